This is an optimization exercise on Yosys and OpenROAD, whose aim is small area and a short achievable clock period, not a production implementation.
Where RTL was checked, it was by simulation tests only, not by an equivalence proof against the original.
The runs stand in the order in which they began. Some may have run side by side, so a run need not build on the results above it, and the first need not be the original design.
Some runs may be left out. An edit can pass the tests and still lose a function that they never use.
Function not checked in runs 7, 8, 10, 12, 15, 19, 24, 30, 31, 34 and 38: the RTL went through the layout flow alone.

<file path="design.v">
module bowling(clock, reset, calculate_score, pin_count, roll, score);
input clock;
input reset;
input calculate_score;
input[3:0] pin_count;
input roll;
output[8:0] score;
reg [8:0] score;
reg [3:0] rolls [0:21];
reg [4:0] frames [0:9];
reg [4:0] roll_index;
reg [4:0] idx;
always @ (posedge clock) begin
   if(reset) begin
      score <= 0;   
      roll_index <= 0;
      idx <= 0;
   end
   else begin
      if(roll) begin
         rolls[roll_index] <= pin_count;
         roll_index <= roll_index + 1;      
      end
      else if (calculate_score) begin
         if(rolls[idx] == 10) begin
            score <= score + 10 + rolls[idx+1] + rolls[idx+2];
            idx <= idx + 1;
         end
         else if(rolls[idx] + rolls[idx+1] == 10) begin
            score <= score + 10 + rolls[idx+2];
            idx <= idx + 2;
         end
         else begin
            score <= score + rolls[idx] + rolls[idx+1];
            idx <= idx + 2;
         end
      end
      else begin
         score <= score;
      end       
   end
end
endmodule
</file>
<file path="constraint.sdc">
create_clock -name core_clock -period 5.0 [get_ports {clock}]
set_input_delay 1.0000 -clock core_clock [delete_from_list [all_inputs] [get_ports {clock}]]
set_output_delay 1.0000 -clock core_clock [all_outputs]
set_load 0.01 [all_outputs]
</file>
<file path="config.mk">
export PLATFORM = sky130hd
export DESIGN_NAME = bowling
export DESIGN_NICKNAME = bowling
export VERILOG_FILES = /design/flow/design.v
export SDC_FILE = /design/flow/constraint.sdc
export NUM_CORES = 4
export LEC_CHECK = 0
export CAP_MARGIN = 20
export CORE_MARGIN = 2
export CORE_UTILIZATION = 40
export SLEW_MARGIN = 20
</file>
<file path="run.sh">
#!/bin/bash
# synth_recipe.tcl (not shown) runs the flow's synth.tcl, then flattens the netlist and writes it again
# the make line also repeats each setting of config.mk as NAME=value (left out here)
make -C /OpenROAD-flow-scripts/flow DESIGN_CONFIG=/design/flow/config.mk WORK_HOME=/design/flow/orfs CLKGATE_MAP_FILE= SYNTH_SCRIPT=/design/flow/synth_recipe.tcl finish
</file>
==> run notes, run 1 <==
# TYPE chip_impl_metric gauge
chip_impl_info{name="dominantRegCellSynth",value="sky130_fd_sc_hd__edfxtp_1"} 1
chip_impl_info{name="hold_path.class",value="flip-flop to flip-flop"} 1
chip_impl_metric{name="synth_seq_cells",unit=""} 112
chip_impl_metric{name="cp.required",unit="ps"} 5250
chip_impl_metric{name="max-clock-path-buffers",unit=""} 2
chip_impl_info{name="synth_most_common_cell",value="sky130_fd_sc_hd__edfxtp_1"} 1
chip_impl_metric{name="drc",unit=""} 0
chip_impl_info{name="critical_path.startpoint_type",value="flip-flop"} 1
chip_impl_metric{name="timing.final.hold_violations",unit=""} 0
chip_impl_metric{name="floorplan.die_area",unit="mm^2"} 0.0194
chip_impl_metric{name="finish.utilization",unit="%"} 44.5
chip_impl_metric{name="io-pin-count",unit=""} 17
chip_impl_metric{name="setup_ws",unit="ps"} 637
chip_impl_metric{name="slew_headroom",unit="%"} 34.7
chip_impl_metric{name="antenna_cells_inserted",unit=""} 0
chip_impl_metric{name="synth_sequential_area_ratio",unit="%"} 42.6
chip_impl_metric{name="ant_nets",unit=""} 0
chip_impl_metric{name="die_width",unit="um"} 139
chip_impl_metric{name="yosysWarningCount",unit=""} 1
chip_impl_metric{name="maximum_number_of_pins_on_one_net_before_global_route_repair",unit=""} 52
chip_impl_metric{name="grt_util_all_layers",unit="%"} 19.0
chip_impl_metric{name="holdWs",unit="ps"} 546
chip_impl_metric{name="antenna_found_initial",unit=""} 0
chip_impl_metric{name="final_nets",unit=""} 653
chip_impl_metric{name="htree_num_levels",unit=""} 3
chip_impl_metric{name="grt_pass1_vias",unit=""} 5052
chip_impl_metric{name="gpl.final_weighted_congestion",unit=""} 0.881
chip_impl_metric{name="area_growth_syn_to_layout",unit="%"} 8.96
chip_impl_metric{name="worst_slew_pin_slew",unit="ps"} 976
chip_impl_metric{name="synthDistinctLibCells",unit=""} 51
chip_impl_metric{name="drt-pass1-iter-count",unit=""} 5
chip_impl_info{name="result_of_the_run",value="no timing/DRC/antenna violations"} 1
chip_impl_metric{name="worst_path_arrival_time",unit="ps"} 4610
chip_impl_metric{name="detailedPlace.worstSlack",unit="ps"} 663
chip_impl_metric{name="syn_nets",unit=""} 650
chip_impl_metric{name="vias_per_cell",unit=""} 5.94
chip_impl_info{name="worstSetupPathType",value="flip-flop to flip-flop"} 1
chip_impl_info{name="cts_tree",value="yes"} 1
chip_impl_metric{name="maximum_clock_rate",unit="MHz"} 229
chip_impl_metric{name="std_cell_rows",unit=""} 49
chip_impl_metric{name="final.setup_skew",unit="ps"} 15.3
chip_impl_metric{name="slew_viol_final",unit=""} 0
chip_impl_info{name="synth_commonest_cells",value="88 x sky130_fd_sc_hd__edfxtp_1, 55 x sky130_fd_sc_hd__nor2_1, 52 x sky130_fd_sc_hd__mux2i_1"} 1
chip_impl_metric{name="placeableCoreArea",unit="mm^2"} 0.0180
chip_impl_metric{name="synthesis.area_per_instance",unit="um^2"} 12.1
chip_impl_metric{name="synth-edff-count",unit=""} 88
chip_impl_metric{name="num_vias",unit=""} 5010
chip_impl_metric{name="layout_min_cycle_time",unit="ps"} 4360
chip_impl_metric{name="post_synth_inst_count",unit=""} 607
chip_impl_metric{name="grt_first_pass_wirelength",unit="um"} 28500
chip_impl_info{name="ctsRootBufferMaster",value="sky130_fd_sc_hd__clkbuf_16"} 1
chip_impl_metric{name="worstPathMaxFanout",unit=""} 51
chip_impl_info{name="synth_top_area_cell",value="sky130_fd_sc_hd__edfxtp_1"} 1
chip_impl_info{name="rsz_0062_raised_after_global_routing",value="false"} 1
chip_impl_metric{name="wl_per_cell",unit="um"} 21.2
chip_impl_metric{name="global_route.overflow_total",unit=""} 0
chip_impl_metric{name="fraction_of_the_cycle_the_final_worst_path_needs",unit="%"} 87.3
chip_impl_metric{name="post_route_cells_drive_above_1_share",unit="%"} 14.6
chip_impl_metric{name="post_cts.resized_instances",unit=""} 0
chip_impl_metric{name="dpl.hpwl",unit="um"} 13400
chip_impl_metric{name="clock_latency",unit="ps"} 370
chip_impl_metric{name="cts_post_setup_buffers_inserted",unit=""} 0
chip_impl_metric{name="first_iter_violations",unit=""} 453
chip_impl_metric{name="cts.sink_count",unit=""} 112
chip_impl_metric{name="maxCapViolations",unit=""} 0
chip_impl_metric{name="finalWirelength",unit="um"} 17900
chip_impl_info{name="critPathCaptureType",value="flip-flop"} 1
chip_impl_metric{name="share_of_the_synthesized_area_in_the_top_cell_type",unit="%"} 36.0
chip_impl_metric{name="numPortBuffers",unit=""} 16
chip_impl_metric{name="cts.reportedPaths.clkPinSlew",unit="ps"} 90
chip_impl_metric{name="setup_viol",unit=""} 0
chip_impl_metric{name="die_height",unit="um"} 139
chip_impl_metric{name="holdBufCountCts",unit=""} 0
chip_impl_info{name="synthTopCellsByArea",value="sky130_fd_sc_hd__edfxtp_1 36%, sky130_fd_sc_hd__mux4_2 15%, sky130_fd_sc_hd__mux2i_1 7.1%"} 1
chip_impl_metric{name="ys_async_sr_fraction",unit="%"} 0
chip_impl_metric{name="post_synth_instance_area",unit="mm^2"} 0.00733
chip_impl_metric{name="floorplan.initialDensity",unit="%"} 40.8
chip_impl_metric{name="numCtsBuffers",unit=""} 9
chip_impl_metric{name="fin_tns_setup",unit="ps"} 0
-- critical path, cell delays in order, from the launching register on --
cell and delay [ps]:
sky130_fd_sc_hd__dfxtp_2 360, sky130_fd_sc_hd__buf_12 310, sky130_fd_sc_hd__mux4_2 570, sky130_fd_sc_hd__mux4_2 470
sky130_fd_sc_hd__nand2_1 80, sky130_fd_sc_hd__o21a_1 220, sky130_fd_sc_hd__fa_1 440, sky130_fd_sc_hd__inv_1 70
sky130_fd_sc_hd__ha_1 160, sky130_fd_sc_hd__inv_1 50, sky130_fd_sc_hd__fa_1 400, sky130_fd_sc_hd__inv_1 70
sky130_fd_sc_hd__a21o_1 100, sky130_fd_sc_hd__a21oi_1 100, sky130_fd_sc_hd__nor3_1 190, sky130_fd_sc_hd__xnor2_1 140
sky130_fd_sc_hd__nor2_1 70, sky130_fd_sc_hd__a2111oi_2 370
-- stage by stage --
step / cell area [um^2] / instances
floorplan: 7330 / 607
global placement: 7690 / 828
detailed placement: 7690 / 828
CTS: 7990 / 844
global route: 7990 / 844
finish: 7990 / 844
-- layout make-up --
class / instances / area [um^2]
repair buffers: 27 / 268
multi-input cells: 423 / 3870
clock buffers: 9 / 225
flip-flops and latches: 112 / 3130
well taps: 229 / 287
inverters: 37 / 139
clock inverters: 7 / 75.1
fillers: 1636 / 9980
-- registers in the layout (all words and copies together) (netlist names), named ones only --
| register | flops |
|---|---|
| rolls | 88 |
| roll_index | 5 |
| score | 9 |
| idx | 5 |
-- cell families (layout without fill, tap and decap cells) --
logic type               after synthesis  after routing  share of synthesized area (%)
AO/OA/AOI/OAI                         98             98                           9.73
XOR/XNOR                              33             33                           3.94
adder cells (fa/ha/maj)               35             35                           7.20
buffers and inverters                 72             80                           4.63
flip-flops                           112            112                           42.6
multiplexers                         101            101                           22.0
AND/OR/NAND/NOR                      156            156                           9.90
-- per-layer routing --
metal  track usage, %  up-vias  routed length [um]
li1                 -     2279                   -
met3             3.65       37                 898
met1             25.5     2528                7730
met2             30.9      166                8710
met5                0        -                   0
met4             6.96        0                 539
-- path summary, 6_finish.rpt --
path,from,to,slack [ps],cells after the start
worst min-delay path,score[0],score[0],550,1
worst min register to register,score[0],score[0],550,1
worst max register to register,idx[0],score[7],640,17
worst max-delay path,idx[0],score[7],640,17
-- cells in the final DEF (no fill, tap or decap), types with 3 or more instances in the layout --
| cell | count |
|---|---|
| sky130_fd_sc_hd__nor2b_1 | 7 |
| sky130_fd_sc_hd__nor2_1 | 55 |
| sky130_fd_sc_hd__fa_1 | 12 |
| sky130_fd_sc_hd__o21ai_0 | 20 |
| sky130_fd_sc_hd__a22oi_1 | 16 |
| sky130_fd_sc_hd__nand2_1 | 50 |
| sky130_fd_sc_hd__dfxtp_1 | 22 |
| sky130_fd_sc_hd__a211oi_1 | 5 |
| sky130_fd_sc_hd__or3_1 | 3 |
| sky130_fd_sc_hd__nor3_1 | 4 |
| sky130_fd_sc_hd__a22o_1 | 5 |
| sky130_fd_sc_hd__o21a_1 | 8 |
| sky130_fd_sc_hd__ha_1 | 23 |
| sky130_fd_sc_hd__a211o_1 | 3 |
| sky130_fd_sc_hd__mux4_2 | 48 |
| sky130_fd_sc_hd__clkbuf_16 | 9 |
| sky130_fd_sc_hd__a21o_1 | 6 |
| sky130_fd_sc_hd__buf_4 | 9 |
| sky130_fd_sc_hd__edfxtp_1 | 88 |
| sky130_fd_sc_hd__nand3_1 | 19 |
| sky130_fd_sc_hd__a21oi_1 | 18 |
| sky130_fd_sc_hd__a2111oi_2 | 5 |
| sky130_fd_sc_hd__mux2i_1 | 52 |
| sky130_fd_sc_hd__a31oi_1 | 3 |
| sky130_fd_sc_hd__clkdlybuf4s50_1 | 16 |
| sky130_fd_sc_hd__inv_1 | 37 |
| sky130_fd_sc_hd__nand3b_1 | 3 |
| sky130_fd_sc_hd__xor2_1 | 18 |
| sky130_fd_sc_hd__xnor2_1 | 15 |
Power of run 1 is not shown: the default activity estimate is doubtful for this run.
==> run 2, diff against run 1 <==
==> design.v (replaced) <==
module bowling(clock, reset, calculate_score, pin_count, roll, score);
input clock;
input reset;
input calculate_score;
input [3:0] pin_count;
input roll;
output [8:0] score;
reg [8:0] score;
reg [3:0] rolls [0:21];
reg [4:0] roll_index;
reg [2:0] q;
reg [1:0] r;
integer k;
always @(posedge clock)
   if (roll && !reset)
      for (k = 0; k < 22; k = k + 1)
         if (roll_index == k) rolls[k] <= pin_count;
wire [2:0] q1 = q + 3'd1;
wire [2:0] a0 = (r != 2'd0) ? q1 : q;
wire [2:0] a1 = (r == 2'd2) ? q1 : q;
wire [2:0] a2 = q;
reg [3:0] B0, B1, B2;
always @* begin
   case (a0)
      3'd0: B0 = rolls[0];  3'd1: B0 = rolls[3];  3'd2: B0 = rolls[6];  3'd3: B0 = rolls[9];
      3'd4: B0 = rolls[12]; 3'd5: B0 = rolls[15]; 3'd6: B0 = rolls[18]; default: B0 = rolls[21];
   endcase
   case (a1)
      3'd0: B1 = rolls[1];  3'd1: B1 = rolls[4];  3'd2: B1 = rolls[7];  3'd3: B1 = rolls[10];
      3'd4: B1 = rolls[13]; 3'd5: B1 = rolls[16]; default: B1 = rolls[19];
   endcase
   case (a2)
      3'd0: B2 = rolls[2];  3'd1: B2 = rolls[5];  3'd2: B2 = rolls[8];  3'd3: B2 = rolls[11];
      3'd4: B2 = rolls[14]; 3'd5: B2 = rolls[17]; default: B2 = rolls[20];
   endcase
end
wire [3:0] a = (r == 2'd0) ? B0 : (r == 2'd1) ? B1 : B2;
wire [3:0] b = (r == 2'd0) ? B1 : (r == 2'd1) ? B2 : B0;
wire [3:0] c = (r == 2'd0) ? B2 : (r == 2'd1) ? B0 : B1;
wire [4:0] ab = a + b;
wire strike = (a == 4'd10);
wire bonus = strike || (ab == 5'd10);
wire [5:0] inc = ab + (bonus ? c : 4'd0);
always @(posedge clock) begin
   if (reset) begin
      score <= 0;
      roll_index <= 0;
      q <= 0;
      r <= 0;
   end
   else if (roll)
      roll_index <= roll_index + 5'd1;
   else if (calculate_score) begin
      score <= score + inc;
      if (strike) begin
         if (r == 2'd2) begin q <= q1; r <= 2'd0; end
         else r <= r + 2'd1;
      end
      else begin
         if (r == 2'd0) r <= 2'd2;
         else begin q <= q1; r <= r - 2'd1; end
      end
   end
end
endmodule
==> run notes, run 2 <==
# TYPE chip_impl_metric gauge
chip_impl_info{name="result_of_the_run",value="complete, but fails checks"} 1
chip_impl_info{name="failed_checks",value="negative setup slack"} 1
chip_impl_metric{name="slew_viol_final",unit=""} 0
chip_impl_metric{name="reg2regPathDepth",unit=""} 28
chip_impl_metric{name="final.setup_skew",unit="ps"} 9.61
chip_impl_info{name="rsz_0062_raised_after_global_routing",value="true"} 1
chip_impl_metric{name="maxCapViolations",unit=""} 0
chip_impl_metric{name="worstPathMaxFanout",unit=""} 7
chip_impl_metric{name="synth-edff-count",unit=""} 88
chip_impl_info{name="ctsRootBufferMaster",value="sky130_fd_sc_hd__clkbuf_16"} 1
chip_impl_info{name="most-common-layout-cells",value="88 x sky130_fd_sc_hd__edfxtp_1, 78 x sky130_fd_sc_hd__buf_4, 52 x sky130_fd_sc_hd__nor2_1"} 1
chip_impl_metric{name="wl_per_cell",unit="um"} 18.5
chip_impl_metric{name="io-pin-count",unit=""} 17
chip_impl_metric{name="worst-path-buf-inv",unit=""} 4
chip_impl_info{name="synth_top_area_cell",value="sky130_fd_sc_hd__edfxtp_1"} 1
chip_impl_metric{name="worst_slew_pin_slew",unit="ps"} 962
chip_impl_metric{name="final_nets",unit=""} 596
chip_impl_metric{name="gpl.final_weighted_congestion",unit=""} 0.860
chip_impl_metric{name="post_synth_inst_count",unit=""} 466
chip_impl_metric{name="synthDistinctLibCells",unit=""} 66
chip_impl_metric{name="die_width",unit="um"} 121
chip_impl_metric{name="drt-pass1-iter-count",unit=""} 5
chip_impl_info{name="critical_path.startpoint_type",value="flip-flop"} 1
chip_impl_metric{name="max-clock-path-buffers",unit=""} 2
chip_impl_metric{name="largest_register_ff_count",unit=""} 88
chip_impl_metric{name="holdBufCountCts",unit=""} 0
chip_impl_metric{name="synth_sequential_area_ratio",unit="%"} 55.0
chip_impl_metric{name="numCtsBuffers",unit=""} 9
chip_impl_metric{name="std_cell_rows",unit=""} 42
chip_impl_metric{name="first_iter_violations",unit=""} 256
chip_impl_metric{name="vias_per_cell",unit=""} 5.36
chip_impl_metric{name="grt_pass1_vias",unit=""} 4072
chip_impl_metric{name="synthesis.area_per_instance",unit="um^2"} 11.8
chip_impl_info{name="critical_path.top_delay_family",value="adder cells"} 1
chip_impl_metric{name="fraction_of_the_cycle_the_final_worst_path_needs",unit="%"} 104
chip_impl_info{name="worstSetupPathType",value="flip-flop to flip-flop"} 1
chip_impl_metric{name="global_route.overflow_total",unit=""} 0
chip_impl_info{name="critPathCaptureType",value="flip-flop"} 1
chip_impl_info{name="registers.top_by_ff_count",value="rolls"} 1
chip_impl_metric{name="antenna_cells_inserted",unit=""} 0
chip_impl_metric{name="slew_headroom",unit="%"} 35.4
chip_impl_metric{name="syn_nets",unit=""} 505
chip_impl_metric{name="post_synth_instance_area",unit="mm^2"} 0.00550
chip_impl_metric{name="share_of_the_synthesized_area_in_the_top_cell_type",unit="%"} 48.1
chip_impl_info{name="final_common_cell",value="sky130_fd_sc_hd__edfxtp_1"} 1
chip_impl_metric{name="numPortBuffers",unit=""} 16
chip_impl_metric{name="muxShareOfSynthArea",unit="%"} 4.69
chip_impl_info{name="hold_path.class",value="flip-flop to flip-flop"} 1
chip_impl_metric{name="grt_first_pass_wirelength",unit="um"} 21900
chip_impl_metric{name="post_route_cells_drive_above_1_share",unit="%"} 30.2
chip_impl_metric{name="critical_path_cell_count",unit=""} 28
chip_impl_metric{name="setup_ws",unit="ps"} -215
chip_impl_metric{name="whs_path_depth",unit=""} 2
chip_impl_metric{name="cp.required",unit="ps"} 5300
chip_impl_metric{name="floorplan.die_area",unit="mm^2"} 0.0147
chip_impl_info{name="worst_path_max_delay_cell",value="sky130_fd_sc_hd__fa_1"} 1
chip_impl_metric{name="area_growth_syn_to_layout",unit="%"} 29.3
chip_impl_metric{name="floorplan.initialDensity",unit="%"} 41.2
chip_impl_info{name="reg_top3",value="rolls: 88 flops, score: 9 flops, roll_index: 5 flops"} 1
chip_impl_info{name="synth_commonest_cells",value="88 x sky130_fd_sc_hd__edfxtp_1, 57 x sky130_fd_sc_hd__nor2_1, 28 x sky130_fd_sc_hd__nand2_1"} 1
chip_impl_info{name="crit_path_frequent_cell",value="sky130_fd_sc_hd__a21oi_2"} 1
chip_impl_metric{name="dpl.hpwl",unit="um"} 9720
chip_impl_metric{name="die_height",unit="um"} 121
chip_impl_info{name="synthTopCellsByArea",value="sky130_fd_sc_hd__edfxtp_1 48%, sky130_fd_sc_hd__dfxtp_1 6.9%, sky130_fd_sc_hd__ha_1 5.7%"} 1
chip_impl_metric{name="setup_viol",unit=""} 4
chip_impl_metric{name="ys_async_sr_fraction",unit="%"} 0
chip_impl_metric{name="timing.final.hold_violations",unit=""} 0
chip_impl_metric{name="finalWirelength",unit="um"} 13600
chip_impl_metric{name="placeableCoreArea",unit="mm^2"} 0.0133
chip_impl_metric{name="grt_util_all_layers",unit="%"} 19.8
chip_impl_metric{name="n_fill_cell",unit=""} 1178
chip_impl_metric{name="synth_compound_gate_area_share",unit="%"} 13.0
chip_impl_metric{name="clock_latency",unit="ps"} 360
chip_impl_metric{name="ant_nets",unit=""} 0
chip_impl_metric{name="cts.sink_count",unit=""} 107
chip_impl_info{name="largest_family_of_logic_cells_by_synthesized_area",value="simple AND/OR/NAND/NOR gates"} 1
chip_impl_metric{name="synth_simple_gate_area_share",unit="%"} 14.0
chip_impl_metric{name="critPathMaxStageDelay",unit="ps"} 440
chip_impl_metric{name="synth_seq_cells",unit=""} 107
chip_impl_info{name="cts_tree",value="yes"} 1
chip_impl_metric{name="yosysWarningCount",unit=""} 2
chip_impl_metric{name="ff2ff_setup_slack",unit="ps"} -210
chip_impl_metric{name="cts.reportedPaths.clkPinSlew",unit="ps"} 70
chip_impl_info{name="synth_most_common_cell",value="sky130_fd_sc_hd__edfxtp_1"} 1
chip_impl_metric{name="drc",unit=""} 0
chip_impl_metric{name="antenna_found_initial",unit=""} 0
chip_impl_metric{name="maximum_clock_rate",unit="MHz"} 192
chip_impl_metric{name="htree_num_levels",unit=""} 3
chip_impl_metric{name="post_synth_xor_area_fraction",unit="%"} 2.07
chip_impl_metric{name="num_vias",unit=""} 3958
chip_impl_metric{name="finish.utilization",unit="%"} 53.2
chip_impl_metric{name="layout_min_cycle_time",unit="ps"} 5210
chip_impl_metric{name="post_synth_fa_ha_maj_area_fraction",unit="%"} 7.88
chip_impl_metric{name="worst_path_arrival_time",unit="ps"} 5510
chip_impl_info{name="dominantRegCellSynth",value="sky130_fd_sc_hd__edfxtp_1"} 1
chip_impl_metric{name="maximum_number_of_pins_on_one_net_before_global_route_repair",unit=""} 24
==> run 2: changes by cell type after synthesis, moves of 9 or more <==
cell,previous run,this run
sky130_fd_sc_hd__a22oi_1,16,6
sky130_fd_sc_hd__inv_1,37,24
sky130_fd_sc_hd__mux2i_1,52,15
sky130_fd_sc_hd__mux4_2,48,2
sky130_fd_sc_hd__nand2_1,50,28
sky130_fd_sc_hd__nand3_1,19,7
sky130_fd_sc_hd__nor3_1,4,13
sky130_fd_sc_hd__o21ai_0,20,9
sky130_fd_sc_hd__xnor2_1,15,5
sky130_fd_sc_hd__xor2_1,18,8
==> run 2: kinds of logic (layout without fill, tap and decap cells) <==
family	count (synthesis)	count (layout)
AND/OR/NAND/NOR	155	155
flip-flops	107	107
multiplexers	22	22
adder cells (fa/ha/maj)	31	31
buffers and inverters	45	141
AO/OA/AOI/OAI	93	93
XOR/XNOR	13	13
==> run 2: path summary, 6_finish.rpt <==
kind	start	to
worst max-delay path	r[0]	score[7]
worst min-delay path	score[8]	score[8]
worst max register to register	r[0]	score[7]
worst min register to register	score[8]	score[8]
==> run 2: area by class of cell <==
cell class / instances / area, um^2 / area share [%]
clock buffer: 9 / 225 / 3.17
clock inverter: 7 / 68.8 / 0.968
inverter: 24 / 90.1 / 1.27
multi-input combinational: 314 / 2630 / 37.0
sequential: 107 / 3030 / 42.7
tap: 176 / 220 / 3.10
timing repair buffer: 101 / 842 / 11.9
==> run 2: stage by stage <==
stage	worst slack [ps]	setup TNS (ps)	hold WS, ps	instance area (um^2)	instances
finish	-215	-765	517	7110	738
global route	-508	-2290	564	7110	738
CTS	-186	-607	514	6970	734
detailed placement	-357	-1270	503	6530	711
global placement	-262	-824	494	6530	711
floorplan	-93.3	-107	497	5670	466
==> run 2: worst min-delay path: cells and delay by family (launching register included) <==
| family | cells | cell delay, ps |
|---|---|---|
| flops | 1 | 340 |
| xor+xnor | 1 | 70 |
| simple gates | 1 | 70 |
==> run 2: repair_timing <==
item / 4_1_cts / 5_1_grt
gates resized for setup: 22 / 21
setup endpoints to repair: 6 / 7
setup buffers: 7 / 4
pin swaps: 15 / 16
==> run 2: metal layers <==
| metal | GRT usage, % | vias to the layer above | share of wire [%] |
|---|---|---|---|
| li1 | - | 1922 | - |
| met1 | 26.1 | 1951 | 46 |
| met2 | 33.3 | 74 | 49 |
| met3 | 4.61 | 11 | 4.0 |
| met4 | 4.67 | 0 | 0.99 |
| met5 | 0 | - | 0 |
Power of run 2 is not shown: the default activity estimate is doubtful for this run.
==> run 3, diff against run 2 <==
==> design.v (replaced) <==
module bowling(clock, reset, calculate_score, pin_count, roll, score);
input clock;
input reset;
input calculate_score;
input [3:0] pin_count;
input roll;
output [8:0] score;
reg [8:0] score;
reg [3:0] rolls [4:21];
reg [4:0] roll_index;
reg [4:0] diff;           
reg [2:0] r;              
reg [2:0] j0, j1, j2;     
reg [3:0] w0, w1, w2, w3;
reg [4:0] s01;
reg bon;
integer k;
always @(posedge clock)
   if (roll)
      for (k = 4; k < 22; k = k + 1)
         if (roll_index == k) rolls[k] <= pin_count;
function [5:0] jdec;
   input [2:0] j;
   jdec = {j[2] & ~j[1], j[1] & ~j[0], j[2] & j[0], ~j[2] & j[1], ~j[1] & j[0], ~j[2] & ~j[0]};
endfunction
function [3:0] sel6;
   input [5:0] s;
   input [3:0] e0, e1, e2, e3, e4, e5;
   sel6 = ({4{s[0]}} & e0) | ({4{s[1]}} & e1) | ({4{s[2]}} & e2)
        | ({4{s[3]}} & e3) | ({4{s[4]}} & e4) | ({4{s[5]}} & e5);
endfunction
wire [5:0] d0 = jdec(j0);
wire [5:0] d1 = jdec(j1);
wire [5:0] d2 = jdec(j2);
wire [3:0] R0 = sel6(d0, rolls[6], rolls[9], rolls[12], rolls[15], rolls[18], rolls[21]);
wire [3:0] R1 = sel6(d1, rolls[4], rolls[7], rolls[10], rolls[13], rolls[16], rolls[19]);
wire [3:0] R2 = sel6(d2, rolls[5], rolls[8], rolls[11], rolls[14], rolls[17], rolls[20]);
wire [3:0] t4 = ({4{r[0]}} & R1) | ({4{r[1]}} & R2) | ({4{r[2]}} & R0);
wire [3:0] t5 = ({4{r[0]}} & R2) | ({4{r[1]}} & R0) | ({4{r[2]}} & R1);
wire strike = (w0 == 4'd10);
wire [4:0] s12 = w1 + w2;
wire [4:0] s23 = w2 + w3;
wire [4:0] sp1 = pin_count + w1;
wire [4:0] s0p = w0 + pin_count;
wire bon12 = (w1 == 4'd10) || (s12 == 5'd10);
wire bon23 = (w2 == 4'd10) || (s23 == 5'd10);
wire bonp1 = (pin_count == 4'd10) || (sp1 == 5'd10);
wire bon0p = strike || (s0p == 5'd10);
wire [8:0] score_next = score + s01 + (bon ? w2 : 4'd0);
always @(posedge clock) begin
   if (reset) begin
      score <= 0;
      roll_index <= 0;
      diff <= 0;
      r <= 3'b001;
      j0 <= 3'd0;
      j1 <= 3'd0;
      j2 <= 3'd0;
   end
   else if (roll) begin
      roll_index <= roll_index + 5'd1;
      diff <= diff + 5'd1;
   end
   else if (calculate_score) begin
      score <= score_next;
      if (strike) begin
         diff <= diff - 5'd1;
         r <= {r[1:0], r[2]};
         if (r[2]) j0 <= {j0[1:0], ~j0[2]};
         if (r[0]) j1 <= {j1[1:0], ~j1[2]};
         if (r[1]) j2 <= {j2[1:0], ~j2[2]};
      end
      else begin
         diff <= diff - 5'd2;
         r <= {r[0], r[2:1]};
         if (!r[0]) j0 <= {j0[1:0], ~j0[2]};
         if (!r[1]) j1 <= {j1[1:0], ~j1[2]};
         if (!r[2]) j2 <= {j2[1:0], ~j2[2]};
      end
   end
end
always @(posedge clock) begin
   if (roll) begin
      if (diff == 5'd0) begin w0 <= pin_count; s01 <= sp1; bon <= bonp1; end
      if (diff == 5'd1) begin w1 <= pin_count; s01 <= s0p; bon <= bon0p; end
      if (diff == 5'd2) w2 <= pin_count;
      if (diff == 5'd3) w3 <= pin_count;
   end
   else if (calculate_score) begin
      if (strike) begin
         w0 <= w1; w1 <= w2; w2 <= w3; w3 <= t4;
         s01 <= s12; bon <= bon12;
      end
      else begin
         w0 <= w2; w1 <= w3; w2 <= t4; w3 <= t5;
         s01 <= s23; bon <= bon23;
      end
   end
end
endmodule
==> run notes, run 3 <==
# TYPE chip_impl_metric gauge
chip_impl_metric{name="muxShareOfSynthArea",unit="%"} 2.13
chip_impl_info{name="synth_top_area_cell",value="sky130_fd_sc_hd__edfxtp_1"} 1
chip_impl_metric{name="synth_compound_gate_area_share",unit="%"} 15.0
chip_impl_info{name="largest_family_of_logic_cells_by_synthesized_area",value="compound AO/OA/AOI/OAI gates"} 1
chip_impl_metric{name="ff2ff_setup_slack",unit="ps"} 2140
chip_impl_metric{name="num_vias",unit=""} 4631
chip_impl_info{name="synthTopCellsByArea",value="sky130_fd_sc_hd__edfxtp_1 43%, sky130_fd_sc_hd__dfxtp_1 9.4%, sky130_fd_sc_hd__ha_1 6.7%"} 1
chip_impl_info{name="registers.top_by_ff_count",value="rolls"} 1
chip_impl_info{name="rsz_0062_raised_after_global_routing",value="false"} 1
chip_impl_metric{name="reg2regPathDepth",unit=""} 11
chip_impl_metric{name="dpl.hpwl",unit="um"} 10500
chip_impl_metric{name="worstPathMaxFanout",unit=""} 8
chip_impl_metric{name="cp.required",unit="ps"} 5180
chip_impl_metric{name="slew_viol_final",unit=""} 0
chip_impl_metric{name="post_synth_xor_area_fraction",unit="%"} 2.53
chip_impl_info{name="final_common_cell",value="sky130_fd_sc_hd__edfxtp_1"} 1
chip_impl_info{name="cts_tree",value="yes"} 1
chip_impl_metric{name="post_route_cells_drive_above_1_share",unit="%"} 7.55
chip_impl_metric{name="post_cts.resized_instances",unit=""} 0
chip_impl_metric{name="maxCapViolations",unit=""} 0
chip_impl_metric{name="max-clock-path-buffers",unit=""} 2
chip_impl_metric{name="antenna_cells_inserted",unit=""} 0
chip_impl_metric{name="final.setup_skew",unit="ps"} 6.99
chip_impl_metric{name="fraction_of_the_cycle_the_final_worst_path_needs",unit="%"} 60.7
chip_impl_metric{name="timing.final.hold_violations",unit=""} 0
chip_impl_metric{name="vias_per_cell",unit=""} 5.44
chip_impl_metric{name="drc",unit=""} 0
chip_impl_info{name="dominantRegCellSynth",value="sky130_fd_sc_hd__edfxtp_1"} 1
chip_impl_info{name="hold_path.class",value="flip-flop to flip-flop"} 1
chip_impl_metric{name="share_of_the_synthesized_area_in_the_top_cell_type",unit="%"} 42.9
chip_impl_info{name="synth_commonest_cells",value="94 x sky130_fd_sc_hd__edfxtp_1, 74 x sky130_fd_sc_hd__nand2_1, 45 x sky130_fd_sc_hd__nor2_1"} 1
chip_impl_info{name="critPathCaptureType",value="flip-flop"} 1
chip_impl_metric{name="post_synth_instance_area",unit="mm^2"} 0.00658
chip_impl_metric{name="post_synth_fa_ha_maj_area_fraction",unit="%"} 9.39
chip_impl_metric{name="wl_per_cell",unit="um"} 17.6
chip_impl_metric{name="maximum_clock_rate",unit="MHz"} 329
chip_impl_metric{name="layout_min_cycle_time",unit="ps"} 3040
chip_impl_info{name="critical_path.startpoint",value="pin_count[1]"} 1
chip_impl_metric{name="floorplan.initialDensity",unit="%"} 41.1
chip_impl_metric{name="slew_headroom",unit="%"} 33.6
chip_impl_metric{name="htree_num_levels",unit=""} 4
chip_impl_metric{name="die_height",unit="um"} 132
chip_impl_info{name="highest_layer",value="met4"} 1
chip_impl_metric{name="cts.sink_count",unit=""} 125
chip_impl_metric{name="synth_sequential_area_ratio",unit="%"} 52.3
chip_impl_metric{name="grt_util_all_layers",unit="%"} 17.8
chip_impl_metric{name="holdBufCountCts",unit=""} 0
chip_impl_metric{name="synthDistinctLibCells",unit=""} 65
chip_impl_metric{name="n_fill_cell",unit=""} 1475
chip_impl_info{name="worstSetupPathType",value="input port to flip-flop"} 1
chip_impl_metric{name="gpl.final_weighted_congestion",unit=""} 0.941
chip_impl_info{name="critPathCapture",value="bon"} 1
chip_impl_metric{name="largest_register_ff_count",unit=""} 72
chip_impl_metric{name="setup_viol",unit=""} 0
chip_impl_metric{name="grt_pass1_vias",unit=""} 4557
chip_impl_info{name="most-common-layout-cells",value="94 x sky130_fd_sc_hd__edfxtp_1, 74 x sky130_fd_sc_hd__nand2_1, 45 x sky130_fd_sc_hd__nor2_1"} 1
chip_impl_metric{name="met1Wirelength",unit="um"} 6920
chip_impl_metric{name="fin_tns_setup",unit="ps"} 0
chip_impl_info{name="reg_top3",value="rolls: 72 flops, score: 9 flops"} 1
chip_impl_metric{name="yosysWarningCount",unit=""} 2
chip_impl_info{name="min-delay-start",value="score[5]"} 1
chip_impl_info{name="worst_r2r_startpoint",value="w2[1]"} 1
chip_impl_metric{name="met3_length",unit="um"} 623
chip_impl_metric{name="final_nets",unit=""} 675
chip_impl_metric{name="maximum_number_of_pins_on_one_net_before_global_route_repair",unit=""} 37
chip_impl_info{name="ctsRootBufferMaster",value="sky130_fd_sc_hd__clkbuf_16"} 1
chip_impl_metric{name="numCtsBuffers",unit=""} 17
chip_impl_metric{name="ys_async_sr_fraction",unit="%"} 0
chip_impl_metric{name="worst_path_arrival_time",unit="ps"} 3210
chip_impl_metric{name="synthesis.area_per_instance",unit="um^2"} 10.8
chip_impl_metric{name="antenna_found_initial",unit=""} 0
chip_impl_metric{name="std_cell_rows",unit=""} 46
chip_impl_metric{name="post_synth_inst_count",unit=""} 607
chip_impl_metric{name="die_width",unit="um"} 132
chip_impl_metric{name="area_growth_syn_to_layout",unit="%"} 13.7
chip_impl_metric{name="syn_nets",unit=""} 659
chip_impl_metric{name="io-pin-count",unit=""} 17
chip_impl_metric{name="placeableCoreArea",unit="mm^2"} 0.0160
chip_impl_metric{name="numPortBuffers",unit=""} 16
chip_impl_metric{name="floorplan.die_area",unit="mm^2"} 0.0175
chip_impl_metric{name="grt_first_pass_wirelength",unit="um"} 24100
chip_impl_metric{name="drt-pass1-iter-count",unit=""} 5
chip_impl_metric{name="synth_simple_gate_area_share",unit="%"} 14.2
chip_impl_metric{name="synth-edff-count",unit=""} 94
chip_impl_metric{name="global_route.overflow_total",unit=""} 0
chip_impl_metric{name="synth_seq_cells",unit=""} 125
chip_impl_metric{name="worst_slew_pin_slew",unit="ps"} 994
chip_impl_metric{name="routed-wl-met2",unit="um"} 7170
chip_impl_metric{name="clock_latency",unit="ps"} 420
chip_impl_metric{name="finalWirelength",unit="um"} 15000
chip_impl_info{name="critical_path.startpoint_type",value="input port"} 1
chip_impl_metric{name="cts_post_setup_buffers_inserted",unit=""} 0
chip_impl_info{name="synth_most_common_cell",value="sky130_fd_sc_hd__edfxtp_1"} 1
chip_impl_info{name="critical_path.reg2reg.endpoint",value="score[7]"} 1
chip_impl_metric{name="ant_nets",unit=""} 0
chip_impl_info{name="result_of_the_run",value="no timing/DRC/antenna violations"} 1
chip_impl_metric{name="cts.reportedPaths.clkPinSlew",unit="ps"} 60
chip_impl_metric{name="first_iter_violations",unit=""} 304
## run 3: changes by cell type after synthesis, sizes merged, moves of 10 or more
| cell | before | now |
|---|---|---|
| dfxtp | 19 | 31 |
| inv | 24 | 39 |
| nand2 | 28 | 75 |
| ha | 25 | 35 |
| a31oi | 2 | 15 |
| buf | 10 | 20 |
| o21ai | 9 | 25 |
| and2 | 8 | 23 |
| nor2 | 57 | 45 |
## run 3: cell type report
type,instances,area [um^2],area share [%]
flip-flops and latches,125,3440,46.0
multi-input cells,416,2850,38.1
clock buffers,19,433,5.79
well taps,216,270,3.61
repair buffers,24,220,2.94
inverters,39,146,1.96
clock inverters,13,120,1.61
## run 3: cell families (layout without fill, tap and decap cells)
family,Yosys count,after routing
and+or+nand+nor,196,196
AOI/OAI and AO/OA,143,143
DFF,125,125
buffers and inverters,66,95
adders and majority gates,44,44
xor gates and xnor gates,19,19
muxes,14,14
## run 3: critical path, stage by stage
cell                              delay, ps
sky130_fd_sc_hd__clkdlybuf4s50_1        690
sky130_fd_sc_hd__inv_1                  180
sky130_fd_sc_hd__fa_1                   480
sky130_fd_sc_hd__xnor2_1                210
sky130_fd_sc_hd__nor3_1                  70
sky130_fd_sc_hd__a311o_1                350
sky130_fd_sc_hd__a31o_2                 230
## run 3: worst min path at each step
stage	to	slack, ps	cells after the start
floorplan	roll_index[4]	480	2
global placement	score[4]	460	2
detailed placement	score[5]	470	2
CTS	score[5]	480	2
global route	score[5]	500	2
finish	score[5]	480	2
## run 3: metrics by stage
step | setup WS, ps | area, um^2 | instances | hold slack (ps) | utilization, %
CTS | 1980 | 7480 | 852 | 478 | 46.8
global placement | 1570 | 6930 | 820 | 458 | 43.3
global route | 1810 | 7480 | 852 | 501 | 46.8
floorplan | 2370 | 6580 | 607 | 484 | -
finish | 1960 | 7480 | 852 | 480 | 46.8
detailed placement | 1540 | 6930 | 820 | 469 | 43.3
## run 3: metal layers
metal,global-route usage [%],vias up
met1,23.0,2254
met3,4.54,22
met5,0,-
met2,28.8,113
li1,-,2242
met4,6.69,0
Power of run 3 is not shown: the default activity estimate is doubtful for this run.
==> run 4, diff against run 3 <==
--- a/config.mk
+++ b/config.mk
@@ -8,4 +8,5 @@
 export CAP_MARGIN = 20
 export CORE_MARGIN = 2
 export CORE_UTILIZATION = 40
+export SETUP_SLACK_MARGIN = 2.2
 export SLEW_MARGIN = 20
==> run notes, run 4 <==
# TYPE chip_impl_metric gauge
chip_impl_metric{name="final_nets",unit=""} 679
chip_impl_metric{name="slew_headroom",unit="%"} 60.3
chip_impl_info{name="reg_top3",value="rolls: 72 flops, score: 9 flops"} 1
chip_impl_metric{name="numPortBuffers",unit=""} 16
chip_impl_metric{name="final.setup_skew",unit="ps"} 7.25
chip_impl_metric{name="io-pin-count",unit=""} 17
chip_impl_metric{name="fraction_of_the_cycle_the_final_worst_path_needs",unit="%"} 54.6
chip_impl_metric{name="cp.required",unit="ps"} 5170
chip_impl_info{name="result_of_the_run",value="no timing/DRC/antenna violations"} 1
chip_impl_metric{name="floorplan.initialDensity",unit="%"} 41.1
chip_impl_info{name="registers.top_by_ff_count",value="rolls"} 1
chip_impl_metric{name="drt-pass1-iter-count",unit=""} 11
chip_impl_metric{name="worst_slew_pin_slew",unit="ps"} 593
chip_impl_metric{name="syn_nets",unit=""} 659
chip_impl_info{name="critical_path.startpoint",value="pin_count[2]"} 1
chip_impl_metric{name="area_growth_syn_to_layout",unit="%"} 14.5
chip_impl_metric{name="ff2ff_setup_slack",unit="ps"} 2310
chip_impl_metric{name="post_dp_cell_area",unit="mm^2"} 0.00693
chip_impl_metric{name="worst_path_arrival_time",unit="ps"} 2900
chip_impl_info{name="final_common_cell",value="sky130_fd_sc_hd__edfxtp_1"} 1
chip_impl_metric{name="max-clock-path-buffers",unit=""} 2
chip_impl_metric{name="grt_first_pass_wirelength",unit="um"} 24200
chip_impl_metric{name="fin_tns_setup",unit="ps"} 0
chip_impl_metric{name="maximum_clock_rate",unit="MHz"} 366
chip_impl_metric{name="global_route.overflow_total",unit=""} 0
chip_impl_metric{name="maximum_number_of_pins_on_one_net_before_global_route_repair",unit=""} 37
chip_impl_metric{name="std_cell_rows",unit=""} 46
chip_impl_metric{name="post_synth_inst_count",unit=""} 607
chip_impl_info{name="critical_path.reg2reg.endpoint",value="score[8]"} 1
chip_impl_metric{name="grt_pass1_vias",unit=""} 4564
chip_impl_metric{name="post_synth_instance_area",unit="mm^2"} 0.00658
chip_impl_metric{name="antenna_found_initial",unit=""} 0
chip_impl_metric{name="timing.final.hold_violations",unit=""} 0
chip_impl_metric{name="layout_min_cycle_time",unit="ps"} 2730
chip_impl_metric{name="maxCapViolations",unit=""} 0
chip_impl_info{name="synth_most_common_cell",value="sky130_fd_sc_hd__edfxtp_1"} 1
chip_impl_info{name="worstSetupPathType",value="input port to flip-flop"} 1
chip_impl_metric{name="num_vias",unit=""} 4655
chip_impl_metric{name="grt_util_all_layers",unit="%"} 17.9
chip_impl_metric{name="htree_num_levels",unit=""} 4
chip_impl_info{name="most-common-layout-cells",value="94 x sky130_fd_sc_hd__edfxtp_1, 73 x sky130_fd_sc_hd__nand2_1, 45 x sky130_fd_sc_hd__nor2_1"} 1
chip_impl_metric{name="cts.reportedPaths.clkPinSlew",unit="ps"} 60
chip_impl_metric{name="largest_register_ff_count",unit=""} 72
chip_impl_info{name="critical_path.startpoint_type",value="input port"} 1
chip_impl_metric{name="dpl.hpwl",unit="um"} 10500
chip_impl_metric{name="synth_seq_cells",unit=""} 125
chip_impl_info{name="hold_path.class",value="flip-flop to flip-flop"} 1
chip_impl_metric{name="wl_per_cell",unit="um"} 17.6
chip_impl_info{name="cts_tree",value="yes"} 1
chip_impl_metric{name="worstPathMaxFanout",unit=""} 23
chip_impl_info{name="synthTopCellsByArea",value="sky130_fd_sc_hd__edfxtp_1 43%, sky130_fd_sc_hd__dfxtp_1 9.4%, sky130_fd_sc_hd__ha_1 6.7%"} 1
chip_impl_metric{name="die_height",unit="um"} 132
chip_impl_metric{name="cts.sink_count",unit=""} 125
chip_impl_metric{name="placeableCoreArea",unit="mm^2"} 0.0160
chip_impl_metric{name="setup_viol",unit=""} 0
chip_impl_info{name="dominantRegCellSynth",value="sky130_fd_sc_hd__edfxtp_1"} 1
chip_impl_metric{name="synthesis.area_per_instance",unit="um^2"} 10.8
chip_impl_metric{name="gpl.final_weighted_congestion",unit=""} 0.941
chip_impl_metric{name="post_route_cells_drive_above_1_share",unit="%"} 8.91
chip_impl_metric{name="finish.instance_area",unit="mm^2"} 0.00753
chip_impl_info{name="critPathCapture",value="bon"} 1
chip_impl_metric{name="antenna_cells_inserted",unit=""} 0
chip_impl_metric{name="first_iter_violations",unit=""} 373
chip_impl_metric{name="slew_viol_final",unit=""} 0
chip_impl_info{name="worst_r2r_startpoint",value="bon"} 1
chip_impl_metric{name="ant_nets",unit=""} 0
chip_impl_metric{name="share_of_the_synthesized_area_in_the_top_cell_type",unit="%"} 42.9
chip_impl_metric{name="reg2regPathDepth",unit=""} 10
chip_impl_metric{name="drc",unit=""} 0
chip_impl_info{name="synth_commonest_cells",value="94 x sky130_fd_sc_hd__edfxtp_1, 74 x sky130_fd_sc_hd__nand2_1, 45 x sky130_fd_sc_hd__nor2_1"} 1
chip_impl_metric{name="synthDistinctLibCells",unit=""} 65
chip_impl_metric{name="finalWirelength",unit="um"} 15100
chip_impl_metric{name="ys_async_sr_fraction",unit="%"} 0
chip_impl_info{name="synth_top_area_cell",value="sky130_fd_sc_hd__edfxtp_1"} 1
chip_impl_metric{name="clock_latency",unit="ps"} 420
chip_impl_metric{name="synth-edff-count",unit=""} 94
chip_impl_metric{name="die_width",unit="um"} 132
chip_impl_metric{name="yosysWarningCount",unit=""} 2
chip_impl_metric{name="finish.utilization",unit="%"} 47.1
chip_impl_info{name="critPathCaptureType",value="flip-flop"} 1
chip_impl_info{name="ctsRootBufferMaster",value="sky130_fd_sc_hd__clkbuf_16"} 1
chip_impl_metric{name="numCtsBuffers",unit=""} 17
chip_impl_metric{name="vias_per_cell",unit=""} 5.44
chip_impl_metric{name="synth_sequential_area_ratio",unit="%"} 52.3
chip_impl_info{name="rsz_0062_raised_after_global_routing",value="true"} 1
chip_impl_metric{name="floorplan.die_area",unit="mm^2"} 0.0175
-- run 4: cell counts after synthesis --
Identical to the previous run, type by type.
-- run 4: through the flow --
| stage | std cells | setup WS, ps | hold slack, ps |
|---|---|---|---|
| 2_1_floorplan | 607 | 2370 | 484 |
| 3_3_place_gp | 820 | 1570 | 458 |
| 3_5_place_dp | 820 | 1540 | 469 |
| 4_1_cts | 854 | 2180 | 478 |
| 5_1_grt | 856 | 2130 | 501 |
| 6_report | 856 | 2270 | 479 |
-- run 4: kinds of logic (layout without fill, tap and decap cells) --
logic type	count (synthesis)	after routing	synth area share, %
xor gates and xnor gates	19	19	2.53
and+or+nand+nor	196	196	14.2
buffers and inverters	66	99	4.39
adders and majority gates	44	44	9.39
AOI/OAI and AO/OA	143	143	15.0
DFF	125	125	52.3
muxes	14	14	2.13
-- run 4: repair_timing --
action	in CTS	in global routing
pin swaps	0	1
setup buffers	2	2
gates resized for setup	2	11
setup endpoints to repair	2	34
hold buffers	0	0
-- run 4: how the worst min path moves through the flow --
stage                        startpoint  cells past startpoint       endpoint
after global routing           score[5]                      2       score[5]
after detailed placement       score[5]                      2       score[5]
after floorplan           roll_index[4]                      2  roll_index[4]
final                          score[5]                      2       score[5]
after CTS                      score[5]                      2       score[5]
after global placement         score[4]                      2       score[4]
-- run 4: critical path, cell delays in order --
cell                              delay [ps]
sky130_fd_sc_hd__clkdlybuf4s50_1         440
sky130_fd_sc_hd__buf_12                  180
sky130_fd_sc_hd__ha_1                    350
sky130_fd_sc_hd__a21oi_2                 150
sky130_fd_sc_hd__xor2_1                  230
sky130_fd_sc_hd__nand4b_1                140
sky130_fd_sc_hd__o311ai_0                140
sky130_fd_sc_hd__a31o_2                  270
-- run 4: final cells by class --
class	count	area, um^2
multi-input combinational	416	2860
inverter	39	146
clock buffer	19	433
timing repair buffer	28	260
sequential	125	3440
tap	216	270
fill	1473	8470
clock inverter	13	120
-- run 4: routing by layer --
| layer | GRT usage [%] | wire [um] | share of wire [%] |
|---|---|---|---|
| met4 | 6.81 | 204 | 1.4 |
| met2 | 29.0 | 7300 | 48 |
| met5 | 0 | 0 | 0 |
| met1 | 23.2 | 6870 | 46 |
| met3 | 4.34 | 722 | 4.8 |
Power of run 4 is not shown: the default activity estimate is doubtful for this run.
==> run 5, diff against run 4 <==
--- a/config.mk
+++ b/config.mk
@@ -8,5 +8,5 @@
 export CAP_MARGIN = 20
 export CORE_MARGIN = 2
 export CORE_UTILIZATION = 40
-export SETUP_SLACK_MARGIN = 2.2
+export SETUP_SLACK_MARGIN = 2.7
 export SLEW_MARGIN = 20
==> run notes, run 5 <==
# TYPE chip_impl_metric gauge
chip_impl_info{name="result_of_the_run",value="no timing/DRC/antenna violations"} 1
chip_impl_metric{name="dpl.hpwl",unit="um"} 10900
chip_impl_info{name="critPathCaptureType",value="flip-flop"} 1
chip_impl_metric{name="maxCapViolations",unit=""} 0
chip_impl_metric{name="worst_slew_pin_slew",unit="ps"} 539
chip_impl_metric{name="area_growth_syn_to_layout",unit="%"} 19.7
chip_impl_metric{name="final_nets",unit=""} 695
chip_impl_metric{name="finalWirelength",unit="um"} 16200
chip_impl_info{name="rsz_0062_raised_after_global_routing",value="true"} 1
chip_impl_metric{name="die_height",unit="um"} 132
chip_impl_info{name="final_common_cell",value="sky130_fd_sc_hd__edfxtp_1"} 1
chip_impl_metric{name="numCtsBuffers",unit=""} 17
chip_impl_metric{name="post_synth_inst_count",unit=""} 607
chip_impl_metric{name="max-clock-path-buffers",unit=""} 2
chip_impl_metric{name="drc",unit=""} 0
chip_impl_metric{name="slew_headroom",unit="%"} 64.0
chip_impl_metric{name="maximum_clock_rate",unit="MHz"} 396
chip_impl_metric{name="post_route_cells_drive_above_1_share",unit="%"} 16.8
chip_impl_metric{name="synth-edff-count",unit=""} 94
chip_impl_metric{name="synth_sequential_area_ratio",unit="%"} 52.3
chip_impl_metric{name="htree_num_levels",unit=""} 4
chip_impl_metric{name="floorplan.initialDensity",unit="%"} 41.1
chip_impl_info{name="synth_most_common_cell",value="sky130_fd_sc_hd__edfxtp_1"} 1
chip_impl_metric{name="syn_nets",unit=""} 659
chip_impl_info{name="hold-path-endpoint",value="score[5]"} 1
chip_impl_metric{name="num_vias",unit=""} 4764
chip_impl_info{name="largest_family_of_logic_cells_by_synthesized_area",value="compound AO/OA/AOI/OAI gates"} 1
chip_impl_metric{name="antenna_found_initial",unit=""} 0
chip_impl_metric{name="post_synth_fa_ha_maj_area_fraction",unit="%"} 9.39
chip_impl_metric{name="cts.sink_count",unit=""} 125
chip_impl_info{name="critical_path.top_delay_family",value="adder cells"} 1
chip_impl_metric{name="die_width",unit="um"} 132
chip_impl_info{name="ctsRootBufferMaster",value="sky130_fd_sc_hd__clkbuf_16"} 1
chip_impl_info{name="worstSetupPathType",value="flip-flop to flip-flop"} 1
chip_impl_metric{name="layout_min_cycle_time",unit="ps"} 2530
chip_impl_metric{name="drt-pass1-iter-count",unit=""} 5
chip_impl_metric{name="maximum_number_of_pins_on_one_net_before_global_route_repair",unit=""} 33
chip_impl_metric{name="fraction_of_the_cycle_the_final_worst_path_needs",unit="%"} 50.5
chip_impl_metric{name="first_iter_violations",unit=""} 435
chip_impl_metric{name="vias_per_cell",unit=""} 5.46
chip_impl_metric{name="synth_seq_cells",unit=""} 125
chip_impl_metric{name="slew_viol_final",unit=""} 0
chip_impl_metric{name="gpl.final_weighted_congestion",unit=""} 0.876
chip_impl_metric{name="antenna_cells_inserted",unit=""} 0
chip_impl_metric{name="share_of_the_synthesized_area_in_the_top_cell_type",unit="%"} 42.9
chip_impl_metric{name="global_route.overflow_total",unit=""} 0
chip_impl_info{name="hold_path.class",value="flip-flop to flip-flop"} 1
chip_impl_info{name="critical_path.reg2reg.endpoint",value="score[7]"} 1
chip_impl_metric{name="synthesis.area_per_instance",unit="um^2"} 10.8
chip_impl_info{name="crit_chain",value="and2_4 -> fa_1 -> ha_2 -> inv_2 -> fa_2 -> nor2b_4 -> o21ai_2 -> a21boi_2 -> o211ai_1 -> xor2_1 -> nor2_1"} 1
chip_impl_metric{name="io-pin-count",unit=""} 17
chip_impl_metric{name="cts.reportedPaths.clkPinSlew",unit="ps"} 60
chip_impl_info{name="dominantRegCellSynth",value="sky130_fd_sc_hd__edfxtp_1"} 1
chip_impl_metric{name="grt_util_all_layers",unit="%"} 19.0
chip_impl_metric{name="grt_first_pass_wirelength",unit="um"} 25700
chip_impl_info{name="min-delay-start",value="score[5]"} 1
chip_impl_metric{name="setup_ws",unit="ps"} 2470
chip_impl_metric{name="wl_per_cell",unit="um"} 18.6
chip_impl_metric{name="ff2ff_setup_slack",unit="ps"} 2470
chip_impl_metric{name="post_synth_instance_area",unit="mm^2"} 0.00658
chip_impl_metric{name="worst-path-buf-inv",unit=""} 1
chip_impl_metric{name="worstPathMaxFanout",unit=""} 2
chip_impl_info{name="synth_commonest_cells",value="94 x sky130_fd_sc_hd__edfxtp_1, 74 x sky130_fd_sc_hd__nand2_1, 45 x sky130_fd_sc_hd__nor2_1"} 1
chip_impl_metric{name="placeableCoreArea",unit="mm^2"} 0.0160
chip_impl_metric{name="synth_compound_gate_area_share",unit="%"} 15.0
chip_impl_metric{name="reg2regPathDepth",unit=""} 11
chip_impl_metric{name="timing.final.hold_violations",unit=""} 0
chip_impl_info{name="reg_top3",value="rolls: 72 flops, score: 9 flops"} 1
chip_impl_info{name="cts_tree",value="yes"} 1
chip_impl_metric{name="detailedPlace.worstSlack",unit="ps"} 1380
chip_impl_metric{name="whs_path_depth",unit=""} 2
chip_impl_metric{name="grt_pass1_vias",unit=""} 4782
chip_impl_info{name="most-common-layout-cells",value="94 x sky130_fd_sc_hd__edfxtp_1, 73 x sky130_fd_sc_hd__nand2_1, 42 x sky130_fd_sc_hd__nor2_1"} 1
chip_impl_metric{name="largest_register_ff_count",unit=""} 72
chip_impl_info{name="worst_r2r_startpoint",value="w2[1]"} 1
chip_impl_metric{name="clock_latency",unit="ps"} 430
chip_impl_metric{name="floorplan.die_area",unit="mm^2"} 0.0175
chip_impl_info{name="worst_path_max_delay_cell",value="sky130_fd_sc_hd__fa_1"} 1
chip_impl_metric{name="fin_tns_setup",unit="ps"} 0
chip_impl_metric{name="post_synth_xor_area_fraction",unit="%"} 2.53
chip_impl_metric{name="final.setup_skew",unit="ps"} 6.46
chip_impl_metric{name="synthDistinctLibCells",unit=""} 65
chip_impl_metric{name="synth_simple_gate_area_share",unit="%"} 14.2
chip_impl_metric{name="finish.instance_area",unit="mm^2"} 0.00787
chip_impl_metric{name="cp.required",unit="ps"} 5300
chip_impl_metric{name="worst_path_arrival_time",unit="ps"} 2820
chip_impl_info{name="synthTopCellsByArea",value="sky130_fd_sc_hd__edfxtp_1 43%, sky130_fd_sc_hd__dfxtp_1 9.4%, sky130_fd_sc_hd__ha_1 6.7%"} 1
chip_impl_metric{name="ant_nets",unit=""} 0
chip_impl_metric{name="holdWs",unit="ps"} 476
chip_impl_metric{name="post_dp_cell_area",unit="mm^2"} 0.00696
chip_impl_metric{name="n_fill_cell",unit=""} 1506
chip_impl_metric{name="ys_async_sr_fraction",unit="%"} 0
chip_impl_info{name="critical_path.startpoint_type",value="flip-flop"} 1
chip_impl_metric{name="std_cell_rows",unit=""} 46
chip_impl_info{name="synth_top_area_cell",value="sky130_fd_sc_hd__edfxtp_1"} 1
chip_impl_metric{name="critPathMaxStageDelay",unit="ps"} 480
chip_impl_info{name="registers.top_by_ff_count",value="rolls"} 1
chip_impl_metric{name="muxShareOfSynthArea",unit="%"} 2.13
chip_impl_metric{name="yosysWarningCount",unit=""} 2
chip_impl_metric{name="numPortBuffers",unit=""} 16
chip_impl_metric{name="setup_viol",unit=""} 0
==> run 5: cell counts after synthesis <==
Identical to the previous run, type by type.
==> run 5: tightest hold or removal path, stage by stage (launching register included) <==
cell and delay (ps):
sky130_fd_sc_hd__dfxtp_1 320, sky130_fd_sc_hd__nand2_1 60, sky130_fd_sc_hd__a21oi_1 50
==> run 5: cell type report <==
class / count / area (um^2) / area share (%)
timing repair buffer: 44 / 435 / 5.53
inverter: 39 / 150 / 1.91
tap: 216 / 270 / 3.43
clock inverter: 15 / 150 / 1.91
multi-input combinational: 416 / 3000 / 38.1
clock buffer: 17 / 425 / 5.40
sequential: 125 / 3440 / 43.7
==> run 5: how the worst max path moves through the flow <==
stage,start,slack (ps),end,cells after the start
6_report,w2[1],2470,score[7],11
5_1_grt,w2[1],2360,score[7],11
4_1_cts,pin_count[1],2450,bon,9
3_5_place_dp,pin_count[3],1380,bon,6
3_3_place_gp,pin_count[3],1370,bon,6
2_1_floorplan,pin_count[0],2490,bon,8
==> run 5: logic make-up after synthesis <==
family,count (synthesis)
muxes,14
adders and majority gates,44
buffers and inverters,66
AOI/OAI and AO/OA,143
xor gates and xnor gates,19
DFF,125
and+or+nand+nor,196
==> run 5: through the flow <==
step,util (%),std cells
after global routing,49.2,872
after global placement,43.5,819
after CTS,48.3,864
after detailed placement,43.5,819
after floorplan,-,607
final,49.2,872
==> run 5: per-layer routing <==
metal	vias to the layer above	wire (um)	GRT usage, %
met1	2290	7130	24.2
met2	146	7950	31.4
met4	0	342	6.57
li1	2287	-	-
met3	41	782	5.00
met5	-	0	0
==> run 5: timing repair <==
| item | CTS | global route |
|---|---|---|
| resized for setup | 52 | 27 |
| setup buffers | 11 | 8 |
| pin swaps | 7 | 17 |
| gates cloned | 2 | 0 |
| hold endpoints to repair | 0 | 0 |
| setup endpoints to repair | 137 | 26 |
| hold buffers | 0 | 0 |
Power of run 5 is not shown: the default activity estimate is doubtful for this run.
==> run 6, diff against run 5 <==
==> design.v (replaced) <==
module bowling(clock, reset, calculate_score, pin_count, roll, score);
input clock;
input reset;
input calculate_score;
input [3:0] pin_count;
input roll;
output [8:0] score;
reg [8:0] score;
reg [3:0] e [0:10];
reg [3:0] o [0:10];
reg [4:0] diff;           
reg ph;                   
reg [4:0] s01;            
reg st;                   
reg bon;                  
wire [3:0] a = ph ? o[0] : e[0];
wire [3:0] b = ph ? e[0] : o[0];
wire [3:0] c = ph ? o[1] : e[1];
wire [3:0] d = ph ? e[1] : o[1];
wire [8:0] score_next = score + s01 + (bon ? c : 4'd0);
wire calc = calculate_score && !roll;
wire shift_e = calc && !(ph && st);
wire shift_o = calc && !(!ph && st);
wire wr_o = roll && (ph ^ diff[0]);
wire wr_e = roll && !(ph ^ diff[0]);
wire head = (diff[4:1] == 4'd0);
wire [4:0] s01_r = pin_count + (diff[0] ? a : b);
wire st_r = diff[0] ? st : (pin_count == 4'd10);
wire bon_r = st_r || (s01_r == 5'd10);
wire [3:0] a_c = st ? b : c;
wire [4:0] s01_c = c + (st ? b : d);
wire st_c = (a_c == 4'd10);
wire bon_c = st_c || (s01_c == 5'd10);
wire [4:0] diff_r = diff + 5'd1;
wire [4:0] diff_c = st ? diff - 5'd1 : diff - 5'd2;
integer i;
reg we, wo;
always @(posedge clock) begin
   for (i = 0; i < 11; i = i + 1) begin
      we = wr_e && (diff[4:1] == i);
      wo = wr_o && (diff[4:1] == i);
      e[i] <= ({4{we}} & pin_count)
            | ({4{shift_e}} & ((i < 10) ? e[i+1] : 4'd0))
            | ({4{!we && !shift_e}} & e[i]);
      o[i] <= ({4{wo}} & pin_count)
            | ({4{shift_o}} & ((i < 10) ? o[i+1] : 4'd0))
            | ({4{!wo && !shift_o}} & o[i]);
   end
end
wire up_r = roll && head;
wire up_c = calc;
always @(posedge clock) begin
   s01 <= ({5{up_r}} & s01_r) | ({5{up_c}} & s01_c) | ({5{!up_r && !up_c}} & s01);
   st <= (up_r & st_r) | (up_c & st_c) | (!up_r && !up_c && st);
   bon <= (up_r & bon_r) | (up_c & bon_c) | (!up_r && !up_c && bon);
end
always @(posedge clock) begin
   if (reset) begin
      score <= 0;
      diff <= 0;
      ph <= 0;
   end
   else if (roll)
      diff <= diff_r;
   else if (calculate_score) begin
      score <= score_next;
      diff <= diff_c;
      ph <= ph ^ st;
   end
end
endmodule
--- a/config.mk
+++ b/config.mk
@@ -8,5 +8,5 @@
 export CAP_MARGIN = 20
 export CORE_MARGIN = 2
 export CORE_UTILIZATION = 40
-export SETUP_SLACK_MARGIN = 2.7
+export SETUP_SLACK_MARGIN = 2.5
 export SLEW_MARGIN = 20
==> run notes, run 6 <==
# TYPE chip_impl_metric gauge
chip_impl_metric{name="max-clock-path-buffers",unit=""} 2
chip_impl_metric{name="grt_pass1_vias",unit=""} 4362
chip_impl_metric{name="n_fill_cell",unit=""} 1271
chip_impl_info{name="hold-path-endpoint",value="e[3][0]"} 1
chip_impl_metric{name="cts.reportedPaths.clkPinSlew",unit="ps"} 70
chip_impl_metric{name="fraction_of_the_cycle_the_final_worst_path_needs",unit="%"} 54.6
chip_impl_info{name="critical_path.reg2reg.endpoint",value="score[7]"} 1
chip_impl_metric{name="numCtsBuffers",unit=""} 9
chip_impl_metric{name="yosysWarningCount",unit=""} 3
chip_impl_metric{name="worstPathMaxFanout",unit=""} 6
chip_impl_metric{name="clock_latency",unit="ps"} 360
chip_impl_metric{name="maximum_number_of_pins_on_one_net_before_global_route_repair",unit=""} 25
chip_impl_metric{name="share_of_the_synthesized_area_in_the_top_cell_type",unit="%"} 41.1
chip_impl_metric{name="finish.instance_area",unit="mm^2"} 0.00632
chip_impl_metric{name="holdWs",unit="ps"} 446
chip_impl_metric{name="reg2regPathDepth",unit=""} 10
chip_impl_metric{name="worst_slew_pin_slew",unit="ps"} 613
chip_impl_metric{name="routed-wl-met2",unit="um"} 6420
chip_impl_metric{name="first_iter_violations",unit=""} 345
chip_impl_metric{name="timing.final.hold_violations",unit=""} 0
chip_impl_metric{name="placed_cells_incl_taps",unit=""} 749
chip_impl_metric{name="synthDistinctLibCells",unit=""} 47
chip_impl_metric{name="instances_no_fill",unit=""} 780
chip_impl_info{name="dominantRegCellSynth",value="sky130_fd_sc_hd__dfxtp_1"} 1
chip_impl_metric{name="antenna_cells_inserted",unit=""} 0
chip_impl_metric{name="drt-pass1-iter-count",unit=""} 4
chip_impl_metric{name="slew_viol_final",unit=""} 0
chip_impl_metric{name="cts.sink_count",unit=""} 110
chip_impl_metric{name="grt_util_all_layers",unit="%"} 19.7
chip_impl_info{name="reg_top3",value="e: 44 flops, o: 44 flops, score: 9 flops"} 1
chip_impl_metric{name="area_growth_syn_to_layout",unit="%"} 17.9
chip_impl_info{name="most-common-layout-cells",value="108 x sky130_fd_sc_hd__dfxtp_1, 89 x sky130_fd_sc_hd__nand2_1, 62 x sky130_fd_sc_hd__a21o_1"} 1
chip_impl_info{name="critical_path.startpoint",value="ph"} 1
chip_impl_metric{name="fin_tns_setup",unit="ps"} 0
chip_impl_metric{name="final.setup_skew",unit="ps"} 11.4
chip_impl_metric{name="post_synth_inst_count",unit=""} 575
chip_impl_metric{name="std_cell_rows",unit=""} 42
chip_impl_info{name="worst_r2r_startpoint",value="ph"} 1
chip_impl_info{name="result_of_the_run",value="no timing/DRC/antenna violations"} 1
chip_impl_info{name="final_common_cell",value="sky130_fd_sc_hd__dfxtp_1"} 1
chip_impl_metric{name="grt_first_pass_wirelength",unit="um"} 22100
chip_impl_info{name="highest_layer",value="met4"} 1
chip_impl_info{name="cts_tree",value="yes"} 1
chip_impl_metric{name="synth_seq_cells",unit=""} 110
chip_impl_info{name="hold_path.class",value="flip-flop to flip-flop"} 1
chip_impl_metric{name="floorplan.die_area",unit="mm^2"} 0.0144
chip_impl_info{name="synth_top_area_cell",value="sky130_fd_sc_hd__dfxtp_1"} 1
chip_impl_metric{name="die_width",unit="um"} 120
chip_impl_metric{name="io-pin-count",unit=""} 17
chip_impl_metric{name="wl_per_cell",unit="um"} 17.4
chip_impl_info{name="rsz_0062_raised_after_global_routing",value="true"} 1
chip_impl_metric{name="maxCapViolations",unit=""} 0
chip_impl_metric{name="drc",unit=""} 0
chip_impl_metric{name="final_nets",unit=""} 639
chip_impl_metric{name="worst_path_arrival_time",unit="ps"} 2940
chip_impl_metric{name="vias_per_cell",unit=""} 5.60
chip_impl_metric{name="num_vias",unit=""} 4368
chip_impl_metric{name="synthesis.area_per_instance",unit="um^2"} 9.33
chip_impl_metric{name="ff2ff_setup_slack",unit="ps"} 2270
chip_impl_metric{name="maximum_clock_rate",unit="MHz"} 366
chip_impl_metric{name="floorplan.initialDensity",unit="%"} 40.7
chip_impl_metric{name="synth_sequential_area_ratio",unit="%"} 41.1
chip_impl_metric{name="ys_async_sr_fraction",unit="%"} 0
chip_impl_metric{name="holdBufCountCts",unit=""} 0
chip_impl_metric{name="dpl.hpwl",unit="um"} 8500
chip_impl_metric{name="syn_nets",unit=""} 613
chip_impl_metric{name="cp.required",unit="ps"} 5210
chip_impl_metric{name="post_dp_cell_area",unit="mm^2"} 0.00573
chip_impl_metric{name="finalWirelength",unit="um"} 13600
chip_impl_metric{name="numPortBuffers",unit=""} 16
chip_impl_metric{name="whs_path_depth",unit=""} 2
chip_impl_metric{name="post_synth_instance_area",unit="mm^2"} 0.00536
chip_impl_metric{name="placeableCoreArea",unit="mm^2"} 0.0132
chip_impl_metric{name="post_route_cells_drive_above_1_share",unit="%"} 13.2
chip_impl_info{name="worstSetupPathType",value="flip-flop to flip-flop"} 1
chip_impl_metric{name="synth-edff-count",unit=""} 0
chip_impl_info{name="critPathCaptureType",value="flip-flop"} 1
chip_impl_info{name="ctsRootBufferMaster",value="sky130_fd_sc_hd__clkbuf_16"} 1
chip_impl_metric{name="met1Wirelength",unit="um"} 6390
chip_impl_metric{name="setup_viol",unit=""} 0
chip_impl_info{name="critical_path.startpoint_type",value="flip-flop"} 1
chip_impl_info{name="synth_commonest_cells",value="110 x sky130_fd_sc_hd__dfxtp_1, 89 x sky130_fd_sc_hd__nand2_1, 62 x sky130_fd_sc_hd__a21o_1"} 1
chip_impl_info{name="min-delay-start",value="e[3][0]"} 1
chip_impl_info{name="synthTopCellsByArea",value="sky130_fd_sc_hd__dfxtp_1 41%, sky130_fd_sc_hd__a22o_1 9.1%, sky130_fd_sc_hd__a21o_1 8.7%"} 1
chip_impl_metric{name="gpl.final_weighted_congestion",unit=""} 0.806
chip_impl_metric{name="layout_min_cycle_time",unit="ps"} 2730
chip_impl_metric{name="global_route.overflow_total",unit=""} 0
chip_impl_metric{name="htree_num_levels",unit=""} 3
chip_impl_metric{name="met3_length",unit="um"} 609
chip_impl_info{name="synth_most_common_cell",value="sky130_fd_sc_hd__dfxtp_1"} 1
chip_impl_metric{name="antenna_found_initial",unit=""} 0
chip_impl_metric{name="slew_headroom",unit="%"} 59.1
chip_impl_metric{name="ant_nets",unit=""} 0
chip_impl_metric{name="die_height",unit="um"} 120
## run 6: worst max path at each step
stage	to	slack [ps]	cells after the start
after global placement	e[6][2]	1470	6
after floorplan	score[7]	2280	11
after CTS	score[5]	2250	10
final	score[7]	2270	10
after global routing	score[7]	2200	10
after detailed placement	e[5][2]	1400	6
## run 6: cell type report
type                       instances  area (um^2)  share of cell area, %
sequential                       110         2210                   34.9
inverter                           9         33.8                  0.534
clock buffer                      13          260                   4.12
timing repair buffer              38          400                   6.33
tap                              176          220                   3.48
multi-input combinational        433         3170                   50.1
clock inverter                     1         30.0                  0.475
## run 6: metrics by stage
| step | util, % | setup slack [ps] |
|---|---|---|
| final | 47.9 | 2270 |
| after global routing | 47.9 | 2200 |
| after CTS | 47.5 | 2250 |
| after detailed placement | 43.5 | 1400 |
| after global placement | 43.5 | 1470 |
| after floorplan | - | 2280 |
## run 6: cell families after synthesis
| logic type | share of synthesized area [%] |
|---|---|
| AO/OA/AOI/OAI | 26.7 |
| XOR/XNOR | 2.57 |
| buffers and inverters | 2.59 |
| flip-flops | 41.1 |
| multiplexers | 2.50 |
| AND/OR/NAND/NOR | 16.7 |
| adder cells (fa/ha/maj) | 7.98 |
## run 6: worst max-delay path, stage by stage, from the launching register on
cell and delay [ps]:
sky130_fd_sc_hd__dfxtp_4 400, sky130_fd_sc_hd__mux2_4 320, sky130_fd_sc_hd__and2_4 170, sky130_fd_sc_hd__fa_1 480, sky130_fd_sc_hd__ha_4 190, sky130_fd_sc_hd__fa_2 350, sky130_fd_sc_hd__a21o_1 170, sky130_fd_sc_hd__a21o_1 200
sky130_fd_sc_hd__a21oi_2 140, sky130_fd_sc_hd__or3_1 110, sky130_fd_sc_hd__a21oi_1 60
## run 6: layer usage
layer  track usage (%)  vias to the layer above
li1                  -                     2138
met1              26.4                     2129
met2              31.6                       88
met3              5.32                       13
met4              4.78                        0
met5                 0                        -
## run 6: timing repair
action	4_1_cts	5_1_grt
gates cloned	4	1
endpoints found under the setup margin	91	11
buffers inserted	12	0
resized for setup	28	7
endpoints found under the hold margin	0	0
pin swaps	11	6
Power of run 6 is not shown: the default activity estimate is doubtful for this run.
==> run 7, diff against run 6 <==
--- a/design.v
+++ b/design.v
@@ -13,10 +13,12 @@
 reg [4:0] s01;            
 reg st;                   
 reg bon;                  
+reg [3:0] cc;             
 wire [3:0] a = ph ? o[0] : e[0];
 wire [3:0] b = ph ? e[0] : o[0];
-wire [3:0] c = ph ? o[1] : e[1];
+wire [3:0] c = cc;
 wire [3:0] d = ph ? e[1] : o[1];
+wire [3:0] f = ph ? o[2] : e[2];
 wire [8:0] score_next = score + s01 + (bon ? c : 4'd0);
 wire calc = calculate_score && !roll;
 wire shift_e = calc && !(ph && st);
@@ -31,6 +33,7 @@
 wire [4:0] s01_c = c + (st ? b : d);
 wire st_c = (a_c == 4'd10);
 wire bon_c = st_c || (s01_c == 5'd10);
+wire [3:0] cc_c = st ? d : f;
 wire [4:0] diff_r = diff + 5'd1;
 wire [4:0] diff_c = st ? diff - 5'd1 : diff - 5'd2;
 integer i;
@@ -53,6 +56,8 @@
    s01 <= ({5{up_r}} & s01_r) | ({5{up_c}} & s01_c) | ({5{!up_r && !up_c}} & s01);
    st <= (up_r & st_r) | (up_c & st_c) | (!up_r && !up_c && st);
    bon <= (up_r & bon_r) | (up_c & bon_c) | (!up_r && !up_c && bon);
+   cc <= ({4{roll && diff == 5'd2}} & pin_count) | ({4{up_c}} & cc_c)
+       | ({4{!(roll && diff == 5'd2) && !up_c}} & cc);
 end
 always @(posedge clock) begin
    if (reset) begin
--- a/config.mk
+++ b/config.mk
@@ -8,5 +8,6 @@
 export CAP_MARGIN = 20
 export CORE_MARGIN = 2
 export CORE_UTILIZATION = 40
+export CTS_BUF_LIST = sky130_fd_sc_hd__clkbuf_4 sky130_fd_sc_hd__clkbuf_8
 export SETUP_SLACK_MARGIN = 2.5
 export SLEW_MARGIN = 20
==> run notes, run 7 <==
# TYPE chip_impl_metric gauge
chip_impl_metric{name="reg2regPathDepth",unit=""} 7
chip_impl_metric{name="area_growth_syn_to_layout",unit="%"} 18.2
chip_impl_metric{name="worstPathMaxFanout",unit=""} 4
chip_impl_metric{name="synth-edff-count",unit=""} 0
chip_impl_info{name="synth_top_area_cell",value="sky130_fd_sc_hd__dfxtp_1"} 1
chip_impl_metric{name="fin_tns_setup",unit="ps"} 0
chip_impl_info{name="worst_r2r_startpoint",value="ph"} 1
chip_impl_metric{name="critPathMaxStageDelay",unit="ps"} 560
chip_impl_metric{name="post_synth_instance_area",unit="mm^2"} 0.00580
chip_impl_metric{name="slew_headroom",unit="%"} 51.3
chip_impl_metric{name="yosysWarningCount",unit=""} 3
chip_impl_metric{name="antenna_found_initial",unit=""} 0
chip_impl_metric{name="io-pin-count",unit=""} 17
chip_impl_metric{name="cts.sink_count",unit=""} 114
chip_impl_metric{name="post_synth_inst_count",unit=""} 581
chip_impl_info{name="hold-path-endpoint",value="e[6][3]"} 1
chip_impl_metric{name="floorplan.initialDensity",unit="%"} 40.4
chip_impl_info{name="dominantRegCellSynth",value="sky130_fd_sc_hd__dfxtp_1"} 1
chip_impl_info{name="synthTopCellsByArea",value="sky130_fd_sc_hd__dfxtp_1 39%, sky130_fd_sc_hd__a22o_1 12%, sky130_fd_sc_hd__a21o_1 11%"} 1
chip_impl_metric{name="share_of_the_synthesized_area_in_the_top_cell_type",unit="%"} 39.3
chip_impl_metric{name="final.setup_skew",unit="ps"} 7.37
chip_impl_metric{name="std_cell_rows",unit=""} 44
chip_impl_metric{name="syn_nets",unit=""} 620
chip_impl_metric{name="synth_seq_cells",unit=""} 114
chip_impl_info{name="worstSetupPathType",value="flip-flop to flip-flop"} 1
chip_impl_metric{name="clock_latency",unit="ps"} 440
chip_impl_metric{name="whs_path_depth",unit=""} 1
chip_impl_info{name="crit_chain",value="mux4_2 -> ha_4 -> fa_1 -> and3b_1 -> nand3b_1 -> nor4b_1 -> or4_1"} 1
chip_impl_metric{name="timing.final.hold_violations",unit=""} 0
chip_impl_metric{name="finalWirelength",unit="um"} 15000
chip_impl_info{name="final_common_cell",value="sky130_fd_sc_hd__dfxtp_1"} 1
chip_impl_metric{name="grt_first_pass_wirelength",unit="um"} 23600
chip_impl_metric{name="holdBufCountCts",unit=""} 0
chip_impl_metric{name="layout_min_cycle_time",unit="ps"} 2580
chip_impl_info{name="worst_path_max_delay_cell",value="sky130_fd_sc_hd__mux4_2"} 1
chip_impl_metric{name="maximum_clock_rate",unit="MHz"} 388
chip_impl_metric{name="dpl.hpwl",unit="um"} 9190
chip_impl_metric{name="grt_pass1_vias",unit=""} 4533
chip_impl_metric{name="global_route.overflow_total",unit=""} 0
chip_impl_metric{name="first_iter_violations",unit=""} 386
chip_impl_info{name="critical_path.reg2reg.endpoint",value="bon"} 1
chip_impl_metric{name="final_nets",unit=""} 647
chip_impl_metric{name="slew_viol_final",unit=""} 0
chip_impl_info{name="synth_most_common_cell",value="sky130_fd_sc_hd__dfxtp_1"} 1
chip_impl_metric{name="cts.reportedPaths.clkPinSlew",unit="ps"} 70
chip_impl_info{name="cts_tree",value="yes"} 1
chip_impl_metric{name="ant_nets",unit=""} 0
chip_impl_metric{name="max-clock-path-buffers",unit=""} 2
chip_impl_metric{name="cp.required",unit="ps"} 5320
chip_impl_info{name="most-common-layout-cells",value="108 x sky130_fd_sc_hd__dfxtp_1, 83 x sky130_fd_sc_hd__a21o_1, 80 x sky130_fd_sc_hd__a22o_1"} 1
chip_impl_info{name="critPathCaptureType",value="flip-flop"} 1
chip_impl_metric{name="n_fill_cell",unit=""} 1345
chip_impl_metric{name="numPortBuffers",unit=""} 16
chip_impl_metric{name="post_route_cells_drive_above_1_share",unit="%"} 16.1
chip_impl_metric{name="maximum_number_of_pins_on_one_net_before_global_route_repair",unit=""} 51
chip_impl_metric{name="ff2ff_setup_slack",unit="ps"} 2420
chip_impl_metric{name="drt-pass1-iter-count",unit=""} 5
chip_impl_metric{name="grt_util_all_layers",unit="%"} 19.1
chip_impl_metric{name="regArea",unit="mm^2"} 0.00229
chip_impl_metric{name="htree_num_levels",unit=""} 4
chip_impl_metric{name="gpl.final_weighted_congestion",unit=""} 0.796
chip_impl_info{name="min-delay-start",value="e[6][3]"} 1
chip_impl_metric{name="synth_sequential_area_ratio",unit="%"} 39.3
chip_impl_info{name="reg_top3",value="e: 44 flops, o: 44 flops, score: 9 flops"} 1
chip_impl_metric{name="synthDistinctLibCells",unit=""} 57
chip_impl_info{name="result_of_the_run",value="no timing/DRC/antenna violations"} 1
chip_impl_metric{name="worst_slew_pin_slew",unit="ps"} 729
chip_impl_metric{name="fraction_of_the_cycle_the_final_worst_path_needs",unit="%"} 51.5
chip_impl_metric{name="setup_viol",unit=""} 0
chip_impl_metric{name="synthesis.area_per_instance",unit="um^2"} 9.98
chip_impl_metric{name="die_height",unit="um"} 124
chip_impl_metric{name="wl_per_cell",unit="um"} 18.6
chip_impl_metric{name="maxCapViolations",unit=""} 0
chip_impl_metric{name="num_vias",unit=""} 4731
chip_impl_metric{name="antenna_cells_inserted",unit=""} 0
chip_impl_metric{name="ys_async_sr_fraction",unit="%"} 0
chip_impl_metric{name="worst_path_arrival_time",unit="ps"} 2890
chip_impl_info{name="synth_commonest_cells",value="114 x sky130_fd_sc_hd__dfxtp_1, 83 x sky130_fd_sc_hd__a21o_1, 80 x sky130_fd_sc_hd__a22o_1"} 1
chip_impl_metric{name="multi_input_comb_area",unit="mm^2"} 0.00338
chip_impl_metric{name="die_width",unit="um"} 124
chip_impl_info{name="hold_path.class",value="flip-flop to flip-flop"} 1
chip_impl_metric{name="drc",unit=""} 0
chip_impl_info{name="critical_path.startpoint_type",value="flip-flop"} 1
chip_impl_metric{name="placeableCoreArea",unit="mm^2"} 0.0144
chip_impl_info{name="ctsRootBufferMaster",value="sky130_fd_sc_hd__clkbuf_8"} 1
chip_impl_metric{name="numCtsBuffers",unit=""} 17
chip_impl_info{name="rsz_0062_raised_after_global_routing",value="true"} 1
chip_impl_metric{name="vias_per_cell",unit=""} 5.88
chip_impl_metric{name="floorplan.die_area",unit="mm^2"} 0.0155
## run 7: cell types whose count changed in the layout (fill, tap and decap cells not counted), sizes merged, moves of 5 or more
cell / previous run / this run
and3: 7 / 12
nor3: 1 / 17
clkinv: 0 / 6
a221o: 0 / 6
nor2: 48 / 40
clkbuf: 14 / 22
inv: 9 / 21
xor2: 8 / 2
a21o: 62 / 83
nand2: 89 / 21
and2: 17 / 7
a22oi: 26 / 1
a22o: 56 / 80
## run 7: worst max path at each step
stage | start | end | slack [ps]
after floorplan | ph | bon | 2430
after global placement | roll | e[6][0] | 1270
after CTS | ph | bon | 2470
after detailed placement | roll | e[4][0] | 1130
after global routing | ph | bon | 2420
final | ph | bon | 2420
## run 7: critical path: cells and delay by family (launching register included)
kind	cells	cell delay (ps)
muxes	1	560
adders and majority gates	2	650
DFF	1	390
and+or+nand+nor	4	830
## run 7: final cells by class
class / count / share of cell area, %
inverters: 21 / 1.15
multi-input cells: 415 / 49.3
flip-flops and latches: 114 / 33.5
repair buffers: 39 / 6.70
well taps: 184 / 3.36
clock buffers: 21 / 4.03
clock inverters: 11 / 1.97
## run 7: per-stage QoR
stage | std cells | utilization, % | setup WS [ps] | area, um^2 | hold slack [ps]
after floorplan | 581 | - | 2430 | 5820 | 426
after global placement | 756 | 42.5 | 1270 | 6110 | 438
after detailed placement | 756 | 42.5 | 1130 | 6110 | 440
after CTS | 797 | 46.9 | 2470 | 6740 | 456
after global routing | 805 | 47.7 | 2420 | 6860 | 472
final | 805 | 47.7 | 2420 | 6860 | 452
## run 7: kinds of logic after synthesis
logic type,after synthesis,share of synthesized area (%)
AOI/OAI and AO/OA,223,29.9
xor gates and xnor gates,7,1.32
adders and majority gates,31,7.59
buffers and inverters,54,4.31
DFF,114,39.3
muxes,10,3.45
and+or+nand+nor,142,14.1
## run 7: repair_timing
item	4_1_cts	5_1_grt
endpoints found under the hold margin	0	0
buffers inserted	6	6
pin swaps	2	3
setup endpoints to repair	110	55
resized for setup	29	16
gates cloned	3	2
## run 7: layer usage
metal | routed length [um] | vias to the layer above | track usage (%)
met3 | 761 | 27 | 5.54
met2 | 6910 | 118 | 29.5
met1 | 7010 | 2323 | 25.8
li1 | - | 2263 | -
met4 | 273 | 0 | 5.75
met5 | 0 | - | 0
Power of run 7 is not shown: the default activity estimate is doubtful for this run.
==> run 8, diff against run 7 <==
--- a/config.mk
+++ b/config.mk
@@ -9,5 +9,5 @@
 export CORE_MARGIN = 2
 export CORE_UTILIZATION = 40
 export CTS_BUF_LIST = sky130_fd_sc_hd__clkbuf_4 sky130_fd_sc_hd__clkbuf_8
-export SETUP_SLACK_MARGIN = 2.5
+export SETUP_SLACK_MARGIN = 2.9
 export SLEW_MARGIN = 20
==> run notes, run 8 <==
# TYPE chip_impl_metric gauge
chip_impl_metric{name="fraction_of_the_cycle_the_final_worst_path_needs",unit="%"} 50.8
chip_impl_metric{name="critPathMaxStageDelay",unit="ps"} 570
chip_impl_info{name="synth_commonest_cells",value="114 x sky130_fd_sc_hd__dfxtp_1, 83 x sky130_fd_sc_hd__a21o_1, 80 x sky130_fd_sc_hd__a22o_1"} 1
chip_impl_metric{name="maximum_number_of_pins_on_one_net_before_global_route_repair",unit=""} 51
chip_impl_metric{name="floorplan.initialDensity",unit="%"} 40.4
chip_impl_metric{name="maximum_clock_rate",unit="MHz"} 393
chip_impl_metric{name="setup_viol",unit=""} 0
chip_impl_metric{name="numCtsBuffers",unit=""} 17
chip_impl_metric{name="cts.sink_count",unit=""} 114
chip_impl_info{name="crit_chain",value="mux4_2 -> ha_4 -> fa_2 -> and3b_1 -> nand3b_1 -> nor4b_1 -> or4_1"} 1
chip_impl_info{name="result_of_the_run",value="no timing/DRC/antenna violations"} 1
chip_impl_metric{name="max-clock-path-buffers",unit=""} 2
chip_impl_metric{name="placeableCoreArea",unit="mm^2"} 0.0144
chip_impl_info{name="reg_top3",value="e: 44 flops, o: 44 flops, score: 9 flops"} 1
chip_impl_metric{name="holdWs",unit="ps"} 452
chip_impl_metric{name="dpl.hpwl",unit="um"} 9370
chip_impl_metric{name="share_of_the_synthesized_area_in_the_top_cell_type",unit="%"} 39.3
chip_impl_metric{name="fin_tns_setup",unit="ps"} 0
chip_impl_info{name="dominantRegCellSynth",value="sky130_fd_sc_hd__dfxtp_1"} 1
chip_impl_metric{name="io-pin-count",unit=""} 17
chip_impl_info{name="most-common-layout-cells",value="102 x sky130_fd_sc_hd__dfxtp_1, 83 x sky130_fd_sc_hd__a21o_1, 80 x sky130_fd_sc_hd__a22o_1"} 1
chip_impl_metric{name="cts.reportedPaths.clkPinSlew",unit="ps"} 70
chip_impl_metric{name="layout_min_cycle_time",unit="ps"} 2540
chip_impl_metric{name="syn_nets",unit=""} 620
chip_impl_metric{name="synth_sequential_area_ratio",unit="%"} 39.3
chip_impl_metric{name="timing.final.hold_violations",unit=""} 0
chip_impl_metric{name="wl_per_cell",unit="um"} 18.7
chip_impl_metric{name="antenna_found_initial",unit=""} 0
chip_impl_metric{name="slew_viol_final",unit=""} 0
chip_impl_metric{name="global_route.overflow_total",unit=""} 0
chip_impl_metric{name="post_synth_inst_count",unit=""} 581
chip_impl_metric{name="finalWirelength",unit="um"} 15200
chip_impl_metric{name="grt_util_all_layers",unit="%"} 20.0
chip_impl_info{name="synth_most_common_cell",value="sky130_fd_sc_hd__dfxtp_1"} 1
chip_impl_metric{name="antenna_cells_inserted",unit=""} 0
chip_impl_info{name="hold_path.class",value="flip-flop to flip-flop"} 1
chip_impl_metric{name="worst_slew_pin_slew",unit="ps"} 739
chip_impl_metric{name="clock_latency",unit="ps"} 440
chip_impl_metric{name="worst_path_arrival_time",unit="ps"} 2850
chip_impl_info{name="cts_tree",value="yes"} 1
chip_impl_metric{name="grt_first_pass_wirelength",unit="um"} 24700
chip_impl_metric{name="n_fill_cell",unit=""} 1277
chip_impl_metric{name="post_synth_instance_area",unit="mm^2"} 0.00580
chip_impl_metric{name="area_growth_syn_to_layout",unit="%"} 20.8
chip_impl_info{name="ctsRootBufferMaster",value="sky130_fd_sc_hd__clkbuf_8"} 1
chip_impl_info{name="final_common_cell",value="sky130_fd_sc_hd__dfxtp_1"} 1
chip_impl_info{name="critical_path.top_delay_family",value="simple AND/OR/NAND/NOR gates"} 1
chip_impl_metric{name="numPortBuffers",unit=""} 16
chip_impl_metric{name="cp.required",unit="ps"} 5310
chip_impl_metric{name="slew_headroom",unit="%"} 50.6
chip_impl_metric{name="synth_seq_cells",unit=""} 114
chip_impl_metric{name="drc",unit=""} 0
chip_impl_metric{name="floorplan.die_area",unit="mm^2"} 0.0155
chip_impl_metric{name="final_nets",unit=""} 657
chip_impl_metric{name="post_route_cells_drive_above_1_share",unit="%"} 22.0
chip_impl_metric{name="maxCapViolations",unit=""} 0
chip_impl_metric{name="std_cell_rows",unit=""} 44
chip_impl_metric{name="num_vias",unit=""} 4752
chip_impl_info{name="critical_path.startpoint_type",value="flip-flop"} 1
chip_impl_metric{name="htree_num_levels",unit=""} 4
chip_impl_info{name="rsz_0062_raised_after_global_routing",value="true"} 1
chip_impl_info{name="critPathCaptureType",value="flip-flop"} 1
chip_impl_metric{name="synthDistinctLibCells",unit=""} 57
chip_impl_metric{name="die_width",unit="um"} 124
chip_impl_metric{name="drt-pass1-iter-count",unit=""} 4
chip_impl_metric{name="yosysWarningCount",unit=""} 3
chip_impl_info{name="synthTopCellsByArea",value="sky130_fd_sc_hd__dfxtp_1 39%, sky130_fd_sc_hd__a22o_1 12%, sky130_fd_sc_hd__a21o_1 11%"} 1
chip_impl_metric{name="synth-edff-count",unit=""} 0
chip_impl_info{name="synth_top_area_cell",value="sky130_fd_sc_hd__dfxtp_1"} 1
chip_impl_metric{name="ant_nets",unit=""} 0
chip_impl_metric{name="synthesis.area_per_instance",unit="um^2"} 9.98
chip_impl_metric{name="holdBufCountCts",unit=""} 0
chip_impl_metric{name="ys_async_sr_fraction",unit="%"} 0
chip_impl_metric{name="worst-path-buf-inv",unit=""} 0
chip_impl_metric{name="final.setup_skew",unit="ps"} 8.15
chip_impl_metric{name="die_height",unit="um"} 124
chip_impl_metric{name="first_iter_violations",unit=""} 457
chip_impl_metric{name="worstPathMaxFanout",unit=""} 5
chip_impl_metric{name="grt_pass1_vias",unit=""} 4678
chip_impl_info{name="worst_path_max_delay_cell",value="sky130_fd_sc_hd__mux4_2"} 1
chip_impl_info{name="worstSetupPathType",value="flip-flop to flip-flop"} 1
chip_impl_metric{name="vias_per_cell",unit=""} 5.85
chip_impl_metric{name="gpl.final_weighted_congestion",unit=""} 0.789
-- run 8: kinds of logic (layout without fill, tap and decap cells) --
| logic type | after synthesis | count (layout) | share of synthesized area [%] |
|---|---|---|---|
| compound gates | 223 | 223 | 29.9 |
| simple gates | 142 | 147 | 14.1 |
| flops | 114 | 114 | 39.3 |
| buf+inv | 54 | 96 | 4.31 |
| fa+ha+maj | 31 | 31 | 7.59 |
| mux | 10 | 10 | 3.45 |
| xor+xnor | 7 | 7 | 1.32 |
-- run 8: layout make-up --
cell class	count	area [um^2]	share of cell area, %
Clock buffer	23	304	4.34
Clock inverter	6	80.1	1.14
Inverter	21	78.8	1.13
Multi-Input combinational cell	418	3520	50.2
Sequential cell	114	2300	32.9
Tap cell	184	230	3.29
Timing Repair Buffer	46	494	7.05
-- run 8: repair_timing --
item | CTS | global route
endpoints found under the setup margin | 121 | 94
setup buffers | 14 | 5
resized for setup | 72 | 27
pin swaps | 15 | 6
gates cloned | 7 | 0
-- run 8: final timing paths --
kind / from / to / slack, ps / depth (start not counted)
setup / recovery: ph / bon / 2460 / 7
hold / removal: o[5][2] / o[5][2] / 450 / 1
setup reg to reg: ph / bon / 2460 / 7
hold reg to reg: o[5][2] / o[5][2] / 450 / 1
-- run 8: worst reg2reg max path, delay by kind of cell (launching register included) --
family	cells	cell delay [ps]
muxes	1	570
adders and majority gates	2	620
DFF	1	400
and+or+nand+nor	4	820
-- run 8: stage by stage --
step	util, %	setup slack [ps]	area [um^2]	instances
floorplan	-	2450	5850	581
global placement	42.8	1290	6150	757
detailed placement	42.8	1180	6150	757
CTS	48.0	2480	6890	807
global route	48.8	2460	7010	812
finish	48.8	2460	7010	812
-- run 8: routing by layer --
layer	track usage, %	part of all wire, %	up-vias
met3	4.55	5.4	26
met4	7.73	1.8	0
li1	-	-	2270
met2	31.3	46	126
met5	0	0	-
met1	26.9	46	2330
Power of run 8 is not shown: the default activity estimate is doubtful for this run.
==> run 9, diff against run 8 <==
--- a/design.v
+++ b/design.v
@@ -13,12 +13,10 @@
 reg [4:0] s01;            
 reg st;                   
 reg bon;                  
-reg [3:0] cc;             
 wire [3:0] a = ph ? o[0] : e[0];
 wire [3:0] b = ph ? e[0] : o[0];
-wire [3:0] c = cc;
+wire [3:0] c = ph ? o[1] : e[1];
 wire [3:0] d = ph ? e[1] : o[1];
-wire [3:0] f = ph ? o[2] : e[2];
 wire [8:0] score_next = score + s01 + (bon ? c : 4'd0);
 wire calc = calculate_score && !roll;
 wire shift_e = calc && !(ph && st);
@@ -33,7 +31,6 @@
 wire [4:0] s01_c = c + (st ? b : d);
 wire st_c = (a_c == 4'd10);
 wire bon_c = st_c || (s01_c == 5'd10);
-wire [3:0] cc_c = st ? d : f;
 wire [4:0] diff_r = diff + 5'd1;
 wire [4:0] diff_c = st ? diff - 5'd1 : diff - 5'd2;
 integer i;
@@ -56,8 +53,6 @@
    s01 <= ({5{up_r}} & s01_r) | ({5{up_c}} & s01_c) | ({5{!up_r && !up_c}} & s01);
    st <= (up_r & st_r) | (up_c & st_c) | (!up_r && !up_c && st);
    bon <= (up_r & bon_r) | (up_c & bon_c) | (!up_r && !up_c && bon);
-   cc <= ({4{roll && diff == 5'd2}} & pin_count) | ({4{up_c}} & cc_c)
-       | ({4{!(roll && diff == 5'd2) && !up_c}} & cc);
 end
 always @(posedge clock) begin
    if (reset) begin
--- a/config.mk
+++ b/config.mk
@@ -9,5 +9,5 @@
 export CORE_MARGIN = 2
 export CORE_UTILIZATION = 40
 export CTS_BUF_LIST = sky130_fd_sc_hd__clkbuf_4 sky130_fd_sc_hd__clkbuf_8
-export SETUP_SLACK_MARGIN = 2.9
+export SETUP_SLACK_MARGIN = 2.5
 export SLEW_MARGIN = 20
==> run notes, run 9 <==
# TYPE chip_impl_metric gauge
chip_impl_info{name="result_of_the_run",value="no timing/DRC/antenna violations"} 1
chip_impl_info{name="rsz_0062_raised_after_global_routing",value="true"} 1
chip_impl_info{name="critical_path.startpoint_type",value="flip-flop"} 1
chip_impl_metric{name="synthDistinctLibCells",unit=""} 47
chip_impl_metric{name="io-pin-count",unit=""} 17
chip_impl_metric{name="std_cell_rows",unit=""} 42
chip_impl_info{name="critPathCaptureType",value="flip-flop"} 1
chip_impl_info{name="highest_layer",value="met4"} 1
chip_impl_metric{name="fin_tns_setup",unit="ps"} 0
chip_impl_metric{name="area_growth_syn_to_layout",unit="%"} 15.8
chip_impl_metric{name="floorplan.initialDensity",unit="%"} 40.7
chip_impl_metric{name="slew_headroom",unit="%"} 57.2
chip_impl_metric{name="fraction_of_the_cycle_the_final_worst_path_needs",unit="%"} 54.6
chip_impl_info{name="synth_most_common_cell",value="sky130_fd_sc_hd__dfxtp_1"} 1
chip_impl_info{name="synthTopCellsByArea",value="sky130_fd_sc_hd__dfxtp_1 41%, sky130_fd_sc_hd__a22o_1 9.1%, sky130_fd_sc_hd__a21o_1 8.7%"} 1
chip_impl_metric{name="clock_latency",unit="ps"} 390
chip_impl_metric{name="gpl.final_weighted_congestion",unit=""} 0.806
chip_impl_metric{name="cts.sink_count",unit=""} 110
chip_impl_metric{name="maxCapViolations",unit=""} 0
chip_impl_metric{name="floorplan.die_area",unit="mm^2"} 0.0144
chip_impl_metric{name="cts.reportedPaths.clkPinSlew",unit="ps"} 100
chip_impl_metric{name="layout_min_cycle_time",unit="ps"} 2730
chip_impl_info{name="hold_path.class",value="flip-flop to flip-flop"} 1
chip_impl_metric{name="antenna_cells_inserted",unit=""} 0
chip_impl_metric{name="synth_seq_cells",unit=""} 110
chip_impl_metric{name="die_width",unit="um"} 120
chip_impl_info{name="reg_top3",value="e: 44 flops, o: 44 flops, score: 9 flops"} 1
chip_impl_metric{name="worst_path_arrival_time",unit="ps"} 3040
chip_impl_metric{name="die_height",unit="um"} 120
chip_impl_metric{name="ant_nets",unit=""} 0
chip_impl_metric{name="final_nets",unit=""} 640
chip_impl_info{name="dominantRegCellSynth",value="sky130_fd_sc_hd__dfxtp_1"} 1
chip_impl_metric{name="wl_per_cell",unit="um"} 17.3
chip_impl_metric{name="met3_length",unit="um"} 763
chip_impl_metric{name="grt_util_all_layers",unit="%"} 19.7
chip_impl_metric{name="cp.required",unit="ps"} 5310
chip_impl_metric{name="num_vias",unit=""} 4384
chip_impl_info{name="synth_commonest_cells",value="110 x sky130_fd_sc_hd__dfxtp_1, 89 x sky130_fd_sc_hd__nand2_1, 62 x sky130_fd_sc_hd__a21o_1"} 1
chip_impl_metric{name="ff2ff_setup_slack",unit="ps"} 2270
chip_impl_metric{name="max-clock-path-buffers",unit=""} 2
chip_impl_metric{name="final.setup_skew",unit="ps"} 16.7
chip_impl_metric{name="vias_per_cell",unit=""} 5.61
chip_impl_metric{name="htree_num_levels",unit=""} 3
chip_impl_metric{name="finalWirelength",unit="um"} 13500
chip_impl_metric{name="share_of_the_synthesized_area_in_the_top_cell_type",unit="%"} 41.1
chip_impl_metric{name="yosysWarningCount",unit=""} 3
chip_impl_metric{name="post_synth_instance_area",unit="mm^2"} 0.00536
chip_impl_metric{name="maximum_number_of_pins_on_one_net_before_global_route_repair",unit=""} 25
chip_impl_metric{name="ys_async_sr_fraction",unit="%"} 0
chip_impl_info{name="synth_top_area_cell",value="sky130_fd_sc_hd__dfxtp_1"} 1
chip_impl_metric{name="post_synth_inst_count",unit=""} 575
chip_impl_metric{name="dpl.hpwl",unit="um"} 8500
chip_impl_metric{name="grt_first_pass_wirelength",unit="um"} 22100
chip_impl_metric{name="antenna_found_initial",unit=""} 0
chip_impl_metric{name="met1Wirelength",unit="um"} 6220
chip_impl_metric{name="worst_slew_pin_slew",unit="ps"} 641
chip_impl_metric{name="holdBufCountCts",unit=""} 0
chip_impl_metric{name="first_iter_violations",unit=""} 343
chip_impl_metric{name="placeableCoreArea",unit="mm^2"} 0.0132
chip_impl_metric{name="numPortBuffers",unit=""} 16
chip_impl_metric{name="drt-pass1-iter-count",unit=""} 5
chip_impl_metric{name="global_route.overflow_total",unit=""} 0
chip_impl_metric{name="slew_viol_final",unit=""} 0
chip_impl_metric{name="grt_pass1_vias",unit=""} 4358
chip_impl_metric{name="worstPathMaxFanout",unit=""} 6
chip_impl_metric{name="post_route_cells_drive_above_1_share",unit="%"} 13.7
chip_impl_info{name="final_common_cell",value="sky130_fd_sc_hd__dfxtp_1"} 1
chip_impl_metric{name="syn_nets",unit=""} 613
chip_impl_metric{name="setup_viol",unit=""} 0
chip_impl_metric{name="timing.final.hold_violations",unit=""} 0
chip_impl_metric{name="routed-wl-met2",unit="um"} 6340
chip_impl_info{name="cts_tree",value="yes"} 1
chip_impl_info{name="ctsRootBufferMaster",value="sky130_fd_sc_hd__clkbuf_8"} 1
chip_impl_metric{name="numCtsBuffers",unit=""} 9
chip_impl_metric{name="synth_sequential_area_ratio",unit="%"} 41.1
chip_impl_info{name="most-common-layout-cells",value="108 x sky130_fd_sc_hd__dfxtp_1, 89 x sky130_fd_sc_hd__nand2_1, 62 x sky130_fd_sc_hd__a21o_1"} 1
chip_impl_info{name="worstSetupPathType",value="flip-flop to flip-flop"} 1
chip_impl_metric{name="drc",unit=""} 0
chip_impl_metric{name="synth-edff-count",unit=""} 0
chip_impl_metric{name="synthesis.area_per_instance",unit="um^2"} 9.33
chip_impl_metric{name="maximum_clock_rate",unit="MHz"} 366
chip_impl_metric{name="n_fill_cell",unit=""} 1283
run 9: cell count changes in the layout (fill, tap and decap cells not counted), sizes merged, moves of 6 or more:
cell,delta
clkdlybuf4s15,-9
a22oi,+25
nor3,-16
nand2,+68
and2,+10
a21o,-21
nor2,+6
buf,-8
clkdlybuf4s50,+13
clkbuf,-13
a221o,-6
inv,-12
xor2,+6
a22o,-24
run 9: per-stage QoR:
step | cell area (um^2) | util, % | std cells | hold slack [ps] | setup slack, ps
global placement | 5730 | 43.5 | 749 | 436 | 1470
global route | 6210 | 47.1 | 781 | 466 | 2180
detailed placement | 5730 | 43.5 | 749 | 436 | 1400
floorplan | 5390 | - | 575 | 423 | 2280
finish | 6210 | 47.1 | 781 | 453 | 2270
CTS | 6180 | 46.9 | 781 | 453 | 2240
run 9: metal layers:
layer,vias to the layer above,GRT usage [%]
li1,2139,-
met4,0,6.10
met1,2134,26.4
met3,14,4.71
met2,97,31.5
met5,-,0
run 9: final cells by class:
cell class              instances  area, um^2  share of cell area (%)
flip-flops and latches        110        2210                    35.5
clock inverters                 1        30.0                   0.483
multi-input cells             433        3170                    51.0
repair buffers                 39         384                    6.18
well taps                     176         220                    3.54
inverters                       9        33.8                   0.544
clock buffers                  13         166                    2.68
run 9: kinds of logic after synthesis:
group,synth area share [%]
buffers and inverters,2.59
flip-flops,41.1
adder cells (fa/ha/maj),7.98
AND/OR/NAND/NOR,16.7
multiplexers,2.50
XOR/XNOR,2.57
AO/OA/AOI/OAI,26.7
run 9: final timing paths:
path | from | to | depth (start not counted)
max | ph | score[5] | 10
min | e[3][0] | e[3][0] | 2
max reg2reg | ph | score[5] | 10
min reg2reg | e[3][0] | e[3][0] | 2
run 9: repair_timing:
item | in CTS | in global routing
hold endpoints to repair | 0 | 0
resized for setup | 25 | 7
setup endpoints to repair | 90 | 87
gates cloned | 4 | 0
buffers inserted | 14 | 0
pin swaps | 11 | 3
run 9: critical path, stage by stage, from the launching register on:
cell and delay (ps):
sky130_fd_sc_hd__dfxtp_4 400, sky130_fd_sc_hd__mux2_4 320, sky130_fd_sc_hd__and2_4 170, sky130_fd_sc_hd__fa_1 480, sky130_fd_sc_hd__ha_4 190, sky130_fd_sc_hd__fa_2 350, sky130_fd_sc_hd__a21o_1 170, sky130_fd_sc_hd__a21o_1 200
sky130_fd_sc_hd__xor2_1 190, sky130_fd_sc_hd__nand2_1 80, sky130_fd_sc_hd__a21oi_1 110
Power of run 9 is not shown: the default activity estimate is doubtful for this run.
==> run 10, diff against run 9 <==
==> design.v (replaced) <==
module bowling(clock, reset, calculate_score, pin_count, roll, score);
input clock;
input reset;
input calculate_score;
input [3:0] pin_count;
input roll;
output [8:0] score;
reg [8:0] score;
reg [3:0] e [0:10];
reg [3:0] o [0:10];
reg [4:0] diff;           
reg ph;                   
reg [4:0] s01;            
reg st;                   
reg bon;                  
reg [3:0] cc;             
wire [3:0] a = ph ? o[0] : e[0];
wire [3:0] b = ph ? e[0] : o[0];
wire [3:0] d = ph ? e[1] : o[1];
wire [3:0] f = ph ? o[2] : e[2];
wire [8:0] score_next = score + s01 + (bon ? cc : 4'd0);
function [4:0] k10;
   input [3:0] x;
   k10 = (x <= 4'd10) ? 5'd10 - x : 5'd31;
endfunction
wire calc = calculate_score && !roll;
wire shift_e = calc && !(ph && st);
wire shift_o = calc && !(!ph && st);
wire wr_o = roll && (ph ^ diff[0]);
wire wr_e = roll && !(ph ^ diff[0]);
wire head = (diff[4:1] == 4'd0);
wire [3:0] other = diff[0] ? a : b;
wire [4:0] s01_r = pin_count + other;
wire st_r = diff[0] ? st : (pin_count == 4'd10);
wire bon_r = st_r || ({1'b0, pin_count} == k10(other));
wire [3:0] nb = st ? b : d;
wire [4:0] s01_c = cc + nb;
wire st_c = st ? (b == 4'd10) : (cc == 4'd10);
wire bon_c = st_c || ({1'b0, cc} == k10(nb));
wire [3:0] cc_c = st ? d : f;
wire [4:0] diff_r = diff + 5'd1;
wire [4:0] diff_c = st ? diff - 5'd1 : diff - 5'd2;
integer i;
reg we, wo;
always @(posedge clock) begin
   for (i = 0; i < 11; i = i + 1) begin
      we = wr_e && (diff[4:1] == i);
      wo = wr_o && (diff[4:1] == i);
      e[i] <= ({4{we}} & pin_count)
            | ({4{shift_e}} & ((i < 10) ? e[i+1] : e[i]))
            | ({4{!we && !shift_e}} & e[i]);
      o[i] <= ({4{wo}} & pin_count)
            | ({4{shift_o}} & ((i < 10) ? o[i+1] : o[i]))
            | ({4{!wo && !shift_o}} & o[i]);
   end
end
wire up_r = roll && head;
wire wr_c = roll && (diff == 5'd2);
always @(posedge clock) begin
   s01 <= ({5{up_r}} & s01_r) | ({5{calc}} & s01_c) | ({5{!up_r && !calc}} & s01);
   st <= (up_r & st_r) | (calc & st_c) | (!up_r && !calc && st);
   bon <= (up_r & bon_r) | (calc & bon_c) | (!up_r && !calc && bon);
   cc <= ({4{wr_c}} & pin_count) | ({4{calc}} & cc_c) | ({4{!wr_c && !calc}} & cc);
end
always @(posedge clock) begin
   if (reset) begin
      score <= 0;
      diff <= 0;
      ph <= 0;
   end
   else if (roll)
      diff <= diff_r;
   else if (calculate_score) begin
      score <= score_next;
      diff <= diff_c;
      ph <= ph ^ st;
   end
end
endmodule
--- a/config.mk
+++ b/config.mk
@@ -9,5 +9,5 @@
 export CORE_MARGIN = 2
 export CORE_UTILIZATION = 40
 export CTS_BUF_LIST = sky130_fd_sc_hd__clkbuf_4 sky130_fd_sc_hd__clkbuf_8
-export SETUP_SLACK_MARGIN = 2.5
+export SETUP_SLACK_MARGIN = 2.7
 export SLEW_MARGIN = 20
==> run notes, run 10 <==
# TYPE chip_impl_metric gauge
chip_impl_metric{name="clock_latency",unit="ps"} 450
chip_impl_metric{name="numPortBuffers",unit=""} 16
chip_impl_info{name="rsz_0062_raised_after_global_routing",value="true"} 1
chip_impl_metric{name="die_height",unit="um"} 124
chip_impl_metric{name="io-pin-count",unit=""} 17
chip_impl_metric{name="numCtsBuffers",unit=""} 17
chip_impl_info{name="dominantRegCellSynth",value="sky130_fd_sc_hd__dfxtp_1"} 1
chip_impl_metric{name="drc",unit=""} 0
chip_impl_metric{name="yosysWarningCount",unit=""} 3
chip_impl_metric{name="wl_per_cell",unit="um"} 16.3
chip_impl_info{name="ctsRootBufferMaster",value="sky130_fd_sc_hd__clkbuf_8"} 1
chip_impl_info{name="critPathCaptureType",value="flip-flop"} 1
chip_impl_metric{name="std_cell_rows",unit=""} 43
chip_impl_metric{name="max-clock-path-buffers",unit=""} 2
chip_impl_metric{name="slew_headroom",unit="%"} 58.8
chip_impl_metric{name="whs_path_depth",unit=""} 2
chip_impl_metric{name="finish.instance_area",unit="mm^2"} 0.00700
chip_impl_info{name="critical_path.reg2reg.endpoint",value="score[7]"} 1
chip_impl_metric{name="die_width",unit="um"} 124
chip_impl_metric{name="cts.sink_count",unit=""} 114
chip_impl_info{name="most-common-layout-cells",value="198 x sky130_fd_sc_hd__nand2_1, 105 x sky130_fd_sc_hd__dfxtp_1, 89 x sky130_fd_sc_hd__a22oi_1"} 1
chip_impl_metric{name="fraction_of_the_cycle_the_final_worst_path_needs",unit="%"} 49.1
chip_impl_metric{name="synth_seq_cells",unit=""} 114
chip_impl_metric{name="cts.reportedPaths.clkPinSlew",unit="ps"} 80
chip_impl_metric{name="setup_viol",unit=""} 0
chip_impl_info{name="hold_path.class",value="flip-flop to flip-flop"} 1
chip_impl_metric{name="maximum_clock_rate",unit="MHz"} 408
chip_impl_metric{name="cp.required",unit="ps"} 5300
chip_impl_info{name="synth_commonest_cells",value="200 x sky130_fd_sc_hd__nand2_1, 114 x sky130_fd_sc_hd__dfxtp_1, 89 x sky130_fd_sc_hd__a22oi_1"} 1
chip_impl_metric{name="post_synth_inst_count",unit=""} 685
chip_impl_info{name="critical_path.startpoint_type",value="flip-flop"} 1
chip_impl_metric{name="synthesis.area_per_instance",unit="um^2"} 8.46
chip_impl_info{name="result_of_the_run",value="no timing/DRC/antenna violations"} 1
chip_impl_metric{name="antenna_cells_inserted",unit=""} 0
chip_impl_metric{name="drt-pass1-iter-count",unit=""} 6
chip_impl_metric{name="fin_tns_setup",unit="ps"} 0
chip_impl_metric{name="maximum_number_of_pins_on_one_net_before_global_route_repair",unit=""} 51
chip_impl_metric{name="critical_path_cell_count",unit=""} 11
chip_impl_metric{name="n_fill_cell",unit=""} 1323
chip_impl_metric{name="post_dp_cell_area",unit="mm^2"} 0.00611
chip_impl_metric{name="critPathMaxStageDelay",unit="ps"} 480
chip_impl_info{name="cts_tree",value="yes"} 1
chip_impl_metric{name="gpl.final_weighted_congestion",unit=""} 0.838
chip_impl_metric{name="antenna_found_initial",unit=""} 0
chip_impl_metric{name="maxCapViolations",unit=""} 0
chip_impl_metric{name="slew_viol_final",unit=""} 0
chip_impl_info{name="worstSetupPathType",value="flip-flop to flip-flop"} 1
chip_impl_info{name="synth_top_area_cell",value="sky130_fd_sc_hd__dfxtp_1"} 1
chip_impl_metric{name="area_growth_syn_to_layout",unit="%"} 20.8
chip_impl_metric{name="ant_nets",unit=""} 0
chip_impl_metric{name="num_vias",unit=""} 5054
chip_impl_metric{name="htree_num_levels",unit=""} 4
chip_impl_metric{name="synth_sequential_area_ratio",unit="%"} 39.4
chip_impl_metric{name="worst_slew_pin_slew",unit="ps"} 617
chip_impl_info{name="worst_r2r_startpoint",value="cc[1]"} 1
chip_impl_metric{name="share_of_the_synthesized_area_in_the_top_cell_type",unit="%"} 39.4
chip_impl_metric{name="reg2regPathDepth",unit=""} 11
chip_impl_metric{name="post_route_cells_drive_above_1_share",unit="%"} 17.1
chip_impl_info{name="critical_path.top_delay_family",value="adder cells"} 1
chip_impl_info{name="worst_path_max_delay_cell",value="sky130_fd_sc_hd__fa_1"} 1
chip_impl_metric{name="syn_nets",unit=""} 728
chip_impl_metric{name="timing.final.hold_violations",unit=""} 0
chip_impl_metric{name="floorplan.initialDensity",unit="%"} 41.3
chip_impl_metric{name="layout_min_cycle_time",unit="ps"} 2450
chip_impl_info{name="final_common_cell",value="sky130_fd_sc_hd__nand2_1"} 1
chip_impl_metric{name="ff2ff_setup_slack",unit="ps"} 2550
chip_impl_metric{name="grt_pass1_vias",unit=""} 4812
chip_impl_metric{name="synth-edff-count",unit=""} 0
chip_impl_metric{name="worst_path_arrival_time",unit="ps"} 2760
chip_impl_metric{name="first_iter_violations",unit=""} 459
chip_impl_metric{name="final_nets",unit=""} 766
chip_impl_metric{name="worst-path-buf-inv",unit=""} 1
chip_impl_metric{name="final.setup_skew",unit="ps"} 15.1
chip_impl_metric{name="grt_first_pass_wirelength",unit="um"} 24300
chip_impl_metric{name="grt_util_all_layers",unit="%"} 19.3
chip_impl_metric{name="finalWirelength",unit="um"} 15000
chip_impl_info{name="synthTopCellsByArea",value="sky130_fd_sc_hd__dfxtp_1 39%, sky130_fd_sc_hd__nand2_1 13%, sky130_fd_sc_hd__a22oi_1 12%"} 1
chip_impl_info{name="reg_top3",value="e: 44 flops, o: 44 flops, score: 9 flops"} 1
chip_impl_metric{name="placeableCoreArea",unit="mm^2"} 0.0140
chip_impl_metric{name="synthDistinctLibCells",unit=""} 51
chip_impl_info{name="synth_most_common_cell",value="sky130_fd_sc_hd__nand2_1"} 1
chip_impl_metric{name="post_synth_instance_area",unit="mm^2"} 0.00580
chip_impl_metric{name="vias_per_cell",unit=""} 5.52
chip_impl_metric{name="dpl.hpwl",unit="um"} 9550
chip_impl_info{name="critPathCapture",value="score[7]"} 1
chip_impl_metric{name="ys_async_sr_fraction",unit="%"} 0
chip_impl_metric{name="floorplan.die_area",unit="mm^2"} 0.0155
chip_impl_metric{name="worstPathMaxFanout",unit=""} 2
chip_impl_info{name="crit_chain",value="and2_4 -> fa_1 -> ha_2 -> inv_2 -> fa_2 -> nor2b_4 -> o21ai_2 -> a21boi_2 -> o211ai_1 -> xor2_1 -> nor2_1"} 1
chip_impl_info{name="critical_path.startpoint",value="cc[1]"} 1
chip_impl_metric{name="global_route.overflow_total",unit=""} 0
[run 10: cell types whose count changed in the layout (fill, tap and decap cells not counted), sizes merged, moves of 6 or more]
cell           delta
a21o             -57
a21oi             +9
a22o             -56
a22oi            +63
buf              +12
clkbuf           +12
clkdlybuf4s50    -12
clkinv            +6
dlygate4sd2       +9
inv               +7
nand2           +111
nand3             -7
[run 10: area by class of cell]
type | instances | area [um^2] | area share, %
well taps | 180 | 225 | 3.22
multi-input cells | 522 | 3450 | 49.3
repair buffers | 52 | 519 | 7.42
flip-flops and latches | 114 | 2300 | 32.9
inverters | 16 | 62.6 | 0.893
clock buffers | 21 | 283 | 4.04
clock inverters | 11 | 154 | 2.20
[run 10: repair_timing]
action	4_1_cts	5_1_grt
gates resized for setup	49	40
hold endpoints to repair	0	0
hold buffers	0	0
cloned	0	2
pin swaps	12	18
endpoints found under the setup margin	111	90
buffers inserted	16	10
[run 10: metrics by stage]
stage / cells / util [%] / setup WS (ps) / hold WS, ps
floorplan: 685 / - / 2660 / 422
global placement: 856 / 43.5 / 1720 / 433
detailed placement: 856 / 43.5 / 1630 / 433
CTS: 904 / 48.2 / 2560 / 447
global route: 916 / 49.9 / 2440 / 455
finish: 916 / 49.9 / 2550 / 443
[run 10: logic make-up after synthesis]
group           count (synthesis)  synth area share [%]
compound gates                151                  17.9
simple gates                  298                  21.8
buf+inv                        49                  3.69
mux                            18                  5.68
xor+xnor                       20                  3.15
flops                         114                  39.4
fa+ha+maj                      35                  8.46
[run 10: how the worst min path moves through the flow]
stage            start  endpoint  slack, ps
6_report       e[6][0]   e[6][0]        440
5_1_grt        o[9][1]   o[9][1]        460
4_1_cts        e[8][0]   e[8][0]        450
3_5_place_dp   o[9][1]   o[9][1]        430
3_3_place_gp   e[6][0]   e[6][0]        430
2_1_floorplan   s01[0]    s01[0]        420
[run 10: tightest hold or removal path, stage by stage, from the launching register on]
cell	delay [ps]
sky130_fd_sc_hd__dfxtp_1	310
sky130_fd_sc_hd__nand2_1	50
sky130_fd_sc_hd__nand2_1	40
[run 10: per-layer routing]
| layer | share of wire [%] | vias up | track usage, % |
|---|---|---|---|
| met5 | 0 | - | 0 |
| met4 | 1.2 | 0 | 5.75 |
| met3 | 5.3 | 18 | 4.81 |
| met2 | 48 | 129 | 30.8 |
| met1 | 45 | 2439 | 25.9 |
| li1 | - | 2468 | - |
Power of run 10 is not shown: the default activity estimate is doubtful for this run.
==> run 11, diff against run 10 <==
==> design.v (replaced) <==
module bowling(clock, reset, calculate_score, pin_count, roll, score);
input clock;
input reset;
input calculate_score;
input [3:0] pin_count;
input roll;
output [8:0] score;
reg [8:0] score;
reg [3:0] e [0:10];
reg [3:0] o [0:10];
reg [4:0] diff;           
reg ph;                   
reg [4:0] s01;            
reg st;                   
reg bon;                  
wire [3:0] a = ph ? o[0] : e[0];
wire [3:0] b = ph ? e[0] : o[0];
wire [3:0] c = ph ? o[1] : e[1];
wire [3:0] d = ph ? e[1] : o[1];
wire [8:0] score_next = score + s01 + (bon ? c : 4'd0);
wire calc = calculate_score && !roll;
wire shift_e = calc && !(ph && st);
wire shift_o = calc && !(!ph && st);
wire wr_o = roll && (ph ^ diff[0]);
wire wr_e = roll && !(ph ^ diff[0]);
wire head = (diff[4:1] == 4'd0);
wire [4:0] s01_r = pin_count + (diff[0] ? a : b);
wire st_r = diff[0] ? st : (pin_count == 4'd10);
wire bon_r = st_r || (s01_r == 5'd10);
wire [3:0] a_c = st ? b : c;
wire [4:0] s01_c = c + (st ? b : d);
wire st_c = (a_c == 4'd10);
wire bon_c = st_c || (s01_c == 5'd10);
wire [4:0] diff_r = diff + 5'd1;
wire [4:0] diff_c = st ? diff - 5'd1 : diff - 5'd2;
integer i;
reg we, wo;
always @(posedge clock) begin
   for (i = 0; i < 11; i = i + 1) begin
      we = wr_e && (diff[4:1] == i);
      wo = wr_o && (diff[4:1] == i);
      e[i] <= ({4{we}} & pin_count)
            | ({4{shift_e}} & ((i < 10) ? e[i+1] : 4'd0))
            | ({4{!we && !shift_e}} & e[i]);
      o[i] <= ({4{wo}} & pin_count)
            | ({4{shift_o}} & ((i < 10) ? o[i+1] : 4'd0))
            | ({4{!wo && !shift_o}} & o[i]);
   end
end
wire up_r = roll && head;
wire up_c = calc;
always @(posedge clock) begin
   s01 <= ({5{up_r}} & s01_r) | ({5{up_c}} & s01_c) | ({5{!up_r && !up_c}} & s01);
   st <= (up_r & st_r) | (up_c & st_c) | (!up_r && !up_c && st);
   bon <= (up_r & bon_r) | (up_c & bon_c) | (!up_r && !up_c && bon);
end
always @(posedge clock) begin
   if (reset) begin
      score <= 0;
      diff <= 0;
      ph <= 0;
   end
   else if (roll)
      diff <= diff_r;
   else if (calculate_score) begin
      score <= score_next;
      diff <= diff_c;
      ph <= ph ^ st;
   end
end
endmodule
--- a/config.mk
+++ b/config.mk
@@ -7,7 +7,7 @@
 export LEC_CHECK = 0
 export CAP_MARGIN = 20
 export CORE_MARGIN = 2
-export CORE_UTILIZATION = 40
+export CORE_UTILIZATION = 60
 export CTS_BUF_LIST = sky130_fd_sc_hd__clkbuf_4 sky130_fd_sc_hd__clkbuf_8
-export SETUP_SLACK_MARGIN = 2.7
+export SETUP_SLACK_MARGIN = 2.5
 export SLEW_MARGIN = 20
==> run notes, run 11 <==
# TYPE chip_impl_metric gauge
chip_impl_metric{name="finish.utilization",unit="%"} 72.0
chip_impl_metric{name="worstPathMaxFanout",unit=""} 6
chip_impl_metric{name="numPortBuffers",unit=""} 16
chip_impl_metric{name="maximum_clock_rate",unit="MHz"} 369
chip_impl_info{name="critical_path.startpoint_type",value="flip-flop"} 1
chip_impl_metric{name="layout_min_cycle_time",unit="ps"} 2710
chip_impl_metric{name="final_nets",unit=""} 644
chip_impl_metric{name="placeableCoreArea",unit="mm^2"} 0.00868
chip_impl_info{name="cts_tree",value="yes"} 1
chip_impl_metric{name="antenna_found_initial",unit=""} 0
chip_impl_info{name="ctsRootBufferMaster",value="sky130_fd_sc_hd__clkbuf_8"} 1
chip_impl_metric{name="n_fill_cell",unit=""} 697
chip_impl_info{name="hold_path.class",value="flip-flop to flip-flop"} 1
chip_impl_metric{name="post_route_cells_drive_above_1_share",unit="%"} 15.7
chip_impl_metric{name="antenna_cells_inserted",unit=""} 0
chip_impl_metric{name="post_synth_inst_count",unit=""} 575
chip_impl_metric{name="synth_seq_cells",unit=""} 110
chip_impl_metric{name="drc",unit=""} 0
chip_impl_metric{name="clock_latency",unit="ps"} 390
chip_impl_metric{name="multi_input_comb_area",unit="mm^2"} 0.00320
chip_impl_info{name="synth_commonest_cells",value="110 x sky130_fd_sc_hd__dfxtp_1, 89 x sky130_fd_sc_hd__nand2_1, 62 x sky130_fd_sc_hd__a21o_1"} 1
chip_impl_metric{name="numCtsBuffers",unit=""} 9
chip_impl_info{name="critPathCaptureType",value="flip-flop"} 1
chip_impl_info{name="final_common_cell",value="sky130_fd_sc_hd__dfxtp_1"} 1
chip_impl_metric{name="yosysWarningCount",unit=""} 3
chip_impl_metric{name="maximum_number_of_pins_on_one_net_before_global_route_repair",unit=""} 31
chip_impl_metric{name="max-clock-path-buffers",unit=""} 2
chip_impl_info{name="synth_most_common_cell",value="sky130_fd_sc_hd__dfxtp_1"} 1
chip_impl_metric{name="ant_nets",unit=""} 0
chip_impl_metric{name="setup_viol",unit=""} 0
chip_impl_metric{name="htree_num_levels",unit=""} 3
chip_impl_metric{name="io-pin-count",unit=""} 17
chip_impl_metric{name="grt_first_pass_wirelength",unit="um"} 21600
chip_impl_info{name="most-common-layout-cells",value="107 x sky130_fd_sc_hd__dfxtp_1, 88 x sky130_fd_sc_hd__nand2_1, 62 x sky130_fd_sc_hd__a21o_1"} 1
chip_impl_metric{name="area_growth_syn_to_layout",unit="%"} 16.4
chip_impl_metric{name="fin_tns_setup",unit="ps"} 0
chip_impl_info{name="result_of_the_run",value="no timing/DRC/antenna violations"} 1
chip_impl_metric{name="maxCapViolations",unit=""} 0
chip_impl_metric{name="timing.final.hold_violations",unit=""} 0
chip_impl_metric{name="synthesis.area_per_instance",unit="um^2"} 9.33
chip_impl_info{name="synthTopCellsByArea",value="sky130_fd_sc_hd__dfxtp_1 41%, sky130_fd_sc_hd__a22o_1 9.1%, sky130_fd_sc_hd__a21o_1 8.7%"} 1
chip_impl_metric{name="wl_per_cell",unit="um"} 18.2
chip_impl_info{name="synth_top_area_cell",value="sky130_fd_sc_hd__dfxtp_1"} 1
chip_impl_metric{name="final.setup_skew",unit="ps"} 9.79
chip_impl_info{name="dominantRegCellSynth",value="sky130_fd_sc_hd__dfxtp_1"} 1
chip_impl_metric{name="first_iter_violations",unit=""} 264
chip_impl_metric{name="gpl.final_weighted_congestion",unit=""} 0.843
chip_impl_metric{name="die_height",unit="um"} 98.6
chip_impl_metric{name="syn_nets",unit=""} 613
chip_impl_metric{name="die_width",unit="um"} 98.6
chip_impl_metric{name="share_of_the_synthesized_area_in_the_top_cell_type",unit="%"} 41.1
chip_impl_info{name="worstSetupPathType",value="flip-flop to flip-flop"} 1
chip_impl_metric{name="grt_util_all_layers",unit="%"} 27.7
chip_impl_metric{name="std_cell_rows",unit=""} 34
chip_impl_metric{name="cts.sink_count",unit=""} 110
chip_impl_metric{name="floorplan.die_area",unit="mm^2"} 0.00971
chip_impl_metric{name="synthDistinctLibCells",unit=""} 47
chip_impl_metric{name="cts.reportedPaths.clkPinSlew",unit="ps"} 110
chip_impl_metric{name="grt_pass1_vias",unit=""} 4429
chip_impl_metric{name="worst_path_arrival_time",unit="ps"} 2970
chip_impl_info{name="reg_top3",value="e: 44 flops, o: 44 flops, score: 9 flops"} 1
chip_impl_metric{name="worst_slew_pin_slew",unit="ps"} 650
chip_impl_metric{name="holdWs",unit="ps"} 457
chip_impl_metric{name="slew_viol_final",unit=""} 0
chip_impl_metric{name="drt-pass1-iter-count",unit=""} 5
chip_impl_metric{name="regArea",unit="mm^2"} 0.00221
chip_impl_metric{name="fraction_of_the_cycle_the_final_worst_path_needs",unit="%"} 54.2
chip_impl_metric{name="synth-edff-count",unit=""} 0
chip_impl_metric{name="floorplan.initialDensity",unit="%"} 61.8
chip_impl_metric{name="global_route.overflow_total",unit=""} 0
chip_impl_metric{name="num_vias",unit=""} 4444
chip_impl_metric{name="post_synth_instance_area",unit="mm^2"} 0.00536
chip_impl_metric{name="vias_per_cell",unit=""} 6.18
chip_impl_metric{name="ys_async_sr_fraction",unit="%"} 0
chip_impl_metric{name="synth_sequential_area_ratio",unit="%"} 41.1
chip_impl_metric{name="finalWirelength",unit="um"} 13100
chip_impl_metric{name="slew_headroom",unit="%"} 56.5
chip_impl_info{name="rsz_0062_raised_after_global_routing",value="true"} 1
chip_impl_metric{name="dpl.hpwl",unit="um"} 8210
chip_impl_metric{name="cp.required",unit="ps"} 5260
[run 11: changes by cell type after synthesis, sizes merged, moves of 5 or more]
cell | before | now
ha | 28 | 23
a22oi | 89 | 26
inv | 16 | 9
a21o | 5 | 62
nand2 | 200 | 89
mux2 | 8 | 3
nand3 | 4 | 11
a22o | 0 | 56
a21oi | 25 | 16
[run 11: layout make-up]
class                           count  area share, %
Clock inverter                      7           1.40
Timing Repair Buffer               44           7.33
Inverter                            9          0.541
Tap cell                          108           2.16
Sequential cell                   110           35.4
Clock buffer                        9           1.98
Multi-Input combinational cell    432           51.2
[run 11: cell families after synthesis]
kind of cell,share of synthesized area [%]
flip-flops,41.1
adder cells (fa/ha/maj),7.98
buffers and inverters,2.59
AND/OR/NAND/NOR,16.7
XOR/XNOR,2.57
AO/OA/AOI/OAI,26.7
multiplexers,2.50
[run 11: path summary, 6_finish.rpt]
check | end | depth (start not counted) | start | slack [ps]
setup reg to reg | score[7] | 10 | ph | 2290
hold reg to reg | o[3][3] | 2 | o[3][3] | 460
setup / recovery | score[7] | 10 | ph | 2290
hold / removal | o[3][3] | 2 | o[3][3] | 460
[run 11: layer usage]
metal	GRT usage [%]	part of all wire, %	vias up
li1	-	-	2153
met1	36.7	45	2129
met2	45.1	48	138
met3	5.32	5.5	24
met4	10.4	1.9	0
met5	0	0	-
[run 11: metrics by stage]
| stage | instance area, um^2 | setup WS, ps | instances |
|---|---|---|---|
| 2_1_floorplan | 5390 | 2280 | 575 |
| 3_3_place_gp | 5650 | 1490 | 682 |
| 3_5_place_dp | 5650 | 1400 | 682 |
| 4_1_cts | 6130 | 2300 | 715 |
| 5_1_grt | 6240 | 2190 | 719 |
| 6_report | 6240 | 2290 | 719 |
[run 11: critical path: stages (launching register included)]
cell and delay (ps):
sky130_fd_sc_hd__dfxtp_4 410, sky130_fd_sc_hd__mux2_4 330, sky130_fd_sc_hd__and2_4 170, sky130_fd_sc_hd__fa_1 480, sky130_fd_sc_hd__ha_4 190, sky130_fd_sc_hd__fa_2 340
sky130_fd_sc_hd__a21o_1 160, sky130_fd_sc_hd__a21o_1 180, sky130_fd_sc_hd__a21oi_2 150, sky130_fd_sc_hd__or3_1 120, sky130_fd_sc_hd__a21oi_1 60
[run 11: repair_timing]
| item | in CTS | in global routing |
|---|---|---|
| setup buffers | 14 | 3 |
| hold endpoints to repair | 0 | 0 |
| setup endpoints to repair | 92 | 8 |
| cloned | 3 | 1 |
| hold buffers | 0 | 0 |
| resized for setup | 28 | 14 |
| pin swaps | 10 | 12 |
Power of run 11 is not shown: the default activity estimate is doubtful for this run.
==> run 12, diff against run 11 <==
==> design.v (replaced) <==
module bowling(clock, reset, calculate_score, pin_count, roll, score);
input clock;
input reset;
input calculate_score;
input [3:0] pin_count;
input roll;
output [8:0] score;
reg [8:0] score;
reg [3:0] e [0:10];
reg [3:0] o [0:10];
reg [4:0] diff;           
reg ph;                   
reg [4:0] s01;            
reg st;                   
reg bon;                  
reg [3:0] cc;             
wire [3:0] a = ph ? o[0] : e[0];
wire [3:0] b = ph ? e[0] : o[0];
wire [3:0] d = ph ? e[1] : o[1];
wire [3:0] f = ph ? o[2] : e[2];
wire [8:0] score_next = score + s01 + (bon ? cc : 4'd0);
function [4:0] k10;
   input [3:0] x;
   k10 = (x <= 4'd10) ? 5'd10 - x : 5'd31;
endfunction
wire calc = calculate_score && !roll;
wire shift_e = calc && !(ph && st);
wire shift_o = calc && !(!ph && st);
wire wr_o = roll && (ph ^ diff[0]);
wire wr_e = roll && !(ph ^ diff[0]);
wire head = (diff[4:1] == 4'd0);
wire [3:0] other = diff[0] ? a : b;
wire [4:0] s01_r = pin_count + other;
wire st_r = diff[0] ? st : (pin_count == 4'd10);
wire bon_r = st_r || ({1'b0, pin_count} == k10(other));
wire [3:0] nb = st ? b : d;
wire [4:0] s01_c = cc + nb;
wire st_c = st ? (b == 4'd10) : (cc == 4'd10);
wire bon_c = st_c || ({1'b0, cc} == k10(nb));
wire [3:0] cc_c = st ? d : f;
wire [4:0] diff_r = diff + 5'd1;
wire [4:0] diff_c = st ? diff - 5'd1 : diff - 5'd2;
integer i;
reg we, wo;
always @(posedge clock) begin
   for (i = 0; i < 11; i = i + 1) begin
      we = wr_e && (diff[4:1] == i);
      wo = wr_o && (diff[4:1] == i);
      e[i] <= ({4{we}} & pin_count)
            | ({4{shift_e}} & ((i < 10) ? e[i+1] : e[i]))
            | ({4{!we && !shift_e}} & e[i]);
      o[i] <= ({4{wo}} & pin_count)
            | ({4{shift_o}} & ((i < 10) ? o[i+1] : o[i]))
            | ({4{!wo && !shift_o}} & o[i]);
   end
end
wire up_r = roll && head;
wire wr_c = roll && (diff == 5'd2);
always @(posedge clock) begin
   s01 <= ({5{up_r}} & s01_r) | ({5{calc}} & s01_c) | ({5{!up_r && !calc}} & s01);
   st <= (up_r & st_r) | (calc & st_c) | (!up_r && !calc && st);
   bon <= (up_r & bon_r) | (calc & bon_c) | (!up_r && !calc && bon);
   cc <= ({4{wr_c}} & pin_count) | ({4{calc}} & cc_c) | ({4{!wr_c && !calc}} & cc);
end
always @(posedge clock) begin
   if (reset) begin
      score <= 0;
      diff <= 0;
      ph <= 0;
   end
   else if (roll)
      diff <= diff_r;
   else if (calculate_score) begin
      score <= score_next;
      diff <= diff_c;
      ph <= ph ^ st;
   end
end
endmodule
--- a/config.mk
+++ b/config.mk
@@ -7,7 +7,7 @@
 export LEC_CHECK = 0
 export CAP_MARGIN = 20
 export CORE_MARGIN = 2
-export CORE_UTILIZATION = 60
+export CORE_UTILIZATION = 40
 export CTS_BUF_LIST = sky130_fd_sc_hd__clkbuf_4 sky130_fd_sc_hd__clkbuf_8
-export SETUP_SLACK_MARGIN = 2.5
+export SETUP_SLACK_MARGIN = 2.4
 export SLEW_MARGIN = 20
==> run notes, run 12 <==
# TYPE chip_impl_metric gauge
chip_impl_metric{name="timing.final.hold_violations",unit=""} 0
chip_impl_metric{name="layout_min_cycle_time",unit="ps"} 2540
chip_impl_metric{name="antenna_found_initial",unit=""} 0
chip_impl_metric{name="synth_compound_gate_area_share",unit="%"} 17.9
chip_impl_metric{name="floorplan.die_area",unit="mm^2"} 0.0155
chip_impl_metric{name="synth_sequential_area_ratio",unit="%"} 39.4
chip_impl_metric{name="dpl.hpwl",unit="um"} 9330
chip_impl_metric{name="share_of_the_synthesized_area_in_the_top_cell_type",unit="%"} 39.4
chip_impl_info{name="final_common_cell",value="sky130_fd_sc_hd__nand2_1"} 1
chip_impl_metric{name="std_cell_rows",unit=""} 43
chip_impl_metric{name="maxCapViolations",unit=""} 0
chip_impl_info{name="hold_path.class",value="flip-flop to flip-flop"} 1
chip_impl_metric{name="numPortBuffers",unit=""} 16
chip_impl_metric{name="post_synth_inst_count",unit=""} 685
chip_impl_metric{name="syn_nets",unit=""} 728
chip_impl_metric{name="max-clock-path-buffers",unit=""} 2
chip_impl_metric{name="floorplan.initialDensity",unit="%"} 41.3
chip_impl_metric{name="final_nets",unit=""} 744
chip_impl_metric{name="ant_nets",unit=""} 0
chip_impl_metric{name="clock_latency",unit="ps"} 440
chip_impl_metric{name="ys_async_sr_fraction",unit="%"} 0
chip_impl_metric{name="worst_path_arrival_time",unit="ps"} 2890
chip_impl_metric{name="synth_simple_gate_area_share",unit="%"} 21.8
chip_impl_metric{name="synthDistinctLibCells",unit=""} 51
chip_impl_info{name="rsz_0062_raised_after_global_routing",value="true"} 1
chip_impl_metric{name="maximum_number_of_pins_on_one_net_before_global_route_repair",unit=""} 51
chip_impl_metric{name="drc",unit=""} 0
chip_impl_info{name="crit_chain",value="clkdlybuf4s50_1 -> nor2b_1 -> buf_4 -> nand3_1 -> or3_1 -> a21oi_1"} 1
chip_impl_metric{name="post_route_cells_drive_above_1_share",unit="%"} 10.5
chip_impl_metric{name="holdBufCountCts",unit=""} 0
chip_impl_metric{name="final.setup_skew",unit="ps"} 14.7
chip_impl_metric{name="finalWirelength",unit="um"} 13800
chip_impl_metric{name="setup_viol",unit=""} 0
chip_impl_metric{name="cts.reportedPaths.clkPinSlew",unit="ps"} 70
chip_impl_info{name="most-common-layout-cells",value="200 x sky130_fd_sc_hd__nand2_1, 109 x sky130_fd_sc_hd__dfxtp_1, 89 x sky130_fd_sc_hd__a22oi_1"} 1
chip_impl_metric{name="grt_util_all_layers",unit="%"} 18.2
chip_impl_metric{name="wl_per_cell",unit="um"} 15.5
chip_impl_metric{name="yosysWarningCount",unit=""} 3
chip_impl_metric{name="global_route.overflow_total",unit=""} 0
chip_impl_info{name="largest_family_of_logic_cells_by_synthesized_area",value="simple AND/OR/NAND/NOR gates"} 1
chip_impl_info{name="worst_path_max_delay_cell",value="sky130_fd_sc_hd__clkdlybuf4s50_1"} 1
chip_impl_metric{name="placeableCoreArea",unit="mm^2"} 0.0140
chip_impl_metric{name="slew_headroom",unit="%"} 49.1
chip_impl_metric{name="maximum_clock_rate",unit="MHz"} 394
chip_impl_metric{name="synthesis.area_per_instance",unit="um^2"} 8.46
chip_impl_metric{name="cts.sink_count",unit=""} 114
chip_impl_info{name="reg_top3",value="e: 44 flops, o: 44 flops, score: 9 flops"} 1
chip_impl_info{name="critical_path.startpoint_type",value="input port"} 1
chip_impl_info{name="synthTopCellsByArea",value="sky130_fd_sc_hd__dfxtp_1 39%, sky130_fd_sc_hd__nand2_1 13%, sky130_fd_sc_hd__a22oi_1 12%"} 1
chip_impl_metric{name="instances_no_fill",unit=""} 894
chip_impl_metric{name="worstPathMaxFanout",unit=""} 16
chip_impl_metric{name="detailedPlace.worstSlack",unit="ps"} 1570
chip_impl_metric{name="drt-pass1-iter-count",unit=""} 6
chip_impl_info{name="dominantRegCellSynth",value="sky130_fd_sc_hd__dfxtp_1"} 1
chip_impl_metric{name="first_iter_violations",unit=""} 334
chip_impl_metric{name="finish.instance_area",unit="mm^2"} 0.00662
chip_impl_info{name="ctsRootBufferMaster",value="sky130_fd_sc_hd__clkbuf_8"} 1
chip_impl_metric{name="synth_seq_cells",unit=""} 114
chip_impl_metric{name="fraction_of_the_cycle_the_final_worst_path_needs",unit="%"} 50.8
chip_impl_metric{name="grt_first_pass_wirelength",unit="um"} 23000
chip_impl_metric{name="vias_per_cell",unit=""} 5.43
chip_impl_metric{name="fin_tns_setup",unit="ps"} 0
chip_impl_metric{name="placed_cells_incl_taps",unit=""} 857
chip_impl_metric{name="synth-edff-count",unit=""} 0
chip_impl_metric{name="muxShareOfSynthArea",unit="%"} 5.68
chip_impl_info{name="worstSetupPathType",value="input port to flip-flop"} 1
chip_impl_metric{name="antenna_cells_inserted",unit=""} 0
chip_impl_info{name="synth_top_area_cell",value="sky130_fd_sc_hd__dfxtp_1"} 1
chip_impl_metric{name="grt_pass1_vias",unit=""} 4667
chip_impl_metric{name="gpl.final_weighted_congestion",unit=""} 0.814
chip_impl_info{name="synth_commonest_cells",value="200 x sky130_fd_sc_hd__nand2_1, 114 x sky130_fd_sc_hd__dfxtp_1, 89 x sky130_fd_sc_hd__a22oi_1"} 1
chip_impl_metric{name="setup_ws",unit="ps"} 2460
chip_impl_info{name="critPathCaptureType",value="flip-flop"} 1
chip_impl_metric{name="io-pin-count",unit=""} 17
chip_impl_metric{name="die_height",unit="um"} 124
chip_impl_metric{name="post_synth_xor_area_fraction",unit="%"} 3.15
chip_impl_info{name="result_of_the_run",value="no timing/DRC/antenna violations"} 1
chip_impl_info{name="cts_tree",value="yes"} 1
chip_impl_metric{name="post_dp_cell_area",unit="mm^2"} 0.00610
chip_impl_info{name="synth_most_common_cell",value="sky130_fd_sc_hd__nand2_1"} 1
chip_impl_metric{name="htree_num_levels",unit=""} 4
chip_impl_metric{name="numCtsBuffers",unit=""} 17
chip_impl_metric{name="num_vias",unit=""} 4857
chip_impl_metric{name="worst_slew_pin_slew",unit="ps"} 762
chip_impl_metric{name="post_synth_instance_area",unit="mm^2"} 0.00580
chip_impl_metric{name="post_synth_fa_ha_maj_area_fraction",unit="%"} 8.46
chip_impl_metric{name="critPathMaxStageDelay",unit="ps"} 600
chip_impl_metric{name="area_growth_syn_to_layout",unit="%"} 14.2
chip_impl_metric{name="slew_viol_final",unit=""} 0
chip_impl_metric{name="cp.required",unit="ps"} 5350
chip_impl_metric{name="die_width",unit="um"} 124
run 12: cell types whose count changed in the layout (fill, tap and decap cells not counted), sizes merged, moves of 9 or more:
cell / change
a22oi: +63
a22o: -56
buf: -12
nand2: +111
clkbuf: +11
a21o: -57
a21oi: +9
run 12: metal layers:
layer	share of wire (%)	vias to the layer above	routed length [um]	track usage (%)
li1	-	2426	-	-
met2	48	106	6600	29.3
met4	1.2	0	161	6.87
met1	47	2310	6520	23.4
met3	4.1	15	567	4.98
met5	0	-	0	0
run 12: kinds of logic after synthesis:
family | after synthesis
XOR/XNOR | 20
AO/OA/AOI/OAI | 151
flip-flops | 114
multiplexers | 18
buffers and inverters | 49
adder cells (fa/ha/maj) | 35
AND/OR/NAND/NOR | 298
run 12: final cells by class:
class,count,area (um^2)
Multi-Input combinational cell,522,3360
Fill cell,1374,7420
Sequential cell,114,2300
Clock inverter,11,126
Tap cell,180,225
Inverter,16,60.1
Clock buffer,21,277
Timing Repair Buffer,30,274
run 12: stage by stage:
stage          hold slack [ps]  util (%)
2_1_floorplan              422         -
3_5_place_dp               434      43.4
4_1_cts                    447      46.7
6_report                   445      47.1
5_1_grt                    455      47.1
3_3_place_gp               431      43.4
run 12: path summary, 6_finish.rpt:
path	cells after the start	slack, ps	start	to
worst max register to register	11	2530	cc[1]	score[7]
worst min-delay path	2	440	o[8][1]	o[8][1]
worst min register to register	2	440	o[8][1]	o[8][1]
worst max-delay path	6	2460	roll	score[8]
run 12: timing repair:
item                       in CTS  in global routing
setup endpoints to repair      94                 72
resized for setup              15                 11
buffers inserted                1                  4
pin swaps                       4                  3
run 12: worst max-delay path: cells and delay by family:
kind / cells / cell delay [ps]
compound gates: 1 / 150
buf+inv: 2 / 900
simple gates: 3 / 830
Power of run 12 is not shown: the default activity estimate is doubtful for this run.
==> run 13, diff against run 12 <==
==> design.v (replaced) <==
module bowling(clock, reset, calculate_score, pin_count, roll, score);
input clock;
input reset;
input calculate_score;
input [3:0] pin_count;
input roll;
output [8:0] score;
reg [8:0] score;
reg [3:0] e [0:10];
reg [3:0] o [0:10];
reg [4:0] diff;           
reg ph;                   
reg [4:0] s01;            
reg st;                   
reg bon;                  
wire [3:0] a = ph ? o[0] : e[0];
wire [3:0] b = ph ? e[0] : o[0];
wire [3:0] c = ph ? o[1] : e[1];
wire [3:0] d = ph ? e[1] : o[1];
wire [8:0] score_next = score + s01 + (bon ? c : 4'd0);
wire calc = calculate_score && !roll;
wire shift_e = calc && !(ph && st);
wire shift_o = calc && !(!ph && st);
wire wr_o = roll && (ph ^ diff[0]);
wire wr_e = roll && !(ph ^ diff[0]);
wire head = (diff[4:1] == 4'd0);
wire [4:0] s01_r = pin_count + (diff[0] ? a : b);
wire st_r = diff[0] ? st : (pin_count == 4'd10);
wire bon_r = st_r || (s01_r == 5'd10);
wire [3:0] a_c = st ? b : c;
wire [4:0] s01_c = c + (st ? b : d);
wire st_c = (a_c == 4'd10);
wire bon_c = st_c || (s01_c == 5'd10);
wire [4:0] diff_r = diff + 5'd1;
wire [4:0] diff_c = st ? diff - 5'd1 : diff - 5'd2;
integer i;
reg we, wo;
always @(posedge clock) begin
   for (i = 0; i < 11; i = i + 1) begin
      we = wr_e && (diff[4:1] == i);
      wo = wr_o && (diff[4:1] == i);
      e[i] <= ({4{we}} & pin_count)
            | ({4{shift_e}} & ((i < 10) ? e[i+1] : 4'd0))
            | ({4{!we && !shift_e}} & e[i]);
      o[i] <= ({4{wo}} & pin_count)
            | ({4{shift_o}} & ((i < 10) ? o[i+1] : 4'd0))
            | ({4{!wo && !shift_o}} & o[i]);
   end
end
wire up_r = roll && head;
wire up_c = calc;
always @(posedge clock) begin
   s01 <= ({5{up_r}} & s01_r) | ({5{up_c}} & s01_c) | ({5{!up_r && !up_c}} & s01);
   st <= (up_r & st_r) | (up_c & st_c) | (!up_r && !up_c && st);
   bon <= (up_r & bon_r) | (up_c & bon_c) | (!up_r && !up_c && bon);
end
always @(posedge clock) begin
   if (reset) begin
      score <= 0;
      diff <= 0;
      ph <= 0;
   end
   else if (roll)
      diff <= diff_r;
   else if (calculate_score) begin
      score <= score_next;
      diff <= diff_c;
      ph <= ph ^ st;
   end
end
endmodule
--- a/config.mk
+++ b/config.mk
@@ -8,6 +8,8 @@
 export CAP_MARGIN = 20
 export CORE_MARGIN = 2
 export CORE_UTILIZATION = 40
-export CTS_BUF_LIST = sky130_fd_sc_hd__clkbuf_4 sky130_fd_sc_hd__clkbuf_8
-export SETUP_SLACK_MARGIN = 2.4
+export CTS_BUF_LIST = sky130_fd_sc_hd__clkbuf_8
+export CTS_CLUSTER_DIAMETER = 80
+export CTS_CLUSTER_SIZE = 30
+export SETUP_SLACK_MARGIN = 2.5
 export SLEW_MARGIN = 20
==> run notes, run 13 <==
# TYPE chip_impl_metric gauge
chip_impl_info{name="result_of_the_run",value="no timing/DRC/antenna violations"} 1
chip_impl_metric{name="maximum_clock_rate",unit="MHz"} 366
chip_impl_info{name="worstSetupPathType",value="flip-flop to flip-flop"} 1
chip_impl_metric{name="area_growth_syn_to_layout",unit="%"} 15.7
chip_impl_metric{name="post_synth_inst_count",unit=""} 575
chip_impl_metric{name="slew_viol_final",unit=""} 0
chip_impl_metric{name="die_height",unit="um"} 120
chip_impl_metric{name="clock_latency",unit="ps"} 390
chip_impl_metric{name="maxCapViolations",unit=""} 0
chip_impl_metric{name="wl_per_cell",unit="um"} 17.3
chip_impl_metric{name="gpl.final_weighted_congestion",unit=""} 0.806
chip_impl_metric{name="synthesis.area_per_instance",unit="um^2"} 9.33
chip_impl_metric{name="floorplan.die_area",unit="mm^2"} 0.0144
chip_impl_info{name="reg_top3",value="e: 44 flops, o: 44 flops, score: 9 flops"} 1
chip_impl_info{name="final_common_cell",value="sky130_fd_sc_hd__dfxtp_1"} 1
chip_impl_metric{name="htree_num_levels",unit=""} 3
chip_impl_metric{name="finish.instance_area",unit="mm^2"} 0.00620
chip_impl_metric{name="finalWirelength",unit="um"} 13500
chip_impl_info{name="rsz_0062_raised_after_global_routing",value="true"} 1
chip_impl_metric{name="die_width",unit="um"} 120
chip_impl_metric{name="yosysWarningCount",unit=""} 3
chip_impl_metric{name="first_iter_violations",unit=""} 344
chip_impl_info{name="worst_r2r_startpoint",value="ph"} 1
chip_impl_info{name="synth_top_area_cell",value="sky130_fd_sc_hd__dfxtp_1"} 1
chip_impl_metric{name="worst_path_arrival_time",unit="ps"} 3040
chip_impl_metric{name="share_of_the_synthesized_area_in_the_top_cell_type",unit="%"} 41.1
chip_impl_metric{name="ff2ff_setup_slack",unit="ps"} 2270
chip_impl_metric{name="antenna_cells_inserted",unit=""} 0
chip_impl_metric{name="global_route.overflow_total",unit=""} 0
chip_impl_metric{name="setup_ws",unit="ps"} 2270
chip_impl_metric{name="post_route_cells_drive_above_1_share",unit="%"} 13.4
chip_impl_metric{name="cts.sink_count",unit=""} 110
chip_impl_metric{name="reg2regPathDepth",unit=""} 10
chip_impl_metric{name="fraction_of_the_cycle_the_final_worst_path_needs",unit="%"} 54.6
chip_impl_info{name="hold_path.class",value="flip-flop to flip-flop"} 1
chip_impl_metric{name="fin_tns_setup",unit="ps"} 0
chip_impl_info{name="cts_tree",value="yes"} 1
chip_impl_metric{name="layout_min_cycle_time",unit="ps"} 2730
chip_impl_metric{name="worst_slew_pin_slew",unit="ps"} 641
chip_impl_info{name="dominantRegCellSynth",value="sky130_fd_sc_hd__dfxtp_1"} 1
chip_impl_metric{name="post_synth_instance_area",unit="mm^2"} 0.00536
chip_impl_metric{name="synth_sequential_area_ratio",unit="%"} 41.1
chip_impl_metric{name="io-pin-count",unit=""} 17
chip_impl_metric{name="dpl.hpwl",unit="um"} 8500
chip_impl_metric{name="numPortBuffers",unit=""} 16
chip_impl_info{name="synthTopCellsByArea",value="sky130_fd_sc_hd__dfxtp_1 41%, sky130_fd_sc_hd__a22o_1 9.1%, sky130_fd_sc_hd__a21o_1 8.7%"} 1
chip_impl_info{name="min-delay-start",value="o[3][2]"} 1
chip_impl_metric{name="cts.reportedPaths.clkPinSlew",unit="ps"} 100
chip_impl_metric{name="detailedPlace.worstSlack",unit="ps"} 1400
chip_impl_metric{name="cp.required",unit="ps"} 5310
chip_impl_metric{name="ant_nets",unit=""} 0
chip_impl_metric{name="grt_first_pass_wirelength",unit="um"} 22100
chip_impl_metric{name="synth-edff-count",unit=""} 0
chip_impl_metric{name="slew_headroom",unit="%"} 57.2
chip_impl_metric{name="final_nets",unit=""} 640
chip_impl_info{name="hold-path-endpoint",value="o[3][2]"} 1
chip_impl_metric{name="placeableCoreArea",unit="mm^2"} 0.0132
chip_impl_metric{name="ys_async_sr_fraction",unit="%"} 0
chip_impl_metric{name="synthDistinctLibCells",unit=""} 47
chip_impl_info{name="synth_most_common_cell",value="sky130_fd_sc_hd__dfxtp_1"} 1
chip_impl_metric{name="syn_nets",unit=""} 613
chip_impl_metric{name="final.setup_skew",unit="ps"} 16.7
chip_impl_metric{name="grt_util_all_layers",unit="%"} 19.7
chip_impl_info{name="critical_path.startpoint_type",value="flip-flop"} 1
chip_impl_metric{name="grt_pass1_vias",unit=""} 4358
chip_impl_metric{name="timing.final.hold_violations",unit=""} 0
chip_impl_metric{name="antenna_found_initial",unit=""} 0
chip_impl_metric{name="drt-pass1-iter-count",unit=""} 5
chip_impl_metric{name="maximum_number_of_pins_on_one_net_before_global_route_repair",unit=""} 25
chip_impl_metric{name="num_vias",unit=""} 4379
chip_impl_info{name="most-common-layout-cells",value="108 x sky130_fd_sc_hd__dfxtp_1, 89 x sky130_fd_sc_hd__nand2_1, 62 x sky130_fd_sc_hd__a21o_1"} 1
chip_impl_info{name="critPathCaptureType",value="flip-flop"} 1
chip_impl_metric{name="worstPathMaxFanout",unit=""} 6
chip_impl_info{name="critical_path.reg2reg.endpoint",value="score[5]"} 1
chip_impl_metric{name="floorplan.initialDensity",unit="%"} 40.7
chip_impl_info{name="ctsRootBufferMaster",value="sky130_fd_sc_hd__clkbuf_8"} 1
chip_impl_metric{name="max-clock-path-buffers",unit=""} 2
chip_impl_metric{name="synth_seq_cells",unit=""} 110
chip_impl_metric{name="drc",unit=""} 0
chip_impl_metric{name="std_cell_rows",unit=""} 42
chip_impl_metric{name="vias_per_cell",unit=""} 5.61
chip_impl_metric{name="setup_viol",unit=""} 0
chip_impl_metric{name="post_dp_cell_area",unit="mm^2"} 0.00573
chip_impl_metric{name="whs_path_depth",unit=""} 2
chip_impl_metric{name="numCtsBuffers",unit=""} 9
chip_impl_info{name="synth_commonest_cells",value="110 x sky130_fd_sc_hd__dfxtp_1, 89 x sky130_fd_sc_hd__nand2_1, 62 x sky130_fd_sc_hd__a21o_1"} 1
## run 13: cell count changes in the layout (fill, tap and decap cells not counted), moves of 8 or more
| cell | before | now |
|---|---|---|
| sky130_fd_sc_hd__a21o_1 | 5 | 62 |
| sky130_fd_sc_hd__a21oi_1 | 24 | 14 |
| sky130_fd_sc_hd__a22o_1 | 0 | 56 |
| sky130_fd_sc_hd__a22oi_1 | 89 | 26 |
| sky130_fd_sc_hd__and2_4 | 0 | 8 |
| sky130_fd_sc_hd__clkbuf_8 | 19 | 11 |
| sky130_fd_sc_hd__nand2_1 | 200 | 89 |
| sky130_fd_sc_hd__nor2_1 | 44 | 36 |
## run 13: how the worst max path moves through the flow
stage / start / to / slack (ps) / depth (start not counted)
final: ph / score[5] / 2270 / 10
after CTS: ph / score[5] / 2240 / 10
after detailed placement: roll / e[5][2] / 1400 / 6
after global routing: ph / score[7] / 2180 / 10
after floorplan: ph / score[7] / 2280 / 11
after global placement: roll / e[6][2] / 1470 / 6
## run 13: timing repair
action,4_1_cts,5_1_grt
hold buffers,0,0
endpoints found under the setup margin,90,87
pin swaps,11,3
resized for setup,25,7
setup buffers,14,0
gates cloned,4,0
## run 13: logic make-up (layout without fill, tap and decap cells)
group | after synthesis | after routing | share of synthesized area (%)
AND/OR/NAND/NOR | 189 | 192 | 16.7
multiplexers | 8 | 8 | 2.50
XOR/XNOR | 14 | 14 | 2.57
adder cells (fa/ha/maj) | 30 | 30 | 7.98
buffers and inverters | 35 | 62 | 2.59
AO/OA/AOI/OAI | 189 | 189 | 26.7
flip-flops | 110 | 110 | 41.1
## run 13: area by class of cell
| class | count | area (um^2) |
|---|---|---|
| fillers | 1284 | 6990 |
| multi-input cells | 433 | 3170 |
| flip-flops and latches | 110 | 2210 |
| repair buffers | 39 | 384 |
| well taps | 176 | 220 |
| clock buffers | 11 | 151 |
| clock inverters | 3 | 37.5 |
| inverters | 9 | 33.8 |
## run 13: worst max-delay path: stages, from the launching register on
cell	delay, ps
sky130_fd_sc_hd__dfxtp_4	400
sky130_fd_sc_hd__mux2_4	320
sky130_fd_sc_hd__and2_4	170
sky130_fd_sc_hd__fa_1	480
sky130_fd_sc_hd__ha_4	190
sky130_fd_sc_hd__fa_2	350
sky130_fd_sc_hd__a21o_1	170
sky130_fd_sc_hd__a21o_1	200
sky130_fd_sc_hd__xor2_1	190
sky130_fd_sc_hd__nand2_1	80
sky130_fd_sc_hd__a21oi_1	110
## run 13: through the flow
stage / std cells / hold WS (ps) / util (%)
floorplan: 575 / 423 / -
global placement: 749 / 436 / 43.5
detailed placement: 749 / 436 / 43.5
CTS: 781 / 453 / 46.8
global route: 781 / 466 / 47.0
finish: 781 / 453 / 47.0
## run 13: metal layers
metal  vias up  wire length [um]  GRT usage (%)
met3        14               789           4.71
met4         0               194           6.10
met1      2127              6200           26.4
met5         -                 0              0
li1       2139                 -              -
met2        99              6330           31.5
Power of run 13 is not shown: the default activity estimate is doubtful for this run.
==> run 14, diff against run 13 <==
--- a/config.mk
+++ b/config.mk
@@ -8,8 +8,6 @@
 export CAP_MARGIN = 20
 export CORE_MARGIN = 2
 export CORE_UTILIZATION = 40
-export CTS_BUF_LIST = sky130_fd_sc_hd__clkbuf_8
-export CTS_CLUSTER_DIAMETER = 80
-export CTS_CLUSTER_SIZE = 30
-export SETUP_SLACK_MARGIN = 2.5
+export CTS_BUF_LIST = sky130_fd_sc_hd__clkbuf_4 sky130_fd_sc_hd__clkbuf_8
+export SETUP_SLACK_MARGIN = 2.3
 export SLEW_MARGIN = 20
==> run notes, run 14 <==
# TYPE chip_impl_metric gauge
chip_impl_metric{name="worst_slew_pin_slew",unit="ps"} 779
chip_impl_info{name="worstSetupPathType",value="flip-flop to flip-flop"} 1
chip_impl_metric{name="antenna_cells_inserted",unit=""} 0
chip_impl_info{name="result_of_the_run",value="no timing/DRC/antenna violations"} 1
chip_impl_metric{name="io-pin-count",unit=""} 17
chip_impl_metric{name="share_of_the_synthesized_area_in_the_top_cell_type",unit="%"} 41.1
chip_impl_metric{name="die_height",unit="um"} 120
chip_impl_info{name="final_common_cell",value="sky130_fd_sc_hd__dfxtp_1"} 1
chip_impl_metric{name="gpl.final_weighted_congestion",unit=""} 0.872
chip_impl_info{name="synth_commonest_cells",value="110 x sky130_fd_sc_hd__dfxtp_1, 89 x sky130_fd_sc_hd__nand2_1, 62 x sky130_fd_sc_hd__a21o_1"} 1
chip_impl_metric{name="final_nets",unit=""} 630
chip_impl_info{name="synth_most_common_cell",value="sky130_fd_sc_hd__dfxtp_1"} 1
chip_impl_metric{name="floorplan.die_area",unit="mm^2"} 0.0144
chip_impl_metric{name="die_width",unit="um"} 120
chip_impl_metric{name="maxCapViolations",unit=""} 0
chip_impl_metric{name="drc",unit=""} 0
chip_impl_metric{name="htree_num_levels",unit=""} 3
chip_impl_metric{name="syn_nets",unit=""} 613
chip_impl_metric{name="drt-pass1-iter-count",unit=""} 5
chip_impl_metric{name="floorplan.initialDensity",unit="%"} 40.7
chip_impl_info{name="most-common-layout-cells",value="108 x sky130_fd_sc_hd__dfxtp_1, 89 x sky130_fd_sc_hd__nand2_1, 62 x sky130_fd_sc_hd__a21o_1"} 1
chip_impl_metric{name="grt_util_all_layers",unit="%"} 18.5
chip_impl_metric{name="final.setup_skew",unit="ps"} 13.1
chip_impl_metric{name="finalWirelength",unit="um"} 12700
chip_impl_metric{name="slew_viol_final",unit=""} 0
chip_impl_metric{name="clock_latency",unit="ps"} 400
chip_impl_metric{name="placeableCoreArea",unit="mm^2"} 0.0132
chip_impl_metric{name="numCtsBuffers",unit=""} 9
chip_impl_metric{name="post_route_cells_drive_above_1_share",unit="%"} 12.2
chip_impl_metric{name="layout_min_cycle_time",unit="ps"} 2770
chip_impl_metric{name="setup_viol",unit=""} 0
chip_impl_metric{name="timing.final.hold_violations",unit=""} 0
chip_impl_metric{name="global_route.overflow_total",unit=""} 0
chip_impl_metric{name="grt_pass1_vias",unit=""} 4102
chip_impl_metric{name="num_vias",unit=""} 4255
chip_impl_metric{name="holdBufCountCts",unit=""} 0
chip_impl_metric{name="maximum_number_of_pins_on_one_net_before_global_route_repair",unit=""} 51
chip_impl_metric{name="synth_sequential_area_ratio",unit="%"} 41.1
chip_impl_metric{name="ff2ff_setup_slack",unit="ps"} 2230
chip_impl_info{name="critPathCaptureType",value="flip-flop"} 1
chip_impl_metric{name="std_cell_rows",unit=""} 42
chip_impl_metric{name="area_growth_syn_to_layout",unit="%"} 13.4
chip_impl_metric{name="synthesis.area_per_instance",unit="um^2"} 9.33
chip_impl_metric{name="synthDistinctLibCells",unit=""} 47
chip_impl_metric{name="fin_tns_setup",unit="ps"} 0
chip_impl_metric{name="worstPathMaxFanout",unit=""} 6
chip_impl_metric{name="cts.sink_count",unit=""} 110
chip_impl_metric{name="reg2regPathDepth",unit=""} 10
chip_impl_metric{name="grt_first_pass_wirelength",unit="um"} 21100
chip_impl_metric{name="yosysWarningCount",unit=""} 3
chip_impl_metric{name="slew_headroom",unit="%"} 48.0
chip_impl_metric{name="antenna_found_initial",unit=""} 0
chip_impl_metric{name="post_synth_instance_area",unit="mm^2"} 0.00536
chip_impl_info{name="rsz_0062_raised_after_global_routing",value="true"} 1
chip_impl_metric{name="wl_per_cell",unit="um"} 16.4
chip_impl_metric{name="synth_seq_cells",unit=""} 110
chip_impl_metric{name="ys_async_sr_fraction",unit="%"} 0
chip_impl_info{name="reg_top3",value="e: 44 flops, o: 44 flops, score: 9 flops"} 1
chip_impl_info{name="critical_path.startpoint_type",value="flip-flop"} 1
chip_impl_metric{name="n_fill_cell",unit=""} 1310
chip_impl_metric{name="post_synth_inst_count",unit=""} 575
chip_impl_metric{name="multi_input_comb_area",unit="mm^2"} 0.00313
chip_impl_metric{name="ant_nets",unit=""} 0
chip_impl_metric{name="numPortBuffers",unit=""} 16
chip_impl_info{name="hold_path.class",value="flip-flop to flip-flop"} 1
chip_impl_metric{name="whs_path_depth",unit=""} 2
chip_impl_metric{name="regArea",unit="mm^2"} 0.00221
chip_impl_info{name="synth_top_area_cell",value="sky130_fd_sc_hd__dfxtp_1"} 1
chip_impl_metric{name="first_iter_violations",unit=""} 333
chip_impl_info{name="cts_tree",value="yes"} 1
chip_impl_metric{name="maximum_clock_rate",unit="MHz"} 360
chip_impl_metric{name="dpl.hpwl",unit="um"} 8760
chip_impl_metric{name="synth-edff-count",unit=""} 0
chip_impl_metric{name="cts.reportedPaths.clkPinSlew",unit="ps"} 110
chip_impl_metric{name="vias_per_cell",unit=""} 5.50
chip_impl_info{name="dominantRegCellSynth",value="sky130_fd_sc_hd__dfxtp_1"} 1
chip_impl_metric{name="fraction_of_the_cycle_the_final_worst_path_needs",unit="%"} 55.5
chip_impl_metric{name="worst_path_arrival_time",unit="ps"} 3030
chip_impl_info{name="ctsRootBufferMaster",value="sky130_fd_sc_hd__clkbuf_8"} 1
chip_impl_metric{name="cp.required",unit="ps"} 5250
chip_impl_info{name="synthTopCellsByArea",value="sky130_fd_sc_hd__dfxtp_1 41%, sky130_fd_sc_hd__a22o_1 9.1%, sky130_fd_sc_hd__a21o_1 8.7%"} 1
chip_impl_metric{name="max-clock-path-buffers",unit=""} 2
[run 14: cell counts after synthesis]
No cell type changed its count.
[run 14: routing by layer]
metal | track usage [%] | up-vias | part of all wire, %
li1 | - | 2122 | -
met1 | 25.5 | 2060 | 49
met2 | 29.8 | 59 | 47
met3 | 4.18 | 14 | 3.2
met4 | 4.12 | 0 | 1.1
met5 | 0 | - | 0
[run 14: through the flow]
step / instances / area (um^2) / utilization (%) / hold slack, ps / worst slack (ps)
after floorplan: 575 / 5390 / - / 423 / 2280
after global placement: 748 / 5710 / 43.3 / 436 / 1420
after detailed placement: 748 / 5710 / 43.3 / 439 / 1330
after CTS: 771 / 6010 / 45.6 / 459 / 2270
after global routing: 773 / 6080 / 46.1 / 470 / 2140
final: 773 / 6080 / 46.1 / 456 / 2230
[run 14: worst paths after layout]
path / start / to
max: ph / score[7]
min: e[2][1] / e[2][1]
max reg2reg: ph / score[7]
min reg2reg: e[2][1] / e[2][1]
[run 14: cell type report]
cell class,count,area share (%)
inverters,9,0.555
repair buffers,30,4.52
multi-input cells,432,51.5
clock buffers,9,2.04
clock inverters,7,1.50
well taps,176,3.62
flip-flops and latches,110,36.3
[run 14: repair_timing]
item | in CTS | in global routing
setup buffers | 5 | 2
setup endpoints to repair | 85 | 54
gates resized for setup | 9 | 15
gates cloned | 2 | 0
pin swaps | 2 | 5
[run 14: logic make-up after synthesis]
group                    Yosys count  share of synthesized area (%)
adder cells (fa/ha/maj)           30                           7.98
flip-flops                       110                           41.1
XOR/XNOR                          14                           2.57
AND/OR/NAND/NOR                  189                           16.7
AO/OA/AOI/OAI                    189                           26.7
buffers and inverters             35                           2.59
multiplexers                       8                           2.50
[run 14: worst max-delay path, cell delays in order, from the launching register on]
cell and delay [ps]:
sky130_fd_sc_hd__dfxtp_4 410, sky130_fd_sc_hd__mux2_4 320, sky130_fd_sc_hd__and2_4 160, sky130_fd_sc_hd__fa_1 480, sky130_fd_sc_hd__ha_4 190, sky130_fd_sc_hd__fa_2 340, sky130_fd_sc_hd__a21o_1 170, sky130_fd_sc_hd__a21o_1 210
sky130_fd_sc_hd__a21oi_2 170, sky130_fd_sc_hd__or3_1 130, sky130_fd_sc_hd__a21oi_1 60
Power of run 14 is not shown: the default activity estimate is doubtful for this run.
==> run 15, diff against run 14 <==
--- a/design.v
+++ b/design.v
@@ -13,10 +13,12 @@
 reg [4:0] s01;            
 reg st;                   
 reg bon;                  
+reg [3:0] cc;             
 wire [3:0] a = ph ? o[0] : e[0];
 wire [3:0] b = ph ? e[0] : o[0];
-wire [3:0] c = ph ? o[1] : e[1];
+wire [3:0] c = cc;
 wire [3:0] d = ph ? e[1] : o[1];
+wire [3:0] f = ph ? o[2] : e[2];
 wire [8:0] score_next = score + s01 + (bon ? c : 4'd0);
 wire calc = calculate_score && !roll;
 wire shift_e = calc && !(ph && st);
@@ -31,6 +33,7 @@
 wire [4:0] s01_c = c + (st ? b : d);
 wire st_c = (a_c == 4'd10);
 wire bon_c = st_c || (s01_c == 5'd10);
+wire [3:0] cc_c = st ? d : f;
 wire [4:0] diff_r = diff + 5'd1;
 wire [4:0] diff_c = st ? diff - 5'd1 : diff - 5'd2;
 integer i;
@@ -53,6 +56,8 @@
    s01 <= ({5{up_r}} & s01_r) | ({5{up_c}} & s01_c) | ({5{!up_r && !up_c}} & s01);
    st <= (up_r & st_r) | (up_c & st_c) | (!up_r && !up_c && st);
    bon <= (up_r & bon_r) | (up_c & bon_c) | (!up_r && !up_c && bon);
+   cc <= ({4{roll && diff == 5'd2}} & pin_count) | ({4{up_c}} & cc_c)
+       | ({4{!(roll && diff == 5'd2) && !up_c}} & cc);
 end
 always @(posedge clock) begin
    if (reset) begin
==> flow/run.sh (new file) <==
#!/bin/bash
# The standard layout, with each port buffered by buf_2 instead of the
# cell buffer_ports picks by default. ORFS keeps each step's log under
# orfs/logs; make's own output goes to make.log.
set -euo pipefail
export BUFFER_PORTS_ARGS="-buffer_cell sky130_fd_sc_hd__buf_2"
bash standard.sh > make.log 2>&1
==> standard.sh (new file) <==
#!/bin/bash
# synth_recipe.tcl (not shown) runs the flow's synth.tcl, then flattens the netlist and writes it again
# the make line also repeats each setting of config.mk as NAME=value (left out here)
make -C /OpenROAD-flow-scripts/flow DESIGN_CONFIG=/design/flow/config.mk WORK_HOME=/design/flow/orfs CLKGATE_MAP_FILE= SYNTH_SCRIPT=/design/flow/synth_recipe.tcl "${@:-finish}"
--- a/config.mk
+++ b/config.mk
@@ -9,5 +9,5 @@
 export CORE_MARGIN = 2
 export CORE_UTILIZATION = 40
 export CTS_BUF_LIST = sky130_fd_sc_hd__clkbuf_4 sky130_fd_sc_hd__clkbuf_8
-export SETUP_SLACK_MARGIN = 2.3
+export SETUP_SLACK_MARGIN = 2.4
 export SLEW_MARGIN = 20
removed: run.sh
==> run notes, run 15 <==
# TYPE chip_impl_metric gauge
chip_impl_metric{name="worst_slew_pin_slew",unit="ps"} 701
chip_impl_metric{name="n_fill_cell",unit=""} 1359
chip_impl_metric{name="drt-pass1-iter-count",unit=""} 4
chip_impl_info{name="synth_top_area_cell",value="sky130_fd_sc_hd__dfxtp_1"} 1
chip_impl_info{name="reg_top3",value="e: 44 flops, o: 44 flops, score: 9 flops"} 1
chip_impl_metric{name="grt_pass1_vias",unit=""} 4650
chip_impl_metric{name="fin_tns_setup",unit="ps"} 0
chip_impl_metric{name="finish.utilization",unit="%"} 45.2
chip_impl_metric{name="synth_seq_cells",unit=""} 114
chip_impl_metric{name="ys_async_sr_fraction",unit="%"} 0
chip_impl_metric{name="ant_nets",unit=""} 0
chip_impl_metric{name="cp.required",unit="ps"} 5320
chip_impl_metric{name="maxCapViolations",unit=""} 0
chip_impl_metric{name="area_growth_syn_to_layout",unit="%"} 12.0
chip_impl_info{name="cts_tree",value="yes"} 1
chip_impl_info{name="critical_path.startpoint_type",value="flip-flop"} 1
chip_impl_metric{name="worst_path_arrival_time",unit="ps"} 2980
chip_impl_metric{name="cts.sink_count",unit=""} 114
chip_impl_metric{name="io-pin-count",unit=""} 17
chip_impl_info{name="synth_commonest_cells",value="114 x sky130_fd_sc_hd__dfxtp_1, 83 x sky130_fd_sc_hd__a21o_1, 80 x sky130_fd_sc_hd__a22o_1"} 1
chip_impl_metric{name="htree_num_levels",unit=""} 4
chip_impl_info{name="ctsRootBufferMaster",value="sky130_fd_sc_hd__clkbuf_8"} 1
chip_impl_metric{name="vias_per_cell",unit=""} 5.91
chip_impl_info{name="crit_chain",value="mux4_2 -> ha_4 -> fa_1 -> and3b_1 -> nand3b_1 -> nor4b_1 -> or4_1"} 1
chip_impl_info{name="worstSetupPathType",value="flip-flop to flip-flop"} 1
chip_impl_info{name="dominantRegCellSynth",value="sky130_fd_sc_hd__dfxtp_1"} 1
chip_impl_metric{name="antenna_cells_inserted",unit=""} 0
chip_impl_metric{name="synth-edff-count",unit=""} 0
chip_impl_metric{name="grt_util_all_layers",unit="%"} 19.2
chip_impl_metric{name="holdBufCountCts",unit=""} 0
chip_impl_info{name="rsz_0062_raised_after_global_routing",value="true"} 1
chip_impl_metric{name="grt_first_pass_wirelength",unit="um"} 23900
chip_impl_info{name="synth_most_common_cell",value="sky130_fd_sc_hd__dfxtp_1"} 1
chip_impl_info{name="most-common-layout-cells",value="112 x sky130_fd_sc_hd__dfxtp_1, 83 x sky130_fd_sc_hd__a21o_1, 80 x sky130_fd_sc_hd__a22o_1"} 1
chip_impl_metric{name="max-clock-path-buffers",unit=""} 2
chip_impl_metric{name="floorplan.initialDensity",unit="%"} 40.4
chip_impl_info{name="final_common_cell",value="sky130_fd_sc_hd__dfxtp_1"} 1
chip_impl_metric{name="wl_per_cell",unit="um"} 18.4
chip_impl_metric{name="layout_min_cycle_time",unit="ps"} 2660
chip_impl_metric{name="slew_headroom",unit="%"} 53.2
chip_impl_metric{name="setup_viol",unit=""} 0
chip_impl_metric{name="die_height",unit="um"} 124
chip_impl_metric{name="final.setup_skew",unit="ps"} 8.46
chip_impl_metric{name="finalWirelength",unit="um"} 14600
chip_impl_metric{name="placeableCoreArea",unit="mm^2"} 0.0144
chip_impl_metric{name="num_vias",unit=""} 4672
chip_impl_info{name="hold_path.class",value="flip-flop to flip-flop"} 1
chip_impl_metric{name="maximum_clock_rate",unit="MHz"} 376
chip_impl_metric{name="holdWs",unit="ps"} 456
chip_impl_metric{name="slew_viol_final",unit=""} 0
chip_impl_metric{name="dpl.hpwl",unit="um"} 9330
chip_impl_metric{name="drc",unit=""} 0
chip_impl_metric{name="std_cell_rows",unit=""} 44
chip_impl_metric{name="cts.reportedPaths.clkPinSlew",unit="ps"} 70
chip_impl_metric{name="maximum_number_of_pins_on_one_net_before_global_route_repair",unit=""} 26
chip_impl_metric{name="post_synth_inst_count",unit=""} 581
chip_impl_metric{name="clock_latency",unit="ps"} 450
chip_impl_metric{name="post_synth_instance_area",unit="mm^2"} 0.00580
chip_impl_info{name="result_of_the_run",value="no timing/DRC/antenna violations"} 1
chip_impl_info{name="synthTopCellsByArea",value="sky130_fd_sc_hd__dfxtp_1 39%, sky130_fd_sc_hd__a22o_1 12%, sky130_fd_sc_hd__a21o_1 11%"} 1
chip_impl_metric{name="die_width",unit="um"} 124
chip_impl_metric{name="detailedPlace.worstSlack",unit="ps"} 1640
chip_impl_metric{name="yosysWarningCount",unit=""} 3
chip_impl_metric{name="antenna_found_initial",unit=""} 0
chip_impl_metric{name="numPortBuffers",unit=""} 16
chip_impl_metric{name="post_route_cells_drive_above_1_share",unit="%"} 14.7
chip_impl_metric{name="share_of_the_synthesized_area_in_the_top_cell_type",unit="%"} 39.3
chip_impl_metric{name="gpl.final_weighted_congestion",unit=""} 0.826
chip_impl_metric{name="worstPathMaxFanout",unit=""} 6
chip_impl_metric{name="first_iter_violations",unit=""} 359
chip_impl_metric{name="synthesis.area_per_instance",unit="um^2"} 9.98
chip_impl_metric{name="floorplan.die_area",unit="mm^2"} 0.0155
chip_impl_info{name="critPathCaptureType",value="flip-flop"} 1
chip_impl_metric{name="numCtsBuffers",unit=""} 17
chip_impl_info{name="worst_path_max_delay_cell",value="sky130_fd_sc_hd__mux4_2"} 1
chip_impl_metric{name="timing.final.hold_violations",unit=""} 0
chip_impl_metric{name="global_route.overflow_total",unit=""} 0
chip_impl_metric{name="final_nets",unit=""} 633
chip_impl_metric{name="syn_nets",unit=""} 620
chip_impl_metric{name="synth_sequential_area_ratio",unit="%"} 39.3
chip_impl_metric{name="setup_ws",unit="ps"} 2340
chip_impl_metric{name="synthDistinctLibCells",unit=""} 57
chip_impl_metric{name="fraction_of_the_cycle_the_final_worst_path_needs",unit="%"} 53.2
chip_impl_metric{name="critPathMaxStageDelay",unit="ps"} 570
[run 15: cell types whose count changed in the layout (fill, tap and decap cells not counted), moves of 15 or more]
cell and delta:
sky130_fd_sc_hd__nand2_1 -68, sky130_fd_sc_hd__a22oi_1 -25, sky130_fd_sc_hd__a22o_1 +24, sky130_fd_sc_hd__a21o_1 +21, sky130_fd_sc_hd__buf_2 +16, sky130_fd_sc_hd__clkdlybuf4s50_1 -15
[run 15: timing repair]
action	4_1_cts	5_1_grt
gates resized for setup	4	3
pin swaps	2	0
gates cloned	4	0
endpoints found under the setup margin	83	5
setup buffers	0	4
[run 15: metal layers]
layer / vias to the layer above / GRT usage (%) / share of wire [%]
met5: - / 0 / 0
met4: 0 / 5.95 / 1.2
met3: 17 / 4.77 / 3.5
met2: 76 / 30.7 / 47
met1: 2345 / 25.6 / 48
li1: 2234 / - / -
[run 15: worst paths after layout]
kind	from	end	slack, ps	cells past startpoint
setup reg to reg	ph	bon	2340	7
hold reg to reg	e[9][2]	e[9][2]	460	1
setup / recovery	ph	bon	2340	7
hold / removal	e[9][2]	e[9][2]	460	1
[run 15: layout make-up]
cell class | instances | area, um^2 | share of cell area, %
Clock inverter | 12 | 133 | 2.04
Multi-Input combinational cell | 417 | 3360 | 51.7
Clock buffer | 20 | 275 | 4.24
Tap cell | 184 | 230 | 3.54
Inverter | 21 | 78.8 | 1.21
Sequential cell | 114 | 2290 | 35.2
Timing Repair Buffer | 23 | 130 | 2.00
[run 15: worst max-delay path: cells and delay by family (launching register included)]
family                   cells  cell delay [ps]
flip-flops                   1              450
adder cells (fa/ha/maj)      2              670
AND/OR/NAND/NOR              4              830
multiplexers                 1              570
[run 15: through the flow]
stage          cell area (um^2)  std cells
2_1_floorplan              5820        581
3_3_place_gp               5990        751
3_5_place_dp               5990        751
4_1_cts                    6450        787
5_1_grt                    6490        791
6_report                   6490        791
[run 15: cells by family after synthesis]
kind of cell | count (synthesis) | synth area share [%]
AO/OA/AOI/OAI | 223 | 29.9
AND/OR/NAND/NOR | 142 | 14.1
flip-flops | 114 | 39.3
buffers and inverters | 54 | 4.31
adder cells (fa/ha/maj) | 31 | 7.59
multiplexers | 10 | 3.45
XOR/XNOR | 7 | 1.32
Power of run 15 is not shown: the default activity estimate is doubtful for this run.
==> run 16, diff against run 15 <==
--- a/design.v
+++ b/design.v
@@ -13,12 +13,10 @@
 reg [4:0] s01;            
 reg st;                   
 reg bon;                  
-reg [3:0] cc;             
 wire [3:0] a = ph ? o[0] : e[0];
 wire [3:0] b = ph ? e[0] : o[0];
-wire [3:0] c = cc;
+wire [3:0] c = ph ? o[1] : e[1];
 wire [3:0] d = ph ? e[1] : o[1];
-wire [3:0] f = ph ? o[2] : e[2];
 wire [8:0] score_next = score + s01 + (bon ? c : 4'd0);
 wire calc = calculate_score && !roll;
 wire shift_e = calc && !(ph && st);
@@ -33,7 +31,6 @@
 wire [4:0] s01_c = c + (st ? b : d);
 wire st_c = (a_c == 4'd10);
 wire bon_c = st_c || (s01_c == 5'd10);
-wire [3:0] cc_c = st ? d : f;
 wire [4:0] diff_r = diff + 5'd1;
 wire [4:0] diff_c = st ? diff - 5'd1 : diff - 5'd2;
 integer i;
@@ -56,8 +53,6 @@
    s01 <= ({5{up_r}} & s01_r) | ({5{up_c}} & s01_c) | ({5{!up_r && !up_c}} & s01);
    st <= (up_r & st_r) | (up_c & st_c) | (!up_r && !up_c && st);
    bon <= (up_r & bon_r) | (up_c & bon_c) | (!up_r && !up_c && bon);
-   cc <= ({4{roll && diff == 5'd2}} & pin_count) | ({4{up_c}} & cc_c)
-       | ({4{!(roll && diff == 5'd2) && !up_c}} & cc);
 end
 always @(posedge clock) begin
    if (reset) begin
==> run notes, run 16 <==
# TYPE chip_impl_metric gauge
chip_impl_info{name="result_of_the_run",value="no timing/DRC/antenna violations"} 1
chip_impl_metric{name="die_height",unit="um"} 120
chip_impl_info{name="synth_top_area_cell",value="sky130_fd_sc_hd__dfxtp_1"} 1
chip_impl_metric{name="grt_util_met3",unit="%"} 3.71
chip_impl_metric{name="worst_slew_pin_slew",unit="ps"} 675
chip_impl_metric{name="reg2regPathDepth",unit=""} 10
chip_impl_metric{name="layout_min_cycle_time",unit="ps"} 2680
chip_impl_metric{name="maximum_number_of_pins_on_one_net_before_global_route_repair",unit=""} 26
chip_impl_metric{name="clock_latency",unit="ps"} 390
chip_impl_info{name="rsz_0062_raised_after_global_routing",value="true"} 1
chip_impl_metric{name="io-pin-count",unit=""} 17
chip_impl_info{name="most-common-layout-cells",value="108 x sky130_fd_sc_hd__dfxtp_1, 89 x sky130_fd_sc_hd__nand2_1, 62 x sky130_fd_sc_hd__a21o_1"} 1
chip_impl_info{name="min-delay-start",value="e[3][3]"} 1
chip_impl_metric{name="cts.reportedPaths.clkPinSlew",unit="ps"} 100
chip_impl_metric{name="floorplan.initialDensity",unit="%"} 40.7
chip_impl_info{name="synth_most_common_cell",value="sky130_fd_sc_hd__dfxtp_1"} 1
chip_impl_metric{name="gpl.final_weighted_congestion",unit=""} 0.822
chip_impl_metric{name="maximum_clock_rate",unit="MHz"} 374
chip_impl_metric{name="share_of_the_synthesized_area_in_the_top_cell_type",unit="%"} 41.1
chip_impl_info{name="hold-path-endpoint",value="e[3][3]"} 1
chip_impl_metric{name="yosysWarningCount",unit=""} 3
chip_impl_metric{name="final_nets",unit=""} 626
chip_impl_info{name="critical_path.startpoint_type",value="flip-flop"} 1
chip_impl_metric{name="slew_headroom",unit="%"} 54.9
chip_impl_metric{name="setup_viol",unit=""} 0
chip_impl_metric{name="timing.final.hold_violations",unit=""} 0
chip_impl_metric{name="slew_viol_final",unit=""} 0
chip_impl_metric{name="drt-pass1-iter-count",unit=""} 4
chip_impl_metric{name="floorplan.die_area",unit="mm^2"} 0.0144
chip_impl_info{name="critical_path.reg2reg.endpoint",value="score[7]"} 1
chip_impl_metric{name="synth_sequential_area_ratio",unit="%"} 41.1
chip_impl_metric{name="synthDistinctLibCells",unit=""} 47
chip_impl_metric{name="ant_nets",unit=""} 0
chip_impl_metric{name="groute.layer.met1.usage",unit="%"} 25.7
chip_impl_metric{name="gr-usage-met2",unit="%"} 28.3
chip_impl_metric{name="cp.required",unit="ps"} 5270
chip_impl_metric{name="vias_per_cell",unit=""} 5.57
chip_impl_metric{name="placed_cells_incl_taps",unit=""} 742
chip_impl_metric{name="htree_num_levels",unit=""} 3
chip_impl_metric{name="dpl.hpwl",unit="um"} 8280
chip_impl_metric{name="cts.sink_count",unit=""} 110
chip_impl_info{name="dominantRegCellSynth",value="sky130_fd_sc_hd__dfxtp_1"} 1
chip_impl_metric{name="grt_util_all_layers",unit="%"} 18.4
chip_impl_info{name="ctsRootBufferMaster",value="sky130_fd_sc_hd__clkbuf_8"} 1
chip_impl_metric{name="synth-edff-count",unit=""} 0
chip_impl_info{name="hold_path.class",value="flip-flop to flip-flop"} 1
chip_impl_metric{name="grt_first_pass_wirelength",unit="um"} 21100
chip_impl_metric{name="synthesis.area_per_instance",unit="um^2"} 9.33
chip_impl_metric{name="drc",unit=""} 0
chip_impl_metric{name="grt_pass1_vias",unit=""} 4181
chip_impl_metric{name="final.setup_skew",unit="ps"} 13.3
chip_impl_metric{name="finish.instance_area",unit="mm^2"} 0.00596
chip_impl_metric{name="antenna_found_initial",unit=""} 0
chip_impl_metric{name="max-clock-path-buffers",unit=""} 2
chip_impl_metric{name="placeableCoreArea",unit="mm^2"} 0.0132
chip_impl_metric{name="fin_tns_setup",unit="ps"} 0
chip_impl_info{name="worstSetupPathType",value="flip-flop to flip-flop"} 1
chip_impl_metric{name="holdWs",unit="ps"} 455
chip_impl_metric{name="post_synth_inst_count",unit=""} 575
chip_impl_metric{name="first_iter_violations",unit=""} 295
chip_impl_info{name="cts_tree",value="yes"} 1
chip_impl_metric{name="global_route.overflow_total",unit=""} 0
chip_impl_metric{name="n_fill_cell",unit=""} 1303
chip_impl_metric{name="maxCapViolations",unit=""} 0
chip_impl_metric{name="die_width",unit="um"} 120
chip_impl_metric{name="finalWirelength",unit="um"} 13000
chip_impl_info{name="reg_top3",value="e: 44 flops, o: 44 flops, score: 9 flops"} 1
chip_impl_info{name="critPathCaptureType",value="flip-flop"} 1
chip_impl_metric{name="std_cell_rows",unit=""} 42
chip_impl_metric{name="syn_nets",unit=""} 613
chip_impl_metric{name="post_synth_instance_area",unit="mm^2"} 0.00536
chip_impl_metric{name="worst_path_arrival_time",unit="ps"} 2950
chip_impl_metric{name="fraction_of_the_cycle_the_final_worst_path_needs",unit="%"} 53.5
chip_impl_metric{name="synth_seq_cells",unit=""} 110
chip_impl_info{name="worst_r2r_startpoint",value="ph"} 1
chip_impl_metric{name="instances_no_fill",unit=""} 769
chip_impl_metric{name="post_route_cells_drive_above_1_share",unit="%"} 13.8
chip_impl_metric{name="post_dp_cell_area",unit="mm^2"} 0.00560
chip_impl_metric{name="ff2ff_setup_slack",unit="ps"} 2320
chip_impl_metric{name="whs_path_depth",unit=""} 2
chip_impl_metric{name="wl_per_cell",unit="um"} 16.8
chip_impl_metric{name="antenna_cells_inserted",unit=""} 0
chip_impl_metric{name="num_vias",unit=""} 4284
chip_impl_metric{name="numPortBuffers",unit=""} 16
chip_impl_metric{name="worstPathMaxFanout",unit=""} 7
chip_impl_metric{name="area_growth_syn_to_layout",unit="%"} 11.2
chip_impl_info{name="final_common_cell",value="sky130_fd_sc_hd__dfxtp_1"} 1
chip_impl_metric{name="ys_async_sr_fraction",unit="%"} 0
chip_impl_info{name="grt_busiest_layer",value="met2"} 1
chip_impl_info{name="synthTopCellsByArea",value="sky130_fd_sc_hd__dfxtp_1 41%, sky130_fd_sc_hd__a22o_1 9.1%, sky130_fd_sc_hd__a21o_1 8.7%"} 1
chip_impl_metric{name="numCtsBuffers",unit=""} 9
chip_impl_info{name="synth_commonest_cells",value="110 x sky130_fd_sc_hd__dfxtp_1, 89 x sky130_fd_sc_hd__nand2_1, 62 x sky130_fd_sc_hd__a21o_1"} 1
[run 16: cell types whose count changed in the layout (fill, tap and decap cells not counted), moves of 7 or more]
| cell | change |
|---|---|
| sky130_fd_sc_hd__a21o_1 | -21 |
| sky130_fd_sc_hd__a22o_1 | -24 |
| sky130_fd_sc_hd__a22oi_1 | +25 |
| sky130_fd_sc_hd__and2_4 | +8 |
| sky130_fd_sc_hd__clkbuf_8 | -11 |
| sky130_fd_sc_hd__inv_1 | -12 |
| sky130_fd_sc_hd__nand2_1 | +68 |
| sky130_fd_sc_hd__nor3_1 | -7 |
| sky130_fd_sc_hd__nor3_2 | -9 |
[run 16: final cells by class]
class / instances / area [um^2] / area share, %
Sequential cell: 110 / 2210 / 37.1
Clock buffer: 9 / 124 / 2.08
Inverter: 9 / 33.8 / 0.567
Multi-Input combinational cell: 434 / 3130 / 52.5
Clock inverter: 7 / 103 / 1.72
Tap cell: 176 / 220 / 3.69
Timing Repair Buffer: 24 / 140 / 2.35
[run 16: worst max path at each step]
stage | from | end
floorplan | ph | score[7]
global placement | roll | e[0][3]
detailed placement | roll | e[0][1]
CTS | ph | score[7]
global route | ph | bon
finish | ph | score[7]
[run 16: through the flow]
step                setup slack, ps  utilization, %
finish                         2320            45.2
floorplan                      2280               -
detailed placement             1800            42.4
CTS                            2320            44.8
global placement               1860            42.4
global route                   2220            45.2
[run 16: worst max-delay path: stages (launching register included)]
cell and delay, ps:
sky130_fd_sc_hd__dfxtp_4 420, sky130_fd_sc_hd__mux2_4 320, sky130_fd_sc_hd__and2_4 150, sky130_fd_sc_hd__fa_1 470
sky130_fd_sc_hd__ha_4 190, sky130_fd_sc_hd__fa_2 340, sky130_fd_sc_hd__a21o_1 160, sky130_fd_sc_hd__a21o_1 200
sky130_fd_sc_hd__a21oi_2 130, sky130_fd_sc_hd__or3_1 110, sky130_fd_sc_hd__a21oi_1 60
[run 16: repair_timing]
item / 4_1_cts / 5_1_grt
pin swaps: 4 / 5
hold buffers: 0 / 0
endpoints found under the setup margin: 87 / 86
gates resized for setup: 9 / 6
gates cloned: 2 / 2
buffers inserted: 5 / 2
[run 16: kinds of logic after synthesis]
logic type / after synthesis / synth area share, %
AO/OA/AOI/OAI: 189 / 26.7
AND/OR/NAND/NOR: 189 / 16.7
flip-flops: 110 / 41.1
buffers and inverters: 35 / 2.59
adder cells (fa/ha/maj): 30 / 7.98
XOR/XNOR: 14 / 2.57
multiplexers: 8 / 2.50
[run 16: per-layer routing]
metal	routed length (um)	share of wire [%]
met4	199	1.5
met1	6250	48
met3	693	5.3
met2	5820	45
met5	0	0
Power of run 16 is not shown: the default activity estimate is doubtful for this run.
==> run 17, diff against run 16 <==
==> flow/run.sh (replaced) <==
#!/bin/bash
# The standard layout (standard.sh) with two changes: each port is buffered
# by buf_2 rather than the cell buffer_ports picks by default, and clock tree
# synthesis inserts no dummy loads. ORFS keeps each step's log under
# orfs/logs; make's own output goes to make.log.
set -euo pipefail
export BUFFER_PORTS_ARGS="-buffer_cell sky130_fd_sc_hd__buf_2"
export CTS_ARGS="-sink_clustering_enable -repair_clock_nets -buf_list {sky130_fd_sc_hd__clkbuf_4 sky130_fd_sc_hd__clkbuf_8} -dont_use_dummy_load"
bash standard.sh > make.log 2>&1
--- a/config.mk
+++ b/config.mk
@@ -8,6 +8,5 @@
 export CAP_MARGIN = 20
 export CORE_MARGIN = 2
 export CORE_UTILIZATION = 40
-export CTS_BUF_LIST = sky130_fd_sc_hd__clkbuf_4 sky130_fd_sc_hd__clkbuf_8
 export SETUP_SLACK_MARGIN = 2.4
 export SLEW_MARGIN = 20
==> run notes, run 17 <==
# TYPE chip_impl_metric gauge
chip_impl_metric{name="dpl.hpwl",unit="um"} 8280
chip_impl_metric{name="grt_pass1_vias",unit=""} 4143
chip_impl_metric{name="io-pin-count",unit=""} 17
chip_impl_metric{name="cts.sink_count",unit=""} 110
chip_impl_metric{name="ant_nets",unit=""} 0
chip_impl_info{name="most-common-layout-cells",value="107 x sky130_fd_sc_hd__dfxtp_1, 89 x sky130_fd_sc_hd__nand2_1, 62 x sky130_fd_sc_hd__a21o_1"} 1
chip_impl_info{name="synthTopCellsByArea",value="sky130_fd_sc_hd__dfxtp_1 41%, sky130_fd_sc_hd__a22o_1 9.1%, sky130_fd_sc_hd__a21o_1 8.7%"} 1
chip_impl_metric{name="maximum_clock_rate",unit="MHz"} 372
chip_impl_metric{name="antenna_cells_inserted",unit=""} 0
chip_impl_metric{name="setup_viol",unit=""} 0
chip_impl_metric{name="numCtsBuffers",unit=""} 9
chip_impl_metric{name="vias_per_cell",unit=""} 5.64
chip_impl_metric{name="floorplan.die_area",unit="mm^2"} 0.0144
chip_impl_info{name="worst_path_max_delay_cell",value="sky130_fd_sc_hd__fa_1"} 1
chip_impl_info{name="result_of_the_run",value="no timing/DRC/antenna violations"} 1
chip_impl_metric{name="cp.required",unit="ps"} 5250
chip_impl_metric{name="timing.final.hold_violations",unit=""} 0
chip_impl_metric{name="synth-edff-count",unit=""} 0
chip_impl_metric{name="grt_first_pass_wirelength",unit="um"} 21000
chip_impl_metric{name="syn_nets",unit=""} 613
chip_impl_metric{name="n_fill_cell",unit=""} 1310
chip_impl_metric{name="post_synth_instance_area",unit="mm^2"} 0.00536
chip_impl_metric{name="worstPathMaxFanout",unit=""} 7
chip_impl_metric{name="grt_util_all_layers",unit="%"} 18.5
chip_impl_info{name="synth_most_common_cell",value="sky130_fd_sc_hd__dfxtp_1"} 1
chip_impl_metric{name="wl_per_cell",unit="um"} 17.1
chip_impl_metric{name="placeableCoreArea",unit="mm^2"} 0.0132
chip_impl_metric{name="area_growth_syn_to_layout",unit="%"} 10.5
chip_impl_metric{name="worst-path-buf-inv",unit=""} 0
chip_impl_metric{name="synth_sequential_area_ratio",unit="%"} 41.1
chip_impl_metric{name="post_route_cells_drive_above_1_share",unit="%"} 13.6
chip_impl_metric{name="layout_min_cycle_time",unit="ps"} 2690
chip_impl_info{name="synth_top_area_cell",value="sky130_fd_sc_hd__dfxtp_1"} 1
chip_impl_metric{name="synth_seq_cells",unit=""} 110
chip_impl_info{name="critical_path.startpoint_type",value="flip-flop"} 1
chip_impl_metric{name="finish.instance_area",unit="mm^2"} 0.00593
chip_impl_metric{name="synthDistinctLibCells",unit=""} 47
chip_impl_metric{name="holdBufCountCts",unit=""} 0
chip_impl_metric{name="max-clock-path-buffers",unit=""} 2
chip_impl_metric{name="die_height",unit="um"} 120
chip_impl_metric{name="final.setup_skew",unit="ps"} 32.2
chip_impl_info{name="critPathCaptureType",value="flip-flop"} 1
chip_impl_info{name="crit_chain",value="mux2_4 -> and2_4 -> fa_1 -> ha_4 -> fa_2 -> a21o_1 -> a21o_1 -> a21oi_2 -> or3_1 -> a21oi_1"} 1
chip_impl_metric{name="num_vias",unit=""} 4309
chip_impl_info{name="reg_top3",value="e: 44 flops, o: 44 flops, score: 9 flops"} 1
chip_impl_metric{name="std_cell_rows",unit=""} 42
chip_impl_metric{name="yosysWarningCount",unit=""} 3
chip_impl_metric{name="global_route.overflow_total",unit=""} 0
chip_impl_metric{name="maxCapViolations",unit=""} 0
chip_impl_info{name="dominantRegCellSynth",value="sky130_fd_sc_hd__dfxtp_1"} 1
chip_impl_metric{name="worst_path_arrival_time",unit="ps"} 2940
chip_impl_info{name="rsz_0062_raised_after_global_routing",value="true"} 1
chip_impl_metric{name="floorplan.initialDensity",unit="%"} 40.7
chip_impl_info{name="worstSetupPathType",value="flip-flop to flip-flop"} 1
chip_impl_info{name="critical_path.top_delay_family",value="adder cells"} 1
chip_impl_metric{name="slew_viol_final",unit=""} 0
chip_impl_metric{name="synthesis.area_per_instance",unit="um^2"} 9.33
chip_impl_metric{name="fraction_of_the_cycle_the_final_worst_path_needs",unit="%"} 53.7
chip_impl_metric{name="finalWirelength",unit="um"} 13100
chip_impl_metric{name="drc",unit=""} 0
chip_impl_metric{name="htree_num_levels",unit=""} 3
chip_impl_info{name="synth_commonest_cells",value="110 x sky130_fd_sc_hd__dfxtp_1, 89 x sky130_fd_sc_hd__nand2_1, 62 x sky130_fd_sc_hd__a21o_1"} 1
chip_impl_metric{name="clock_latency",unit="ps"} 390
chip_impl_info{name="cts_tree",value="yes"} 1
chip_impl_metric{name="first_iter_violations",unit=""} 364
chip_impl_metric{name="post_dp_cell_area",unit="mm^2"} 0.00560
chip_impl_metric{name="share_of_the_synthesized_area_in_the_top_cell_type",unit="%"} 41.1
chip_impl_metric{name="final_nets",unit=""} 628
chip_impl_metric{name="critPathMaxStageDelay",unit="ps"} 470
chip_impl_metric{name="slew_headroom",unit="%"} 59.0
chip_impl_metric{name="worst_slew_pin_slew",unit="ps"} 615
chip_impl_info{name="hold_path.class",value="flip-flop to flip-flop"} 1
chip_impl_info{name="final_common_cell",value="sky130_fd_sc_hd__dfxtp_1"} 1
chip_impl_info{name="ctsRootBufferMaster",value="sky130_fd_sc_hd__clkbuf_8"} 1
chip_impl_metric{name="post_synth_inst_count",unit=""} 575
chip_impl_metric{name="antenna_found_initial",unit=""} 0
chip_impl_metric{name="die_width",unit="um"} 120
chip_impl_metric{name="holdWs",unit="ps"} 451
chip_impl_metric{name="drt-pass1-iter-count",unit=""} 5
chip_impl_metric{name="ys_async_sr_fraction",unit="%"} 0
chip_impl_metric{name="gpl.final_weighted_congestion",unit=""} 0.822
chip_impl_metric{name="cts.reportedPaths.clkPinSlew",unit="ps"} 90
chip_impl_info{name="crit_path_frequent_cell",value="sky130_fd_sc_hd__a21o_1"} 1
chip_impl_metric{name="maximum_number_of_pins_on_one_net_before_global_route_repair",unit=""} 26
chip_impl_metric{name="fin_tns_setup",unit="ps"} 0
chip_impl_metric{name="numPortBuffers",unit=""} 16
-- run 17: cell counts after synthesis --
Identical to the previous run, type by type.
-- run 17: layer usage --
metal	track usage, %	vias to the layer above	wire, um
met5	0	-	0
met4	5.00	0	161
met3	4.75	12	617
met2	28.1	79	5890
met1	26.0	2099	6410
li1	-	2119	-
-- run 17: path summary, 6_finish.rpt --
path,cells past startpoint,startpoint,to,slack (ps)
hold / removal,2,e[3][3],e[3][3],450
setup / recovery,10,ph,score[7],2310
hold reg to reg,2,e[3][3],e[3][3],450
setup reg to reg,10,ph,score[7],2310
-- run 17: cells by family (layout without fill, tap and decap cells) --
kind of cell	after synthesis	count (layout)	share of synthesized area (%)
AO/OA/AOI/OAI	189	189	26.7
flip-flops	110	110	41.1
multiplexers	8	8	2.50
adder cells (fa/ha/maj)	30	30	7.98
buffers and inverters	35	43	2.59
XOR/XNOR	14	14	2.57
AND/OR/NAND/NOR	189	194	16.7
-- run 17: metrics by stage --
step                      cells  util (%)  setup slack [ps]
after floorplan             575         -              2280
after global routing        764      45.0              2230
after global placement      742      42.4              1860
after detailed placement    742      42.4              1800
final                       764      45.0              2310
after CTS                   758      44.1              2250
-- run 17: layout make-up --
| type | count | area, um^2 | share of cell area (%) |
|---|---|---|---|
| multi-input cells | 435 | 3190 | 53.9 |
| flip-flops and latches | 110 | 2210 | 37.3 |
| well taps | 176 | 220 | 3.71 |
| repair buffers | 25 | 148 | 2.49 |
| clock buffers | 9 | 124 | 2.09 |
| inverters | 9 | 33.8 | 0.570 |
-- run 17: timing repair --
action | in CTS | in global routing
resized for setup | 9 | 13
setup buffers | 5 | 3
gates cloned | 2 | 3
endpoints found under the setup margin | 87 | 85
pin swaps | 8 | 6
-- run 17: tightest hold or removal path, stage by stage, from the launching register on --
cell	delay, ps
sky130_fd_sc_hd__dfxtp_1	320
sky130_fd_sc_hd__nand2_1	50
sky130_fd_sc_hd__nand2_1	40
Power of run 17 is not shown: the default activity estimate is doubtful for this run.
==> run 18, diff against run 17 <==
--- a/config.mk
+++ b/config.mk
@@ -8,5 +8,5 @@
 export CAP_MARGIN = 20
 export CORE_MARGIN = 2
 export CORE_UTILIZATION = 40
-export SETUP_SLACK_MARGIN = 2.4
+export SETUP_SLACK_MARGIN = 2.6
 export SLEW_MARGIN = 20
==> run notes, run 18 <==
# TYPE chip_impl_metric gauge
chip_impl_metric{name="post_route_cells_drive_above_1_share",unit="%"} 13.9
chip_impl_metric{name="num_vias",unit=""} 4375
chip_impl_metric{name="met3_length",unit="um"} 532
chip_impl_info{name="worst_path_max_delay_cell",value="sky130_fd_sc_hd__fa_1"} 1
chip_impl_metric{name="cts.reportedPaths.clkPinSlew",unit="ps"} 90
chip_impl_info{name="worstSetupPathType",value="flip-flop to flip-flop"} 1
chip_impl_info{name="synthTopCellsByArea",value="sky130_fd_sc_hd__dfxtp_1 41%, sky130_fd_sc_hd__a22o_1 9.1%, sky130_fd_sc_hd__a21o_1 8.7%"} 1
chip_impl_metric{name="vias_per_cell",unit=""} 5.72
chip_impl_metric{name="synth_compound_gate_area_share",unit="%"} 26.7
chip_impl_metric{name="met1Wirelength",unit="um"} 6290
chip_impl_metric{name="grt_util_all_layers",unit="%"} 19.4
chip_impl_metric{name="synth_simple_gate_area_share",unit="%"} 16.7
chip_impl_info{name="ctsRootBufferMaster",value="sky130_fd_sc_hd__clkbuf_8"} 1
chip_impl_info{name="dominantRegCellSynth",value="sky130_fd_sc_hd__dfxtp_1"} 1
chip_impl_metric{name="synth_seq_cells",unit=""} 110
chip_impl_metric{name="maximum_number_of_pins_on_one_net_before_global_route_repair",unit=""} 26
chip_impl_metric{name="holdWs",unit="ps"} 448
chip_impl_metric{name="maxCapViolations",unit=""} 0
chip_impl_metric{name="slew_headroom",unit="%"} 51.4
chip_impl_metric{name="grt_pass1_vias",unit=""} 4263
chip_impl_metric{name="placed_cells_incl_taps",unit=""} 742
chip_impl_metric{name="routed-wl-met2",unit="um"} 6250
chip_impl_metric{name="dpl.hpwl",unit="um"} 8460
chip_impl_metric{name="finalWirelength",unit="um"} 13400
chip_impl_metric{name="drt-pass1-iter-count",unit=""} 5
chip_impl_metric{name="synth_sequential_area_ratio",unit="%"} 41.1
chip_impl_metric{name="post_synth_xor_area_fraction",unit="%"} 2.57
chip_impl_metric{name="antenna_found_initial",unit=""} 0
chip_impl_info{name="cts_tree",value="yes"} 1
chip_impl_metric{name="worstPathMaxFanout",unit=""} 5
chip_impl_metric{name="post_synth_fa_ha_maj_area_fraction",unit="%"} 7.98
chip_impl_info{name="final_common_cell",value="sky130_fd_sc_hd__dfxtp_1"} 1
chip_impl_metric{name="numPortBuffers",unit=""} 16
chip_impl_info{name="crit_path_frequent_cell",value="sky130_fd_sc_hd__a21o_1"} 1
chip_impl_metric{name="io-pin-count",unit=""} 17
chip_impl_metric{name="final_nets",unit=""} 629
chip_impl_metric{name="slew_viol_final",unit=""} 0
chip_impl_metric{name="synthesis.area_per_instance",unit="um^2"} 9.33
chip_impl_info{name="most-common-layout-cells",value="107 x sky130_fd_sc_hd__dfxtp_1, 89 x sky130_fd_sc_hd__nand2_1, 62 x sky130_fd_sc_hd__a21o_1"} 1
chip_impl_info{name="reg_top3",value="e: 44 flops, o: 44 flops, score: 9 flops"} 1
chip_impl_metric{name="layout_min_cycle_time",unit="ps"} 2700
chip_impl_metric{name="yosysWarningCount",unit=""} 3
chip_impl_metric{name="max-clock-path-buffers",unit=""} 2
chip_impl_metric{name="floorplan.initialDensity",unit="%"} 40.7
chip_impl_info{name="critical_path.startpoint_type",value="flip-flop"} 1
chip_impl_metric{name="std_cell_rows",unit=""} 42
chip_impl_metric{name="timing.final.hold_violations",unit=""} 0
chip_impl_metric{name="final.setup_skew",unit="ps"} 22.3
chip_impl_metric{name="share_of_the_synthesized_area_in_the_top_cell_type",unit="%"} 41.1
chip_impl_metric{name="finish.utilization",unit="%"} 45.0
chip_impl_metric{name="wl_per_cell",unit="um"} 17.5
chip_impl_metric{name="setup_viol",unit=""} 0
chip_impl_metric{name="post_synth_instance_area",unit="mm^2"} 0.00536
chip_impl_metric{name="syn_nets",unit=""} 613
chip_impl_metric{name="critPathMaxStageDelay",unit="ps"} 480
chip_impl_metric{name="fraction_of_the_cycle_the_final_worst_path_needs",unit="%"} 54.0
chip_impl_metric{name="synth-edff-count",unit=""} 0
chip_impl_info{name="largest_family_of_logic_cells_by_synthesized_area",value="compound AO/OA/AOI/OAI gates"} 1
chip_impl_metric{name="instances_no_fill",unit=""} 765
chip_impl_metric{name="cts.sink_count",unit=""} 110
chip_impl_metric{name="first_iter_violations",unit=""} 349
chip_impl_metric{name="worst_slew_pin_slew",unit="ps"} 729
chip_impl_metric{name="gpl.final_weighted_congestion",unit=""} 0.822
chip_impl_metric{name="ant_nets",unit=""} 0
chip_impl_metric{name="maximum_clock_rate",unit="MHz"} 371
chip_impl_info{name="synth_top_area_cell",value="sky130_fd_sc_hd__dfxtp_1"} 1
chip_impl_metric{name="placeableCoreArea",unit="mm^2"} 0.0132
chip_impl_metric{name="holdBufCountCts",unit=""} 0
chip_impl_metric{name="htree_num_levels",unit=""} 3
chip_impl_metric{name="worst_path_arrival_time",unit="ps"} 2950
chip_impl_metric{name="drc",unit=""} 0
chip_impl_metric{name="muxShareOfSynthArea",unit="%"} 2.50
chip_impl_metric{name="die_width",unit="um"} 120
chip_impl_metric{name="post_synth_inst_count",unit=""} 575
chip_impl_metric{name="area_growth_syn_to_layout",unit="%"} 10.7
chip_impl_metric{name="antenna_cells_inserted",unit=""} 0
chip_impl_info{name="critPathCaptureType",value="flip-flop"} 1
chip_impl_metric{name="floorplan.die_area",unit="mm^2"} 0.0144
chip_impl_metric{name="n_fill_cell",unit=""} 1278
chip_impl_info{name="crit_chain",value="mux2_4 -> and2_4 -> fa_1 -> ha_4 -> fa_2 -> a21o_1 -> a21o_1 -> a21oi_2 -> or3_1 -> a21oi_1"} 1
chip_impl_metric{name="synthDistinctLibCells",unit=""} 47
chip_impl_metric{name="fin_tns_setup",unit="ps"} 0
chip_impl_info{name="synth_most_common_cell",value="sky130_fd_sc_hd__dfxtp_1"} 1
chip_impl_metric{name="clock_latency",unit="ps"} 380
chip_impl_metric{name="cp.required",unit="ps"} 5250
chip_impl_info{name="hold_path.class",value="flip-flop to flip-flop"} 1
chip_impl_info{name="result_of_the_run",value="no timing/DRC/antenna violations"} 1
chip_impl_info{name="highest_layer",value="met4"} 1
chip_impl_metric{name="global_route.overflow_total",unit=""} 0
chip_impl_metric{name="grt_first_pass_wirelength",unit="um"} 21800
chip_impl_metric{name="ys_async_sr_fraction",unit="%"} 0
chip_impl_metric{name="numCtsBuffers",unit=""} 9
chip_impl_metric{name="die_height",unit="um"} 120
chip_impl_info{name="synth_commonest_cells",value="110 x sky130_fd_sc_hd__dfxtp_1, 89 x sky130_fd_sc_hd__nand2_1, 62 x sky130_fd_sc_hd__a21o_1"} 1
chip_impl_info{name="rsz_0062_raised_after_global_routing",value="true"} 1
## run 18: what timing repair did
item	in CTS	in global routing
buffers inserted	8	0
setup endpoints to repair	91	16
gates resized for setup	15	8
pin swaps	6	4
hold endpoints to repair	0	0
cloned	5	1
## run 18: cell families (layout without fill, tap and decap cells)
| family | Yosys count | in the layout |
|---|---|---|
| adder cells (fa/ha/maj) | 30 | 30 |
| multiplexers | 8 | 8 |
| flip-flops | 110 | 110 |
| AO/OA/AOI/OAI | 189 | 189 |
| AND/OR/NAND/NOR | 189 | 195 |
| buffers and inverters | 35 | 43 |
| XOR/XNOR | 14 | 14 |
## run 18: path summary, 6_finish.rpt
check / cells past startpoint / slack (ps) / end / startpoint
worst min register to register: 2 / 450 / e[3][1] / e[3][1]
worst max-delay path: 10 / 2300 / score[7] / ph
worst max register to register: 10 / 2300 / score[7] / ph
worst min-delay path: 2 / 450 / e[3][1] / e[3][1]
## run 18: worst max-delay path: cells and delay by family, from the launching register on
kind | cells | cell delay (ps)
adder cells (fa/ha/maj) | 3 | 1000
AO/OA/AOI/OAI | 4 | 570
flip-flops | 1 | 390
multiplexers | 1 | 310
AND/OR/NAND/NOR | 2 | 290
## run 18: area by class of cell
type	count	area, um^2	area share, %
flip-flops and latches	110	2210	37.2
clock buffers	9	124	2.09
inverters	9	33.8	0.569
repair buffers	25	160	2.70
multi-input cells	436	3190	53.7
well taps	176	220	3.71
## run 18: through the flow
step,setup slack (ps),area [um^2]
after floorplan,2280,5390
after global routing,2180,5940
after global placement,1870,5600
final,2300,5940
after detailed placement,1780,5600
after CTS,2310,5880
## run 18: per-layer routing
| metal | global-route usage (%) | up-vias |
|---|---|---|
| met1 | 25.9 | 2133 |
| met5 | 0 | - |
| li1 | - | 2123 |
| met3 | 4.33 | 24 |
| met2 | 30.9 | 95 |
| met4 | 7.13 | 0 |
Power of run 18 is not shown: the default activity estimate is doubtful for this run.
==> run 19, diff against run 18 <==
--- a/design.v
+++ b/design.v
@@ -12,11 +12,13 @@
 reg ph;                   
 reg [4:0] s01;            
 reg st;                   
-reg bon;                  
+reg [3:0] cc;             
 wire [3:0] a = ph ? o[0] : e[0];
 wire [3:0] b = ph ? e[0] : o[0];
-wire [3:0] c = ph ? o[1] : e[1];
+wire [3:0] c = cc;
 wire [3:0] d = ph ? e[1] : o[1];
+wire [3:0] f = ph ? o[2] : e[2];
+wire bon = st || (s01 == 5'd10);
 wire [8:0] score_next = score + s01 + (bon ? c : 4'd0);
 wire calc = calculate_score && !roll;
 wire shift_e = calc && !(ph && st);
@@ -26,11 +28,10 @@
 wire head = (diff[4:1] == 4'd0);
 wire [4:0] s01_r = pin_count + (diff[0] ? a : b);
 wire st_r = diff[0] ? st : (pin_count == 4'd10);
-wire bon_r = st_r || (s01_r == 5'd10);
 wire [3:0] a_c = st ? b : c;
 wire [4:0] s01_c = c + (st ? b : d);
 wire st_c = (a_c == 4'd10);
-wire bon_c = st_c || (s01_c == 5'd10);
+wire [3:0] cc_c = st ? d : f;
 wire [4:0] diff_r = diff + 5'd1;
 wire [4:0] diff_c = st ? diff - 5'd1 : diff - 5'd2;
 integer i;
@@ -52,7 +53,8 @@
 always @(posedge clock) begin
    s01 <= ({5{up_r}} & s01_r) | ({5{up_c}} & s01_c) | ({5{!up_r && !up_c}} & s01);
    st <= (up_r & st_r) | (up_c & st_c) | (!up_r && !up_c && st);
-   bon <= (up_r & bon_r) | (up_c & bon_c) | (!up_r && !up_c && bon);
+   cc <= ({4{roll && diff == 5'd2}} & pin_count) | ({4{up_c}} & cc_c)
+       | ({4{!(roll && diff == 5'd2) && !up_c}} & cc);
 end
 always @(posedge clock) begin
    if (reset) begin
--- a/config.mk
+++ b/config.mk
@@ -8,5 +8,5 @@
 export CAP_MARGIN = 20
 export CORE_MARGIN = 2
 export CORE_UTILIZATION = 40
-export SETUP_SLACK_MARGIN = 2.6
+export SETUP_SLACK_MARGIN = 2.4
 export SLEW_MARGIN = 20
==> run notes, run 19 <==
# TYPE chip_impl_metric gauge
chip_impl_info{name="synth_commonest_cells",value="113 x sky130_fd_sc_hd__dfxtp_1, 87 x sky130_fd_sc_hd__a21o_1, 73 x sky130_fd_sc_hd__a22o_1"} 1
chip_impl_metric{name="ys_async_sr_fraction",unit="%"} 0
chip_impl_metric{name="syn_nets",unit=""} 615
chip_impl_metric{name="wl_per_cell",unit="um"} 18.0
chip_impl_info{name="critPathCaptureType",value="flip-flop"} 1
chip_impl_metric{name="worst_slew_pin_slew",unit="ps"} 657
chip_impl_metric{name="maxCapViolations",unit=""} 0
chip_impl_metric{name="ant_nets",unit=""} 0
chip_impl_metric{name="layout_min_cycle_time",unit="ps"} 2660
chip_impl_info{name="worst_r2r_startpoint",value="s01[2]"} 1
chip_impl_metric{name="post_synth_inst_count",unit=""} 576
chip_impl_metric{name="post_route_cells_drive_above_1_share",unit="%"} 20.2
chip_impl_metric{name="antenna_cells_inserted",unit=""} 0
chip_impl_metric{name="num_vias",unit=""} 4528
chip_impl_info{name="hold_path.class",value="flip-flop to flip-flop"} 1
chip_impl_metric{name="maximum_clock_rate",unit="MHz"} 375
chip_impl_metric{name="ff2ff_setup_slack",unit="ps"} 2340
chip_impl_metric{name="worst_path_arrival_time",unit="ps"} 3030
chip_impl_metric{name="gpl.final_weighted_congestion",unit=""} 0.750
chip_impl_metric{name="drc",unit=""} 0
chip_impl_metric{name="area_growth_syn_to_layout",unit="%"} 10.0
chip_impl_metric{name="critPathMaxStageDelay",unit="ps"} 400
chip_impl_metric{name="finalWirelength",unit="um"} 14000
chip_impl_metric{name="whs_path_depth",unit=""} 1
chip_impl_metric{name="die_height",unit="um"} 125
chip_impl_info{name="critical_path.top_delay_family",value="compound AO/OA/AOI/OAI gates"} 1
chip_impl_metric{name="global_route.overflow_total",unit=""} 0
chip_impl_metric{name="grt_util_met3",unit="%"} 5.09
chip_impl_metric{name="synth_seq_cells",unit=""} 113
chip_impl_metric{name="grt_pass1_vias",unit=""} 4367
chip_impl_metric{name="cts.sink_count",unit=""} 113
chip_impl_info{name="critical_path.startpoint_type",value="flip-flop"} 1
chip_impl_metric{name="synthesis.area_per_instance",unit="um^2"} 10.2
chip_impl_metric{name="clock_latency",unit="ps"} 440
chip_impl_metric{name="max-clock-path-buffers",unit=""} 2
chip_impl_metric{name="groute.layer.met1.usage",unit="%"} 24.1
chip_impl_metric{name="numPortBuffers",unit=""} 16
chip_impl_metric{name="dpl.hpwl",unit="um"} 8980
chip_impl_info{name="min-delay-start",value="e[3][1]"} 1
chip_impl_metric{name="grt_util_all_layers",unit="%"} 18.0
chip_impl_info{name="result_of_the_run",value="no timing/DRC/antenna violations"} 1
chip_impl_metric{name="timing.final.hold_violations",unit=""} 0
chip_impl_metric{name="numCtsBuffers",unit=""} 17
chip_impl_metric{name="placeableCoreArea",unit="mm^2"} 0.0144
chip_impl_metric{name="floorplan.die_area",unit="mm^2"} 0.0156
chip_impl_metric{name="floorplan.initialDensity",unit="%"} 40.6
chip_impl_metric{name="antenna_found_initial",unit=""} 0
chip_impl_metric{name="gr-usage-met2",unit="%"} 28.4
chip_impl_metric{name="vias_per_cell",unit=""} 5.81
chip_impl_metric{name="io-pin-count",unit=""} 17
chip_impl_info{name="final_common_cell",value="sky130_fd_sc_hd__dfxtp_1"} 1
chip_impl_info{name="synth_most_common_cell",value="sky130_fd_sc_hd__dfxtp_1"} 1
chip_impl_metric{name="fraction_of_the_cycle_the_final_worst_path_needs",unit="%"} 53.3
chip_impl_metric{name="first_iter_violations",unit=""} 280
chip_impl_metric{name="post_synth_instance_area",unit="mm^2"} 0.00586
chip_impl_info{name="critical_path.reg2reg.endpoint",value="score[7]"} 1
chip_impl_info{name="worst_path_max_delay_cell",value="sky130_fd_sc_hd__o41ai_4"} 1
chip_impl_metric{name="synth_sequential_area_ratio",unit="%"} 38.6
chip_impl_metric{name="cts.reportedPaths.clkPinSlew",unit="ps"} 70
chip_impl_info{name="synthTopCellsByArea",value="sky130_fd_sc_hd__dfxtp_1 39%, sky130_fd_sc_hd__a21o_1 11%, sky130_fd_sc_hd__a22o_1 11%"} 1
chip_impl_metric{name="slew_viol_final",unit=""} 0
chip_impl_metric{name="std_cell_rows",unit=""} 44
chip_impl_metric{name="final_nets",unit=""} 636
chip_impl_info{name="reg_top3",value="e: 44 flops, o: 44 flops, score: 9 flops"} 1
chip_impl_metric{name="drt-pass1-iter-count",unit=""} 5
chip_impl_info{name="synth_top_area_cell",value="sky130_fd_sc_hd__dfxtp_1"} 1
chip_impl_metric{name="synth-edff-count",unit=""} 0
chip_impl_info{name="crit_chain",value="o41ai_4 -> buf_4 -> buf_4 -> nand2_1 -> fa_2 -> inv_2 -> ha_4 -> fa_2 -> a21oi_2 -> o211a_1 -> or3_1 -> a21oi_2"} 1
chip_impl_metric{name="synthDistinctLibCells",unit=""} 61
chip_impl_info{name="rsz_0062_raised_after_global_routing",value="true"} 1
chip_impl_metric{name="die_width",unit="um"} 125
chip_impl_metric{name="reg2regPathDepth",unit=""} 12
chip_impl_info{name="worstSetupPathType",value="flip-flop to flip-flop"} 1
chip_impl_metric{name="fin_tns_setup",unit="ps"} 0
chip_impl_metric{name="maximum_number_of_pins_on_one_net_before_global_route_repair",unit=""} 26
chip_impl_metric{name="htree_num_levels",unit=""} 4
chip_impl_metric{name="worstPathMaxFanout",unit=""} 3
chip_impl_metric{name="share_of_the_synthesized_area_in_the_top_cell_type",unit="%"} 38.6
chip_impl_metric{name="grt_first_pass_wirelength",unit="um"} 22700
chip_impl_metric{name="setup_viol",unit=""} 0
chip_impl_info{name="ctsRootBufferMaster",value="sky130_fd_sc_hd__clkbuf_8"} 1
chip_impl_info{name="cts_tree",value="yes"} 1
chip_impl_info{name="most-common-layout-cells",value="107 x sky130_fd_sc_hd__dfxtp_1, 87 x sky130_fd_sc_hd__a21o_1, 73 x sky130_fd_sc_hd__a22o_1"} 1
chip_impl_metric{name="final.setup_skew",unit="ps"} 23.7
chip_impl_metric{name="slew_headroom",unit="%"} 56.1
chip_impl_metric{name="worst-path-buf-inv",unit=""} 3
chip_impl_info{name="hold-path-endpoint",value="e[3][1]"} 1
chip_impl_metric{name="cp.required",unit="ps"} 5360
chip_impl_metric{name="yosysWarningCount",unit=""} 3
chip_impl_info{name="grt_busiest_layer",value="met2"} 1
chip_impl_info{name="dominantRegCellSynth",value="sky130_fd_sc_hd__dfxtp_1"} 1
run 19: cell count changes in the layout (fill, tap and decap cells not counted), moves of 6 or more:
cell                       before  now
sky130_fd_sc_hd__and2_4         8    1
sky130_fd_sc_hd__nand2_1       89   29
sky130_fd_sc_hd__inv_1          9   22
sky130_fd_sc_hd__a22o_2         0    7
sky130_fd_sc_hd__a21o_1        62   87
sky130_fd_sc_hd__clkbuf_8       9   17
sky130_fd_sc_hd__a22o_1        56   73
sky130_fd_sc_hd__a22oi_1       26    1
sky130_fd_sc_hd__nor3_2         0    6
sky130_fd_sc_hd__nor2_1        36   29
sky130_fd_sc_hd__a221o_1        0    6
run 19: final cells by class:
class	instances	area, um^2
inverters	25	93.8
fillers	1382	7980
well taps	184	230
multi-input cells	412	3440
clock buffers	17	234
flip-flops and latches	113	2270
repair buffers	28	170
run 19: layer usage:
layer	share of wire (%)	vias to the layer above
met2	46	87
met1	48	2236
met5	0	-
met4	1.6	0
li1	-	2184
met3	4.2	21
run 19: worst max-delay path by stage:
stage           start       end  cells past startpoint
2_1_floorplan  s01[1]  score[5]                      9
3_3_place_gp     roll   e[2][3]                      5
3_5_place_dp     roll   e[2][3]                      5
4_1_cts          roll   e[9][3]                      5
5_1_grt        s01[1]  score[8]                     11
6_report       s01[2]  score[7]                     12
run 19: kinds of logic (layout without fill, tap and decap cells):
| logic type | after synthesis | after routing | synth area share [%] |
|---|---|---|---|
| AND/OR/NAND/NOR | 135 | 139 | 13.8 |
| AO/OA/AOI/OAI | 220 | 220 | 29.2 |
| flip-flops | 113 | 113 | 38.6 |
| multiplexers | 13 | 13 | 4.19 |
| buffers and inverters | 55 | 70 | 5.10 |
| adder cells (fa/ha/maj) | 31 | 31 | 7.52 |
| XOR/XNOR | 9 | 9 | 1.60 |
run 19: repair_timing:
action | in CTS | in global routing
resized for setup | 15 | 12
buffers inserted | 4 | 6
pin swaps | 15 | 8
endpoints found under the setup margin | 91 | 88
cloned | 2 | 2
hold buffers | 0 | 0
run 19: per-stage QoR:
stage	utilization (%)	setup WS [ps]	instance area (um^2)	instances	hold WS (ps)
floorplan	-	2420	5890	576	426
global placement	41.8	1770	6020	748	439
detailed placement	41.8	1710	6020	748	444
CTS	44.0	2220	6340	771	453
global route	44.7	2250	6450	779	463
finish	44.7	2340	6450	779	450
Power of run 19 is not shown: the default activity estimate is doubtful for this run.
==> run 20, diff against run 19 <==
--- a/design.v
+++ b/design.v
@@ -12,12 +12,10 @@
 reg ph;                   
 reg [4:0] s01;            
 reg st;                   
-reg [3:0] cc;             
 wire [3:0] a = ph ? o[0] : e[0];
 wire [3:0] b = ph ? e[0] : o[0];
-wire [3:0] c = cc;
+wire [3:0] c = ph ? o[1] : e[1];
 wire [3:0] d = ph ? e[1] : o[1];
-wire [3:0] f = ph ? o[2] : e[2];
 wire bon = st || (s01 == 5'd10);
 wire [8:0] score_next = score + s01 + (bon ? c : 4'd0);
 wire calc = calculate_score && !roll;
@@ -31,7 +29,6 @@
 wire [3:0] a_c = st ? b : c;
 wire [4:0] s01_c = c + (st ? b : d);
 wire st_c = (a_c == 4'd10);
-wire [3:0] cc_c = st ? d : f;
 wire [4:0] diff_r = diff + 5'd1;
 wire [4:0] diff_c = st ? diff - 5'd1 : diff - 5'd2;
 integer i;
@@ -53,8 +50,6 @@
 always @(posedge clock) begin
    s01 <= ({5{up_r}} & s01_r) | ({5{up_c}} & s01_c) | ({5{!up_r && !up_c}} & s01);
    st <= (up_r & st_r) | (up_c & st_c) | (!up_r && !up_c && st);
-   cc <= ({4{roll && diff == 5'd2}} & pin_count) | ({4{up_c}} & cc_c)
-       | ({4{!(roll && diff == 5'd2) && !up_c}} & cc);
 end
 always @(posedge clock) begin
    if (reset) begin
--- a/config.mk
+++ b/config.mk
@@ -8,5 +8,5 @@
 export CAP_MARGIN = 20
 export CORE_MARGIN = 2
 export CORE_UTILIZATION = 40
-export SETUP_SLACK_MARGIN = 2.4
+export SETUP_SLACK_MARGIN = 2.6
 export SLEW_MARGIN = 20
==> run notes, run 20 <==
# TYPE chip_impl_metric gauge
chip_impl_metric{name="share_of_the_synthesized_area_in_the_top_cell_type",unit="%"} 39.4
chip_impl_metric{name="synth-edff-count",unit=""} 0
chip_impl_metric{name="cp.required",unit="ps"} 5290
chip_impl_metric{name="numPortBuffers",unit=""} 16
chip_impl_info{name="worstSetupPathType",value="flip-flop to flip-flop"} 1
chip_impl_metric{name="layout_min_cycle_time",unit="ps"} 2660
chip_impl_info{name="synthTopCellsByArea",value="sky130_fd_sc_hd__dfxtp_1 39%, sky130_fd_sc_hd__a22o_1 11%, sky130_fd_sc_hd__a21o_1 9.5%"} 1
chip_impl_metric{name="floorplan.die_area",unit="mm^2"} 0.0148
chip_impl_metric{name="global_route.overflow_total",unit=""} 0
chip_impl_info{name="synth_most_common_cell",value="sky130_fd_sc_hd__dfxtp_1"} 1
chip_impl_metric{name="slew_viol_final",unit=""} 0
chip_impl_info{name="critPathCapture",value="score[3]"} 1
chip_impl_metric{name="multi_input_comb_area",unit="mm^2"} 0.00330
chip_impl_metric{name="max-clock-path-buffers",unit=""} 2
chip_impl_metric{name="post_route_cells_drive_above_1_share",unit="%"} 20.6
chip_impl_metric{name="ant_nets",unit=""} 0
chip_impl_metric{name="final.setup_skew",unit="ps"} 33.4
chip_impl_metric{name="n_fill_cell",unit=""} 1301
chip_impl_metric{name="cts.sink_count",unit=""} 109
chip_impl_metric{name="grt_util_all_layers",unit="%"} 19.6
chip_impl_metric{name="grt_pass1_vias",unit=""} 4384
chip_impl_info{name="synth_commonest_cells",value="109 x sky130_fd_sc_hd__dfxtp_1, 72 x sky130_fd_sc_hd__a22o_1, 70 x sky130_fd_sc_hd__a21o_1"} 1
chip_impl_info{name="final_common_cell",value="sky130_fd_sc_hd__dfxtp_1"} 1
chip_impl_metric{name="io-pin-count",unit=""} 17
chip_impl_info{name="synth_top_area_cell",value="sky130_fd_sc_hd__dfxtp_1"} 1
chip_impl_metric{name="placeableCoreArea",unit="mm^2"} 0.0137
chip_impl_info{name="critical_path.reg2reg.endpoint",value="score[3]"} 1
chip_impl_metric{name="ys_async_sr_fraction",unit="%"} 0
chip_impl_metric{name="std_cell_rows",unit=""} 43
chip_impl_metric{name="final_nets",unit=""} 627
chip_impl_metric{name="post_synth_inst_count",unit=""} 562
chip_impl_metric{name="area_growth_syn_to_layout",unit="%"} 12.6
chip_impl_metric{name="worstPathMaxFanout",unit=""} 5
chip_impl_metric{name="numCtsBuffers",unit=""} 9
chip_impl_metric{name="ff2ff_setup_slack",unit="ps"} 2340
chip_impl_info{name="critPathCaptureType",value="flip-flop"} 1
chip_impl_metric{name="dpl.hpwl",unit="um"} 8930
chip_impl_metric{name="grt_first_pass_wirelength",unit="um"} 22700
chip_impl_info{name="critical_path.startpoint_type",value="flip-flop"} 1
chip_impl_metric{name="first_iter_violations",unit=""} 385
chip_impl_info{name="most-common-layout-cells",value="104 x sky130_fd_sc_hd__dfxtp_1, 72 x sky130_fd_sc_hd__a22o_1, 70 x sky130_fd_sc_hd__a21o_1"} 1
chip_impl_metric{name="htree_num_levels",unit=""} 3
chip_impl_info{name="hold_path.class",value="flip-flop to flip-flop"} 1
chip_impl_metric{name="drc",unit=""} 0
chip_impl_metric{name="synth_seq_cells",unit=""} 109
chip_impl_metric{name="setup_viol",unit=""} 0
chip_impl_metric{name="floorplan.initialDensity",unit="%"} 40.4
chip_impl_metric{name="worst_slew_pin_slew",unit="ps"} 647
chip_impl_metric{name="slew_headroom",unit="%"} 56.9
chip_impl_info{name="worst_r2r_startpoint",value="ph"} 1
chip_impl_metric{name="syn_nets",unit=""} 600
chip_impl_metric{name="finalWirelength",unit="um"} 14000
chip_impl_metric{name="wl_per_cell",unit="um"} 18.3
chip_impl_metric{name="antenna_found_initial",unit=""} 0
chip_impl_info{name="cts_tree",value="yes"} 1
chip_impl_metric{name="maxCapViolations",unit=""} 0
chip_impl_metric{name="cts.reportedPaths.clkPinSlew",unit="ps"} 90
chip_impl_metric{name="num_vias",unit=""} 4461
chip_impl_info{name="reg_top3",value="e: 44 flops, o: 44 flops, score: 9 flops"} 1
chip_impl_info{name="ctsRootBufferMaster",value="sky130_fd_sc_hd__clkbuf_8"} 1
chip_impl_metric{name="drt-pass1-iter-count",unit=""} 4
chip_impl_metric{name="gpl.final_weighted_congestion",unit=""} 0.839
chip_impl_metric{name="post_synth_instance_area",unit="mm^2"} 0.00554
chip_impl_info{name="result_of_the_run",value="no timing/DRC/antenna violations"} 1
chip_impl_info{name="dominantRegCellSynth",value="sky130_fd_sc_hd__dfxtp_1"} 1
chip_impl_metric{name="synthDistinctLibCells",unit=""} 58
chip_impl_metric{name="worst_path_arrival_time",unit="ps"} 2950
chip_impl_metric{name="fraction_of_the_cycle_the_final_worst_path_needs",unit="%"} 53.1
chip_impl_metric{name="vias_per_cell",unit=""} 5.82
chip_impl_metric{name="synth_sequential_area_ratio",unit="%"} 39.4
chip_impl_info{name="critical_path.startpoint",value="ph"} 1
chip_impl_metric{name="die_width",unit="um"} 122
chip_impl_metric{name="synthesis.area_per_instance",unit="um^2"} 9.86
chip_impl_metric{name="timing.final.hold_violations",unit=""} 0
chip_impl_metric{name="maximum_number_of_pins_on_one_net_before_global_route_repair",unit=""} 26
chip_impl_metric{name="clock_latency",unit="ps"} 390
chip_impl_metric{name="regArea",unit="mm^2"} 0.00219
chip_impl_metric{name="reg2regPathDepth",unit=""} 10
chip_impl_info{name="rsz_0062_raised_after_global_routing",value="true"} 1
chip_impl_metric{name="maximum_clock_rate",unit="MHz"} 376
chip_impl_metric{name="fin_tns_setup",unit="ps"} 0
chip_impl_metric{name="antenna_cells_inserted",unit=""} 0
chip_impl_metric{name="yosysWarningCount",unit=""} 3
chip_impl_metric{name="die_height",unit="um"} 122
-- run 20: area by class of cell --
type                    count  area share, %
inverters                  24           1.44
flip-flops and latches    109           35.2
multi-input cells         401           52.8
repair buffers             44           4.99
clock buffers               9           1.99
well taps                 180           3.61
-- run 20: logic make-up after synthesis --
family | synth area share (%)
buffers and inverters | 4.38
multiplexers | 3.18
AND/OR/NAND/NOR | 13.6
AO/OA/AOI/OAI | 29.9
adder cells (fa/ha/maj) | 7.72
flip-flops | 39.4
XOR/XNOR | 1.90
-- run 20: repair_timing --
action                                 4_1_cts  5_1_grt
pin swaps                                   16       17
endpoints found under the hold margin        0        0
resized for setup                           22       19
setup endpoints to repair                   91       10
hold buffers                                 0        0
buffers inserted                            18        8
gates cloned                                 4        0
-- run 20: per-layer routing --
metal / GRT usage, % / share of wire, % / routed length, um
met1: 26.3 / 47 / 6620
met2: 31.5 / 47 / 6590
met3: 3.14 / 3.9 / 547
met4: 7.90 / 2.0 / 285
met5: 0 / 0 / 0
-- run 20: per-stage QoR --
| stage | hold slack, ps | worst slack [ps] | cell area (um^2) | util, % | instances |
|---|---|---|---|---|---|
| after CTS | 465 | 2420 | 6100 | 44.4 | 759 |
| after global routing | 477 | 2220 | 6240 | 45.5 | 767 |
| after floorplan | 426 | 2330 | 5570 | - | 562 |
| after global placement | 437 | 1820 | 5740 | 41.8 | 728 |
| final | 461 | 2340 | 6240 | 45.5 | 767 |
| after detailed placement | 443 | 1740 | 5740 | 41.8 | 728 |
-- run 20: worst max-delay path: stages (launching register included) --
cell and delay (ps):
sky130_fd_sc_hd__dfxtp_4 400, sky130_fd_sc_hd__mux2_4 310, sky130_fd_sc_hd__and2_4 160, sky130_fd_sc_hd__fa_1 470, sky130_fd_sc_hd__buf_6 140, sky130_fd_sc_hd__fa_2 420, sky130_fd_sc_hd__buf_6 130, sky130_fd_sc_hd__buf_6 100
sky130_fd_sc_hd__xor2_1 140, sky130_fd_sc_hd__nor2_1 80, sky130_fd_sc_hd__a211oi_1 220
-- run 20: worst min-delay path by stage --
stage / slack [ps] / end / startpoint / cells past startpoint
2_1_floorplan: 430 / o[2][3] / o[2][3] / 1
3_3_place_gp: 440 / o[7][3] / o[7][3] / 1
3_5_place_dp: 440 / o[8][0] / o[8][0] / 1
4_1_cts: 460 / o[7][2] / o[7][2] / 1
5_1_grt: 480 / e[8][0] / e[8][0] / 1
6_report: 460 / o[7][2] / o[7][2] / 1
Power of run 20 is not shown: the default activity estimate is doubtful for this run.
==> run 21, diff against run 20 <==
--- a/config.mk
+++ b/config.mk
@@ -8,5 +8,6 @@
 export CAP_MARGIN = 20
 export CORE_MARGIN = 2
 export CORE_UTILIZATION = 40
-export SETUP_SLACK_MARGIN = 2.6
+export SETUP_SLACK_MARGIN = 2.4
 export SLEW_MARGIN = 20
+export TNS_END_PERCENT = 0
==> run notes, run 21 <==
# TYPE chip_impl_metric gauge
chip_impl_info{name="result_of_the_run",value="no timing/DRC/antenna violations"} 1
chip_impl_info{name="hold_path.class",value="flip-flop to flip-flop"} 1
chip_impl_metric{name="wl_per_cell",unit="um"} 17.2
chip_impl_info{name="synth_top_area_cell",value="sky130_fd_sc_hd__dfxtp_1"} 1
chip_impl_metric{name="io-pin-count",unit=""} 17
chip_impl_metric{name="maximum_clock_rate",unit="MHz"} 382
chip_impl_metric{name="yosysWarningCount",unit=""} 3
chip_impl_metric{name="grt_first_pass_wirelength",unit="um"} 20700
chip_impl_info{name="dominantRegCellSynth",value="sky130_fd_sc_hd__dfxtp_1"} 1
chip_impl_metric{name="worst-path-buf-inv",unit=""} 2
chip_impl_metric{name="dpl.hpwl",unit="um"} 8630
chip_impl_metric{name="die_height",unit="um"} 122
chip_impl_metric{name="global_route.overflow_total",unit=""} 0
chip_impl_metric{name="worst_slew_pin_slew",unit="ps"} 992
chip_impl_metric{name="post_synth_instance_area",unit="mm^2"} 0.00554
chip_impl_metric{name="ys_async_sr_fraction",unit="%"} 0
chip_impl_metric{name="num_vias",unit=""} 4326
chip_impl_info{name="critPathCaptureType",value="flip-flop"} 1
chip_impl_metric{name="ff2ff_setup_slack",unit="ps"} 2410
chip_impl_info{name="critical_path.startpoint",value="roll"} 1
chip_impl_metric{name="clock_latency",unit="ps"} 380
chip_impl_info{name="critPathCapture",value="e[6][0]"} 1
chip_impl_metric{name="holdBufCountCts",unit=""} 0
chip_impl_metric{name="synth_seq_cells",unit=""} 109
chip_impl_metric{name="worstPathMaxFanout",unit=""} 25
chip_impl_metric{name="final.setup_skew",unit="ps"} 31.2
chip_impl_metric{name="critical_path_cell_count",unit=""} 6
chip_impl_metric{name="antenna_found_initial",unit=""} 0
chip_impl_metric{name="htree_num_levels",unit=""} 3
chip_impl_metric{name="layout_min_cycle_time",unit="ps"} 2620
chip_impl_info{name="critical_path.reg2reg.endpoint",value="score[3]"} 1
chip_impl_metric{name="finalWirelength",unit="um"} 12900
chip_impl_info{name="worst_path_max_delay_cell",value="sky130_fd_sc_hd__nand2b_1"} 1
chip_impl_metric{name="timing.final.hold_violations",unit=""} 0
chip_impl_info{name="synth_commonest_cells",value="109 x sky130_fd_sc_hd__dfxtp_1, 72 x sky130_fd_sc_hd__a22o_1, 70 x sky130_fd_sc_hd__a21o_1"} 1
chip_impl_metric{name="detailedPlace.worstSlack",unit="ps"} 1770
chip_impl_metric{name="grt_pass1_vias",unit=""} 4176
chip_impl_metric{name="gpl.final_weighted_congestion",unit=""} 0.830
chip_impl_info{name="ctsRootBufferMaster",value="sky130_fd_sc_hd__clkbuf_8"} 1
chip_impl_metric{name="synthDistinctLibCells",unit=""} 58
chip_impl_metric{name="floorplan.die_area",unit="mm^2"} 0.0148
chip_impl_metric{name="placeableCoreArea",unit="mm^2"} 0.0137
chip_impl_info{name="synth_most_common_cell",value="sky130_fd_sc_hd__dfxtp_1"} 1
chip_impl_info{name="synthTopCellsByArea",value="sky130_fd_sc_hd__dfxtp_1 39%, sky130_fd_sc_hd__a22o_1 11%, sky130_fd_sc_hd__a21o_1 9.5%"} 1
chip_impl_metric{name="share_of_the_synthesized_area_in_the_top_cell_type",unit="%"} 39.4
chip_impl_metric{name="slew_headroom",unit="%"} 33.8
chip_impl_metric{name="antenna_cells_inserted",unit=""} 0
chip_impl_info{name="rsz_0062_raised_after_global_routing",value="true"} 1
chip_impl_metric{name="grt_util_all_layers",unit="%"} 17.8
chip_impl_metric{name="drt-pass1-iter-count",unit=""} 5
chip_impl_metric{name="cts.sink_count",unit=""} 109
chip_impl_metric{name="post_synth_inst_count",unit=""} 562
chip_impl_metric{name="ant_nets",unit=""} 0
chip_impl_metric{name="floorplan.initialDensity",unit="%"} 40.4
chip_impl_metric{name="synth_sequential_area_ratio",unit="%"} 39.4
chip_impl_metric{name="post_route_cells_drive_above_1_share",unit="%"} 15.3
chip_impl_metric{name="fin_tns_setup",unit="ps"} 0
chip_impl_info{name="worst_r2r_startpoint",value="ph"} 1
chip_impl_metric{name="syn_nets",unit=""} 600
chip_impl_info{name="cts_tree",value="yes"} 1
chip_impl_metric{name="setup_viol",unit=""} 0
chip_impl_metric{name="max-clock-path-buffers",unit=""} 2
chip_impl_info{name="final_common_cell",value="sky130_fd_sc_hd__dfxtp_1"} 1
chip_impl_metric{name="first_iter_violations",unit=""} 260
chip_impl_metric{name="reg2regPathDepth",unit=""} 10
chip_impl_metric{name="final_nets",unit=""} 608
chip_impl_info{name="worstSetupPathType",value="input port to flip-flop"} 1
chip_impl_info{name="critical_path.top_delay_family",value="simple AND/OR/NAND/NOR gates"} 1
chip_impl_metric{name="cp.required",unit="ps"} 5270
chip_impl_info{name="reg_top3",value="e: 44 flops, o: 44 flops, score: 9 flops"} 1
chip_impl_metric{name="worst_path_arrival_time",unit="ps"} 2890
chip_impl_metric{name="numPortBuffers",unit=""} 16
chip_impl_metric{name="area_growth_syn_to_layout",unit="%"} 8.87
chip_impl_metric{name="synth-edff-count",unit=""} 0
chip_impl_info{name="crit_chain",value="buf_2 -> nand2b_1 -> nor2_4 -> buf_16 -> nor2_1 -> a21o_1"} 1
chip_impl_metric{name="slew_viol_final",unit=""} 0
chip_impl_metric{name="cts.reportedPaths.clkPinSlew",unit="ps"} 90
chip_impl_metric{name="fraction_of_the_cycle_the_final_worst_path_needs",unit="%"} 52.4
chip_impl_info{name="most-common-layout-cells",value="104 x sky130_fd_sc_hd__dfxtp_1, 72 x sky130_fd_sc_hd__a22o_1, 70 x sky130_fd_sc_hd__a21o_1"} 1
chip_impl_metric{name="critPathMaxStageDelay",unit="ps"} 620
chip_impl_metric{name="std_cell_rows",unit=""} 43
chip_impl_metric{name="maxCapViolations",unit=""} 0
chip_impl_metric{name="setup_ws",unit="ps"} 2380
chip_impl_metric{name="numCtsBuffers",unit=""} 9
chip_impl_metric{name="die_width",unit="um"} 122
chip_impl_metric{name="synthesis.area_per_instance",unit="um^2"} 9.86
chip_impl_metric{name="drc",unit=""} 0
chip_impl_metric{name="vias_per_cell",unit=""} 5.78
chip_impl_info{name="critical_path.startpoint_type",value="input port"} 1
chip_impl_metric{name="maximum_number_of_pins_on_one_net_before_global_route_repair",unit=""} 51
run 21: logic make-up (layout without fill, tap and decap cells):
logic type | count (synthesis) | after routing | synth area share (%)
buf+inv | 56 | 59 | 4.38
xor+xnor | 9 | 9 | 1.90
fa+ha+maj | 30 | 30 | 7.72
simple gates | 135 | 138 | 13.6
mux | 12 | 12 | 3.18
compound gates | 211 | 211 | 29.9
flops | 109 | 109 | 39.4
run 21: layer usage:
layer / GRT usage, % / wire length, um / vias to the layer above
met1: 23.9 / 6200 / 2118
met4: 7.26 / 253 / 0
li1: - / - / 2101
met5: 0 / 0 / -
met3: 2.90 / 525 / 18
met2: 28.5 / 5890 / 89
run 21: through the flow:
step	utilization [%]	hold slack, ps	instances	cell area (um^2)
after floorplan	-	426	562	5570
after global placement	41.8	435	728	5740
after detailed placement	41.8	439	728	5740
after CTS	42.9	461	740	5890
after global routing	44.0	473	748	6030
final	44.0	463	748	6030
run 21: repair_timing:
item,4_1_cts,5_1_grt
pin swaps,0,6
endpoints found under the setup margin,90,65
cloned,0,3
buffers inserted,3,4
gates resized for setup,3,13
run 21: final cells by class:
cell class	instances	area [um^2]
Timing Repair Buffer	26	179
Fill cell	1328	7690
Clock buffer	9	124
Multi-Input combinational cell	400	3220
Inverter	24	90.1
Tap cell	180	225
Sequential cell	109	2190
run 21: worst register-to-register path, stage by stage, from the launching register on:
cell and delay, ps:
sky130_fd_sc_hd__dfxtp_4 380, sky130_fd_sc_hd__mux2i_4 240, sky130_fd_sc_hd__inv_1 90, sky130_fd_sc_hd__and2_1 150
sky130_fd_sc_hd__fa_1 480, sky130_fd_sc_hd__ha_4 190, sky130_fd_sc_hd__fa_2 400, sky130_fd_sc_hd__buf_4 150
sky130_fd_sc_hd__xor2_1 140, sky130_fd_sc_hd__nor2_1 50, sky130_fd_sc_hd__a211oi_1 220
run 21: worst min path at each step:
stage,slack (ps),from,cells after the start,endpoint
2_1_floorplan,430,o[2][3],1,o[2][3]
3_3_place_gp,440,o[7][3],1,o[7][3]
3_5_place_dp,440,o[7][3],1,o[7][3]
4_1_cts,460,e[5][0],1,e[5][0]
5_1_grt,470,e[6][2],1,e[6][2]
6_report,460,e[6][2],1,e[6][2]
Power of run 21 is not shown: the default activity estimate is doubtful for this run.
==> run 22, diff against run 21 <==
--- a/config.mk
+++ b/config.mk
@@ -8,6 +8,5 @@
 export CAP_MARGIN = 20
 export CORE_MARGIN = 2
 export CORE_UTILIZATION = 40
-export SETUP_SLACK_MARGIN = 2.4
+export SETUP_SLACK_MARGIN = 2.2
 export SLEW_MARGIN = 20
-export TNS_END_PERCENT = 0
==> run notes, run 22 <==
# TYPE chip_impl_metric gauge
chip_impl_info{name="result_of_the_run",value="no timing/DRC/antenna violations"} 1
chip_impl_metric{name="gpl.final_weighted_congestion",unit=""} 0.843
chip_impl_metric{name="floorplan.die_area",unit="mm^2"} 0.0148
chip_impl_info{name="worst_r2r_startpoint",value="ph"} 1
chip_impl_metric{name="final_nets",unit=""} 603
chip_impl_metric{name="synth_seq_cells",unit=""} 109
chip_impl_metric{name="first_iter_violations",unit=""} 323
chip_impl_metric{name="timing.final.hold_violations",unit=""} 0
chip_impl_metric{name="placed_cells_incl_taps",unit=""} 729
chip_impl_metric{name="antenna_cells_inserted",unit=""} 0
chip_impl_metric{name="dpl.hpwl",unit="um"} 8740
chip_impl_metric{name="maxCapViolations",unit=""} 0
chip_impl_metric{name="max-clock-path-buffers",unit=""} 2
chip_impl_info{name="reg_top3",value="e: 44 flops, o: 44 flops, score: 9 flops"} 1
chip_impl_metric{name="post_route_cells_drive_above_1_share",unit="%"} 13.7
chip_impl_metric{name="numCtsBuffers",unit=""} 9
chip_impl_metric{name="maximum_clock_rate",unit="MHz"} 373
chip_impl_info{name="cts_tree",value="yes"} 1
chip_impl_metric{name="worst_slew_pin_slew",unit="ps"} 920
chip_impl_info{name="hold_path.class",value="flip-flop to flip-flop"} 1
chip_impl_metric{name="post_synth_inst_count",unit=""} 562
chip_impl_metric{name="floorplan.initialDensity",unit="%"} 40.4
chip_impl_metric{name="worst-path-buf-inv",unit=""} 1
chip_impl_metric{name="share_of_the_synthesized_area_in_the_top_cell_type",unit="%"} 39.4
chip_impl_metric{name="clock_latency",unit="ps"} 380
chip_impl_info{name="ctsRootBufferMaster",value="sky130_fd_sc_hd__clkbuf_8"} 1
chip_impl_metric{name="placeableCoreArea",unit="mm^2"} 0.0137
chip_impl_metric{name="cts.reportedPaths.clkPinSlew",unit="ps"} 80
chip_impl_info{name="critPathCaptureType",value="flip-flop"} 1
chip_impl_info{name="critical_path.startpoint_type",value="input port"} 1
chip_impl_metric{name="io-pin-count",unit=""} 17
chip_impl_metric{name="die_height",unit="um"} 122
chip_impl_metric{name="worst_path_arrival_time",unit="ps"} 3000
chip_impl_info{name="synth_commonest_cells",value="109 x sky130_fd_sc_hd__dfxtp_1, 72 x sky130_fd_sc_hd__a22o_1, 70 x sky130_fd_sc_hd__a21o_1"} 1
chip_impl_metric{name="synth-edff-count",unit=""} 0
chip_impl_metric{name="whs_path_depth",unit=""} 1
chip_impl_info{name="most-common-layout-cells",value="105 x sky130_fd_sc_hd__dfxtp_1, 72 x sky130_fd_sc_hd__a22o_1, 70 x sky130_fd_sc_hd__a21o_1"} 1
chip_impl_metric{name="final.setup_skew",unit="ps"} 26.0
chip_impl_metric{name="setup_ws",unit="ps"} 2320
chip_impl_metric{name="yosysWarningCount",unit=""} 3
chip_impl_metric{name="grt_first_pass_wirelength",unit="um"} 20200
chip_impl_metric{name="drc",unit=""} 0
chip_impl_metric{name="critPathMaxStageDelay",unit="ps"} 920
chip_impl_metric{name="synthDistinctLibCells",unit=""} 58
chip_impl_metric{name="synth_sequential_area_ratio",unit="%"} 39.4
chip_impl_info{name="worstSetupPathType",value="input port to flip-flop"} 1
chip_impl_metric{name="reg2regPathDepth",unit=""} 9
chip_impl_metric{name="layout_min_cycle_time",unit="ps"} 2680
chip_impl_info{name="critical_path.reg2reg.endpoint",value="score[5]"} 1
chip_impl_metric{name="ys_async_sr_fraction",unit="%"} 0
chip_impl_metric{name="post_synth_instance_area",unit="mm^2"} 0.00554
chip_impl_metric{name="die_width",unit="um"} 122
chip_impl_metric{name="worstPathMaxFanout",unit=""} 22
chip_impl_metric{name="finalWirelength",unit="um"} 12500
chip_impl_info{name="min-delay-start",value="e[9][3]"} 1
chip_impl_info{name="final_common_cell",value="sky130_fd_sc_hd__dfxtp_1"} 1
chip_impl_metric{name="htree_num_levels",unit=""} 3
chip_impl_info{name="worst_path_max_delay_cell",value="sky130_fd_sc_hd__nor2_2"} 1
chip_impl_metric{name="wl_per_cell",unit="um"} 16.9
chip_impl_info{name="synth_top_area_cell",value="sky130_fd_sc_hd__dfxtp_1"} 1
chip_impl_metric{name="global_route.overflow_total",unit=""} 0
chip_impl_info{name="synthTopCellsByArea",value="sky130_fd_sc_hd__dfxtp_1 39%, sky130_fd_sc_hd__a22o_1 11%, sky130_fd_sc_hd__a21o_1 9.5%"} 1
chip_impl_metric{name="ff2ff_setup_slack",unit="ps"} 2320
chip_impl_metric{name="area_growth_syn_to_layout",unit="%"} 6.80
chip_impl_metric{name="fin_tns_setup",unit="ps"} 0
chip_impl_metric{name="maximum_number_of_pins_on_one_net_before_global_route_repair",unit=""} 51
chip_impl_metric{name="detailedPlace.worstSlack",unit="ps"} 1740
chip_impl_metric{name="slew_viol_final",unit=""} 0
chip_impl_info{name="critical_path.top_delay_family",value="simple AND/OR/NAND/NOR gates"} 1
chip_impl_metric{name="numPortBuffers",unit=""} 16
chip_impl_info{name="dominantRegCellSynth",value="sky130_fd_sc_hd__dfxtp_1"} 1
chip_impl_metric{name="vias_per_cell",unit=""} 5.71
chip_impl_info{name="crit_chain",value="buf_2 -> nand2b_1 -> nor2_2 -> a22o_1 -> a21o_2"} 1
chip_impl_metric{name="grt_pass1_vias",unit=""} 4026
chip_impl_metric{name="ant_nets",unit=""} 0
chip_impl_metric{name="antenna_found_initial",unit=""} 0
chip_impl_metric{name="cp.required",unit="ps"} 5310
chip_impl_metric{name="synthesis.area_per_instance",unit="um^2"} 9.86
chip_impl_metric{name="instances_no_fill",unit=""} 743
chip_impl_info{name="synth_most_common_cell",value="sky130_fd_sc_hd__dfxtp_1"} 1
chip_impl_metric{name="std_cell_rows",unit=""} 43
chip_impl_metric{name="syn_nets",unit=""} 600
chip_impl_metric{name="slew_headroom",unit="%"} 38.6
chip_impl_metric{name="fraction_of_the_cycle_the_final_worst_path_needs",unit="%"} 53.7
chip_impl_info{name="hold-path-endpoint",value="e[9][3]"} 1
chip_impl_metric{name="drt-pass1-iter-count",unit=""} 4
chip_impl_metric{name="grt_util_all_layers",unit="%"} 17.3
chip_impl_info{name="rsz_0062_raised_after_global_routing",value="false"} 1
chip_impl_metric{name="cts.sink_count",unit=""} 109
chip_impl_metric{name="num_vias",unit=""} 4240
chip_impl_metric{name="setup_viol",unit=""} 0
[run 22: cell counts after synthesis]
No cell type changed its count.
[run 22: logic make-up (layout without fill, tap and decap cells)]
group                      count (synthesis)  count (layout)  synth area share, %
xor gates and xnor gates                   9               9                 1.90
buffers and inverters                     56              56                 4.38
and+or+nand+nor                          135             136                 13.6
muxes                                     12              12                 3.18
adders and majority gates                 30              30                 7.72
DFF                                      109             109                 39.4
AOI/OAI and AO/OA                        211             211                 29.9
[run 22: worst max-delay path by stage]
| stage | depth (start not counted) | startpoint | end | slack [ps] |
|---|---|---|---|---|
| floorplan | 12 | ph | score[7] | 2240 |
| global placement | 8 | ph | score[8] | 1820 |
| detailed placement | 5 | roll | e[4][2] | 1740 |
| finish | 5 | roll | o[2][0] | 2320 |
| CTS | 5 | roll | e[7][1] | 2160 |
| global route | 8 | st | score[5] | 2210 |
[run 22: layout make-up]
type | count | area [um^2]
multi-input cells | 398 | 3140
fillers | 1337 | 7800
inverters | 24 | 90.1
clock buffers | 9 | 124
repair buffers | 23 | 145
flip-flops and latches | 109 | 2190
well taps | 180 | 225
[run 22: per-stage QoR]
stage / cell area [um^2] / utilization, % / hold slack, ps
floorplan: 5560 / - / 426
global placement: 5740 / 41.8 / 436
detailed placement: 5740 / 41.8 / 440
CTS: 5890 / 42.9 / 461
global route: 5920 / 43.1 / 478
finish: 5920 / 43.1 / 456
[run 22: routing by layer]
| metal | vias up | track usage [%] | part of all wire [%] | wire, um |
|---|---|---|---|---|
| met5 | - | 0 | 0 | 0 |
| met4 | 0 | 4.24 | 1.4 | 172 |
| met3 | 15 | 4.07 | 4.5 | 564 |
| met2 | 77 | 27.4 | 47 | 5930 |
| met1 | 2058 | 23.8 | 47 | 5870 |
| li1 | 2090 | - | - | - |
[run 22: repair_timing]
| action | 4_1_cts | 5_1_grt |
|---|---|---|
| pin swaps | 0 | 1 |
| gates cloned | 0 | 1 |
| endpoints found under the setup margin | 49 | 44 |
| buffers inserted | 3 | 0 |
| resized for setup | 3 | 3 |
| hold buffers | 0 | 0 |
[run 22: worst reg2reg max path: stages, from the launching register on]
cell,delay (ps)
sky130_fd_sc_hd__dfxtp_4,390
sky130_fd_sc_hd__mux2i_2,260
sky130_fd_sc_hd__inv_1,80
sky130_fd_sc_hd__and2_1,170
sky130_fd_sc_hd__fa_1,430
sky130_fd_sc_hd__ha_1,230
sky130_fd_sc_hd__fa_2,420
sky130_fd_sc_hd__a21oi_1,180
sky130_fd_sc_hd__o21ai_0,120
sky130_fd_sc_hd__o41ai_1,290
Power of run 22 is not shown: the default activity estimate is doubtful for this run.
==> run 23, diff against run 22 <==
--- a/config.mk
+++ b/config.mk
@@ -8,5 +8,5 @@
 export CAP_MARGIN = 20
 export CORE_MARGIN = 2
 export CORE_UTILIZATION = 40
-export SETUP_SLACK_MARGIN = 2.2
+export SETUP_SLACK_MARGIN = 2.4
 export SLEW_MARGIN = 20
==> run notes, run 23 <==
# TYPE chip_impl_metric gauge
chip_impl_metric{name="syn_nets",unit=""} 600
chip_impl_metric{name="slew_headroom",unit="%"} 50.7
chip_impl_metric{name="timing.final.hold_violations",unit=""} 0
chip_impl_metric{name="max-clock-path-buffers",unit=""} 2
chip_impl_metric{name="grt_first_pass_wirelength",unit="um"} 21800
chip_impl_metric{name="slew_viol_final",unit=""} 0
chip_impl_metric{name="floorplan.initialDensity",unit="%"} 40.4
chip_impl_metric{name="setup_ws",unit="ps"} 2410
chip_impl_metric{name="worstPathMaxFanout",unit=""} 5
chip_impl_info{name="final_common_cell",value="sky130_fd_sc_hd__dfxtp_1"} 1
chip_impl_info{name="dominantRegCellSynth",value="sky130_fd_sc_hd__dfxtp_1"} 1
chip_impl_metric{name="io-pin-count",unit=""} 17
chip_impl_metric{name="fraction_of_the_cycle_the_final_worst_path_needs",unit="%"} 51.7
chip_impl_info{name="critPathCaptureType",value="flip-flop"} 1
chip_impl_info{name="crit_chain",value="mux2_2 -> and2_1 -> fa_1 -> ha_1 -> a21o_1 -> o21ai_4 -> a21oi_2 -> mux2_2"} 1
chip_impl_metric{name="synthDistinctLibCells",unit=""} 58
chip_impl_info{name="most-common-layout-cells",value="104 x sky130_fd_sc_hd__dfxtp_1, 72 x sky130_fd_sc_hd__a22o_1, 70 x sky130_fd_sc_hd__a21o_1"} 1
chip_impl_info{name="reg_top3",value="e: 44 flops, o: 44 flops, score: 9 flops"} 1
chip_impl_metric{name="floorplan.die_area",unit="mm^2"} 0.0148
chip_impl_metric{name="wl_per_cell",unit="um"} 17.7
chip_impl_metric{name="drt-pass1-iter-count",unit=""} 6
chip_impl_metric{name="post_synth_inst_count",unit=""} 562
chip_impl_metric{name="post_route_cells_drive_above_1_share",unit="%"} 17.4
chip_impl_metric{name="placed_cells_incl_taps",unit=""} 728
chip_impl_info{name="crit_path_frequent_cell",value="sky130_fd_sc_hd__mux2_2"} 1
chip_impl_info{name="critical_path.top_delay_family",value="adder cells"} 1
chip_impl_metric{name="worst_path_arrival_time",unit="ps"} 2840
chip_impl_info{name="worst_path_max_delay_cell",value="sky130_fd_sc_hd__fa_1"} 1
chip_impl_metric{name="critical_path_cell_count",unit=""} 8
chip_impl_metric{name="holdWs",unit="ps"} 461
chip_impl_metric{name="htree_num_levels",unit=""} 3
chip_impl_metric{name="worst_slew_pin_slew",unit="ps"} 738
chip_impl_metric{name="die_width",unit="um"} 122
chip_impl_info{name="rsz_0062_raised_after_global_routing",value="true"} 1
chip_impl_metric{name="grt_pass1_vias",unit=""} 4216
chip_impl_metric{name="die_height",unit="um"} 122
chip_impl_metric{name="critPathMaxStageDelay",unit="ps"} 490
chip_impl_metric{name="antenna_found_initial",unit=""} 0
chip_impl_info{name="cts_tree",value="yes"} 1
chip_impl_metric{name="std_cell_rows",unit=""} 43
chip_impl_info{name="critical_path.startpoint_type",value="flip-flop"} 1
chip_impl_metric{name="share_of_the_synthesized_area_in_the_top_cell_type",unit="%"} 39.4
chip_impl_metric{name="drc",unit=""} 0
chip_impl_info{name="ctsRootBufferMaster",value="sky130_fd_sc_hd__clkbuf_8"} 1
chip_impl_metric{name="synth_sequential_area_ratio",unit="%"} 39.4
chip_impl_metric{name="cts.reportedPaths.clkPinSlew",unit="ps"} 80
chip_impl_metric{name="fin_tns_setup",unit="ps"} 0
chip_impl_info{name="hold_path.class",value="flip-flop to flip-flop"} 1
chip_impl_metric{name="whs_path_depth",unit=""} 1
chip_impl_metric{name="synth_seq_cells",unit=""} 109
chip_impl_metric{name="placeableCoreArea",unit="mm^2"} 0.0137
chip_impl_metric{name="instances_no_fill",unit=""} 755
chip_impl_metric{name="first_iter_violations",unit=""} 325
chip_impl_metric{name="area_growth_syn_to_layout",unit="%"} 9.75
chip_impl_metric{name="grt_util_all_layers",unit="%"} 18.9
chip_impl_metric{name="final_nets",unit=""} 615
chip_impl_metric{name="setup_viol",unit=""} 0
chip_impl_metric{name="reg2regPathDepth",unit=""} 8
chip_impl_metric{name="dpl.hpwl",unit="um"} 8740
chip_impl_metric{name="vias_per_cell",unit=""} 5.76
chip_impl_info{name="synthTopCellsByArea",value="sky130_fd_sc_hd__dfxtp_1 39%, sky130_fd_sc_hd__a22o_1 11%, sky130_fd_sc_hd__a21o_1 9.5%"} 1
chip_impl_metric{name="global_route.overflow_total",unit=""} 0
chip_impl_metric{name="ant_nets",unit=""} 0
chip_impl_metric{name="finalWirelength",unit="um"} 13300
chip_impl_metric{name="post_synth_instance_area",unit="mm^2"} 0.00554
chip_impl_metric{name="num_vias",unit=""} 4350
chip_impl_metric{name="cp.required",unit="ps"} 5250
chip_impl_metric{name="numCtsBuffers",unit=""} 9
chip_impl_metric{name="cts.sink_count",unit=""} 109
chip_impl_info{name="worstSetupPathType",value="flip-flop to flip-flop"} 1
chip_impl_metric{name="ys_async_sr_fraction",unit="%"} 0
chip_impl_metric{name="antenna_cells_inserted",unit=""} 0
chip_impl_metric{name="layout_min_cycle_time",unit="ps"} 2590
chip_impl_metric{name="final.setup_skew",unit="ps"} 34.2
chip_impl_metric{name="worst-path-buf-inv",unit=""} 0
chip_impl_metric{name="detailedPlace.worstSlack",unit="ps"} 1710
chip_impl_metric{name="clock_latency",unit="ps"} 390
chip_impl_metric{name="ff2ff_setup_slack",unit="ps"} 2410
chip_impl_metric{name="synth-edff-count",unit=""} 0
chip_impl_metric{name="maximum_number_of_pins_on_one_net_before_global_route_repair",unit=""} 26
chip_impl_metric{name="numPortBuffers",unit=""} 16
chip_impl_info{name="synth_most_common_cell",value="sky130_fd_sc_hd__dfxtp_1"} 1
chip_impl_metric{name="gpl.final_weighted_congestion",unit=""} 0.822
chip_impl_info{name="synth_commonest_cells",value="109 x sky130_fd_sc_hd__dfxtp_1, 72 x sky130_fd_sc_hd__a22o_1, 70 x sky130_fd_sc_hd__a21o_1"} 1
chip_impl_metric{name="maxCapViolations",unit=""} 0
chip_impl_info{name="synth_top_area_cell",value="sky130_fd_sc_hd__dfxtp_1"} 1
chip_impl_metric{name="synthesis.area_per_instance",unit="um^2"} 9.86
chip_impl_metric{name="maximum_clock_rate",unit="MHz"} 387
chip_impl_metric{name="yosysWarningCount",unit=""} 3
chip_impl_info{name="result_of_the_run",value="no timing/DRC/antenna violations"} 1
==> run 23: cell count changes in the layout (fill, tap and decap cells not counted), moves of 2 or more <==
| cell | previous run | this run |
|---|---|---|
| sky130_fd_sc_hd__buf_4 | 6 | 15 |
| sky130_fd_sc_hd__ha_1 | 23 | 21 |
| sky130_fd_sc_hd__a21oi_2 | 2 | 6 |
| sky130_fd_sc_hd__ha_4 | 0 | 2 |
| sky130_fd_sc_hd__nor2_4 | 2 | 4 |
| sky130_fd_sc_hd__a21oi_1 | 13 | 9 |
==> run 23: cell families after synthesis <==
family,after synthesis,share of synthesized area [%]
DFF,109,39.4
muxes,12,3.18
adders and majority gates,30,7.72
and+or+nand+nor,135,13.6
buffers and inverters,56,4.38
AOI/OAI and AO/OA,211,29.9
xor gates and xnor gates,9,1.90
==> run 23: through the flow <==
step | utilization [%] | instance area [um^2]
2_1_floorplan | - | 5570
3_3_place_gp | 41.8 | 5740
3_5_place_dp | 41.8 | 5740
4_1_cts | 43.7 | 5990
5_1_grt | 44.3 | 6080
6_report | 44.3 | 6080
==> run 23: per-layer routing <==
| layer | routed length (um) | up-vias | global-route usage (%) | part of all wire [%] |
|---|---|---|---|---|
| met5 | 0 | - | 0 | 0 |
| met4 | 198 | 0 | 6.32 | 1.5 |
| met3 | 428 | 14 | 3.79 | 3.2 |
| met2 | 6130 | 71 | 30.4 | 46 |
| met1 | 6590 | 2154 | 25.4 | 49 |
| li1 | - | 2111 | - | - |
==> run 23: cell type report <==
| class | instances | area, um^2 |
|---|---|---|
| clock buffer | 9 | 124 |
| fill | 1310 | 7640 |
| inverter | 24 | 90.1 |
| multi-input combinational | 401 | 3250 |
| sequential | 109 | 2190 |
| tap | 180 | 225 |
| timing repair buffer | 32 | 204 |
==> run 23: path summary, 6_finish.rpt <==
path,to,from
max,score[8],ph
min,e[6][2],e[6][2]
max reg2reg,score[8],ph
min reg2reg,e[6][2],e[6][2]
==> run 23: timing repair <==
| action | 4_1_cts | 5_1_grt |
|---|---|---|
| pin swaps | 3 | 5 |
| setup buffers | 9 | 5 |
| endpoints found under the setup margin | 90 | 8 |
| hold endpoints to repair | 0 | 0 |
| hold buffers | 0 | 0 |
| gates cloned | 4 | 0 |
| resized for setup | 12 | 10 |
Power of run 23 is not shown: the default activity estimate is doubtful for this run.
==> run 24, diff against run 23 <==
--- a/design.v
+++ b/design.v
@@ -17,7 +17,8 @@
 wire [3:0] c = ph ? o[1] : e[1];
 wire [3:0] d = ph ? e[1] : o[1];
 wire bon = st || (s01 == 5'd10);
-wire [8:0] score_next = score + s01 + (bon ? c : 4'd0);
+wire [3:0] m = ({4{bon && ph}} & o[1]) | ({4{bon && !ph}} & e[1]);
+wire [8:0] score_next = score + s01 + m;
 wire calc = calculate_score && !roll;
 wire shift_e = calc && !(ph && st);
 wire shift_o = calc && !(!ph && st);
==> run notes, run 24 <==
# TYPE chip_impl_metric gauge
chip_impl_metric{name="die_height",unit="um"} 121
chip_impl_metric{name="post_synth_fa_ha_maj_area_fraction",unit="%"} 7.81
chip_impl_metric{name="yosysWarningCount",unit=""} 3
chip_impl_metric{name="std_cell_rows",unit=""} 42
chip_impl_metric{name="slew_viol_final",unit=""} 0
chip_impl_metric{name="post_synth_xor_area_fraction",unit="%"} 1.71
chip_impl_metric{name="max-clock-path-buffers",unit=""} 2
chip_impl_metric{name="maximum_clock_rate",unit="MHz"} 378
chip_impl_info{name="largest_family_of_logic_cells_by_synthesized_area",value="compound AO/OA/AOI/OAI gates"} 1
chip_impl_info{name="result_of_the_run",value="no timing/DRC/antenna violations"} 1
chip_impl_metric{name="synthDistinctLibCells",unit=""} 57
chip_impl_metric{name="cts.reportedPaths.clkPinSlew",unit="ps"} 80
chip_impl_info{name="worstSetupPathType",value="flip-flop to flip-flop"} 1
chip_impl_metric{name="synth_compound_gate_area_share",unit="%"} 30.4
chip_impl_metric{name="synth-edff-count",unit=""} 0
chip_impl_metric{name="layout_min_cycle_time",unit="ps"} 2650
chip_impl_metric{name="fin_tns_setup",unit="ps"} 0
chip_impl_info{name="synth_commonest_cells",value="109 x sky130_fd_sc_hd__dfxtp_1, 87 x sky130_fd_sc_hd__a21o_1, 80 x sky130_fd_sc_hd__a22o_1"} 1
chip_impl_metric{name="global_route.overflow_total",unit=""} 0
chip_impl_metric{name="antenna_cells_inserted",unit=""} 0
chip_impl_metric{name="numPortBuffers",unit=""} 16
chip_impl_metric{name="post_route_cells_drive_above_1_share",unit="%"} 17.4
chip_impl_metric{name="drt-pass1-iter-count",unit=""} 4
chip_impl_metric{name="num_vias",unit=""} 4285
chip_impl_metric{name="synth_simple_gate_area_share",unit="%"} 12.8
chip_impl_info{name="critPathCaptureType",value="flip-flop"} 1
chip_impl_metric{name="htree_num_levels",unit=""} 3
chip_impl_metric{name="gpl.final_weighted_congestion",unit=""} 0.815
chip_impl_metric{name="dpl.hpwl",unit="um"} 8460
chip_impl_metric{name="placed_cells_incl_taps",unit=""} 721
chip_impl_metric{name="final_nets",unit=""} 610
chip_impl_info{name="synth_top_area_cell",value="sky130_fd_sc_hd__dfxtp_1"} 1
chip_impl_metric{name="share_of_the_synthesized_area_in_the_top_cell_type",unit="%"} 39.8
chip_impl_info{name="hold_path.class",value="flip-flop to flip-flop"} 1
chip_impl_metric{name="post_synth_inst_count",unit=""} 557
chip_impl_info{name="most-common-layout-cells",value="104 x sky130_fd_sc_hd__dfxtp_1, 87 x sky130_fd_sc_hd__a21o_1, 80 x sky130_fd_sc_hd__a22o_1"} 1
chip_impl_info{name="critical_path.top_delay_family",value="adder cells"} 1
chip_impl_metric{name="floorplan.die_area",unit="mm^2"} 0.0146
chip_impl_metric{name="numCtsBuffers",unit=""} 9
chip_impl_metric{name="post_synth_instance_area",unit="mm^2"} 0.00548
chip_impl_metric{name="grt_util_all_layers",unit="%"} 18.8
chip_impl_metric{name="vias_per_cell",unit=""} 5.74
chip_impl_metric{name="synth_sequential_area_ratio",unit="%"} 39.8
chip_impl_metric{name="finish.utilization",unit="%"} 45.6
chip_impl_info{name="rsz_0062_raised_after_global_routing",value="true"} 1
chip_impl_metric{name="maximum_number_of_pins_on_one_net_before_global_route_repair",unit=""} 51
chip_impl_metric{name="final.setup_skew",unit="ps"} 23.6
chip_impl_metric{name="ff2ff_setup_slack",unit="ps"} 2350
chip_impl_info{name="ctsRootBufferMaster",value="sky130_fd_sc_hd__clkbuf_8"} 1
chip_impl_metric{name="first_iter_violations",unit=""} 263
chip_impl_metric{name="syn_nets",unit=""} 595
chip_impl_metric{name="drc",unit=""} 0
chip_impl_metric{name="cp.required",unit="ps"} 5260
chip_impl_metric{name="timing.final.hold_violations",unit=""} 0
chip_impl_metric{name="critPathMaxStageDelay",unit="ps"} 600
chip_impl_info{name="final_common_cell",value="sky130_fd_sc_hd__dfxtp_1"} 1
chip_impl_metric{name="synth_seq_cells",unit=""} 109
chip_impl_metric{name="cts.sink_count",unit=""} 109
chip_impl_metric{name="area_growth_syn_to_layout",unit="%"} 10.7
chip_impl_metric{name="clock_latency",unit="ps"} 380
chip_impl_info{name="synthTopCellsByArea",value="sky130_fd_sc_hd__dfxtp_1 40%, sky130_fd_sc_hd__a22o_1 13%, sky130_fd_sc_hd__a21o_1 12%"} 1
chip_impl_metric{name="maxCapViolations",unit=""} 0
chip_impl_metric{name="worst_path_arrival_time",unit="ps"} 2900
chip_impl_metric{name="ys_async_sr_fraction",unit="%"} 0
chip_impl_metric{name="antenna_found_initial",unit=""} 0
chip_impl_metric{name="finalWirelength",unit="um"} 13000
chip_impl_metric{name="worst-path-buf-inv",unit=""} 2
chip_impl_info{name="synth_most_common_cell",value="sky130_fd_sc_hd__dfxtp_1"} 1
chip_impl_info{name="reg_top3",value="e: 44 flops, o: 44 flops, score: 9 flops"} 1
chip_impl_metric{name="floorplan.initialDensity",unit="%"} 41.2
chip_impl_metric{name="wl_per_cell",unit="um"} 17.4
chip_impl_metric{name="placeableCoreArea",unit="mm^2"} 0.0133
chip_impl_metric{name="io-pin-count",unit=""} 17
chip_impl_metric{name="muxShareOfSynthArea",unit="%"} 3.40
chip_impl_metric{name="worstPathMaxFanout",unit=""} 3
chip_impl_info{name="critical_path.startpoint_type",value="flip-flop"} 1
chip_impl_metric{name="grt_first_pass_wirelength",unit="um"} 21600
chip_impl_metric{name="fraction_of_the_cycle_the_final_worst_path_needs",unit="%"} 52.9
chip_impl_metric{name="instances_no_fill",unit=""} 746
chip_impl_info{name="cts_tree",value="yes"} 1
chip_impl_info{name="crit_chain",value="buf_6 -> mux2i_4 -> inv_2 -> and2_4 -> fa_2 -> ha_4 -> a21o_1 -> o21ai_4 -> a21oi_2 -> mux2_2"} 1
chip_impl_info{name="worst_path_max_delay_cell",value="sky130_fd_sc_hd__fa_2"} 1
chip_impl_metric{name="die_width",unit="um"} 121
chip_impl_metric{name="grt_pass1_vias",unit=""} 4303
chip_impl_metric{name="ant_nets",unit=""} 0
chip_impl_metric{name="setup_viol",unit=""} 0
chip_impl_info{name="dominantRegCellSynth",value="sky130_fd_sc_hd__dfxtp_1"} 1
chip_impl_metric{name="worst_slew_pin_slew",unit="ps"} 715
chip_impl_metric{name="slew_headroom",unit="%"} 52.3
chip_impl_metric{name="synthesis.area_per_instance",unit="um^2"} 9.84
==> run 24: cell type report <==
class | count | area, um^2
inverter | 21 | 78.8
multi-input combinational | 399 | 3240
timing repair buffer | 32 | 211
fill | 1241 | 7230
sequential | 109 | 2190
tap | 176 | 220
clock buffer | 9 | 124
==> run 24: kinds of logic after synthesis <==
kind of cell,after synthesis
fa+ha+maj,30
mux,13
simple gates,129
flops,109
xor+xnor,9
compound gates,216
buf+inv,51
==> run 24: repair_timing <==
action	CTS	global route
endpoints found under the setup margin	46	87
endpoints found under the hold margin	0	0
gates resized for setup	16	17
pin swaps	10	8
cloned	1	1
setup buffers	13	1
hold buffers	0	0
==> run 24: final timing paths <==
kind                              start  endpoint  cells past startpoint
worst max-delay path                 ph  score[6]                     10
worst min-delay path            o[3][1]   o[3][1]                      1
worst max register to register       ph  score[6]                     10
worst min register to register  o[3][1]   o[3][1]                      1
==> run 24: metrics by stage <==
step	setup slack (ps)	instance area, um^2	hold slack [ps]
after floorplan	2420	5490	426
after global placement	1880	5670	436
after detailed placement	1780	5670	441
after CTS	2340	5980	462
after global routing	2260	6060	483
final	2350	6060	460
==> run 24: metal layers <==
metal | part of all wire [%] | up-vias | global-route usage, % | routed length [um]
li1 | - | 2088 | - | -
met1 | 46 | 2110 | 23.4 | 5990
met2 | 48 | 66 | 31.4 | 6300
met3 | 3.3 | 21 | 4.65 | 424
met4 | 2.2 | 0 | 6.61 | 290
met5 | 0 | - | 0 | 0
Power of run 24 is not shown: the default activity estimate is doubtful for this run.
==> run 25, diff against run 24 <==
--- a/design.v
+++ b/design.v
@@ -17,8 +17,7 @@
 wire [3:0] c = ph ? o[1] : e[1];
 wire [3:0] d = ph ? e[1] : o[1];
 wire bon = st || (s01 == 5'd10);
-wire [3:0] m = ({4{bon && ph}} & o[1]) | ({4{bon && !ph}} & e[1]);
-wire [8:0] score_next = score + s01 + m;
+wire [8:0] score_next = score + s01 + (bon ? c : 4'd0);
 wire calc = calculate_score && !roll;
 wire shift_e = calc && !(ph && st);
 wire shift_o = calc && !(!ph && st);
--- a/config.mk
+++ b/config.mk
@@ -8,5 +8,6 @@
 export CAP_MARGIN = 20
 export CORE_MARGIN = 2
 export CORE_UTILIZATION = 40
+export PLACE_DENSITY = 0.8
 export SETUP_SLACK_MARGIN = 2.4
 export SLEW_MARGIN = 20
==> run notes, run 25 <==
# TYPE chip_impl_metric gauge
chip_impl_info{name="result_of_the_run",value="no timing/DRC/antenna violations"} 1
chip_impl_metric{name="max-clock-path-buffers",unit=""} 2
chip_impl_info{name="synth_most_common_cell",value="sky130_fd_sc_hd__dfxtp_1"} 1
chip_impl_info{name="ctsRootBufferMaster",value="sky130_fd_sc_hd__clkbuf_8"} 1
chip_impl_metric{name="std_cell_rows",unit=""} 43
chip_impl_metric{name="maximum_clock_rate",unit="MHz"} 383
chip_impl_metric{name="drc",unit=""} 0
chip_impl_info{name="final_common_cell",value="sky130_fd_sc_hd__dfxtp_1"} 1
chip_impl_metric{name="placed_cells_incl_taps",unit=""} 730
chip_impl_metric{name="wl_per_cell",unit="um"} 17.1
chip_impl_metric{name="holdBufCountCts",unit=""} 0
chip_impl_metric{name="area_growth_syn_to_layout",unit="%"} 8.94
chip_impl_metric{name="numPortBuffers",unit=""} 16
chip_impl_metric{name="maximum_number_of_pins_on_one_net_before_global_route_repair",unit=""} 51
chip_impl_metric{name="drt-pass1-iter-count",unit=""} 5
chip_impl_metric{name="grt_first_pass_wirelength",unit="um"} 21200
chip_impl_metric{name="slew_viol_final",unit=""} 0
chip_impl_metric{name="final_nets",unit=""} 610
chip_impl_metric{name="timing.final.hold_violations",unit=""} 0
chip_impl_metric{name="floorplan.initialDensity",unit="%"} 40.4
chip_impl_metric{name="final.setup_skew",unit="ps"} 17.3
chip_impl_info{name="rsz_0062_raised_after_global_routing",value="true"} 1
chip_impl_metric{name="setup_viol",unit=""} 0
chip_impl_metric{name="htree_num_levels",unit=""} 3
chip_impl_metric{name="global_route.overflow_total",unit=""} 0
chip_impl_metric{name="worstPathMaxFanout",unit=""} 5
chip_impl_info{name="synth_commonest_cells",value="109 x sky130_fd_sc_hd__dfxtp_1, 72 x sky130_fd_sc_hd__a22o_1, 70 x sky130_fd_sc_hd__a21o_1"} 1
chip_impl_metric{name="worst_path_arrival_time",unit="ps"} 2900
chip_impl_metric{name="cts.sink_count",unit=""} 109
chip_impl_info{name="cts_tree",value="yes"} 1
chip_impl_info{name="worst_path_max_delay_cell",value="sky130_fd_sc_hd__fa_1"} 1
chip_impl_metric{name="finalWirelength",unit="um"} 12800
chip_impl_info{name="critical_path.startpoint_type",value="flip-flop"} 1
chip_impl_metric{name="syn_nets",unit=""} 600
chip_impl_metric{name="instances_no_fill",unit=""} 750
chip_impl_info{name="most-common-layout-cells",value="103 x sky130_fd_sc_hd__dfxtp_1, 72 x sky130_fd_sc_hd__a22o_1, 70 x sky130_fd_sc_hd__a21o_1"} 1
chip_impl_metric{name="synth-edff-count",unit=""} 0
chip_impl_metric{name="reg2regPathDepth",unit=""} 10
chip_impl_metric{name="die_width",unit="um"} 122
chip_impl_metric{name="num_vias",unit=""} 4458
chip_impl_metric{name="synth_seq_cells",unit=""} 109
chip_impl_metric{name="vias_per_cell",unit=""} 5.94
chip_impl_metric{name="die_height",unit="um"} 122
chip_impl_metric{name="post_synth_instance_area",unit="mm^2"} 0.00554
chip_impl_metric{name="synth_sequential_area_ratio",unit="%"} 39.4
chip_impl_info{name="worstSetupPathType",value="flip-flop to flip-flop"} 1
chip_impl_metric{name="critPathMaxStageDelay",unit="ps"} 490
chip_impl_info{name="crit_chain",value="mux2i_2 -> inv_1 -> and2_4 -> fa_1 -> ha_2 -> fa_2 -> a21oi_2 -> o211a_1 -> or3_1 -> a21oi_2"} 1
chip_impl_metric{name="placeableCoreArea",unit="mm^2"} 0.0137
chip_impl_metric{name="cp.required",unit="ps"} 5290
chip_impl_metric{name="share_of_the_synthesized_area_in_the_top_cell_type",unit="%"} 39.4
chip_impl_info{name="hold_path.class",value="flip-flop to flip-flop"} 1
chip_impl_metric{name="post_route_cells_drive_above_1_share",unit="%"} 17.4
chip_impl_metric{name="multi_input_comb_area",unit="mm^2"} 0.00322
chip_impl_metric{name="whs_path_depth",unit=""} 1
chip_impl_metric{name="clock_latency",unit="ps"} 370
chip_impl_metric{name="yosysWarningCount",unit=""} 3
chip_impl_metric{name="finish.instance_area",unit="mm^2"} 0.00604
chip_impl_metric{name="post_dp_cell_area",unit="mm^2"} 0.00574
chip_impl_metric{name="floorplan.die_area",unit="mm^2"} 0.0148
chip_impl_metric{name="antenna_cells_inserted",unit=""} 0
chip_impl_metric{name="dpl.hpwl",unit="um"} 8630
chip_impl_metric{name="synthDistinctLibCells",unit=""} 58
chip_impl_metric{name="antenna_found_initial",unit=""} 0
chip_impl_metric{name="maxCapViolations",unit=""} 0
chip_impl_metric{name="layout_min_cycle_time",unit="ps"} 2610
chip_impl_metric{name="cts.reportedPaths.clkPinSlew",unit="ps"} 90
chip_impl_metric{name="fraction_of_the_cycle_the_final_worst_path_needs",unit="%"} 52.2
chip_impl_metric{name="regArea",unit="mm^2"} 0.00219
chip_impl_metric{name="post_synth_inst_count",unit=""} 562
chip_impl_info{name="critPathCaptureType",value="flip-flop"} 1
chip_impl_metric{name="gpl.final_weighted_congestion",unit=""} 0.890
chip_impl_metric{name="fin_tns_setup",unit="ps"} 0
chip_impl_metric{name="io-pin-count",unit=""} 17
chip_impl_info{name="synth_top_area_cell",value="sky130_fd_sc_hd__dfxtp_1"} 1
chip_impl_metric{name="slew_headroom",unit="%"} 53.5
chip_impl_metric{name="ys_async_sr_fraction",unit="%"} 0
chip_impl_info{name="dominantRegCellSynth",value="sky130_fd_sc_hd__dfxtp_1"} 1
chip_impl_metric{name="grt_pass1_vias",unit=""} 4387
chip_impl_metric{name="finish.utilization",unit="%"} 44.0
chip_impl_metric{name="grt_util_all_layers",unit="%"} 17.7
chip_impl_metric{name="worst_slew_pin_slew",unit="ps"} 696
chip_impl_metric{name="n_fill_cell",unit=""} 1274
chip_impl_metric{name="ant_nets",unit=""} 0
chip_impl_info{name="reg_top3",value="e: 44 flops, o: 44 flops, score: 9 flops"} 1
chip_impl_info{name="synthTopCellsByArea",value="sky130_fd_sc_hd__dfxtp_1 39%, sky130_fd_sc_hd__a22o_1 11%, sky130_fd_sc_hd__a21o_1 9.5%"} 1
chip_impl_metric{name="numCtsBuffers",unit=""} 9
chip_impl_metric{name="synthesis.area_per_instance",unit="um^2"} 9.86
chip_impl_metric{name="first_iter_violations",unit=""} 410
chip_impl_info{name="crit_path_frequent_cell",value="sky130_fd_sc_hd__a21oi_2"} 1
[run 25: cell types whose count changed in the layout (fill, tap and decap cells not counted), moves of 5 or more]
cell / change
sky130_fd_sc_hd__a21o_2: +8
sky130_fd_sc_hd__a21o_1: -17
sky130_fd_sc_hd__a221o_1: +8
sky130_fd_sc_hd__nor3_2: -6
sky130_fd_sc_hd__a22o_1: -8
sky130_fd_sc_hd__nor3_1: +7
sky130_fd_sc_hd__nor3_4: +5
[run 25: cell families (layout without fill, tap and decap cells)]
family	after synthesis	after routing	share of synthesized area (%)
and+or+nand+nor	135	136	13.6
DFF	109	109	39.4
buffers and inverters	56	63	4.38
adders and majority gates	30	30	7.72
AOI/OAI and AO/OA	211	211	29.9
xor gates and xnor gates	9	9	1.90
muxes	12	12	3.18
[run 25: timing repair]
item / CTS / global route
pin swaps: 5 / 9
resized for setup: 9 / 15
setup endpoints to repair: 50 / 51
hold endpoints to repair: 0 / 0
setup buffers: 8 / 2
gates cloned: 1 / 0
[run 25: worst max-delay path, delay by kind of cell, from the launching register on]
family / cells / cell delay [ps]
multiplexers: 1 / 230
flip-flops: 1 / 400
buffers and inverters: 1 / 100
adder cells (fa/ha/maj): 3 / 930
AO/OA/AOI/OAI: 3 / 410
AND/OR/NAND/NOR: 2 / 470
[run 25: worst paths after layout]
check	from	to	slack, ps
worst max register to register	ph	score[7]	2390
worst min-delay path	o[9][3]	o[9][3]	460
worst max-delay path	ph	score[7]	2390
worst min register to register	o[9][3]	o[9][3]	460
[run 25: area by class of cell]
class,count,area share (%)
Tap cell,180,3.73
Sequential cell,109,36.4
Timing Repair Buffer,30,3.07
Inverter,24,1.49
Clock buffer,9,2.05
Multi-Input combinational cell,398,53.3
[run 25: per-stage QoR]
stage          hold slack, ps  worst slack [ps]
2_1_floorplan             426              2330
3_3_place_gp              436              1810
3_5_place_dp              439              1670
4_1_cts                   462              2390
5_1_grt                   474              2310
6_report                  460              2390
[run 25: per-layer routing]
| layer | track usage (%) | up-vias | wire length [um] |
|---|---|---|---|
| met5 | 0 | - | 0 |
| met4 | 6.03 | 0 | 282 |
| met3 | 3.09 | 28 | 615 |
| met2 | 29.2 | 126 | 5960 |
| met1 | 23.6 | 2203 | 5980 |
| li1 | - | 2101 | - |
Power of run 25 is not shown: the default activity estimate is doubtful for this run.
==> run 26, diff against run 25 <==
--- a/config.mk
+++ b/config.mk
@@ -7,7 +7,6 @@
 export LEC_CHECK = 0
 export CAP_MARGIN = 20
 export CORE_MARGIN = 2
-export CORE_UTILIZATION = 40
-export PLACE_DENSITY = 0.8
+export CORE_UTILIZATION = 60
 export SETUP_SLACK_MARGIN = 2.4
 export SLEW_MARGIN = 20
==> run notes, run 26 <==
# TYPE chip_impl_metric gauge
chip_impl_metric{name="post_route_cells_drive_above_1_share",unit="%"} 18.1
chip_impl_metric{name="vias_per_cell",unit=""} 6.32
chip_impl_metric{name="wl_per_cell",unit="um"} 18.5
chip_impl_metric{name="ff2ff_setup_slack",unit="ps"} 2420
chip_impl_info{name="dominantRegCellSynth",value="sky130_fd_sc_hd__dfxtp_1"} 1
chip_impl_metric{name="timing.final.hold_violations",unit=""} 0
chip_impl_metric{name="synth_sequential_area_ratio",unit="%"} 39.4
chip_impl_info{name="critPathCaptureType",value="flip-flop"} 1
chip_impl_metric{name="die_width",unit="um"} 100
chip_impl_metric{name="grt_pass1_vias",unit=""} 4079
chip_impl_metric{name="multi_input_comb_area",unit="mm^2"} 0.00325
chip_impl_metric{name="ant_nets",unit=""} 0
chip_impl_metric{name="slew_headroom",unit="%"} 33.9
chip_impl_metric{name="worst_slew_pin_slew",unit="ps"} 991
chip_impl_metric{name="maximum_number_of_pins_on_one_net_before_global_route_repair",unit=""} 51
chip_impl_metric{name="synth_seq_cells",unit=""} 109
chip_impl_metric{name="worstPathMaxFanout",unit=""} 40
chip_impl_metric{name="maxCapViolations",unit=""} 0
chip_impl_metric{name="layout_min_cycle_time",unit="ps"} 2650
chip_impl_metric{name="synthDistinctLibCells",unit=""} 58
chip_impl_metric{name="synth-edff-count",unit=""} 0
chip_impl_info{name="synthTopCellsByArea",value="sky130_fd_sc_hd__dfxtp_1 39%, sky130_fd_sc_hd__a22o_1 11%, sky130_fd_sc_hd__a21o_1 9.5%"} 1
chip_impl_info{name="most-common-layout-cells",value="104 x sky130_fd_sc_hd__dfxtp_1, 72 x sky130_fd_sc_hd__a22o_1, 70 x sky130_fd_sc_hd__a21o_1"} 1
chip_impl_metric{name="floorplan.die_area",unit="mm^2"} 0.0100
chip_impl_metric{name="drt-pass1-iter-count",unit=""} 4
chip_impl_metric{name="cts.sink_count",unit=""} 109
chip_impl_info{name="critical_path.startpoint_type",value="input port"} 1
chip_impl_metric{name="synthesis.area_per_instance",unit="um^2"} 9.86
chip_impl_metric{name="drc",unit=""} 0
chip_impl_metric{name="dpl.hpwl",unit="um"} 8540
chip_impl_metric{name="cts.reportedPaths.clkPinSlew",unit="ps"} 80
chip_impl_metric{name="antenna_cells_inserted",unit=""} 0
chip_impl_metric{name="fraction_of_the_cycle_the_final_worst_path_needs",unit="%"} 53.0
chip_impl_metric{name="numCtsBuffers",unit=""} 9
chip_impl_metric{name="gpl.final_weighted_congestion",unit=""} 0.802
chip_impl_metric{name="yosysWarningCount",unit=""} 3
chip_impl_info{name="synth_top_area_cell",value="sky130_fd_sc_hd__dfxtp_1"} 1
chip_impl_metric{name="fin_tns_setup",unit="ps"} 0
chip_impl_metric{name="groute.layer.met1.usage",unit="%"} 36.5
chip_impl_metric{name="io-pin-count",unit=""} 17
chip_impl_metric{name="gr-usage-met2",unit="%"} 40.5
chip_impl_metric{name="slew_viol_final",unit=""} 0
chip_impl_info{name="hold_path.class",value="flip-flop to flip-flop"} 1
chip_impl_metric{name="post_synth_inst_count",unit=""} 562
chip_impl_metric{name="grt_util_all_layers",unit="%"} 25.7
chip_impl_info{name="grt_busiest_layer",value="met2"} 1
chip_impl_info{name="final_common_cell",value="sky130_fd_sc_hd__dfxtp_1"} 1
chip_impl_metric{name="final.setup_skew",unit="ps"} 39.2
chip_impl_metric{name="cp.required",unit="ps"} 5240
chip_impl_metric{name="die_height",unit="um"} 100
chip_impl_metric{name="syn_nets",unit=""} 600
chip_impl_metric{name="regArea",unit="mm^2"} 0.00219
chip_impl_info{name="synth_most_common_cell",value="sky130_fd_sc_hd__dfxtp_1"} 1
chip_impl_metric{name="antenna_found_initial",unit=""} 0
chip_impl_metric{name="worst_path_arrival_time",unit="ps"} 2890
chip_impl_metric{name="htree_num_levels",unit=""} 3
chip_impl_metric{name="floorplan.initialDensity",unit="%"} 60.8
chip_impl_metric{name="ys_async_sr_fraction",unit="%"} 0
chip_impl_metric{name="grt_util_met3",unit="%"} 4.60
chip_impl_metric{name="share_of_the_synthesized_area_in_the_top_cell_type",unit="%"} 39.4
chip_impl_info{name="cts_tree",value="yes"} 1
chip_impl_info{name="synth_commonest_cells",value="109 x sky130_fd_sc_hd__dfxtp_1, 72 x sky130_fd_sc_hd__a22o_1, 70 x sky130_fd_sc_hd__a21o_1"} 1
chip_impl_metric{name="area_growth_syn_to_layout",unit="%"} 8.81
chip_impl_info{name="rsz_0062_raised_after_global_routing",value="true"} 1
chip_impl_info{name="worstSetupPathType",value="input port to flip-flop"} 1
chip_impl_metric{name="final_nets",unit=""} 616
chip_impl_metric{name="setup_viol",unit=""} 0
chip_impl_info{name="result_of_the_run",value="no timing/DRC/antenna violations"} 1
chip_impl_metric{name="post_synth_instance_area",unit="mm^2"} 0.00554
chip_impl_info{name="reg_top3",value="e: 44 flops, o: 44 flops, score: 9 flops"} 1
chip_impl_metric{name="clock_latency",unit="ps"} 380
chip_impl_metric{name="placeableCoreArea",unit="mm^2"} 0.00911
chip_impl_metric{name="finalWirelength",unit="um"} 12700
chip_impl_info{name="ctsRootBufferMaster",value="sky130_fd_sc_hd__clkbuf_8"} 1
chip_impl_metric{name="holdWs",unit="ps"} 457
chip_impl_metric{name="maximum_clock_rate",unit="MHz"} 378
chip_impl_metric{name="numPortBuffers",unit=""} 16
chip_impl_metric{name="global_route.overflow_total",unit=""} 0
chip_impl_metric{name="num_vias",unit=""} 4342
chip_impl_metric{name="grt_first_pass_wirelength",unit="um"} 20400
chip_impl_metric{name="max-clock-path-buffers",unit=""} 2
chip_impl_metric{name="std_cell_rows",unit=""} 35
chip_impl_metric{name="n_fill_cell",unit=""} 783
chip_impl_metric{name="first_iter_violations",unit=""} 145
-- run 26: worst max-delay path, stage by stage --
cell	delay, ps
sky130_fd_sc_hd__buf_2	160
sky130_fd_sc_hd__nand2b_1	620
sky130_fd_sc_hd__nor2_4	520
sky130_fd_sc_hd__buf_12	250
sky130_fd_sc_hd__nor2_1	120
sky130_fd_sc_hd__a21o_1	190
-- run 26: metal layers --
layer / vias up / routed length, um
met5: - / 0
met4: 0 / 222
met3: 17 / 625
met2: 99 / 5940
met1: 2119 / 5930
li1: 2107 / -
-- run 26: final timing paths --
kind                               from        to  cells after the start
worst max-delay path               roll   e[1][2]                      6
worst min register to register  o[7][0]   o[7][0]                      1
worst min-delay path            o[7][0]   o[7][0]                      1
worst max register to register       ph  score[7]                     10
-- run 26: layout make-up --
class                   count  area share (%)
clock buffers               9            2.05
well taps                 111            2.30
inverters                  24            1.49
flip-flops and latches    109            36.4
repair buffers             35            3.90
multi-input cells         399            53.9
-- run 26: metrics by stage --
step / utilization (%) / worst slack, ps / cells / cell area (um^2)
floorplan: - / 2330 / 562 / 5570
global placement: 62.0 / 1820 / 659 / 5650
detailed placement: 62.0 / 1770 / 659 / 5650
CTS: 63.7 / 2160 / 671 / 5810
global route: 66.2 / 2310 / 687 / 6030
finish: 66.2 / 2350 / 687 / 6030
-- run 26: cells by family after synthesis --
logic type	share of synthesized area, %
simple gates	13.6
fa+ha+maj	7.72
flops	39.4
buf+inv	4.38
compound gates	29.9
mux	3.18
xor+xnor	1.90
-- run 26: repair_timing --
| action | CTS | global route |
|---|---|---|
| cloned | 0 | 2 |
| pin swaps | 0 | 11 |
| resized for setup | 6 | 19 |
| hold buffers | 0 | 0 |
| setup endpoints to repair | 87 | 47 |
| buffers inserted | 3 | 13 |
Power of run 26 is not shown: the default activity estimate is doubtful for this run.
==> run 27, diff against run 26 <==
--- a/design.v
+++ b/design.v
@@ -38,10 +38,10 @@
       we = wr_e && (diff[4:1] == i);
       wo = wr_o && (diff[4:1] == i);
       e[i] <= ({4{we}} & pin_count)
-            | ({4{shift_e}} & ((i < 10) ? e[i+1] : 4'd0))
+            | ({4{shift_e}} & ((i < 10) ? e[i+1] : e[i]))
             | ({4{!we && !shift_e}} & e[i]);
       o[i] <= ({4{wo}} & pin_count)
-            | ({4{shift_o}} & ((i < 10) ? o[i+1] : 4'd0))
+            | ({4{shift_o}} & ((i < 10) ? o[i+1] : o[i]))
             | ({4{!wo && !shift_o}} & o[i]);
    end
 end
--- a/config.mk
+++ b/config.mk
@@ -7,6 +7,6 @@
 export LEC_CHECK = 0
 export CAP_MARGIN = 20
 export CORE_MARGIN = 2
-export CORE_UTILIZATION = 60
-export SETUP_SLACK_MARGIN = 2.4
+export CORE_UTILIZATION = 40
+export SETUP_SLACK_MARGIN = 2.2
 export SLEW_MARGIN = 20
==> run notes, run 27 <==
# TYPE chip_impl_metric gauge
chip_impl_metric{name="slew_viol_final",unit=""} 0
chip_impl_metric{name="grt_pass1_vias",unit=""} 4130
chip_impl_metric{name="gpl.final_weighted_congestion",unit=""} 0.827
chip_impl_metric{name="wl_per_cell",unit="um"} 16.2
chip_impl_metric{name="placeableCoreArea",unit="mm^2"} 0.0132
chip_impl_metric{name="post_synth_xor_area_fraction",unit="%"} 1.74
chip_impl_metric{name="num_vias",unit=""} 4122
chip_impl_metric{name="post_synth_fa_ha_maj_area_fraction",unit="%"} 7.92
chip_impl_metric{name="synth_sequential_area_ratio",unit="%"} 40.4
chip_impl_info{name="largest_family_of_logic_cells_by_synthesized_area",value="compound AO/OA/AOI/OAI gates"} 1
chip_impl_metric{name="worstPathMaxFanout",unit=""} 4
chip_impl_info{name="ctsRootBufferMaster",value="sky130_fd_sc_hd__clkbuf_8"} 1
chip_impl_info{name="result_of_the_run",value="no timing/DRC/antenna violations"} 1
chip_impl_metric{name="holdBufCountCts",unit=""} 0
chip_impl_metric{name="slew_headroom",unit="%"} 54.5
chip_impl_metric{name="dpl.hpwl",unit="um"} 8030
chip_impl_info{name="synth_commonest_cells",value="109 x sky130_fd_sc_hd__dfxtp_1, 86 x sky130_fd_sc_hd__a21o_1, 80 x sky130_fd_sc_hd__a22o_1"} 1
chip_impl_metric{name="grt_first_pass_wirelength",unit="um"} 20100
chip_impl_metric{name="worst_path_arrival_time",unit="ps"} 2900
chip_impl_info{name="grt_busiest_layer",value="met2"} 1
chip_impl_metric{name="worst_slew_pin_slew",unit="ps"} 680
chip_impl_metric{name="regArea",unit="mm^2"} 0.00219
chip_impl_info{name="rsz_0062_raised_after_global_routing",value="false"} 1
chip_impl_info{name="most-common-layout-cells",value="106 x sky130_fd_sc_hd__dfxtp_1, 86 x sky130_fd_sc_hd__a21o_1, 80 x sky130_fd_sc_hd__a22o_1"} 1
chip_impl_metric{name="setup_viol",unit=""} 0
chip_impl_metric{name="cp.required",unit="ps"} 5240
chip_impl_metric{name="reg2regPathDepth",unit=""} 9
chip_impl_metric{name="numCtsBuffers",unit=""} 9
chip_impl_metric{name="global_route.overflow_total",unit=""} 0
chip_impl_info{name="hold_path.class",value="flip-flop to flip-flop"} 1
chip_impl_metric{name="timing.final.hold_violations",unit=""} 0
chip_impl_metric{name="final.setup_skew",unit="ps"} 32.9
chip_impl_metric{name="antenna_found_initial",unit=""} 0
chip_impl_metric{name="placed_cells_incl_taps",unit=""} 712
chip_impl_info{name="dominantRegCellSynth",value="sky130_fd_sc_hd__dfxtp_1"} 1
chip_impl_metric{name="drt-pass1-iter-count",unit=""} 5
chip_impl_info{name="reg_top3",value="e: 44 flops, o: 44 flops, score: 9 flops"} 1
chip_impl_metric{name="area_growth_syn_to_layout",unit="%"} 7.15
chip_impl_metric{name="synth_compound_gate_area_share",unit="%"} 30.3
chip_impl_metric{name="max-clock-path-buffers",unit=""} 2
chip_impl_metric{name="cts.reportedPaths.clkPinSlew",unit="ps"} 90
chip_impl_metric{name="muxShareOfSynthArea",unit="%"} 4.93
chip_impl_metric{name="numPortBuffers",unit=""} 16
chip_impl_metric{name="maximum_number_of_pins_on_one_net_before_global_route_repair",unit=""} 51
chip_impl_metric{name="syn_nets",unit=""} 585
chip_impl_metric{name="floorplan.initialDensity",unit="%"} 40.8
chip_impl_metric{name="gr-usage-met2",unit="%"} 28.3
chip_impl_metric{name="synthesis.area_per_instance",unit="um^2"} 9.88
chip_impl_metric{name="yosysWarningCount",unit=""} 3
chip_impl_metric{name="share_of_the_synthesized_area_in_the_top_cell_type",unit="%"} 40.4
chip_impl_metric{name="fraction_of_the_cycle_the_final_worst_path_needs",unit="%"} 53.1
chip_impl_info{name="synth_top_area_cell",value="sky130_fd_sc_hd__dfxtp_1"} 1
chip_impl_metric{name="ys_async_sr_fraction",unit="%"} 0
chip_impl_metric{name="grt_util_met3",unit="%"} 3.07
chip_impl_info{name="critical_path.startpoint",value="s01[4]"} 1
chip_impl_metric{name="vias_per_cell",unit=""} 5.69
chip_impl_metric{name="htree_num_levels",unit=""} 3
chip_impl_metric{name="first_iter_violations",unit=""} 205
chip_impl_metric{name="post_synth_instance_area",unit="mm^2"} 0.00540
chip_impl_info{name="critPathCaptureType",value="flip-flop"} 1
chip_impl_metric{name="io-pin-count",unit=""} 17
chip_impl_metric{name="synth_seq_cells",unit=""} 109
chip_impl_info{name="critical_path.startpoint_type",value="flip-flop"} 1
chip_impl_metric{name="maxCapViolations",unit=""} 0
chip_impl_metric{name="ant_nets",unit=""} 0
chip_impl_info{name="worstSetupPathType",value="flip-flop to flip-flop"} 1
chip_impl_metric{name="synthDistinctLibCells",unit=""} 50
chip_impl_metric{name="post_route_cells_drive_above_1_share",unit="%"} 11.7
chip_impl_metric{name="drc",unit=""} 0
chip_impl_metric{name="multi_input_comb_area",unit="mm^2"} 0.00305
chip_impl_metric{name="layout_min_cycle_time",unit="ps"} 2650
chip_impl_info{name="cts_tree",value="yes"} 1
chip_impl_metric{name="groute.layer.met1.usage",unit="%"} 22.5
chip_impl_metric{name="finalWirelength",unit="um"} 11700
chip_impl_metric{name="floorplan.die_area",unit="mm^2"} 0.0145
chip_impl_metric{name="std_cell_rows",unit=""} 42
chip_impl_metric{name="post_synth_inst_count",unit=""} 547
chip_impl_info{name="synthTopCellsByArea",value="sky130_fd_sc_hd__dfxtp_1 40%, sky130_fd_sc_hd__a22o_1 13%, sky130_fd_sc_hd__a21o_1 12%"} 1
chip_impl_info{name="final_common_cell",value="sky130_fd_sc_hd__dfxtp_1"} 1
chip_impl_info{name="critical_path.reg2reg.endpoint",value="score[5]"} 1
chip_impl_metric{name="clock_latency",unit="ps"} 390
chip_impl_metric{name="n_fill_cell",unit=""} 1311
chip_impl_metric{name="synth-edff-count",unit=""} 0
chip_impl_metric{name="die_width",unit="um"} 120
chip_impl_metric{name="die_height",unit="um"} 120
chip_impl_info{name="critPathCapture",value="score[5]"} 1
chip_impl_metric{name="instances_no_fill",unit=""} 724
chip_impl_metric{name="final_nets",unit=""} 588
chip_impl_info{name="synth_most_common_cell",value="sky130_fd_sc_hd__dfxtp_1"} 1
chip_impl_metric{name="fin_tns_setup",unit="ps"} 0
chip_impl_metric{name="maximum_clock_rate",unit="MHz"} 377
chip_impl_info{name="worst_r2r_startpoint",value="s01[4]"} 1
chip_impl_metric{name="antenna_cells_inserted",unit=""} 0
chip_impl_metric{name="ff2ff_setup_slack",unit="ps"} 2350
chip_impl_metric{name="grt_util_all_layers",unit="%"} 17.3
chip_impl_metric{name="synth_simple_gate_area_share",unit="%"} 11.1
chip_impl_metric{name="cts.sink_count",unit=""} 109
## run 27: changes by cell type after synthesis, moves of 6 or more
cell                      change
sky130_fd_sc_hd__mux2_2       +8
sky130_fd_sc_hd__nor3_4       -6
sky130_fd_sc_hd__a22o_1       +8
sky130_fd_sc_hd__nand3_1      -8
sky130_fd_sc_hd__a21o_1      +16
sky130_fd_sc_hd__a221o_1      -8
sky130_fd_sc_hd__a21o_2       -8
sky130_fd_sc_hd__o21ai_0      -8
## run 27: metal layers
layer | wire [um] | up-vias | part of all wire [%]
li1 | - | 2035 | -
met1 | 5510 | 1993 | 47
met2 | 5500 | 75 | 47
met3 | 444 | 19 | 3.8
met4 | 246 | 0 | 2.1
met5 | 0 | - | 0
## run 27: cell families after synthesis
| family | after synthesis |
|---|---|
| AND/OR/NAND/NOR | 120 |
| adder cells (fa/ha/maj) | 30 |
| flip-flops | 109 |
| buffers and inverters | 50 |
| XOR/XNOR | 9 |
| AO/OA/AOI/OAI | 209 |
| multiplexers | 20 |
## run 27: worst max-delay path: stages, from the launching register on
cell,delay (ps)
sky130_fd_sc_hd__dfxtp_1,400
sky130_fd_sc_hd__nor2_1,60
sky130_fd_sc_hd__a41o_1,270
sky130_fd_sc_hd__and2_1,160
sky130_fd_sc_hd__fa_1,430
sky130_fd_sc_hd__ha_1,230
sky130_fd_sc_hd__fa_2,430
sky130_fd_sc_hd__a21o_1,170
sky130_fd_sc_hd__a211oi_1,290
sky130_fd_sc_hd__o41ai_2,90
## run 27: how the worst min path moves through the flow
stage	start	endpoint	cells past startpoint	slack, ps
4_1_cts	e[4][2]	e[4][2]	1	460
3_3_place_gp	o[6][3]	o[6][3]	1	430
2_1_floorplan	o[8][3]	o[8][3]	1	430
5_1_grt	e[4][2]	e[4][2]	1	470
6_report	o[4][1]	o[4][1]	1	460
3_5_place_dp	o[4][3]	o[4][3]	1	440
## run 27: area by class of cell
type	instances	share of cell area [%]
multi-input cells	388	52.7
flip-flops and latches	109	37.8
repair buffers	22	2.23
well taps	176	3.80
inverters	20	1.30
clock buffers	9	2.14
## run 27: metrics by stage
step	hold WS [ps]	area, um^2	utilization [%]	setup slack [ps]
floorplan	426	5420	-	2260
global placement	433	5620	42.4	1880
detailed placement	439	5620	42.4	1730
CTS	460	5760	43.5	2280
global route	474	5790	43.7	2210
finish	457	5790	43.7	2350
## run 27: what timing repair did
action / in CTS / in global routing
resized for setup: 3 / 6
setup endpoints to repair: 8 / 3
endpoints found under the hold margin: 0 / 0
buffers inserted: 2 / 1
Power of run 27 is not shown: the default activity estimate is doubtful for this run.
==> run 28, diff against run 27 <==
--- a/config.mk
+++ b/config.mk
@@ -8,5 +8,5 @@
 export CAP_MARGIN = 20
 export CORE_MARGIN = 2
 export CORE_UTILIZATION = 40
-export SETUP_SLACK_MARGIN = 2.2
+export SETUP_SLACK_MARGIN = 2.4
 export SLEW_MARGIN = 20
==> run notes, run 28 <==
# TYPE chip_impl_metric gauge
chip_impl_info{name="result_of_the_run",value="no timing/DRC/antenna violations"} 1
chip_impl_metric{name="post_route_cells_drive_above_1_share",unit="%"} 13.9
chip_impl_metric{name="numPortBuffers",unit=""} 16
chip_impl_metric{name="slew_viol_final",unit=""} 0
chip_impl_metric{name="io-pin-count",unit=""} 17
chip_impl_metric{name="cp.required",unit="ps"} 5310
chip_impl_info{name="rsz_0062_raised_after_global_routing",value="true"} 1
chip_impl_info{name="hold_path.class",value="flip-flop to flip-flop"} 1
chip_impl_metric{name="ys_async_sr_fraction",unit="%"} 0
chip_impl_metric{name="grt_first_pass_wirelength",unit="um"} 20100
chip_impl_metric{name="post_synth_inst_count",unit=""} 547
chip_impl_metric{name="vias_per_cell",unit=""} 5.73
chip_impl_metric{name="max-clock-path-buffers",unit=""} 2
chip_impl_metric{name="floorplan.initialDensity",unit="%"} 40.8
chip_impl_info{name="ctsRootBufferMaster",value="sky130_fd_sc_hd__clkbuf_8"} 1
chip_impl_metric{name="die_width",unit="um"} 120
chip_impl_metric{name="drt-pass1-iter-count",unit=""} 4
chip_impl_metric{name="placeableCoreArea",unit="mm^2"} 0.0132
chip_impl_metric{name="synthDistinctLibCells",unit=""} 50
chip_impl_info{name="reg_top3",value="e: 44 flops, o: 44 flops, score: 9 flops"} 1
chip_impl_metric{name="grt_util_all_layers",unit="%"} 17.3
chip_impl_metric{name="final_nets",unit=""} 592
chip_impl_metric{name="n_fill_cell",unit=""} 1303
chip_impl_metric{name="drc",unit=""} 0
chip_impl_info{name="synth_most_common_cell",value="sky130_fd_sc_hd__dfxtp_1"} 1
chip_impl_metric{name="synth_sequential_area_ratio",unit="%"} 40.4
chip_impl_info{name="dominantRegCellSynth",value="sky130_fd_sc_hd__dfxtp_1"} 1
chip_impl_metric{name="num_vias",unit=""} 4172
chip_impl_metric{name="finalWirelength",unit="um"} 12100
chip_impl_info{name="synthTopCellsByArea",value="sky130_fd_sc_hd__dfxtp_1 40%, sky130_fd_sc_hd__a22o_1 13%, sky130_fd_sc_hd__a21o_1 12%"} 1
chip_impl_metric{name="synthesis.area_per_instance",unit="um^2"} 9.88
chip_impl_metric{name="clock_latency",unit="ps"} 390
chip_impl_metric{name="die_height",unit="um"} 120
chip_impl_metric{name="timing.final.hold_violations",unit=""} 0
chip_impl_metric{name="maximum_number_of_pins_on_one_net_before_global_route_repair",unit=""} 51
chip_impl_metric{name="antenna_found_initial",unit=""} 0
chip_impl_metric{name="worstPathMaxFanout",unit=""} 4
chip_impl_metric{name="layout_min_cycle_time",unit="ps"} 2590
chip_impl_metric{name="share_of_the_synthesized_area_in_the_top_cell_type",unit="%"} 40.4
chip_impl_metric{name="ant_nets",unit=""} 0
chip_impl_metric{name="yosysWarningCount",unit=""} 3
chip_impl_metric{name="cts.sink_count",unit=""} 109
chip_impl_metric{name="fraction_of_the_cycle_the_final_worst_path_needs",unit="%"} 51.7
chip_impl_metric{name="syn_nets",unit=""} 585
chip_impl_metric{name="floorplan.die_area",unit="mm^2"} 0.0145
chip_impl_metric{name="numCtsBuffers",unit=""} 9
chip_impl_metric{name="synth_seq_cells",unit=""} 109
chip_impl_metric{name="area_growth_syn_to_layout",unit="%"} 8.64
chip_impl_metric{name="gpl.final_weighted_congestion",unit=""} 0.817
chip_impl_metric{name="maxCapViolations",unit=""} 0
chip_impl_metric{name="std_cell_rows",unit=""} 42
chip_impl_metric{name="worst_slew_pin_slew",unit="ps"} 723
chip_impl_metric{name="antenna_cells_inserted",unit=""} 0
chip_impl_info{name="most-common-layout-cells",value="102 x sky130_fd_sc_hd__dfxtp_1, 86 x sky130_fd_sc_hd__a21o_1, 80 x sky130_fd_sc_hd__a22o_1"} 1
chip_impl_metric{name="global_route.overflow_total",unit=""} 0
chip_impl_metric{name="reg2regPathDepth",unit=""} 10
chip_impl_info{name="synth_top_area_cell",value="sky130_fd_sc_hd__dfxtp_1"} 1
chip_impl_info{name="synth_commonest_cells",value="109 x sky130_fd_sc_hd__dfxtp_1, 86 x sky130_fd_sc_hd__a21o_1, 80 x sky130_fd_sc_hd__a22o_1"} 1
chip_impl_info{name="worstSetupPathType",value="flip-flop to flip-flop"} 1
chip_impl_metric{name="maximum_clock_rate",unit="MHz"} 387
chip_impl_info{name="critical_path.startpoint_type",value="flip-flop"} 1
chip_impl_info{name="critPathCaptureType",value="flip-flop"} 1
chip_impl_metric{name="grt_pass1_vias",unit=""} 4109
chip_impl_metric{name="dpl.hpwl",unit="um"} 8080
chip_impl_metric{name="htree_num_levels",unit=""} 3
chip_impl_metric{name="whs_path_depth",unit=""} 1
chip_impl_metric{name="slew_headroom",unit="%"} 51.7
chip_impl_metric{name="final.setup_skew",unit="ps"} 31.1
chip_impl_metric{name="wl_per_cell",unit="um"} 16.6
chip_impl_metric{name="cts.reportedPaths.clkPinSlew",unit="ps"} 90
chip_impl_metric{name="post_synth_instance_area",unit="mm^2"} 0.00540
chip_impl_info{name="final_common_cell",value="sky130_fd_sc_hd__dfxtp_1"} 1
chip_impl_metric{name="fin_tns_setup",unit="ps"} 0
chip_impl_metric{name="synth-edff-count",unit=""} 0
chip_impl_metric{name="worst_path_arrival_time",unit="ps"} 2890
chip_impl_metric{name="first_iter_violations",unit=""} 265
chip_impl_info{name="cts_tree",value="yes"} 1
chip_impl_metric{name="setup_viol",unit=""} 0
==> run 28: path summary, 6_finish.rpt <==
path              startpoint  endpoint  slack [ps]
setup / recovery          ph  score[7]        2410
hold / removal       o[3][0]   o[3][0]         460
hold reg to reg      o[3][0]   o[3][0]         460
setup reg to reg          ph  score[7]        2410
==> run 28: stage by stage <==
step | setup WS (ps) | cells | instance area [um^2] | util, % | hold slack (ps)
2_1_floorplan | 2350 | 547 | 5430 | - | 426
6_report | 2410 | 728 | 5870 | 44.3 | 459
3_3_place_gp | 2130 | 712 | 5630 | 42.5 | 433
3_5_place_dp | 2090 | 712 | 5630 | 42.5 | 439
4_1_cts | 2410 | 723 | 5770 | 43.6 | 462
5_1_grt | 2310 | 728 | 5870 | 44.3 | 473
==> run 28: final cells by class <==
class,instances,area (um^2),area share (%)
clock buffer,9,124,2.11
inverter,20,75.1,1.28
sequential,109,2200,37.4
timing repair buffer,26,155,2.64
tap,176,220,3.75
multi-input combinational,388,3100,52.8
==> run 28: cell families (layout without fill, tap and decap cells) <==
| group | after synthesis | count (layout) | synth area share (%) |
|---|---|---|---|
| AO/OA/AOI/OAI | 209 | 209 | 30.3 |
| XOR/XNOR | 9 | 9 | 1.74 |
| adder cells (fa/ha/maj) | 30 | 30 | 7.92 |
| buffers and inverters | 50 | 55 | 3.61 |
| flip-flops | 109 | 109 | 40.4 |
| multiplexers | 20 | 20 | 4.93 |
| AND/OR/NAND/NOR | 120 | 120 | 11.1 |
==> run 28: critical path, cell delays in order, from the launching register on <==
cell and delay (ps):
sky130_fd_sc_hd__dfxtp_4 370, sky130_fd_sc_hd__mux2i_2 250, sky130_fd_sc_hd__inv_1 90, sky130_fd_sc_hd__and2_4 150
sky130_fd_sc_hd__fa_1 480, sky130_fd_sc_hd__ha_2 200, sky130_fd_sc_hd__fa_2 240, sky130_fd_sc_hd__a21oi_2 70
sky130_fd_sc_hd__o211a_1 230, sky130_fd_sc_hd__or3_1 320, sky130_fd_sc_hd__a21oi_2 130
==> run 28: repair_timing <==
action,in CTS,in global routing
endpoints found under the hold margin,0,0
pin swaps,0,5
setup buffers,2,5
hold buffers,0,0
gates resized for setup,4,15
endpoints found under the setup margin,6,7
==> run 28: layer usage <==
layer	routed length (um)	global-route usage, %	vias up
met2	5720	28.2	75
li1	-	-	2037
met5	0	0	-
met3	552	4.76	23
met4	241	5.89	0
met1	5550	22.2	2037
Power of run 28 is not shown: the default activity estimate is doubtful for this run.
==> run 29, diff against run 28 <==
==> flow/run.sh (replaced) <==
#!/bin/bash
# The standard layout (standard.sh) with two changes: each port is buffered
# by buf_2 rather than the cell buffer_ports picks by default, and clock tree
# synthesis inserts no dummy loads and clusters up to 24 sinks per buffer. ORFS keeps each step's log under
# orfs/logs; make's own output goes to make.log.
set -euo pipefail
export BUFFER_PORTS_ARGS="-buffer_cell sky130_fd_sc_hd__buf_2"
export CTS_ARGS="-sink_clustering_enable -repair_clock_nets -buf_list {sky130_fd_sc_hd__clkbuf_4 sky130_fd_sc_hd__clkbuf_8} -dont_use_dummy_load -sink_clustering_size 24 -sink_clustering_max_diameter 100"
bash standard.sh > make.log 2>&1
==> run notes, run 29 <==
# TYPE chip_impl_metric gauge
chip_impl_metric{name="drc",unit=""} 0
chip_impl_metric{name="ff2ff_setup_slack",unit="ps"} 2410
chip_impl_info{name="final_common_cell",value="sky130_fd_sc_hd__dfxtp_1"} 1
chip_impl_metric{name="finalWirelength",unit="um"} 12100
chip_impl_metric{name="post_synth_instance_area",unit="mm^2"} 0.00540
chip_impl_info{name="ctsRootBufferMaster",value="sky130_fd_sc_hd__clkbuf_8"} 1
chip_impl_metric{name="grt_util_all_layers",unit="%"} 17.3
chip_impl_metric{name="vias_per_cell",unit=""} 5.73
chip_impl_metric{name="post_synth_inst_count",unit=""} 547
chip_impl_metric{name="post_dp_cell_area",unit="mm^2"} 0.00563
chip_impl_metric{name="maxCapViolations",unit=""} 0
chip_impl_metric{name="dpl.hpwl",unit="um"} 8080
chip_impl_metric{name="fraction_of_the_cycle_the_final_worst_path_needs",unit="%"} 51.7
chip_impl_info{name="synth_top_area_cell",value="sky130_fd_sc_hd__dfxtp_1"} 1
chip_impl_info{name="worstSetupPathType",value="flip-flop to flip-flop"} 1
chip_impl_info{name="reg_top3",value="e: 44 flops, o: 44 flops, score: 9 flops"} 1
chip_impl_metric{name="met3_length",unit="um"} 552
chip_impl_info{name="worst_r2r_startpoint",value="ph"} 1
chip_impl_metric{name="setup_viol",unit=""} 0
chip_impl_info{name="critPathCaptureType",value="flip-flop"} 1
chip_impl_metric{name="holdWs",unit="ps"} 459
chip_impl_metric{name="fin_tns_setup",unit="ps"} 0
chip_impl_metric{name="std_cell_rows",unit=""} 42
chip_impl_metric{name="final_nets",unit=""} 592
chip_impl_metric{name="io-pin-count",unit=""} 17
chip_impl_metric{name="cp.required",unit="ps"} 5310
chip_impl_metric{name="final.setup_skew",unit="ps"} 31.1
chip_impl_metric{name="slew_headroom",unit="%"} 51.7
chip_impl_info{name="critical_path.startpoint_type",value="flip-flop"} 1
chip_impl_metric{name="antenna_found_initial",unit=""} 0
chip_impl_info{name="most-common-layout-cells",value="102 x sky130_fd_sc_hd__dfxtp_1, 86 x sky130_fd_sc_hd__a21o_1, 80 x sky130_fd_sc_hd__a22o_1"} 1
chip_impl_metric{name="area_growth_syn_to_layout",unit="%"} 8.64
chip_impl_metric{name="critPathMaxStageDelay",unit="ps"} 480
chip_impl_metric{name="htree_num_levels",unit=""} 3
chip_impl_metric{name="die_height",unit="um"} 120
chip_impl_metric{name="synthesis.area_per_instance",unit="um^2"} 9.88
chip_impl_metric{name="worst_path_arrival_time",unit="ps"} 2890
chip_impl_metric{name="num_vias",unit=""} 4172
chip_impl_metric{name="max-clock-path-buffers",unit=""} 2
chip_impl_metric{name="cts.sink_count",unit=""} 109
chip_impl_info{name="cts_tree",value="yes"} 1
chip_impl_metric{name="whs_path_depth",unit=""} 1
chip_impl_metric{name="antenna_cells_inserted",unit=""} 0
chip_impl_metric{name="post_route_cells_drive_above_1_share",unit="%"} 13.9
chip_impl_info{name="dominantRegCellSynth",value="sky130_fd_sc_hd__dfxtp_1"} 1
chip_impl_metric{name="floorplan.die_area",unit="mm^2"} 0.0145
chip_impl_metric{name="detailedPlace.worstSlack",unit="ps"} 2090
chip_impl_metric{name="reg2regPathDepth",unit=""} 10
chip_impl_metric{name="n_fill_cell",unit=""} 1303
chip_impl_info{name="min-delay-start",value="o[3][0]"} 1
chip_impl_metric{name="regArea",unit="mm^2"} 0.00220
chip_impl_metric{name="setup_ws",unit="ps"} 2410
chip_impl_metric{name="met1Wirelength",unit="um"} 5550
chip_impl_metric{name="synth_seq_cells",unit=""} 109
chip_impl_metric{name="numCtsBuffers",unit=""} 9
chip_impl_metric{name="syn_nets",unit=""} 585
chip_impl_metric{name="ys_async_sr_fraction",unit="%"} 0
chip_impl_metric{name="placeableCoreArea",unit="mm^2"} 0.0132
chip_impl_metric{name="finish.instance_area",unit="mm^2"} 0.00587
chip_impl_metric{name="floorplan.initialDensity",unit="%"} 40.8
chip_impl_metric{name="ant_nets",unit=""} 0
chip_impl_info{name="hold-path-endpoint",value="o[3][0]"} 1
chip_impl_info{name="synthTopCellsByArea",value="sky130_fd_sc_hd__dfxtp_1 40%, sky130_fd_sc_hd__a22o_1 13%, sky130_fd_sc_hd__a21o_1 12%"} 1
chip_impl_metric{name="worst_slew_pin_slew",unit="ps"} 723
chip_impl_info{name="synth_commonest_cells",value="109 x sky130_fd_sc_hd__dfxtp_1, 86 x sky130_fd_sc_hd__a21o_1, 80 x sky130_fd_sc_hd__a22o_1"} 1
chip_impl_metric{name="clock_latency",unit="ps"} 390
chip_impl_metric{name="routed-wl-met2",unit="um"} 5720
chip_impl_metric{name="grt_first_pass_wirelength",unit="um"} 20100
chip_impl_info{name="crit_path_frequent_cell",value="sky130_fd_sc_hd__a21oi_2"} 1
chip_impl_info{name="crit_chain",value="mux2i_2 -> inv_1 -> and2_4 -> fa_1 -> ha_2 -> fa_2 -> a21oi_2 -> o211a_1 -> or3_1 -> a21oi_2"} 1
chip_impl_info{name="critical_path.reg2reg.endpoint",value="score[7]"} 1
chip_impl_metric{name="slew_viol_final",unit=""} 0
chip_impl_metric{name="layout_min_cycle_time",unit="ps"} 2590
chip_impl_metric{name="synth-edff-count",unit=""} 0
chip_impl_metric{name="gpl.final_weighted_congestion",unit=""} 0.817
chip_impl_metric{name="die_width",unit="um"} 120
chip_impl_metric{name="worstPathMaxFanout",unit=""} 4
chip_impl_info{name="rsz_0062_raised_after_global_routing",value="true"} 1
chip_impl_metric{name="synthDistinctLibCells",unit=""} 50
chip_impl_info{name="worst_path_max_delay_cell",value="sky130_fd_sc_hd__fa_1"} 1
chip_impl_metric{name="multi_input_comb_area",unit="mm^2"} 0.00310
chip_impl_metric{name="numPortBuffers",unit=""} 16
chip_impl_metric{name="share_of_the_synthesized_area_in_the_top_cell_type",unit="%"} 40.4
chip_impl_metric{name="maximum_number_of_pins_on_one_net_before_global_route_repair",unit=""} 51
chip_impl_metric{name="global_route.overflow_total",unit=""} 0
chip_impl_metric{name="grt_pass1_vias",unit=""} 4109
chip_impl_metric{name="yosysWarningCount",unit=""} 3
chip_impl_metric{name="timing.final.hold_violations",unit=""} 0
chip_impl_info{name="highest_layer",value="met4"} 1
chip_impl_info{name="hold_path.class",value="flip-flop to flip-flop"} 1
chip_impl_metric{name="maximum_clock_rate",unit="MHz"} 387
chip_impl_metric{name="synth_sequential_area_ratio",unit="%"} 40.4
chip_impl_info{name="synth_most_common_cell",value="sky130_fd_sc_hd__dfxtp_1"} 1
chip_impl_metric{name="cts.reportedPaths.clkPinSlew",unit="ps"} 90
chip_impl_metric{name="drt-pass1-iter-count",unit=""} 4
chip_impl_metric{name="first_iter_violations",unit=""} 265
chip_impl_metric{name="wl_per_cell",unit="um"} 16.6
chip_impl_info{name="result_of_the_run",value="no timing/DRC/antenna violations"} 1
run 29: cell counts after synthesis:
No cell type changed its count.
run 29: worst max path at each step:
stage	start	cells after the start	to	slack, ps
final	ph	10	score[7]	2410
after global routing	ph	10	score[7]	2310
after CTS	s01[4]	10	score[7]	2410
after detailed placement	ph	8	score[6]	2090
after global placement	ph	8	score[8]	2130
after floorplan	ph	12	score[7]	2350
run 29: final cells by class:
| cell class | instances | area share [%] |
|---|---|---|
| clock buffers | 9 | 2.11 |
| inverters | 20 | 1.28 |
| multi-input cells | 388 | 52.8 |
| flip-flops and latches | 109 | 37.4 |
| well taps | 176 | 3.75 |
| repair buffers | 26 | 2.64 |
run 29: critical path: cells and delay by family (launching register included):
kind	cells	cell delay, ps
simple gates	2	470
flops	1	370
fa+ha+maj	3	920
mux	1	250
compound gates	3	430
buf+inv	1	90
run 29: per-stage QoR:
step	utilization [%]	std cells
4_1_cts	43.6	723
3_3_place_gp	42.5	712
2_1_floorplan	-	547
3_5_place_dp	42.5	712
6_report	44.3	728
5_1_grt	44.3	728
run 29: cell families after synthesis:
kind of cell             synth area share (%)
multiplexers                             4.93
buffers and inverters                    3.61
flip-flops                               40.4
adder cells (fa/ha/maj)                  7.92
AO/OA/AOI/OAI                            30.3
XOR/XNOR                                 1.74
AND/OR/NAND/NOR                          11.1
run 29: timing repair:
action,in CTS,in global routing
setup buffers,2,5
setup endpoints to repair,6,7
resized for setup,4,15
hold buffers,0,0
pin swaps,0,5
run 29: metal layers:
layer,vias to the layer above,GRT usage [%]
met1,2037,22.2
met4,0,5.89
li1,2037,-
met3,23,4.76
met5,-,0
met2,75,28.2
Power of run 29 is not shown: the default activity estimate is doubtful for this run.
==> run 30, diff against run 29 <==
--- a/design.v
+++ b/design.v
@@ -12,10 +12,12 @@
 reg ph;                   
 reg [4:0] s01;            
 reg st;                   
+reg [3:0] cc;             
 wire [3:0] a = ph ? o[0] : e[0];
 wire [3:0] b = ph ? e[0] : o[0];
-wire [3:0] c = ph ? o[1] : e[1];
+wire [3:0] c = cc;
 wire [3:0] d = ph ? e[1] : o[1];
+wire [3:0] f = ph ? o[2] : e[2];
 wire bon = st || (s01 == 5'd10);
 wire [8:0] score_next = score + s01 + (bon ? c : 4'd0);
 wire calc = calculate_score && !roll;
@@ -29,6 +31,7 @@
 wire [3:0] a_c = st ? b : c;
 wire [4:0] s01_c = c + (st ? b : d);
 wire st_c = (a_c == 4'd10);
+wire [3:0] cc_c = st ? d : f;
 wire [4:0] diff_r = diff + 5'd1;
 wire [4:0] diff_c = st ? diff - 5'd1 : diff - 5'd2;
 integer i;
@@ -50,6 +53,8 @@
 always @(posedge clock) begin
    s01 <= ({5{up_r}} & s01_r) | ({5{up_c}} & s01_c) | ({5{!up_r && !up_c}} & s01);
    st <= (up_r & st_r) | (up_c & st_c) | (!up_r && !up_c && st);
+   cc <= ({4{roll && diff == 5'd2}} & pin_count) | ({4{up_c}} & cc_c)
+       | ({4{!(roll && diff == 5'd2) && !up_c}} & cc);
 end
 always @(posedge clock) begin
    if (reset) begin
==> flow/run.sh (replaced) <==
#!/bin/bash
# The standard layout (standard.sh) with two changes: each port is buffered
# by buf_2 rather than the cell buffer_ports picks by default, and clock tree
# synthesis inserts no dummy loads. ORFS keeps each step's log under
# orfs/logs; make's own output goes to make.log.
set -euo pipefail
export BUFFER_PORTS_ARGS="-buffer_cell sky130_fd_sc_hd__buf_2"
export CTS_ARGS="-sink_clustering_enable -repair_clock_nets -buf_list {sky130_fd_sc_hd__clkbuf_4 sky130_fd_sc_hd__clkbuf_8} -dont_use_dummy_load"
bash standard.sh > make.log 2>&1
==> run notes, run 30 <==
# TYPE chip_impl_metric gauge
chip_impl_metric{name="cts.sink_count",unit=""} 113
chip_impl_metric{name="floorplan.initialDensity",unit="%"} 41.1
chip_impl_metric{name="layout_min_cycle_time",unit="ps"} 2660
chip_impl_metric{name="final_nets",unit=""} 613
chip_impl_info{name="dominantRegCellSynth",value="sky130_fd_sc_hd__dfxtp_1"} 1
chip_impl_metric{name="floorplan.die_area",unit="mm^2"} 0.0153
chip_impl_metric{name="ys_async_sr_fraction",unit="%"} 0
chip_impl_metric{name="setup_viol",unit=""} 0
chip_impl_info{name="result_of_the_run",value="no timing/DRC/antenna violations"} 1
chip_impl_metric{name="critPathMaxStageDelay",unit="ps"} 500
chip_impl_metric{name="cts.reportedPaths.clkPinSlew",unit="ps"} 60
chip_impl_metric{name="reg2regPathDepth",unit=""} 10
chip_impl_metric{name="grt_pass1_vias",unit=""} 4262
chip_impl_metric{name="dpl.hpwl",unit="um"} 8910
chip_impl_metric{name="worstPathMaxFanout",unit=""} 5
chip_impl_info{name="synth_top_area_cell",value="sky130_fd_sc_hd__dfxtp_1"} 1
chip_impl_info{name="critical_path.reg2reg.endpoint",value="score[8]"} 1
chip_impl_metric{name="ant_nets",unit=""} 0
chip_impl_info{name="most-common-layout-cells",value="107 x sky130_fd_sc_hd__dfxtp_1, 87 x sky130_fd_sc_hd__a21o_1, 80 x sky130_fd_sc_hd__a22o_1"} 1
chip_impl_metric{name="syn_nets",unit=""} 600
chip_impl_metric{name="fraction_of_the_cycle_the_final_worst_path_needs",unit="%"} 53.3
chip_impl_metric{name="groute.layer.met1.usage",unit="%"} 24.7
chip_impl_metric{name="synth_seq_cells",unit=""} 113
chip_impl_metric{name="synth_compound_gate_area_share",unit="%"} 29.0
chip_impl_metric{name="max-clock-path-buffers",unit=""} 2
chip_impl_metric{name="drt-pass1-iter-count",unit=""} 4
chip_impl_metric{name="area_growth_syn_to_layout",unit="%"} 10.3
chip_impl_metric{name="worst_path_arrival_time",unit="ps"} 2990
chip_impl_metric{name="cp.required",unit="ps"} 5330
chip_impl_info{name="worst_path_max_delay_cell",value="sky130_fd_sc_hd__fa_1"} 1
chip_impl_info{name="hold-path-endpoint",value="o[7][2]"} 1
chip_impl_metric{name="ff2ff_setup_slack",unit="ps"} 2340
chip_impl_info{name="synth_commonest_cells",value="113 x sky130_fd_sc_hd__dfxtp_1, 87 x sky130_fd_sc_hd__a21o_1, 80 x sky130_fd_sc_hd__a22o_1"} 1
chip_impl_metric{name="maximum_number_of_pins_on_one_net_before_global_route_repair",unit=""} 51
chip_impl_info{name="worst_r2r_startpoint",value="s01[2]"} 1
chip_impl_metric{name="post_route_cells_drive_above_1_share",unit="%"} 17.5
chip_impl_info{name="grt_busiest_layer",value="met2"} 1
chip_impl_info{name="synthTopCellsByArea",value="sky130_fd_sc_hd__dfxtp_1 39%, sky130_fd_sc_hd__a22o_1 12%, sky130_fd_sc_hd__a21o_1 11%"} 1
chip_impl_metric{name="die_height",unit="um"} 124
chip_impl_info{name="critical_path.startpoint_type",value="flip-flop"} 1
chip_impl_metric{name="wl_per_cell",unit="um"} 17.7
chip_impl_metric{name="placeableCoreArea",unit="mm^2"} 0.0139
chip_impl_metric{name="synthesis.area_per_instance",unit="um^2"} 10.2
chip_impl_info{name="hold_path.class",value="flip-flop to flip-flop"} 1
chip_impl_metric{name="grt_first_pass_wirelength",unit="um"} 21600
chip_impl_metric{name="drc",unit=""} 0
chip_impl_metric{name="slew_headroom",unit="%"} 55.1
chip_impl_metric{name="synth-edff-count",unit=""} 0
chip_impl_metric{name="post_synth_instance_area",unit="mm^2"} 0.00573
chip_impl_metric{name="gpl.final_weighted_congestion",unit=""} 0.837
chip_impl_metric{name="regArea",unit="mm^2"} 0.00228
chip_impl_metric{name="final.setup_skew",unit="ps"} 14.5
chip_impl_metric{name="clock_latency",unit="ps"} 440
chip_impl_info{name="min-delay-start",value="o[7][2]"} 1
chip_impl_metric{name="maxCapViolations",unit=""} 0
chip_impl_metric{name="muxShareOfSynthArea",unit="%"} 5.65
chip_impl_metric{name="synth_simple_gate_area_share",unit="%"} 13.0
chip_impl_metric{name="io-pin-count",unit=""} 17
chip_impl_info{name="crit_chain",value="o41ai_4 -> buf_4 -> nand2_1 -> fa_1 -> inv_2 -> ha_4 -> o21a_1 -> o21ai_4 -> a21oi_2 -> mux2_4"} 1
chip_impl_info{name="rsz_0062_raised_after_global_routing",value="true"} 1
chip_impl_metric{name="multi_input_comb_area",unit="mm^2"} 0.00337
chip_impl_metric{name="first_iter_violations",unit=""} 267
chip_impl_info{name="final_common_cell",value="sky130_fd_sc_hd__dfxtp_1"} 1
chip_impl_metric{name="post_synth_fa_ha_maj_area_fraction",unit="%"} 7.68
chip_impl_metric{name="timing.final.hold_violations",unit=""} 0
chip_impl_info{name="largest_family_of_logic_cells_by_synthesized_area",value="compound AO/OA/AOI/OAI gates"} 1
chip_impl_info{name="critPathCaptureType",value="flip-flop"} 1
chip_impl_metric{name="finalWirelength",unit="um"} 13300
chip_impl_metric{name="antenna_cells_inserted",unit=""} 0
chip_impl_metric{name="yosysWarningCount",unit=""} 3
chip_impl_info{name="synth_most_common_cell",value="sky130_fd_sc_hd__dfxtp_1"} 1
chip_impl_metric{name="synth_sequential_area_ratio",unit="%"} 39.5
chip_impl_info{name="ctsRootBufferMaster",value="sky130_fd_sc_hd__clkbuf_8"} 1
chip_impl_metric{name="holdBufCountCts",unit=""} 0
chip_impl_metric{name="share_of_the_synthesized_area_in_the_top_cell_type",unit="%"} 39.5
chip_impl_metric{name="std_cell_rows",unit=""} 43
chip_impl_metric{name="antenna_found_initial",unit=""} 0
chip_impl_metric{name="whs_path_depth",unit=""} 1
chip_impl_metric{name="htree_num_levels",unit=""} 4
chip_impl_metric{name="numCtsBuffers",unit=""} 17
chip_impl_metric{name="worst_slew_pin_slew",unit="ps"} 668
chip_impl_metric{name="synthDistinctLibCells",unit=""} 53
chip_impl_metric{name="grt_util_all_layers",unit="%"} 18.6
chip_impl_metric{name="numPortBuffers",unit=""} 16
chip_impl_metric{name="global_route.overflow_total",unit=""} 0
chip_impl_info{name="worstSetupPathType",value="flip-flop to flip-flop"} 1
chip_impl_metric{name="maximum_clock_rate",unit="MHz"} 376
chip_impl_metric{name="die_width",unit="um"} 124
chip_impl_metric{name="slew_viol_final",unit=""} 0
chip_impl_metric{name="gr-usage-met2",unit="%"} 29.2
chip_impl_metric{name="num_vias",unit=""} 4298
chip_impl_info{name="cts_tree",value="yes"} 1
chip_impl_metric{name="grt_util_met3",unit="%"} 4.95
chip_impl_metric{name="n_fill_cell",unit=""} 1325
chip_impl_info{name="reg_top3",value="e: 44 flops, o: 44 flops, score: 9 flops"} 1
chip_impl_metric{name="vias_per_cell",unit=""} 5.72
chip_impl_metric{name="post_synth_xor_area_fraction",unit="%"} 1.51
chip_impl_metric{name="post_synth_inst_count",unit=""} 561
chip_impl_metric{name="fin_tns_setup",unit="ps"} 0
run 30: cell families after synthesis:
group	count (synthesis)
DFF	113
muxes	21
buffers and inverters	51
AOI/OAI and AO/OA	212
xor gates and xnor gates	9
adders and majority gates	31
and+or+nand+nor	124
run 30: worst max-delay path by stage:
| stage | to | slack (ps) | cells past startpoint | from |
|---|---|---|---|---|
| 6_report | score[8] | 2340 | 10 | s01[2] |
| 5_1_grt | score[7] | 2200 | 9 | s01[2] |
| 4_1_cts | score[7] | 2360 | 9 | s01[2] |
| 3_5_place_dp | e[1][1] | 1730 | 5 | roll |
| 3_3_place_gp | e[8][0] | 1820 | 5 | roll |
| 2_1_floorplan | score[5] | 2420 | 9 | s01[1] |
run 30: area by class of cell:
cell class / instances / share of cell area, %
Clock buffer: 17 / 3.70
Tap cell: 180 / 3.56
Inverter: 21 / 1.25
Sequential cell: 113 / 36.0
Timing Repair Buffer: 23 / 2.16
Multi-Input combinational cell: 398 / 53.3
run 30: metrics by stage:
stage | instances | setup slack, ps | hold slack (ps) | util [%] | instance area, um^2
2_1_floorplan | 561 | 2420 | 426 | - | 5760
3_3_place_gp | 730 | 1820 | 434 | 42.8 | 5970
3_5_place_dp | 730 | 1730 | 440 | 42.9 | 5980
4_1_cts | 750 | 2360 | 454 | 45.0 | 6270
5_1_grt | 752 | 2200 | 469 | 45.4 | 6320
6_report | 752 | 2340 | 451 | 45.4 | 6320
run 30: repair_timing:
item	4_1_cts	5_1_grt
gates resized for setup	12	11
gates cloned	1	0
endpoints found under the setup margin	51	67
buffers inserted	2	2
pin swaps	11	5
run 30: routing by layer:
layer,vias to the layer above,wire length (um)
met2,74,6140
li1,2106,-
met4,0,117
met3,10,558
met1,2108,6480
met5,-,0
run 30: worst max-delay path: cells and delay by family (launching register included):
kind	cells	cell delay, ps
AO/OA/AOI/OAI	4	840
adder cells (fa/ha/maj)	2	790
buffers and inverters	2	220
flip-flops	1	350
multiplexers	1	310
AND/OR/NAND/NOR	1	60
Power of run 30 is not shown: the default activity estimate is doubtful for this run.
==> run 31, diff against run 30 <==
--- a/design.v
+++ b/design.v
@@ -12,12 +12,10 @@
 reg ph;                   
 reg [4:0] s01;            
 reg st;                   
-reg [3:0] cc;             
 wire [3:0] a = ph ? o[0] : e[0];
 wire [3:0] b = ph ? e[0] : o[0];
-wire [3:0] c = cc;
+wire [3:0] c = ph ? o[1] : e[1];
 wire [3:0] d = ph ? e[1] : o[1];
-wire [3:0] f = ph ? o[2] : e[2];
 wire bon = st || (s01 == 5'd10);
 wire [8:0] score_next = score + s01 + (bon ? c : 4'd0);
 wire calc = calculate_score && !roll;
@@ -31,9 +29,7 @@
 wire [3:0] a_c = st ? b : c;
 wire [4:0] s01_c = c + (st ? b : d);
 wire st_c = (a_c == 4'd10);
-wire [3:0] cc_c = st ? d : f;
-wire [4:0] diff_r = diff + 5'd1;
-wire [4:0] diff_c = st ? diff - 5'd1 : diff - 5'd2;
+wire [4:0] diff_n = diff + (roll ? 5'd1 : {4'hf, st});
 integer i;
 reg we, wo;
 always @(posedge clock) begin
@@ -53,21 +49,18 @@
 always @(posedge clock) begin
    s01 <= ({5{up_r}} & s01_r) | ({5{up_c}} & s01_c) | ({5{!up_r && !up_c}} & s01);
    st <= (up_r & st_r) | (up_c & st_c) | (!up_r && !up_c && st);
-   cc <= ({4{roll && diff == 5'd2}} & pin_count) | ({4{up_c}} & cc_c)
-       | ({4{!(roll && diff == 5'd2) && !up_c}} & cc);
 end
 always @(posedge clock) begin
+   if (reset || calc)
+      score <= score_next & {9{!reset}};
    if (reset) begin
-      score <= 0;
       diff <= 0;
       ph <= 0;
    end
-   else if (roll)
-      diff <= diff_r;
-   else if (calculate_score) begin
-      score <= score_next;
-      diff <= diff_c;
-      ph <= ph ^ st;
+   else if (roll || calculate_score) begin
+      diff <= diff_n;
+      if (!roll)
+         ph <= ph ^ st;
    end
 end
 endmodule
==> run notes, run 31 <==
# TYPE chip_impl_metric gauge
chip_impl_info{name="result_of_the_run",value="no timing/DRC/antenna violations"} 1
chip_impl_metric{name="maxCapViolations",unit=""} 0
chip_impl_metric{name="grt_pass1_vias",unit=""} 4025
chip_impl_metric{name="maximum_clock_rate",unit="MHz"} 363
chip_impl_metric{name="share_of_the_synthesized_area_in_the_top_cell_type",unit="%"} 36.4
chip_impl_metric{name="ys_async_sr_fraction",unit="%"} 0
chip_impl_metric{name="drc",unit=""} 0
chip_impl_metric{name="synthesis.area_per_instance",unit="um^2"} 10.2
chip_impl_metric{name="dpl.hpwl",unit="um"} 8250
chip_impl_metric{name="cp.required",unit="ps"} 5120
chip_impl_info{name="reg_top3",value="e: 44 flops, o: 44 flops, score: 9 flops"} 1
chip_impl_metric{name="numCtsBuffers",unit=""} 9
chip_impl_metric{name="grt_util_all_layers",unit="%"} 17.5
chip_impl_info{name="crit_chain",value="inv_2 -> nor3_4 -> a31oi_4 -> buf_4 -> a21oi_2 -> fa_1 -> ha_4 -> o21ai_2 -> o21ai_1 -> o2111ai_1 -> mux2_2"} 1
chip_impl_metric{name="fin_tns_setup",unit="ps"} 0
chip_impl_metric{name="numPortBuffers",unit=""} 16
chip_impl_info{name="final_common_cell",value="sky130_fd_sc_hd__dfxtp_1"} 1
chip_impl_metric{name="synthDistinctLibCells",unit=""} 48
chip_impl_metric{name="worst-path-buf-inv",unit=""} 2
chip_impl_metric{name="wl_per_cell",unit="um"} 16.9
chip_impl_info{name="rsz_0062_raised_after_global_routing",value="true"} 1
chip_impl_metric{name="floorplan.initialDensity",unit="%"} 41.2
chip_impl_metric{name="cts.reportedPaths.clkPinSlew",unit="ps"} 80
chip_impl_metric{name="first_iter_violations",unit=""} 295
chip_impl_metric{name="holdWs",unit="ps"} 456
chip_impl_metric{name="die_height",unit="um"} 121
chip_impl_metric{name="floorplan.die_area",unit="mm^2"} 0.0147
chip_impl_info{name="worstSetupPathType",value="flip-flop to flip-flop"} 1
chip_impl_metric{name="slew_viol_final",unit=""} 0
chip_impl_metric{name="htree_num_levels",unit=""} 3
chip_impl_metric{name="io-pin-count",unit=""} 17
chip_impl_metric{name="synth_seq_cells",unit=""} 109
chip_impl_info{name="critical_path.startpoint_type",value="flip-flop"} 1
chip_impl_metric{name="worst_path_arrival_time",unit="ps"} 2870
chip_impl_metric{name="yosysWarningCount",unit=""} 3
chip_impl_metric{name="maximum_number_of_pins_on_one_net_before_global_route_repair",unit=""} 51
chip_impl_metric{name="max-clock-path-buffers",unit=""} 2
chip_impl_metric{name="cts.sink_count",unit=""} 109
chip_impl_info{name="ctsRootBufferMaster",value="sky130_fd_sc_hd__clkbuf_8"} 1
chip_impl_metric{name="n_fill_cell",unit=""} 1310
chip_impl_info{name="dominantRegCellSynth",value="sky130_fd_sc_hd__dfxtp_1"} 1
chip_impl_metric{name="synth-edff-count",unit=""} 9
chip_impl_metric{name="area_growth_syn_to_layout",unit="%"} 10.1
chip_impl_metric{name="slew_headroom",unit="%"} 54.4
chip_impl_info{name="critical_path.top_delay_family",value="adder cells"} 1
chip_impl_metric{name="global_route.overflow_total",unit=""} 0
chip_impl_metric{name="gpl.final_weighted_congestion",unit=""} 0.865
chip_impl_metric{name="finalWirelength",unit="um"} 12200
chip_impl_metric{name="grt_first_pass_wirelength",unit="um"} 20200
chip_impl_metric{name="clock_latency",unit="ps"} 390
chip_impl_metric{name="final_nets",unit=""} 583
chip_impl_info{name="synth_top_area_cell",value="sky130_fd_sc_hd__dfxtp_1"} 1
chip_impl_metric{name="worstPathMaxFanout",unit=""} 4
chip_impl_metric{name="syn_nets",unit=""} 573
chip_impl_metric{name="antenna_found_initial",unit=""} 0
chip_impl_metric{name="antenna_cells_inserted",unit=""} 0
chip_impl_metric{name="layout_min_cycle_time",unit="ps"} 2750
chip_impl_info{name="critPathCaptureType",value="flip-flop"} 1
chip_impl_metric{name="num_vias",unit=""} 4095
chip_impl_info{name="synth_most_common_cell",value="sky130_fd_sc_hd__dfxtp_1"} 1
chip_impl_metric{name="fraction_of_the_cycle_the_final_worst_path_needs",unit="%"} 55.0
chip_impl_metric{name="setup_viol",unit=""} 0
chip_impl_info{name="synth_commonest_cells",value="100 x sky130_fd_sc_hd__dfxtp_1, 85 x sky130_fd_sc_hd__a21o_1, 80 x sky130_fd_sc_hd__a22o_1"} 1
chip_impl_metric{name="vias_per_cell",unit=""} 5.68
chip_impl_metric{name="post_synth_instance_area",unit="mm^2"} 0.00550
chip_impl_metric{name="worst_slew_pin_slew",unit="ps"} 684
chip_impl_metric{name="holdBufCountCts",unit=""} 0
chip_impl_metric{name="final.setup_skew",unit="ps"} 28.3
chip_impl_metric{name="critPathMaxStageDelay",unit="ps"} 440
chip_impl_metric{name="post_route_cells_drive_above_1_share",unit="%"} 17.4
chip_impl_metric{name="synth_sequential_area_ratio",unit="%"} 41.3
chip_impl_metric{name="std_cell_rows",unit=""} 42
chip_impl_metric{name="timing.final.hold_violations",unit=""} 0
chip_impl_metric{name="ant_nets",unit=""} 0
chip_impl_metric{name="drt-pass1-iter-count",unit=""} 4
chip_impl_info{name="worst_path_max_delay_cell",value="sky130_fd_sc_hd__fa_1"} 1
chip_impl_info{name="cts_tree",value="yes"} 1
chip_impl_metric{name="placeableCoreArea",unit="mm^2"} 0.0133
chip_impl_metric{name="post_synth_inst_count",unit=""} 537
chip_impl_metric{name="die_width",unit="um"} 121
chip_impl_info{name="synthTopCellsByArea",value="sky130_fd_sc_hd__dfxtp_1 36%, sky130_fd_sc_hd__a22o_1 13%, sky130_fd_sc_hd__a21o_1 12%"} 1
chip_impl_info{name="most-common-layout-cells",value="94 x sky130_fd_sc_hd__dfxtp_1, 85 x sky130_fd_sc_hd__a21o_1, 80 x sky130_fd_sc_hd__a22o_1"} 1
chip_impl_info{name="hold_path.class",value="flip-flop to flip-flop"} 1
==> run 31: cell types whose count changed after synthesis, moves of 4 or more <==
cell                       delta
sky130_fd_sc_hd__and3_1       -7
sky130_fd_sc_hd__dfxtp_1     -13
sky130_fd_sc_hd__edfxtp_1     +9
sky130_fd_sc_hd__ha_1         -4
sky130_fd_sc_hd__inv_1        -5
sky130_fd_sc_hd__mux2_1       -4
sky130_fd_sc_hd__mux2_2       +4
sky130_fd_sc_hd__mux4_2       -4
sky130_fd_sc_hd__nand2_1      -5
sky130_fd_sc_hd__nand2b_1     +5
sky130_fd_sc_hd__nor2_2       -7
sky130_fd_sc_hd__nor2b_1      +6
sky130_fd_sc_hd__nor3_1       +8
==> run 31: area by class of cell <==
class                           count  area (um^2)  share of cell area [%]
Multi-Input combinational cell    384         3200                    52.9
Sequential cell                   109         2280                    37.7
Tap cell                          176          220                    3.64
Timing Repair Buffer               27          166                    2.75
Clock buffer                        9          124                    2.05
Inverter                           16         60.1                   0.992
==> run 31: what timing repair did <==
item                       4_1_cts  5_1_grt
cloned                           0        1
setup buffers                    6        2
pin swaps                        8        9
hold endpoints to repair         0        0
gates resized for setup         24        7
setup endpoints to repair       46       19
==> run 31: metrics by stage <==
step / std cells / util (%) / area (um^2) / setup slack, ps
after floorplan: 537 / - / 5540 / 2170
after global placement: 703 / 42.9 / 5730 / 1850
after detailed placement: 703 / 42.9 / 5730 / 1720
after CTS: 718 / 44.9 / 6000 / 2300
after global routing: 721 / 45.4 / 6060 / 2140
final: 721 / 45.4 / 6060 / 2250
==> run 31: worst paths after layout <==
path | startpoint | endpoint | slack (ps) | depth (start not counted)
min | o[5][3] | o[5][3] | 460 | 1
max reg2reg | s01[1] | score[8] | 2250 | 11
min reg2reg | o[5][3] | o[5][3] | 460 | 1
max | s01[1] | score[8] | 2250 | 11
==> run 31: logic make-up after synthesis <==
group	count (synthesis)	share of synthesized area, %
XOR/XNOR	8	1.55
buffers and inverters	45	3.32
AND/OR/NAND/NOR	126	13.2
multiplexers	17	4.25
flip-flops	109	41.3
AO/OA/AOI/OAI	204	28.9
adder cells (fa/ha/maj)	28	7.46
==> run 31: metal layers <==
layer | global-route usage [%] | up-vias | wire length [um]
li1 | - | 2020 | -
met1 | 23.9 | 1990 | 5830
met2 | 27.4 | 70 | 5680
met3 | 4.56 | 15 | 505
met4 | 5.10 | 0 | 181
met5 | 0 | - | 0
==> run 31: worst reg2reg max path, delay by kind of cell (launching register included) <==
| kind | cells | cell delay [ps] |
|---|---|---|
| mux | 1 | 350 |
| fa+ha+maj | 2 | 710 |
| buf+inv | 2 | 210 |
| simple gates | 1 | 220 |
| flops | 1 | 340 |
| compound gates | 5 | 670 |
Power of run 31 is not shown: the default activity estimate is doubtful for this run.
==> run 32, diff against run 31 <==
--- a/design.v
+++ b/design.v
@@ -51,16 +51,17 @@
    st <= (up_r & st_r) | (up_c & st_c) | (!up_r && !up_c && st);
 end
 always @(posedge clock) begin
-   if (reset || calc)
-      score <= score_next & {9{!reset}};
    if (reset) begin
+      score <= 0;
       diff <= 0;
       ph <= 0;
    end
    else if (roll || calculate_score) begin
       diff <= diff_n;
-      if (!roll)
+      if (!roll) begin
+         score <= score_next;
          ph <= ph ^ st;
+      end
    end
 end
 endmodule
--- a/config.mk
+++ b/config.mk
@@ -8,5 +8,5 @@
 export CAP_MARGIN = 20
 export CORE_MARGIN = 2
 export CORE_UTILIZATION = 40
-export SETUP_SLACK_MARGIN = 2.4
+export SETUP_SLACK_MARGIN = 2.5
 export SLEW_MARGIN = 20
==> run notes, run 32 <==
# TYPE chip_impl_metric gauge
chip_impl_metric{name="syn_nets",unit=""} 576
chip_impl_info{name="most-common-layout-cells",value="104 x sky130_fd_sc_hd__dfxtp_1, 87 x sky130_fd_sc_hd__a21o_1, 80 x sky130_fd_sc_hd__a22o_1"} 1
chip_impl_metric{name="grt_pass1_vias",unit=""} 3988
chip_impl_info{name="dominantRegCellSynth",value="sky130_fd_sc_hd__dfxtp_1"} 1
chip_impl_info{name="result_of_the_run",value="no timing/DRC/antenna violations"} 1
chip_impl_metric{name="yosysWarningCount",unit=""} 3
chip_impl_metric{name="maximum_clock_rate",unit="MHz"} 383
chip_impl_info{name="synth_commonest_cells",value="109 x sky130_fd_sc_hd__dfxtp_1, 87 x sky130_fd_sc_hd__a21o_1, 80 x sky130_fd_sc_hd__a22o_1"} 1
chip_impl_metric{name="io-pin-count",unit=""} 17
chip_impl_metric{name="ys_async_sr_fraction",unit="%"} 0
chip_impl_metric{name="finalWirelength",unit="um"} 12000
chip_impl_metric{name="gpl.final_weighted_congestion",unit=""} 0.827
chip_impl_metric{name="die_width",unit="um"} 120
chip_impl_info{name="grt_busiest_layer",value="met2"} 1
chip_impl_metric{name="maximum_number_of_pins_on_one_net_before_global_route_repair",unit=""} 51
chip_impl_metric{name="groute.layer.met1.usage",unit="%"} 22.1
chip_impl_metric{name="htree_num_levels",unit=""} 3
chip_impl_info{name="critPathCaptureType",value="flip-flop"} 1
chip_impl_metric{name="timing.final.hold_violations",unit=""} 0
chip_impl_metric{name="std_cell_rows",unit=""} 42
chip_impl_metric{name="numPortBuffers",unit=""} 16
chip_impl_metric{name="cp.required",unit="ps"} 5280
chip_impl_metric{name="synthDistinctLibCells",unit=""} 48
chip_impl_metric{name="regArea",unit="mm^2"} 0.00219
chip_impl_info{name="final_common_cell",value="sky130_fd_sc_hd__dfxtp_1"} 1
chip_impl_metric{name="slew_viol_final",unit=""} 0
chip_impl_metric{name="post_route_cells_drive_above_1_share",unit="%"} 17.8
chip_impl_metric{name="wl_per_cell",unit="um"} 16.4
chip_impl_metric{name="max-clock-path-buffers",unit=""} 2
chip_impl_metric{name="cts.sink_count",unit=""} 109
chip_impl_metric{name="grt_util_all_layers",unit="%"} 17.3
chip_impl_info{name="rsz_0062_raised_after_global_routing",value="true"} 1
chip_impl_metric{name="antenna_found_initial",unit=""} 0
chip_impl_metric{name="final_nets",unit=""} 590
chip_impl_metric{name="vias_per_cell",unit=""} 5.59
chip_impl_metric{name="n_fill_cell",unit=""} 1279
chip_impl_metric{name="cts.reportedPaths.clkPinSlew",unit="ps"} 90
chip_impl_metric{name="instances_no_fill",unit=""} 728
chip_impl_metric{name="post_synth_fa_ha_maj_area_fraction",unit="%"} 7.66
chip_impl_metric{name="synth_seq_cells",unit=""} 109
chip_impl_info{name="reg_top3",value="e: 44 flops, o: 44 flops, score: 9 flops"} 1
chip_impl_metric{name="ant_nets",unit=""} 0
chip_impl_metric{name="slew_headroom",unit="%"} 56.4
chip_impl_metric{name="synth_sequential_area_ratio",unit="%"} 40.7
chip_impl_metric{name="clock_latency",unit="ps"} 390
chip_impl_metric{name="die_height",unit="um"} 120
chip_impl_info{name="worstSetupPathType",value="flip-flop to flip-flop"} 1
chip_impl_metric{name="share_of_the_synthesized_area_in_the_top_cell_type",unit="%"} 40.7
chip_impl_metric{name="dpl.hpwl",unit="um"} 7920
chip_impl_metric{name="global_route.overflow_total",unit=""} 0
chip_impl_metric{name="setup_viol",unit=""} 0
chip_impl_metric{name="synth_compound_gate_area_share",unit="%"} 31.0
chip_impl_metric{name="first_iter_violations",unit=""} 224
chip_impl_metric{name="post_synth_xor_area_fraction",unit="%"} 0.981
chip_impl_metric{name="multi_input_comb_area",unit="mm^2"} 0.00318
chip_impl_info{name="synth_most_common_cell",value="sky130_fd_sc_hd__dfxtp_1"} 1
chip_impl_metric{name="num_vias",unit=""} 4070
chip_impl_metric{name="fraction_of_the_cycle_the_final_worst_path_needs",unit="%"} 52.2
chip_impl_info{name="synth_top_area_cell",value="sky130_fd_sc_hd__dfxtp_1"} 1
chip_impl_metric{name="synthesis.area_per_instance",unit="um^2"} 9.92
chip_impl_metric{name="muxShareOfSynthArea",unit="%"} 4.58
chip_impl_metric{name="final.setup_skew",unit="ps"} 23.8
chip_impl_metric{name="drc",unit=""} 0
chip_impl_metric{name="post_synth_inst_count",unit=""} 540
chip_impl_info{name="synthTopCellsByArea",value="sky130_fd_sc_hd__dfxtp_1 41%, sky130_fd_sc_hd__a22o_1 13%, sky130_fd_sc_hd__a21o_1 12%"} 1
chip_impl_info{name="hold_path.class",value="flip-flop to flip-flop"} 1
chip_impl_metric{name="fin_tns_setup",unit="ps"} 0
chip_impl_info{name="largest_family_of_logic_cells_by_synthesized_area",value="compound AO/OA/AOI/OAI gates"} 1
chip_impl_metric{name="post_dp_cell_area",unit="mm^2"} 0.00565
chip_impl_metric{name="area_growth_syn_to_layout",unit="%"} 11.4
chip_impl_metric{name="synth_simple_gate_area_share",unit="%"} 12.0
chip_impl_info{name="critical_path.startpoint_type",value="flip-flop"} 1
chip_impl_metric{name="layout_min_cycle_time",unit="ps"} 2610
chip_impl_metric{name="antenna_cells_inserted",unit=""} 0
chip_impl_metric{name="placed_cells_incl_taps",unit=""} 708
chip_impl_metric{name="drt-pass1-iter-count",unit=""} 7
chip_impl_metric{name="grt_first_pass_wirelength",unit="um"} 19800
chip_impl_metric{name="floorplan.initialDensity",unit="%"} 40.8
chip_impl_metric{name="maxCapViolations",unit=""} 0
chip_impl_metric{name="grt_util_met3",unit="%"} 4.28
chip_impl_metric{name="synth-edff-count",unit=""} 0
chip_impl_info{name="ctsRootBufferMaster",value="sky130_fd_sc_hd__clkbuf_8"} 1
chip_impl_metric{name="numCtsBuffers",unit=""} 9
chip_impl_metric{name="post_synth_instance_area",unit="mm^2"} 0.00536
chip_impl_metric{name="finish.instance_area",unit="mm^2"} 0.00597
chip_impl_metric{name="worst_path_arrival_time",unit="ps"} 2890
chip_impl_metric{name="worst_slew_pin_slew",unit="ps"} 653
chip_impl_metric{name="placeableCoreArea",unit="mm^2"} 0.0131
chip_impl_metric{name="worstPathMaxFanout",unit=""} 5
chip_impl_info{name="cts_tree",value="yes"} 1
chip_impl_metric{name="gr-usage-met2",unit="%"} 28.9
chip_impl_metric{name="floorplan.die_area",unit="mm^2"} 0.0143
-- run 32: per-layer routing --
metal / vias up / routed length [um]
met5: - / 0
met4: 0 / 116
met3: 9 / 371
met2: 39 / 5640
met1: 1984 / 5830
li1: 2038 / -
-- run 32: final cells by class --
type | count | area share (%)
clock buffer | 9 | 2.08
inverter | 11 | 0.692
multi-input combinational | 390 | 53.3
sequential | 109 | 36.8
tap | 176 | 3.69
timing repair buffer | 33 | 3.48
-- run 32: worst paths after layout --
path / slack [ps] / end / from / cells after the start
setup / recovery: 2390 / score[6] / s01[0] / 10
hold / removal: 460 / o[5][1] / o[5][1] / 1
setup reg to reg: 2390 / score[6] / s01[0] / 10
hold reg to reg: 460 / o[5][1] / o[5][1] / 1
-- run 32: logic make-up after synthesis --
group                    count (synthesis)
AO/OA/AOI/OAI                          214
AND/OR/NAND/NOR                        123
flip-flops                             109
buffers and inverters                   42
adder cells (fa/ha/maj)                 28
multiplexers                            18
XOR/XNOR                                 6
-- run 32: timing repair --
| item | 4_1_cts | 5_1_grt |
|---|---|---|
| setup buffers | 10 | 0 |
| resized for setup | 15 | 11 |
| setup endpoints to repair | 46 | 27 |
| hold buffers | 0 | 0 |
| pin swaps | 9 | 12 |
| cloned | 0 | 1 |
-- run 32: critical path, stage by stage (launching register included) --
cell                      delay (ps)
sky130_fd_sc_hd__dfxtp_2         350
sky130_fd_sc_hd__nor3b_4         230
sky130_fd_sc_hd__a31oi_4         130
sky130_fd_sc_hd__buf_4           170
sky130_fd_sc_hd__a21oi_4         140
sky130_fd_sc_hd__fa_1            450
sky130_fd_sc_hd__ha_4            320
sky130_fd_sc_hd__o21a_1          140
sky130_fd_sc_hd__o21ai_2          80
sky130_fd_sc_hd__a21oi_1         160
sky130_fd_sc_hd__mux2_2          340
-- run 32: stage by stage --
stage / utilization (%) / hold slack [ps] / setup slack (ps)
CTS: 45.0 / 461 / 2370
global route: 45.4 / 478 / 2300
global placement: 43.0 / 435 / 1890
detailed placement: 43.0 / 439 / 1820
finish: 45.4 / 458 / 2390
floorplan: - / 426 / 2340
Power of run 32 is not shown: the default activity estimate is doubtful for this run.
==> run 33, diff against run 32 <==
--- a/config.mk
+++ b/config.mk
@@ -8,5 +8,5 @@
 export CAP_MARGIN = 20
 export CORE_MARGIN = 2
 export CORE_UTILIZATION = 40
-export SETUP_SLACK_MARGIN = 2.5
+export SETUP_SLACK_MARGIN = 2.4
 export SLEW_MARGIN = 20
==> run notes, run 33 <==
# TYPE chip_impl_metric gauge
chip_impl_metric{name="cts.sink_count",unit=""} 109
chip_impl_info{name="critPathCaptureType",value="flip-flop"} 1
chip_impl_metric{name="cts.reportedPaths.clkPinSlew",unit="ps"} 80
chip_impl_info{name="hold_path.class",value="flip-flop to flip-flop"} 1
chip_impl_info{name="min-delay-start",value="o[9][0]"} 1
chip_impl_metric{name="setup_viol",unit=""} 0
chip_impl_metric{name="std_cell_rows",unit=""} 42
chip_impl_metric{name="maxCapViolations",unit=""} 0
chip_impl_metric{name="synth-edff-count",unit=""} 0
chip_impl_metric{name="floorplan.initialDensity",unit="%"} 40.8
chip_impl_metric{name="n_fill_cell",unit=""} 1279
chip_impl_metric{name="grt_util_all_layers",unit="%"} 16.9
chip_impl_metric{name="drc",unit=""} 0
chip_impl_metric{name="worst_path_arrival_time",unit="ps"} 2860
chip_impl_info{name="worstSetupPathType",value="flip-flop to flip-flop"} 1
chip_impl_metric{name="vias_per_cell",unit=""} 5.58
chip_impl_metric{name="cp.required",unit="ps"} 5270
chip_impl_metric{name="yosysWarningCount",unit=""} 3
chip_impl_metric{name="antenna_cells_inserted",unit=""} 0
chip_impl_metric{name="maximum_clock_rate",unit="MHz"} 385
chip_impl_metric{name="numCtsBuffers",unit=""} 9
chip_impl_metric{name="die_height",unit="um"} 120
chip_impl_metric{name="final.setup_skew",unit="ps"} 13.8
chip_impl_metric{name="ant_nets",unit=""} 0
chip_impl_metric{name="first_iter_violations",unit=""} 274
chip_impl_metric{name="timing.final.hold_violations",unit=""} 0
chip_impl_info{name="reg_top3",value="e: 44 flops, o: 44 flops, score: 9 flops"} 1
chip_impl_metric{name="fin_tns_setup",unit="ps"} 0
chip_impl_metric{name="placeableCoreArea",unit="mm^2"} 0.0131
chip_impl_metric{name="synthesis.area_per_instance",unit="um^2"} 9.92
chip_impl_metric{name="area_growth_syn_to_layout",unit="%"} 8.99
chip_impl_info{name="critical_path.startpoint_type",value="flip-flop"} 1
chip_impl_metric{name="finish.instance_area",unit="mm^2"} 0.00584
chip_impl_metric{name="post_synth_instance_area",unit="mm^2"} 0.00536
chip_impl_info{name="final_common_cell",value="sky130_fd_sc_hd__dfxtp_1"} 1
chip_impl_metric{name="wl_per_cell",unit="um"} 16.0
chip_impl_metric{name="slew_headroom",unit="%"} 55.5
chip_impl_info{name="worst_r2r_startpoint",value="s01[0]"} 1
chip_impl_info{name="synth_most_common_cell",value="sky130_fd_sc_hd__dfxtp_1"} 1
chip_impl_info{name="synthTopCellsByArea",value="sky130_fd_sc_hd__dfxtp_1 41%, sky130_fd_sc_hd__a22o_1 13%, sky130_fd_sc_hd__a21o_1 12%"} 1
chip_impl_metric{name="maximum_number_of_pins_on_one_net_before_global_route_repair",unit=""} 51
chip_impl_metric{name="post_route_cells_drive_above_1_share",unit="%"} 14.9
chip_impl_metric{name="post_synth_inst_count",unit=""} 540
chip_impl_metric{name="grt_first_pass_wirelength",unit="um"} 19600
chip_impl_metric{name="gpl.final_weighted_congestion",unit=""} 0.816
chip_impl_metric{name="floorplan.die_area",unit="mm^2"} 0.0143
chip_impl_info{name="synth_top_area_cell",value="sky130_fd_sc_hd__dfxtp_1"} 1
chip_impl_metric{name="finalWirelength",unit="um"} 11500
chip_impl_metric{name="syn_nets",unit=""} 576
chip_impl_metric{name="io-pin-count",unit=""} 17
chip_impl_info{name="critical_path.startpoint",value="s01[0]"} 1
chip_impl_metric{name="dpl.hpwl",unit="um"} 7760
chip_impl_metric{name="worstPathMaxFanout",unit=""} 4
chip_impl_metric{name="layout_min_cycle_time",unit="ps"} 2600
chip_impl_metric{name="numPortBuffers",unit=""} 16
chip_impl_metric{name="die_width",unit="um"} 120
chip_impl_metric{name="slew_viol_final",unit=""} 0
chip_impl_metric{name="antenna_found_initial",unit=""} 0
chip_impl_metric{name="ys_async_sr_fraction",unit="%"} 0
chip_impl_metric{name="multi_input_comb_area",unit="mm^2"} 0.00311
chip_impl_metric{name="final_nets",unit=""} 582
chip_impl_info{name="most-common-layout-cells",value="104 x sky130_fd_sc_hd__dfxtp_1, 87 x sky130_fd_sc_hd__a21o_1, 80 x sky130_fd_sc_hd__a22o_1"} 1
chip_impl_metric{name="htree_num_levels",unit=""} 3
chip_impl_metric{name="share_of_the_synthesized_area_in_the_top_cell_type",unit="%"} 40.7
chip_impl_metric{name="post_dp_cell_area",unit="mm^2"} 0.00562
chip_impl_metric{name="synth_sequential_area_ratio",unit="%"} 40.7
chip_impl_metric{name="num_vias",unit=""} 4016
chip_impl_info{name="synth_commonest_cells",value="109 x sky130_fd_sc_hd__dfxtp_1, 87 x sky130_fd_sc_hd__a21o_1, 80 x sky130_fd_sc_hd__a22o_1"} 1
chip_impl_metric{name="drt-pass1-iter-count",unit=""} 4
chip_impl_info{name="rsz_0062_raised_after_global_routing",value="true"} 1
chip_impl_metric{name="regArea",unit="mm^2"} 0.00219
chip_impl_info{name="dominantRegCellSynth",value="sky130_fd_sc_hd__dfxtp_1"} 1
chip_impl_info{name="ctsRootBufferMaster",value="sky130_fd_sc_hd__clkbuf_8"} 1
chip_impl_info{name="result_of_the_run",value="no timing/DRC/antenna violations"} 1
chip_impl_metric{name="synthDistinctLibCells",unit=""} 48
chip_impl_metric{name="clock_latency",unit="ps"} 380
chip_impl_metric{name="global_route.overflow_total",unit=""} 0
chip_impl_metric{name="fraction_of_the_cycle_the_final_worst_path_needs",unit="%"} 51.9
chip_impl_info{name="cts_tree",value="yes"} 1
chip_impl_metric{name="max-clock-path-buffers",unit=""} 2
chip_impl_metric{name="grt_pass1_vias",unit=""} 3818
chip_impl_metric{name="worst_slew_pin_slew",unit="ps"} 662
chip_impl_metric{name="synth_seq_cells",unit=""} 109
==> run 33: critical path, stage by stage (launching register included) <==
cell,delay [ps]
sky130_fd_sc_hd__dfxtp_2,350
sky130_fd_sc_hd__nor3b_4,230
sky130_fd_sc_hd__a31oi_4,150
sky130_fd_sc_hd__nor2_2,140
sky130_fd_sc_hd__fa_1,420
sky130_fd_sc_hd__ha_2,200
sky130_fd_sc_hd__fa_2,360
sky130_fd_sc_hd__a21o_1,180
sky130_fd_sc_hd__a211oi_2,170
sky130_fd_sc_hd__nor4_1,70
sky130_fd_sc_hd__a31o_2,230
==> run 33: repair_timing <==
action / CTS / global route
pin swaps: 7 / 5
hold buffers: 0 / 0
gates resized for setup: 10 / 5
setup endpoints to repair: 5 / 4
setup buffers: 5 / 0
==> run 33: cells by family (layout without fill, tap and decap cells) <==
| kind of cell | after synthesis | after routing | synth area share [%] |
|---|---|---|---|
| flip-flops | 109 | 109 | 40.7 |
| XOR/XNOR | 6 | 6 | 0.981 |
| AND/OR/NAND/NOR | 123 | 123 | 12.0 |
| AO/OA/AOI/OAI | 214 | 214 | 31.0 |
| multiplexers | 18 | 18 | 4.58 |
| buffers and inverters | 42 | 46 | 3.08 |
| adder cells (fa/ha/maj) | 28 | 28 | 7.66 |
==> run 33: final timing paths <==
| kind | end | slack (ps) | cells past startpoint |
|---|---|---|---|
| worst max-delay path | score[5] | 2400 | 10 |
| worst min register to register | o[9][0] | 460 | 1 |
| worst min-delay path | o[9][0] | 460 | 1 |
| worst max register to register | score[5] | 2400 | 10 |
==> run 33: per-layer routing <==
layer | global-route usage (%) | routed length, um
met3 | 2.85 | 371
met5 | 0 | 0
met1 | 23.7 | 5790
met2 | 26.1 | 5140
met4 | 6.69 | 207
==> run 33: stage by stage <==
stage          setup WS (ps)  hold slack (ps)  utilization (%)  instances
3_3_place_gp            2210              435             42.8        706
2_1_floorplan           2340              426                -        540
4_1_cts                 2390              463             44.3        720
3_5_place_dp            2170              441             42.8        706
6_report                2400              458             44.5        720
5_1_grt                 2280              480             44.5        720
==> run 33: cell type report <==
type | count | area share, %
clock buffers | 9 | 2.12
inverters | 11 | 0.707
multi-input cells | 389 | 53.2
flip-flops and latches | 109 | 37.6
well taps | 176 | 3.77
repair buffers | 26 | 2.66
Power of run 33 is not shown: the default activity estimate is doubtful for this run.
==> run 34, diff against run 33 <==
--- a/design.v
+++ b/design.v
@@ -8,7 +8,8 @@
 reg [8:0] score;
 reg [3:0] e [0:10];
 reg [3:0] o [0:10];
-reg [4:0] diff;           
+reg [3:0] q;              
+reg bw;                   
 reg ph;                   
 reg [4:0] s01;            
 reg st;                   
@@ -21,21 +22,22 @@
 wire calc = calculate_score && !roll;
 wire shift_e = calc && !(ph && st);
 wire shift_o = calc && !(!ph && st);
-wire wr_o = roll && (ph ^ diff[0]);
-wire wr_e = roll && !(ph ^ diff[0]);
-wire head = (diff[4:1] == 4'd0);
-wire [4:0] s01_r = pin_count + (diff[0] ? a : b);
-wire st_r = diff[0] ? st : (pin_count == 4'd10);
+wire wr_o = roll && bw;
+wire wr_e = roll && !bw;
+wire d0 = bw ^ ph;        
+wire head = (q == 4'd0);
+wire [4:0] s01_r = pin_count + (bw ? e[0] : o[0]);
+wire st_r = d0 ? st : (pin_count == 4'd10);
 wire [3:0] a_c = st ? b : c;
 wire [4:0] s01_c = c + (st ? b : d);
 wire st_c = (a_c == 4'd10);
-wire [4:0] diff_n = diff + (roll ? 5'd1 : {4'hf, st});
+wire [3:0] q_n = q + (roll ? {3'b0, d0} : (st && d0) ? 4'd0 : 4'hf);
 integer i;
 reg we, wo;
 always @(posedge clock) begin
    for (i = 0; i < 11; i = i + 1) begin
-      we = wr_e && (diff[4:1] == i);
-      wo = wr_o && (diff[4:1] == i);
+      we = wr_e && (q == i);
+      wo = wr_o && (q == i);
       e[i] <= ({4{we}} & pin_count)
             | ({4{shift_e}} & ((i < 10) ? e[i+1] : e[i]))
             | ({4{!we && !shift_e}} & e[i]);
@@ -53,12 +55,15 @@
 always @(posedge clock) begin
    if (reset) begin
       score <= 0;
-      diff <= 0;
+      q <= 0;
+      bw <= 0;
       ph <= 0;
    end
    else if (roll || calculate_score) begin
-      diff <= diff_n;
-      if (!roll) begin
+      q <= q_n;
+      if (roll)
+         bw <= !bw;
+      else begin
          score <= score_next;
          ph <= ph ^ st;
       end
==> run notes, run 34 <==
# TYPE chip_impl_metric gauge
chip_impl_info{name="result_of_the_run",value="no timing/DRC/antenna violations"} 1
chip_impl_metric{name="post_synth_inst_count",unit=""} 537
chip_impl_metric{name="wl_per_cell",unit="um"} 16.6
chip_impl_metric{name="ys_async_sr_fraction",unit="%"} 0
chip_impl_metric{name="reg2regPathDepth",unit=""} 10
chip_impl_metric{name="fraction_of_the_cycle_the_final_worst_path_needs",unit="%"} 54.9
chip_impl_info{name="critical_path.startpoint_type",value="flip-flop"} 1
chip_impl_metric{name="n_fill_cell",unit=""} 1260
chip_impl_metric{name="io-pin-count",unit=""} 17
chip_impl_metric{name="final.setup_skew",unit="ps"} 19.6
chip_impl_info{name="critPathCaptureType",value="flip-flop"} 1
chip_impl_metric{name="cts.reportedPaths.clkPinSlew",unit="ps"} 80
chip_impl_metric{name="setup_viol",unit=""} 0
chip_impl_info{name="synth_top_area_cell",value="sky130_fd_sc_hd__dfxtp_1"} 1
chip_impl_info{name="cts_tree",value="yes"} 1
chip_impl_metric{name="grt_util_all_layers",unit="%"} 17.1
chip_impl_info{name="worstSetupPathType",value="flip-flop to flip-flop"} 1
chip_impl_metric{name="timing.final.hold_violations",unit=""} 0
chip_impl_metric{name="synthDistinctLibCells",unit=""} 60
chip_impl_metric{name="grt_first_pass_wirelength",unit="um"} 19900
chip_impl_metric{name="floorplan.die_area",unit="mm^2"} 0.0146
chip_impl_metric{name="final_nets",unit=""} 581
chip_impl_info{name="synthTopCellsByArea",value="sky130_fd_sc_hd__dfxtp_1 40%, sky130_fd_sc_hd__a22o_1 12%, sky130_fd_sc_hd__a21o_1 11%"} 1
chip_impl_metric{name="dpl.hpwl",unit="um"} 8050
chip_impl_metric{name="grt_pass1_vias",unit=""} 4077
chip_impl_metric{name="maxCapViolations",unit=""} 0
chip_impl_metric{name="ant_nets",unit=""} 0
chip_impl_info{name="synth_most_common_cell",value="sky130_fd_sc_hd__dfxtp_1"} 1
chip_impl_metric{name="finalWirelength",unit="um"} 12000
chip_impl_metric{name="groute.layer.met1.usage",unit="%"} 20.9
chip_impl_metric{name="critPathMaxStageDelay",unit="ps"} 490
chip_impl_metric{name="worst_slew_pin_slew",unit="ps"} 577
chip_impl_metric{name="clock_latency",unit="ps"} 380
chip_impl_metric{name="share_of_the_synthesized_area_in_the_top_cell_type",unit="%"} 39.8
chip_impl_info{name="final_common_cell",value="sky130_fd_sc_hd__dfxtp_1"} 1
chip_impl_metric{name="gr-usage-met2",unit="%"} 29.5
chip_impl_metric{name="numCtsBuffers",unit=""} 9
chip_impl_metric{name="area_growth_syn_to_layout",unit="%"} 10.1
chip_impl_metric{name="synth-edff-count",unit=""} 0
chip_impl_metric{name="cts.sink_count",unit=""} 109
chip_impl_metric{name="synth_sequential_area_ratio",unit="%"} 39.8
chip_impl_info{name="grt_busiest_layer",value="met2"} 1
chip_impl_metric{name="placeableCoreArea",unit="mm^2"} 0.0133
chip_impl_info{name="critical_path.top_delay_family",value="simple AND/OR/NAND/NOR gates"} 1
chip_impl_metric{name="worst_path_arrival_time",unit="ps"} 3050
chip_impl_metric{name="numPortBuffers",unit=""} 16
chip_impl_info{name="ctsRootBufferMaster",value="sky130_fd_sc_hd__clkbuf_8"} 1
chip_impl_metric{name="drt-pass1-iter-count",unit=""} 4
chip_impl_metric{name="synthesis.area_per_instance",unit="um^2"} 10.2
chip_impl_info{name="worst_path_max_delay_cell",value="sky130_fd_sc_hd__or4_4"} 1
chip_impl_metric{name="htree_num_levels",unit=""} 3
chip_impl_metric{name="gpl.final_weighted_congestion",unit=""} 0.764
chip_impl_info{name="hold_path.class",value="flip-flop to flip-flop"} 1
chip_impl_metric{name="regArea",unit="mm^2"} 0.00220
chip_impl_metric{name="maximum_number_of_pins_on_one_net_before_global_route_repair",unit=""} 51
chip_impl_metric{name="first_iter_violations",unit=""} 222
chip_impl_metric{name="syn_nets",unit=""} 572
chip_impl_metric{name="cp.required",unit="ps"} 5300
chip_impl_metric{name="floorplan.initialDensity",unit="%"} 41.2
chip_impl_metric{name="max-clock-path-buffers",unit=""} 2
chip_impl_metric{name="die_width",unit="um"} 121
chip_impl_metric{name="drc",unit=""} 0
chip_impl_metric{name="std_cell_rows",unit=""} 42
chip_impl_metric{name="fin_tns_setup",unit="ps"} 0
chip_impl_metric{name="multi_input_comb_area",unit="mm^2"} 0.00324
chip_impl_info{name="crit_chain",value="nor3b_4 -> a31oi_4 -> buf_6 -> nor2b_4 -> fa_1 -> ha_4 -> a211o_1 -> a211oi_4 -> or4_4 -> a21oi_2"} 1
chip_impl_metric{name="global_route.overflow_total",unit=""} 0
chip_impl_metric{name="num_vias",unit=""} 4084
chip_impl_metric{name="worstPathMaxFanout",unit=""} 4
chip_impl_metric{name="slew_headroom",unit="%"} 61.5
chip_impl_metric{name="critical_path_cell_count",unit=""} 10
chip_impl_metric{name="synth_seq_cells",unit=""} 109
chip_impl_metric{name="antenna_found_initial",unit=""} 0
chip_impl_info{name="synth_commonest_cells",value="109 x sky130_fd_sc_hd__dfxtp_1, 80 x sky130_fd_sc_hd__a21o_1, 77 x sky130_fd_sc_hd__a22o_1"} 1
chip_impl_metric{name="die_height",unit="um"} 121
chip_impl_metric{name="layout_min_cycle_time",unit="ps"} 2740
chip_impl_metric{name="antenna_cells_inserted",unit=""} 0
chip_impl_info{name="reg_top3",value="e: 44 flops, o: 44 flops, score: 9 flops"} 1
chip_impl_metric{name="whs_path_depth",unit=""} 1
chip_impl_metric{name="worst-path-buf-inv",unit=""} 1
chip_impl_info{name="rsz_0062_raised_after_global_routing",value="true"} 1
chip_impl_metric{name="finish.utilization",unit="%"} 45.4
chip_impl_metric{name="yosysWarningCount",unit=""} 3
chip_impl_metric{name="slew_viol_final",unit=""} 0
chip_impl_info{name="dominantRegCellSynth",value="sky130_fd_sc_hd__dfxtp_1"} 1
chip_impl_metric{name="grt_util_met3",unit="%"} 4.56
chip_impl_metric{name="vias_per_cell",unit=""} 5.67
chip_impl_metric{name="post_route_cells_drive_above_1_share",unit="%"} 19.1
chip_impl_info{name="most-common-layout-cells",value="102 x sky130_fd_sc_hd__dfxtp_1, 80 x sky130_fd_sc_hd__a21o_1, 77 x sky130_fd_sc_hd__a22o_1"} 1
chip_impl_metric{name="maximum_clock_rate",unit="MHz"} 364
chip_impl_metric{name="post_synth_instance_area",unit="mm^2"} 0.00548
-- run 34: changes by cell type after synthesis, moves of 7 or more --
cell	change
sky130_fd_sc_hd__a21o_1	-7
sky130_fd_sc_hd__o21ai_0	-7
sky130_fd_sc_hd__inv_1	+7
sky130_fd_sc_hd__nor3_1	-13
sky130_fd_sc_hd__nand2_1	-16
sky130_fd_sc_hd__nor3_2	-7
sky130_fd_sc_hd__nor2_1	+13
-- run 34: layout make-up --
class,instances,area share (%)
multi-input cells,380,53.7
flip-flops and latches,109,36.4
well taps,176,3.65
repair buffers,28,3.09
clock buffers,9,2.05
inverters,18,1.12
-- run 34: cell families after synthesis --
group | share of synthesized area (%)
AOI/OAI and AO/OA | 29.3
xor gates and xnor gates | 0.800
adders and majority gates | 7.27
buffers and inverters | 3.75
DFF | 39.8
muxes | 6.05
and+or+nand+nor | 13.0
-- run 34: worst paths after layout --
check / to / slack [ps] / start
setup / recovery: score[8] / 2260 / s01[2]
hold / removal: o[9][1] / 460 / o[9][1]
setup reg to reg: score[8] / 2260 / s01[2]
hold reg to reg: o[9][1] / 460 / o[9][1]
-- run 34: worst reg2reg max path, delay by kind of cell (launching register included) --
family | cells | cell delay (ps)
buffers and inverters | 1 | 150
flip-flops | 1 | 360
AO/OA/AOI/OAI | 4 | 560
AND/OR/NAND/NOR | 3 | 840
adder cells (fa/ha/maj) | 2 | 780
-- run 34: through the flow --
step,cell area [um^2],hold slack (ps),setup WS (ps),std cells
5_1_grt,6030,470,2170,720
3_3_place_gp,5670,435,2040,700
6_report,6030,456,2260,720
2_1_floorplan,5500,426,2400,537
4_1_cts,5930,462,2310,718
3_5_place_dp,5670,440,1860,700
-- run 34: repair_timing --
action,in CTS,in global routing
setup endpoints to repair,9,7
resized for setup,19,13
hold buffers,0,0
pin swaps,16,10
setup buffers,9,1
-- run 34: per-layer routing --
layer  vias up  part of all wire, %
li1       2008                    -
met1      2016                   46
met2        52                   50
met3         8                  3.3
met4         0                 0.94
met5         -                    0
Power of run 34 is not shown: the default activity estimate is doubtful for this run.
==> run 35, diff against run 34 <==
--- a/design.v
+++ b/design.v
@@ -8,8 +8,7 @@
 reg [8:0] score;
 reg [3:0] e [0:10];
 reg [3:0] o [0:10];
-reg [3:0] q;              
-reg bw;                   
+reg [4:0] diff;           
 reg ph;                   
 reg [4:0] s01;            
 reg st;                   
@@ -22,22 +21,21 @@
 wire calc = calculate_score && !roll;
 wire shift_e = calc && !(ph && st);
 wire shift_o = calc && !(!ph && st);
-wire wr_o = roll && bw;
-wire wr_e = roll && !bw;
-wire d0 = bw ^ ph;        
-wire head = (q == 4'd0);
-wire [4:0] s01_r = pin_count + (bw ? e[0] : o[0]);
-wire st_r = d0 ? st : (pin_count == 4'd10);
+wire wr_o = roll && (ph ^ diff[0]);
+wire wr_e = roll && !(ph ^ diff[0]);
+wire head = (diff[4:1] == 4'd0);
+wire [4:0] s01_r = pin_count + (diff[0] ? a : b);
+wire st_r = diff[0] ? st : (pin_count == 4'd10);
 wire [3:0] a_c = st ? b : c;
 wire [4:0] s01_c = c + (st ? b : d);
 wire st_c = (a_c == 4'd10);
-wire [3:0] q_n = q + (roll ? {3'b0, d0} : (st && d0) ? 4'd0 : 4'hf);
+wire [4:0] diff_n = diff + (roll ? 5'd1 : {4'hf, st});
 integer i;
 reg we, wo;
 always @(posedge clock) begin
    for (i = 0; i < 11; i = i + 1) begin
-      we = wr_e && (q == i);
-      wo = wr_o && (q == i);
+      we = wr_e && (diff[4:1] == i);
+      wo = wr_o && (diff[4:1] == i);
       e[i] <= ({4{we}} & pin_count)
             | ({4{shift_e}} & ((i < 10) ? e[i+1] : e[i]))
             | ({4{!we && !shift_e}} & e[i]);
@@ -55,15 +53,12 @@
 always @(posedge clock) begin
    if (reset) begin
       score <= 0;
-      q <= 0;
-      bw <= 0;
+      diff <= 0;
       ph <= 0;
    end
    else if (roll || calculate_score) begin
-      q <= q_n;
-      if (roll)
-         bw <= !bw;
-      else begin
+      diff <= diff_n;
+      if (!roll) begin
          score <= score_next;
          ph <= ph ^ st;
       end
--- a/config.mk
+++ b/config.mk
@@ -8,5 +8,6 @@
 export CAP_MARGIN = 20
 export CORE_MARGIN = 2
 export CORE_UTILIZATION = 40
+export GPL_TIMING_DRIVEN = 0
 export SETUP_SLACK_MARGIN = 2.4
 export SLEW_MARGIN = 20
==> run notes, run 35 <==
# TYPE chip_impl_metric gauge
chip_impl_metric{name="num_vias",unit=""} 4253
chip_impl_metric{name="numCtsBuffers",unit=""} 9
chip_impl_metric{name="synth_seq_cells",unit=""} 109
chip_impl_info{name="worst_r2r_startpoint",value="ph"} 1
chip_impl_metric{name="first_iter_violations",unit=""} 243
chip_impl_metric{name="worstPathMaxFanout",unit=""} 5
chip_impl_info{name="largest_family_of_logic_cells_by_synthesized_area",value="compound AO/OA/AOI/OAI gates"} 1
chip_impl_info{name="ctsRootBufferMaster",value="sky130_fd_sc_hd__clkbuf_8"} 1
chip_impl_metric{name="std_cell_rows",unit=""} 42
chip_impl_metric{name="area_growth_syn_to_layout",unit="%"} 12.3
chip_impl_metric{name="clock_latency",unit="ps"} 380
chip_impl_info{name="critPathCaptureType",value="flip-flop"} 1
chip_impl_info{name="hold_path.class",value="flip-flop to flip-flop"} 1
chip_impl_metric{name="share_of_the_synthesized_area_in_the_top_cell_type",unit="%"} 40.7
chip_impl_info{name="rsz_0062_raised_after_global_routing",value="true"} 1
chip_impl_metric{name="synthesis.area_per_instance",unit="um^2"} 9.92
chip_impl_metric{name="post_route_cells_drive_above_1_share",unit="%"} 15.4
chip_impl_metric{name="slew_headroom",unit="%"} 58.6
chip_impl_metric{name="syn_nets",unit=""} 576
chip_impl_metric{name="placeableCoreArea",unit="mm^2"} 0.0131
chip_impl_metric{name="numPortBuffers",unit=""} 15
chip_impl_metric{name="wl_per_cell",unit="um"} 16.5
chip_impl_metric{name="antenna_cells_inserted",unit=""} 0
chip_impl_metric{name="die_height",unit="um"} 120
chip_impl_metric{name="die_width",unit="um"} 120
chip_impl_metric{name="maximum_clock_rate",unit="MHz"} 369
chip_impl_info{name="critical_path.startpoint",value="ph"} 1
chip_impl_metric{name="post_synth_fa_ha_maj_area_fraction",unit="%"} 7.66
chip_impl_info{name="reg_top3",value="e: 44 flops, o: 44 flops, score: 9 flops"} 1
chip_impl_metric{name="synthDistinctLibCells",unit=""} 48
chip_impl_info{name="final_common_cell",value="sky130_fd_sc_hd__dfxtp_1"} 1
chip_impl_metric{name="vias_per_cell",unit=""} 5.68
chip_impl_metric{name="synth_simple_gate_area_share",unit="%"} 12.0
chip_impl_metric{name="global_route.overflow_total",unit=""} 0
chip_impl_info{name="synth_most_common_cell",value="sky130_fd_sc_hd__dfxtp_1"} 1
chip_impl_metric{name="gpl.final_weighted_congestion",unit=""} 0.818
chip_impl_metric{name="setup_viol",unit=""} 0
chip_impl_metric{name="worst_path_arrival_time",unit="ps"} 2970
chip_impl_metric{name="dpl.hpwl",unit="um"} 9070
chip_impl_metric{name="ff2ff_setup_slack",unit="ps"} 2290
chip_impl_metric{name="cp.required",unit="ps"} 5260
chip_impl_info{name="min-delay-start",value="o[4][3]"} 1
chip_impl_info{name="critical_path.startpoint_type",value="flip-flop"} 1
chip_impl_metric{name="timing.final.hold_violations",unit=""} 0
chip_impl_info{name="synthTopCellsByArea",value="sky130_fd_sc_hd__dfxtp_1 41%, sky130_fd_sc_hd__a22o_1 13%, sky130_fd_sc_hd__a21o_1 12%"} 1
chip_impl_metric{name="fin_tns_setup",unit="ps"} 0
chip_impl_metric{name="finalWirelength",unit="um"} 12300
chip_impl_metric{name="worst_slew_pin_slew",unit="ps"} 616
chip_impl_metric{name="muxShareOfSynthArea",unit="%"} 4.58
chip_impl_metric{name="post_synth_xor_area_fraction",unit="%"} 0.981
chip_impl_metric{name="floorplan.initialDensity",unit="%"} 40.8
chip_impl_metric{name="ys_async_sr_fraction",unit="%"} 0
chip_impl_metric{name="synth_compound_gate_area_share",unit="%"} 31.0
chip_impl_metric{name="grt_first_pass_wirelength",unit="um"} 21000
chip_impl_metric{name="synth-edff-count",unit=""} 0
chip_impl_metric{name="grt_pass1_vias",unit=""} 4164
chip_impl_metric{name="post_synth_instance_area",unit="mm^2"} 0.00536
chip_impl_metric{name="drc",unit=""} 0
chip_impl_metric{name="drt-pass1-iter-count",unit=""} 5
chip_impl_info{name="result_of_the_run",value="no timing/DRC/antenna violations"} 1
chip_impl_metric{name="yosysWarningCount",unit=""} 3
chip_impl_metric{name="fraction_of_the_cycle_the_final_worst_path_needs",unit="%"} 54.2
chip_impl_metric{name="max-clock-path-buffers",unit=""} 2
chip_impl_metric{name="final.setup_skew",unit="ps"} 19.2
chip_impl_metric{name="synth_sequential_area_ratio",unit="%"} 40.7
chip_impl_metric{name="post_synth_inst_count",unit=""} 540
chip_impl_info{name="cts_tree",value="yes"} 1
chip_impl_info{name="dominantRegCellSynth",value="sky130_fd_sc_hd__dfxtp_1"} 1
chip_impl_metric{name="ant_nets",unit=""} 0
chip_impl_metric{name="maximum_number_of_pins_on_one_net_before_global_route_repair",unit=""} 18
chip_impl_info{name="worstSetupPathType",value="flip-flop to flip-flop"} 1
chip_impl_metric{name="final_nets",unit=""} 611
chip_impl_metric{name="cts.sink_count",unit=""} 109
chip_impl_metric{name="slew_viol_final",unit=""} 0
chip_impl_info{name="synth_commonest_cells",value="109 x sky130_fd_sc_hd__dfxtp_1, 87 x sky130_fd_sc_hd__a21o_1, 80 x sky130_fd_sc_hd__a22o_1"} 1
chip_impl_info{name="most-common-layout-cells",value="106 x sky130_fd_sc_hd__dfxtp_1, 87 x sky130_fd_sc_hd__a21o_1, 80 x sky130_fd_sc_hd__a22o_1"} 1
chip_impl_metric{name="htree_num_levels",unit=""} 3
chip_impl_metric{name="cts.reportedPaths.clkPinSlew",unit="ps"} 90
chip_impl_info{name="synth_top_area_cell",value="sky130_fd_sc_hd__dfxtp_1"} 1
chip_impl_metric{name="maxCapViolations",unit=""} 0
chip_impl_metric{name="io-pin-count",unit=""} 17
chip_impl_metric{name="antenna_found_initial",unit=""} 0
chip_impl_metric{name="grt_util_all_layers",unit="%"} 18.4
chip_impl_metric{name="layout_min_cycle_time",unit="ps"} 2710
chip_impl_metric{name="floorplan.die_area",unit="mm^2"} 0.0143
==> run 35: changes by cell type after synthesis, moves of 4 or more <==
cell	change
sky130_fd_sc_hd__nor2_2	-5
sky130_fd_sc_hd__nand2_1	+16
sky130_fd_sc_hd__nor3_2	+7
sky130_fd_sc_hd__o21ai_0	+7
sky130_fd_sc_hd__a21o_1	+7
sky130_fd_sc_hd__nor3_1	+13
sky130_fd_sc_hd__nor2_1	-13
sky130_fd_sc_hd__inv_1	-7
sky130_fd_sc_hd__clkbuf_1	+4
==> run 35: metal layers <==
metal,up-vias,GRT usage [%],wire length [um]
met1,2089,23.8,5700
met5,-,0,0
met3,15,4.42,415
met2,69,30.4,6050
met4,0,5.29,166
li1,2080,-,-
==> run 35: kinds of logic after synthesis <==
| family | count (synthesis) |
|---|---|
| adders and majority gates | 28 |
| AOI/OAI and AO/OA | 214 |
| and+or+nand+nor | 123 |
| DFF | 109 |
| buffers and inverters | 42 |
| muxes | 18 |
| xor gates and xnor gates | 6 |
==> run 35: area by class of cell <==
class                   count  area (um^2)
repair buffers             24          143
well taps                 176          220
clock buffers               9          124
fillers                  1310         7120
multi-input cells         389         3150
flip-flops and latches    109         2190
inverters                  11         41.3
plain buffers              31          150
==> run 35: worst paths after layout <==
check | to | cells past startpoint
worst min register to register | o[4][3] | 1
worst max-delay path | score[6] | 10
worst max register to register | score[6] | 10
worst min-delay path | o[4][3] | 1
==> run 35: critical path, cell delays in order (launching register included) <==
cell and delay (ps):
sky130_fd_sc_hd__dfxtp_2 330, sky130_fd_sc_hd__buf_6 110, sky130_fd_sc_hd__buf_8 120, sky130_fd_sc_hd__mux2_4 310
sky130_fd_sc_hd__nor2b_4 130, sky130_fd_sc_hd__fa_2 600, sky130_fd_sc_hd__ha_4 210, sky130_fd_sc_hd__a21o_1 220
sky130_fd_sc_hd__o21ai_4 210, sky130_fd_sc_hd__a21oi_2 70, sky130_fd_sc_hd__mux2_2 270
==> run 35: stage by stage <==
stage | util, % | hold WS [ps] | instance area (um^2) | std cells | setup slack, ps
2_1_floorplan | - | 426 | 5420 | 540 | 2340
3_3_place_gp | 43.5 | 432 | 5710 | 731 | 2120
3_5_place_dp | 43.5 | 440 | 5710 | 731 | 2120
4_1_cts | 45.3 | 458 | 5950 | 749 | 2290
5_1_grt | 45.8 | 473 | 6020 | 749 | 2220
6_report | 45.8 | 457 | 6020 | 749 | 2290
==> run 35: what timing repair did <==
item                                    CTS  global route
gates resized for setup                  11            16
pin swaps                                 8            10
endpoints found under the setup margin    6            36
buffers inserted                          9             0
hold buffers                              0             0
Power of run 35 is not shown: the default activity estimate is doubtful for this run.
==> run 36, diff against run 35 <==
--- a/config.mk
+++ b/config.mk
@@ -8,6 +8,5 @@
 export CAP_MARGIN = 20
 export CORE_MARGIN = 2
 export CORE_UTILIZATION = 40
-export GPL_TIMING_DRIVEN = 0
-export SETUP_SLACK_MARGIN = 2.4
+export SETUP_SLACK_MARGIN = 2.3
 export SLEW_MARGIN = 20
==> run notes, run 36 <==
# TYPE chip_impl_metric gauge
chip_impl_info{name="dominantRegCellSynth",value="sky130_fd_sc_hd__dfxtp_1"} 1
chip_impl_metric{name="slew_viol_final",unit=""} 0
chip_impl_metric{name="clock_latency",unit="ps"} 390
chip_impl_metric{name="synthesis.area_per_instance",unit="um^2"} 9.92
chip_impl_metric{name="holdWs",unit="ps"} 457
chip_impl_metric{name="dpl.hpwl",unit="um"} 8090
chip_impl_info{name="worst_r2r_startpoint",value="ph"} 1
chip_impl_info{name="worstSetupPathType",value="flip-flop to flip-flop"} 1
chip_impl_info{name="worst_path_max_delay_cell",value="sky130_fd_sc_hd__fa_1"} 1
chip_impl_metric{name="drt-pass1-iter-count",unit=""} 4
chip_impl_metric{name="worstPathMaxFanout",unit=""} 8
chip_impl_metric{name="grt_pass1_vias",unit=""} 3967
chip_impl_metric{name="finish.utilization",unit="%"} 44.4
chip_impl_info{name="final_common_cell",value="sky130_fd_sc_hd__dfxtp_1"} 1
chip_impl_metric{name="antenna_found_initial",unit=""} 0
chip_impl_metric{name="fin_tns_setup",unit="ps"} 0
chip_impl_metric{name="numCtsBuffers",unit=""} 9
chip_impl_metric{name="post_synth_inst_count",unit=""} 540
chip_impl_metric{name="whs_path_depth",unit=""} 1
chip_impl_metric{name="io-pin-count",unit=""} 17
chip_impl_metric{name="grt_util_all_layers",unit="%"} 17.3
chip_impl_metric{name="finalWirelength",unit="um"} 12100
chip_impl_metric{name="maximum_number_of_pins_on_one_net_before_global_route_repair",unit=""} 51
chip_impl_info{name="hold_path.class",value="flip-flop to flip-flop"} 1
chip_impl_metric{name="grt_first_pass_wirelength",unit="um"} 19800
chip_impl_info{name="critical_path.startpoint_type",value="flip-flop"} 1
chip_impl_metric{name="drc",unit=""} 0
chip_impl_info{name="synth_commonest_cells",value="109 x sky130_fd_sc_hd__dfxtp_1, 87 x sky130_fd_sc_hd__a21o_1, 80 x sky130_fd_sc_hd__a22o_1"} 1
chip_impl_metric{name="synth_compound_gate_area_share",unit="%"} 31.0
chip_impl_metric{name="floorplan.die_area",unit="mm^2"} 0.0143
chip_impl_metric{name="yosysWarningCount",unit=""} 3
chip_impl_metric{name="ant_nets",unit=""} 0
chip_impl_metric{name="post_synth_xor_area_fraction",unit="%"} 0.981
chip_impl_metric{name="gpl.final_weighted_congestion",unit=""} 0.837
chip_impl_metric{name="worst_path_arrival_time",unit="ps"} 2980
chip_impl_metric{name="post_synth_instance_area",unit="mm^2"} 0.00536
chip_impl_info{name="ctsRootBufferMaster",value="sky130_fd_sc_hd__clkbuf_8"} 1
chip_impl_metric{name="synth_simple_gate_area_share",unit="%"} 12.0
chip_impl_metric{name="numPortBuffers",unit=""} 16
chip_impl_metric{name="wl_per_cell",unit="um"} 16.7
chip_impl_metric{name="die_height",unit="um"} 120
chip_impl_metric{name="cp.required",unit="ps"} 5290
chip_impl_metric{name="post_synth_fa_ha_maj_area_fraction",unit="%"} 7.66
chip_impl_metric{name="num_vias",unit=""} 4096
chip_impl_metric{name="fraction_of_the_cycle_the_final_worst_path_needs",unit="%"} 53.8
chip_impl_metric{name="area_growth_syn_to_layout",unit="%"} 8.73
chip_impl_metric{name="global_route.overflow_total",unit=""} 0
chip_impl_metric{name="critPathMaxStageDelay",unit="ps"} 510
chip_impl_metric{name="synth_sequential_area_ratio",unit="%"} 40.7
chip_impl_metric{name="antenna_cells_inserted",unit=""} 0
chip_impl_metric{name="muxShareOfSynthArea",unit="%"} 4.58
chip_impl_info{name="synthTopCellsByArea",value="sky130_fd_sc_hd__dfxtp_1 41%, sky130_fd_sc_hd__a22o_1 13%, sky130_fd_sc_hd__a21o_1 12%"} 1
chip_impl_metric{name="reg2regPathDepth",unit=""} 8
chip_impl_metric{name="first_iter_violations",unit=""} 247
chip_impl_metric{name="std_cell_rows",unit=""} 42
chip_impl_info{name="hold-path-endpoint",value="e[7][1]"} 1
chip_impl_metric{name="detailedPlace.worstSlack",unit="ps"} 1780
chip_impl_metric{name="placeableCoreArea",unit="mm^2"} 0.0131
chip_impl_metric{name="final.setup_skew",unit="ps"} 18.0
chip_impl_info{name="crit_chain",value="mux2_4 -> nor2b_2 -> fa_1 -> fa_2 -> a21o_1 -> a211oi_2 -> nor4_1 -> a31o_2"} 1
chip_impl_metric{name="slew_headroom",unit="%"} 45.7
chip_impl_metric{name="share_of_the_synthesized_area_in_the_top_cell_type",unit="%"} 40.7
chip_impl_metric{name="max-clock-path-buffers",unit=""} 2
chip_impl_metric{name="ys_async_sr_fraction",unit="%"} 0
chip_impl_info{name="rsz_0062_raised_after_global_routing",value="true"} 1
chip_impl_metric{name="cts.reportedPaths.clkPinSlew",unit="ps"} 100
chip_impl_metric{name="post_route_cells_drive_above_1_share",unit="%"} 14.7
chip_impl_info{name="synth_top_area_cell",value="sky130_fd_sc_hd__dfxtp_1"} 1
chip_impl_info{name="result_of_the_run",value="no timing/DRC/antenna violations"} 1
chip_impl_metric{name="synth_seq_cells",unit=""} 109
chip_impl_info{name="most-common-layout-cells",value="104 x sky130_fd_sc_hd__dfxtp_1, 87 x sky130_fd_sc_hd__a21o_1, 80 x sky130_fd_sc_hd__a22o_1"} 1
chip_impl_metric{name="ff2ff_setup_slack",unit="ps"} 2310
chip_impl_metric{name="setup_ws",unit="ps"} 2310
chip_impl_info{name="cts_tree",value="yes"} 1
chip_impl_metric{name="setup_viol",unit=""} 0
chip_impl_metric{name="vias_per_cell",unit=""} 5.68
chip_impl_metric{name="syn_nets",unit=""} 576
chip_impl_metric{name="cts.sink_count",unit=""} 109
chip_impl_metric{name="final_nets",unit=""} 583
chip_impl_info{name="min-delay-start",value="e[7][1]"} 1
chip_impl_metric{name="layout_min_cycle_time",unit="ps"} 2690
chip_impl_info{name="synth_most_common_cell",value="sky130_fd_sc_hd__dfxtp_1"} 1
chip_impl_metric{name="maximum_clock_rate",unit="MHz"} 372
chip_impl_metric{name="floorplan.initialDensity",unit="%"} 40.8
chip_impl_metric{name="synth-edff-count",unit=""} 0
chip_impl_info{name="largest_family_of_logic_cells_by_synthesized_area",value="compound AO/OA/AOI/OAI gates"} 1
chip_impl_metric{name="timing.final.hold_violations",unit=""} 0
chip_impl_info{name="critical_path.reg2reg.endpoint",value="score[5]"} 1
chip_impl_info{name="reg_top3",value="e: 44 flops, o: 44 flops, score: 9 flops"} 1
chip_impl_metric{name="htree_num_levels",unit=""} 3
chip_impl_metric{name="die_width",unit="um"} 120
chip_impl_metric{name="synthDistinctLibCells",unit=""} 48
chip_impl_metric{name="worst_slew_pin_slew",unit="ps"} 813
chip_impl_metric{name="maxCapViolations",unit=""} 0
chip_impl_info{name="critPathCaptureType",value="flip-flop"} 1
[run 36: cell counts after synthesis]
No cell type changed its count.
[run 36: cells by family after synthesis]
logic type	count (synthesis)
AOI/OAI and AO/OA	214
and+or+nand+nor	123
DFF	109
buffers and inverters	42
adders and majority gates	28
muxes	18
xor gates and xnor gates	6
[run 36: timing repair]
item	CTS	global route
pin swaps	0	5
gates resized for setup	3	15
endpoints found under the setup margin	19	13
gates cloned	0	1
hold buffers	0	0
setup buffers	0	4
[run 36: critical path: cells and delay by family (launching register included)]
kind	cells	cell delay, ps
adder cells (fa/ha/maj)	2	940
flip-flops	1	420
multiplexers	1	320
AND/OR/NAND/NOR	2	250
AO/OA/AOI/OAI	3	650
[run 36: layer usage]
metal	wire length, um	vias to the layer above	track usage (%)
met3	348	16	3.37
met5	0	-	0
met4	232	0	7.43
li1	-	2027	-
met2	5690	58	27.6
met1	5810	1995	22.8
[run 36: worst max-delay path by stage]
stage               startpoint  endpoint  slack, ps
floorplan                   ph  score[5]       2300
global placement          roll   o[9][0]       1830
detailed placement        roll   o[9][0]       1780
CTS                         st  score[5]       2220
global route                ph  score[5]       2230
finish                      ph  score[5]       2310
[run 36: layout make-up]
class | count | area, um^2
fill | 1301 | 7310
timing repair buffer | 26 | 155
tap | 176 | 220
multi-input combinational | 390 | 3100
inverter | 11 | 41.3
sequential | 109 | 2190
clock buffer | 9 | 124
[run 36: through the flow]
stage               instance area, um^2  cells
floorplan                          5390    540
finish                             5830    721
global route                       5830    721
CTS                                5740    716
global placement                   5600    707
detailed placement                 5600    707
Power of run 36 is not shown: the default activity estimate is doubtful for this run.
==> run 37, diff against run 36 <==
--- a/config.mk
+++ b/config.mk
@@ -8,5 +8,5 @@
 export CAP_MARGIN = 20
 export CORE_MARGIN = 2
 export CORE_UTILIZATION = 40
-export SETUP_SLACK_MARGIN = 2.3
+export SETUP_SLACK_MARGIN = 2.45
 export SLEW_MARGIN = 20
==> run notes, run 37 <==
# TYPE chip_impl_metric gauge
chip_impl_metric{name="cts.reportedPaths.clkPinSlew",unit="ps"} 90
chip_impl_metric{name="maxCapViolations",unit=""} 0
chip_impl_metric{name="vias_per_cell",unit=""} 5.62
chip_impl_metric{name="worst-path-buf-inv",unit=""} 0
chip_impl_metric{name="num_vias",unit=""} 4055
chip_impl_metric{name="setup_viol",unit=""} 0
chip_impl_metric{name="drc",unit=""} 0
chip_impl_metric{name="synthDistinctLibCells",unit=""} 48
chip_impl_metric{name="die_height",unit="um"} 120
chip_impl_metric{name="cts.sink_count",unit=""} 109
chip_impl_metric{name="maximum_number_of_pins_on_one_net_before_global_route_repair",unit=""} 51
chip_impl_metric{name="synthesis.area_per_instance",unit="um^2"} 9.92
chip_impl_metric{name="grt_pass1_vias",unit=""} 3979
chip_impl_metric{name="synth-edff-count",unit=""} 0
chip_impl_info{name="critical_path.startpoint_type",value="flip-flop"} 1
chip_impl_metric{name="fraction_of_the_cycle_the_final_worst_path_needs",unit="%"} 51.9
chip_impl_metric{name="finish.utilization",unit="%"} 44.6
chip_impl_metric{name="fin_tns_setup",unit="ps"} 0
chip_impl_info{name="ctsRootBufferMaster",value="sky130_fd_sc_hd__clkbuf_8"} 1
chip_impl_metric{name="synth_seq_cells",unit=""} 109
chip_impl_metric{name="worst_path_arrival_time",unit="ps"} 2850
chip_impl_info{name="result_of_the_run",value="no timing/DRC/antenna violations"} 1
chip_impl_metric{name="area_growth_syn_to_layout",unit="%"} 9.41
chip_impl_metric{name="max-clock-path-buffers",unit=""} 2
chip_impl_info{name="synth_most_common_cell",value="sky130_fd_sc_hd__dfxtp_1"} 1
chip_impl_metric{name="cp.required",unit="ps"} 5260
chip_impl_metric{name="synth_sequential_area_ratio",unit="%"} 40.7
chip_impl_metric{name="grt_first_pass_wirelength",unit="um"} 19500
chip_impl_metric{name="maximum_clock_rate",unit="MHz"} 386
chip_impl_info{name="reg_top3",value="e: 44 flops, o: 44 flops, score: 9 flops"} 1
chip_impl_metric{name="io-pin-count",unit=""} 17
chip_impl_metric{name="worstPathMaxFanout",unit=""} 4
chip_impl_metric{name="numCtsBuffers",unit=""} 9
chip_impl_metric{name="placeableCoreArea",unit="mm^2"} 0.0131
chip_impl_metric{name="layout_min_cycle_time",unit="ps"} 2590
chip_impl_info{name="most-common-layout-cells",value="104 x sky130_fd_sc_hd__dfxtp_1, 87 x sky130_fd_sc_hd__a21o_1, 80 x sky130_fd_sc_hd__a22o_1"} 1
chip_impl_metric{name="ant_nets",unit=""} 0
chip_impl_info{name="synth_commonest_cells",value="109 x sky130_fd_sc_hd__dfxtp_1, 87 x sky130_fd_sc_hd__a21o_1, 80 x sky130_fd_sc_hd__a22o_1"} 1
chip_impl_info{name="crit_chain",value="nor3b_4 -> a31oi_4 -> nor2_2 -> fa_1 -> ha_2 -> fa_2 -> a21o_1 -> a211oi_2 -> nor4_1 -> a31o_2"} 1
chip_impl_metric{name="grt_util_all_layers",unit="%"} 16.9
chip_impl_metric{name="share_of_the_synthesized_area_in_the_top_cell_type",unit="%"} 40.7
chip_impl_info{name="rsz_0062_raised_after_global_routing",value="true"} 1
chip_impl_info{name="synthTopCellsByArea",value="sky130_fd_sc_hd__dfxtp_1 41%, sky130_fd_sc_hd__a22o_1 13%, sky130_fd_sc_hd__a21o_1 12%"} 1
chip_impl_metric{name="wl_per_cell",unit="um"} 16.0
chip_impl_info{name="cts_tree",value="yes"} 1
chip_impl_metric{name="post_route_cells_drive_above_1_share",unit="%"} 15.4
chip_impl_metric{name="n_fill_cell",unit=""} 1307
chip_impl_metric{name="ys_async_sr_fraction",unit="%"} 0
chip_impl_metric{name="post_synth_inst_count",unit=""} 540
chip_impl_metric{name="finalWirelength",unit="um"} 11600
chip_impl_metric{name="numPortBuffers",unit=""} 16
chip_impl_info{name="dominantRegCellSynth",value="sky130_fd_sc_hd__dfxtp_1"} 1
chip_impl_metric{name="drt-pass1-iter-count",unit=""} 6
chip_impl_metric{name="dpl.hpwl",unit="um"} 7970
chip_impl_metric{name="std_cell_rows",unit=""} 42
chip_impl_metric{name="final.setup_skew",unit="ps"} 23.5
chip_impl_info{name="hold_path.class",value="flip-flop to flip-flop"} 1
chip_impl_info{name="critical_path.top_delay_family",value="adder cells"} 1
chip_impl_metric{name="syn_nets",unit=""} 576
chip_impl_info{name="final_common_cell",value="sky130_fd_sc_hd__dfxtp_1"} 1
chip_impl_metric{name="worst_slew_pin_slew",unit="ps"} 650
chip_impl_info{name="synth_top_area_cell",value="sky130_fd_sc_hd__dfxtp_1"} 1
chip_impl_metric{name="slew_headroom",unit="%"} 56.7
chip_impl_metric{name="antenna_found_initial",unit=""} 0
chip_impl_metric{name="slew_viol_final",unit=""} 0
chip_impl_metric{name="clock_latency",unit="ps"} 380
chip_impl_metric{name="yosysWarningCount",unit=""} 3
chip_impl_metric{name="floorplan.die_area",unit="mm^2"} 0.0143
chip_impl_metric{name="critPathMaxStageDelay",unit="ps"} 430
chip_impl_metric{name="timing.final.hold_violations",unit=""} 0
chip_impl_metric{name="floorplan.initialDensity",unit="%"} 40.8
chip_impl_metric{name="global_route.overflow_total",unit=""} 0
chip_impl_info{name="worstSetupPathType",value="flip-flop to flip-flop"} 1
chip_impl_info{name="worst_path_max_delay_cell",value="sky130_fd_sc_hd__fa_1"} 1
chip_impl_metric{name="die_width",unit="um"} 120
chip_impl_info{name="critPathCaptureType",value="flip-flop"} 1
chip_impl_metric{name="gpl.final_weighted_congestion",unit=""} 0.841
chip_impl_metric{name="htree_num_levels",unit=""} 3
chip_impl_metric{name="first_iter_violations",unit=""} 240
chip_impl_metric{name="antenna_cells_inserted",unit=""} 0
chip_impl_metric{name="final_nets",unit=""} 583
chip_impl_metric{name="post_synth_instance_area",unit="mm^2"} 0.00536
==> run 37: per-stage QoR <==
stage               worst slack [ps]  area (um^2)  hold slack, ps  instances
floorplan                       2340         5420             426        540
global placement                2230         5630             434        706
detailed placement              2160         5630             439        706
CTS                             2360         5820             463        720
global route                    2270         5860             475        721
finish                          2410         5860             460        721
==> run 37: path summary, 6_finish.rpt <==
| check | from | to | slack (ps) | cells past startpoint |
|---|---|---|---|---|
| worst max register to register | s01[0] | score[5] | 2410 | 10 |
| worst max-delay path | s01[0] | score[5] | 2410 | 10 |
| worst min-delay path | o[7][3] | o[7][3] | 460 | 1 |
| worst min register to register | o[7][3] | o[7][3] | 460 | 1 |
==> run 37: final cells by class <==
type / count / area, um^2 / area share [%]
multi-input combinational: 389 / 3120 / 53.3
sequential: 109 / 2190 / 37.4
tap: 176 / 220 / 3.76
timing repair buffer: 27 / 163 / 2.77
clock buffer: 9 / 124 / 2.11
inverter: 11 / 41.3 / 0.704
==> run 37: cell families (layout without fill, tap and decap cells) <==
family / after synthesis / after routing / synth area share, %
AND/OR/NAND/NOR: 123 / 123 / 12.0
multiplexers: 18 / 18 / 4.58
flip-flops: 109 / 109 / 40.7
AO/OA/AOI/OAI: 214 / 214 / 31.0
buffers and inverters: 42 / 47 / 3.08
XOR/XNOR: 6 / 6 / 0.981
adder cells (fa/ha/maj): 28 / 28 / 7.66
==> run 37: per-layer routing <==
metal	vias up	GRT usage, %	share of wire [%]
met5	-	0	0
li1	2024	-	-
met2	41	27.3	46
met1	1976	22.6	49
met4	0	5.51	1.5
met3	14	3.71	3.0
==> run 37: repair_timing <==
item	in CTS	in global routing
gates resized for setup	8	7
endpoints found under the setup margin	5	4
pin swaps	3	5
hold buffers	0	0
buffers inserted	5	1
Power of run 37 is not shown: the default activity estimate is doubtful for this run.
==> run 38, diff against run 37 <==
--- a/design.v
+++ b/design.v
@@ -10,13 +10,15 @@
 reg [3:0] o [0:10];
 reg [4:0] diff;           
 reg ph;                   
-reg [4:0] s01;            
+reg [4:0] s01x;           
+reg phc;                  
 reg st;                   
 wire [3:0] a = ph ? o[0] : e[0];
 wire [3:0] b = ph ? e[0] : o[0];
-wire [3:0] c = ph ? o[1] : e[1];
+wire [3:0] c = phc ? o[1] : e[1];
 wire [3:0] d = ph ? e[1] : o[1];
-wire bon = st || (s01 == 5'd10);
+wire [4:0] s01 = s01x ^ 5'd10;
+wire bon = st || (s01x == 5'd0);
 wire [8:0] score_next = score + s01 + (bon ? c : 4'd0);
 wire calc = calculate_score && !roll;
 wire shift_e = calc && !(ph && st);
@@ -47,7 +49,8 @@
 wire up_r = roll && head;
 wire up_c = calc;
 always @(posedge clock) begin
-   s01 <= ({5{up_r}} & s01_r) | ({5{up_c}} & s01_c) | ({5{!up_r && !up_c}} & s01);
+   s01x <= ({5{up_r}} & (s01_r ^ 5'd10)) | ({5{up_c}} & (s01_c ^ 5'd10))
+         | ({5{!up_r && !up_c}} & s01x);
    st <= (up_r & st_r) | (up_c & st_c) | (!up_r && !up_c && st);
 end
 always @(posedge clock) begin
@@ -55,12 +58,14 @@
       score <= 0;
       diff <= 0;
       ph <= 0;
+      phc <= 0;
    end
    else if (roll || calculate_score) begin
       diff <= diff_n;
       if (!roll) begin
          score <= score_next;
          ph <= ph ^ st;
+         phc <= phc ^ st;
       end
    end
 end
--- a/config.mk
+++ b/config.mk
@@ -8,5 +8,5 @@
 export CAP_MARGIN = 20
 export CORE_MARGIN = 2
 export CORE_UTILIZATION = 40
-export SETUP_SLACK_MARGIN = 2.45
+export SETUP_SLACK_MARGIN = 2.4
 export SLEW_MARGIN = 20
==> run notes, run 38 <==
# TYPE chip_impl_metric gauge
chip_impl_metric{name="synthDistinctLibCells",unit=""} 45
chip_impl_metric{name="grt_util_all_layers",unit="%"} 17.1
chip_impl_info{name="synth_commonest_cells",value="110 x sky130_fd_sc_hd__dfxtp_1, 85 x sky130_fd_sc_hd__a21o_1, 80 x sky130_fd_sc_hd__a22o_1"} 1
chip_impl_info{name="critical_path.startpoint_type",value="flip-flop"} 1
chip_impl_metric{name="slew_headroom",unit="%"} 51.5
chip_impl_metric{name="maximum_number_of_pins_on_one_net_before_global_route_repair",unit=""} 51
chip_impl_metric{name="antenna_cells_inserted",unit=""} 0
chip_impl_metric{name="setup_viol",unit=""} 0
chip_impl_info{name="critical_path.top_delay_family",value="adder cells"} 1
chip_impl_info{name="reg_top3",value="e: 44 flops, o: 44 flops, score: 9 flops"} 1
chip_impl_metric{name="timing.final.hold_violations",unit=""} 0
chip_impl_metric{name="ff2ff_setup_slack",unit="ps"} 2050
chip_impl_info{name="critical_path.reg2reg.endpoint",value="score[7]"} 1
chip_impl_metric{name="max-clock-path-buffers",unit=""} 2
chip_impl_metric{name="share_of_the_synthesized_area_in_the_top_cell_type",unit="%"} 40.6
chip_impl_metric{name="fin_tns_setup",unit="ps"} 0
chip_impl_metric{name="layout_min_cycle_time",unit="ps"} 2950
chip_impl_metric{name="worstPathMaxFanout",unit=""} 3
chip_impl_metric{name="worst_path_arrival_time",unit="ps"} 3230
chip_impl_info{name="grt_busiest_layer",value="met2"} 1
chip_impl_metric{name="post_synth_inst_count",unit=""} 551
chip_impl_metric{name="vias_per_cell",unit=""} 5.57
chip_impl_metric{name="maxCapViolations",unit=""} 0
chip_impl_metric{name="finalWirelength",unit="um"} 11700
chip_impl_metric{name="clock_latency",unit="ps"} 390
chip_impl_metric{name="placeableCoreArea",unit="mm^2"} 0.0132
chip_impl_info{name="worst_path_max_delay_cell",value="sky130_fd_sc_hd__or4_4"} 1
chip_impl_info{name="final_common_cell",value="sky130_fd_sc_hd__dfxtp_1"} 1
chip_impl_metric{name="ant_nets",unit=""} 0
chip_impl_metric{name="antenna_found_initial",unit=""} 0
chip_impl_metric{name="final_nets",unit=""} 592
chip_impl_metric{name="reg2regPathDepth",unit=""} 12
chip_impl_metric{name="post_synth_instance_area",unit="mm^2"} 0.00543
chip_impl_metric{name="worst_slew_pin_slew",unit="ps"} 727
chip_impl_info{name="synth_top_area_cell",value="sky130_fd_sc_hd__dfxtp_1"} 1
chip_impl_info{name="critPathCaptureType",value="flip-flop"} 1
chip_impl_metric{name="cts.reportedPaths.clkPinSlew",unit="ps"} 80
chip_impl_metric{name="grt_util_met3",unit="%"} 3.07
chip_impl_metric{name="wl_per_cell",unit="um"} 16.1
chip_impl_info{name="worst_r2r_startpoint",value="s01x[0]"} 1
chip_impl_metric{name="synthesis.area_per_instance",unit="um^2"} 9.86
chip_impl_metric{name="drt-pass1-iter-count",unit=""} 4
chip_impl_metric{name="floorplan.initialDensity",unit="%"} 41.0
chip_impl_info{name="critPathCapture",value="score[7]"} 1
chip_impl_metric{name="std_cell_rows",unit=""} 42
chip_impl_metric{name="floorplan.die_area",unit="mm^2"} 0.0145
chip_impl_metric{name="yosysWarningCount",unit=""} 3
chip_impl_metric{name="dpl.hpwl",unit="um"} 7950
chip_impl_info{name="synthTopCellsByArea",value="sky130_fd_sc_hd__dfxtp_1 41%, sky130_fd_sc_hd__a22o_1 13%, sky130_fd_sc_hd__a21o_1 12%"} 1
chip_impl_metric{name="fraction_of_the_cycle_the_final_worst_path_needs",unit="%"} 59.1
chip_impl_metric{name="first_iter_violations",unit=""} 291
chip_impl_metric{name="drc",unit=""} 0
chip_impl_metric{name="n_fill_cell",unit=""} 1306
chip_impl_metric{name="grt_first_pass_wirelength",unit="um"} 19900
chip_impl_metric{name="gr-usage-met2",unit="%"} 27.0
chip_impl_metric{name="synth_seq_cells",unit=""} 110
chip_impl_metric{name="grt_pass1_vias",unit=""} 3940
chip_impl_metric{name="num_vias",unit=""} 4067
chip_impl_info{name="critical_path.startpoint",value="s01x[0]"} 1
chip_impl_info{name="result_of_the_run",value="no timing/DRC/antenna violations"} 1
chip_impl_metric{name="die_width",unit="um"} 121
chip_impl_metric{name="numPortBuffers",unit=""} 16
chip_impl_metric{name="worst-path-buf-inv",unit=""} 2
chip_impl_metric{name="synth_sequential_area_ratio",unit="%"} 40.6
chip_impl_info{name="dominantRegCellSynth",value="sky130_fd_sc_hd__dfxtp_1"} 1
chip_impl_metric{name="gpl.final_weighted_congestion",unit=""} 0.764
chip_impl_metric{name="global_route.overflow_total",unit=""} 0
chip_impl_metric{name="synth-edff-count",unit=""} 0
chip_impl_info{name="most-common-layout-cells",value="107 x sky130_fd_sc_hd__dfxtp_1, 85 x sky130_fd_sc_hd__a21o_1, 80 x sky130_fd_sc_hd__a22o_1"} 1
chip_impl_info{name="rsz_0062_raised_after_global_routing",value="true"} 1
chip_impl_info{name="ctsRootBufferMaster",value="sky130_fd_sc_hd__clkbuf_8"} 1
chip_impl_metric{name="maximum_clock_rate",unit="MHz"} 338
chip_impl_metric{name="post_route_cells_drive_above_1_share",unit="%"} 15.3
chip_impl_info{name="hold_path.class",value="flip-flop to flip-flop"} 1
chip_impl_metric{name="io-pin-count",unit=""} 17
chip_impl_info{name="worstSetupPathType",value="flip-flop to flip-flop"} 1
chip_impl_metric{name="htree_num_levels",unit=""} 3
chip_impl_metric{name="cts.sink_count",unit=""} 110
chip_impl_metric{name="die_height",unit="um"} 121
chip_impl_metric{name="ys_async_sr_fraction",unit="%"} 0
chip_impl_metric{name="groute.layer.met1.usage",unit="%"} 23.1
chip_impl_info{name="cts_tree",value="yes"} 1
chip_impl_info{name="synth_most_common_cell",value="sky130_fd_sc_hd__dfxtp_1"} 1
chip_impl_metric{name="area_growth_syn_to_layout",unit="%"} 8.59
chip_impl_metric{name="syn_nets",unit=""} 587
chip_impl_metric{name="critical_path_cell_count",unit=""} 12
chip_impl_metric{name="numCtsBuffers",unit=""} 9
chip_impl_metric{name="cp.required",unit="ps"} 5270
chip_impl_metric{name="slew_viol_final",unit=""} 0
chip_impl_metric{name="final.setup_skew",unit="ps"} 23.1
chip_impl_metric{name="critPathMaxStageDelay",unit="ps"} 550
chip_impl_info{name="crit_chain",value="or4_4 -> o21ai_4 -> nand2_2 -> fa_1 -> inv_1 -> ha_2 -> inv_2 -> fa_2 -> nor2b_4 -> o31ai_2 -> a21oi_1 -> mux2_2"} 1
[run 38: cell types whose count changed after synthesis, sizes merged, moves of 3 or more]
cell	before	now
o21a	2	5
inv	11	20
or3	3	0
nand2	30	33
[run 38: per-layer routing]
layer,vias up,wire length (um)
li1,2039,-
met1,1959,5630
met2,56,5460
met3,13,475
met4,0,174
met5,-,0
[run 38: timing repair]
| item | 4_1_cts | 5_1_grt |
|---|---|---|
| pin swaps | 8 | 4 |
| setup endpoints to repair | 11 | 8 |
| endpoints found under the hold margin | 0 | 0 |
| cloned | 0 | 0 |
| hold buffers | 0 | 0 |
| resized for setup | 11 | 5 |
| buffers inserted | 5 | 0 |
[run 38: metrics by stage]
stage | setup slack, ps | utilization [%] | std cells | area (um^2) | hold slack, ps
2_1_floorplan | 2100 | - | 551 | 5460 | 426
3_3_place_gp | 2010 | 42.8 | 716 | 5670 | 433
3_5_place_dp | 1960 | 42.8 | 716 | 5670 | 440
4_1_cts | 2050 | 44.4 | 730 | 5880 | 462
5_1_grt | 1930 | 44.5 | 730 | 5900 | 477
6_report | 2050 | 44.5 | 730 | 5900 | 457
[run 38: worst min path at each step]
stage / slack (ps) / start / end / cells after the start
after detailed placement: 440 / o[6][3] / o[6][3] / 1
after global routing: 480 / e[4][0] / e[4][0] / 1
after global placement: 430 / o[8][3] / o[8][3] / 1
after CTS: 460 / e[9][3] / e[9][3] / 1
after floorplan: 430 / o[7][3] / o[7][3] / 1
final: 460 / e[9][3] / e[9][3] / 1
[run 38: worst register-to-register path, cell delays in order, from the launching register on]
cell and delay (ps):
sky130_fd_sc_hd__dfxtp_2 330, sky130_fd_sc_hd__or4_4 550, sky130_fd_sc_hd__o21ai_4 170, sky130_fd_sc_hd__nand2_2 70, sky130_fd_sc_hd__fa_1 420, sky130_fd_sc_hd__inv_1 70
sky130_fd_sc_hd__ha_2 180, sky130_fd_sc_hd__inv_2 40, sky130_fd_sc_hd__fa_2 350, sky130_fd_sc_hd__nor2b_4 130, sky130_fd_sc_hd__o31ai_2 70, sky130_fd_sc_hd__a21oi_1 140
sky130_fd_sc_hd__mux2_2 340
[run 38: cell families after synthesis]
kind of cell               Yosys count  synth area share (%)
AOI/OAI and AO/OA                  213                  30.4
xor gates and xnor gates             7                  1.27
adders and majority gates           28                  7.56
buffers and inverters               50                  3.62
DFF                                110                  40.6
muxes                               18                  4.56
and+or+nand+nor                    125                  12.0
[run 38: final cells by class]
type / count / area [um^2] / area share, %
clock buffer: 9 / 124 / 2.10
timing repair buffer: 24 / 140 / 2.38
inverter: 20 / 75.1 / 1.27
tap: 176 / 220 / 3.73
multi-input combinational: 391 / 3130 / 53.1
sequential: 110 / 2210 / 37.4
Power of run 38 is not shown: the default activity estimate is doubtful for this run.

-- port drivers added, routing unchanged --
In the flow no input, the clock included, has a driving cell. The finished layouts below were timed again as built, in two steps. Step 1, drivers: a clkbuf_16 drives clock and a buf_2 each remaining input, both assumed. Step 2 moves the port delays by t, midway between the first and last clock arrival at a register: inputs arrive t later, outputs are due t later. That takes back most of the time a late clock gives input paths. Slacks: no drivers / after step 1 / after step 2; pairs: no drivers / after step 1.
run | shift t [ns] | setup WS [ns] | worst hold slack (ns) | slew at the worst register clock pin (ns)
run 1 | 0.401 | 0.637 / 0.637 / 0.637 | 0.546 / 0.546 / 0.546 | 0.09 / 0.09
run 2 | 0.399 | -0.215 / -0.215 / -0.215 | 0.517 / 0.517 / 0.517 | 0.08 / 0.08
run 3 | 0.460 | 1.963 / 1.979 / 1.519 | 0.480 / 0.480 / 0.480 | 0.06 / 0.06
run 4 | 0.459 | 2.269 / 2.290 / 1.831 | 0.479 / 0.479 / 0.479 | 0.06 / 0.06
run 5 | 0.460 | 2.474 / 2.474 / 2.080 | 0.476 / 0.476 / 0.476 | 0.06 / 0.06
run 6 | 0.390 | 2.268 / 2.268 / 2.078 | 0.446 / 0.446 / 0.446 | 0.07 / 0.07
run 7 | 0.478 | 2.423 / 2.423 / 2.072 | 0.452 / 0.452 / 0.452 | 0.07 / 0.07
run 8 | 0.475 | 2.458 / 2.458 / 2.196 | 0.452 / 0.452 / 0.452 | 0.07 / 0.07
run 9 | 0.420 | 2.270 / 2.270 / 2.066 | 0.453 / 0.453 / 0.453 | 0.10 / 0.10
run 10 | 0.476 | 2.547 / 2.547 / 2.328 | 0.443 / 0.443 / 0.443 | 0.08 / 0.08
run 11 | 0.421 | 2.290 / 2.290 / 2.112 | 0.457 / 0.457 / 0.457 | 0.11 / 0.11
run 12 | 0.470 | 2.462 / 2.469 / 1.999 | 0.445 / 0.445 / 0.445 | 0.08 / 0.08
run 13 | 0.419 | 2.269 / 2.269 / 2.065 | 0.453 / 0.453 / 0.453 | 0.10 / 0.10
run 14 | 0.427 | 2.225 / 2.225 / 1.980 | 0.456 / 0.456 / 0.456 | 0.12 / 0.12
run 15 | 0.485 | 2.342 / 2.342 / 1.893 | 0.456 / 0.456 / 0.456 | 0.07 / 0.07
run 16 | 0.419 | 2.323 / 2.323 / 2.078 | 0.455 / 0.455 / 0.455 | 0.11 / 0.11
run 17 | 0.411 | 2.313 / 2.313 / 2.078 | 0.451 / 0.451 / 0.451 | 0.11 / 0.11
run 18 | 0.408 | 2.301 / 2.301 / 2.111 | 0.448 / 0.448 / 0.448 | 0.10 / 0.10
run 19 | 0.461 | 2.337 / 2.337 / 2.180 | 0.450 / 0.450 / 0.450 | 0.07 / 0.07
run 20 | 0.416 | 2.344 / 2.344 / 2.262 | 0.461 / 0.461 / 0.461 | 0.11 / 0.11
run 21 | 0.400 | 2.379 / 2.389 / 1.989 | 0.463 / 0.463 / 0.463 | 0.10 / 0.10
run 22 | 0.403 | 2.317 / 2.325 / 1.928 | 0.456 / 0.456 / 0.456 | 0.10 / 0.10
run 23 | 0.411 | 2.414 / 2.414 / 2.135 | 0.461 / 0.461 / 0.461 | 0.11 / 0.11
run 24 | 0.406 | 2.355 / 2.355 / 2.192 | 0.460 / 0.460 / 0.460 | 0.10 / 0.10
run 25 | 0.392 | 2.391 / 2.391 / 2.176 | 0.460 / 0.460 / 0.460 | 0.10 / 0.10
run 26 | 0.395 | 2.352 / 2.366 / 1.970 | 0.457 / 0.457 / 0.457 | 0.11 / 0.11
run 27 | 0.411 | 2.346 / 2.346 / 2.162 | 0.457 / 0.457 / 0.457 | 0.10 / 0.10
run 28 | 0.407 | 2.415 / 2.415 / 2.163 | 0.459 / 0.459 / 0.459 | 0.10 / 0.10
run 29 | 0.407 | 2.415 / 2.415 / 2.163 | 0.459 / 0.459 / 0.459 | 0.10 / 0.10
run 30 | 0.469 | 2.337 / 2.337 / 2.201 | 0.451 / 0.451 / 0.451 | 0.07 / 0.07
run 31 | 0.412 | 2.248 / 2.248 / 2.198 | 0.456 / 0.456 / 0.456 | 0.10 / 0.10
run 32 | 0.414 | 2.392 / 2.392 / 2.149 | 0.458 / 0.458 / 0.458 | 0.10 / 0.10
run 33 | 0.409 | 2.404 / 2.404 / 2.111 | 0.458 / 0.458 / 0.458 | 0.10 / 0.10
run 34 | 0.403 | 2.256 / 2.256 / 2.256 | 0.456 / 0.456 / 0.456 | 0.10 / 0.10
run 35 | 0.408 | 2.288 / 2.288 / 2.146 | 0.457 / 0.457 / 0.457 | 0.10 / 0.10
run 36 | 0.413 | 2.311 / 2.311 / 2.070 | 0.457 / 0.457 / 0.457 | 0.10 / 0.10
run 37 | 0.407 | 2.407 / 2.407 / 2.126 | 0.460 / 0.460 / 0.460 | 0.10 / 0.10
run 38 | 0.413 | 2.045 / 2.045 / 2.045 | 0.457 / 0.457 / 0.457 | 0.10 / 0.10
The setup slack of run 12, which loses most, moves by +0.007 ns with the drivers and by -0.463 ns with both steps.
